Context: an optimization exercise on an open-source flow, tuned for small area, a short achievable clock period and few clock cycles. The choices shown serve that exercise and are no tape-out recipe.
RTL that was checked went through simulation tests only; none was proved equivalent to the original.
The runs stand in the order in which they began. Some may have run side by side, so a run need not build on the results above it, and the first need not be the original design.
The series may have gaps, and a smaller design here may also do less where the tests do not look.
Function not checked in runs 9, 13, 16, 18, 41, 54 and 55: the RTL went through the layout flow alone.
Power figures rest on the tool's default switching activity, not on a simulated workload.

`flow/run.sh`:
```
#!/bin/bash
# synth_recipe.tcl (not shown) runs the flow's synth.tcl, then flattens the netlist and writes it again
# the make line also repeats each setting of config.mk as NAME=value (left out here)
make -C /OpenROAD-flow-scripts/flow DESIGN_CONFIG=/design/flow/config.mk WORK_HOME=/design/flow/orfs CLKGATE_MAP_FILE= SYNTH_SCRIPT=/design/flow/synth_recipe.tcl finish
```
`flow/config.mk`:
```
export PLATFORM = sky130hd
export DESIGN_NAME = div
export DESIGN_NICKNAME = div
export VERILOG_FILES = /design/flow/design.v
export SDC_FILE = /design/flow/constraint.sdc
export NUM_CORES = 4
export LEC_CHECK = 0
export CAP_MARGIN = 20
export CORE_MARGIN = 2
export CORE_UTILIZATION = 40
export PLACE_DENSITY = 0.65
export SLEW_MARGIN = 20
```
`flow/constraint.sdc`:
```
create_clock -name core_clock -period 8.0 [get_ports {clk}]
set_input_delay 1.6000 -clock core_clock [delete_from_list [all_inputs] [get_ports {clk}]]
set_output_delay 1.6000 -clock core_clock [all_outputs]
set_load 0.01 [all_outputs]
```
`flow/design.v`:
```
module div (
    input wire clk,
    input wire rst_n,
    input wire [32-1:0] dividend_i,     
    input wire [32-1:0] divisor_i,      
    input wire                       start_i,        
    input wire                       ctrl_ready_i,   
    input wire [                3:0] op_i,           
    output reg [32-1:0] result_o,   
    output reg busy_o,   
    output reg valid_o   
);
    typedef enum logic [3:0] {
        STATE_IDLE  = 4'b0001,
        STATE_START = 4'b0010,
        STATE_CALC  = 4'b0100,
        STATE_END   = 4'b1000
    } state_t;
    state_t state;
    reg [32-1:0] dividend_r;
    reg [32-1:0] divisor_r;
    reg [3:0] op_r;
    reg [31:0] count;
    reg [32-1:0] div_result;
    reg [32-1:0] div_remain;
    reg [32-1:0] minuend;
    reg invert_result;
    wire op_div = op_r[0];
    wire op_divu = op_r[1];
    wire op_rem = op_r[2];
    wire op_remu = op_r[3];
    wire [31:0] dividend_invert = (-dividend_r);
    wire [31:0] divisor_invert = (-divisor_r);
    wire minuend_ge_divisor = minuend >= divisor_r;
    wire [31:0] minuend_sub_res = minuend - divisor_r;
    wire [31:0] div_result_tmp = minuend_ge_divisor ? ({div_result[30:0], 1'b1}) : ({div_result[30:0], 1'b0});
    wire [31:0] minuend_tmp = minuend_ge_divisor ? minuend_sub_res[30:0] : minuend[30:0];
    wire [31:0] dividend_abs = dividend_r[31] ? -dividend_r : dividend_r;
    wire [31:0] divisor_abs = divisor_r[31] ? -divisor_r : divisor_r;
    always @(posedge clk) begin
        if (!rst_n) begin
            state         <= STATE_IDLE;
            result_o      <= 32'h0;
            div_result    <= 32'h0;
            div_remain    <= 32'h0;
            op_r          <= 4'h0;
            dividend_r    <= 32'h0;
            divisor_r     <= 32'h0;
            minuend       <= 32'h0;
            invert_result <= 1'b0;
            busy_o        <= 1'b0;
            valid_o       <= 1'b0;
            count         <= 32'h0;
        end else begin
            case (state)
                STATE_IDLE: begin
                    if (ctrl_ready_i) begin
                        valid_o <= 1'b0;
                        if (start_i == 1'b1) begin
                            op_r       <= op_i;
                            dividend_r <= dividend_i;
                            divisor_r  <= divisor_i;
                            state      <= STATE_START;
                            busy_o     <= 1'b1;
                        end else begin
                            op_r       <= 3'h0;
                            dividend_r <= 32'h0;
                            divisor_r  <= 32'h0;
                            result_o   <= 32'h0;
                            busy_o     <= 1'b0;
                        end
                    end
                end
                STATE_START: begin
                    valid_o <= 1'b0;
                    if (divisor_r == 32'h0) begin
                        if (op_div | op_divu) begin
                            result_o <= 32'hffffffff;
                        end else begin
                            result_o <= dividend_r;
                        end
                        state   <= STATE_IDLE;
                        busy_o  <= 1'b0;
                        valid_o <= 1'b1;
                    end else if (
                        (op_div | op_rem) ? (dividend_abs < divisor_abs) : (dividend_r < divisor_r)
                    ) begin
                        if (op_div) begin
                            result_o <= 32'b0;
                        end else if (op_rem) begin
                            result_o <= dividend_r;
                        end else if (op_divu) begin
                            result_o <= 32'b0;
                        end else if (op_remu) begin
                            result_o <= dividend_r;
                        end
                        state   <= STATE_IDLE;
                        busy_o  <= 1'b0;
                        valid_o <= 1'b1;
                    end else begin
                        busy_o     <= 1'b1;
                        count      <= 32'h40000000;
                        state      <= STATE_CALC;
                        div_result <= 32'h0;
                        div_remain <= 32'h0;
                        if (op_div | op_rem) begin
                            if (dividend_r[31] == 1'b1) begin
                                dividend_r <= dividend_invert;
                                minuend    <= dividend_invert[31];
                            end else begin
                                minuend <= dividend_r[31];
                            end
                            if (divisor_r[31] == 1'b1) begin
                                divisor_r <= divisor_invert;
                            end
                        end else begin
                            minuend <= dividend_r[31];
                        end
                        if ((op_div && (dividend_r[31] ^ divisor_r[31] == 1'b1))
                            || (op_rem && (dividend_r[31] == 1'b1))) begin
                            invert_result <= 1'b1;
                        end else begin
                            invert_result <= 1'b0;
                        end
                    end
                end
                STATE_CALC: begin
                    busy_o     <= 1'b1;
                    dividend_r <= {dividend_r[30:0], 1'b0};
                    div_result <= div_result_tmp;
                    count      <= {1'b0, count[31:1]};
                    if (|count) begin
                        minuend <= {minuend_tmp[30:0], dividend_r[30]};
                    end else begin
                        state <= STATE_END;
                        if (minuend_ge_divisor) begin
                            div_remain <= minuend_sub_res;
                        end else begin
                            div_remain <= minuend;
                        end
                    end
                end
                STATE_END: begin
                    state   <= STATE_IDLE;
                    busy_o  <= 1'b0;
                    valid_o <= 1'b1;
                    if (op_div | op_divu) begin
                        if (invert_result) begin
                            result_o <= (-div_result);
                        end else begin
                            result_o <= div_result;
                        end
                    end else begin
                        if (invert_result) begin
                            result_o <= (-div_remain);
                        end else begin
                            result_o <= div_remain;
                        end
                    end
                end
            endcase
        end
    end
endmodule
```
==> results.py, run 1 <==
metrics = {
    "status": {
        "status": "no timing/DRC/antenna violations",
    },
    "floorplan": {
        "core_um2": 41670,
        "dieWidth_um": 208.9,
        "die_h_um": 208.9,
        "die_area_um2": 43660,
        "start_util_pct": 40.32,
        "pin_count": 106,
        "rows": 75,
    },
    "critical_path": {
        "slowest_delay_ns": 0.73,
        "cp_max_fo": 75,
        "path_common_cell": "a211oi_1",
        "crit_chain": "or4_4 -> nor4_4 -> nand4_1 -> or4_1 -> o31a_1 -> xor2_1 -> ha_1 -> a21oi_1 -> o21ai_0 -> a211oi_1 -> a21oi_1 -> a311o_1 -> nand3_4 -> buf_4 -> a211oi_1 -> a211oi_1",
        "startpoint_type": "flip-flop",
        "rrSetupSlack_ns": 2.42,
        "critPathKind": "reg2reg",
        "cp-end-kind": "flip-flop",
        "crit_path_top_delay_cell": "buf_4",
        "worstPathArrival_ns": 6.07,
        "cp.required_ns": 8.48,
    },
    "sta": {
        "layout_min_cycle_time_ns": 5.585,
        "max_freq_ghz": 0.1791,
        "finalSetupViolCount": 0,
        "clock_skew_ns": 0.01514,
        "fin_tns_setup_ns": 0,
        "finalCritPeriodShare_pct": 69.81,
        "hold_slack_ns": 0.4635,
        "slew_headroom_pct": 24.38,
        "tightest_slew_ns": 1.134,
        "drv_slew": 0,
        "final-hold-violation-count": 0,
        "rsz0062_at_grt": "no",
    },
    "synth": {
        "synth_async_sr_flop_share_pct": 0,
        "syn-cell-area_um2": 16800,
        "syn_inst": 2189,
        "yosysWarningCount": 1,
        "synth-compound-area-share_pct": 32.28,
        "yosysTopAreaCellShare_pct": 27.88,
        "yosys-top-cells-area": "dfxtp_1, a21oi_1, ha_1",
        "syn_avg_cell_area_um2": 7.675,
        "synth-simple-area-share_pct": 20.92,
        "yosys_most_used_dff": "dfxtp_1",
        "ys_ff_latch": 234,
        "synthDistinctLibCells": 87,
        "synth-edff-count": 0,
        "seq_area_frac_synth_pct": 27.88,
        "synth_commonest_cells": "a21oi_1, nand2_1, dfxtp_1, clkbuf_1, o21ai_0",
        "synthAdderAreaFrac_pct": 7.418,
        "synth_top_family_by_area": "compound AO/OA/AOI/OAI gates",
        "synthMuxAreaShare_pct": 0.7448,
        "yosysTopAreaCell": "dfxtp_1",
        "syn_nets": 2360,
        "synth.most_common_cell": "a21oi_1",
        "synthXorXnorAreaFrac_pct": 5.422,
    },
    "power_and_ir_drop": {
        "p_comb_share_pct": 39.4,
        "p_leak_uw": 0.007077,
        "pwr-share-clk_pct": 30.0,
        "seqPwrFrac_pct": 30.5,
        "power_density_nw_per_um2": 236.9,
        "switchingPower_uw": 1804,
        "vdd_drop_max_mv": 0.1715,
        "swShare_pct": 39.88,
        "internal-power_uw": 2720,
    },
    "route": {
        "wl_per_cell_um": 23.75,
        "wl_met2_um": 28120,
        "viasPerCell": 6.491,
        "met3_length_um": 5189,
        "drcViolationCount": 0,
        "num_vias": 17747,
        "ant_nets": 0,
        "met1Wirelength_um": 27830,
        "top_layer": "met4",
        "drtIter0Drc": 2175,
        "first_pass_iters": 6,
        "routed_wl_um": 64940,
    },
    "clocking": {
        "cts_tree": "done",
        "cts.sinks": 234,
        "cts_resized": 0,
        "cts_setup_buffers": 0,
        "cts_buffers": 27,
        "cts_hold_buf": 0,
        "cts-htree-levels": 1,
        "cts_root_buf": "clkbuf_16",
        "clockBufferDepth": 3,
        "clock_latency_ns": 0.58,
        "clkSlewWorstSetupHoldPaths_ns": 0.06,
    },
    "hold_path": {
        "min_path_type": "reg2reg",
    },
    "job": {
        "maxCapViolCount": 0,
    },
    "finish": {
        "drive_above_1_share_pct": 5.695,
        "final_nets": 2348,
        "area_growth_pct": 13.64,
        "antennaDiodeCount": 0,
    },
    "global_routing": {
        "gr-total-overflow": 0,
        "grt_antenna_before_repair": 1,
        "grt_pass1_vias": 15849,
        "grt_use_total_pct": 28.73,
        "grt_max_degree": 104,
        "grt_pass1_wl_um": 98300,
    },
    "placed_design": {
        "gp_congestion": 0.9519,
        "portBuffers": 105,
        "dp_hpwl_um": 48000,
    },
}
==> power groups by stage <==
stage | registers, µW | logic, µW | clock network (µW)
final | 1380 | 1780 | 1360
after global routing | 1390 | 1960 | 1420
after CTS | 1380 | 1740 | 1380
after detailed placement | 1400 | 1730 | 0
after global placement | 1400 | 1700 | 0
after floorplan | 1340 | 1280 | 0
==> worst max-delay path: cells and delay by family (launching register included) <==
family / cells / cell delay [ns]
xor+xnor: 1 / 0.16
compound gates: 8 / 1.84
fa+ha+maj: 1 / 0.33
flops: 1 / 0.40
buf+inv: 1 / 0.73
simple gates: 5 / 2.00
==> routing by layer <==
metal	vias to the layer above	track usage (%)
li1	8260	-
met1	8503	40.38
met2	856	43.53
met3	128	2.600
met4	0	15.47
met5	-	0
==> area by class of cell <==
class                   count  area, µm²
fillers                  4194      22570
repair buffers            134       1272
multi-input cells        1729      11310
flip-flops and latches    234       4686
clock inverters            14      219.0
inverters                  51      193.9
well taps                 539      674.4
clock buffers              33      738.2
==> final timing paths <==
check	from	end	cells after the start
min	minuend[11]	minuend[11]	2
min reg2reg	minuend[11]	minuend[11]	2
max reg2reg	dividend_r[10]	divisor_r[10]	16
max	dividend_r[10]	divisor_r[10]	16
==> flip-flops by register name, indices dropped and copies added (netlist names) <==
| signal | cells |
|---|---|
| div_remain | 32 |
| div_result | 32 |
| dividend_r | 32 |
| divisor_r | 32 |
| minuend | 32 |
| result_o | 32 |
| count | 31 |
| op_r | 4 |
| state | 4 |
| busy_o | 1 |
| invert_result | 1 |
| valid_o | 1 |
==> cell usage in the layout, fill, tap and decap left out, types with 24 or more instances in the layout <==
master and instances:
a211oi_1 88, a21oi_1 254, a22o_1 39, and3_1 24
buf_4 28, clkbuf_16 27, clkdlybuf4s50_1 105, dfxtp_1 233
ha_1 98, inv_1 50, nand2_1 253, nand3_1 115
nor2_1 89, nor3_1 48, o211ai_1 31, o21ai_0 139
o31ai_1 33, xnor2_1 78, xor2_1 26
==> metrics by stage <==
stage                     std cells  cell area (µm²)  total power [µW]  setup slack, ns  utilization, %
after detailed placement       2687            18120              3135            2.515           43.49
final                          2734            19090              4523            2.415           45.82
after CTS                      2734            19080              4499            2.490           45.79
after floorplan                2189            16800              2624            3.462               -
after global routing           2734            19090              4771            2.076           45.82
after global placement         2687            18110              3101            2.443           43.46
==> cell families (layout without fill, tap and decap cells) <==
| logic type | count (synthesis) | count (layout) |
|---|---|---|
| adder cells (fa/ha/maj) | 99 | 99 |
| buffers and inverters | 226 | 232 |
| XOR/XNOR | 104 | 104 |
| multiplexers | 10 | 10 |
| AO/OA/AOI/OAI | 817 | 817 |
| flip-flops | 234 | 234 |
| AND/OR/NAND/NOR | 699 | 699 |
Testbench counts, summed over its fixed seeds: cycles 141,936.
==> inputs of run 2 (changes only) <==
==> flow/design.v (replaced) <==
module div (
    input wire clk,
    input wire rst_n,
    input wire [32-1:0] dividend_i,
    input wire [32-1:0] divisor_i,
    input wire                       start_i,
    input wire                       ctrl_ready_i,
    input wire [                3:0] op_i,
    output wire [32-1:0] result_o,
    output reg                        busy_o,
    output reg                        valid_o
);
    localparam [2:0] S_IDLE = 3'd0, S_PREP = 3'd1, S_ITER = 3'd2, S_FIN = 3'd3, S_FIX = 3'd4;
    reg  [2:0] state;
    reg [31:0] r;       
    reg [31:0] x;       
    reg [31:0] q;       
    reg  [4:0] cnt;
    reg        sa, sb;  
    reg        is_rem, is_div;
    wire sgn_i = op_i[0] | op_i[2];
    wire sa_i  = sgn_i & dividend_i[31];
    wire sb_i  = sgn_i & divisor_i[31];
    wire        cin = ~sb | (sa & (state == S_PREP));
    wire [32:0] sum = {1'b0, r} + {1'b0, x} + {32'd0, cin};
    wire        cout = sum[32];
    wire        negq = is_div & (sa ^ sb);
    wire        negr = is_rem & sa;
    reg  [31:0] inc_in;
    reg         inc_c;
    always @(*) begin
        case (state)
            S_PREP:  begin inc_in = r;  inc_c = sa; end
            S_FIX:   begin inc_in = ~r; inc_c = 1'b0; end
            default: begin
                inc_in = is_rem ? (r ^ {32{sa}}) : ~q;
                inc_c  = is_rem ? sa : 1'b1;
            end
        endcase
    end
    wire [31:0] inc_out = inc_in + {31'd0, inc_c};
    function automatic [5:0] blen(input [31:0] v);
        integer i;
        begin
            blen = 6'd0;
            for (i = 0; i < 32; i = i + 1) if (v[i]) blen = i[5:0] + 6'd1;
        end
    endfunction
    wire [5:0] la = blen(r) + {5'd0, sa};           
    wire [5:0] lb = blen(~x | {31'd0, sb});         
    wire [5:0] kk = la - lb;
    wire [4:0] k  = kk[4:0];
    reg  [31:0] x_init;
    always @(*) begin
        x_init = x;
        if (k[0]) x_init = {x_init[30:0], {1{~sb}}};
        if (k[1]) x_init = {x_init[29:0], {2{~sb}}};
        if (k[2]) x_init = {x_init[27:0], {4{~sb}}};
        if (k[3]) x_init = {x_init[23:0], {8{~sb}}};
        if (k[4]) x_init = {x_init[15:0], {16{~sb}}};
    end
    wire bz = ~sb & (&x);                           
    wire lt = ~cout;
    wire eq = sa & ~sb & (&sum[31:0]);             
    assign result_o = q;
    always @(posedge clk) begin
        if (!rst_n) begin
            state   <= S_IDLE;
            busy_o  <= 1'b0;
            valid_o <= 1'b0;
        end else begin
            case (state)
                S_IDLE: begin
                    r      <= dividend_i ^ {32{sa_i}};
                    x      <= divisor_i ^ {32{~sb_i}};
                    sa     <= sa_i;
                    sb     <= sb_i;
                    is_rem <= op_i[2] | op_i[3];
                    is_div <= op_i[0] | op_i[1];
                    if (ctrl_ready_i) begin
                        valid_o <= 1'b0;
                        if (start_i) begin
                            state  <= S_PREP;
                            busy_o <= 1'b1;
                        end
                    end
                end
                S_PREP: begin
                    if (bz | lt) begin
                        if (is_rem & sa & ~eq) begin
                            state <= S_FIX;
                        end else begin
                            q       <= is_rem ? (inc_out & {32{~eq}}) : {32{bz | eq}};
                            state   <= S_IDLE;
                            busy_o  <= 1'b0;
                            valid_o <= 1'b1;
                        end
                    end else begin
                        r     <= inc_out;
                        x     <= x_init;
                        cnt   <= k;
                        q     <= 32'd0;
                        state <= S_ITER;
                    end
                end
                S_ITER: begin
                    if (cout) r <= sum[31:0];
                    q   <= {q[30:0], cout};
                    x   <= {1'b1, x[31:1]};
                    cnt <= cnt - 5'd1;
                    if (cnt == 5'd0) begin
                        if (is_rem | negq) begin
                            state <= S_FIN;
                        end else begin
                            state   <= S_IDLE;
                            busy_o  <= 1'b0;
                            valid_o <= 1'b1;
                        end
                    end
                end
                default: begin   
                    q       <= inc_out;
                    state   <= S_IDLE;
                    busy_o  <= 1'b0;
                    valid_o <= 1'b1;
                end
            endcase
        end
    end
endmodule
==> run 2 against run 1 <==
  * Via count shrank 29%
  * Still clean
  * Worst setup slack worse by 0.35 ns
  * Critical path type unchanged
  * Fmax fell by 5.9%
  * Area after synthesis fell by 25%
  * Synthesized cell count shrank 31%
  * Sequential share of layout area decreased by 1.7 points
  * Hold slack improved by 0.030 ns
  * Final cell count decreased by 29%
  * Sequential cell count down 124
  * Critical endpoint is now x[9]
  * Critical path depth is 5 higher
==> results.py, run 2 <==
metrics = {
    "clocking": {
        "cts_setup_buffers": 0,
        "cts_buffers": 9,
        "cts_root_buf": "clkbuf_16",
        "cts_hold_buf": 0,
        "cts_tree": "done",
        "cts-htree-levels": 3,
        "cts_resized": 0,
        "cts.sinks": 110,
        "clkSlewWorstSetupHoldPaths_ns": 0.08,
        "clock_latency_ns": 0.39,
        "clockBufferDepth": 2,
    },
    "finish": {
        "final_cell_mix": "nand2_1, o21ai_0, nor2_1, edfxtp_1, clkdlybuf4s50_1",
        "multiInputGateArea_um2": 8682,
        "nFillCells": 3077,
        "final_nets": 1654,
        "layout_commonest_cell": "nand2_1",
        "area_growth_pct": 12.53,
        "reg_top3": "q: 32 flops, r: 32 flops, x: 32 flops",
        "drive_above_1_share_pct": 6.883,
        "regArea_um2": 3253,
    },
    "synth": {
        "syn_inst": 1517,
        "yosysTopAreaCellShare_pct": 24.97,
        "synth-edff-count": 105,
        "synth_async_sr_flop_share_pct": 0,
        "synth_commonest_cells": "nand2_1, o21ai_0, nor2_1, edfxtp_1, clkbuf_1",
        "seq_area_frac_synth_pct": 25.76,
        "yosys_most_used_dff": "edfxtp_1",
        "yosysTopAreaCell": "edfxtp_1",
        "syn_nets": 1636,
        "yosys-top-cells-area": "edfxtp_1, xor2_1, o21ai_0",
        "synthDistinctLibCells": 91,
        "yosysWarningCount": 1,
        "syn_avg_cell_area_um2": 8.324,
        "ys_ff_latch": 110,
        "syn-cell-area_um2": 12630,
        "synth.most_common_cell": "nand2_1",
    },
    "floorplan": {
        "core_um2": 31310,
        "die_h_um": 181.7,
        "die_area_um2": 33010,
        "start_util_pct": 40.33,
        "pin_count": 106,
        "rows": 65,
        "dieWidth_um": 181.7,
    },
    "global_routing": {
        "grt_pass1_vias": 11623,
        "grt_use_total_pct": 25.87,
        "grt_pass1_wl_um": 67250,
        "grt_max_degree": 104,
        "gr-total-overflow": 0,
        "grt_antenna_before_repair": 2,
    },
    "critical_path": {
        "critPathKind": "reg2reg",
        "rr_startpoint": "r[1]",
        "cp_top_family": "compound AO/OA/AOI/OAI gates",
        "r2r-end": "x[9]",
        "crit_chain": "inv_1 -> a211oi_1 -> o31ai_1 -> a211oi_1 -> nor3_1 -> nor3_1 -> nor3_1 -> o311ai_0 -> a211oi_1 -> or3_1 -> a21oi_1 -> ha_1 -> ha_1 -> a21o_1 -> a21oi_1 -> xor2_2 -> buf_4 -> a21o_1 -> nor2_1 -> o21ai_0 -> nand2_1",
        "worstPathArrival_ns": 6.06,
        "rrSetupSlack_ns": 2.07,
        "slowest_delay_ns": 0.74,
        "path_buf_inv": 2,
        "crit_path_top_delay_cell": "xor2_2",
        "crit_start": "r[1]",
        "cp_max_fo": 16,
        "cp.required_ns": 8.12,
        "crit_cells": 21,
        "startpoint_type": "flip-flop",
        "cp-end-kind": "flip-flop",
        "cp-endpoint": "x[9]",
        "r2r_cells": 21,
    },
    "sta": {
        "fin_tns_setup_ns": 0,
        "slew_headroom_pct": 32.08,
        "rsz0062_at_grt": "no",
        "clock_skew_ns": 0.01711,
        "tightest_slew_ns": 1.019,
        "finalCritPeriodShare_pct": 74.17,
        "finalSetupViolCount": 0,
        "max_freq_ghz": 0.1685,
        "layout_min_cycle_time_ns": 5.933,
        "drv_slew": 0,
        "final-hold-violation-count": 0,
    },
    "hold_path": {
        "min_path_type": "reg2reg",
    },
    "placed_design": {
        "portBuffers": 105,
        "dp_hpwl_um": 31990,
        "gp_congestion": 0.9741,
    },
    "job": {
        "maxCapViolCount": 0,
    },
    "route": {
        "drtIter0Drc": 1443,
        "drcViolationCount": 0,
        "routed_wl_um": 43350,
        "wl_per_cell_um": 22.31,
        "viasPerCell": 6.462,
        "ant_nets": 0,
        "num_vias": 12555,
        "first_pass_iters": 6,
    },
    "status": {
        "status": "no timing/DRC/antenna violations",
    },
}
-- run 2: cell count changes after synthesis, moves of 43 or more --
cell / previous run / this run
dfxtp_1: 234 / 5
a21oi_1: 254 / 86
nand2_1: 253 / 145
edfxtp_1: 0 / 105
nand3_1: 116 / 39
a211oi_1: 88 / 26
xor2_1: 26 / 82
ha_1: 98 / 44
clkbuf_1: 141 / 88
nor2_1: 93 / 136
-- run 2: cell families (layout without fill, tap and decap cells) --
group / count (synthesis) / count (layout) / synth area share (%)
AOI/OAI and AO/OA: 517 / 517 / 28.61
and+or+nand+nor: 464 / 464 / 17.36
buffers and inverters: 176 / 199 / 6.193
xor gates and xnor gates: 129 / 129 / 9.067
DFF: 110 / 110 / 25.76
muxes: 74 / 74 / 8.175
adders and majority gates: 47 / 47 / 4.836
other: 0 / 1 / 0
-- run 2: worst min path at each step --
stage / from / endpoint / slack, ns / depth (start not counted)
after global routing: valid_o / valid_o / 0.53 / 2
after CTS: valid_o / valid_o / 0.49 / 2
after global placement: valid_o / valid_o / 0.48 / 2
after detailed placement: valid_o / valid_o / 0.47 / 2
after floorplan: valid_o / valid_o / 0.50 / 2
final: valid_o / valid_o / 0.49 / 2
-- run 2: final cells by class --
class	count	share of cell area, %
Clock buffer	10	1.611
Sequential cell	110	22.89
Antenna cell	1	0.01761
Clock inverter	6	0.6604
Tap cell	402	3.540
Multi-Input combinational cell	1231	61.10
Timing Repair Buffer	127	8.699
Inverter	56	1.479
-- run 2: through the flow --
stage	instance area [µm²]	hold slack, ns	util [%]	std cells	worst slack (ns)
3_5_place_dp	13860	0.4663	44.26	1925	2.064
6_report	14210	0.4939	45.38	1943	2.067
4_1_cts	14180	0.4947	45.29	1941	2.038
2_1_floorplan	12630	0.4975	-	1517	0.5277
3_3_place_gp	13860	0.4768	44.26	1925	2.221
5_1_grt	14210	0.5285	45.37	1942	1.685
-- run 2: routing by layer --
metal	routed length [µm]	up-vias	track usage [%]
met5	0	-	0
li1	-	5811	-
met3	3593	82	4.091
met4	1315	0	8.715
met2	20120	627	41.85
met1	18320	6035	35.27
Testbench counts for the RTL of run 2, summed over its fixed seeds: cycles 63,044.
Power of run 2 is left out: the tool's default activity adds up to more than one toggle a clock period on the data nets, which glitch-free logic cannot reach.
==> inputs of run 3 (changes only) <==
--- a/flow/config.mk
+++ b/flow/config.mk
@@ -9,4 +9,5 @@
 export CORE_MARGIN = 2
 export CORE_UTILIZATION = 40
 export PLACE_DENSITY = 0.65
+export SETUP_SLACK_MARGIN = 2
 export SLEW_MARGIN = 20
==> run 3 against run 2 <==
  * Cell area about the same
  * Worst setup slack better by 0.33 ns
  * Die area unchanged
  * Utilization about the same
  * Final cell count about the same
  * Critical path depth down 6
  * Register-to-register slack better by 0.33 ns
  * Non-clock buffer count up 2
  * Fmax up 6.0%
==> results.py, run 3 <==
metrics = {
    "synth": {
        "syn_avg_cell_area_um2": 8.324,
        "synth.most_common_cell": "nand2_1",
        "yosys_most_used_dff": "edfxtp_1",
        "synth_commonest_cells": "nand2_1, o21ai_0, nor2_1, edfxtp_1, clkbuf_1",
        "yosys-top-cells-area": "edfxtp_1, xor2_1, o21ai_0",
        "ys_ff_latch": 110,
        "synth-edff-count": 105,
        "yosysWarningCount": 1,
        "synthDistinctLibCells": 91,
        "syn_nets": 1636,
        "syn-cell-area_um2": 12630,
        "seq_area_frac_synth_pct": 25.76,
        "yosysTopAreaCell": "edfxtp_1",
        "synth_async_sr_flop_share_pct": 0,
        "yosysTopAreaCellShare_pct": 24.97,
        "syn_inst": 1517,
    },
    "clocking": {
        "cts_tree": "done",
        "cts_root_buf": "clkbuf_16",
        "cts_buffers": 9,
        "cts-htree-levels": 3,
        "cts.sinks": 110,
        "clockBufferDepth": 2,
        "clkSlewWorstSetupHoldPaths_ns": 0.09,
        "clock_latency_ns": 0.38,
    },
    "sta": {
        "slew_headroom_pct": 26.22,
        "clock_skew_ns": 0.02198,
        "setup_ws_ns": 2.400,
        "max_freq_ghz": 0.1786,
        "drv_slew": 0,
        "fin_tns_setup_ns": 0,
        "layout_min_cycle_time_ns": 5.600,
        "tightest_slew_ns": 1.107,
        "finalCritPeriodShare_pct": 70.00,
        "finalSetupViolCount": 0,
        "rsz0062_at_grt": "no",
        "final-hold-violation-count": 0,
    },
    "floorplan": {
        "dieWidth_um": 181.7,
        "die_h_um": 181.7,
        "die_area_um2": 33010,
        "start_util_pct": 40.33,
        "pin_count": 106,
        "core_um2": 31310,
        "rows": 65,
    },
    "placed_design": {
        "gp_congestion": 0.9628,
        "portBuffers": 105,
        "dp_hpwl_um": 31700,
        "place_area_um2": 13880,
        "preCtsSetupSlack_ns": 2.284,
    },
    "critical_path": {
        "crit_chain": "inv_1 -> a21oi_1 -> fa_1 -> fa_1 -> nand2b_1 -> a21oi_1 -> nor3_1 -> o41ai_2 -> o31ai_1 -> xor2_2 -> or4_4 -> nor4_4 -> nand4_2 -> a31o_1 -> a221o_1",
        "cp.required_ns": 8.12,
        "cp-end-kind": "flip-flop",
        "cp_max_fo": 27,
        "critPathKind": "reg2reg",
        "startpoint_type": "flip-flop",
        "worstPathArrival_ns": 5.72,
        "path_buf_inv": 1,
        "slowest_delay_ns": 0.68,
        "crit_path_top_delay_cell": "a31o_1",
        "cp_top_family": "compound AO/OA/AOI/OAI gates",
    },
    "route": {
        "wl_per_cell_um": 22.26,
        "viasPerCell": 6.470,
        "drtIter0Drc": 1478,
        "num_vias": 12578,
        "drcViolationCount": 0,
        "first_pass_iters": 8,
        "ant_nets": 0,
        "routed_wl_um": 43280,
    },
    "job": {
        "maxCapViolCount": 0,
    },
    "finish": {
        "post-route-cell-area_um2": 14210,
        "drive_above_1_share_pct": 7.134,
        "reg_top3": "q: 32 flops, r: 32 flops, x: 32 flops",
        "nFillCells": 3059,
        "final_nets": 1656,
        "antennaDiodeCount": 0,
        "layout_commonest_cell": "nand2_1",
        "final_cell_mix": "nand2_1, o21ai_0, nor2_1, edfxtp_1, clkdlybuf4s50_1",
        "area_growth_pct": 12.50,
    },
    "status": {
        "status": "no timing/DRC/antenna violations",
    },
    "hold_path": {
        "min_path_type": "reg2reg",
    },
    "global_routing": {
        "grt_use_total_pct": 25.67,
        "grt_pass1_vias": 11949,
        "grt_pass1_wl_um": 67240,
        "grt_max_degree": 108,
        "gr-total-overflow": 0,
        "grt_antenna_before_repair": 0,
    },
}
## run 3: area by class of cell
class	instances	area [µm²]	area share, %
clock inverter	7	76.32	0.5373
timing repair buffer	129	1235	8.693
clock buffer	9	225.2	1.585
tap	402	503.0	3.541
multi-input combinational	1231	8702	61.26
inverter	56	210.2	1.480
sequential	110	3254	22.91
## run 3: metrics by stage
stage | utilization [%] | hold slack, ns | instances
global placement | 44.34 | 0.4829 | 1926
global route | 45.37 | 0.5328 | 1944
floorplan | - | 0.4975 | 1517
CTS | 45.30 | 0.4986 | 1942
detailed placement | 44.34 | 0.4838 | 1926
finish | 45.37 | 0.5016 | 1944
## run 3: cell families after synthesis
kind of cell             count (synthesis)  share of synthesized area, %
flip-flops                             110                         25.76
AND/OR/NAND/NOR                        464                         17.36
multiplexers                            74                         8.175
adder cells (fa/ha/maj)                 47                         4.836
AO/OA/AOI/OAI                          517                         28.61
buffers and inverters                  176                         6.193
XOR/XNOR                               129                         9.067
## run 3: worst min-delay path, stage by stage, from the launching register on
cell,delay (ns)
dfxtp_1,0.33
nand3_1,0.07
o2bb2ai_1,0.06
## run 3: final timing paths
path            from       to  slack, ns  depth (start not counted)
max               sb    q[30]       2.40                         15
min          valid_o  valid_o       0.50                          2
max reg2reg       sb    q[30]       2.40                         15
min reg2reg  valid_o  valid_o       0.50                          2
## run 3: routing by layer
layer,part of all wire (%),global-route usage [%]
met1,43,35.36
met2,46,41.32
met5,0,0
met3,7.5,3.410
met4,3.5,9.138
## run 3: repair_timing
action | in CTS | in global routing
gates resized for setup | 0 | 1
setup endpoints to repair | 0 | 46
hold buffers | 0 | 0
buffers inserted | 0 | 1
endpoints found under the hold margin | 0 | 0
Power of run 3 is left out for the same reason.
==> inputs of run 4 (changes only) <==
--- a/flow/config.mk
+++ b/flow/config.mk
@@ -9,5 +9,5 @@
 export CORE_MARGIN = 2
 export CORE_UTILIZATION = 40
 export PLACE_DENSITY = 0.65
-export SETUP_SLACK_MARGIN = 2
+export SETUP_SLACK_MARGIN = 4
 export SLEW_MARGIN = 20
==> run 4 against run 3 <==
  * Still clean on timing, DRC and antenna
  * Utilization increased by 7.6 points
  * Area after synthesis unchanged
  * Register-to-register slack improved by 0.33 ns
  * Clock skew decreased by 0.0064 ns
  * Worst setup slack better by 0.33 ns
  * Die area did not move
  * First-iteration DRC count is 27% higher
  * Critical path depth is 6 higher
==> results.py, run 4 <==
metrics = {
    "critical_path": {
        "crit_chain": "a211oi_4 -> o31ai_2 -> a211oi_2 -> nor3_1 -> nor3_1 -> nor3_2 -> o311ai_2 -> a211oi_1 -> or3_1 -> a21oi_2 -> ha_4 -> inv_2 -> fa_4 -> buf_12 -> buf_6 -> mux4_2 -> mux2i_4 -> nor2_1 -> nor3_1 -> nor3_1 -> a221o_1",
        "rrSetupSlack_ns": 2.73,
        "cp_max_fo": 5,
        "worstPathArrival_ns": 5.40,
        "cp.required_ns": 8.13,
        "path_common_cell": "nor3_1",
        "cp-end-kind": "flip-flop",
        "startpoint_type": "flip-flop",
        "path_buf_inv": 3,
        "critPathKind": "reg2reg",
        "slowest_delay_ns": 0.86,
        "cp_top_family": "compound AO/OA/AOI/OAI gates",
        "crit_path_top_delay_cell": "fa_4",
    },
    "synth": {
        "synth-edff-count": 105,
        "yosysTopAreaCell": "edfxtp_1",
        "seq_area_frac_synth_pct": 25.76,
        "synth_commonest_cells": "nand2_1, o21ai_0, nor2_1, edfxtp_1, clkbuf_1",
        "yosysWarningCount": 1,
        "yosys-top-cells-area": "edfxtp_1, xor2_1, o21ai_0",
        "yosys_most_used_dff": "edfxtp_1",
        "synth_async_sr_flop_share_pct": 0,
        "synthDistinctLibCells": 91,
        "syn_avg_cell_area_um2": 8.324,
        "synth.most_common_cell": "nand2_1",
        "syn-cell-area_um2": 12630,
        "syn_inst": 1517,
        "syn_nets": 1636,
        "yosysTopAreaCellShare_pct": 24.97,
        "ys_ff_latch": 110,
    },
    "finish": {
        "final_nets": 1784,
        "drive_above_1_share_pct": 21.14,
        "reg_top3": "q: 32 flops, r: 32 flops, x: 32 flops",
        "antennaDiodeCount": 0,
        "layout_commonest_cell": "nand2_1",
        "post-route-util_pct": 52.98,
        "area_growth_pct": 31.36,
        "instances_no_fill": 2072,
        "final_cell_mix": "nand2_1, nor2_1, o21ai_0, edfxtp_1, clkdlybuf4s50_1",
    },
    "global_routing": {
        "grt_antenna_before_repair": 0,
        "grt_use_total_pct": 29.53,
        "gr-total-overflow": 0,
        "grt_pass1_vias": 12403,
        "grt_pass1_wl_um": 75160,
        "grt_max_degree": 81,
    },
    "clocking": {
        "clock_latency_ns": 0.38,
        "cts_hold_buf": 0,
        "cts.sinks": 110,
        "clkSlewWorstSetupHoldPaths_ns": 0.08,
        "cts_tree": "done",
        "cts_buffers": 9,
        "clockBufferDepth": 2,
        "cts_root_buf": "clkbuf_16",
        "cts-htree-levels": 3,
    },
    "sta": {
        "hold_slack_ns": 0.5075,
        "layout_min_cycle_time_ns": 5.270,
        "slew_headroom_pct": 26.54,
        "rsz0062_at_grt": "yes",
        "finalCritPeriodShare_pct": 65.88,
        "final-hold-violation-count": 0,
        "clock_skew_ns": 0.01557,
        "finalSetupViolCount": 0,
        "max_freq_ghz": 0.1897,
        "drv_slew": 0,
        "fin_tns_setup_ns": 0,
        "tightest_slew_ns": 1.094,
    },
    "floorplan": {
        "rows": 65,
        "dieWidth_um": 181.7,
        "pin_count": 106,
        "die_area_um2": 33010,
        "core_um2": 31310,
        "start_util_pct": 40.33,
        "die_h_um": 181.7,
    },
    "job": {
        "maxCapViolCount": 0,
    },
    "route": {
        "viasPerCell": 6.696,
        "num_vias": 13874,
        "drcViolationCount": 0,
        "drtIter0Drc": 1873,
        "ant_nets": 0,
        "first_pass_iters": 6,
        "wl_per_cell_um": 25.23,
        "routed_wl_um": 52280,
    },
    "hold_path": {
        "min_path_type": "reg2reg",
    },
    "placed_design": {
        "dp_hpwl_um": 33950,
        "portBuffers": 105,
        "post-place-cells": 1926,
        "gp_congestion": 0.9496,
    },
    "status": {
        "status": "no timing/DRC/antenna violations",
    },
}
-- run 4: cell counts after synthesis --
Identical to the previous run, type by type.
-- run 4: area by class of cell --
| cell class | instances | area (µm²) |
|---|---|---|
| clock inverters | 6 | 66.31 |
| inverters | 56 | 215.2 |
| fillers | 2814 | 14720 |
| repair buffers | 251 | 2708 |
| multi-input cells | 1237 | 9604 |
| flip-flops and latches | 110 | 3262 |
| well taps | 402 | 503.0 |
| clock buffers | 10 | 229.0 |
-- run 4: timing repair --
| item | CTS | global route |
|---|---|---|
| buffers inserted | 57 | 55 |
| pin swaps | 38 | 34 |
| resized for setup | 102 | 94 |
| gates cloned | 8 | 10 |
| setup endpoints to repair | 188 | 180 |
-- run 4: worst reg2reg max path: cells and delay by family (launching register included) --
kind	cells	cell delay (ns)
buffers and inverters	3	0.27
AOI/OAI and AO/OA	7	1.48
and+or+nand+nor	7	1.03
muxes	2	0.74
DFF	1	0.48
adders and majority gates	2	1.03
-- run 4: final timing paths --
kind | startpoint | end | depth (start not counted)
setup / recovery | r[4] | x[18] | 21
hold / removal | valid_o | valid_o | 2
setup reg to reg | r[4] | x[18] | 21
hold reg to reg | valid_o | valid_o | 2
-- run 4: routing by layer --
metal | part of all wire (%) | routed length, µm | vias up | GRT usage, %
met2 | 44 | 23020 | 901 | 46.50
met3 | 10 | 5332 | 204 | 5.535
li1 | - | - | 6091 | -
met5 | 0 | 0 | - | 0
met1 | 40 | 20660 | 6678 | 38.94
met4 | 6.2 | 3261 | 0 | 14.70
-- run 4: logic make-up after synthesis --
logic type                 Yosys count  share of synthesized area, %
adders and majority gates           47                         4.836
buffers and inverters              176                         6.193
DFF                                110                         25.76
xor gates and xnor gates           129                         9.067
muxes                               74                         8.175
and+or+nand+nor                    464                         17.36
AOI/OAI and AO/OA                  517                         28.61
-- run 4: metrics by stage --
stage | worst slack (ns) | cell area (µm²)
after global placement | 2.329 | 14080
after CTS | 2.987 | 15460
final | 2.730 | 16590
after global routing | 2.556 | 16590
after detailed placement | 2.268 | 14080
after floorplan | 2.807 | 13010
Power of run 4 is left out for the same reason.
==> inputs of run 5 (changes only) <==
==> flow/design.v (replaced) <==
module div (
    input wire clk,
    input wire rst_n,
    input wire [32-1:0] dividend_i,
    input wire [32-1:0] divisor_i,
    input wire                       start_i,
    input wire                       ctrl_ready_i,
    input wire [                3:0] op_i,
    output wire [32-1:0] result_o,
    output reg                        busy_o,
    output reg                        valid_o
);
    localparam [2:0] S_IDLE = 3'd0, S_PREP = 3'd1, S_ITER = 3'd2, S_FIN = 3'd3, S_FIX = 3'd4;
    reg  [2:0] state;
    reg [31:0] r;       
    reg [31:0] x;       
    reg [31:0] q;       
    reg  [4:0] cnt;
    reg  [4:0] pa, pb;  
    reg        sa, sb;  
    reg        is_rem, is_div;
    reg        eq_r, bz_r;
    function automatic [4:0] msb32(input [31:0] v);
        reg [7:0] nz;
        reg [1:0] p [0:7];
        reg [2:0] g;
        integer i;
        begin
            for (i = 0; i < 8; i = i + 1) begin
                nz[i]   = |v[4*i+:4];
                p[i][1] = v[4*i+3] | v[4*i+2];
                p[i][0] = v[4*i+3] | (~v[4*i+2] & v[4*i+1]);
            end
            g[2] = |nz[7:4];
            g[1] = g[2] ? (nz[7] | nz[6]) : (nz[3] | nz[2]);
            g[0] = g[2] ? (nz[7] | (~nz[6] & nz[5])) : (nz[3] | (~nz[2] & nz[1]));
            msb32 = {g, p[g]};
        end
    endfunction
    wire        sgn_i = op_i[0] | op_i[2];
    wire        sa_i  = sgn_i & dividend_i[31];
    wire        sb_i  = sgn_i & divisor_i[31];
    wire [31:0] a_m   = dividend_i ^ {32{sa_i}};    
    wire [31:0] b_m   = divisor_i ^ {32{sb_i}};     
    wire        cin = ~sb | (sa & (state == S_PREP));
    wire [32:0] sum = {1'b0, r} + {1'b0, x} + {32'd0, cin};
    wire        cout = sum[32];
    wire        prep = (state == S_PREP);
    wire [31:0] inc_in = prep ? r : (is_rem ? (r ^ {32{sa}}) : ~q);
    wire        inc_c  = (prep | is_rem) ? sa : 1'b1;
    wire [31:0] inc_out = inc_in + {31'd0, inc_c};
    wire [5:0] kk = {1'b0, pa} + {5'd0, sa} - {1'b0, pb};
    wire [4:0] k  = kk[4:0];
    reg  [31:0] x_init;
    always @(*) begin
        x_init = x;
        if (k[0]) x_init = {x_init[30:0], {1{~sb}}};
        if (k[1]) x_init = {x_init[29:0], {2{~sb}}};
        if (k[2]) x_init = {x_init[27:0], {4{~sb}}};
        if (k[3]) x_init = {x_init[23:0], {8{~sb}}};
        if (k[4]) x_init = {x_init[15:0], {16{~sb}}};
    end
    wire bz = ~sb & (&x);                           
    wire lt = ~cout;
    wire eq = ~sb & (&sum[31:0]);                   
    assign result_o = q;
    always @(posedge clk) begin
        if (!rst_n) begin
            state   <= S_IDLE;
            busy_o  <= 1'b0;
            valid_o <= 1'b0;
        end else begin
            case (state)
                S_IDLE: begin
                    r      <= a_m;
                    x      <= ~b_m;
                    pa     <= msb32(a_m);
                    pb     <= msb32(b_m | {31'd0, sb_i});
                    sa     <= sa_i;
                    sb     <= sb_i;
                    is_rem <= op_i[2] | op_i[3];
                    is_div <= op_i[0] | op_i[1];
                    if (ctrl_ready_i) begin
                        valid_o <= 1'b0;
                        if (start_i) begin
                            state  <= S_PREP;
                            busy_o <= 1'b1;
                        end
                    end
                end
                S_PREP: begin
                    r    <= inc_out;
                    x    <= x_init;
                    cnt  <= k;
                    q    <= is_rem ? inc_out : {32{bz}};
                    eq_r <= eq;
                    bz_r <= bz;
                    if (bz | lt) begin
                        if (sa & (is_rem | ~sb)) begin
                            state <= S_FIX;
                        end else begin
                            state   <= S_IDLE;
                            busy_o  <= 1'b0;
                            valid_o <= 1'b1;
                        end
                    end else begin
                        state <= S_ITER;
                    end
                end
                S_ITER: begin
                    if (cout) r <= sum[31:0];
                    q   <= {q[30:0], cout};
                    x   <= {1'b1, x[31:1]};
                    cnt <= cnt - 5'd1;
                    if (cnt == 5'd0) begin
                        if (is_rem | (is_div & (sa ^ sb))) begin
                            state <= S_FIN;
                        end else begin
                            state   <= S_IDLE;
                            busy_o  <= 1'b0;
                            valid_o <= 1'b1;
                        end
                    end
                end
                S_FIX: begin
                    if (eq_r) q <= {32{~is_rem}};
                    else      q <= is_rem ? inc_out : {32{bz_r}};
                    state   <= S_IDLE;
                    busy_o  <= 1'b0;
                    valid_o <= 1'b1;
                end
                default: begin   
                    q       <= inc_out;
                    state   <= S_IDLE;
                    busy_o  <= 1'b0;
                    valid_o <= 1'b1;
                end
            endcase
        end
    end
endmodule
--- a/flow/config.mk
+++ b/flow/config.mk
@@ -9,5 +9,4 @@
 export CORE_MARGIN = 2
 export CORE_UTILIZATION = 40
 export PLACE_DENSITY = 0.65
-export SETUP_SLACK_MARGIN = 4
 export SLEW_MARGIN = 20
==> run 5 against run 4 <==
  * Still clean
  * Synthesized cell count is 4.6% higher
  * Critical path depth down 7
  * Area after synthesis increased by 1.7%
  * Global-route usage is 1.6 points lower
  * First-iteration DRC count is 21% lower
  * Cell area is 11% lower
  * Via count shrank 6.3%
  * Routed wire length down 9.9%
  * Hold slack improved by 0.11 ns
  * Sequential share of layout area increased by 4.8 points
  * Highest routed layer unchanged
==> results.py, run 5 <==
metrics = {
    "status": {
        "status": "no timing/DRC/antenna violations",
    },
    "placed_design": {
        "dp_hpwl_um": 35380,
        "preCtsSetupSlack_ns": 2.258,
        "portBuffers": 105,
        "gp_congestion": 0.9467,
    },
    "sta": {
        "drv_slew": 0,
        "setup_ws_ns": 2.646,
        "rsz0062_at_grt": "no",
        "slew_headroom_pct": 32.04,
        "fin_tns_setup_ns": 0,
        "layout_min_cycle_time_ns": 5.354,
        "clock_skew_ns": 0.01617,
        "final-hold-violation-count": 0,
        "max_freq_ghz": 0.1868,
        "finalCritPeriodShare_pct": 66.93,
        "finalSetupViolCount": 0,
        "tightest_slew_ns": 1.009,
    },
    "synth": {
        "synth_async_sr_flop_share_pct": 0,
        "synthAdderAreaFrac_pct": 4.658,
        "syn_nets": 1705,
        "yosysTopAreaCellShare_pct": 27.36,
        "yosysWarningCount": 3,
        "ys_ff_latch": 122,
        "synth-simple-area-share_pct": 20.97,
        "synth-edff-count": 117,
        "synthXorXnorAreaFrac_pct": 8.595,
        "yosys_most_used_dff": "edfxtp_1",
        "synthDistinctLibCells": 82,
        "synth_top_family_by_area": "compound AO/OA/AOI/OAI gates",
        "synth_commonest_cells": "nand2_1, a21oi_1, nor2_1, o21ai_0, edfxtp_1",
        "syn-cell-area_um2": 12840,
        "syn_avg_cell_area_um2": 8.091,
        "synth.most_common_cell": "nand2_1",
        "synthMuxAreaShare_pct": 5.087,
        "seq_area_frac_synth_pct": 28.14,
        "syn_inst": 1587,
        "yosysTopAreaCell": "edfxtp_1",
        "synth-compound-area-share_pct": 27.73,
        "yosys-top-cells-area": "edfxtp_1, xnor2_1, a21oi_1",
    },
    "global_routing": {
        "gr-total-overflow": 0,
        "grt_antenna_before_repair": 0,
        "grt_pass1_wl_um": 72370,
        "grt_use_total_pct": 27.94,
        "grt_max_degree": 69,
        "grt_pass1_vias": 12015,
    },
    "route": {
        "first_pass_iters": 5,
        "drtIter0Drc": 1483,
        "routed_wl_um": 47110,
        "wl_per_cell_um": 23.02,
        "num_vias": 13002,
        "drcViolationCount": 0,
        "viasPerCell": 6.355,
        "ant_nets": 0,
    },
    "clocking": {
        "cts_resized": 0,
        "cts_tree": "done",
        "cts_root_buf": "clkbuf_16",
        "clock_latency_ns": 0.44,
        "clkSlewWorstSetupHoldPaths_ns": 0.06,
        "cts_buffers": 17,
        "cts_setup_buffers": 0,
        "cts_hold_buf": 0,
        "clockBufferDepth": 2,
        "cts.sinks": 122,
        "cts-htree-levels": 4,
    },
    "critical_path": {
        "cp.required_ns": 8.28,
        "rr_startpoint": "sb",
        "critPathKind": "in2reg",
        "path_common_cell": "o21ai_0",
        "path_buf_inv": 4,
        "slowest_delay_ns": 0.68,
        "cp-end-kind": "flip-flop",
        "startpoint_type": "input pin",
        "cp_max_fo": 25,
        "crit_start": "op_i[0]",
        "cp_top_family": "buffers and inverters",
        "crit_chain": "clkdlybuf4s50_1 -> o21ai_1 -> buf_4 -> clkinv_1 -> buf_4 -> or3_1 -> or3_1 -> o21ai_0 -> a21boi_0 -> o21ai_0 -> a21oi_1 -> and2_1 -> o21ai_0 -> a31oi_1",
        "worstPathArrival_ns": 5.64,
        "crit_path_top_delay_cell": "clkinv_1",
    },
    "floorplan": {
        "die_area_um2": 33550,
        "rows": 65,
        "core_um2": 31560,
        "dieWidth_um": 183.2,
        "die_h_um": 183.2,
        "start_util_pct": 40.69,
        "pin_count": 106,
    },
    "hold_path": {
        "hold_path.startpoint": "q[14]",
        "min_path_type": "reg2reg",
    },
    "finish": {
        "layout_commonest_cell": "nand2_1",
        "drive_above_1_share_pct": 6.934,
        "antennaDiodeCount": 0,
        "reg_top3": "q: 32 flops, r: 32 flops, x: 32 flops",
        "final_nets": 1749,
        "final_cell_mix": "nand2_1, a21oi_1, nor2_1, o21ai_0, edfxtp_1",
        "area_growth_pct": 15.23,
    },
    "job": {
        "maxCapViolCount": 0,
    },
}
[run 5: changes by cell type after synthesis, moves of 10 or more]
cell / previous run / this run
a31oi_1: 13 / 23
xnor2_1: 45 / 95
a221o_1: 55 / 27
mux2i_1: 48 / 27
o21ai_0: 140 / 128
nand2b_1: 10 / 34
xor2_1: 82 / 31
nor2b_1: 6 / 29
a21o_1: 23 / 11
edfxtp_1: 105 / 117
a21oi_1: 86 / 149
nand2_1: 145 / 161
clkbuf_1: 88 / 76
[run 5: path summary, 6_finish.rpt]
check	to	slack, ns	cells past startpoint
worst max-delay path	pb[0]	2.65	14
worst min-delay path	q[15]	0.61	2
worst max register to register	eq_r	2.94	14
worst min register to register	q[15]	0.61	2
[run 5: cells by family after synthesis]
group,after synthesis
AND/OR/NAND/NOR,544
multiplexers,47
buffers and inverters,156
AO/OA/AOI/OAI,546
flip-flops,122
XOR/XNOR,126
adder cells (fa/ha/maj),46
[run 5: tightest hold or removal path: cells and delay by family, from the launching register on]
kind / cells / cell delay [ns]
AND/OR/NAND/NOR: 1 / 0.06
AO/OA/AOI/OAI: 1 / 0.07
flip-flops: 1 / 0.38
[run 5: layer usage]
layer | track usage, % | wire, µm
met1 | 39.12 | 20590
met2 | 43.88 | 21200
met3 | 3.892 | 3689
met4 | 10.40 | 1624
met5 | 0 | 0
[run 5: through the flow]
step | hold slack (ns) | cell area, µm² | cells | util, %
4_1_cts | 0.6108 | 14780 | 2046 | 46.85
5_1_grt | 0.6543 | 14800 | 2046 | 46.89
3_5_place_dp | 0.5875 | 14230 | 2014 | 45.10
2_1_floorplan | 0.5833 | 12840 | 1587 | -
6_report | 0.6149 | 14800 | 2046 | 46.89
3_3_place_gp | 0.5621 | 14230 | 2014 | 45.10
[run 5: layout make-up]
class,count,area (µm²)
Fill cell,3086,16760
Tap cell,402,503.0
Clock inverter,15,125.1
Multi-Input combinational cell,1309,8698
Inverter,51,191.4
Timing Repair Buffer,130,1239
Sequential cell,122,3613
Clock buffer,17,425.4
Testbench counts for the RTL of run 5, summed over its fixed seeds: cycles 63,313.
Power of run 5 is not shown: the default activity estimate is doubtful for this run.
==> inputs of run 6 (changes only) <==
--- a/flow/config.mk
+++ b/flow/config.mk
@@ -9,4 +9,5 @@
 export CORE_MARGIN = 2
 export CORE_UTILIZATION = 40
 export PLACE_DENSITY = 0.65
+export SETUP_SLACK_MARGIN = 3
 export SLEW_MARGIN = 20
==> run 6 against run 5 <==
  * Still clean on timing, DRC and antenna
  * Clock-buffer cell count grew 5
  * Final cell count grew 0.29%
  * Routed wire length grew 0.37%
  * Global-route usage grew 0.053 points
  * Register-to-register slack gained 0.26 ns
  * Hold slack lost 0.037 ns
  * Synthesized cell count is the same
  * Die area is the same
==> results.py, run 6 <==
metrics = {
    "status": {
        "status": "no timing/DRC/antenna violations",
    },
    "synth": {
        "synth.most_common_cell": "nand2_1",
        "yosysTopAreaCellShare_pct": 27.36,
        "synthAdderAreaFrac_pct": 4.658,
        "synth_commonest_cells": "nand2_1, a21oi_1, nor2_1, o21ai_0, edfxtp_1",
        "syn_inst": 1587,
        "synth_top_family_by_area": "compound AO/OA/AOI/OAI gates",
        "synth_async_sr_flop_share_pct": 0,
        "ys_ff_latch": 122,
        "synth-edff-count": 117,
        "yosys-top-cells-area": "edfxtp_1, xnor2_1, a21oi_1",
        "yosys_most_used_dff": "edfxtp_1",
        "syn_nets": 1705,
        "synthMuxAreaShare_pct": 5.087,
        "synth-simple-area-share_pct": 20.97,
        "syn_avg_cell_area_um2": 8.091,
        "synthDistinctLibCells": 82,
        "yosysWarningCount": 3,
        "synth-compound-area-share_pct": 27.73,
        "seq_area_frac_synth_pct": 28.14,
        "syn-cell-area_um2": 12840,
        "yosysTopAreaCell": "edfxtp_1",
        "synthXorXnorAreaFrac_pct": 8.595,
    },
    "global_routing": {
        "grt_use_met2_pct": 44.91,
        "grt_max_degree": 69,
        "top_usage_layer": "met2",
        "grt_pass1_wl_um": 72670,
        "gr-usage-met1_pct": 37.51,
        "grt_pass1_vias": 12355,
        "grt_use_total_pct": 28.00,
        "met3_usage_pct": 4.925,
        "grt_antenna_before_repair": 0,
        "gr-total-overflow": 0,
    },
    "sta": {
        "clock_skew_ns": 0.01289,
        "layout_min_cycle_time_ns": 4.795,
        "rsz0062_at_grt": "no",
        "finalSetupViolCount": 0,
        "final-hold-violation-count": 0,
        "drv_slew": 0,
        "tightest_slew_ns": 1.091,
        "slew_headroom_pct": 27.01,
        "fin_tns_setup_ns": 0,
        "max_freq_ghz": 0.2085,
        "finalCritPeriodShare_pct": 59.94,
    },
    "critical_path": {
        "cp_top_family": "simple AND/OR/NAND/NOR gates",
        "startpoint_type": "flip-flop",
        "crit_path_top_delay_cell": "edfxtp_1",
        "path_buf_inv": 1,
        "worstPathArrival_ns": 5.03,
        "cp_max_fo": 11,
        "path_common_cell": "nor4_1",
        "crit_chain": "inv_1 -> a21oi_1 -> fa_1 -> fa_1 -> nand2b_1 -> a21oi_2 -> o211ai_1 -> a221o_1 -> nor4_1 -> nand4b_1 -> nor4_1 -> nand4_1 -> or4_1 -> nor4_1",
        "rrSetupSlack_ns": 3.20,
        "slowest_delay_ns": 0.59,
        "cp-end-kind": "flip-flop",
        "critPathKind": "reg2reg",
        "cp.required_ns": 8.24,
    },
    "route": {
        "routed_wl_um": 47280,
        "drcViolationCount": 0,
        "num_vias": 13230,
        "drtIter0Drc": 1818,
        "ant_nets": 0,
        "wl_per_cell_um": 23.04,
        "first_pass_iters": 6,
        "viasPerCell": 6.447,
    },
    "finish": {
        "reg_top3": "q: 32 flops, r: 32 flops, x: 32 flops",
        "final_nets": 1755,
        "area_growth_pct": 16.09,
        "layout_commonest_cell": "nand2_1",
        "final_cell_mix": "nand2_1, a21oi_1, nor2_1, o21ai_0, edfxtp_1",
        "nFillCells": 3066,
        "antennaDiodeCount": 0,
        "drive_above_1_share_pct": 7.576,
    },
    "clocking": {
        "cts_root_buf": "clkbuf_16",
        "cts.sinks": 122,
        "cts_hold_buf": 0,
        "cts_buffers": 17,
        "cts-htree-levels": 4,
        "clkSlewWorstSetupHoldPaths_ns": 0.06,
        "cts_tree": "done",
        "clock_latency_ns": 0.44,
        "clockBufferDepth": 2,
    },
    "floorplan": {
        "dieWidth_um": 183.2,
        "die_area_um2": 33550,
        "rows": 65,
        "die_h_um": 183.2,
        "start_util_pct": 40.69,
        "pin_count": 106,
        "core_um2": 31560,
    },
    "placed_design": {
        "gp_congestion": 0.9699,
        "dp_hpwl_um": 35340,
        "portBuffers": 105,
    },
    "hold_path": {
        "min_path_type": "reg2reg",
    },
    "job": {
        "maxCapViolCount": 0,
    },
}
run 6: changes by cell type in the layout (fill, tap and decap cells not counted), sizes merged:
cell	before	now
inv	53	51
clkbuf	17	22
clkinv	7	5
bufinv	1	0
buf	25	31
run 6: stage by stage:
stage | cell area [µm²] | utilization [%] | hold WS, ns | setup WS, ns | cells
2_1_floorplan | 12860 | - | 0.5833 | 3.040 | 1587
3_3_place_gp | 14210 | 45.04 | 0.5603 | 2.832 | 2011
3_5_place_dp | 14210 | 45.04 | 0.5685 | 2.788 | 2011
4_1_cts | 14810 | 46.94 | 0.5828 | 3.152 | 2043
5_1_grt | 14910 | 47.24 | 0.6049 | 2.981 | 2052
6_report | 14910 | 47.24 | 0.5781 | 3.205 | 2052
run 6: repair_timing:
action / in CTS / in global routing
buffers inserted: 0 / 9
endpoints found under the hold margin: 0 / 0
resized for setup: 0 / 4
setup endpoints to repair: 0 / 35
run 6: worst reg2reg max path, stage by stage (launching register included):
cell	delay [ns]
edfxtp_1	0.59
inv_1	0.26
a21oi_1	0.09
fa_1	0.45
fa_1	0.42
nand2b_1	0.19
a21oi_2	0.25
o211ai_1	0.11
a221o_1	0.35
nor4_1	0.29
nand4b_1	0.18
nor4_1	0.40
nand4_1	0.15
or4_1	0.56
nor4_1	0.31
run 6: routing by layer:
metal / part of all wire [%] / vias to the layer above
met5: 0 / -
met2: 45 / 708
met3: 8.0 / 112
met4: 3.9 / 0
met1: 43 / 6311
li1: - / 6099
run 6: final timing paths:
check / to / from / depth (start not counted)
worst min-delay path: busy_o / busy_o / 2
worst min register to register: busy_o / busy_o / 2
worst max register to register: eq_r / sb / 14
worst max-delay path: eq_r / sb / 14
run 6: cell type report:
| cell class | count | area, µm² | share of cell area (%) |
|---|---|---|---|
| clock inverter | 10 | 78.83 | 0.5288 |
| timing repair buffer | 136 | 1287 | 8.638 |
| sequential | 122 | 3613 | 24.24 |
| clock buffer | 22 | 518.0 | 3.475 |
| inverter | 51 | 198.9 | 1.335 |
| multi-input combinational | 1309 | 8706 | 58.41 |
| tap | 402 | 503.0 | 3.374 |
Power of run 6 is not shown: the default activity estimate is doubtful for this run.
==> inputs of run 7 (changes only) <==
--- a/flow/config.mk
+++ b/flow/config.mk
@@ -9,5 +9,5 @@
 export CORE_MARGIN = 2
 export CORE_UTILIZATION = 40
 export PLACE_DENSITY = 0.65
-export SETUP_SLACK_MARGIN = 3
+export SETUP_SLACK_MARGIN = 5
 export SLEW_MARGIN = 20
==> run 7 against run 6 <==
  * Still clean
  * Utilization increased by 14 points
  * Routed wire length increased by 25%
  * Clock-buffer cell count decreased by 3
==> results.py, run 7 <==
metrics = {
    "floorplan": {
        "die_area_um2": 33550,
        "core_um2": 31560,
        "die_h_um": 183.2,
        "dieWidth_um": 183.2,
        "pin_count": 106,
        "start_util_pct": 40.69,
        "rows": 65,
    },
    "synth": {
        "synth_commonest_cells": "nand2_1, a21oi_1, nor2_1, o21ai_0, edfxtp_1",
        "syn-cell-area_um2": 12840,
        "synth-edff-count": 117,
        "yosysTopAreaCell": "edfxtp_1",
        "syn_avg_cell_area_um2": 8.091,
        "ys_ff_latch": 122,
        "syn_nets": 1705,
        "synth_async_sr_flop_share_pct": 0,
        "yosys_most_used_dff": "edfxtp_1",
        "yosys-top-cells-area": "edfxtp_1, xnor2_1, a21oi_1",
        "yosysWarningCount": 3,
        "yosysTopAreaCellShare_pct": 27.36,
        "seq_area_frac_synth_pct": 28.14,
        "synthDistinctLibCells": 82,
        "synth.most_common_cell": "nand2_1",
        "syn_inst": 1587,
    },
    "route": {
        "num_vias": 15465,
        "first_pass_iters": 10,
        "drtIter0Drc": 2253,
        "ant_nets": 0,
        "viasPerCell": 6.786,
        "wl_per_cell_um": 25.88,
        "drcViolationCount": 0,
        "routed_wl_um": 58980,
    },
    "global_routing": {
        "gr-total-overflow": 0,
        "grt_pass1_vias": 13921,
        "grt_max_degree": 51,
        "grt_use_total_pct": 32.70,
        "grt_pass1_wl_um": 83460,
        "grt_antenna_before_repair": 3,
    },
    "critical_path": {
        "path_buf_inv": 6,
        "cp_max_fo": 9,
        "crit_path_top_delay_cell": "dfxtp_4",
        "cp.required_ns": 8.16,
        "cp_top_family": "compound AO/OA/AOI/OAI gates",
        "startpoint_type": "flip-flop",
        "path_common_cell": "buf_6",
        "slowest_delay_ns": 0.42,
        "worstPathArrival_ns": 4.28,
        "r2r_cells": 18,
        "crit_cells": 18,
        "critPathKind": "reg2reg",
        "cp-end-kind": "flip-flop",
        "crit_chain": "nor3b_4 -> a21oi_4 -> fa_2 -> fa_2 -> nand2b_4 -> a21oi_4 -> buf_6 -> o21ai_4 -> a21oi_2 -> o311a_1 -> a41oi_4 -> buf_6 -> buf_6 -> o21a_4 -> buf_6 -> a21oi_4 -> buf_6 -> buf_12",
    },
    "sta": {
        "hold_slack_ns": 0.6040,
        "slew_headroom_pct": 34.04,
        "fin_tns_setup_ns": 0,
        "clock_skew_ns": 0.01319,
        "finalCritPeriodShare_pct": 51.55,
        "finalSetupViolCount": 0,
        "layout_min_cycle_time_ns": 4.124,
        "rsz0062_at_grt": "yes",
        "tightest_slew_ns": 0.9894,
        "drv_slew": 0,
        "final-hold-violation-count": 0,
        "max_freq_ghz": 0.2425,
    },
    "finish": {
        "layout_commonest_cell": "buf_4",
        "area_growth_pct": 50.81,
        "final_nets": 1982,
        "drive_above_1_share_pct": 33.53,
        "reg_top3": "q: 32 flops, r: 32 flops, x: 32 flops",
        "post-route-util_pct": 61.36,
        "final_cell_mix": "buf_4, nand2_1, edfxtp_1, a21oi_1, nor2_1",
    },
    "job": {
        "maxCapViolCount": 0,
    },
    "clocking": {
        "cts-htree-levels": 4,
        "clock_latency_ns": 0.45,
        "clockBufferDepth": 2,
        "cts_tree": "done",
        "cts_hold_buf": 0,
        "cts_root_buf": "clkbuf_16",
        "cts.sinks": 122,
        "clkSlewWorstSetupHoldPaths_ns": 0.06,
        "cts_buffers": 17,
    },
    "status": {
        "status": "no timing/DRC/antenna violations",
    },
    "hold_path": {
        "min_path_type": "reg2reg",
        "worstHoldPathCells": 2,
    },
    "placed_design": {
        "portBuffers": 105,
        "dp_hpwl_um": 34960,
        "gp_congestion": 0.9611,
    },
}
-- run 7: cell counts after synthesis --
Identical to the previous run, type by type.
-- run 7: worst paths after layout --
check | start | endpoint | slack, ns
setup / recovery | state[0] | r[9] | 3.88
setup reg to reg | state[0] | r[9] | 3.88
hold reg to reg | q[11] | q[12] | 0.60
hold / removal | q[11] | q[12] | 0.60
-- run 7: cell families (layout without fill, tap and decap cells) --
| group | after synthesis | in the layout | share of synthesized area (%) |
|---|---|---|---|
| other | 0 | 1 | 0 |
| muxes | 47 | 47 | 5.087 |
| and+or+nand+nor | 544 | 546 | 20.97 |
| DFF | 122 | 122 | 28.14 |
| buffers and inverters | 156 | 440 | 4.814 |
| AOI/OAI and AO/OA | 546 | 549 | 27.73 |
| xor gates and xnor gates | 126 | 126 | 8.595 |
| adders and majority gates | 46 | 46 | 4.658 |
-- run 7: layout make-up --
cell class	instances	area [µm²]
Timing Repair inverter	5	37.54
Clock inverter	12	107.6
Tap cell	402	503.0
Inverter	51	237.7
Multi-Input combinational cell	1314	10650
Antenna cell	1	2.502
Sequential cell	122	3618
Timing Repair Buffer	353	3779
Fill cell	2480	12190
Clock buffer	19	432.9
-- run 7: worst register-to-register path, stage by stage, from the launching register on --
cell	delay [ns]
dfxtp_4	0.42
nor3b_4	0.29
a21oi_4	0.09
fa_2	0.39
fa_2	0.41
nand2b_4	0.17
a21oi_4	0.18
buf_6	0.13
o21ai_4	0.06
a21oi_2	0.23
o311a_1	0.25
a41oi_4	0.17
buf_6	0.16
buf_6	0.11
o21a_4	0.21
buf_6	0.12
a21oi_4	0.18
buf_6	0.13
buf_12	0.13
-- run 7: what timing repair did --
| action | CTS | global route |
|---|---|---|
| pin swaps | 116 | 107 |
| resized for setup | 345 | 191 |
| cloned | 20 | 4 |
| setup endpoints to repair | 195 | 181 |
| setup buffers | 167 | 46 |
-- run 7: stage by stage --
step                      instances  setup slack, ns  instance area, µm²
after floorplan                1587            3.632               13390
after global placement         2010            2.408               14520
after detailed placement       2010            2.283               14520
after CTS                      2228            3.862               18090
after global routing           2278            3.734               19360
final                          2279            3.876               19360
-- run 7: metal layers --
layer	routed length (µm)	share of wire (%)	vias up	GRT usage (%)
met3	7162	12	297	6.970
met2	25880	44	1259	50.79
met5	33	0.056	-	0
met4	3678	6.2	4	16.10
met1	22230	38	7344	43.22
li1	-	-	6561	-
Power of run 7 is not shown: the default activity estimate is doubtful for this run.
==> inputs of run 8 (changes only) <==
--- a/flow/config.mk
+++ b/flow/config.mk
@@ -5,6 +5,7 @@
 export SDC_FILE = /design/flow/constraint.sdc
 export NUM_CORES = 4
 export LEC_CHECK = 0
+export ABC_AREA = 1
 export CAP_MARGIN = 20
 export CORE_MARGIN = 2
 export CORE_UTILIZATION = 40
==> run 8 against run 7 <==
  * Still clean on timing, DRC and antenna
  * Synthesized cell count increased by 30%
  * Via count increased by 2.6%
  * Non-clock buffer count decreased by 89
  * Fmax increased by 20%
  * Hold slack got worse by 0.16 ns
  * Register-to-register slack improved by 0.69 ns
==> results.py, run 8 <==
metrics = {
    "sta": {
        "slew_headroom_pct": 35.47,
        "clock_skew_ns": 0.01154,
        "finalCritPeriodShare_pct": 42.96,
        "rsz0062_at_grt": "yes",
        "tightest_slew_ns": 0.9622,
        "finalSetupViolCount": 0,
        "max_freq_ghz": 0.2910,
        "final-hold-violation-count": 0,
        "fin_tns_setup_ns": 0,
        "drv_slew": 0,
        "layout_min_cycle_time_ns": 3.437,
    },
    "critical_path": {
        "cp.required_ns": 8.20,
        "crit_path_top_delay_cell": "fa_2",
        "cp-end-kind": "flip-flop",
        "crit_chain": "buf_12 -> clkinvlp_4 -> ha_4 -> inv_2 -> ha_4 -> fa_2 -> buf_6 -> buf_12 -> buf_16 -> nand2_2 -> o21ai_4 -> nand2_2 -> o21ai_2 -> o21ai_2 -> nand2_1 -> nand3_1 -> nand2_1",
        "cp_max_fo": 11,
        "worstPathArrival_ns": 3.64,
        "slowest_delay_ns": 0.50,
        "r2r_cells": 17,
        "critPathKind": "reg2reg",
        "startpoint_type": "flip-flop",
    },
    "finish": {
        "antennaDiodeCount": 0,
        "buf_share_pct": 14.67,
        "signal_buffers": 264,
        "final_cell_mix": "nand2_1, inv_1, nor2_1, nand3_1, edfxtp_1",
        "seq_cells": 122,
        "sh_seq_area_pct": 18.91,
        "nFillCells": 3102,
        "regArea_um2": 3618,
        "nNonClkInverters": 253,
        "layout_commonest_cell": "nand2_1",
        "final_nets": 2383,
        "multi_input_area_share_pct": 54.49,
        "n_clock_buffer": 19,
        "multiInputGateArea_um2": 10430,
        "clock_cell_area_share_pct": 3.329,
        "drive_above_1_share_pct": 23.57,
        "area_growth_pct": 40.62,
        "multi_input_cells": 1607,
        "largest_class": "multi-input gates",
        "reg_top3": "q: 32 flops, r: 32 flops, x: 32 flops",
    },
    "clocking": {
        "cts_tree": "done",
        "clockBufferDepth": 2,
        "cts_root_buf": "clkbuf_16",
        "cts-htree-levels": 4,
        "cts_buffers": 17,
        "clkSlewWorstSetupHoldPaths_ns": 0.07,
        "clock_latency_ns": 0.46,
        "cts.sinks": 122,
    },
    "synth": {
        "syn_avg_cell_area_um2": 6.614,
        "synth-edff-count": 117,
        "yosysWarningCount": 3,
        "synth_async_sr_flop_share_pct": 0,
        "seq_area_frac_synth_pct": 26.56,
        "synth.most_common_cell": "nand2_1",
        "synthDistinctLibCells": 53,
        "yosysTopAreaCell": "edfxtp_1",
        "synth_commonest_cells": "nand2_1, inv_1, nand3_1, nor2_1, o21ai_0",
        "syn_nets": 2175,
        "ys_ff_latch": 122,
        "yosys-top-cells-area": "edfxtp_1, nand2_1, inv_1",
        "yosys_most_used_dff": "edfxtp_1",
        "syn_inst": 2057,
        "yosysTopAreaCellShare_pct": 25.82,
        "syn-cell-area_um2": 13610,
    },
    "route": {
        "wl_per_cell_um": 22.27,
        "viasPerCell": 5.818,
        "routed_wl_um": 60720,
        "drtIter0Drc": 1836,
        "drcViolationCount": 0,
        "first_pass_iters": 7,
        "ant_nets": 0,
        "num_vias": 15861,
    },
    "floorplan": {
        "die_area_um2": 35510,
        "start_util_pct": 40.57,
        "die_h_um": 188.4,
        "pin_count": 106,
        "rows": 67,
        "core_um2": 33530,
        "dieWidth_um": 188.4,
        "tapCellCount": 448,
    },
    "global_routing": {
        "grt_use_total_pct": 32.98,
        "gr-total-overflow": 0,
        "grt_max_degree": 62,
        "grt_antenna_before_repair": 0,
        "grt_pass1_wl_um": 87890,
        "grt_pass1_vias": 14996,
    },
    "placed_design": {
        "dp_hpwl_um": 40870,
        "portBuffers": 105,
        "gp_congestion": 1.013,
    },
    "hold_path": {
        "worstHoldPathCells": 2,
        "min_path_type": "reg2reg",
    },
    "job": {
        "maxCapViolCount": 0,
    },
    "status": {
        "status": "no timing/DRC/antenna violations",
    },
}
[run 8: changes by cell type after synthesis, sizes merged, moves of 26 or more]
cell / delta
xnor2: -55
nand2b: -35
nor2: +27
a21oi: -87
nand2: +498
xor2: +56
nand3: +120
o21ai: +29
o211ai: +29
a221o: -26
inv: +194
nor2b: -28
[run 8: what timing repair did]
action,in CTS,in global routing
setup endpoints to repair,211,123
gates resized for setup,332,205
hold endpoints to repair,0,0
hold buffers,0,0
setup buffers,81,50
gates cloned,17,2
pin swaps,88,91
[run 8: worst paths after layout]
kind / from / endpoint / slack (ns)
worst max-delay path: sa / x[22] / 4.56
worst min-delay path: busy_o / busy_o / 0.45
worst max register to register: sa / x[22] / 4.56
worst min register to register: busy_o / busy_o / 0.45
[run 8: layer usage]
metal | global-route usage, % | part of all wire, % | vias up
met2 | 55.80 | 47 | 917
li1 | - | - | 7305
met5 | 0 | 0 | -
met4 | 20.67 | 7.2 | 0
met3 | 3.725 | 7.8 | 225
met1 | 40.13 | 38 | 7414
[run 8: kinds of logic (layout without fill, tap and decap cells)]
family	count (synthesis)	in the layout	synth area share, %
adders and majority gates	46	46	4.396
xor gates and xnor gates	127	127	8.700
and+or+nand+nor	1060	1067	33.24
buffers and inverters	335	549	10.35
DFF	122	122	26.56
AOI/OAI and AO/OA	345	345	15.15
muxes	22	22	1.619
[run 8: metrics by stage]
| step | hold WS, ns | setup WS, ns | cell area, µm² | util [%] | instances |
|---|---|---|---|---|---|
| 2_1_floorplan | 0.4650 | 4.704 | 13710 | - | 2057 |
| 3_3_place_gp | 0.4367 | 2.966 | 14990 | 44.69 | 2544 |
| 3_5_place_dp | 0.4378 | 3.028 | 14990 | 44.69 | 2544 |
| 4_1_cts | 0.4474 | 4.736 | 17700 | 52.80 | 2674 |
| 5_1_grt | 0.4725 | 4.515 | 19130 | 57.06 | 2726 |
| 6_report | 0.4457 | 4.563 | 19130 | 57.06 | 2726 |
[run 8: critical path, delay by kind of cell (launching register included)]
kind                       cells  cell delay [ns]
AOI/OAI and AO/OA              3             0.55
and+or+nand+nor                5             0.49
buffers and inverters          6             0.77
adders and majority gates      3             0.96
DFF                            1             0.39
Power of run 8 is not shown: the default activity estimate is doubtful for this run.
==> inputs of run 9 (changes only) <==
==> flow/design.v (replaced) <==
module div (
    input wire clk,
    input wire rst_n,
    input wire [32-1:0] dividend_i,
    input wire [32-1:0] divisor_i,
    input wire                       start_i,
    input wire                       ctrl_ready_i,
    input wire [                3:0] op_i,
    output wire [32-1:0] result_o,
    output reg                        busy_o,
    output reg                        valid_o
);
    reg        s_prep, s_iter, s_fin;   
    reg [31:0] r;       
    reg [31:0] x;       
    reg [31:0] q;       
    reg  [4:0] cnt;
    reg  [4:0] pa, pb;  
    reg        sa, sb;  
    reg        is_rem, is_div;
    reg        cin;               
    reg        inc_q, inc_x, inc_c;  
    reg        f_const, f_val;    
    function automatic [4:0] msb32(input [31:0] v);
        reg [7:0] nz;
        reg [1:0] p [0:7];
        reg [2:0] g;
        integer i;
        begin
            for (i = 0; i < 8; i = i + 1) begin
                nz[i]   = |v[4*i+:4];
                p[i][1] = v[4*i+3] | v[4*i+2];
                p[i][0] = v[4*i+3] | (~v[4*i+2] & v[4*i+1]);
            end
            g[2] = |nz[7:4];
            g[1] = g[2] ? (nz[7] | nz[6]) : (nz[3] | nz[2]);
            g[0] = g[2] ? (nz[7] | (~nz[6] & nz[5])) : (nz[3] | (~nz[2] & nz[1]));
            msb32 = {g, p[g]};
        end
    endfunction
    wire        sgn_i = op_i[0] | op_i[2];
    wire        sa_i  = sgn_i & dividend_i[31];
    wire        sb_i  = sgn_i & divisor_i[31];
    wire [31:0] a_m   = dividend_i ^ {32{sa_i}};    
    wire [31:0] b_m   = divisor_i ^ {32{sb_i}};     
    wire [32:0] sum  = {1'b0, r} + {1'b0, x} + {32'd0, cin};
    wire        cout = sum[32];
    wire [31:0] inc_in  = inc_q ? ~q : (r ^ {32{inc_x}});
    wire [31:0] inc_out = inc_in + {31'd0, inc_c};
    wire [5:0] kk = {1'b0, pa} + {5'd0, sa} - {1'b0, pb};
    wire [4:0] k  = kk[4:0];
    reg  [31:0] x_init;
    always @(*) begin
        x_init = x;
        if (k[0]) x_init = {x_init[30:0], {1{~sb}}};
        if (k[1]) x_init = {x_init[29:0], {2{~sb}}};
        if (k[2]) x_init = {x_init[27:0], {4{~sb}}};
        if (k[3]) x_init = {x_init[23:0], {8{~sb}}};
        if (k[4]) x_init = {x_init[15:0], {16{~sb}}};
    end
    wire bz = ~sb & (&x);                           
    wire lt = ~cout;
    wire eq = ~sb & (&sum[31:0]);                   
    wire early = bz | lt;
    wire fix   = sa & (is_rem | ~sb);               
    wire last  = (cnt == 5'd0);
    wire fin_needed = is_rem | (is_div & (sa ^ sb));
    assign result_o = q;
    always @(posedge clk) begin
        if (!rst_n) begin
            busy_o  <= 1'b0;
            valid_o <= 1'b0;
            s_prep  <= 1'b0;
            s_iter  <= 1'b0;
            s_fin   <= 1'b0;
        end else begin
            if (!busy_o) begin
                if (ctrl_ready_i) begin
                    valid_o <= 1'b0;
                    if (start_i) begin
                        busy_o <= 1'b1;
                        s_prep <= 1'b1;
                    end
                end
            end
            if (s_prep) begin
                s_prep <= 1'b0;
                if (early) begin
                    if (fix) begin
                        s_fin <= 1'b1;
                    end else begin
                        busy_o  <= 1'b0;
                        valid_o <= 1'b1;
                    end
                end else begin
                    s_iter <= 1'b1;
                end
            end
            if (s_iter & last) begin
                s_iter <= 1'b0;
                if (fin_needed) begin
                    s_fin <= 1'b1;
                end else begin
                    busy_o  <= 1'b0;
                    valid_o <= 1'b1;
                end
            end
            if (s_fin) begin
                s_fin   <= 1'b0;
                busy_o  <= 1'b0;
                valid_o <= 1'b1;
            end
        end
    end
    always @(posedge clk) begin
        pa <= msb32(a_m);
        pb <= msb32(b_m | {31'd0, sb_i});
        if (!busy_o) begin
            r      <= a_m;
            x      <= ~b_m;
            sa     <= sa_i;
            sb     <= sb_i;
            is_rem <= op_i[2] | op_i[3];
            is_div <= op_i[0] | op_i[1];
            cin    <= sa_i | ~sb_i;
            inc_q  <= 1'b0;
            inc_x  <= 1'b0;
            inc_c  <= sa_i;
        end
        if (s_prep) begin
            r       <= inc_out;
            x       <= x_init;
            cnt     <= k;
            q       <= is_rem ? inc_out : {32{bz}};
            cin     <= ~sb;
            inc_q   <= is_div;
            inc_x   <= sa;
            inc_c   <= is_rem ? sa : 1'b1;
            f_const <= ~is_rem | eq;
            f_val   <= ~is_rem & (bz | eq);
        end
        if (s_iter) begin
            if (cout) r <= sum[31:0];
            q       <= {q[30:0], cout};
            x       <= {1'b1, x[31:1]};
            cnt     <= cnt - 5'd1;
            f_const <= 1'b0;
        end
        if (s_fin) begin
            q <= f_const ? {32{f_val}} : inc_out;
        end
    end
endmodule
--- a/flow/config.mk
+++ b/flow/config.mk
@@ -10,5 +10,5 @@
 export CORE_MARGIN = 2
 export CORE_UTILIZATION = 40
 export PLACE_DENSITY = 0.65
-export SETUP_SLACK_MARGIN = 5
+export SETUP_SLACK_MARGIN = 4
 export SLEW_MARGIN = 20
==> run 9 against run 8 <==
  * Still clean on timing, DRC and antenna
  * Area after synthesis grew 4.6%
  * Sequential share of layout area is 1.4 points higher
  * Via count shrank 2.1%
  * Non-clock buffer count is 139 lower
  * Clock-buffer cell count unchanged
  * Final cell count is 4.1% higher
  * Global-route usage down 0.84 points
  * Fmax decreased by 9.5%
  * First-iteration DRC count shrank 14%
  * Sequential cell count is 4 higher
  * Hold slack better by 0.12 ns
  * Critical endpoint is now pa[1]
==> results.py, run 9 <==
metrics = {
    "sta": {
        "drv_slew": 0,
        "tightest_slew_ns": 1.081,
        "finalSetupViolCount": 0,
        "clock_skew_ns": 0.01571,
        "hold_slack_ns": 0.5666,
        "slew_headroom_pct": 27.51,
        "setup_ws_ns": 4.202,
        "layout_min_cycle_time_ns": 3.798,
        "final-hold-violation-count": 0,
        "fin_tns_setup_ns": 0,
        "finalCritPeriodShare_pct": 47.47,
        "max_freq_ghz": 0.2633,
        "rsz0062_at_grt": "yes",
    },
    "critical_path": {
        "critPathKind": "in2reg",
        "startpoint_type": "input pin",
        "rr_startpoint": "sa",
        "rrSetupSlack_ns": 4.28,
        "worstPathArrival_ns": 4.12,
        "cp_max_fo": 33,
        "cp.required_ns": 8.33,
        "cp-end-kind": "flip-flop",
        "r2r-end": "x[16]",
        "r2r_cells": 15,
    },
    "clocking": {
        "cts_buffers": 17,
        "cts.sinks": 126,
        "cts_root_buf": "clkbuf_16",
        "clockBufferDepth": 2,
        "cts_tree": "done",
        "clock_latency_ns": 0.47,
        "clkSlewWorstSetupHoldPaths_ns": 0.07,
        "cts-htree-levels": 4,
    },
    "floorplan": {
        "die_h_um": 192.6,
        "start_util_pct": 40.30,
        "pin_count": 106,
        "core_um2": 35310,
        "dieWidth_um": 192.6,
        "die_area_um2": 37100,
        "rows": 69,
    },
    "global_routing": {
        "grt_pass1_wl_um": 88460,
        "grt_max_degree": 61,
        "grt_antenna_before_repair": 1,
        "gr-total-overflow": 0,
        "grt_pass1_vias": 14807,
        "grt_use_total_pct": 32.15,
    },
    "placed_design": {
        "portBuffers": 105,
        "place_area_um2": 15480,
        "gp_congestion": 1.006,
        "dp_hpwl_um": 46660,
        "preCtsSetupSlack_ns": 3.580,
    },
    "route": {
        "wl_per_cell_um": 20.72,
        "viasPerCell": 5.472,
        "drtIter0Drc": 1588,
        "first_pass_iters": 6,
        "ant_nets": 0,
        "num_vias": 15529,
        "drcViolationCount": 0,
        "routed_wl_um": 58790,
    },
    "synth": {
        "syn_inst": 2316,
        "syn-cell-area_um2": 14230,
        "syn_nets": 2434,
        "synth.most_common_cell": "nand2_1",
        "ys_ff_latch": 126,
        "yosys_most_used_dff": "edfxtp_1",
        "synth_async_sr_flop_share_pct": 0,
        "seq_area_frac_synth_pct": 23.14,
        "synthDistinctLibCells": 60,
        "synth-edff-count": 77,
        "yosysTopAreaCellShare_pct": 21.47,
        "yosysWarningCount": 3,
        "yosysTopAreaCell": "nand2_1",
        "syn_avg_cell_area_um2": 6.145,
        "yosys-top-cells-area": "nand2_1, edfxtp_1, inv_1",
        "synth_commonest_cells": "nand2_1, inv_1, nor2_1, o21ai_0, nand3_1",
    },
    "power_and_ir_drop": {
        "vdd_drop_max_mv": 0.1754,
        "p_leak_uw": 0.007634,
        "power_density_nw_per_um2": 287.8,
        "report.power.total_uw": 4655,
    },
    "finish": {
        "final_cell_mix": "nand2_1, inv_1, nor2_1, o21ai_0, nand3_1",
        "drive_above_1_share_pct": 6.944,
        "reg_top3": "q: 32 flops, r: 32 flops, x: 32 flops",
        "layout_commonest_cell": "nand2_1",
        "final_nets": 2482,
        "post-route-cell-area_um2": 16170,
        "nFillCells": 3769,
        "area_growth_pct": 13.65,
        "regArea_um2": 3293,
        "multiInputGateArea_um2": 9414,
    },
    "hold_path": {
        "hold_path.startpoint": "is_div",
        "worstHoldPathCells": 2,
        "min_path_type": "reg2reg",
        "min_to": "inc_q",
    },
    "job": {
        "maxCapViolCount": 0,
    },
    "status": {
        "status": "no timing/DRC/antenna violations",
    },
}
-- run 9: metal layers --
layer	up-vias	share of wire [%]	track usage [%]
met4	0	3.1	10.22
met5	-	0	0
met2	662	45	51.30
met1	7217	44	43.86
met3	85	7.6	5.783
li1	7565	-	-
-- run 9: per-stage QoR --
stage | utilization (%) | instances
5_1_grt | 45.80 | 2837
4_1_cts | 45.49 | 2833
3_5_place_dp | 43.85 | 2801
3_3_place_gp | 43.85 | 2801
6_report | 45.81 | 2838
2_1_floorplan | - | 2316
-- run 9: worst max-delay path, cell delays in order --
cell and delay, ns:
clkdlybuf4s50_1 0.50, inv_2 0.06, nand2_4 0.13, nand2_8 0.21, xor2_2 0.29, nand2_1 0.11
nor2_1 0.36, nand2_1 0.16, nor2_1 0.16, nand2_1 0.09, nand2_1 0.13, inv_1 0.10
nand3_1 0.08, nand4_1 0.09
-- run 9: logic make-up (layout without fill, tap and decap cells) --
logic type / count (synthesis) / in the layout / synth area share, %
muxes: 14 / 14 / 0.9847
and+or+nand+nor: 1276 / 1276 / 37.81
buffers and inverters: 382 / 442 / 11.10
DFF: 126 / 126 / 23.14
adders and majority gates: 46 / 46 / 4.203
AOI/OAI and AO/OA: 353 / 353 / 14.44
other: 0 / 1 / 0
xor gates and xnor gates: 119 / 119 / 8.326
-- run 9: worst max path at each step --
stage,startpoint,end,slack [ns],cells past startpoint
6_report,op_i[2],pa[1],4.20,14
5_1_grt,op_i[2],pa[1],4.00,14
4_1_cts,sa,x[1],4.01,15
3_5_place_dp,op_i[2],pa[1],3.58,11
3_3_place_gp,op_i[2],pa[1],3.61,11
2_1_floorplan,op_i[2],pa[0],4.86,14
-- run 9: what timing repair did --
action | 4_1_cts | 5_1_grt
resized for setup | 1 | 17
endpoints found under the setup margin | 2 | 40
cloned | 1 | 0
setup buffers | 0 | 3
hold buffers | 0 | 0
-- run 9: power by group --
part / internal (µW) / switching, µW
registers: 827 / 162
logic: 886 / 1990
clock network: 436 / 356
-- run 9: final cells by class --
class	instances	area share [%]
multi-input cells	1808	58.20
inverters	285	6.684
flip-flops and latches	126	20.36
repair inverters	1	0.04641
well taps	461	3.566
clock inverters	12	0.6034
repair buffers	125	7.581
diodes	1	0.01547
clock buffers	19	2.940
==> inputs of run 10 (changes only) <==
==> flow/design.v: back to that of run 5 <==
==> run 10 against run 9 <==
  * Still clean
  * Area after synthesis shrank 4.4%
  * Routed wire length shrank 6.0%
  * Sequential cell count shrank 4
  * Global-route usage shrank 1.3 points
  * Die area shrank 4.3%
  * Largest cell class unchanged
  * Critical path depth grew 2
  * Cell area shrank 2.0%
  * Hold slack lost 0.12 ns
  * Worst setup slack lost 0.17 ns
  * Non-clock buffer count grew 14
  * Fmax shrank 4.2%
==> results.py, run 10 <==
metrics = {
    "finish": {
        "area_growth_pct": 16.47,
        "layout_commonest_cell": "nand2_1",
        "final_cell_mix": "nand2_1, inv_1, nand3_1, nor2_1",
        "final_nets": 2250,
        "nFillCells": 3489,
        "instances_no_fill": 2593,
        "reg_top3": "q: 32 flops, r: 32 flops, x: 32 flops",
        "antennaDiodeCount": 0,
        "drive_above_1_share_pct": 6.993,
        "post-route-cell-area_um2": 15850,
    },
    "synth": {
        "yosys-top-cells-area": "edfxtp_1, nand2_1, inv_1",
        "seq_area_frac_synth_pct": 26.56,
        "yosysWarningCount": 3,
        "yosysTopAreaCellShare_pct": 25.82,
        "syn-cell-area_um2": 13610,
        "synth-edff-count": 117,
        "synth_async_sr_flop_share_pct": 0,
        "yosysTopAreaCell": "edfxtp_1",
        "syn_avg_cell_area_um2": 6.614,
        "synth.most_common_cell": "nand2_1",
        "synthDistinctLibCells": 53,
        "synth_commonest_cells": "nand2_1, inv_1, nand3_1, nor2_1, o21ai_0",
        "yosys_most_used_dff": "edfxtp_1",
        "syn_nets": 2175,
        "syn_inst": 2057,
        "ys_ff_latch": 122,
    },
    "floorplan": {
        "rows": 67,
        "core_um2": 33530,
        "start_util_pct": 40.57,
        "die_h_um": 188.4,
        "dieWidth_um": 188.4,
        "die_area_um2": 35510,
        "pin_count": 106,
    },
    "placed_design": {
        "post-place-cells": 2548,
        "dp_hpwl_um": 42930,
        "gp_congestion": 1.003,
        "portBuffers": 105,
        "place_area_um2": 14930,
    },
    "critical_path": {
        "worstPathArrival_ns": 4.15,
        "path_common_cell": "inv_1",
        "cp-end-kind": "flip-flop",
        "crit_path_top_delay_cell": "fa_1",
        "r2r_cells": 16,
        "cp_max_fo": 32,
        "cp.required_ns": 8.19,
        "critPathKind": "reg2reg",
        "startpoint_type": "flip-flop",
        "slowest_delay_ns": 0.44,
        "r2r-end": "x[24]",
        "rr_startpoint": "sa",
        "rrSetupSlack_ns": 4.04,
        "crit_chain": "buf_12 -> clkinvlp_4 -> ha_1 -> inv_1 -> ha_2 -> fa_1 -> xor2_2 -> buf_6 -> inv_1 -> buf_4 -> nor2_1 -> a21oi_1 -> mux2i_1 -> nand2_1 -> nand3_1 -> o221ai_1",
    },
    "job": {
        "maxCapViolCount": 0,
    },
    "route": {
        "wl_per_cell_um": 21.31,
        "first_pass_iters": 6,
        "drtIter0Drc": 1504,
        "num_vias": 14659,
        "routed_wl_um": 55260,
        "ant_nets": 0,
        "drcViolationCount": 0,
        "viasPerCell": 5.653,
    },
    "sta": {
        "fin_tns_setup_ns": 0,
        "tightest_slew_ns": 0.9291,
        "rsz0062_at_grt": "yes",
        "slew_headroom_pct": 37.49,
        "finalSetupViolCount": 0,
        "layout_min_cycle_time_ns": 3.963,
        "finalCritPeriodShare_pct": 49.54,
        "hold_slack_ns": 0.4487,
        "final-hold-violation-count": 0,
        "clock_skew_ns": 0.01138,
        "max_freq_ghz": 0.2523,
        "drv_slew": 0,
    },
    "hold_path": {
        "worstHoldPathCells": 2,
        "min_path_type": "reg2reg",
        "min_to": "busy_o",
        "hold_path.startpoint": "busy_o",
    },
    "clocking": {
        "cts_buffers": 17,
        "clock_latency_ns": 0.46,
        "cts_hold_buf": 0,
        "clockBufferDepth": 2,
        "cts.sinks": 122,
        "cts_root_buf": "clkbuf_16",
        "clkSlewWorstSetupHoldPaths_ns": 0.06,
        "cts_tree": "done",
        "cts-htree-levels": 4,
    },
    "global_routing": {
        "grt_max_degree": 62,
        "grt_use_total_pct": 30.87,
        "grt_pass1_vias": 14052,
        "grt_pass1_wl_um": 82250,
        "gr-total-overflow": 0,
        "grt_antenna_before_repair": 0,
    },
    "status": {
        "status": "no timing/DRC/antenna violations",
    },
}
==> run 10: what timing repair did <==
item                                    CTS  global route
gates resized for setup                  12            33
pin swaps                                 2             3
endpoints found under the hold margin     0             0
endpoints found under the setup margin   72            72
buffers inserted                          0            10
cloned                                    2             1
==> run 10: per-stage QoR <==
step           util (%)  setup slack, ns
6_report          47.26            4.037
5_1_grt           47.26            3.917
4_1_cts           46.42            4.003
3_5_place_dp      44.53            2.903
3_3_place_gp      44.53            2.818
2_1_floorplan         -            4.229
==> run 10: cell type report <==
type	count	area, µm²	share of cell area, %
timing repair buffer	139	1380	8.709
clock inverter	13	107.6	0.6790
sequential	122	3615	22.81
inverter	250	952.2	6.009
multi-input combinational	1602	8756	55.25
clock buffer	19	475.5	3.000
tap	448	560.5	3.537
==> run 10: worst max-delay path by stage <==
stage,endpoint,from,cells past startpoint
after global routing,pa[0],op_i[0],17
final,x[24],sa,16
after CTS,r[17],sa,18
after detailed placement,x[6],sa,14
after global placement,x[6],sa,14
after floorplan,r[0],state[0],18
==> run 10: logic make-up after synthesis <==
kind of cell	Yosys count	synth area share [%]
and+or+nand+nor	1060	33.24
AOI/OAI and AO/OA	345	15.15
buffers and inverters	335	10.35
xor gates and xnor gates	127	8.700
DFF	122	26.56
adders and majority gates	46	4.396
muxes	22	1.619
==> run 10: critical path, delay by kind of cell, from the launching register on <==
family / cells / cell delay, ns
buffers and inverters: 6 / 1.04
adder cells (fa/ha/maj): 3 / 0.95
AND/OR/NAND/NOR: 3 / 0.45
multiplexers: 1 / 0.40
flip-flops: 1 / 0.39
AO/OA/AOI/OAI: 2 / 0.23
XOR/XNOR: 1 / 0.20
==> run 10: metal layers <==
layer | wire length (µm) | GRT usage, % | share of wire [%] | vias up
li1 | - | - | - | 7008
met1 | 22010 | 37.64 | 40 | 6837
met2 | 26480 | 53.60 | 48 | 677
met3 | 3866 | 3.818 | 7.0 | 137
met4 | 2901 | 15.69 | 5.2 | 0
met5 | 0 | 0 | 0 | -
Testbench counts for the RTL of run 10, summed over its fixed seeds: cycles 63,313.
Power of run 10 is not shown: the default activity estimate is doubtful for this run.
==> inputs of run 11 (changes only) <==
--- a/flow/config.mk
+++ b/flow/config.mk
@@ -10,5 +10,5 @@
 export CORE_MARGIN = 2
 export CORE_UTILIZATION = 40
 export PLACE_DENSITY = 0.65
-export SETUP_SLACK_MARGIN = 4
+export SETUP_SLACK_MARGIN = 4.5
 export SLEW_MARGIN = 20
==> run 11 against run 10 <==
  * Hold slack hardly changed
  * Via count is 2.4% higher
  * Die area stayed put
  * Routed wire length is 4.8% higher
  * Utilization is 3.9 points higher
  * Register-to-register slack better by 0.49 ns
  * Largest cell class unchanged
  * Highest routed layer unchanged
==> results.py, run 11 <==
metrics = {
    "placed_design": {
        "gp_congestion": 0.9887,
        "post-place-cells": 2544,
        "portBuffers": 105,
        "dp_hpwl_um": 42290,
    },
    "clocking": {
        "clock_latency_ns": 0.44,
        "cts.sinks": 122,
        "cts-htree-levels": 4,
        "clkSlewWorstSetupHoldPaths_ns": 0.06,
        "cts_root_buf": "clkbuf_16",
        "clockBufferDepth": 2,
        "cts_hold_buf": 0,
        "cts_buffers": 17,
        "cts_tree": "done",
    },
    "hold_path": {
        "min_path_type": "reg2reg",
    },
    "route": {
        "routed_wl_um": 57920,
        "num_vias": 15018,
        "drtIter0Drc": 1521,
        "wl_per_cell_um": 21.89,
        "ant_nets": 0,
        "first_pass_iters": 9,
        "drcViolationCount": 0,
        "viasPerCell": 5.676,
    },
    "synth": {
        "synthDistinctLibCells": 53,
        "syn_avg_cell_area_um2": 6.614,
        "syn_inst": 2057,
        "yosysWarningCount": 3,
        "yosys-top-cells-area": "edfxtp_1, nand2_1, inv_1",
        "yosysTopAreaCellShare_pct": 25.82,
        "yosysTopAreaCell": "edfxtp_1",
        "synth-edff-count": 117,
        "synth_commonest_cells": "nand2_1, inv_1, nand3_1, nor2_1, o21ai_0",
        "synth_async_sr_flop_share_pct": 0,
        "seq_area_frac_synth_pct": 26.56,
        "syn-cell-area_um2": 13610,
        "syn_nets": 2175,
        "yosys_most_used_dff": "edfxtp_1",
        "synth.most_common_cell": "nand2_1",
        "ys_ff_latch": 122,
    },
    "global_routing": {
        "grt_use_total_pct": 31.86,
        "grt_pass1_vias": 14423,
        "grt_pass1_wl_um": 84750,
        "grt_max_degree": 70,
        "grt_antenna_before_repair": 0,
        "gr-total-overflow": 0,
    },
    "finish": {
        "drive_above_1_share_pct": 12.97,
        "layout_commonest_cell": "nand2_1",
        "instances_no_fill": 2646,
        "reg_top3": "q: 32 flops, r: 32 flops, x: 32 flops",
        "area_growth_pct": 25.97,
        "antennaDiodeCount": 0,
        "final_nets": 2303,
        "nFillCells": 3386,
        "final_cell_mix": "nand2_1, inv_1, nand3_1, nor2_1, edfxtp_1",
    },
    "sta": {
        "finalCritPeriodShare_pct": 43.47,
        "clock_skew_ns": 0.01338,
        "slew_headroom_pct": 46.74,
        "rsz0062_at_grt": "yes",
        "tightest_slew_ns": 0.7916,
        "max_freq_ghz": 0.2875,
        "finalSetupViolCount": 0,
        "layout_min_cycle_time_ns": 3.478,
        "fin_tns_setup_ns": 0,
        "drv_slew": 0,
        "final-hold-violation-count": 0,
    },
    "critical_path": {
        "cp-end-kind": "flip-flop",
        "critPathKind": "reg2reg",
        "cp.required_ns": 8.15,
        "startpoint_type": "flip-flop",
        "worstPathArrival_ns": 3.63,
        "cp_max_fo": 24,
    },
    "status": {
        "status": "no timing/DRC/antenna violations",
    },
    "floorplan": {
        "die_area_um2": 35510,
        "start_util_pct": 40.57,
        "pin_count": 106,
        "dieWidth_um": 188.4,
        "rows": 67,
        "core_um2": 33530,
        "die_h_um": 188.4,
    },
    "job": {
        "maxCapViolCount": 0,
    },
}
[run 11: layout make-up]
type / count / area [µm²] / area share (%)
repair inverters: 2 / 15.01 / 0.08760
inverters: 250 / 974.7 / 5.687
well taps: 448 / 560.5 / 3.271
clock buffers: 21 / 514.2 / 3.000
clock inverters: 11 / 82.58 / 0.4818
flip-flops and latches: 122 / 3615 / 21.09
repair buffers: 186 / 1967 / 11.48
multi-input cells: 1606 / 9410 / 54.91
[run 11: cell families after synthesis]
family                   Yosys count  synth area share [%]
AO/OA/AOI/OAI                    345                 15.15
XOR/XNOR                         127                 8.700
adder cells (fa/ha/maj)           46                 4.396
buffers and inverters            335                 10.35
flip-flops                       122                 26.56
multiplexers                      22                 1.619
AND/OR/NAND/NOR                 1060                 33.24
[run 11: metrics by stage]
step	area [µm²]	setup slack, ns	util [%]	hold WS [ns]
3_5_place_dp	14910	2.917	44.46	0.4384
4_1_cts	16660	4.507	49.68	0.4473
6_report	17140	4.522	51.11	0.4484
2_1_floorplan	13610	4.500	-	0.4650
3_3_place_gp	14910	2.929	44.45	0.4349
5_1_grt	17140	4.442	51.11	0.4628
[run 11: path summary, 6_finish.rpt]
check,startpoint,endpoint,slack (ns),cells past startpoint
min,busy_o,busy_o,0.45,2
max,sa,x[31],4.52,15
min reg2reg,busy_o,busy_o,0.45,2
max reg2reg,sa,x[31],4.52,15
[run 11: per-layer routing]
| layer | track usage (%) | share of wire (%) |
|---|---|---|
| met5 | 0 | 0 |
| met4 | 14.36 | 4.4 |
| met3 | 3.408 | 6.0 |
| met2 | 56.80 | 50 |
| met1 | 38.68 | 40 |
[run 11: critical path, cell delays in order, from the launching register on]
cell and delay [ns]:
edfxtp_1 0.39, buf_12 0.13, clkinvlp_4 0.08, buf_4 0.16, ha_1 0.26, inv_1 0.04, ha_2 0.19, fa_2 0.62
buf_12 0.18, inv_12 0.09, mux2i_2 0.25, mux2i_2 0.17, mux2i_2 0.30, nand2_1 0.13, nand3_1 0.09, o211ai_1 0.11
[run 11: what timing repair did]
item                                    in CTS  in global routing
setup buffers                               34                 23
gates resized for setup                    124                 80
pin swaps                                   22                 30
endpoints found under the setup margin     147                 98
gates cloned                                10                  3
Power of run 11 is not shown: the default activity estimate is doubtful for this run.
==> inputs of run 12 (changes only) <==
--- a/flow/config.mk
+++ b/flow/config.mk
@@ -8,7 +8,7 @@
 export ABC_AREA = 1
 export CAP_MARGIN = 20
 export CORE_MARGIN = 2
-export CORE_UTILIZATION = 40
-export PLACE_DENSITY = 0.65
-export SETUP_SLACK_MARGIN = 4.5
+export CORE_UTILIZATION = 55
+export PLACE_DENSITY = 0.7
+export SETUP_SLACK_MARGIN = 4
 export SLEW_MARGIN = 20
==> run 12 against run 11 <==
  * Critical endpoint is now pb[0]
  * Still clean
  * Critical path type is now in2reg
  * Utilization grew 13 points
  * Sequential cell count is the same
  * Fmax shrank 11%
==> results.py, run 12 <==
metrics = {
    "status": {
        "status": "no timing/DRC/antenna violations",
    },
    "placed_design": {
        "dp_hpwl_um": 39650,
        "place_area_um2": 14730,
        "portBuffers": 105,
        "gp_congestion": 0.9992,
        "post-place-cells": 2418,
    },
    "route": {
        "wl_per_cell_um": 21.39,
        "first_pass_iters": 9,
        "routed_wl_um": 52530,
        "ant_nets": 0,
        "num_vias": 15019,
        "viasPerCell": 6.115,
        "drcViolationCount": 0,
        "drtIter0Drc": 2181,
    },
    "global_routing": {
        "gr-total-overflow": 0,
        "grt_pass1_wl_um": 79160,
        "grt_antenna_before_repair": 0,
        "grt_use_total_pct": 39.70,
        "grt_max_degree": 91,
        "grt_pass1_vias": 14119,
    },
    "synth": {
        "synth_async_sr_flop_share_pct": 0,
        "seq_area_frac_synth_pct": 26.56,
        "synth_commonest_cells": "nand2_1, inv_1, nand3_1, nor2_1, o21ai_0",
        "yosysWarningCount": 3,
        "yosys_most_used_dff": "edfxtp_1",
        "synth.most_common_cell": "nand2_1",
        "syn_nets": 2175,
        "yosys-top-cells-area": "edfxtp_1, nand2_1, inv_1",
        "synth-edff-count": 117,
        "syn_inst": 2057,
        "yosysTopAreaCell": "edfxtp_1",
        "syn_avg_cell_area_um2": 6.614,
        "syn-cell-area_um2": 13610,
        "ys_ff_latch": 122,
        "synthDistinctLibCells": 53,
        "yosysTopAreaCellShare_pct": 25.82,
    },
    "clocking": {
        "clockBufferDepth": 2,
        "clock_latency_ns": 0.44,
        "cts_root_buf": "clkbuf_16",
        "cts_buffers": 17,
        "clkSlewWorstSetupHoldPaths_ns": 0.07,
        "cts-htree-levels": 4,
        "cts.sinks": 122,
        "cts_tree": "done",
    },
    "finish": {
        "area_growth_pct": 14.44,
        "reg_top3": "q: 32 flops, r: 32 flops, x: 32 flops",
        "instances_no_fill": 2456,
        "drive_above_1_share_pct": 6.288,
        "layout_commonest_cell": "nand2_1",
        "final_nets": 2236,
        "post-route-cell-area_um2": 15570,
        "final_cell_mix": "nand2_1, inv_1, nand3_1, nor2_1, o21ai_0",
        "nFillCells": 2256,
    },
    "sta": {
        "tightest_slew_ns": 0.9574,
        "max_freq_ghz": 0.2570,
        "clock_skew_ns": 0.02317,
        "finalCritPeriodShare_pct": 48.64,
        "fin_tns_setup_ns": 0,
        "finalSetupViolCount": 0,
        "layout_min_cycle_time_ns": 3.891,
        "slew_headroom_pct": 36.17,
        "drv_slew": 0,
        "hold_slack_ns": 0.4498,
        "final-hold-violation-count": 0,
        "rsz0062_at_grt": "yes",
    },
    "critical_path": {
        "r2r_cells": 15,
        "rrSetupSlack_ns": 4.14,
        "cp.required_ns": 8.19,
        "cp_max_fo": 32,
        "startpoint_type": "input pin",
        "worstPathArrival_ns": 4.08,
        "r2r-end": "x[20]",
        "cp-end-kind": "flip-flop",
        "critPathKind": "in2reg",
        "rr_startpoint": "sa",
    },
    "hold_path": {
        "hold_path.startpoint": "busy_o",
        "worstHoldPathCells": 2,
        "min_path_type": "reg2reg",
        "min_to": "busy_o",
    },
    "floorplan": {
        "die_h_um": 161.3,
        "die_area_um2": 26010,
        "core_um2": 24320,
        "pin_count": 106,
        "dieWidth_um": 161.3,
        "start_util_pct": 55.94,
        "rows": 57,
    },
    "job": {
        "maxCapViolCount": 0,
    },
}
## run 12: routing by layer
metal	up-vias	wire, µm	GRT usage (%)
li1	6990	-	-
met1	6874	19350	48.05
met2	938	24450	67.11
met3	217	4899	5.907
met4	0	3827	23.74
met5	-	0	0
## run 12: how the worst max path moves through the flow
stage | depth (start not counted) | slack [ns] | to | startpoint
floorplan | 18 | 4.23 | r[0] | state[0]
finish | 14 | 4.11 | pb[0] | op_i[0]
global placement | 14 | 3.30 | x[31] | sa
detailed placement | 14 | 3.19 | x[31] | sa
CTS | 14 | 4.02 | x[31] | sa
global route | 16 | 3.96 | pb[0] | op_i[0]
## run 12: cell families (layout without fill, tap and decap cells)
| kind of cell | after synthesis | in the layout | synth area share (%) |
|---|---|---|---|
| AOI/OAI and AO/OA | 345 | 345 | 15.15 |
| xor gates and xnor gates | 127 | 127 | 8.700 |
| adders and majority gates | 46 | 46 | 4.396 |
| buffers and inverters | 335 | 408 | 10.35 |
| DFF | 122 | 122 | 26.56 |
| muxes | 22 | 22 | 1.619 |
| other | 0 | 1 | 0 |
| and+or+nand+nor | 1060 | 1061 | 33.24 |
## run 12: layout make-up
type	instances	area [µm²]	area share (%)
antenna	1	2.502	0.01607
clock buffer	18	439.2	2.821
clock inverter	14	158.9	1.021
inverter	250	949.7	6.099
multi-input combinational	1601	8730	56.07
sequential	122	3613	23.21
tap	324	405.4	2.604
timing repair buffer	125	1266	8.132
timing repair inverter	1	5.005	0.03214
## run 12: worst max-delay path, cell delays in order
cell and delay [ns]:
clkdlybuf4s50_1 0.49, inv_2 0.06, nand2_4 0.16, nand2_8 0.24
xnor2_1 0.60, nor3_2 0.15, nand2_1 0.18, inv_1 0.08
nand3_1 0.10, inv_1 0.05, a21oi_1 0.11, nand3_1 0.08
nor2_1 0.10, nand2_1 0.05
## run 12: metrics by stage
| step | setup slack [ns] | utilization, % |
|---|---|---|
| after floorplan | 4.229 | - |
| after global placement | 3.304 | 60.58 |
| after detailed placement | 3.191 | 60.58 |
| after CTS | 4.016 | 63.23 |
| after global routing | 3.964 | 64.01 |
| final | 4.109 | 64.02 |
## run 12: repair_timing
item                                    in CTS  in global routing
pin swaps                                    0                  1
hold buffers                                 0                  0
gates cloned                                 1                  2
setup buffers                                1                  1
endpoints found under the setup margin      78                 90
gates resized for setup                     12                 25
Power of run 12 is not shown: the default activity estimate is doubtful for this run.
==> inputs of run 13 (changes only) <==
==> flow/design.v (replaced) <==
module div (
    input wire clk,
    input wire rst_n,
    input wire [32-1:0] dividend_i,
    input wire [32-1:0] divisor_i,
    input wire                       start_i,
    input wire                       ctrl_ready_i,
    input wire [                3:0] op_i,
    output wire [32-1:0] result_o,
    output reg                        busy_o,
    output reg                        valid_o
);
    reg        s_prep, s_iter, s_cor, s_fin;   
    reg [32:0] r;       
    reg [31:0] x;       
    reg [31:0] q;       
    reg  [4:0] cnt;
    reg  [4:0] pa, pb;  
    reg        sa, sb;  
    reg        is_rem, is_div;
    reg        cin;               
    reg        inc_q, inc_x, inc_c;  
    reg        f_const, f_val;    
    function automatic [4:0] msb32(input [31:0] v);
        reg [7:0] nz;
        reg [1:0] p [0:7];
        reg [2:0] g;
        integer i;
        begin
            for (i = 0; i < 8; i = i + 1) begin
                nz[i]   = |v[4*i+:4];
                p[i][1] = v[4*i+3] | v[4*i+2];
                p[i][0] = v[4*i+3] | (~v[4*i+2] & v[4*i+1]);
            end
            g[2] = |nz[7:4];
            g[1] = g[2] ? (nz[7] | nz[6]) : (nz[3] | nz[2]);
            g[0] = g[2] ? (nz[7] | (~nz[6] & nz[5])) : (nz[3] | (~nz[2] & nz[1]));
            msb32 = {g, p[g]};
        end
    endfunction
    wire        sgn_i = op_i[0] | op_i[2];
    wire        sa_i  = sgn_i & dividend_i[31];
    wire        sb_i  = sgn_i & divisor_i[31];
    wire [31:0] a_m   = dividend_i ^ {32{sa_i}};    
    wire [31:0] b_m   = divisor_i ^ {32{sb_i}};     
    wire        neg  = r[32];
    wire [32:0] sum  = r + ({1'b1, x} ^ {33{neg}}) + {32'd0, cin ^ neg};
    wire        qbit = ~sum[32];
    wire [31:0] inc_in  = inc_q ? ~q : (r[31:0] ^ {32{inc_x}});
    wire [31:0] inc_out = inc_in + {31'd0, inc_c};
    wire [5:0] kk = {1'b0, pa} + {5'd0, sa} - {1'b0, pb};
    wire [4:0] k  = kk[4:0];
    reg  [31:0] x_init;
    always @(*) begin
        x_init = x;
        if (k[0]) x_init = {x_init[30:0], {1{~sb}}};
        if (k[1]) x_init = {x_init[29:0], {2{~sb}}};
        if (k[2]) x_init = {x_init[27:0], {4{~sb}}};
        if (k[3]) x_init = {x_init[23:0], {8{~sb}}};
        if (k[4]) x_init = {x_init[15:0], {16{~sb}}};
    end
    wire bz = ~sb & (&x);                           
    wire lt = sum[32];
    wire eq = ~sb & (&sum[31:0]);                   
    wire early = bz | lt;
    wire fix   = sa & (is_rem | ~sb);               
    wire last  = (cnt == 5'd0);
    wire fin_needed = is_rem | (is_div & (sa ^ sb));
    assign result_o = q;
    always @(posedge clk) begin
        if (!rst_n) begin
            busy_o  <= 1'b0;
            valid_o <= 1'b0;
            s_prep  <= 1'b0;
            s_iter  <= 1'b0;
            s_cor   <= 1'b0;
            s_fin   <= 1'b0;
        end else begin
            if (!busy_o) begin
                if (ctrl_ready_i) begin
                    valid_o <= 1'b0;
                    if (start_i) begin
                        busy_o <= 1'b1;
                        s_prep <= 1'b1;
                    end
                end
            end
            if (s_prep) begin
                s_prep <= 1'b0;
                if (early) begin
                    if (fix) begin
                        s_fin <= 1'b1;
                    end else begin
                        busy_o  <= 1'b0;
                        valid_o <= 1'b1;
                    end
                end else begin
                    s_iter <= 1'b1;
                end
            end
            if (s_iter & last) begin
                s_iter <= 1'b0;
                if (is_rem & sum[32]) begin
                    s_cor <= 1'b1;
                end else if (fin_needed) begin
                    s_fin <= 1'b1;
                end else begin
                    busy_o  <= 1'b0;
                    valid_o <= 1'b1;
                end
            end
            if (s_cor) begin
                s_cor <= 1'b0;
                s_fin <= 1'b1;
            end
            if (s_fin) begin
                s_fin   <= 1'b0;
                busy_o  <= 1'b0;
                valid_o <= 1'b1;
            end
        end
    end
    always @(posedge clk) begin
        pa <= msb32(a_m);
        pb <= msb32(b_m | {31'd0, sb_i});
        if (!busy_o) begin
            r      <= {1'b0, a_m};
            x      <= ~b_m;
            sa     <= sa_i;
            sb     <= sb_i;
            is_rem <= op_i[2] | op_i[3];
            is_div <= op_i[0] | op_i[1];
            cin    <= sa_i | ~sb_i;
            inc_q  <= 1'b0;
            inc_x  <= 1'b0;
            inc_c  <= sa_i;
        end
        if (s_prep) begin
            r       <= {1'b0, inc_out};
            x       <= x_init;
            cnt     <= k;
            q       <= is_rem ? inc_out : {32{bz}};
            cin     <= ~sb;
            inc_q   <= is_div;
            inc_x   <= sa;
            inc_c   <= is_rem ? sa : 1'b1;
            f_const <= ~is_rem | eq;
            f_val   <= ~is_rem & (bz | eq);
        end
        if (s_iter) begin
            r       <= sum;
            q       <= {q[30:0], qbit};
            if (!last) x <= {1'b1, x[31:1]};
            cnt     <= cnt - 5'd1;
            f_const <= 1'b0;
        end
        if (s_cor) begin
            r <= sum;
        end
        if (s_fin) begin
            q <= f_const ? {32{f_val}} : inc_out;
        end
    end
endmodule
--- a/flow/config.mk
+++ b/flow/config.mk
@@ -8,7 +8,7 @@
 export ABC_AREA = 1
 export CAP_MARGIN = 20
 export CORE_MARGIN = 2
-export CORE_UTILIZATION = 55
-export PLACE_DENSITY = 0.7
+export CORE_UTILIZATION = 40
+export PLACE_DENSITY = 0.65
 export SETUP_SLACK_MARGIN = 4
 export SLEW_MARGIN = 20
==> run 13 against run 12 <==
  * Routed wire length rose by 8.0%
  * Utilization is 18 points lower
  * Area after synthesis rose by 8.8%
  * Hold slack improved by 0.071 ns
  * Critical path type is now reg2reg
  * Critical path depth is 1 lower
  * Largest cell class unchanged
==> results.py, run 13 <==
metrics = {
    "status": {
        "status": "no timing/DRC/antenna violations",
    },
    "floorplan": {
        "start_util_pct": 40.53,
        "die_area_um2": 38570,
        "dieWidth_um": 196.4,
        "pin_count": 106,
        "rows": 70,
        "die_h_um": 196.4,
        "core_um2": 36520,
    },
    "sta": {
        "finalSetupViolCount": 0,
        "rsz0062_at_grt": "yes",
        "finalCritPeriodShare_pct": 47.07,
        "max_freq_ghz": 0.2656,
        "tightest_slew_ns": 0.9830,
        "layout_min_cycle_time_ns": 3.766,
        "setup_ws_ns": 4.234,
        "slew_headroom_pct": 34.39,
        "clock_skew_ns": 0.01007,
        "fin_tns_setup_ns": 0,
        "final-hold-violation-count": 0,
        "drv_slew": 0,
    },
    "critical_path": {
        "rrSetupSlack_ns": 4.23,
        "cp-end-kind": "flip-flop",
        "startpoint_type": "flip-flop",
        "cp_max_fo": 36,
        "critPathKind": "reg2reg",
        "worstPathArrival_ns": 4.10,
        "cp.required_ns": 8.33,
    },
    "synth": {
        "synth_commonest_cells": "nand2_1, inv_1, nor2_1, o21ai_0, xor2_1",
        "syn-cell-area_um2": 14800,
        "yosysWarningCount": 3,
        "synth_async_sr_flop_share_pct": 0,
        "yosysTopAreaCellShare_pct": 19.62,
        "seq_area_frac_synth_pct": 22.65,
        "synthDistinctLibCells": 51,
        "syn_nets": 2545,
        "yosys-top-cells-area": "nand2_1, edfxtp_1, xor2_1",
        "synth-edff-count": 79,
        "syn_avg_cell_area_um2": 6.097,
        "ys_ff_latch": 128,
        "yosysTopAreaCell": "nand2_1",
        "syn_inst": 2428,
        "synth.most_common_cell": "nand2_1",
        "yosys_most_used_dff": "edfxtp_1",
    },
    "finish": {
        "final_nets": 2590,
        "final_cell_mix": "nand2_1, inv_1, o21ai_0, nor2_1, xor2_1",
        "post-route-cell-area_um2": 16780,
        "area_growth_pct": 13.32,
        "reg_top3": "r: 33 flops, q: 32 flops, x: 32 flops",
        "instances_no_fill": 2954,
        "largest_reg_flops": 33,
        "layout_commonest_cell": "nand2_1",
        "drive_above_1_share_pct": 5.511,
        "top_register": "r",
        "antennaDiodeCount": 0,
    },
    "global_routing": {
        "grt_max_degree": 75,
        "grt_use_total_pct": 29.03,
        "gr-total-overflow": 0,
        "grt_antenna_before_repair": 1,
        "grt_pass1_wl_um": 85180,
        "grt_pass1_vias": 14931,
    },
    "route": {
        "first_pass_iters": 6,
        "drcViolationCount": 0,
        "routed_wl_um": 56710,
        "ant_nets": 0,
        "wl_per_cell_um": 19.20,
        "viasPerCell": 5.486,
        "num_vias": 16205,
        "drtIter0Drc": 1633,
    },
    "hold_path": {
        "min_path_type": "reg2reg",
    },
    "placed_design": {
        "dp_hpwl_um": 44660,
        "post-place-cells": 2922,
        "place_area_um2": 16140,
        "portBuffers": 105,
        "preCtsSetupSlack_ns": 3.862,
        "gp_congestion": 1.017,
    },
    "job": {
        "maxCapViolCount": 0,
    },
    "power_and_ir_drop": {
        "p_leak_uw": 0.008127,
        "report.power.total_uw": 5327,
        "vdd_drop_max_mv": 0.2174,
        "power_density_nw_per_um2": 317.5,
    },
    "clocking": {
        "cts-htree-levels": 4,
        "clockBufferDepth": 2,
        "cts_buffers": 17,
        "cts_root_buf": "clkbuf_16",
        "cts_tree": "done",
        "cts_setup_buffers": 0,
        "cts.sinks": 128,
        "clkSlewWorstSetupHoldPaths_ns": 0.06,
        "clock_latency_ns": 0.46,
    },
}
==> run 13: cell count changes after synthesis, moves of 14 or more <==
cell	delta
o21ai_0	+84
inv_1	+48
nand2_1	+124
xor2_1	+59
nand3_1	-26
o211ai_1	-21
o221ai_1	-16
a21oi_1	+59
edfxtp_1	-38
xnor2_1	-28
nor2_1	+63
dfxtp_1	+44
o22ai_1	+14
==> run 13: layer usage <==
layer	GRT usage [%]	vias up	wire (µm)	part of all wire [%]
met5	0	-	11	0.019
met4	7.969	2	1334	2.4
met2	45.25	728	24950	44
met1	39.56	7460	24730	44
li1	-	7932	-	-
met3	7.752	83	5678	10
==> run 13: worst paths after layout <==
path,endpoint,start,cells after the start
max reg2reg,x[26],sa,13
min,s_cor,s_cor,1
max,x[26],sa,13
min reg2reg,s_cor,s_cor,1
==> run 13: through the flow <==
step           utilization (%)  hold WS (ns)
3_5_place_dp             44.20        0.5053
2_1_floorplan                -        0.4230
4_1_cts                  45.91        0.5141
6_report                 45.93        0.5206
5_1_grt                  45.93        0.5355
3_3_place_gp             44.20        0.5069
==> run 13: area by class of cell <==
class	instances	area [µm²]
sequential	128	3354
clock inverter	10	160.2
clock buffer	22	464.2
inverter	297	1119
tap	468	585.6
multi-input combinational	1900	9858
fill	3874	19750
timing repair buffer	129	1235
==> run 13: logic make-up after synthesis <==
group                    synth area share [%]
adder cells (fa/ha/maj)                 3.955
AO/OA/AOI/OAI                           16.33
XOR/XNOR                                9.973
AND/OR/NAND/NOR                         35.37
multiplexers                           0.8114
flip-flops                              22.65
buffers and inverters                   10.91
==> run 13: what timing repair did <==
item                                    in CTS  in global routing
hold buffers                                 0                  0
gates resized for setup                      0                  2
endpoints found under the setup margin       0                  7
==> run 13: critical path, stage by stage (launching register included) <==
cell and delay, ns:
edfxtp_1 0.40, inv_1 0.09, ha_1 0.27, inv_1 0.04, ha_1 0.21, fa_1 0.43, xnor2_2 0.16, buf_4 0.26
inv_1 0.54, o21ai_0 0.24, o21ai_0 0.47, o21ai_0 0.23, a21oi_1 0.20, a21oi_1 0.07
==> run 13: power by group <==
part	internal (µW)	total [µW]	switching, µW
clock	537	867	330
combinational	1060	3420	2360
sequential	853	1040	189
total	2450	5330	2880
==> inputs of run 14 (changes only) <==
==> flow/design.v: back to that of run 5 <==
--- a/flow/config.mk
+++ b/flow/config.mk
@@ -8,7 +8,7 @@
 export ABC_AREA = 1
 export CAP_MARGIN = 20
 export CORE_MARGIN = 2
-export CORE_UTILIZATION = 40
-export PLACE_DENSITY = 0.65
-export SETUP_SLACK_MARGIN = 4
+export CORE_UTILIZATION = 55
+export PLACE_DENSITY = 0.7
+export SETUP_SLACK_MARGIN = 4.5
 export SLEW_MARGIN = 20
==> run 14 against run 13 <==
  * Non-clock buffer count is 51 higher
  * Critical path depth is 1 higher
  * Fmax is 9.8% higher
  * Worst setup slack better by 0.34 ns
  * Via count is 3.5% lower
  * Clock-buffer cell count is 4 lower
  * Hold slack worse by 0.076 ns
  * Routed wire length is 1.0% lower
  * Global-route usage is 13 points higher
  * Area after synthesis is 8.1% lower
  * Critical path type is now in2reg
==> results.py, run 14 <==
metrics = {
    "status": {
        "status": "no timing/DRC/antenna violations",
    },
    "finish": {
        "instances_no_fill": 2515,
        "antennaDiodeCount": 0,
        "final_cell_mix": "nand2_1, inv_1, nand3_1, nor2_1, edfxtp_1",
        "area_growth_pct": 24.20,
        "layout_commonest_cell": "nand2_1",
        "reg_top3": "q: 32 flops, r: 32 flops, x: 32 flops",
        "drive_above_1_share_pct": 12.00,
        "final_nets": 2296,
    },
    "synth": {
        "synthDistinctLibCells": 53,
        "synth-edff-count": 117,
        "synthAdderAreaFrac_pct": 4.396,
        "synth_top_family_by_area": "simple AND/OR/NAND/NOR gates",
        "yosys_most_used_dff": "edfxtp_1",
        "ys_ff_latch": 122,
        "synth-compound-area-share_pct": 15.15,
        "syn_nets": 2175,
        "yosysTopAreaCellShare_pct": 25.82,
        "yosys-top-cells-area": "edfxtp_1, nand2_1, inv_1",
        "syn_avg_cell_area_um2": 6.614,
        "synth.most_common_cell": "nand2_1",
        "synth_async_sr_flop_share_pct": 0,
        "yosysWarningCount": 3,
        "synthMuxAreaShare_pct": 1.619,
        "yosysTopAreaCell": "edfxtp_1",
        "synth-simple-area-share_pct": 33.24,
        "syn_inst": 2057,
        "synth_commonest_cells": "nand2_1, inv_1, nand3_1, nor2_1, o21ai_0",
        "syn-cell-area_um2": 13610,
        "synthXorXnorAreaFrac_pct": 8.700,
        "seq_area_frac_synth_pct": 26.56,
    },
    "clocking": {
        "cts_buffers": 17,
        "clkSlewWorstSetupHoldPaths_ns": 0.07,
        "cts.sinks": 122,
        "cts_hold_buf": 0,
        "cts_tree": "done",
        "cts-htree-levels": 4,
        "clock_latency_ns": 0.44,
        "cts_root_buf": "clkbuf_16",
        "clockBufferDepth": 2,
    },
    "critical_path": {
        "critPathKind": "in2reg",
        "startpoint_type": "input pin",
        "rrSetupSlack_ns": 4.63,
        "cp_top_family": "simple AND/OR/NAND/NOR gates",
        "crit_cells": 14,
        "r2r-end": "x[31]",
        "crit_path_top_delay_cell": "clkbuf_2",
        "rr_startpoint": "sa",
        "crit_start": "dividend_i[31]",
        "r2r_cells": 14,
        "cp.required_ns": 8.17,
        "slowest_delay_ns": 0.35,
        "path_buf_inv": 2,
        "crit_chain": "clkbuf_2 -> nand2_8 -> buf_12 -> xnor2_2 -> nor2_1 -> nand3_1 -> nand2_1 -> nand2_1 -> nand2_2 -> nand2_2 -> nand2_1 -> nor2_1 -> nor2_1 -> nand4_1",
        "cp-end-kind": "flip-flop",
        "cp-endpoint": "pa[0]",
        "worstPathArrival_ns": 3.60,
        "cp_max_fo": 7,
    },
    "floorplan": {
        "start_util_pct": 55.94,
        "core_um2": 24320,
        "dieWidth_um": 161.3,
        "die_h_um": 161.3,
        "pin_count": 106,
        "rows": 57,
        "die_area_um2": 26010,
    },
    "route": {
        "drcViolationCount": 0,
        "top_layer": "met4",
        "num_vias": 15642,
        "first_pass_iters": 8,
        "ant_nets": 0,
        "drtIter0Drc": 2174,
        "viasPerCell": 6.219,
        "routed_wl_um": 56140,
        "wl_per_cell_um": 22.32,
        "met1Wirelength_um": 19920,
        "met3_length_um": 6105,
        "wl_met2_um": 25570,
    },
    "global_routing": {
        "top_usage_layer": "met2",
        "grt_pass1_wl_um": 83860,
        "met3_usage_pct": 7.550,
        "grt_antenna_before_repair": 0,
        "grt_use_total_pct": 42.24,
        "gr-total-overflow": 0,
        "grt_pass1_vias": 14927,
        "grt_use_met2_pct": 68.83,
        "grt_max_degree": 92,
        "gr-usage-met1_pct": 50.86,
    },
    "sta": {
        "final-hold-violation-count": 0,
        "fin_tns_setup_ns": 0,
        "max_freq_ghz": 0.2916,
        "finalSetupViolCount": 0,
        "rsz0062_at_grt": "yes",
        "finalCritPeriodShare_pct": 42.87,
        "slew_headroom_pct": 38.63,
        "clock_skew_ns": 0.01733,
        "tightest_slew_ns": 0.9205,
        "drv_slew": 0,
        "layout_min_cycle_time_ns": 3.430,
    },
    "placed_design": {
        "dp_hpwl_um": 38490,
        "post-place-cells": 2418,
        "portBuffers": 105,
        "gp_congestion": 1.002,
    },
    "hold_path": {
        "min_path_type": "reg2reg",
    },
    "job": {
        "maxCapViolCount": 0,
    },
}
[run 14: cell count changes in the layout (fill, tap and decap cells not counted), sizes merged, moves of 23 or more]
| cell | previous run | this run |
|---|---|---|
| nand2 | 795 | 664 |
| o21ai | 237 | 163 |
| nor2 | 230 | 159 |
| xor2 | 150 | 87 |
| a21oi | 121 | 62 |
| inv | 292 | 245 |
| buf | 24 | 70 |
| dfxtp | 49 | 5 |
| edfxtp | 79 | 117 |
| xnor2 | 10 | 40 |
| nand3 | 126 | 153 |
| o211ai | 24 | 47 |
[run 14: timing repair]
action / CTS / global route
pin swaps: 30 / 23
resized for setup: 120 / 55
cloned: 10 / 2
endpoints found under the setup margin: 128 / 98
buffers inserted: 40 / 13
[run 14: how the worst min path moves through the flow]
| stage | to | startpoint | depth (start not counted) | slack (ns) |
|---|---|---|---|---|
| finish | busy_o | busy_o | 2 | 0.44 |
| global route | busy_o | busy_o | 2 | 0.49 |
| CTS | busy_o | busy_o | 2 | 0.45 |
| detailed placement | busy_o | busy_o | 2 | 0.44 |
| global placement | busy_o | busy_o | 2 | 0.44 |
| floorplan | busy_o | busy_o | 2 | 0.47 |
[run 14: per-stage QoR]
stage / setup WS, ns / hold slack, ns / instance area, µm² / util, %
floorplan: 4.500 / 0.4650 / 13610 / -
global placement: 3.271 / 0.4351 / 14730 / 60.57
detailed placement: 3.271 / 0.4384 / 14740 / 60.62
CTS: 4.490 / 0.4483 / 16520 / 67.94
global route: 4.379 / 0.4872 / 16900 / 69.48
finish: 4.570 / 0.4449 / 16900 / 69.48
[run 14: worst reg2reg max path, delay by kind of cell (launching register included)]
kind / cells / cell delay [ns]
and+or+nand+nor: 2 / 0.18
DFF: 1 / 0.44
muxes: 3 / 0.78
adders and majority gates: 3 / 0.90
AOI/OAI and AO/OA: 1 / 0.09
buffers and inverters: 5 / 0.71
[run 14: layout make-up]
type | count | area, µm²
Clock buffer | 18 | 429.2
Clock inverter | 14 | 163.9
Fill cell | 2021 | 7422
Inverter | 250 | 974.7
Multi-Input combinational cell | 1605 | 9348
Sequential cell | 122 | 3616
Tap cell | 324 | 405.4
Timing Repair Buffer | 180 | 1946
Timing Repair inverter | 2 | 15.01
Testbench counts for the RTL of run 14, summed over its fixed seeds: cycles 63,313.
Power of run 14 is not shown: the default activity estimate is doubtful for this run.
==> inputs of run 15 (changes only) <==
--- a/flow/config.mk
+++ b/flow/config.mk
@@ -8,7 +8,8 @@
 export ABC_AREA = 1
 export CAP_MARGIN = 20
 export CORE_MARGIN = 2
-export CORE_UTILIZATION = 55
-export PLACE_DENSITY = 0.7
+export CORE_UTILIZATION = 50
+export PLACE_DENSITY = 0.65
 export SETUP_SLACK_MARGIN = 4.5
 export SLEW_MARGIN = 20
+export TNS_END_PERCENT = 100
==> run 15 against run 14 <==
  * Clock-buffer cell count increased by 1
  * Non-clock buffer count increased by 5
  * Die area increased by 9.7%
  * Area after synthesis unchanged
  * Register-to-register slack got worse by 0.08 ns
  * Via count decreased by 2.2%
  * Fmax decreased by 0.78%
  * Highest routed layer is now met5
  * Sequential cell count unchanged
==> results.py, run 15 <==
metrics = {
    "critical_path": {
        "critPathKind": "in2reg",
        "cp_max_fo": 8,
        "rr_startpoint": "state[2]",
        "r2r_cells": 16,
        "cp-end-kind": "flip-flop",
        "startpoint_type": "input pin",
        "cp.required_ns": 8.20,
        "rrSetupSlack_ns": 4.55,
        "r2r-end": "eq_r",
        "worstPathArrival_ns": 3.66,
    },
    "route": {
        "routed_wl_um": 56700,
        "viasPerCell": 6.028,
        "drtIter0Drc": 1827,
        "num_vias": 15300,
        "ant_nets": 0,
        "drcViolationCount": 0,
        "wl_per_cell_um": 22.34,
        "first_pass_iters": 6,
    },
    "hold_path": {
        "min_to": "busy_o",
        "hold_path.startpoint": "busy_o",
        "min_path_type": "reg2reg",
        "worstHoldPathCells": 2,
    },
    "sta": {
        "max_freq_ghz": 0.2893,
        "finalCritPeriodShare_pct": 43.21,
        "tightest_slew_ns": 0.9155,
        "finalSetupViolCount": 0,
        "layout_min_cycle_time_ns": 3.457,
        "final-hold-violation-count": 0,
        "slew_headroom_pct": 38.41,
        "rsz0062_at_grt": "yes",
        "clock_skew_ns": 0.01553,
        "drv_slew": 0,
        "fin_tns_setup_ns": 0,
    },
    "synth": {
        "yosysTopAreaCellShare_pct": 25.82,
        "seq_area_frac_synth_pct": 26.56,
        "syn_nets": 2175,
        "synth_async_sr_flop_share_pct": 0,
        "ys_ff_latch": 122,
        "syn_inst": 2057,
        "synth_commonest_cells": "nand2_1, inv_1, nand3_1, nor2_1, o21ai_0",
        "synthDistinctLibCells": 53,
        "yosys_most_used_dff": "edfxtp_1",
        "yosysWarningCount": 3,
        "yosysTopAreaCell": "edfxtp_1",
        "syn_avg_cell_area_um2": 6.614,
        "synth-edff-count": 117,
        "syn-cell-area_um2": 13610,
        "synth.most_common_cell": "nand2_1",
        "yosys-top-cells-area": "edfxtp_1, nand2_1, inv_1",
    },
    "finish": {
        "reg_top3": "q: 32 flops, r: 32 flops, x: 32 flops",
        "regArea_um2": 3620,
        "final_nets": 2302,
        "layout_commonest_cell": "nand2_1",
        "final_cell_mix": "nand2_1, inv_1, nand3_1, nor2_1, edfxtp_1",
        "area_growth_pct": 23.70,
        "instances_no_fill": 2538,
        "nFillCells": 2504,
        "multiInputGateArea_um2": 9304,
        "drive_above_1_share_pct": 11.97,
        "antennaDiodeCount": 0,
    },
    "job": {
        "maxCapViolCount": 0,
    },
    "clocking": {
        "clkSlewWorstSetupHoldPaths_ns": 0.07,
        "clock_latency_ns": 0.45,
        "cts_tree": "done",
        "clockBufferDepth": 2,
        "cts_root_buf": "clkbuf_16",
        "cts_buffers": 17,
        "cts_hold_buf": 0,
        "cts.sinks": 122,
        "cts-htree-levels": 4,
    },
    "global_routing": {
        "grt_max_degree": 88,
        "gr-total-overflow": 0,
        "grt_antenna_before_repair": 1,
        "grt_use_total_pct": 38.82,
        "grt_pass1_vias": 14511,
        "grt_pass1_wl_um": 83090,
    },
    "floorplan": {
        "start_util_pct": 50.77,
        "dieWidth_um": 169.0,
        "rows": 60,
        "die_area_um2": 28550,
        "core_um2": 26800,
        "die_h_um": 169.0,
        "pin_count": 106,
    },
    "status": {
        "status": "no timing/DRC/antenna violations",
    },
    "placed_design": {
        "gp_congestion": 1.006,
        "dp_hpwl_um": 40880,
        "post-place-cells": 2436,
        "portBuffers": 105,
    },
}
[run 15: cell counts after synthesis]
Identical to the previous run, type by type.
[run 15: worst max-delay path, cell delays in order]
cell and delay (ns):
dlygate4sd2_1 0.23, inv_2 0.07, nand2_8 0.14, buf_12 0.15, nand2_8 0.12, buf_4 0.20, xnor2_2 0.15, nor2_4 0.14
nand2_1 0.10, nand2_1 0.10, nand2_2 0.10, nand3_2 0.10, inv_1 0.05, a21oi_1 0.13, nand3_1 0.08, nor2_1 0.12
nand2_1 0.06
[run 15: layout make-up]
class,count,area share [%]
Timing Repair Buffer,185,11.09
Clock inverter,13,1.145
Tap cell,341,2.535
Sequential cell,122,21.51
Inverter,250,5.777
Clock buffer,19,2.572
Timing Repair inverter,2,0.08921
Multi-Input combinational cell,1606,55.28
[run 15: per-layer routing]
layer	up-vias	wire, µm	global-route usage [%]
li1	7139	-	-
met1	7009	21220	46.83
met2	921	26250	64.74
met3	229	5033	5.939
met4	2	4194	25.00
met5	-	13	0
[run 15: metrics by stage]
stage / utilization, % / hold slack (ns) / cell area (µm²) / setup slack, ns
2_1_floorplan: - / 0.4650 / 13610 / 4.500
3_3_place_gp: 55.10 / 0.4317 / 14770 / 3.665
3_5_place_dp: 55.10 / 0.4598 / 14770 / 3.541
4_1_cts: 60.56 / 0.4697 / 16230 / 4.447
5_1_grt: 62.80 / 0.5059 / 16830 / 4.418
6_report: 62.80 / 0.4753 / 16830 / 4.543
[run 15: cell families after synthesis]
logic type,share of synthesized area [%]
AND/OR/NAND/NOR,33.24
AO/OA/AOI/OAI,15.15
adder cells (fa/ha/maj),4.396
multiplexers,1.619
buffers and inverters,10.35
XOR/XNOR,8.700
flip-flops,26.56
[run 15: repair_timing]
action                                 4_1_cts  5_1_grt
cloned                                       8        3
pin swaps                                   23       32
endpoints found under the hold margin        0        0
buffers inserted                            32       27
gates resized for setup                     89       82
setup endpoints to repair                  131       89
[run 15: worst max-delay path by stage]
stage	from	to	slack, ns	cells after the start
2_1_floorplan	state[2]	r[0]	4.50	19
3_3_place_gp	op_i[0]	pb[0]	3.66	16
3_5_place_dp	op_i[0]	pb[0]	3.54	16
4_1_cts	state[2]	r[18]	4.45	18
5_1_grt	op_i[2]	pb[1]	4.42	16
6_report	op_i[2]	pb[0]	4.54	17
Power of run 15 is not shown: the default activity estimate is doubtful for this run.
==> inputs of run 16 (changes only) <==
--- a/flow/design.v
+++ b/flow/design.v
@@ -43,12 +43,14 @@
     wire [31:0] a_m   = dividend_i ^ {32{sa_i}};    
     wire [31:0] b_m   = divisor_i ^ {32{sb_i}};     
     wire        cin = ~sb | (sa & (state == S_PREP));
-    wire [32:0] sum = {1'b0, r} + {1'b0, x} + {32'd0, cin};
+    wire [32:0] sum;
     wire        cout = sum[32];
+    add32 u_add (.a(r), .b(x), .ci(cin), .s(sum));
     wire        prep = (state == S_PREP);
     wire [31:0] inc_in = prep ? r : (is_rem ? (r ^ {32{sa}}) : ~q);
     wire        inc_c  = (prep | is_rem) ? sa : 1'b1;
-    wire [31:0] inc_out = inc_in + {31'd0, inc_c};
+    wire [31:0] inc_out;
+    inc32 u_inc (.a(inc_in), .ci(inc_c), .s(inc_out));
     wire [5:0] kk = {1'b0, pa} + {5'd0, sa} - {1'b0, pb};
     wire [4:0] k  = kk[4:0];
     reg  [31:0] x_init;
@@ -139,3 +141,46 @@
         end
     end
 endmodule
+module add32 (
+    input  wire [31:0] a,
+    input  wire [31:0] b,
+    input  wire        ci,
+    output wire [32:0] s
+);
+    reg [31:0] g [0:5];
+    reg [31:0] p [0:5];
+    integer l, i;
+    always @(*) begin
+        g[0] = a & b;
+        p[0] = a ^ b;
+        g[0][0] = g[0][0] | (p[0][0] & ci);
+        for (l = 0; l < 5; l = l + 1) begin
+            g[l+1] = g[l];
+            p[l+1] = p[l];
+            for (i = 0; i < 32; i = i + 1)
+                if ((i >> l) & 1) begin
+                    g[l+1][i] = g[l][i] | (p[l][i] & g[l][((i >> l) << l) - 1]);
+                    p[l+1][i] = p[l][i] & p[l][((i >> l) << l) - 1];
+                end
+        end
+    end
+    assign s = {g[5][31], (a ^ b) ^ {g[5][30:0], ci}};
+endmodule
+module inc32 (
+    input  wire [31:0] a,
+    input  wire        ci,
+    output wire [31:0] s
+);
+    reg [31:0] t [0:5];
+    integer l, i;
+    always @(*) begin
+        t[0] = a;
+        t[0][0] = a[0] & ci;
+        for (l = 0; l < 5; l = l + 1) begin
+            t[l+1] = t[l];
+            for (i = 0; i < 32; i = i + 1)
+                if ((i >> l) & 1) t[l+1][i] = t[l][i] & t[l][((i >> l) << l) - 1];
+        end
+    end
+    assign s = a ^ {t[5][30:0], ci};
+endmodule
--- a/flow/config.mk
+++ b/flow/config.mk
@@ -8,8 +8,7 @@
 export ABC_AREA = 1
 export CAP_MARGIN = 20
 export CORE_MARGIN = 2
-export CORE_UTILIZATION = 50
+export CORE_UTILIZATION = 40
 export PLACE_DENSITY = 0.65
 export SETUP_SLACK_MARGIN = 4.5
 export SLEW_MARGIN = 20
-export TNS_END_PERCENT = 100
==> run 16 against run 15 <==
  * Highest routed layer is now met4
  * Non-clock buffer count up 36
  * Sequential cell count unchanged
  * Clock skew decreased by 0.00074 ns
  * Utilization is 9.0 points lower
  * Via count decreased by 10%
==> results.py, run 16 <==
metrics = {
    "synth": {
        "ys_ff_latch": 122,
        "synth-compound-area-share_pct": 16.50,
        "synthAdderAreaFrac_pct": 5.833,
        "yosys_most_used_dff": "edfxtp_1",
        "synthXorXnorAreaFrac_pct": 7.128,
        "synth_top_family_by_area": "simple AND/OR/NAND/NOR gates",
        "synthDistinctLibCells": 53,
        "syn_nets": 1895,
        "yosysTopAreaCell": "edfxtp_1",
        "synthMuxAreaShare_pct": 1.713,
        "synth-simple-area-share_pct": 30.01,
        "synth_commonest_cells": "nand2_1, inv_1, nor2_1, o21ai_0, edfxtp_1",
        "syn-cell-area_um2": 12270,
        "syn_inst": 1770,
        "yosys-top-cells-area": "edfxtp_1, nand2_1, inv_1",
        "synth_async_sr_flop_share_pct": 0,
        "synth-edff-count": 117,
        "syn_avg_cell_area_um2": 6.932,
        "synth.most_common_cell": "nand2_1",
        "seq_area_frac_synth_pct": 29.45,
        "yosysTopAreaCellShare_pct": 28.64,
        "yosysWarningCount": 8,
    },
    "sta": {
        "finalCritPeriodShare_pct": 47.78,
        "fin_tns_setup_ns": 0,
        "slew_headroom_pct": 25.79,
        "tightest_slew_ns": 1.112,
        "max_freq_ghz": 0.2616,
        "final-hold-violation-count": 0,
        "finalSetupViolCount": 0,
        "hold_slack_ns": 0.4603,
        "setup_ws_ns": 4.178,
        "drv_slew": 0,
        "layout_min_cycle_time_ns": 3.822,
        "clock_skew_ns": 0.01479,
        "rsz0062_at_grt": "yes",
    },
    "critical_path": {
        "path_common_cell": "nor2_1",
        "crit_path_top_delay_cell": "fa_2",
        "critPathKind": "reg2reg",
        "slowest_delay_ns": 0.48,
        "path_buf_inv": 5,
        "cp_max_fo": 3,
        "worstPathArrival_ns": 4.10,
        "cp_top_family": "simple AND/OR/NAND/NOR gates",
        "cp.required_ns": 8.27,
        "startpoint_type": "flip-flop",
        "cp-end-kind": "flip-flop",
    },
    "floorplan": {
        "dieWidth_um": 179.1,
        "rows": 64,
        "die_h_um": 179.1,
        "die_area_um2": 32090,
        "core_um2": 30430,
        "pin_count": 106,
        "start_util_pct": 40.32,
    },
    "route": {
        "routed_wl_um": 49070,
        "drtIter0Drc": 1611,
        "wl_per_cell_um": 20.87,
        "viasPerCell": 5.838,
        "drcViolationCount": 0,
        "first_pass_iters": 5,
        "num_vias": 13724,
        "ant_nets": 0,
    },
    "clocking": {
        "clockBufferDepth": 2,
        "cts.sinks": 122,
        "clkSlewWorstSetupHoldPaths_ns": 0.06,
        "cts-htree-levels": 4,
        "cts_hold_buf": 0,
        "cts_tree": "done",
        "cts_root_buf": "clkbuf_16",
        "cts_buffers": 17,
        "clock_latency_ns": 0.43,
    },
    "global_routing": {
        "grt_pass1_wl_um": 70940,
        "grt_antenna_before_repair": 0,
        "grt_pass1_vias": 12362,
        "grt_max_degree": 60,
        "grt_use_total_pct": 29.56,
        "gr-total-overflow": 0,
    },
    "placed_design": {
        "gp_congestion": 0.9994,
        "place_area_um2": 13610,
        "preCtsSetupSlack_ns": 3.283,
        "portBuffers": 105,
        "dp_hpwl_um": 32770,
    },
    "finish": {
        "antennaDiodeCount": 0,
        "reg_top3": "q: 32 flops, r: 32 flops, x: 32 flops",
        "drive_above_1_share_pct": 18.41,
        "area_growth_pct": 33.42,
        "final_cell_mix": "nand2_1, inv_1, nor2_1, edfxtp_1, o21ai_0",
        "multiInputGateArea_um2": 8611,
        "layout_commonest_cell": "nand2_1",
        "post-route-util_pct": 53.80,
        "final_nets": 2067,
        "nFillCells": 2835,
        "post-route-cell-area_um2": 16370,
        "regArea_um2": 3621,
    },
    "power_and_ir_drop": {
        "p_leak_uw": 0.006961,
        "power_density_nw_per_um2": 301.8,
        "vdd_drop_max_mv": 0.1851,
    },
    "job": {
        "maxCapViolCount": 0,
    },
    "status": {
        "status": "no timing/DRC/antenna violations",
    },
    "hold_path": {
        "min_path_type": "reg2reg",
    },
}
[run 16: tightest hold or removal path: cells and delay by family, from the launching register on]
| kind | cells | cell delay [ns] |
|---|---|---|
| compound gates | 1 | 0.05 |
| buf+inv | 1 | 0.06 |
| flops | 1 | 0.31 |
[run 16: final cells by class]
cell class              instances  area share [%]
clock inverters                14           1.047
repair buffers                221           13.26
multi-input cells            1373           52.60
clock buffers                  18           2.622
well taps                     396           3.027
flip-flops and latches        122           22.12
repair inverters                7          0.3440
inverters                     200           4.976
[run 16: layer usage]
metal,track usage (%),wire [µm],share of wire [%],vias to the layer above
li1,-,-,-,6314
met1,38.23,19350,39,6428
met2,48.77,22580,46,817
met3,4.411,4480,9.1,165
met4,13.27,2656,5.4,0
met5,0,0,0,-
[run 16: timing repair]
| action | CTS | global route |
|---|---|---|
| gates resized for setup | 116 | 160 |
| endpoints found under the setup margin | 128 | 124 |
| pin swaps | 30 | 49 |
| buffers inserted | 41 | 56 |
| gates cloned | 10 | 7 |
[run 16: power by group]
group	leakage (µW)	total [µW]	switching, µW	internal, µW
clock network	0.000288	822	330	492
registers	0.00114	1050	151	895
logic	0.00553	3070	1890	1180
total	0.00696	4940	2370	2570
[run 16: through the flow]
| stage | power (µW) | cells |
|---|---|---|
| final | 4940 | 2351 |
| after global routing | 5225 | 2351 |
| after CTS | 4525 | 2288 |
| after detailed placement | 3427 | 2205 |
| after global placement | 3398 | 2205 |
| after floorplan | 2734 | 1770 |
[run 16: final timing paths]
kind / depth (start not counted) / startpoint / slack (ns) / endpoint
max: 28 / state[1] / 4.18 / eq_r
max reg2reg: 28 / state[1] / 4.18 / eq_r
min: 2 / busy_o / 0.46 / busy_o
min reg2reg: 2 / busy_o / 0.46 / busy_o
[run 16: logic make-up (layout without fill, tap and decap cells)]
group                    count (synthesis)  after routing
flip-flops                             122            122
AO/OA/AOI/OAI                          328            329
AND/OR/NAND/NOR                        866            871
multiplexers                            21             21
buffers and inverters                  281            460
adder cells (fa/ha/maj)                 53             53
XOR/XNOR                                99             99
==> inputs of run 17 (changes only) <==
--- a/flow/design.v
+++ b/flow/design.v
@@ -43,14 +43,12 @@
     wire [31:0] a_m   = dividend_i ^ {32{sa_i}};    
     wire [31:0] b_m   = divisor_i ^ {32{sb_i}};     
     wire        cin = ~sb | (sa & (state == S_PREP));
-    wire [32:0] sum;
+    wire [32:0] sum = {1'b0, r} + {1'b0, x} + {32'd0, cin};
     wire        cout = sum[32];
-    add32 u_add (.a(r), .b(x), .ci(cin), .s(sum));
     wire        prep = (state == S_PREP);
     wire [31:0] inc_in = prep ? r : (is_rem ? (r ^ {32{sa}}) : ~q);
     wire        inc_c  = (prep | is_rem) ? sa : 1'b1;
-    wire [31:0] inc_out;
-    inc32 u_inc (.a(inc_in), .ci(inc_c), .s(inc_out));
+    wire [31:0] inc_out = inc_in + {31'd0, inc_c};
     wire [5:0] kk = {1'b0, pa} + {5'd0, sa} - {1'b0, pb};
     wire [4:0] k  = kk[4:0];
     reg  [31:0] x_init;
@@ -141,46 +139,3 @@
         end
     end
 endmodule
-module add32 (
-    input  wire [31:0] a,
-    input  wire [31:0] b,
-    input  wire        ci,
-    output wire [32:0] s
-);
-    reg [31:0] g [0:5];
-    reg [31:0] p [0:5];
-    integer l, i;
-    always @(*) begin
-        g[0] = a & b;
-        p[0] = a ^ b;
-        g[0][0] = g[0][0] | (p[0][0] & ci);
-        for (l = 0; l < 5; l = l + 1) begin
-            g[l+1] = g[l];
-            p[l+1] = p[l];
-            for (i = 0; i < 32; i = i + 1)
-                if ((i >> l) & 1) begin
-                    g[l+1][i] = g[l][i] | (p[l][i] & g[l][((i >> l) << l) - 1]);
-                    p[l+1][i] = p[l][i] & p[l][((i >> l) << l) - 1];
-                end
-        end
-    end
-    assign s = {g[5][31], (a ^ b) ^ {g[5][30:0], ci}};
-endmodule
-module inc32 (
-    input  wire [31:0] a,
-    input  wire        ci,
-    output wire [31:0] s
-);
-    reg [31:0] t [0:5];
-    integer l, i;
-    always @(*) begin
-        t[0] = a;
-        t[0][0] = a[0] & ci;
-        for (l = 0; l < 5; l = l + 1) begin
-            t[l+1] = t[l];
-            for (i = 0; i < 32; i = i + 1)
-                if ((i >> l) & 1) t[l+1][i] = t[l][i] & t[l][((i >> l) << l) - 1];
-        end
-    end
-    assign s = a ^ {t[5][30:0], ci};
-endmodule
--- a/flow/config.mk
+++ b/flow/config.mk
@@ -8,7 +8,7 @@
 export ABC_AREA = 1
 export CAP_MARGIN = 20
 export CORE_MARGIN = 2
-export CORE_UTILIZATION = 40
+export CORE_UTILIZATION = 50
 export PLACE_DENSITY = 0.65
 export SETUP_SLACK_MARGIN = 4.5
 export SLEW_MARGIN = 20
==> run 17 against run 16 <==
  * Area after synthesis increased by 11%
  * Highest routed layer is now met5
  * Sequential cell count unchanged
  * Register-to-register slack improved by 0.37 ns
  * Fmax increased by 11%
  * Still clean on timing, DRC and antenna
  * Critical path depth decreased by 11
==> results.py, run 17 <==
metrics = {
    "status": {
        "status": "no timing/DRC/antenna violations",
    },
    "synth": {
        "synth-compound-area-share_pct": 15.15,
        "synthDistinctLibCells": 53,
        "synth.most_common_cell": "nand2_1",
        "yosysWarningCount": 3,
        "syn_nets": 2175,
        "yosys-top-cells-area": "edfxtp_1, nand2_1, inv_1",
        "yosysTopAreaCell": "edfxtp_1",
        "seq_area_frac_synth_pct": 26.56,
        "synthMuxAreaShare_pct": 1.619,
        "yosysTopAreaCellShare_pct": 25.82,
        "synth-edff-count": 117,
        "synthAdderAreaFrac_pct": 4.396,
        "synthXorXnorAreaFrac_pct": 8.700,
        "syn_inst": 2057,
        "synth_async_sr_flop_share_pct": 0,
        "synth-simple-area-share_pct": 33.24,
        "syn_avg_cell_area_um2": 6.614,
        "synth_commonest_cells": "nand2_1, inv_1, nand3_1, nor2_1, o21ai_0",
        "ys_ff_latch": 122,
        "synth_top_family_by_area": "simple AND/OR/NAND/NOR gates",
        "yosys_most_used_dff": "edfxtp_1",
        "syn-cell-area_um2": 13610,
    },
    "route": {
        "drcViolationCount": 0,
        "first_pass_iters": 6,
        "num_vias": 15300,
        "viasPerCell": 6.028,
        "met3_length_um": 5033,
        "ant_nets": 0,
        "top_layer": "met5",
        "wl_per_cell_um": 22.34,
        "wl_met2_um": 26250,
        "drtIter0Drc": 1827,
        "routed_wl_um": 56700,
        "met1Wirelength_um": 21220,
    },
    "hold_path": {
        "min_path_type": "reg2reg",
        "hold_path.startpoint": "busy_o",
    },
    "clocking": {
        "cts.sinks": 122,
        "clockBufferDepth": 2,
        "cts_tree": "done",
        "cts_buffers": 17,
        "cts-htree-levels": 4,
        "cts_hold_buf": 0,
        "cts_root_buf": "clkbuf_16",
        "clkSlewWorstSetupHoldPaths_ns": 0.07,
        "clock_latency_ns": 0.45,
    },
    "sta": {
        "hold_slack_ns": 0.4753,
        "max_freq_ghz": 0.2893,
        "slew_headroom_pct": 38.41,
        "finalCritPeriodShare_pct": 43.21,
        "fin_tns_setup_ns": 0,
        "drv_slew": 0,
        "rsz0062_at_grt": "yes",
        "clock_skew_ns": 0.01553,
        "final-hold-violation-count": 0,
        "finalSetupViolCount": 0,
        "layout_min_cycle_time_ns": 3.457,
        "tightest_slew_ns": 0.9155,
    },
    "job": {
        "maxCapViolCount": 0,
    },
    "finish": {
        "area_growth_pct": 23.70,
        "final_cell_mix": "nand2_1, inv_1, nand3_1, nor2_1, edfxtp_1",
        "final_nets": 2302,
        "drive_above_1_share_pct": 11.97,
        "antennaDiodeCount": 0,
        "post-route-util_pct": 62.80,
        "layout_commonest_cell": "nand2_1",
        "post-route-cell-area_um2": 16830,
        "reg_top3": "q: 32 flops, r: 32 flops, x: 32 flops",
    },
    "global_routing": {
        "grt_use_total_pct": 38.82,
        "grt_pass1_wl_um": 83090,
        "grt_antenna_before_repair": 1,
        "grt_pass1_vias": 14511,
        "grt_max_degree": 88,
        "gr-total-overflow": 0,
    },
    "floorplan": {
        "rows": 60,
        "die_area_um2": 28550,
        "start_util_pct": 50.77,
        "dieWidth_um": 169.0,
        "core_um2": 26800,
        "die_h_um": 169.0,
        "pin_count": 106,
    },
    "critical_path": {
        "rrSetupSlack_ns": 4.55,
        "path_common_cell": "nand2_1",
        "worstPathArrival_ns": 3.66,
        "r2r-end": "eq_r",
        "cp.required_ns": 8.20,
        "cp-end-kind": "flip-flop",
        "critPathKind": "in2reg",
        "crit_path_top_delay_cell": "dlygate4sd2_1",
        "startpoint_type": "input pin",
        "crit_start": "op_i[2]",
        "cp_max_fo": 8,
        "rr_startpoint": "state[2]",
        "crit_chain": "dlygate4sd2_1 -> inv_2 -> nand2_8 -> buf_12 -> nand2_8 -> buf_4 -> xnor2_2 -> nor2_4 -> nand2_1 -> nand2_1 -> nand2_2 -> nand3_2 -> inv_1 -> a21oi_1 -> nand3_1 -> nor2_1 -> nand2_1",
        "r2r_cells": 16,
        "slowest_delay_ns": 0.23,
        "cp-endpoint": "pb[0]",
    },
    "placed_design": {
        "place_area_um2": 14770,
        "dp_hpwl_um": 40880,
        "portBuffers": 105,
        "gp_congestion": 1.006,
    },
}
==> run 17: changes by cell type in the layout (fill, tap and decap cells not counted), sizes merged, moves of 12 or more <==
cell,change
nand3,+41
buf,-37
nand4,+14
xor2,+36
o211a,-12
inv,+51
o211ai,+27
o221ai,-14
o21ai,+20
nand2,+141
==> run 17: worst min path at each step <==
stage                         end  slack (ns)  depth (start not counted)
after global routing      valid_o        0.51                          2
after detailed placement  valid_o        0.46                          2
after global placement     busy_o        0.43                          2
after floorplan            busy_o        0.47                          2
final                      busy_o        0.48                          2
after CTS                 valid_o        0.47                          2
==> run 17: stage by stage <==
step                      instances  setup slack [ns]
after global routing           2538             4.418
after detailed placement       2436             3.541
final                          2538             4.543
after CTS                      2508             4.447
after floorplan                2057             4.500
after global placement         2436             3.665
==> run 17: metal layers <==
layer,vias up,track usage (%)
li1,7139,-
met1,7009,46.83
met2,921,64.74
met3,229,5.939
met4,2,25.00
met5,-,0
==> run 17: area by class of cell <==
type / instances / area, µm²
Clock buffer: 19 / 432.9
Timing Repair Buffer: 185 / 1867
Clock inverter: 13 / 192.7
Sequential cell: 122 / 3620
Tap cell: 341 / 426.7
Fill cell: 2504 / 9971
Multi-Input combinational cell: 1606 / 9304
Timing Repair inverter: 2 / 15.01
Inverter: 250 / 972.2
==> run 17: kinds of logic (layout without fill, tap and decap cells) <==
kind of cell / Yosys count / after routing
multiplexers: 22 / 22
XOR/XNOR: 127 / 128
adder cells (fa/ha/maj): 46 / 46
AO/OA/AOI/OAI: 345 / 345
flip-flops: 122 / 122
buffers and inverters: 335 / 469
AND/OR/NAND/NOR: 1060 / 1065
==> run 17: critical path: cells and delay by family <==
family | cells | cell delay (ns)
simple gates | 10 | 1.06
buf+inv | 5 | 0.70
xor+xnor | 1 | 0.15
compound gates | 1 | 0.13
==> run 17: timing repair <==
action | CTS | global route
resized for setup | 89 | 82
pin swaps | 23 | 32
buffers inserted | 32 | 27
endpoints found under the hold margin | 0 | 0
cloned | 8 | 3
setup endpoints to repair | 131 | 89
Testbench counts for the RTL of run 17, summed over its fixed seeds: cycles 63,313.
Power of run 17 is not shown: the default activity estimate is doubtful for this run.
==> inputs of run 18 (changes only) <==
--- a/flow/design.v
+++ b/flow/design.v
@@ -19,7 +19,6 @@
     reg  [4:0] pa, pb;  
     reg        sa, sb;  
     reg        is_rem, is_div;
-    reg        eq_r, bz_r;
     function automatic [4:0] msb32(input [31:0] v);
         reg [7:0] nz;
         reg [1:0] p [0:7];
@@ -43,13 +42,15 @@
     wire [31:0] a_m   = dividend_i ^ {32{sa_i}};    
     wire [31:0] b_m   = divisor_i ^ {32{sb_i}};     
     wire        cin = ~sb | (sa & (state == S_PREP));
-    wire [32:0] sum = {1'b0, r} + {1'b0, x} + {32'd0, cin};
+    wire [32:0] sum;
     wire        cout = sum[32];
+    add32 u_add (.a(r), .b(x), .ci(cin), .s(sum));
     wire        prep = (state == S_PREP);
     wire [31:0] inc_in = prep ? r : (is_rem ? (r ^ {32{sa}}) : ~q);
     wire        inc_c  = (prep | is_rem) ? sa : 1'b1;
-    wire [31:0] inc_out = inc_in + {31'd0, inc_c};
-    wire [5:0] kk = {1'b0, pa} + {5'd0, sa} - {1'b0, pb};
+    wire [31:0] inc_out;
+    inc32 u_inc (.a(inc_in), .ci(inc_c), .s(inc_out));
+    wire [5:0] kk = {1'b0, pa} - {1'b0, pb};
     wire [4:0] k  = kk[4:0];
     reg  [31:0] x_init;
     always @(*) begin
@@ -62,7 +63,7 @@
     end
     wire bz = ~sb & (&x);                           
     wire lt = ~cout;
-    wire eq = ~sb & (&sum[31:0]);                   
+    wire early = bz | ((sa & ~sb) ? kk[5] : lt);
     assign result_o = q;
     always @(posedge clk) begin
         if (!rst_n) begin
@@ -74,8 +75,8 @@
                 S_IDLE: begin
                     r      <= a_m;
                     x      <= ~b_m;
-                    pa     <= msb32(a_m);
-                    pb     <= msb32(b_m | {31'd0, sb_i});
+                    pa     <= sa_i ? msb32({~dividend_i[30:0], 1'b1}) : msb32(dividend_i);
+                    pb     <= sb_i ? msb32(~divisor_i | 32'd1) : msb32(divisor_i);
                     sa     <= sa_i;
                     sb     <= sb_i;
                     is_rem <= op_i[2] | op_i[3];
@@ -93,10 +94,8 @@
                     x    <= x_init;
                     cnt  <= k;
                     q    <= is_rem ? inc_out : {32{bz}};
-                    eq_r <= eq;
-                    bz_r <= bz;
-                    if (bz | lt) begin
-                        if (sa & (is_rem | ~sb)) begin
+                    if (early) begin
+                        if (sa & is_rem) begin
                             state <= S_FIX;
                         end else begin
                             state   <= S_IDLE;
@@ -123,8 +122,7 @@
                     end
                 end
                 S_FIX: begin
-                    if (eq_r) q <= {32{~is_rem}};
-                    else      q <= is_rem ? inc_out : {32{bz_r}};
+                    q       <= inc_out;
                     state   <= S_IDLE;
                     busy_o  <= 1'b0;
                     valid_o <= 1'b1;
@@ -139,3 +137,46 @@
         end
     end
 endmodule
+module add32 (
+    input  wire [31:0] a,
+    input  wire [31:0] b,
+    input  wire        ci,
+    output wire [32:0] s
+);
+    reg [31:0] g [0:5];
+    reg [31:0] p [0:5];
+    integer l, i;
+    always @(*) begin
+        g[0] = a & b;
+        p[0] = a ^ b;
+        g[0][0] = g[0][0] | (p[0][0] & ci);
+        for (l = 0; l < 5; l = l + 1) begin
+            g[l+1] = g[l];
+            p[l+1] = p[l];
+            for (i = 0; i < 32; i = i + 1)
+                if ((i >> l) & 1) begin
+                    g[l+1][i] = g[l][i] | (p[l][i] & g[l][((i >> l) << l) - 1]);
+                    p[l+1][i] = p[l][i] & p[l][((i >> l) << l) - 1];
+                end
+        end
+    end
+    assign s = {g[5][31], (a ^ b) ^ {g[5][30:0], ci}};
+endmodule
+module inc32 (
+    input  wire [31:0] a,
+    input  wire        ci,
+    output wire [31:0] s
+);
+    reg [31:0] t [0:5];
+    integer l, i;
+    always @(*) begin
+        t[0] = a;
+        t[0][0] = a[0] & ci;
+        for (l = 0; l < 5; l = l + 1) begin
+            t[l+1] = t[l];
+            for (i = 0; i < 32; i = i + 1)
+                if ((i >> l) & 1) t[l+1][i] = t[l][i] & t[l][((i >> l) << l) - 1];
+        end
+    end
+    assign s = a ^ {t[5][30:0], ci};
+endmodule
==> run 18 against run 17 <==
  * Fmax is 1.8% higher
  * Register-to-register slack improved by 0.06 ns
  * Clock skew decreased by 0.0042 ns
  * Global-route usage shrank 5.2 points
  * First-iteration DRC count shrank 14%
  * Synthesized cell count is 2.7% lower
  * Cell area down 10%
  * Non-clock buffer count down 40
  * Sequential cell count shrank 2
  * Worst setup slack better by 0.060 ns
  * Utilization fell by 2.8 points
==> results.py, run 18 <==
metrics = {
    "clocking": {
        "cts_root_buf": "clkbuf_16",
        "clockBufferDepth": 2,
        "cts.sinks": 120,
        "cts-htree-levels": 4,
        "clock_latency_ns": 0.44,
        "cts_buffers": 17,
        "clkSlewWorstSetupHoldPaths_ns": 0.07,
        "cts_tree": "done",
    },
    "route": {
        "ant_nets": 0,
        "routed_wl_um": 45670,
        "wl_per_cell_um": 18.83,
        "met1Wirelength_um": 19430,
        "drtIter0Drc": 1580,
        "first_pass_iters": 5,
        "met3_length_um": 4959,
        "wl_met2_um": 19700,
        "top_layer": "met4",
        "viasPerCell": 5.799,
        "num_vias": 14062,
        "drcViolationCount": 0,
    },
    "critical_path": {
        "worstPathArrival_ns": 3.58,
        "startpoint_type": "input pin",
        "crit_chain": "clkdlybuf4s50_1 -> nand2_1 -> nor3_4 -> nand2_1 -> inv_1 -> nand3_2 -> o21ai_2 -> nor2_1 -> nor3_1",
        "cp-end-kind": "flip-flop",
        "path_common_cell": "nand2_1",
        "rr_startpoint": "state[1]",
        "r2r_cells": 18,
        "slowest_delay_ns": 0.55,
        "path_buf_inv": 2,
        "cp_top_family": "simple AND/OR/NAND/NOR gates",
        "cp.required_ns": 8.19,
        "crit_path_top_delay_cell": "clkdlybuf4s50_1",
        "rrSetupSlack_ns": 4.61,
        "cp_max_fo": 5,
        "critPathKind": "in2reg",
        "r2r-end": "r[9]",
    },
    "power_and_ir_drop": {
        "seqPwrFrac_pct": 25.7,
        "vdd_drop_max_mv": 0.1758,
        "p_leak_uw": 0.006824,
    },
    "finish": {
        "post-route-cell-area_um2": 15070,
        "final_nets": 2205,
        "instances_no_fill": 2425,
        "antennaDiodeCount": 0,
        "area_growth_pct": 18.05,
        "layout_commonest_cell": "nand2_1",
        "final_cell_mix": "nand2_1, inv_1, nand3_1, o21ai_0, nor2_1",
        "drive_above_1_share_pct": 7.876,
        "reg_top3": "q: 32 flops, r: 32 flops, x: 32 flops",
    },
    "floorplan": {
        "core_um2": 25110,
        "die_h_um": 163.8,
        "pin_count": 106,
        "start_util_pct": 50.85,
        "die_area_um2": 26830,
        "rows": 58,
        "dieWidth_um": 163.8,
    },
    "sta": {
        "max_freq_ghz": 0.2944,
        "hold_slack_ns": 0.4822,
        "setup_ws_ns": 4.603,
        "drv_slew": 0,
        "slew_headroom_pct": 49.41,
        "layout_min_cycle_time_ns": 3.397,
        "finalCritPeriodShare_pct": 42.46,
        "fin_tns_setup_ns": 0,
        "finalSetupViolCount": 0,
        "final-hold-violation-count": 0,
        "clock_skew_ns": 0.01132,
        "rsz0062_at_grt": "yes",
        "tightest_slew_ns": 0.7588,
    },
    "synth": {
        "synth_commonest_cells": "nand2_1, inv_1, nand3_1, o21ai_0, nor2_1",
        "synth-edff-count": 115,
        "synth_async_sr_flop_share_pct": 0,
        "yosysTopAreaCellShare_pct": 27.05,
        "yosysTopAreaCell": "edfxtp_1",
        "seq_area_frac_synth_pct": 27.83,
        "syn_inst": 2002,
        "synthDistinctLibCells": 51,
        "yosys-top-cells-area": "edfxtp_1, nand2_1, nand3_1",
        "yosysWarningCount": 10,
        "ys_ff_latch": 120,
        "syn_avg_cell_area_um2": 6.378,
        "yosys_most_used_dff": "edfxtp_1",
        "syn_nets": 2125,
        "synth.most_common_cell": "nand2_1",
        "syn-cell-area_um2": 12770,
    },
    "placed_design": {
        "dp_hpwl_um": 33210,
        "portBuffers": 105,
        "preCtsSetupSlack_ns": 3.283,
        "place_area_um2": 14010,
        "gp_congestion": 1.026,
        "post-place-cells": 2366,
    },
    "global_routing": {
        "grt_max_degree": 63,
        "gr-total-overflow": 0,
        "grt_pass1_wl_um": 68860,
        "grt_antenna_before_repair": 0,
        "grt_use_total_pct": 33.67,
        "grt_pass1_vias": 12617,
    },
    "status": {
        "status": "no timing/DRC/antenna violations",
    },
    "job": {
        "maxCapViolCount": 0,
    },
    "hold_path": {
        "worstHoldPathCells": 2,
        "min_to": "valid_o",
        "min_path_type": "reg2reg",
        "hold_path.startpoint": "valid_o",
    },
}
-- run 18: cell count changes in the layout (fill, tap and decap cells not counted), moves of 12 or more --
cell / change
nand2_1: -65
nand3b_1: +13
o21ai_0: +75
xnor2_1: -21
inv_1: +21
a21oi_1: +49
buf_4: -26
nor2_1: -12
o21ai_1: -31
xor2_4: -12
nand3_1: +54
xor2_1: -55
-- run 18: area by class of cell --
cell class | instances | area (µm²)
sequential | 120 | 3555
timing repair inverter | 3 | 22.52
clock buffer | 18 | 429.2
fill | 2512 | 10040
inverter | 262 | 1006
multi-input combinational | 1533 | 8073
tap | 330 | 412.9
clock inverter | 14 | 163.9
timing repair buffer | 145 | 1411
-- run 18: layer usage --
| metal | vias to the layer above | global-route usage, % |
|---|---|---|
| li1 | 6892 | - |
| met1 | 6388 | 46.80 |
| met2 | 692 | 50.90 |
| met3 | 90 | 7.854 |
| met4 | 0 | 12.56 |
| met5 | - | 0 |
-- run 18: what timing repair did --
| action | 4_1_cts | 5_1_grt |
|---|---|---|
| buffers inserted | 9 | 13 |
| pin swaps | 2 | 9 |
| setup endpoints to repair | 99 | 84 |
| gates resized for setup | 37 | 45 |
| cloned | 4 | 0 |
| hold buffers | 0 | 0 |
-- run 18: worst max-delay path by stage --
stage	from	endpoint	slack (ns)	cells after the start
CTS	dividend_i[31]	r[8]	4.50	7
floorplan	rst_n	r[0]	4.50	6
finish	dividend_i[25]	pa[3]	4.60	9
detailed placement	rst_n	r[11]	3.28	7
global placement	rst_n	r[10]	3.30	7
global route	op_i[2]	r[28]	4.44	8
-- run 18: cells by family after synthesis --
kind of cell | Yosys count | synth area share [%]
adders and majority gates | 51 | 5.409
muxes | 20 | 1.568
and+or+nand+nor | 1036 | 35.23
AOI/OAI and AO/OA | 408 | 17.85
DFF | 120 | 27.83
xor gates and xnor gates | 17 | 1.166
buffers and inverters | 350 | 10.95
-- run 18: worst min-delay path, cell delays in order, from the launching register on --
cell	delay, ns
dfxtp_1	0.31
nand3_1	0.07
nand2_1	0.05
-- run 18: stage by stage --
step | util (%) | total power (µW)
6_report | 60.03 | 4296
3_3_place_gp | 55.79 | 3329
4_1_cts | 58.93 | 4204
2_1_floorplan | - | 2694
3_5_place_dp | 55.79 | 3367
5_1_grt | 60.03 | 4599
==> inputs of run 19 (changes only) <==
--- a/flow/design.v
+++ b/flow/design.v
@@ -50,7 +50,7 @@
     wire        inc_c  = (prep | is_rem) ? sa : 1'b1;
     wire [31:0] inc_out;
     inc32 u_inc (.a(inc_in), .ci(inc_c), .s(inc_out));
-    wire [5:0] kk = {1'b0, pa} - {1'b0, pb};
+    wire [5:0] kk = {1'b0, pa} + {5'd0, sa} - {1'b0, pb};
     wire [4:0] k  = kk[4:0];
     reg  [31:0] x_init;
     always @(*) begin
@@ -75,8 +75,8 @@
                 S_IDLE: begin
                     r      <= a_m;
                     x      <= ~b_m;
-                    pa     <= sa_i ? msb32({~dividend_i[30:0], 1'b1}) : msb32(dividend_i);
-                    pb     <= sb_i ? msb32(~divisor_i | 32'd1) : msb32(divisor_i);
+                    pa     <= msb32(a_m);
+                    pb     <= msb32(b_m | {31'd0, sb_i});
                     sa     <= sa_i;
                     sb     <= sb_i;
                     is_rem <= op_i[2] | op_i[3];
--- a/flow/config.mk
+++ b/flow/config.mk
@@ -10,5 +10,5 @@
 export CORE_MARGIN = 2
 export CORE_UTILIZATION = 50
 export PLACE_DENSITY = 0.65
-export SETUP_SLACK_MARGIN = 4.5
+export SETUP_SLACK_MARGIN = 5
 export SLEW_MARGIN = 20
==> run 19 against run 18 <==
  * Clock power increased by 2%
  * Sequential cell count is the same
  * Still clean
  * Largest power group unchanged
  * Non-clock buffer count is 156 higher
  * Global-route usage increased by 4.6 points
  * Synthesized cell count increased by 0.70%
  * Die area grew 1.3%
  * Highest routed layer is now met5
  * Combinational power rose by 48%
  * Power up 26%
  * Final cell count is 7.4% higher
  * First-iteration DRC count grew 0.32%
  * Fmax rose by 4.3%
  * Sequential power about the same
==> results.py, run 19 <==
metrics = {
    "global_routing": {
        "grt_pass1_wl_um": 78480,
        "grt_max_degree": 71,
        "grt_pass1_vias": 13937,
        "gr-total-overflow": 0,
        "grt_antenna_before_repair": 2,
        "grt_use_total_pct": 38.23,
    },
    "status": {
        "status": "no timing/DRC/antenna violations",
    },
    "power_and_ir_drop": {
        "vdd_drop_max_mv": 0.1843,
        "p_comb_share_pct": 65.5,
        "internal-power_uw": 2798,
        "pwr-share-clk_pct": 14.9,
        "p_leak_uw": 0.008322,
        "seqPwrFrac_pct": 19.7,
        "swShare_pct": 48.36,
        "report.power.total_uw": 5418,
        "switchingPower_uw": 2620,
        "power_density_nw_per_um2": 300.1,
    },
    "synth": {
        "syn_nets": 2144,
        "synth_async_sr_flop_share_pct": 0,
        "syn_inst": 2016,
        "yosysWarningCount": 8,
        "synth-edff-count": 115,
        "syn_avg_cell_area_um2": 6.419,
        "yosys-top-cells-area": "edfxtp_1, nand2_1, nand3_1",
        "syn-cell-area_um2": 12940,
        "yosysTopAreaCell": "edfxtp_1",
        "ys_ff_latch": 120,
        "synthDistinctLibCells": 54,
        "seq_area_frac_synth_pct": 27.46,
        "synth.most_common_cell": "nand2_1",
        "synth_commonest_cells": "nand2_1, inv_1, nand3_1, o21ai_0, edfxtp_1",
        "yosysTopAreaCellShare_pct": 26.69,
        "yosys_most_used_dff": "edfxtp_1",
    },
    "clocking": {
        "cts_tree": "done",
        "clock_latency_ns": 0.43,
        "cts_buffers": 17,
        "cts_hold_buf": 0,
        "cts.sinks": 120,
        "clkSlewWorstSetupHoldPaths_ns": 0.06,
        "cts_root_buf": "clkbuf_16",
        "clockBufferDepth": 2,
        "cts-htree-levels": 4,
    },
    "critical_path": {
        "crit_path_top_delay_cell": "fa_2",
        "crit_chain": "inv_4 -> ha_4 -> inv_2 -> ha_4 -> fa_2 -> buf_12 -> clkinv_8 -> nand2_1 -> nand2_1 -> nand2_1 -> o21ai_2 -> mux2i_1 -> a21oi_1 -> o21ai_1 -> o211ai_1",
        "rr_startpoint": "sa",
        "slowest_delay_ns": 0.61,
        "rrSetupSlack_ns": 4.74,
        "cp.required_ns": 8.10,
        "worstPathArrival_ns": 3.36,
        "cp_top_family": "adder cells",
        "cp-endpoint": "x[30]",
        "path_common_cell": "nand2_1",
        "cp_max_fo": 9,
        "cp-end-kind": "flip-flop",
        "critPathKind": "reg2reg",
        "crit_cells": 15,
        "startpoint_type": "flip-flop",
        "crit_start": "sa",
        "path_buf_inv": 4,
        "r2r_cells": 15,
        "r2r-end": "x[30]",
    },
    "finish": {
        "multiInputGateArea_um2": 9370,
        "final_cell_mix": "nand2_1, inv_1, nand3_1, buf_4, edfxtp_1",
        "regArea_um2": 3556,
        "reg_top3": "q: 32 flops, r: 32 flops, x: 32 flops",
        "drive_above_1_share_pct": 25.45,
        "antennaDiodeCount": 0,
        "layout_commonest_cell": "nand2_1",
        "final_nets": 2390,
        "area_growth_pct": 39.50,
        "nFillCells": 2044,
    },
    "sta": {
        "final-hold-violation-count": 0,
        "slew_headroom_pct": 40.56,
        "clock_skew_ns": 0.01233,
        "finalCritPeriodShare_pct": 40.72,
        "max_freq_ghz": 0.3070,
        "fin_tns_setup_ns": 0,
        "rsz0062_at_grt": "yes",
        "tightest_slew_ns": 0.8916,
        "layout_min_cycle_time_ns": 3.257,
        "drv_slew": 0,
        "finalSetupViolCount": 0,
    },
    "route": {
        "viasPerCell": 5.981,
        "drtIter0Drc": 1585,
        "first_pass_iters": 6,
        "wl_per_cell_um": 20.47,
        "num_vias": 15581,
        "routed_wl_um": 53320,
        "ant_nets": 0,
        "drcViolationCount": 0,
    },
    "placed_design": {
        "dp_hpwl_um": 33100,
        "portBuffers": 105,
        "gp_congestion": 0.9692,
    },
    "hold_path": {
        "min_path_type": "reg2reg",
        "worstHoldPathCells": 2,
        "hold_path.startpoint": "busy_o",
        "min_to": "busy_o",
    },
    "floorplan": {
        "die_h_um": 164.9,
        "start_util_pct": 51.09,
        "dieWidth_um": 164.9,
        "pin_count": 106,
        "core_um2": 25330,
        "rows": 58,
        "die_area_um2": 27180,
    },
    "job": {
        "maxCapViolCount": 0,
    },
}
run 19: cell types whose count changed after synthesis, moves of 8 or more:
cell / previous run / this run
nor2_2: 4 / 13
inv_1: 253 / 224
nand2_1: 575 / 780
nand4_1: 35 / 24
a22oi_1: 1 / 12
o221ai_1: 13 / 31
nor3_1: 22 / 11
nor2_4: 3 / 11
a21oi_1: 111 / 50
o21ai_0: 203 / 130
buf_4: 4 / 15
nand3_1: 204 / 188
nor2_1: 137 / 94
o211ai_1: 48 / 32
run 19: power groups by stage:
stage	clock network (µW)	logic (µW)	registers [µW]
6_report	805	3550	1070
2_1_floorplan	0	1820	1000
3_3_place_gp	0	2410	1070
3_5_place_dp	0	2420	1070
5_1_grt	825	3820	1070
4_1_cts	801	3100	1050
run 19: worst min-delay path: cells and delay by family, from the launching register on:
kind	cells	cell delay, ns
flops	1	0.31
buf+inv	1	0.04
compound gates	1	0.05
run 19: layer usage:
| layer | vias to the layer above | wire length [µm] | GRT usage [%] |
|---|---|---|---|
| li1 | 7220 | - | - |
| met1 | 7158 | 20770 | 49.53 |
| met2 | 983 | 23550 | 60.37 |
| met3 | 216 | 6213 | 9.869 |
| met4 | 4 | 2756 | 16.36 |
| met5 | - | 23 | 0 |
run 19: final cells by class:
class	count	share of cell area, %
clock buffers	23	2.537
clock inverters	9	0.7001
inverters	233	5.233
multi-input cells	1584	51.91
flip-flops and latches	120	19.70
well taps	330	2.287
repair buffers	301	17.28
repair inverters	5	0.3535
run 19: through the flow:
step	util [%]	instances	area [µm²]	hold slack, ns	worst slack, ns
floorplan	-	2016	13190	0.4652	4.522
global placement	55.92	2374	14160	0.4355	3.252
detailed placement	55.92	2374	14160	0.4326	3.279
CTS	67.33	2564	17050	0.4424	4.894
global route	71.27	2605	18050	0.4628	4.706
finish	71.27	2605	18050	0.4389	4.743
run 19: kinds of logic after synthesis:
kind of cell    count (synthesis)  synth area share, %
mux                            15                1.160
simple gates                 1173                38.77
fa+ha+maj                      56                5.821
compound gates                303                14.62
buf+inv                       327                10.68
xor+xnor                       22                1.489
flops                         120                27.46
run 19: repair_timing:
item,CTS,global route
setup buffers,131,40
pin swaps,141,82
endpoints found under the setup margin,161,130
resized for setup,311,169
cloned,27,1
Testbench counts for the RTL of run 19, summed over its fixed seeds: cycles 63,187.
==> inputs of run 20 (changes only) <==
--- a/flow/config.mk
+++ b/flow/config.mk
@@ -10,5 +10,5 @@
 export CORE_MARGIN = 2
 export CORE_UTILIZATION = 50
 export PLACE_DENSITY = 0.65
-export SETUP_SLACK_MARGIN = 5
+export SETUP_SLACK_MARGIN = 4.5
 export SLEW_MARGIN = 20
==> run 20 against run 19 <==
  * Still clean
  * Utilization down 11 points
  * Cell area down 16%
  * Power is 17% lower
  * Combinational power down 27%
  * Hold slack improved by 0.026 ns
  * Sequential power barely moved
  * Area after synthesis unchanged
  * Clock skew about the same
  * First-iteration DRC count is 2.4% lower
  * Die area did not move
  * Critical path type is now in2reg
==> results.py, run 20 <==
metrics = {
    "synth": {
        "syn_avg_cell_area_um2": 6.419,
        "syn_nets": 2144,
        "synth.most_common_cell": "nand2_1",
        "yosys-top-cells-area": "edfxtp_1, nand2_1, nand3_1",
        "yosysTopAreaCellShare_pct": 26.69,
        "synthDistinctLibCells": 54,
        "ys_ff_latch": 120,
        "synth-edff-count": 115,
        "syn-cell-area_um2": 12940,
        "yosys_most_used_dff": "edfxtp_1",
        "yosysTopAreaCell": "edfxtp_1",
        "seq_area_frac_synth_pct": 27.46,
        "yosysWarningCount": 8,
        "syn_inst": 2016,
        "synth_commonest_cells": "nand2_1, inv_1, nand3_1, o21ai_0, edfxtp_1",
        "synth_async_sr_flop_share_pct": 0,
    },
    "route": {
        "viasPerCell": 5.742,
        "drcViolationCount": 0,
        "met1Wirelength_um": 19430,
        "first_pass_iters": 6,
        "met3_length_um": 4150,
        "num_vias": 14045,
        "routed_wl_um": 45970,
        "ant_nets": 0,
        "drtIter0Drc": 1547,
        "top_layer": "met5",
        "wl_met2_um": 20740,
        "wl_per_cell_um": 18.79,
    },
    "floorplan": {
        "dieWidth_um": 164.9,
        "core_um2": 25330,
        "pin_count": 106,
        "rows": 58,
        "die_area_um2": 27180,
        "die_h_um": 164.9,
        "start_util_pct": 51.09,
    },
    "critical_path": {
        "rr_startpoint": "sa",
        "path_common_cell": "nor2_1",
        "worstPathArrival_ns": 3.57,
        "cp_max_fo": 6,
        "crit_chain": "clkdlybuf4s50_1 -> nand3b_1 -> nand2_1 -> nor2_1 -> nand2_1 -> nor2_2 -> nand2_2 -> nor2_4 -> nor2_4 -> nand3_1 -> nor2_1 -> nor2_1 -> nand3_1",
        "slowest_delay_ns": 0.48,
        "cp_top_family": "simple AND/OR/NAND/NOR gates",
        "startpoint_type": "input pin",
        "critPathKind": "in2reg",
        "cp.required_ns": 8.18,
        "r2r_cells": 13,
        "rrSetupSlack_ns": 4.69,
        "path_buf_inv": 1,
        "cp-end-kind": "flip-flop",
        "r2r-end": "x[6]",
        "crit_path_top_delay_cell": "clkdlybuf4s50_1",
    },
    "global_routing": {
        "grt_pass1_vias": 12783,
        "grt_use_total_pct": 34.21,
        "grt_pass1_wl_um": 70710,
        "grt_max_degree": 72,
        "gr-total-overflow": 0,
        "grt_antenna_before_repair": 3,
    },
    "hold_path": {
        "hold_path.startpoint": "valid_o",
        "min_path_type": "reg2reg",
        "worstHoldPathCells": 2,
        "min_to": "valid_o",
    },
    "finish": {
        "antennaDiodeCount": 0,
        "post-route-cell-area_um2": 15200,
        "final_nets": 2231,
        "reg_top3": "q: 32 flops, r: 32 flops, x: 32 flops",
        "nFillCells": 2458,
        "area_growth_pct": 17.45,
        "drive_above_1_share_pct": 9.546,
        "layout_commonest_cell": "nand2_1",
        "post-route-util_pct": 60.01,
        "final_cell_mix": "nand2_1, inv_1, nand3_1, o21ai_0, edfxtp_1",
        "instances_no_fill": 2446,
    },
    "clocking": {
        "clkSlewWorstSetupHoldPaths_ns": 0.06,
        "cts.sinks": 120,
        "clock_latency_ns": 0.44,
        "cts_root_buf": "clkbuf_16",
        "clockBufferDepth": 2,
        "cts_buffers": 17,
        "cts_tree": "done",
        "cts-htree-levels": 4,
    },
    "sta": {
        "setup_ws_ns": 4.608,
        "rsz0062_at_grt": "no",
        "finalSetupViolCount": 0,
        "final-hold-violation-count": 0,
        "slew_headroom_pct": 53.27,
        "max_freq_ghz": 0.2948,
        "finalCritPeriodShare_pct": 42.40,
        "tightest_slew_ns": 0.7009,
        "layout_min_cycle_time_ns": 3.392,
        "fin_tns_setup_ns": 0,
        "drv_slew": 0,
        "clock_skew_ns": 0.01271,
    },
    "power_and_ir_drop": {
        "power_density_nw_per_um2": 295.2,
        "p_leak_uw": 0.007069,
        "vdd_drop_max_mv": 0.1889,
    },
    "placed_design": {
        "preCtsSetupSlack_ns": 2.709,
        "post-place-cells": 2375,
        "dp_hpwl_um": 33880,
        "place_area_um2": 14100,
        "portBuffers": 105,
        "gp_congestion": 0.9748,
    },
    "job": {
        "maxCapViolCount": 0,
    },
    "status": {
        "status": "no timing/DRC/antenna violations",
    },
}
==> run 20: final cells by class <==
class / count / area (µm²) / area share (%)
flip-flops and latches: 120 / 3555 / 23.39
multi-input cells: 1572 / 8194 / 53.91
repair buffers: 157 / 1519 / 9.994
inverters: 233 / 902.1 / 5.936
repair inverters: 2 / 12.51 / 0.08232
well taps: 330 / 412.9 / 2.717
clock buffers: 17 / 425.4 / 2.799
clock inverters: 15 / 177.7 / 1.169
==> run 20: repair_timing <==
action                                  in CTS  in global routing
endpoints found under the setup margin     136                108
hold buffers                                 0                  0
gates resized for setup                     43                 34
pin swaps                                    9                  8
buffers inserted                            20                 13
gates cloned                                 3                  3
==> run 20: worst max path at each step <==
| stage | start | to | depth (start not counted) |
|---|---|---|---|
| after floorplan | state[2] | r[17] | 24 |
| after global placement | sa | x[23] | 12 |
| after detailed placement | sa | x[7] | 12 |
| after CTS | sa | x[20] | 12 |
| after global routing | op_i[2] | pa[1] | 17 |
| final | divisor_i[30] | pb[0] | 13 |
==> run 20: kinds of logic (layout without fill, tap and decap cells) <==
| logic type | after synthesis | after routing | synth area share (%) |
|---|---|---|---|
| simple gates | 1173 | 1176 | 38.77 |
| buf+inv | 327 | 424 | 10.68 |
| compound gates | 303 | 303 | 14.62 |
| flops | 120 | 120 | 27.46 |
| fa+ha+maj | 56 | 56 | 5.821 |
| xor+xnor | 22 | 22 | 1.489 |
| mux | 15 | 15 | 1.160 |
==> run 20: worst reg2reg max path, delay by kind of cell (launching register included) <==
kind,cells,cell delay [ns]
DFF,1,0.41
AOI/OAI and AO/OA,2,0.29
xor gates and xnor gates,1,0.12
adders and majority gates,3,0.90
buffers and inverters,4,1.05
and+or+nand+nor,3,0.38
==> run 20: power by group <==
part	switching [µW]	leakage (µW)	internal [µW]
Clock	330	0.000293	491
Combinational	1710	0.00566	893
Sequential	166	0.00112	900
Total	2200	0.00707	2280
==> run 20: metrics by stage <==
stage,total power [µW],hold WS [ns]
after floorplan,2781,0.4652
after global placement,3440,0.4346
after detailed placement,3467,0.4521
after CTS,4328,0.4644
after global routing,4827,0.4960
final,4487,0.4650
==> run 20: metal layers <==
metal	up-vias	global-route usage, %
li1	6855	-
met1	6444	45.52
met2	634	55.27
met3	106	6.630
met4	6	12.45
met5	-	0
==> inputs of run 21 (changes only) <==
==> flow/flow/run.sh (new file) <==
#!/bin/bash
# The standard layout (standard.sh, standard synthesis included),
# with the port buffers that ORFS inserts before global placement made
# from sky130_fd_sc_hd__buf_1 instead of the library's pick.
set -euo pipefail
export BUFFER_PORTS_ARGS="-buffer_cell sky130_fd_sc_hd__buf_1"
bash standard.sh > standard.log 2>&1
==> flow/standard.sh (new file) <==
#!/bin/bash
# synth_recipe.tcl (not shown) runs the flow's synth.tcl, then flattens the netlist and writes it again
# the make line also repeats each setting of config.mk as NAME=value (left out here)
make -C /OpenROAD-flow-scripts/flow DESIGN_CONFIG=/design/flow/config.mk WORK_HOME=/design/flow/orfs CLKGATE_MAP_FILE= SYNTH_SCRIPT=/design/flow/synth_recipe.tcl "${@:-finish}"
removed: flow/run.sh
==> run 21 against run 20 <==
  * Still clean on timing, DRC and antenna
  * First-iteration DRC count down 14%
  * Utilization down 2.6 points
  * Die area unchanged
  * Combinational power down 2%
  * Clock power up 3.7%
  * Routed wire length down 2.3%
  * Via count down 0.59%
  * Power down 0.46%
  * Critical path depth up 4
  * Clock skew up 0.0027 ns
  * Worst setup slack better by 0.016 ns
  * Hold slack worse by 0.023 ns
==> results.py, run 21 <==
metrics = {
    "sta": {
        "layout_min_cycle_time_ns": 3.376,
        "drv_slew": 0,
        "finalCritPeriodShare_pct": 42.20,
        "max_freq_ghz": 0.2962,
        "slew_headroom_pct": 30.20,
        "final-hold-violation-count": 0,
        "clock_skew_ns": 0.01545,
        "hold_slack_ns": 0.4418,
        "finalSetupViolCount": 0,
        "tightest_slew_ns": 1.045,
        "rsz0062_at_grt": "yes",
        "fin_tns_setup_ns": 0,
    },
    "power_and_ir_drop": {
        "p_leak_uw": 0.006774,
        "power_density_nw_per_um2": 307.2,
        "vdd_drop_max_mv": 0.1793,
    },
    "placed_design": {
        "gp_congestion": 0.9397,
        "dp_hpwl_um": 32880,
        "portBuffers": 105,
    },
    "critical_path": {
        "cp.required_ns": 8.16,
        "crit_chain": "buf_2 -> nor2_4 -> buf_4 -> nor2_4 -> buf_4 -> nand2_1 -> nand2_1 -> nor2_1 -> nand2_1 -> nor2_4 -> nand2_1 -> nor2_1 -> nor2_2 -> nand3b_1 -> nor2_1 -> nor2_1 -> nand3_1",
        "cp-end-kind": "flip-flop",
        "cp_max_fo": 5,
        "crit_path_top_delay_cell": "nor2_4",
        "cp_top_family": "simple AND/OR/NAND/NOR gates",
        "rrSetupSlack_ns": 4.63,
        "path_buf_inv": 3,
        "critPathKind": "in2reg",
        "startpoint_type": "input pin",
        "worstPathArrival_ns": 3.54,
        "slowest_delay_ns": 0.19,
    },
    "synth": {
        "synth_commonest_cells": "nand2_1, inv_1, nand3_1, o21ai_0, edfxtp_1",
        "syn_inst": 2016,
        "synth-edff-count": 115,
        "syn_nets": 2144,
        "yosysTopAreaCellShare_pct": 26.69,
        "ys_ff_latch": 120,
        "synthDistinctLibCells": 54,
        "synth.most_common_cell": "nand2_1",
        "syn-cell-area_um2": 12940,
        "yosys-top-cells-area": "edfxtp_1, nand2_1, nand3_1",
        "synth_async_sr_flop_share_pct": 0,
        "yosysTopAreaCell": "edfxtp_1",
        "seq_area_frac_synth_pct": 27.46,
        "yosys_most_used_dff": "edfxtp_1",
        "yosysWarningCount": 8,
        "syn_avg_cell_area_um2": 6.419,
    },
    "floorplan": {
        "core_um2": 25330,
        "start_util_pct": 51.09,
        "dieWidth_um": 164.9,
        "die_area_um2": 27180,
        "rows": 58,
        "pin_count": 106,
        "die_h_um": 164.9,
    },
    "finish": {
        "final_nets": 2222,
        "drive_above_1_share_pct": 8.923,
        "area_growth_pct": 12.35,
        "layout_commonest_cell": "nand2_1",
        "reg_top3": "q: 32 flops, r: 32 flops, x: 32 flops",
        "final_cell_mix": "nand2_1, inv_1, nand3_1, o21ai_0, edfxtp_1",
    },
    "route": {
        "first_pass_iters": 5,
        "viasPerCell": 5.727,
        "routed_wl_um": 44910,
        "wl_per_cell_um": 18.42,
        "drtIter0Drc": 1332,
        "ant_nets": 0,
        "num_vias": 13962,
        "drcViolationCount": 0,
    },
    "clocking": {
        "clockBufferDepth": 2,
        "clock_latency_ns": 0.43,
        "cts_tree": "done",
        "cts_root_buf": "clkbuf_16",
        "cts_buffers": 17,
        "cts.sinks": 120,
        "clkSlewWorstSetupHoldPaths_ns": 0.06,
        "cts-htree-levels": 4,
        "cts_hold_buf": 0,
    },
    "global_routing": {
        "grt_max_degree": 71,
        "grt_pass1_wl_um": 68640,
        "grt_pass1_vias": 12432,
        "grt_antenna_before_repair": 1,
        "gr-total-overflow": 0,
        "grt_use_total_pct": 33.03,
    },
    "hold_path": {
        "min_path_type": "reg2reg",
    },
    "status": {
        "status": "no timing/DRC/antenna violations",
    },
    "job": {
        "maxCapViolCount": 0,
    },
}
[run 21: cell counts after synthesis]
Identical to the previous run, type by type.
[run 21: cells by family after synthesis]
| logic type | count (synthesis) | synth area share (%) |
|---|---|---|
| buf+inv | 327 | 10.68 |
| simple gates | 1173 | 38.77 |
| compound gates | 303 | 14.62 |
| fa+ha+maj | 56 | 5.821 |
| flops | 120 | 27.46 |
| mux | 15 | 1.160 |
| xor+xnor | 22 | 1.489 |
[run 21: per-stage QoR]
step                utilization [%]  cells  setup WS (ns)  instance area [µm²]  total power, µW
finish                        57.40   2438          4.624                14540             4467
global route                  57.39   2437          4.468                14540             4783
CTS                           56.41   2423          4.513                14290             4334
detailed placement            52.99   2374          3.267                13420             3417
global placement              52.99   2374          3.303                13420             3388
floorplan                         -   2016          4.503                12990             2781
[run 21: cell type report]
cell class,instances,area (µm²)
Clock buffer,24,481.7
Timing Repair inverter,2,15.01
Clock inverter,8,143.9
Antenna cell,1,2.502
Fill cell,2498,10790
Inverter,233,903.4
Multi-Input combinational cell,1571,8160
Tap cell,330,412.9
Sequential cell,120,3553
Timing Repair Buffer,149,864.6
[run 21: routing by layer]
layer	track usage [%]	wire length, µm
met5	0	0
met4	10.32	1285
met3	5.475	4169
met2	52.76	20170
met1	45.70	19280
[run 21: report_power, final]
part	leakage, µW	internal (µW)	switching, µW
Combinational	0.00535	838	1720
Clock	0.000308	546	305
Sequential	0.00112	900	164
[run 21: worst min-delay path, stage by stage, from the launching register on]
cell	delay (ns)
dfxtp_1	0.31
inv_1	0.05
a21oi_1	0.05
[run 21: path summary, 6_finish.rpt]
check | depth (start not counted) | from | end
max | 17 | op_i[2] | pa[1]
min | 2 | busy_o | busy_o
max reg2reg | 13 | sa | x[15]
min reg2reg | 2 | busy_o | busy_o
[run 21: repair_timing]
action                                  CTS  global route
resized for setup                        28            32
endpoints found under the setup margin  135            95
pin swaps                                 5             6
setup buffers                            14            12
cloned                                    3             2
==> inputs of run 22 (changes only) <==
--- a/flow/design.v
+++ b/flow/design.v
@@ -10,15 +10,15 @@
     output reg                        busy_o,
     output reg                        valid_o
 );
-    localparam [2:0] S_IDLE = 3'd0, S_PREP = 3'd1, S_ITER = 3'd2, S_FIN = 3'd3, S_FIX = 3'd4;
-    reg  [2:0] state;
+    localparam [1:0] S_IDLE = 2'd0, S_PREP = 2'd1, S_ITER = 2'd2, S_FIN = 2'd3;
+    reg  [1:0] state;
     reg [31:0] r;       
     reg [31:0] x;       
     reg [31:0] q;       
     reg  [4:0] cnt;
     reg  [4:0] pa, pb;  
     reg        sa, sb;  
-    reg        is_rem, is_div;
+    reg        is_rem;   
     function automatic [4:0] msb32(input [31:0] v);
         reg [7:0] nz;
         reg [1:0] p [0:7];
@@ -50,7 +50,7 @@
     wire        inc_c  = (prep | is_rem) ? sa : 1'b1;
     wire [31:0] inc_out;
     inc32 u_inc (.a(inc_in), .ci(inc_c), .s(inc_out));
-    wire [5:0] kk = {1'b0, pa} + {5'd0, sa} - {1'b0, pb};
+    wire [5:0] kk = {1'b0, pa} - {1'b0, pb};
     wire [4:0] k  = kk[4:0];
     reg  [31:0] x_init;
     always @(*) begin
@@ -73,14 +73,6 @@
         end else begin
             case (state)
                 S_IDLE: begin
-                    r      <= a_m;
-                    x      <= ~b_m;
-                    pa     <= msb32(a_m);
-                    pb     <= msb32(b_m | {31'd0, sb_i});
-                    sa     <= sa_i;
-                    sb     <= sb_i;
-                    is_rem <= op_i[2] | op_i[3];
-                    is_div <= op_i[0] | op_i[1];
                     if (ctrl_ready_i) begin
                         valid_o <= 1'b0;
                         if (start_i) begin
@@ -90,13 +82,9 @@
                     end
                 end
                 S_PREP: begin
-                    r    <= inc_out;
-                    x    <= x_init;
-                    cnt  <= k;
-                    q    <= is_rem ? inc_out : {32{bz}};
                     if (early) begin
                         if (sa & is_rem) begin
-                            state <= S_FIX;
+                            state <= S_FIN;
                         end else begin
                             state   <= S_IDLE;
                             busy_o  <= 1'b0;
@@ -107,12 +95,8 @@
                     end
                 end
                 S_ITER: begin
-                    if (cout) r <= sum[31:0];
-                    q   <= {q[30:0], cout};
-                    x   <= {1'b1, x[31:1]};
-                    cnt <= cnt - 5'd1;
                     if (cnt == 5'd0) begin
-                        if (is_rem | (is_div & (sa ^ sb))) begin
+                        if (is_rem | (sa ^ sb)) begin
                             state <= S_FIN;
                         end else begin
                             state   <= S_IDLE;
@@ -121,20 +105,42 @@
                         end
                     end
                 end
-                S_FIX: begin
-                    q       <= inc_out;
-                    state   <= S_IDLE;
-                    busy_o  <= 1'b0;
-                    valid_o <= 1'b1;
-                end
                 default: begin   
-                    q       <= inc_out;
                     state   <= S_IDLE;
                     busy_o  <= 1'b0;
                     valid_o <= 1'b1;
                 end
             endcase
         end
+    end
+    always @(posedge clk) begin
+        pa <= sa_i ? msb32({~dividend_i[30:0], 1'b1}) : msb32(dividend_i);
+        pb <= sb_i ? msb32(~divisor_i | 32'd1) : msb32(divisor_i);
+        case (state)
+            S_IDLE:  x <= ~b_m;
+            S_PREP:  x <= x_init;
+            default: x <= {1'b1, x[31:1]};
+        endcase
+        cnt <= (state == S_PREP) ? k : cnt - 5'd1;
+        case (state)
+            S_IDLE: begin
+                r      <= a_m;
+                sa     <= sa_i;
+                sb     <= sb_i;
+                is_rem <= op_i[2] | op_i[3];
+            end
+            S_PREP: begin
+                r <= inc_out;
+                q <= is_rem ? inc_out : {32{bz}};
+            end
+            S_ITER: begin
+                if (cout) r <= sum[31:0];
+                q <= {q[30:0], cout};
+            end
+            default: begin   
+                q <= inc_out;
+            end
+        endcase
     end
 endmodule
 module add32 (
==> flow/run.sh (new file) <==
#!/bin/bash
# synth_recipe.tcl (not shown) runs the flow's synth.tcl, then flattens the netlist and writes it again
# the make line also repeats each setting of config.mk as NAME=value (left out here)
make -C /OpenROAD-flow-scripts/flow DESIGN_CONFIG=/design/flow/config.mk WORK_HOME=/design/flow/orfs CLKGATE_MAP_FILE= SYNTH_SCRIPT=/design/flow/synth_recipe.tcl finish
removed: flow/flow/run.sh
removed: flow/standard.sh
==> run 22 against run 21 <==
  * Still clean on timing, DRC and antenna
  * Synthesized cell count is 5.7% higher
  * Non-clock buffer count is 17 lower
  * Critical endpoint is now pa[1]
  * Die area is 2.2% lower
  * Global-route usage is 1.2 points higher
  * Worst setup slack worse by 0.075 ns
  * Clock skew is 0.0048 ns higher
==> results.py, run 22 <==
metrics = {
    "synth": {
        "syn_nets": 2258,
        "syn_avg_cell_area_um2": 5.935,
        "synth.most_common_cell": "nand2_1",
        "synth-edff-count": 69,
        "syn-cell-area_um2": 12650,
        "synth-compound-area-share_pct": 18.22,
        "synthAdderAreaFrac_pct": 5.857,
        "seq_area_frac_synth_pct": 24.14,
        "synthDistinctLibCells": 47,
        "synth_top_family_by_area": "simple AND/OR/NAND/NOR gates",
        "yosys_most_used_dff": "edfxtp_1",
        "yosysTopAreaCell": "nand2_1",
        "synth_commonest_cells": "nand2_1, inv_1, nor2_1, o21ai_0, nand3_1",
        "synth_async_sr_flop_share_pct": 0,
        "syn_inst": 2131,
        "yosysWarningCount": 10,
        "yosysTopAreaCellShare_pct": 19.74,
        "ys_ff_latch": 118,
        "synth-simple-area-share_pct": 38.86,
        "yosys-top-cells-area": "nand2_1, edfxtp_1, dfxtp_1",
        "synthMuxAreaShare_pct": 1.504,
        "synthXorXnorAreaFrac_pct": 0.8310,
    },
    "sta": {
        "final-hold-violation-count": 0,
        "fin_tns_setup_ns": 0,
        "slew_headroom_pct": 43.06,
        "tightest_slew_ns": 0.8541,
        "drv_slew": 0,
        "max_freq_ghz": 0.2898,
        "layout_min_cycle_time_ns": 3.451,
        "clock_skew_ns": 0.02024,
        "hold_slack_ns": 0.4404,
        "rsz0062_at_grt": "yes",
        "finalCritPeriodShare_pct": 43.14,
        "finalSetupViolCount": 0,
    },
    "critical_path": {
        "crit_path_top_delay_cell": "clkdlybuf4s50_1",
        "cp.required_ns": 8.31,
        "slowest_delay_ns": 0.57,
        "cp_max_fo": 5,
        "r2r-end": "r[16]",
        "crit_start": "dividend_i[16]",
        "r2r_cells": 15,
        "rr_startpoint": "is_rem",
        "cp-end-kind": "flip-flop",
        "cp_top_family": "simple AND/OR/NAND/NOR gates",
        "worstPathArrival_ns": 3.77,
        "critPathKind": "in2reg",
        "startpoint_type": "input pin",
        "rrSetupSlack_ns": 4.66,
        "path_buf_inv": 3,
        "crit_chain": "clkdlybuf4s50_1 -> inv_1 -> nor3_2 -> nand2_2 -> o21ai_4 -> inv_1 -> nand3_1 -> nand3_1 -> nand3b_1 -> nor2_1 -> nor2_1",
    },
    "placed_design": {
        "gp_congestion": 0.9918,
        "portBuffers": 104,
        "dp_hpwl_um": 33600,
    },
    "finish": {
        "area_growth_pct": 16.84,
        "reg_top3": "q: 32 flops, r: 32 flops, x: 32 flops",
        "drive_above_1_share_pct": 6.397,
        "final_nets": 2318,
        "layout_commonest_cell": "nand2_1",
        "final_cell_mix": "nand2_1, inv_1, nor2_1, nand3_1, o21ai_0",
        "antennaDiodeCount": 0,
    },
    "job": {
        "maxCapViolCount": 0,
    },
    "floorplan": {
        "dieWidth_um": 163.0,
        "rows": 58,
        "pin_count": 106,
        "core_um2": 25040,
        "die_area_um2": 26580,
        "die_h_um": 163.0,
        "start_util_pct": 50.51,
    },
    "route": {
        "ant_nets": 0,
        "drcViolationCount": 0,
        "routed_wl_um": 46280,
        "viasPerCell": 5.815,
        "drtIter0Drc": 1518,
        "num_vias": 14736,
        "first_pass_iters": 6,
        "wl_per_cell_um": 18.26,
    },
    "hold_path": {
        "worstHoldPathCells": 2,
        "hold_path.startpoint": "busy_o",
        "min_to": "busy_o",
        "min_path_type": "reg2reg",
    },
    "status": {
        "status": "no timing/DRC/antenna violations",
    },
    "clocking": {
        "cts_tree": "done",
        "clkSlewWorstSetupHoldPaths_ns": 0.07,
        "cts_root_buf": "clkbuf_16",
        "clock_latency_ns": 0.44,
        "cts-htree-levels": 4,
        "cts.sinks": 118,
        "clockBufferDepth": 2,
        "cts_hold_buf": 0,
        "cts_buffers": 17,
    },
    "global_routing": {
        "grt_antenna_before_repair": 0,
        "grt_use_total_pct": 34.26,
        "grt_max_degree": 69,
        "grt_pass1_wl_um": 70530,
        "grt_pass1_vias": 13179,
        "gr-total-overflow": 0,
    },
}
==> run 22: logic make-up (layout without fill, tap and decap cells) <==
logic type,after synthesis,after routing
DFF,118,118
adders and majority gates,55,55
muxes,19,19
buffers and inverters,340,411
AOI/OAI and AO/OA,424,424
and+or+nand+nor,1163,1165
xor gates and xnor gates,12,12
==> run 22: worst max-delay path by stage <==
| stage | to | slack (ns) | depth (start not counted) |
|---|---|---|---|
| final | pa[1] | 4.55 | 11 |
| after global routing | pa[1] | 4.47 | 11 |
| after CTS | r[21] | 4.51 | 9 |
| after detailed placement | r[16] | 3.71 | 17 |
| after global placement | r[16] | 3.79 | 17 |
| after floorplan | r[16] | 4.48 | 21 |
==> run 22: per-layer routing <==
metal,track usage [%],part of all wire (%),up-vias,routed length (µm)
met3,6.272,9.8,103,4536
met1,47.29,43,6735,20130
met5,0,0,-,0
li1,-,-,7183,-
met4,15.65,3.9,0,1818
met2,52.00,43,715,19800
==> run 22: worst reg2reg max path, delay by kind of cell (launching register included) <==
family                   cells  cell delay [ns]
adder cells (fa/ha/maj)      3             0.64
AND/OR/NAND/NOR              6             0.93
AO/OA/AOI/OAI                3             0.48
buffers and inverters        3             0.62
flip-flops                   1             0.41
==> run 22: repair_timing <==
item / CTS / global route
setup buffers: 7 / 3
endpoints found under the setup margin: 111 / 63
cloned: 1 / 1
pin swaps: 1 / 3
resized for setup: 21 / 39
==> run 22: through the flow <==
step           instance area (µm²)  cells  util (%)  setup WS, ns
3_5_place_dp                 13890   2490     55.50         3.713
3_3_place_gp                 13890   2490     55.50         3.789
2_1_floorplan                12730   2131         -         4.476
6_report                     14780   2534     59.02         4.549
4_1_cts                      14610   2530     58.36         4.514
5_1_grt                      14780   2534     59.02         4.470
==> run 22: layout make-up <==
cell class                 count  area (µm²)
clock inverter                 8       60.06
clock buffer                  24       514.2
fill                        2513       10260
sequential                   118        3055
timing repair buffer         132        1313
tap                          330       412.9
multi-input combinational   1675        8477
inverter                     247       944.7
Testbench counts for the RTL of run 22, summed over its fixed seeds: cycles 63,181.
Power of run 22 is not shown: the default activity estimate is doubtful for this run.
==> inputs of run 23 (changes only) <==
==> flow/flow/run.sh (new file) <==
#!/bin/bash
# The standard layout (standard.sh, standard synthesis included),
# with the port buffers that ORFS inserts before global placement made
# from sky130_fd_sc_hd__buf_2 instead of the library's pick.
set -euo pipefail
export BUFFER_PORTS_ARGS="-buffer_cell sky130_fd_sc_hd__buf_2"
bash standard.sh > standard.log 2>&1
==> flow/standard.sh (new file) <==
#!/bin/bash
# synth_recipe.tcl (not shown) runs the flow's synth.tcl, then flattens the netlist and writes it again
# the make line also repeats each setting of config.mk as NAME=value (left out here)
make -C /OpenROAD-flow-scripts/flow DESIGN_CONFIG=/design/flow/config.mk WORK_HOME=/design/flow/orfs CLKGATE_MAP_FILE= SYNTH_SCRIPT=/design/flow/synth_recipe.tcl "${@:-finish}"
removed: flow/run.sh
==> run 23 against run 22 <==
  * Non-clock buffer count rose by 1
  * Final cell count barely moved
  * Sequential cell count is the same
  * Largest cell class unchanged
==> results.py, run 23 <==
metrics = {
    "critical_path": {
        "crit_start": "divisor_i[31]",
        "slowest_delay_ns": 0.65,
        "cp_top_family": "compound AO/OA/AOI/OAI gates",
        "cp_max_fo": 64,
        "cp-end-kind": "flip-flop",
        "startpoint_type": "input pin",
        "path_buf_inv": 3,
        "cp.required_ns": 8.27,
        "crit_chain": "buf_2 -> inv_1 -> nor2_1 -> inv_4 -> o21ai_0 -> o211ai_1",
        "rr_startpoint": "is_rem",
        "worstPathArrival_ns": 3.67,
        "crit_path_top_delay_cell": "o21ai_0",
        "critPathKind": "in2reg",
        "rrSetupSlack_ns": 4.63,
    },
    "global_routing": {
        "gr-total-overflow": 0,
        "grt_max_degree": 65,
        "grt_antenna_before_repair": 0,
        "grt_pass1_vias": 12928,
        "grt_pass1_wl_um": 70160,
        "grt_use_total_pct": 34.20,
    },
    "clocking": {
        "clkSlewWorstSetupHoldPaths_ns": 0.06,
        "cts-htree-levels": 4,
        "cts_tree": "done",
        "cts_root_buf": "clkbuf_16",
        "clockBufferDepth": 2,
        "clock_latency_ns": 0.44,
        "cts.sinks": 118,
        "cts_buffers": 17,
    },
    "route": {
        "ant_nets": 0,
        "first_pass_iters": 8,
        "num_vias": 14626,
        "drtIter0Drc": 1584,
        "viasPerCell": 5.770,
        "routed_wl_um": 45660,
        "drcViolationCount": 0,
        "wl_per_cell_um": 18.01,
    },
    "synth": {
        "synth_commonest_cells": "nand2_1, inv_1, nor2_1, o21ai_0, nand3_1",
        "synthDistinctLibCells": 47,
        "syn_avg_cell_area_um2": 5.935,
        "synth_async_sr_flop_share_pct": 0,
        "synth-edff-count": 69,
        "yosys_most_used_dff": "edfxtp_1",
        "synth.most_common_cell": "nand2_1",
        "yosysWarningCount": 10,
        "syn_nets": 2258,
        "seq_area_frac_synth_pct": 24.14,
        "syn-cell-area_um2": 12650,
        "yosys-top-cells-area": "nand2_1, edfxtp_1, dfxtp_1",
        "ys_ff_latch": 118,
        "yosysTopAreaCellShare_pct": 19.74,
        "syn_inst": 2131,
        "yosysTopAreaCell": "nand2_1",
    },
    "floorplan": {
        "rows": 58,
        "pin_count": 106,
        "core_um2": 25040,
        "die_area_um2": 26580,
        "die_h_um": 163.0,
        "start_util_pct": 50.51,
        "dieWidth_um": 163.0,
    },
    "finish": {
        "area_growth_pct": 12.05,
        "nFillCells": 2634,
        "final_nets": 2319,
        "antennaDiodeCount": 0,
        "reg_top3": "q: 32 flops, r: 32 flops, x: 32 flops",
        "post-route-cell-area_um2": 14170,
        "drive_above_1_share_pct": 10.66,
        "final_cell_mix": "nand2_1, inv_1, nor2_1, nand3_1, o21ai_0",
        "instances_no_fill": 2535,
        "layout_commonest_cell": "nand2_1",
    },
    "sta": {
        "final-hold-violation-count": 0,
        "finalCritPeriodShare_pct": 42.38,
        "clock_skew_ns": 0.01713,
        "tightest_slew_ns": 0.8166,
        "fin_tns_setup_ns": 0,
        "layout_min_cycle_time_ns": 3.390,
        "drv_slew": 0,
        "slew_headroom_pct": 45.50,
        "rsz0062_at_grt": "yes",
        "finalSetupViolCount": 0,
        "max_freq_ghz": 0.2950,
    },
    "placed_design": {
        "gp_congestion": 0.9666,
        "dp_hpwl_um": 33390,
        "portBuffers": 104,
        "post-place-cells": 2487,
        "place_area_um2": 13350,
    },
    "hold_path": {
        "hold_path.startpoint": "busy_o",
        "min_path_type": "reg2reg",
    },
    "job": {
        "maxCapViolCount": 0,
    },
    "status": {
        "status": "no timing/DRC/antenna violations",
    },
}
-- run 23: cell count changes in the layout (fill, tap and decap cells not counted), moves of 3 or more --
cell / delta
buf_2: +104
buf_4: +3
clkbuf_1: -3
clkdlybuf4s50_1: -100
dlymetal6s2s_1: -4
nor2_1: +7
nor2_2: -3
nor2_4: -4
nor3_1: +4
nor3_2: -4
o21ai_0: +4
-- run 23: stage by stage --
| stage | utilization, % | hold WS [ns] | worst slack (ns) |
|---|---|---|---|
| after floorplan | - | 0.4348 | 4.476 |
| after global placement | 53.33 | 0.4309 | 3.790 |
| after detailed placement | 53.34 | 0.4356 | 3.692 |
| after CTS | 56.09 | 0.4453 | 4.452 |
| after global routing | 56.60 | 0.4492 | 4.467 |
| final | 56.60 | 0.4428 | 4.610 |
-- run 23: cells by family after synthesis --
logic type	count (synthesis)	share of synthesized area (%)
XOR/XNOR	12	0.8311
AND/OR/NAND/NOR	1163	38.86
AO/OA/AOI/OAI	424	18.22
multiplexers	19	1.504
adder cells (fa/ha/maj)	55	5.857
flip-flops	118	24.14
buffers and inverters	340	10.59
-- run 23: path summary, 6_finish.rpt --
path | to | cells after the start
max | x[18] | 6
max reg2reg | r[16] | 16
min | busy_o | 2
min reg2reg | busy_o | 2
-- run 23: area by class of cell --
cell class	count	area (µm²)	share of cell area (%)
Multi-Input combinational cell	1675	8403	59.30
Timing Repair Buffer	133	765.7	5.403
Tap cell	330	412.9	2.914
Sequential cell	118	3055	21.56
Clock inverter	12	101.3	0.7152
Inverter	247	943.4	6.657
Clock buffer	20	489.2	3.452
-- run 23: what timing repair did --
action	in CTS	in global routing
setup buffers	6	8
cloned	1	1
pin swaps	1	1
endpoints found under the setup margin	88	54
resized for setup	10	17
hold endpoints to repair	0	0
hold buffers	0	0
-- run 23: routing by layer --
layer / vias to the layer above / GRT usage, % / wire length (µm)
li1: 7177 / - / -
met4: 0 / 14.04 / 1611
met3: 93 / 7.745 / 4528
met1: 6670 / 47.53 / 19940
met2: 686 / 51.14 / 19570
met5: - / 0 / 0
-- run 23: tightest hold or removal path: cells and delay by family (launching register included) --
kind / cells / cell delay, ns
AO/OA/AOI/OAI: 1 / 0.05
buffers and inverters: 1 / 0.05
flip-flops: 1 / 0.31
Power of run 23 is not shown: the default activity estimate is doubtful for this run.
==> inputs of run 24 (changes only) <==
==> flow/flow/run.sh (replaced) <==
#!/bin/bash
# The standard layout (standard.sh, standard synthesis included),
# with the port buffers that ORFS inserts before global placement made
# from sky130_fd_sc_hd__buf_1 instead of the library's pick.
set -euo pipefail
export BUFFER_PORTS_ARGS="-buffer_cell sky130_fd_sc_hd__buf_1"
bash standard.sh > standard.log 2>&1
==> run 24 against run 23 <==
  * Largest cell class unchanged
  * Register-to-register slack gained 0.02 ns
  * Worst setup slack gained 0.039 ns
  * Sequential cell count is the same
  * Utilization shrank 0.38 points
  * Final cell count is essentially flat
  * Fmax grew 1.2%
  * Area after synthesis is the same
  * Cell area shrank 0.68%
  * First-iteration DRC count shrank 1.3%
  * Still clean
  * Die area is the same
  * Routed wire length grew 0.80%
==> results.py, run 24 <==
metrics = {
    "route": {
        "routed_wl_um": 46020,
        "drtIter0Drc": 1563,
        "num_vias": 14725,
        "wl_per_cell_um": 18.15,
        "viasPerCell": 5.806,
        "ant_nets": 0,
        "first_pass_iters": 7,
        "drcViolationCount": 0,
    },
    "placed_design": {
        "dp_hpwl_um": 33090,
        "preCtsSetupSlack_ns": 3.722,
        "place_area_um2": 13240,
        "post-place-cells": 2489,
        "gp_congestion": 0.9655,
        "portBuffers": 104,
    },
    "synth": {
        "yosysWarningCount": 10,
        "syn_avg_cell_area_um2": 5.935,
        "syn_inst": 2131,
        "yosys-top-cells-area": "nand2_1, edfxtp_1, dfxtp_1",
        "synth-edff-count": 69,
        "synthDistinctLibCells": 47,
        "seq_area_frac_synth_pct": 24.14,
        "synth_async_sr_flop_share_pct": 0,
        "syn-cell-area_um2": 12650,
        "synth_commonest_cells": "nand2_1, inv_1, nor2_1, o21ai_0, nand3_1",
        "yosysTopAreaCellShare_pct": 19.74,
        "ys_ff_latch": 118,
        "yosysTopAreaCell": "nand2_1",
        "syn_nets": 2258,
        "synth.most_common_cell": "nand2_1",
        "yosys_most_used_dff": "edfxtp_1",
    },
    "critical_path": {
        "crit_chain": "inv_2 -> ha_4 -> buf_16 -> nor2_4 -> or2_2 -> ha_1 -> ha_1 -> nand2_1 -> nor2_4 -> nand2_4 -> nor2_4 -> nand3_1 -> inv_1 -> ha_1 -> a21oi_1 -> a32oi_1",
        "cp-end-kind": "flip-flop",
        "worstPathArrival_ns": 3.50,
        "startpoint_type": "flip-flop",
        "cp.required_ns": 8.15,
        "crit_path_top_delay_cell": "nor2_4",
        "critPathKind": "reg2reg",
        "slowest_delay_ns": 0.39,
        "cp_max_fo": 13,
    },
    "global_routing": {
        "grt_max_degree": 65,
        "grt_pass1_vias": 12941,
        "grt_pass1_wl_um": 69840,
        "grt_antenna_before_repair": 0,
        "grt_use_total_pct": 34.02,
        "gr-total-overflow": 0,
    },
    "floorplan": {
        "start_util_pct": 50.51,
        "die_area_um2": 26580,
        "rows": 58,
        "die_h_um": 163.0,
        "pin_count": 106,
        "core_um2": 25040,
        "dieWidth_um": 163.0,
    },
    "sta": {
        "finalCritPeriodShare_pct": 41.89,
        "setup_ws_ns": 4.649,
        "layout_min_cycle_time_ns": 3.351,
        "finalSetupViolCount": 0,
        "tightest_slew_ns": 1.006,
        "clock_skew_ns": 0.01975,
        "drv_slew": 0,
        "max_freq_ghz": 0.2984,
        "hold_slack_ns": 0.4459,
        "rsz0062_at_grt": "yes",
        "final-hold-violation-count": 0,
        "slew_headroom_pct": 32.70,
        "fin_tns_setup_ns": 0,
    },
    "finish": {
        "final_cell_mix": "nand2_1, inv_1, nor2_1, nand3_1, o21ai_0",
        "antennaDiodeCount": 0,
        "post-route-cell-area_um2": 14070,
        "reg_top3": "q: 32 flops, r: 32 flops, x: 32 flops",
        "drive_above_1_share_pct": 5.848,
        "instances_no_fill": 2536,
        "final_nets": 2320,
        "layout_commonest_cell": "nand2_1",
        "area_growth_pct": 11.29,
        "post-route-util_pct": 56.22,
    },
    "clocking": {
        "cts_hold_buf": 0,
        "cts_buffers": 17,
        "cts.sinks": 118,
        "cts-htree-levels": 4,
        "clkSlewWorstSetupHoldPaths_ns": 0.07,
        "clockBufferDepth": 2,
        "cts_tree": "done",
        "cts_root_buf": "clkbuf_16",
        "clock_latency_ns": 0.44,
    },
    "status": {
        "status": "no timing/DRC/antenna violations",
    },
    "job": {
        "maxCapViolCount": 0,
    },
    "hold_path": {
        "min_path_type": "reg2reg",
    },
}
[run 24: cell count changes in the layout (fill, tap and decap cells not counted), sizes merged]
cell      previous run  this run
clkinvlp             1         3
inv                255       251
clkinv               3         5
buf                133       132
bufinv               0         1
bufbuf               0         1
[run 24: final timing paths]
kind	cells after the start	slack [ns]	endpoint	startpoint
max	16	4.65	r[16]	state[1]
min	2	0.45	busy_o	busy_o
max reg2reg	16	4.65	r[16]	state[1]
min reg2reg	2	0.45	busy_o	busy_o
[run 24: critical path, delay by kind of cell (launching register included)]
| kind | cells | cell delay, ns |
|---|---|---|
| buf+inv | 3 | 0.30 |
| compound gates | 2 | 0.27 |
| simple gates | 7 | 1.31 |
| flops | 1 | 0.36 |
| fa+ha+maj | 4 | 0.80 |
[run 24: layout make-up]
type | instances | area (µm²)
fillers | 2627 | 10960
multi-input cells | 1675 | 8401
flip-flops and latches | 118 | 3055
inverters | 247 | 942.2
repair buffers | 134 | 698.2
clock buffers | 19 | 442.9
well taps | 330 | 412.9
clock inverters | 13 | 122.6
[run 24: repair_timing]
action | 4_1_cts | 5_1_grt
setup endpoints to repair | 90 | 61
resized for setup | 15 | 13
cloned | 2 | 2
pin swaps | 1 | 1
buffers inserted | 5 | 6
[run 24: kinds of logic (layout without fill, tap and decap cells)]
family                   after synthesis  in the layout  synth area share [%]
multiplexers                          19             19                 1.504
AO/OA/AOI/OAI                        424            424                 18.22
flip-flops                           118            118                 24.14
XOR/XNOR                              12             12                0.8311
buffers and inverters                340            413                 10.59
AND/OR/NAND/NOR                     1163           1165                 38.86
adder cells (fa/ha/maj)               55             55                 5.857
[run 24: routing by layer]
| metal | wire length, µm | part of all wire [%] | up-vias | GRT usage, % |
|---|---|---|---|---|
| met5 | 0 | 0 | - | 0 |
| met4 | 1425 | 3.1 | 0 | 11.75 |
| met3 | 4477 | 9.7 | 96 | 6.171 |
| met2 | 20310 | 44 | 705 | 53.35 |
| met1 | 19800 | 43 | 6732 | 47.09 |
| li1 | - | - | 7192 | - |
Power of run 24 is not shown: the default activity estimate is doubtful for this run.
==> inputs of run 25 (changes only) <==
--- a/flow/config.mk
+++ b/flow/config.mk
@@ -9,6 +9,7 @@
 export CAP_MARGIN = 20
 export CORE_MARGIN = 2
 export CORE_UTILIZATION = 50
+export CTS_BUF_LIST = sky130_fd_sc_hd__clkbuf_4 sky130_fd_sc_hd__clkbuf_8
 export PLACE_DENSITY = 0.65
 export SETUP_SLACK_MARGIN = 4.5
 export SLEW_MARGIN = 20
==> run 25 against run 24 <==
  * Area after synthesis unchanged
  * Clock-buffer cell count unchanged
  * Sequential cell count unchanged
  * Die area unchanged
  * Critical path depth decreased by 10
  * Hold slack improved by 0.0034 ns
  * Critical endpoint is now x[30]
  * First-iteration DRC count increased by 4.2%
  * Routed wire length decreased by 0.70%
==> results.py, run 25 <==
metrics = {
    "finish": {
        "multiInputGateArea_um2": 8401,
        "post-route-cell-area_um2": 13910,
        "final_cell_mix": "nand2_1, inv_1, nor2_1, nand3_1, o21ai_0",
        "nFillCells": 2657,
        "layout_commonest_cell": "nand2_1",
        "area_growth_pct": 9.982,
        "antennaDiodeCount": 0,
        "drive_above_1_share_pct": 6.021,
        "regArea_um2": 3055,
        "final_nets": 2323,
        "reg_top3": "q: 32 flops, r: 32 flops, x: 32 flops",
    },
    "global_routing": {
        "grt_max_degree": 65,
        "grt_pass1_vias": 12901,
        "grt_pass1_wl_um": 69740,
        "grt_antenna_before_repair": 0,
        "grt_use_total_pct": 33.92,
        "gr-total-overflow": 0,
    },
    "critical_path": {
        "critPathKind": "in2reg",
        "startpoint_type": "input pin",
        "cp.required_ns": 8.19,
        "rr_startpoint": "state[1]",
        "cp-end-kind": "flip-flop",
        "crit_chain": "buf_1 -> inv_1 -> nor2_1 -> inv_4 -> o21ai_0 -> nand3_1",
        "cp_max_fo": 64,
        "r2r-end": "r[16]",
        "rrSetupSlack_ns": 4.69,
        "r2r_cells": 17,
        "slowest_delay_ns": 0.57,
        "worstPathArrival_ns": 3.57,
        "crit_path_top_delay_cell": "nor2_1",
    },
    "floorplan": {
        "start_util_pct": 50.51,
        "die_area_um2": 26580,
        "core_um2": 25040,
        "pin_count": 106,
        "dieWidth_um": 163.0,
        "rows": 58,
        "die_h_um": 163.0,
    },
    "synth": {
        "synthMuxAreaShare_pct": 1.504,
        "synth-simple-area-share_pct": 38.86,
        "synthDistinctLibCells": 47,
        "yosysTopAreaCellShare_pct": 19.74,
        "yosys-top-cells-area": "nand2_1, edfxtp_1, dfxtp_1",
        "syn_inst": 2131,
        "yosysWarningCount": 10,
        "ys_ff_latch": 118,
        "seq_area_frac_synth_pct": 24.14,
        "synth-compound-area-share_pct": 18.22,
        "synth.most_common_cell": "nand2_1",
        "syn_avg_cell_area_um2": 5.935,
        "synth-edff-count": 69,
        "syn-cell-area_um2": 12650,
        "synth_async_sr_flop_share_pct": 0,
        "yosys_most_used_dff": "edfxtp_1",
        "synth_top_family_by_area": "simple AND/OR/NAND/NOR gates",
        "yosysTopAreaCell": "nand2_1",
        "synthXorXnorAreaFrac_pct": 0.8310,
        "syn_nets": 2258,
        "synthAdderAreaFrac_pct": 5.857,
        "synth_commonest_cells": "nand2_1, inv_1, nor2_1, o21ai_0, nand3_1",
    },
    "route": {
        "met3_length_um": 4251,
        "top_layer": "met4",
        "routed_wl_um": 45700,
        "wl_per_cell_um": 18.00,
        "met1Wirelength_um": 19910,
        "num_vias": 14641,
        "drtIter0Drc": 1628,
        "drcViolationCount": 0,
        "wl_met2_um": 20340,
        "ant_nets": 0,
        "first_pass_iters": 6,
        "viasPerCell": 5.766,
    },
    "hold_path": {
        "min_path_type": "reg2reg",
        "min_to": "busy_o",
        "worstHoldPathCells": 2,
        "hold_path.startpoint": "busy_o",
    },
    "clocking": {
        "cts_tree": "done",
        "cts_buffers": 17,
        "clock_latency_ns": 0.48,
        "cts-htree-levels": 4,
        "clkSlewWorstSetupHoldPaths_ns": 0.09,
        "cts_root_buf": "clkbuf_8",
        "cts.sinks": 118,
        "clockBufferDepth": 2,
    },
    "sta": {
        "tightest_slew_ns": 1.054,
        "layout_min_cycle_time_ns": 3.379,
        "slew_headroom_pct": 29.50,
        "finalCritPeriodShare_pct": 42.24,
        "max_freq_ghz": 0.2959,
        "final-hold-violation-count": 0,
        "setup_ws_ns": 4.621,
        "finalSetupViolCount": 0,
        "clock_skew_ns": 0.02488,
        "rsz0062_at_grt": "yes",
        "hold_slack_ns": 0.4493,
        "fin_tns_setup_ns": 0,
        "drv_slew": 0,
    },
    "placed_design": {
        "place_area_um2": 13240,
        "gp_congestion": 0.9655,
        "dp_hpwl_um": 33090,
        "portBuffers": 104,
        "preCtsSetupSlack_ns": 3.722,
    },
    "status": {
        "status": "no timing/DRC/antenna violations",
    },
    "job": {
        "maxCapViolCount": 0,
    },
}
==> run 25: area by class of cell <==
class,instances,share of cell area (%)
Sequential cell,118,21.97
Tap cell,330,2.968
Timing Repair Buffer,137,5.181
Clock buffer,19,1.835
Clock inverter,13,0.8815
Multi-Input combinational cell,1675,60.39
Inverter,247,6.773
==> run 25: timing repair <==
action / in CTS / in global routing
pin swaps: 1 / 3
cloned: 2 / 2
endpoints found under the setup margin: 90 / 57
hold buffers: 0 / 0
resized for setup: 15 / 13
buffers inserted: 5 / 9
==> run 25: worst max-delay path, delay by kind of cell <==
kind,cells,cell delay [ns]
buf+inv,3,0.67
compound gates,1,0.54
simple gates,2,0.75
==> run 25: logic make-up after synthesis <==
| kind of cell | Yosys count |
|---|---|
| and+or+nand+nor | 1163 |
| AOI/OAI and AO/OA | 424 |
| muxes | 19 |
| adders and majority gates | 55 |
| xor gates and xnor gates | 12 |
| DFF | 118 |
| buffers and inverters | 340 |
==> run 25: worst max path at each step <==
stage / startpoint / to / slack, ns
finish: divisor_i[31] / x[30] / 4.62
global route: state[1] / r[17] / 4.50
CTS: is_rem / r[16] / 4.50
detailed placement: state[1] / r[8] / 3.72
global placement: state[1] / r[7] / 3.76
floorplan: state[1] / r[16] / 4.48
==> run 25: per-stage QoR <==
stage	cells	util, %
CTS	2528	54.97
finish	2539	55.56
floorplan	2131	-
global route	2539	55.56
detailed placement	2489	52.87
global placement	2489	52.87
==> run 25: metal layers <==
layer	global-route usage, %	up-vias
met5	0	-
li1	-	7199
met1	47.33	6689
met4	11.18	0
met2	53.31	677
met3	5.688	76
Power of run 25 is not shown: the default activity estimate is doubtful for this run.
==> inputs of run 26 (changes only) <==
--- a/flow/config.mk
+++ b/flow/config.mk
@@ -9,7 +9,6 @@
 export CAP_MARGIN = 20
 export CORE_MARGIN = 2
 export CORE_UTILIZATION = 50
-export CTS_BUF_LIST = sky130_fd_sc_hd__clkbuf_4 sky130_fd_sc_hd__clkbuf_8
 export PLACE_DENSITY = 0.65
-export SETUP_SLACK_MARGIN = 4.5
+export SETUP_SLACK_MARGIN = 4.75
 export SLEW_MARGIN = 20
==> run 26 against run 25 <==
  * Still clean on timing, DRC and antenna
  * Via count increased by 0.74%
  * Routed wire length increased by 4.4%
  * Die area is the same
  * Cell area rose by 4.6%
  * Global-route usage rose by 1.3 points
  * Sequential share of layout area fell by 0.97 points
  * Synthesized cell count is the same
  * Fmax increased by 4.7%
  * Area after synthesis unchanged
  * Critical path depth grew 1
  * Clock skew down 0.011 ns
==> results.py, run 26 <==
metrics = {
    "sta": {
        "layout_min_cycle_time_ns": 3.227,
        "rsz0062_at_grt": "yes",
        "slew_headroom_pct": 32.30,
        "finalSetupViolCount": 0,
        "finalCritPeriodShare_pct": 40.34,
        "final-hold-violation-count": 0,
        "tightest_slew_ns": 1.012,
        "fin_tns_setup_ns": 0,
        "drv_slew": 0,
        "hold_slack_ns": 0.4404,
        "max_freq_ghz": 0.3099,
        "clock_skew_ns": 0.01368,
    },
    "floorplan": {
        "rows": 58,
        "core_um2": 25040,
        "pin_count": 106,
        "die_h_um": 163.0,
        "die_area_um2": 26580,
        "start_util_pct": 50.51,
        "dieWidth_um": 163.0,
    },
    "synth": {
        "yosysWarningCount": 10,
        "yosysTopAreaCell": "nand2_1",
        "syn_avg_cell_area_um2": 5.935,
        "syn_nets": 2258,
        "yosys_most_used_dff": "edfxtp_1",
        "synthXorXnorAreaFrac_pct": 0.8310,
        "synthMuxAreaShare_pct": 1.504,
        "synthDistinctLibCells": 47,
        "ys_ff_latch": 118,
        "synth_commonest_cells": "nand2_1, inv_1, nor2_1, o21ai_0, nand3_1",
        "synth-edff-count": 69,
        "synth_top_family_by_area": "simple AND/OR/NAND/NOR gates",
        "synth-simple-area-share_pct": 38.86,
        "syn_inst": 2131,
        "seq_area_frac_synth_pct": 24.14,
        "yosys-top-cells-area": "nand2_1, edfxtp_1, dfxtp_1",
        "syn-cell-area_um2": 12650,
        "synth_async_sr_flop_share_pct": 0,
        "synth-compound-area-share_pct": 18.22,
        "yosysTopAreaCellShare_pct": 19.74,
        "synthAdderAreaFrac_pct": 5.857,
        "synth.most_common_cell": "nand2_1",
    },
    "route": {
        "wl_per_cell_um": 18.61,
        "drtIter0Drc": 1647,
        "num_vias": 14750,
        "ant_nets": 0,
        "drcViolationCount": 0,
        "first_pass_iters": 6,
        "viasPerCell": 5.755,
        "routed_wl_um": 47710,
    },
    "finish": {
        "area_growth_pct": 15.04,
        "instances_no_fill": 2563,
        "nFillCells": 2606,
        "multiInputGateArea_um2": 8507,
        "layout_commonest_cell": "nand2_1",
        "drive_above_1_share_pct": 8.240,
        "final_nets": 2347,
        "antennaDiodeCount": 0,
        "regArea_um2": 3055,
        "reg_top3": "q: 32 flops, r: 32 flops, x: 32 flops",
        "final_cell_mix": "nand2_1, inv_1, nor2_1, nand3_1, o21ai_0",
    },
    "clocking": {
        "cts_tree": "done",
        "cts_hold_buf": 0,
        "cts.sinks": 118,
        "clock_latency_ns": 0.44,
        "clkSlewWorstSetupHoldPaths_ns": 0.06,
        "cts-htree-levels": 4,
        "cts_buffers": 17,
        "clockBufferDepth": 2,
        "cts_root_buf": "clkbuf_16",
    },
    "placed_design": {
        "gp_congestion": 0.9885,
        "portBuffers": 104,
        "dp_hpwl_um": 34040,
        "post-place-cells": 2488,
    },
    "hold_path": {
        "min_path_type": "reg2reg",
    },
    "global_routing": {
        "grt_pass1_wl_um": 72160,
        "gr-total-overflow": 0,
        "grt_antenna_before_repair": 1,
        "grt_max_degree": 65,
        "grt_use_total_pct": 35.18,
        "grt_pass1_vias": 13211,
    },
    "critical_path": {
        "cp_max_fo": 41,
        "cp-end-kind": "flip-flop",
        "slowest_delay_ns": 0.60,
        "critPathKind": "in2reg",
        "cp.required_ns": 8.15,
        "crit_path_top_delay_cell": "o21ai_0",
        "startpoint_type": "input pin",
        "path_common_cell": "nor2_1",
        "worstPathArrival_ns": 3.38,
        "crit_chain": "buf_1 -> nor2_1 -> nor2_2 -> clkinvlp_4 -> nor2_1 -> o21ai_0 -> nand2_1",
    },
    "job": {
        "maxCapViolCount": 0,
    },
    "status": {
        "status": "no timing/DRC/antenna violations",
    },
}
==> run 26: cell types whose count changed in the layout (fill, tap and decap cells not counted), moves of 4 or more <==
cell       delta
nor2_1        -9
buf_12        +5
buf_4        +15
buf_1         -6
clkbuf_16    +20
clkbuf_8     -15
buf_6         +4
clkbuf_2      +6
nor2_2        +8
o21ai_0       -4
==> run 26: layer usage <==
| layer | part of all wire [%] | track usage [%] | vias to the layer above |
|---|---|---|---|
| met3 | 10 | 7.415 | 121 |
| met5 | 0.027 | 0 | - |
| met1 | 42 | 48.10 | 6675 |
| li1 | - | - | 7250 |
| met4 | 3.9 | 13.80 | 2 |
| met2 | 44 | 54.33 | 702 |
==> run 26: cell type report <==
class                           instances  area share (%)
Timing Repair inverter                  1         0.06020
Timing Repair Buffer                  160           6.588
Sequential cell                       118           21.00
Multi-Input combinational cell       1675           58.47
Inverter                              247           6.734
Clock buffer                           24           3.750
Clock inverter                          8          0.5590
Tap cell                              330           2.838
==> run 26: final timing paths <==
| kind | startpoint | to | slack, ns | depth (start not counted) |
|---|---|---|---|---|
| worst min-delay path | busy_o | busy_o | 0.44 | 2 |
| worst max-delay path | op_i[0] | r[29] | 4.77 | 7 |
| worst min register to register | busy_o | busy_o | 0.44 | 2 |
| worst max register to register | state[1] | r[6] | 4.84 | 17 |
==> run 26: stage by stage <==
step	cell area [µm²]	worst slack (ns)	util, %
floorplan	12740	4.495	-
global placement	13240	3.768	52.89
detailed placement	13240	3.702	52.89
CTS	14140	4.755	56.49
global route	14550	4.688	58.11
finish	14550	4.773	58.11
==> run 26: repair_timing <==
item                       4_1_cts  5_1_grt
buffers inserted                12       26
pin swaps                        3        9
setup endpoints to repair      122       67
gates resized for setup         26       43
gates cloned                     3        2
==> run 26: critical path, delay by kind of cell <==
kind                   cells  cell delay [ns]
AOI/OAI and AO/OA          1             0.60
and+or+nand+nor            4             0.65
buffers and inverters      2             0.51
==> run 26: logic make-up (layout without fill, tap and decap cells) <==
logic type / after synthesis / in the layout
and+or+nand+nor: 1163 / 1164
AOI/OAI and AO/OA: 424 / 425
buffers and inverters: 340 / 440
DFF: 118 / 118
adders and majority gates: 55 / 55
muxes: 19 / 19
xor gates and xnor gates: 12 / 12
Power of run 26 is not shown: the default activity estimate is doubtful for this run.
==> inputs of run 27 (changes only) <==
--- a/flow/design.v
+++ b/flow/design.v
@@ -50,7 +50,7 @@
     wire        inc_c  = (prep | is_rem) ? sa : 1'b1;
     wire [31:0] inc_out;
     inc32 u_inc (.a(inc_in), .ci(inc_c), .s(inc_out));
-    wire [5:0] kk = {1'b0, pa} - {1'b0, pb};
+    wire [5:0] kk = {1'b0, pa} + {5'd0, sa} - {1'b0, pb};
     wire [4:0] k  = kk[4:0];
     reg  [31:0] x_init;
     always @(*) begin
@@ -114,8 +114,8 @@
         end
     end
     always @(posedge clk) begin
-        pa <= sa_i ? msb32({~dividend_i[30:0], 1'b1}) : msb32(dividend_i);
-        pb <= sb_i ? msb32(~divisor_i | 32'd1) : msb32(divisor_i);
+        pa <= msb32(a_m);
+        pb <= msb32(b_m | {31'd0, sb_i});
         case (state)
             S_IDLE:  x <= ~b_m;
             S_PREP:  x <= x_init;
--- a/flow/config.mk
+++ b/flow/config.mk
@@ -10,5 +10,5 @@
 export CORE_MARGIN = 2
 export CORE_UTILIZATION = 50
 export PLACE_DENSITY = 0.65
-export SETUP_SLACK_MARGIN = 4.75
+export SETUP_SLACK_MARGIN = 4.5
 export SLEW_MARGIN = 20
==> run 27 against run 26 <==
  * Register-to-register slack got worse by 0.22 ns
  * Clock-buffer cell count decreased by 4
  * Final cell count decreased by 3.7%
  * Routed wire length decreased by 9.7%
  * Area after synthesis decreased by 2.7%
  * Critical path type is now reg2reg
  * Still clean
  * Global-route usage decreased by 2.4 points
  * First-iteration DRC count decreased by 1.7%
  * Critical path depth increased by 11
==> results.py, run 27 <==
metrics = {
    "status": {
        "status": "no timing/DRC/antenna violations",
    },
    "critical_path": {
        "crit_chain": "inv_2 -> ha_4 -> buf_12 -> a21oi_1 -> fa_1 -> fa_2 -> inv_1 -> nand2_1 -> nand2_1 -> nand3_1 -> nand2_2 -> nand2_1 -> nand2_4 -> inv_1 -> fa_1 -> o22ai_1 -> nand2_1 -> o21ai_0",
        "crit_path_top_delay_cell": "fa_1",
        "slowest_delay_ns": 0.49,
        "crit_start": "state[1]",
        "cp_max_fo": 10,
        "rr_startpoint": "state[1]",
        "path_common_cell": "nand2_1",
        "startpoint_type": "flip-flop",
        "cp-end-kind": "flip-flop",
        "cp.required_ns": 8.15,
        "worstPathArrival_ns": 3.53,
        "critPathKind": "reg2reg",
        "cp_top_family": "adder cells",
        "rrSetupSlack_ns": 4.62,
        "path_buf_inv": 4,
    },
    "synth": {
        "ys_ff_latch": 118,
        "yosys-top-cells-area": "nand2_1, edfxtp_1, dfxtp_1",
        "synth_async_sr_flop_share_pct": 0,
        "synth.most_common_cell": "nand2_1",
        "yosys_most_used_dff": "edfxtp_1",
        "synth_commonest_cells": "nand2_1, inv_1, nor2_1, o21ai_0, nand3_1",
        "syn-cell-area_um2": 12310,
        "synth-compound-area-share_pct": 16.32,
        "synthDistinctLibCells": 50,
        "synth-edff-count": 69,
        "syn_nets": 2183,
        "yosysTopAreaCellShare_pct": 23.73,
        "syn_avg_cell_area_um2": 6.000,
        "synthAdderAreaFrac_pct": 6.528,
        "yosysTopAreaCell": "nand2_1",
        "seq_area_frac_synth_pct": 24.81,
        "yosysWarningCount": 8,
        "synthMuxAreaShare_pct": 1.220,
        "synthXorXnorAreaFrac_pct": 1.566,
        "synth_top_family_by_area": "simple AND/OR/NAND/NOR gates",
        "synth-simple-area-share_pct": 38.40,
        "syn_inst": 2051,
    },
    "sta": {
        "finalSetupViolCount": 0,
        "rsz0062_at_grt": "yes",
        "fin_tns_setup_ns": 0,
        "drv_slew": 0,
        "clock_skew_ns": 0.01254,
        "max_freq_ghz": 0.2958,
        "tightest_slew_ns": 0.9027,
        "layout_min_cycle_time_ns": 3.380,
        "finalCritPeriodShare_pct": 42.25,
        "final-hold-violation-count": 0,
        "slew_headroom_pct": 39.75,
    },
    "finish": {
        "final_cell_mix": "nand2_1, inv_1, nor2_1, nand3_1, o21ai_0",
        "final_nets": 2262,
        "area_growth_pct": 12.91,
        "nFillCells": 2504,
        "reg_top3": "q: 32 flops, r: 32 flops, x: 32 flops",
        "drive_above_1_share_pct": 7.933,
        "antennaDiodeCount": 0,
        "layout_commonest_cell": "nand2_1",
    },
    "route": {
        "first_pass_iters": 6,
        "routed_wl_um": 43070,
        "drcViolationCount": 0,
        "ant_nets": 0,
        "wl_per_cell_um": 17.46,
        "num_vias": 13953,
        "viasPerCell": 5.656,
        "drtIter0Drc": 1619,
    },
    "hold_path": {
        "min_path_type": "reg2reg",
        "hold_path.startpoint": "busy_o",
    },
    "floorplan": {
        "dieWidth_um": 160.9,
        "rows": 57,
        "pin_count": 106,
        "core_um2": 24250,
        "die_area_um2": 25880,
        "die_h_um": 160.9,
        "start_util_pct": 50.75,
    },
    "placed_design": {
        "portBuffers": 104,
        "dp_hpwl_um": 30330,
        "gp_congestion": 0.9245,
    },
    "global_routing": {
        "gr-total-overflow": 0,
        "grt_use_total_pct": 32.81,
        "grt_pass1_wl_um": 66990,
        "grt_antenna_before_repair": 0,
        "grt_max_degree": 61,
        "grt_pass1_vias": 12372,
    },
    "clocking": {
        "cts_root_buf": "clkbuf_16",
        "clockBufferDepth": 2,
        "cts_hold_buf": 0,
        "cts_buffers": 17,
        "cts_tree": "done",
        "cts.sinks": 118,
        "clkSlewWorstSetupHoldPaths_ns": 0.06,
        "clock_latency_ns": 0.43,
        "cts-htree-levels": 4,
    },
    "job": {
        "maxCapViolCount": 0,
    },
}
## run 27: cell types whose count changed in the layout (fill, tap and decap cells not counted), sizes merged, moves of 8 or more
| cell | previous run | this run |
|---|---|---|
| nand2 | 677 | 795 |
| a21oi | 159 | 99 |
| nand3 | 188 | 135 |
| nor2 | 213 | 161 |
| o21ai | 189 | 155 |
| nand4 | 41 | 26 |
| o221ai | 3 | 18 |
| buf | 152 | 141 |
| clkinvlp | 1 | 9 |
| xor2 | 9 | 17 |
## run 27: logic make-up (layout without fill, tap and decap cells)
| logic type | after synthesis | count (layout) |
|---|---|---|
| buffers and inverters | 343 | 432 |
| AO/OA/AOI/OAI | 345 | 345 |
| XOR/XNOR | 22 | 22 |
| AND/OR/NAND/NOR | 1148 | 1151 |
| multiplexers | 15 | 15 |
| adder cells (fa/ha/maj) | 60 | 60 |
| flip-flops | 118 | 118 |
## run 27: timing repair
item | 4_1_cts | 5_1_grt
setup buffers | 7 | 20
gates resized for setup | 25 | 38
setup endpoints to repair | 137 | 91
pin swaps | 2 | 6
cloned | 5 | 4
## run 27: metrics by stage
stage	instances	cell area (µm²)	worst slack, ns	hold slack (ns)	util (%)
detailed placement	2399	12820	3.377	0.4444	52.86
floorplan	2051	12330	4.504	0.4465	-
global placement	2398	12810	3.433	0.4324	52.81
global route	2467	13890	4.476	0.4802	57.30
CTS	2443	13560	4.462	0.4540	55.92
finish	2467	13890	4.620	0.4469	57.30
## run 27: path summary, 6_finish.rpt
check	to	cells after the start
setup reg to reg	r[16]	18
hold / removal	busy_o	2
setup / recovery	r[16]	18
hold reg to reg	busy_o	2
## run 27: area by class of cell
type                    count  area (µm²)  share of cell area (%)
clock buffers              20       446.7                   3.215
clock inverters            12       77.57                  0.5583
inverters                 249       973.4                   7.006
multi-input cells        1593        8064                   58.04
flip-flops and latches    118        3054                   21.98
well taps                 324       405.4                   2.918
repair buffers            148       853.3                   6.141
repair inverters            3       20.02                  0.1441
## run 27: per-layer routing
metal	vias up	GRT usage [%]	wire length [µm]
li1	6825	-	-
met1	6379	47.42	19180
met2	666	49.75	18720
met3	83	6.353	4065
met4	0	9.416	1105
met5	-	0	0
Testbench counts for the RTL of run 27, summed over its fixed seeds: cycles 63,187.
Power of run 27 is not shown: the default activity estimate is doubtful for this run.
==> inputs of run 28 (changes only) <==
--- a/flow/config.mk
+++ b/flow/config.mk
@@ -10,5 +10,5 @@
 export CORE_MARGIN = 2
 export CORE_UTILIZATION = 50
 export PLACE_DENSITY = 0.65
-export SETUP_SLACK_MARGIN = 4.5
+export SETUP_SLACK_MARGIN = 5
 export SLEW_MARGIN = 20
==> run 28 against run 27 <==
  * Still clean
  * Hold slack improved by 0.0053 ns
  * Utilization rose by 10 points
  * Synthesized cell count did not move
  * Die area did not move
  * Worst setup slack improved by 0.23 ns
  * Non-clock buffer count rose by 137
==> results.py, run 28 <==
metrics = {
    "sta": {
        "setup_ws_ns": 4.848,
        "finalSetupViolCount": 0,
        "finalCritPeriodShare_pct": 39.40,
        "tightest_slew_ns": 0.9487,
        "final-hold-violation-count": 0,
        "hold_slack_ns": 0.4522,
        "slew_headroom_pct": 36.69,
        "rsz0062_at_grt": "yes",
        "max_freq_ghz": 0.3172,
        "drv_slew": 0,
        "fin_tns_setup_ns": 0,
        "layout_min_cycle_time_ns": 3.152,
        "clock_skew_ns": 0.009301,
    },
    "floorplan": {
        "rows": 57,
        "die_area_um2": 25880,
        "core_um2": 24250,
        "dieWidth_um": 160.9,
        "pin_count": 106,
        "start_util_pct": 50.75,
        "die_h_um": 160.9,
    },
    "finish": {
        "final_cell_mix": "nand2_1, inv_1, buf_4, nand3_1, nor2_1",
        "post-route-util_pct": 67.70,
        "layout_commonest_cell": "nand2_1",
        "reg_top3": "q: 32 flops, r: 32 flops, x: 32 flops",
        "nFillCells": 2108,
        "drive_above_1_share_pct": 23.43,
        "area_growth_pct": 33.41,
        "final_nets": 2407,
        "antennaDiodeCount": 0,
    },
    "critical_path": {
        "r2r-end": "r[16]",
        "cp-end-kind": "flip-flop",
        "r2r_cells": 18,
        "startpoint_type": "input pin",
        "worstPathArrival_ns": 3.48,
        "cp.required_ns": 8.32,
        "crit_start": "op_i[2]",
        "rrSetupSlack_ns": 4.88,
        "rr_startpoint": "state[1]",
        "critPathKind": "in2reg",
        "cp_max_fo": 7,
    },
    "hold_path": {
        "min_to": "busy_o",
        "min_path_type": "reg2reg",
        "worstHoldPathCells": 2,
        "hold_path.startpoint": "busy_o",
    },
    "clocking": {
        "cts_buffers": 17,
        "clock_latency_ns": 0.44,
        "clkSlewWorstSetupHoldPaths_ns": 0.06,
        "cts.sinks": 118,
        "cts_hold_buf": 0,
        "cts-htree-levels": 4,
        "cts_tree": "done",
        "clockBufferDepth": 2,
        "cts_root_buf": "clkbuf_16",
    },
    "route": {
        "drcViolationCount": 0,
        "routed_wl_um": 50270,
        "wl_met2_um": 21980,
        "viasPerCell": 5.908,
        "num_vias": 15433,
        "met3_length_um": 5962,
        "wl_per_cell_um": 19.24,
        "ant_nets": 0,
        "drtIter0Drc": 1888,
        "top_layer": "met4",
        "first_pass_iters": 8,
        "met1Wirelength_um": 19810,
    },
    "global_routing": {
        "met3_usage_pct": 7.515,
        "grt_max_degree": 85,
        "grt_antenna_before_repair": 0,
        "grt_pass1_vias": 13182,
        "gr-usage-met1_pct": 47.97,
        "grt_use_total_pct": 35.29,
        "gr-total-overflow": 0,
        "top_usage_layer": "met2",
        "grt_pass1_wl_um": 71400,
        "grt_use_met2_pct": 54.64,
    },
    "synth": {
        "syn-cell-area_um2": 12310,
        "syn_nets": 2183,
        "yosys_most_used_dff": "edfxtp_1",
        "ys_ff_latch": 118,
        "synthDistinctLibCells": 50,
        "synth-edff-count": 69,
        "synth.most_common_cell": "nand2_1",
        "seq_area_frac_synth_pct": 24.81,
        "synth_async_sr_flop_share_pct": 0,
        "yosysTopAreaCell": "nand2_1",
        "syn_avg_cell_area_um2": 6.000,
        "yosysWarningCount": 8,
        "synth_commonest_cells": "nand2_1, inv_1, nor2_1, o21ai_0, nand3_1",
        "yosysTopAreaCellShare_pct": 23.73,
        "yosys-top-cells-area": "nand2_1, edfxtp_1, dfxtp_1",
        "syn_inst": 2051,
    },
    "job": {
        "maxCapViolCount": 0,
    },
    "status": {
        "status": "no timing/DRC/antenna violations",
    },
    "placed_design": {
        "portBuffers": 104,
        "dp_hpwl_um": 30480,
        "gp_congestion": 0.9466,
        "preCtsSetupSlack_ns": 3.250,
    },
}
-- run 28: cell counts after synthesis --
Identical to the previous run, type by type.
-- run 28: timing repair --
item / CTS / global route
cloned: 16 / 5
pin swaps: 51 / 99
gates resized for setup: 153 / 243
hold endpoints to repair: 0 / 0
setup endpoints to repair: 145 / 94
setup buffers: 90 / 74
-- run 28: critical path, cell delays in order --
cell	delay, ns
buf_12	0.11
nor2_4	0.05
buf_6	0.12
nor2_4	0.16
buf_12	0.15
buf_6	0.09
nand2_1	0.05
nand2_2	0.09
nand2_2	0.06
nor2_2	0.13
buf_4	0.13
nand2_1	0.08
nand2_2	0.11
nand2_4	0.09
nand4_1	0.10
nand3_1	0.11
nor2_1	0.15
nand2_1	0.07
-- run 28: how the worst max path moves through the flow --
| stage | end | depth (start not counted) | slack [ns] |
|---|---|---|---|
| floorplan | r[16] | 20 | 4.79 |
| global placement | pb[1] | 15 | 3.35 |
| detailed placement | pb[1] | 15 | 3.25 |
| CTS | r[16] | 18 | 4.93 |
| global route | pb[0] | 20 | 4.76 |
| finish | pb[1] | 18 | 4.85 |
-- run 28: stage by stage --
step                      cells  area (µm²)
after floorplan            2051       12470
after global placement     2395       12860
after detailed placement   2395       12860
after CTS                  2533       14940
after global routing       2612       16420
final                      2612       16420
-- run 28: final cells by class --
class / count / area (µm²) / area share (%)
multi-input cells: 1599 / 9059 / 55.18
clock buffers: 17 / 425.4 / 2.591
repair buffers: 285 / 2297 / 13.99
well taps: 324 / 405.4 / 2.469
flip-flops and latches: 118 / 3055 / 18.61
clock inverters: 15 / 128.9 / 0.7850
repair inverters: 5 / 38.79 / 0.2363
inverters: 249 / 1007 / 6.135
-- run 28: cell families (layout without fill, tap and decap cells) --
| logic type | Yosys count | after routing | share of synthesized area [%] |
|---|---|---|---|
| xor+xnor | 22 | 22 | 1.566 |
| fa+ha+maj | 60 | 60 | 6.528 |
| buf+inv | 343 | 571 | 11.15 |
| simple gates | 1148 | 1153 | 38.40 |
| compound gates | 345 | 349 | 16.32 |
| flops | 118 | 118 | 24.81 |
| mux | 15 | 15 | 1.220 |
Power of run 28 is not shown: the default activity estimate is doubtful for this run.
==> inputs of run 29 (changes only) <==
--- a/flow/config.mk
+++ b/flow/config.mk
@@ -10,5 +10,5 @@
 export CORE_MARGIN = 2
 export CORE_UTILIZATION = 50
 export PLACE_DENSITY = 0.65
-export SETUP_SLACK_MARGIN = 5
+export SETUP_SLACK_MARGIN = 4.75
 export SLEW_MARGIN = 20
==> run 29 against run 28 <==
  * Sequential cell count stayed put
  * Global-route usage is 2.4 points lower
  * Worst setup slack worse by 0.013 ns
  * Routed wire length is 12% lower
  * Synthesized cell count stayed put
  * Clock skew is 0.0048 ns higher
  * Final cell count is 4.4% lower
  * Critical path depth is 3 lower
  * Highest routed layer unchanged
  * Still clean
  * Utilization is 7.9 points lower
  * Register-to-register slack worse by 0.02 ns
  * Non-clock buffer count is 107 lower
==> results.py, run 29 <==
metrics = {
    "critical_path": {
        "rrSetupSlack_ns": 4.86,
        "worstPathArrival_ns": 3.49,
        "critPathKind": "in2reg",
        "cp.required_ns": 8.33,
        "slowest_delay_ns": 0.22,
        "cp_max_fo": 22,
        "r2r_cells": 16,
        "crit_chain": "buf_4 -> o21ai_4 -> clkbuf_16 -> nand2_1 -> nand2_1 -> nor2_1 -> nand2_1 -> nor2_4 -> nand2_2 -> nor2_1 -> nor2_2 -> nand4_1 -> nand3_1 -> nor2_1 -> nand2_1",
        "startpoint_type": "input pin",
        "crit_path_top_delay_cell": "nor2_4",
        "path_common_cell": "nand2_1",
        "rr_startpoint": "sa",
        "cp-end-kind": "flip-flop",
        "r2r-end": "x[30]",
    },
    "route": {
        "drtIter0Drc": 1587,
        "ant_nets": 0,
        "viasPerCell": 5.649,
        "met3_length_um": 4201,
        "routed_wl_um": 44210,
        "wl_per_cell_um": 17.70,
        "top_layer": "met4",
        "num_vias": 14106,
        "met1Wirelength_um": 19340,
        "drcViolationCount": 0,
        "first_pass_iters": 6,
        "wl_met2_um": 19270,
    },
    "synth": {
        "synth-edff-count": 69,
        "synth_commonest_cells": "nand2_1, inv_1, nor2_1, o21ai_0, nand3_1",
        "yosysWarningCount": 8,
        "syn_nets": 2183,
        "seq_area_frac_synth_pct": 24.81,
        "synth_top_family_by_area": "simple AND/OR/NAND/NOR gates",
        "yosys-top-cells-area": "nand2_1, edfxtp_1, dfxtp_1",
        "syn_avg_cell_area_um2": 6.000,
        "synthMuxAreaShare_pct": 1.220,
        "synthAdderAreaFrac_pct": 6.528,
        "syn-cell-area_um2": 12310,
        "yosys_most_used_dff": "edfxtp_1",
        "synth-simple-area-share_pct": 38.40,
        "yosysTopAreaCellShare_pct": 23.73,
        "synth.most_common_cell": "nand2_1",
        "synth_async_sr_flop_share_pct": 0,
        "synth-compound-area-share_pct": 16.32,
        "ys_ff_latch": 118,
        "syn_inst": 2051,
        "synthXorXnorAreaFrac_pct": 1.566,
        "synthDistinctLibCells": 50,
        "yosysTopAreaCell": "nand2_1",
    },
    "finish": {
        "final_cell_mix": "nand2_1, inv_1, nor2_1, nand3_1, o21ai_0",
        "layout_commonest_cell": "nand2_1",
        "antennaDiodeCount": 0,
        "reg_top3": "q: 32 flops, r: 32 flops, x: 32 flops",
        "area_growth_pct": 17.90,
        "final_nets": 2292,
        "drive_above_1_share_pct": 11.04,
        "nFillCells": 2443,
    },
    "sta": {
        "clock_skew_ns": 0.01409,
        "finalSetupViolCount": 0,
        "finalCritPeriodShare_pct": 39.57,
        "fin_tns_setup_ns": 0,
        "tightest_slew_ns": 0.9406,
        "rsz0062_at_grt": "yes",
        "slew_headroom_pct": 37.22,
        "drv_slew": 0,
        "final-hold-violation-count": 0,
        "setup_ws_ns": 4.834,
        "max_freq_ghz": 0.3159,
        "layout_min_cycle_time_ns": 3.166,
    },
    "floorplan": {
        "start_util_pct": 50.75,
        "pin_count": 106,
        "die_area_um2": 25880,
        "dieWidth_um": 160.9,
        "core_um2": 24250,
        "die_h_um": 160.9,
        "rows": 57,
    },
    "placed_design": {
        "dp_hpwl_um": 30450,
        "portBuffers": 104,
        "gp_congestion": 0.9508,
        "preCtsSetupSlack_ns": 3.308,
    },
    "global_routing": {
        "grt_max_degree": 87,
        "grt_pass1_vias": 12534,
        "grt_pass1_wl_um": 67170,
        "grt_antenna_before_repair": 0,
        "grt_use_total_pct": 32.91,
        "gr-total-overflow": 0,
    },
    "hold_path": {
        "min_to": "busy_o",
        "hold_path.startpoint": "busy_o",
        "worstHoldPathCells": 2,
        "min_path_type": "reg2reg",
    },
    "clocking": {
        "clockBufferDepth": 2,
        "clock_latency_ns": 0.44,
        "cts_tree": "done",
        "cts.sinks": 118,
        "cts_buffers": 17,
        "clkSlewWorstSetupHoldPaths_ns": 0.06,
        "cts_hold_buf": 0,
        "cts-htree-levels": 4,
        "cts_root_buf": "clkbuf_16",
    },
    "job": {
        "maxCapViolCount": 0,
    },
    "status": {
        "status": "no timing/DRC/antenna violations",
    },
}
==> run 29: cell counts after synthesis <==
No cell type changed its count.
==> run 29: cells by family (layout without fill, tap and decap cells) <==
logic type	count (synthesis)	in the layout
simple gates	1148	1151
compound gates	345	345
buf+inv	343	462
flops	118	118
fa+ha+maj	60	60
xor+xnor	22	22
mux	15	15
==> run 29: area by class of cell <==
class | count | area [µm²] | area share [%]
Tap cell | 324 | 405.4 | 2.794
Multi-Input combinational cell | 1593 | 8228 | 56.71
Inverter | 249 | 994.7 | 6.856
Timing Repair inverter | 3 | 23.77 | 0.1639
Clock inverter | 6 | 31.28 | 0.2156
Clock buffer | 26 | 564.3 | 3.890
Sequential cell | 118 | 3055 | 21.06
Timing Repair Buffer | 178 | 1205 | 8.305
==> run 29: stage by stage <==
stage / hold WS [ns] / std cells / util, % / area [µm²]
5_1_grt: 0.4726 / 2497 / 59.83 / 14510
3_3_place_gp: 0.4312 / 2398 / 52.89 / 12820
3_5_place_dp: 0.4399 / 2400 / 53.01 / 12850
2_1_floorplan: 0.4457 / 2051 / - / 12370
6_report: 0.4468 / 2497 / 59.83 / 14510
4_1_cts: 0.4487 / 2461 / 57.30 / 13890
==> run 29: critical path, delay by kind of cell <==
family / cells / cell delay, ns
AO/OA/AOI/OAI: 1 / 0.12
buffers and inverters: 2 / 0.39
AND/OR/NAND/NOR: 12 / 1.37
==> run 29: worst max-delay path by stage <==
stage               endpoint  slack, ns           from
floorplan              r[16]       4.77       state[1]
global placement       pb[0]       3.41  divisor_i[31]
detailed placement     pb[0]       3.31  divisor_i[31]
CTS                    r[16]       4.71       state[1]
global route           pb[0]       4.65        op_i[0]
finish                 pb[1]       4.83  divisor_i[31]
==> run 29: routing by layer <==
layer  vias up  global-route usage [%]
met3        92                   5.630
met4         0                   11.65
met1      6446                   46.79
met2       673                   50.33
li1       6895                       -
met5         -                       0
==> run 29: timing repair <==
| item | CTS | global route |
|---|---|---|
| resized for setup | 52 | 77 |
| setup endpoints to repair | 142 | 76 |
| gates cloned | 5 | 4 |
| pin swaps | 7 | 17 |
| buffers inserted | 24 | 32 |
Power of run 29 is not shown: the default activity estimate is doubtful for this run.
==> inputs of run 30 (changes only) <==
--- a/flow/config.mk
+++ b/flow/config.mk
@@ -8,7 +8,7 @@
 export ABC_AREA = 1
 export CAP_MARGIN = 20
 export CORE_MARGIN = 2
-export CORE_UTILIZATION = 50
-export PLACE_DENSITY = 0.65
+export CORE_UTILIZATION = 60
+export PLACE_DENSITY = 0.75
 export SETUP_SLACK_MARGIN = 4.75
 export SLEW_MARGIN = 20
==> run 30 against run 29 <==
  * Global-route usage up 5.2 points
  * Hold slack got worse by 0.0076 ns
  * Largest cell class unchanged
  * Highest routed layer unchanged
  * Synthesized cell count unchanged
  * Register-to-register slack lost 0.05 ns
  * Cell area shrank 0.35%
  * Fmax down 0.86%
  * Final cell count is 2.1% lower
  * Sequential share of layout area grew 0.075 points
  * Non-clock buffer count stayed put
  * Critical path depth up 1
  * Routed wire length is 0.95% lower
  * Clock-buffer cell count fell by 6
==> results.py, run 30 <==
metrics = {
    "finish": {
        "antennaDiodeCount": 0,
        "layout_commonest_cell": "nand2_1",
        "drive_above_1_share_pct": 11.04,
        "final_cell_mix": "nand2_1, inv_1, nor2_1, nand3_1, o21ai_0",
        "reg_top3": "q: 32 flops, r: 32 flops, x: 32 flops",
        "final_nets": 2293,
        "area_growth_pct": 17.48,
    },
    "floorplan": {
        "dieWidth_um": 147.2,
        "start_util_pct": 61.01,
        "core_um2": 20170,
        "rows": 52,
        "pin_count": 106,
        "die_h_um": 147.2,
        "die_area_um2": 21670,
    },
    "placed_design": {
        "portBuffers": 104,
        "dp_hpwl_um": 29490,
        "gp_congestion": 0.9918,
    },
    "critical_path": {
        "critPathKind": "in2reg",
        "startpoint_type": "input pin",
        "rr_startpoint": "sa",
        "worstPathArrival_ns": 3.49,
        "crit_start": "op_i[2]",
        "cp-end-kind": "flip-flop",
        "cp.required_ns": 8.29,
        "cp_max_fo": 16,
    },
    "hold_path": {
        "hold_path.startpoint": "busy_o",
        "min_path_type": "reg2reg",
    },
    "clocking": {
        "clkSlewWorstSetupHoldPaths_ns": 0.06,
        "cts-htree-levels": 4,
        "clock_latency_ns": 0.43,
        "cts_tree": "done",
        "cts_buffers": 17,
        "cts_root_buf": "clkbuf_16",
        "clockBufferDepth": 2,
        "cts.sinks": 118,
        "cts_hold_buf": 0,
    },
    "synth": {
        "yosys-top-cells-area": "nand2_1, edfxtp_1, dfxtp_1",
        "synth_async_sr_flop_share_pct": 0,
        "synthDistinctLibCells": 50,
        "yosysTopAreaCell": "nand2_1",
        "ys_ff_latch": 118,
        "syn_inst": 2051,
        "synth.most_common_cell": "nand2_1",
        "yosysWarningCount": 8,
        "yosys_most_used_dff": "edfxtp_1",
        "synth_commonest_cells": "nand2_1, inv_1, nor2_1, o21ai_0, nand3_1",
        "yosysTopAreaCellShare_pct": 23.73,
        "synth-edff-count": 69,
        "syn_avg_cell_area_um2": 6.000,
        "seq_area_frac_synth_pct": 24.81,
        "syn_nets": 2183,
        "syn-cell-area_um2": 12310,
    },
    "sta": {
        "drv_slew": 0,
        "finalCritPeriodShare_pct": 39.91,
        "hold_slack_ns": 0.4392,
        "fin_tns_setup_ns": 0,
        "slew_headroom_pct": 39.64,
        "final-hold-violation-count": 0,
        "clock_skew_ns": 0.01083,
        "tightest_slew_ns": 0.9044,
        "rsz0062_at_grt": "yes",
        "layout_min_cycle_time_ns": 3.193,
        "max_freq_ghz": 0.3132,
        "finalSetupViolCount": 0,
    },
    "global_routing": {
        "grt_max_degree": 61,
        "grt_pass1_vias": 12529,
        "grt_pass1_wl_um": 65140,
        "gr-total-overflow": 0,
        "grt_antenna_before_repair": 0,
        "grt_use_total_pct": 38.12,
    },
    "route": {
        "drtIter0Drc": 1830,
        "met3_length_um": 5745,
        "drcViolationCount": 0,
        "met1Wirelength_um": 17290,
        "first_pass_iters": 7,
        "top_layer": "met4",
        "ant_nets": 0,
        "num_vias": 14538,
        "wl_per_cell_um": 17.91,
        "routed_wl_um": 43780,
        "wl_met2_um": 19120,
        "viasPerCell": 5.948,
    },
    "job": {
        "maxCapViolCount": 0,
    },
    "status": {
        "status": "no timing/DRC/antenna violations",
    },
}
-- run 30: cell type report --
| cell class | count | area [µm²] |
|---|---|---|
| repair buffers | 178 | 1231 |
| fillers | 1786 | 5713 |
| inverters | 249 | 1002 |
| multi-input cells | 1593 | 8208 |
| clock buffers | 20 | 500.5 |
| repair inverters | 4 | 31.28 |
| well taps | 270 | 337.8 |
| clock inverters | 12 | 90.09 |
| flip-flops and latches | 118 | 3055 |
-- run 30: path summary, 6_finish.rpt --
check                              end  slack (ns)  cells past startpoint
worst max register to register   x[30]        4.81                     16
worst min register to register  busy_o        0.44                      2
worst min-delay path            busy_o        0.44                      2
worst max-delay path             pa[1]        4.81                     16
-- run 30: cells by family (layout without fill, tap and decap cells) --
logic type / after synthesis / after routing / synth area share (%)
compound gates: 345 / 345 / 16.32
xor+xnor: 22 / 22 / 1.566
fa+ha+maj: 60 / 60 / 6.528
buf+inv: 343 / 463 / 11.15
flops: 118 / 118 / 24.81
mux: 15 / 15 / 1.220
simple gates: 1148 / 1151 / 38.40
-- run 30: metrics by stage --
stage | utilization, % | setup slack [ns] | instance area, µm² | cells
after floorplan | - | 4.769 | 12370 | 2051
after global placement | 63.21 | 3.412 | 12750 | 2343
after detailed placement | 63.21 | 3.400 | 12750 | 2343
after CTS | 68.14 | 4.748 | 13740 | 2400
after global routing | 71.67 | 4.634 | 14460 | 2444
final | 71.67 | 4.807 | 14460 | 2444
-- run 30: worst max-delay path, stage by stage --
cell	delay (ns)
buf_2	0.14
nor2_4	0.25
nor2_4	0.11
clkbuf_16	0.19
nand2_1	0.08
nand2_1	0.08
nor2_1	0.17
nand2_1	0.12
nor2_2	0.16
inv_1	0.07
nand3_1	0.06
inv_1	0.04
nand2_1	0.08
nor2_1	0.05
nor2_1	0.15
nand4_1	0.13
-- run 30: metal layers --
layer,up-vias,global-route usage [%]
met5,-,0
met4,0,12.93
met3,134,9.068
met2,931,58.95
met1,6576,52.50
li1,6897,-
-- run 30: repair_timing --
item	4_1_cts	5_1_grt
endpoints found under the hold margin	0	0
pin swaps	6	20
resized for setup	48	90
cloned	7	4
buffers inserted	18	39
endpoints found under the setup margin	137	73
Power of run 30 is not shown: the default activity estimate is doubtful for this run.
==> inputs of run 31 (changes only) <==
==> flow/config.mk (replaced) <==
export PLATFORM = sky130hd
export DESIGN_NAME = div
export DESIGN_NICKNAME = div
export VERILOG_FILES = /design/flow/design.v
export SDC_FILE = /design/flow/constraint.sdc
export NUM_CORES = 4
export LEC_CHECK = 0
export CAP_MARGIN = 20
export CORE_MARGIN = 2
export CORE_UTILIZATION = 50
export PLACE_DENSITY = 0.65
export SETUP_SLACK_MARGIN = 4.75
export SLEW_MARGIN = 20
==> run 31 against run 30 <==
  * Via count decreased by 11%
  * Worst setup slack got worse by 0.21 ns
  * Still clean on timing, DRC and antenna
  * Final cell count decreased by 21%
  * Global-route usage decreased by 3.9 points
  * Hold slack improved by 0.042 ns
  * Non-clock buffer count increased by 36
  * Fmax decreased by 6.2%
==> results.py, run 31 <==
metrics = {
    "global_routing": {
        "gr-total-overflow": 0,
        "met3_usage_pct": 8.866,
        "grt_max_degree": 57,
        "grt_use_met2_pct": 50.82,
        "gr-usage-met1_pct": 48.42,
        "grt_pass1_wl_um": 65220,
        "grt_use_total_pct": 34.25,
        "grt_pass1_vias": 11377,
        "top_usage_layer": "met2",
        "grt_antenna_before_repair": 1,
    },
    "finish": {
        "area_growth_pct": 27.70,
        "layout_commonest_cell": "nand2_1",
        "reg_top3": "q: 32 flops, r: 32 flops, x: 32 flops",
        "post-route-cell-area_um2": 14990,
        "final_cell_mix": "nand2_1, a21oi_1, buf_1, nor2_1, xnor2_1",
        "final_nets": 1740,
        "drive_above_1_share_pct": 19.43,
    },
    "critical_path": {
        "cp_top_family": "compound AO/OA/AOI/OAI gates",
        "cp_max_fo": 4,
        "cp-end-kind": "flip-flop",
        "rrSetupSlack_ns": 4.60,
        "critPathKind": "reg2reg",
        "rr_startpoint": "r[5]",
        "crit_chain": "ha_1 -> a21oi_1 -> nand2_1 -> o211ai_1 -> nand3b_1 -> buf_4 -> a221oi_2 -> xor2_1 -> o22ai_1 -> or3_1",
        "worstPathArrival_ns": 3.59,
        "r2r_cells": 10,
        "slowest_delay_ns": 0.48,
        "crit_path_top_delay_cell": "edfxtp_1",
        "r2r-end": "r[27]",
        "path_buf_inv": 1,
        "cp.required_ns": 8.19,
        "startpoint_type": "flip-flop",
        "crit_cells": 10,
    },
    "hold_path": {
        "min_path_type": "reg2reg",
        "hold_path.startpoint": "cnt[0]",
        "worstHoldPathCells": 1,
        "min_to": "cnt[0]",
    },
    "synth": {
        "seq_area_frac_synth_pct": 26.00,
        "ys_ff_latch": 118,
        "synthDistinctLibCells": 80,
        "synth_async_sr_flop_share_pct": 0,
        "yosysTopAreaCellShare_pct": 17.65,
        "synth-edff-count": 69,
        "yosysTopAreaCell": "edfxtp_1",
        "syn-cell-area_um2": 11740,
        "syn_nets": 1599,
        "yosys-top-cells-area": "edfxtp_1, dfxtp_1, xnor2_1",
        "syn_inst": 1467,
        "synth.most_common_cell": "nand2_1",
        "yosysWarningCount": 8,
        "synth_commonest_cells": "nand2_1, a21oi_1, nor2_1, xnor2_1, o21ai_0",
        "syn_avg_cell_area_um2": 8.004,
        "yosys_most_used_dff": "edfxtp_1",
    },
    "sta": {
        "final-hold-violation-count": 0,
        "setup_ws_ns": 4.595,
        "tightest_slew_ns": 0.8581,
        "slew_headroom_pct": 42.79,
        "max_freq_ghz": 0.2937,
        "finalSetupViolCount": 0,
        "layout_min_cycle_time_ns": 3.405,
        "fin_tns_setup_ns": 0,
        "rsz0062_at_grt": "yes",
        "hold_slack_ns": 0.4816,
        "finalCritPeriodShare_pct": 42.56,
        "clock_skew_ns": 0.01333,
        "drv_slew": 0,
    },
    "clocking": {
        "cts.sinks": 118,
        "cts_buffers": 17,
        "cts-htree-levels": 4,
        "cts_root_buf": "clkbuf_16",
        "cts_tree": "done",
        "clockBufferDepth": 2,
        "clkSlewWorstSetupHoldPaths_ns": 0.06,
        "clock_latency_ns": 0.44,
    },
    "route": {
        "num_vias": 12967,
        "first_pass_iters": 8,
        "drtIter0Drc": 1928,
        "drcViolationCount": 0,
        "viasPerCell": 6.681,
        "wl_per_cell_um": 23.25,
        "ant_nets": 0,
        "routed_wl_um": 45130,
    },
    "status": {
        "status": "no timing/DRC/antenna violations",
    },
    "floorplan": {
        "start_util_pct": 50.47,
        "core_um2": 23260,
        "die_area_um2": 24720,
        "pin_count": 106,
        "die_h_um": 157.2,
        "rows": 56,
        "dieWidth_um": 157.2,
    },
    "placed_design": {
        "preCtsSetupSlack_ns": 3.105,
        "place_area_um2": 12500,
        "gp_congestion": 0.9579,
        "dp_hpwl_um": 28550,
        "portBuffers": 104,
    },
    "job": {
        "maxCapViolCount": 0,
    },
}
[run 31: changes by cell type after synthesis, moves of 35 or more]
cell | previous run | this run
a21oi_1 | 99 | 140
inv_1 | 241 | 60
nand2_1 | 778 | 183
nand3_1 | 134 | 25
nor2_1 | 144 | 90
o21ai_0 | 138 | 86
o22ai_1 | 3 | 38
xnor2_1 | 5 | 87
[run 31: how the worst max path moves through the flow]
stage	slack (ns)	startpoint	end
global route	4.53	state[1]	r[17]
floorplan	4.39	state[1]	r[0]
finish	4.60	r[5]	r[27]
CTS	4.61	state[1]	r[29]
global placement	3.17	op_i[2]	pb[0]
detailed placement	3.10	op_i[2]	pb[0]
[run 31: metrics by stage]
| step | cells | util, % |
|---|---|---|
| final | 1941 | 64.45 |
| after global routing | 1940 | 64.44 |
| after CTS | 1897 | 60.76 |
| after detailed placement | 1814 | 53.75 |
| after global placement | 1814 | 53.75 |
| after floorplan | 1467 | - |
[run 31: cell families after synthesis]
| family | count (synthesis) | share of synthesized area [%] |
|---|---|---|
| AOI/OAI and AO/OA | 497 | 27.91 |
| adders and majority gates | 60 | 6.841 |
| DFF | 118 | 26.00 |
| and+or+nand+nor | 447 | 18.00 |
| xor gates and xnor gates | 115 | 8.578 |
| buffers and inverters | 160 | 5.616 |
| muxes | 70 | 7.055 |
[run 31: layout make-up]
| type | count | area [µm²] |
|---|---|---|
| antenna | 1 | 2.502 |
| clock buffer | 28 | 581.8 |
| timing repair inverter | 2 | 13.76 |
| sequential | 118 | 3058 |
| clock inverter | 4 | 48.80 |
| multi-input combinational | 1191 | 8986 |
| fill | 1999 | 8269 |
| timing repair buffer | 214 | 1608 |
| inverter | 64 | 295.3 |
| tap | 319 | 399.1 |
[run 31: repair_timing]
item | in CTS | in global routing
cloned | 6 | 6
gates resized for setup | 95 | 97
pin swaps | 37 | 36
buffers inserted | 45 | 37
setup endpoints to repair | 142 | 104
hold buffers | 0 | 0
[run 31: per-layer routing]
layer | vias to the layer above | part of all wire [%] | wire [µm]
met2 | 851 | 43 | 19530
met1 | 6167 | 41 | 18540
li1 | 5794 | - | -
met5 | - | 0 | 0
met4 | 0 | 3.9 | 1739
met3 | 155 | 12 | 5317
Power of run 31 is not shown: the default activity estimate is doubtful for this run.
==> inputs of run 32 (changes only) <==
--- a/flow/config.mk
+++ b/flow/config.mk
@@ -5,9 +5,10 @@
 export SDC_FILE = /design/flow/constraint.sdc
 export NUM_CORES = 4
 export LEC_CHECK = 0
+export ABC_AREA = 1
 export CAP_MARGIN = 20
 export CORE_MARGIN = 2
 export CORE_UTILIZATION = 50
 export PLACE_DENSITY = 0.65
-export SETUP_SLACK_MARGIN = 4.75
+export SETUP_SLACK_MARGIN = 4.85
 export SLEW_MARGIN = 20
==> run 32 against run 31 <==
  * Sequential share of layout area down 0.32 points
  * Non-clock buffer count down 19
  * Final cell count increased by 30%
  * Cell area rose by 1.6%
  * Critical path depth increased by 6
  * Fmax up 5.9%
  * Utilization down 1.6 points
  * Clock-buffer cell count down 10
  * Routed wire length up 2.0%
  * Synthesized cell count rose by 40%
  * Via count increased by 11%
  * Critical endpoint is now x[30]
==> results.py, run 32 <==
metrics = {
    "status": {
        "status": "no timing/DRC/antenna violations",
    },
    "sta": {
        "slew_headroom_pct": 39.04,
        "finalCritPeriodShare_pct": 40.17,
        "final-hold-violation-count": 0,
        "finalSetupViolCount": 0,
        "tightest_slew_ns": 0.9134,
        "max_freq_ghz": 0.3112,
        "clock_skew_ns": 0.01192,
        "layout_min_cycle_time_ns": 3.214,
        "fin_tns_setup_ns": 0,
        "drv_slew": 0,
        "rsz0062_at_grt": "yes",
        "hold_slack_ns": 0.4539,
    },
    "route": {
        "first_pass_iters": 6,
        "wl_met2_um": 20140,
        "top_layer": "met5",
        "met3_length_um": 4988,
        "wl_per_cell_um": 18.26,
        "viasPerCell": 5.726,
        "ant_nets": 0,
        "drtIter0Drc": 1648,
        "routed_wl_um": 46040,
        "drcViolationCount": 0,
        "num_vias": 14436,
        "met1Wirelength_um": 19350,
    },
    "synth": {
        "yosys_most_used_dff": "edfxtp_1",
        "syn_inst": 2051,
        "synthDistinctLibCells": 50,
        "yosysWarningCount": 8,
        "syn-cell-area_um2": 12310,
        "ys_ff_latch": 118,
        "synth-edff-count": 69,
        "synth_async_sr_flop_share_pct": 0,
        "seq_area_frac_synth_pct": 24.81,
        "syn_avg_cell_area_um2": 6.000,
        "yosys-top-cells-area": "nand2_1, edfxtp_1, dfxtp_1",
        "synth_commonest_cells": "nand2_1, inv_1, nor2_1, o21ai_0, nand3_1",
        "yosysTopAreaCellShare_pct": 23.73,
        "synth.most_common_cell": "nand2_1",
        "yosysTopAreaCell": "nand2_1",
        "syn_nets": 2183,
    },
    "clocking": {
        "cts-htree-levels": 4,
        "cts_root_buf": "clkbuf_16",
        "cts_buffers": 17,
        "clock_latency_ns": 0.44,
        "cts_hold_buf": 0,
        "cts.sinks": 118,
        "clkSlewWorstSetupHoldPaths_ns": 0.06,
        "cts_tree": "done",
        "cts_resized": 73,
        "cts_setup_buffers": 31,
        "clockBufferDepth": 2,
    },
    "critical_path": {
        "startpoint_type": "flip-flop",
        "r2r_cells": 16,
        "critPathKind": "reg2reg",
        "cp_max_fo": 6,
        "slowest_delay_ns": 0.60,
        "cp-end-kind": "flip-flop",
        "rr_startpoint": "sa",
        "worstPathArrival_ns": 3.39,
        "crit_chain": "inv_2 -> ha_4 -> inv_2 -> ha_4 -> fa_2 -> buf_12 -> clkinvlp_4 -> buf_12 -> buf_4 -> o21ai_2 -> o21ai_1 -> mux2i_1 -> buf_4 -> nand2_1 -> o21ai_0 -> nand3_1",
        "crit_cells": 16,
        "path_buf_inv": 7,
        "cp_top_family": "adder cells",
        "crit_path_top_delay_cell": "fa_2",
        "rrSetupSlack_ns": 4.79,
        "r2r-end": "x[30]",
        "cp.required_ns": 8.18,
    },
    "hold_path": {
        "worstHoldPathCells": 2,
        "min_to": "busy_o",
        "min_path_type": "reg2reg",
        "hold_path.startpoint": "busy_o",
    },
    "floorplan": {
        "rows": 57,
        "dieWidth_um": 160.9,
        "pin_count": 106,
        "die_area_um2": 25880,
        "core_um2": 24250,
        "start_util_pct": 50.75,
        "die_h_um": 160.9,
    },
    "finish": {
        "final_cell_mix": "nand2_1, inv_1, nand3_1, nor2_1, o21ai_0",
        "drive_above_1_share_pct": 15.16,
        "nFillCells": 2266,
        "final_nets": 2316,
        "regArea_um2": 3058,
        "layout_commonest_cell": "nand2_1",
        "area_growth_pct": 23.79,
        "reg_top3": "q: 32 flops, r: 32 flops, x: 32 flops",
        "multiInputGateArea_um2": 8600,
        "antennaDiodeCount": 0,
    },
    "global_routing": {
        "grt_pass1_vias": 12573,
        "gr-total-overflow": 0,
        "grt_pass1_wl_um": 68050,
        "gr-usage-met1_pct": 47.21,
        "grt_max_degree": 61,
        "grt_use_total_pct": 33.46,
        "grt_antenna_before_repair": 1,
        "top_usage_layer": "met2",
        "met3_usage_pct": 7.206,
        "grt_use_met2_pct": 51.93,
    },
    "placed_design": {
        "gp_congestion": 0.9526,
        "dp_hpwl_um": 30470,
        "portBuffers": 104,
    },
    "job": {
        "maxCapViolCount": 0,
    },
}
## run 32: cell count changes in the layout (fill, tap and decap cells not counted), moves of 41 or more
cell     previous run  this run
o21ai_0            69       110
xnor2_1            82         4
nand3_1            19       126
nand2_2             3        57
inv_1              54       225
nor2_1             85       126
nand2_1           178       723
## run 32: cell type report
class	instances	share of cell area (%)
multi-input combinational	1598	56.45
sequential	118	20.07
timing repair buffer	195	9.782
inverter	249	6.604
clock buffer	18	2.817
tap	324	2.661
clock inverter	14	1.363
timing repair inverter	5	0.2464
## run 32: worst max path at each step
stage | startpoint | end | slack, ns
2_1_floorplan | state[1] | r[16] | 4.78
3_3_place_gp | divisor_i[31] | pb[0] | 3.37
3_5_place_dp | divisor_i[31] | pb[0] | 3.38
4_1_cts | state[1] | r[16] | 4.83
5_1_grt | state[1] | r[16] | 4.70
6_report | sa | x[30] | 4.79
## run 32: through the flow
| step | worst slack, ns | instances | cell area, µm² | utilization [%] |
|---|---|---|---|---|
| 2_1_floorplan | 4.778 | 2051 | 12400 | - |
| 3_3_place_gp | 3.369 | 2397 | 12840 | 52.96 |
| 3_5_place_dp | 3.377 | 2397 | 12850 | 52.98 |
| 4_1_cts | 4.830 | 2469 | 14160 | 58.41 |
| 5_1_grt | 4.701 | 2521 | 15230 | 62.82 |
| 6_report | 4.786 | 2521 | 15230 | 62.82 |
## run 32: worst reg2reg max path, cell delays in order, from the launching register on
cell        delay, ns
edfxtp_1         0.40
inv_2            0.08
ha_4             0.26
inv_2            0.04
ha_4             0.16
fa_2             0.61
buf_12           0.13
clkinvlp_4       0.13
buf_12           0.16
buf_4            0.15
o21ai_2          0.19
o21ai_1          0.13
mux2i_1          0.16
buf_4            0.15
nand2_1          0.05
o21ai_0          0.07
nand3_1          0.09
## run 32: cells by family (layout without fill, tap and decap cells)
| kind of cell | after synthesis | after routing | synth area share (%) |
|---|---|---|---|
| AOI/OAI and AO/OA | 345 | 348 | 16.32 |
| xor gates and xnor gates | 22 | 22 | 1.566 |
| adders and majority gates | 60 | 60 | 6.528 |
| buffers and inverters | 343 | 481 | 11.15 |
| DFF | 118 | 118 | 24.81 |
| muxes | 15 | 15 | 1.220 |
| and+or+nand+nor | 1148 | 1153 | 38.40 |
Power of run 32 is not shown: the default activity estimate is doubtful for this run.
==> inputs of run 33 (changes only) <==
--- a/flow/design.v
+++ b/flow/design.v
@@ -19,6 +19,7 @@
     reg  [4:0] pa, pb;  
     reg        sa, sb;  
     reg        is_rem;   
+    reg        cin;      
     function automatic [4:0] msb32(input [31:0] v);
         reg [7:0] nz;
         reg [1:0] p [0:7];
@@ -41,7 +42,6 @@
     wire        sb_i  = sgn_i & divisor_i[31];
     wire [31:0] a_m   = dividend_i ^ {32{sa_i}};    
     wire [31:0] b_m   = divisor_i ^ {32{sb_i}};     
-    wire        cin = ~sb | (sa & (state == S_PREP));
     wire [32:0] sum;
     wire        cout = sum[32];
     add32 u_add (.a(r), .b(x), .ci(cin), .s(sum));
@@ -122,6 +122,7 @@
             default: x <= {1'b1, x[31:1]};
         endcase
         cnt <= (state == S_PREP) ? k : cnt - 5'd1;
+        cin <= (state == S_IDLE) ? (sa_i | ~sb_i) : ~sb;
         case (state)
             S_IDLE: begin
                 r      <= a_m;
--- a/flow/config.mk
+++ b/flow/config.mk
@@ -10,5 +10,5 @@
 export CORE_MARGIN = 2
 export CORE_UTILIZATION = 50
 export PLACE_DENSITY = 0.65
-export SETUP_SLACK_MARGIN = 4.85
+export SETUP_SLACK_MARGIN = 5
 export SLEW_MARGIN = 20
==> run 33 against run 32 <==
  * Global-route usage rose by 0.80 points
  * Area after synthesis increased by 1.3%
  * Worst setup slack improved by 0.16 ns
  * Clock skew rose by 0.00088 ns
  * Utilization rose by 0.26 points
  * Sequential cell count is 1 higher
  * Non-clock buffer count grew 12
  * Hold slack improved by 0.0052 ns
  * Register-to-register slack better by 0.30 ns
  * Die area is 1.3% higher
  * Critical path depth down 1
==> results.py, run 33 <==
metrics = {
    "route": {
        "ant_nets": 0,
        "first_pass_iters": 6,
        "viasPerCell": 5.720,
        "num_vias": 14585,
        "wl_per_cell_um": 18.53,
        "drcViolationCount": 0,
        "drtIter0Drc": 1780,
        "routed_wl_um": 47240,
    },
    "floorplan": {
        "dieWidth_um": 161.9,
        "pin_count": 106,
        "die_h_um": 161.9,
        "die_area_um2": 26210,
        "rows": 57,
        "start_util_pct": 51.11,
        "core_um2": 24390,
    },
    "synth": {
        "syn-cell-area_um2": 12470,
        "ys_ff_latch": 119,
        "synth-edff-count": 69,
        "synth_async_sr_flop_share_pct": 0,
        "yosys-top-cells-area": "nand2_1, edfxtp_1, dfxtp_1",
        "synth_commonest_cells": "nand2_1, inv_1, nand3_1, nor2_1, o21ai_0",
        "yosysTopAreaCell": "nand2_1",
        "syn_nets": 2200,
        "yosysTopAreaCellShare_pct": 24.12,
        "syn_avg_cell_area_um2": 6.028,
        "synthDistinctLibCells": 49,
        "syn_inst": 2068,
        "yosys_most_used_dff": "edfxtp_1",
        "yosysWarningCount": 8,
        "seq_area_frac_synth_pct": 24.65,
        "synth.most_common_cell": "nand2_1",
    },
    "hold_path": {
        "min_path_type": "reg2reg",
        "worstHoldPathCells": 2,
        "hold_path.startpoint": "valid_o",
        "min_to": "valid_o",
    },
    "finish": {
        "final_nets": 2345,
        "post-route-util_pct": 63.09,
        "instances_no_fill": 2550,
        "regArea_um2": 3077,
        "drive_above_1_share_pct": 15.86,
        "multiInputGateArea_um2": 8584,
        "final_cell_mix": "nand2_1, inv_1, nand3_1, o21ai_0, nor2_1",
        "antennaDiodeCount": 0,
        "post-route-cell-area_um2": 15390,
        "area_growth_pct": 23.44,
        "nFillCells": 2360,
        "layout_commonest_cell": "nand2_1",
        "reg_top3": "q: 32 flops, r: 32 flops, x: 32 flops",
    },
    "clocking": {
        "clockBufferDepth": 2,
        "cts-htree-levels": 4,
        "clock_latency_ns": 0.44,
        "cts_tree": "done",
        "cts_hold_buf": 0,
        "cts_root_buf": "clkbuf_16",
        "cts.sinks": 119,
        "clkSlewWorstSetupHoldPaths_ns": 0.06,
        "cts_buffers": 17,
    },
    "placed_design": {
        "gp_congestion": 0.9788,
        "portBuffers": 104,
        "dp_hpwl_um": 30780,
        "place_area_um2": 12990,
        "post-place-cells": 2417,
    },
    "sta": {
        "finalCritPeriodShare_pct": 38.17,
        "slew_headroom_pct": 41.40,
        "finalSetupViolCount": 0,
        "drv_slew": 0,
        "layout_min_cycle_time_ns": 3.054,
        "clock_skew_ns": 0.01281,
        "max_freq_ghz": 0.3275,
        "final-hold-violation-count": 0,
        "fin_tns_setup_ns": 0,
        "tightest_slew_ns": 0.8780,
        "rsz0062_at_grt": "yes",
    },
    "critical_path": {
        "cp-end-kind": "flip-flop",
        "path_buf_inv": 3,
        "worstPathArrival_ns": 3.36,
        "r2r-end": "x[30]",
        "critPathKind": "in2reg",
        "cp.required_ns": 8.30,
        "cp_top_family": "simple AND/OR/NAND/NOR gates",
        "rrSetupSlack_ns": 5.09,
        "rr_startpoint": "sa",
        "crit_path_top_delay_cell": "nor2_4",
        "startpoint_type": "input pin",
        "cp_max_fo": 7,
        "r2r_cells": 15,
        "crit_chain": "buf_12 -> nor2_4 -> buf_6 -> nor2_4 -> buf_12 -> nand2_1 -> nand2_2 -> nor2_2 -> nand2_2 -> nor2_4 -> nor2_1 -> nand4_1 -> nor2_1 -> nor2_1 -> nand4_1",
        "slowest_delay_ns": 0.22,
    },
    "global_routing": {
        "grt_pass1_wl_um": 69830,
        "grt_max_degree": 59,
        "grt_antenna_before_repair": 0,
        "grt_use_total_pct": 34.26,
        "grt_pass1_vias": 12968,
        "gr-total-overflow": 0,
    },
    "status": {
        "status": "no timing/DRC/antenna violations",
    },
    "job": {
        "maxCapViolCount": 0,
    },
}
==> run 33: changes by cell type after synthesis, sizes merged, moves of 8 or more <==
cell   change
a21oi     -11
o21ai     -15
nor2      -10
nand2     +29
or2        +8
inv       +13
==> run 33: timing repair <==
item,in CTS,in global routing
pin swaps,21,58
gates resized for setup,96,138
cloned,14,10
buffers inserted,38,39
endpoints found under the setup margin,131,86
==> run 33: metrics by stage <==
stage / hold slack (ns) / worst slack [ns]
after global routing: 0.5019 / 4.883
after CTS: 0.4614 / 4.966
after detailed placement: 0.4513 / 3.851
after floorplan: 0.4350 / 5.001
final: 0.4591 / 4.946
after global placement: 0.4531 / 3.898
==> run 33: worst max-delay path by stage <==
| stage | start | end | cells after the start |
|---|---|---|---|
| CTS | sa | x[6] | 15 |
| global placement | dividend_i[31] | pa[0] | 14 |
| detailed placement | state[1] | q[31] | 18 |
| finish | op_i[0] | pa[0] | 15 |
| global route | op_i[0] | pa[0] | 15 |
| floorplan | op_i[0] | pa[0] | 14 |
==> run 33: final cells by class <==
cell class                 count  area share [%]
sequential                   119           20.00
multi-input combinational   1601           55.79
clock inverter                11          0.5285
timing repair buffer         207           10.46
clock buffer                  21           3.415
timing repair inverter         5          0.2602
inverter                     262           6.920
tap                          324           2.635
==> run 33: worst reg2reg max path: stages (launching register included) <==
cell and delay [ns]:
edfxtp_1 0.37, inv_2 0.06, ha_1 0.27, inv_1 0.06, ha_4 0.17, fa_2 0.39, xor2_4 0.19, buf_12 0.16
clkinvlp_4 0.22, buf_6 0.21, nor2_1 0.13, a31oi_1 0.08, nand2_1 0.07, nand3_1 0.06, nand3_1 0.13, nand3_1 0.09
==> run 33: cells by family (layout without fill, tap and decap cells) <==
kind of cell               after synthesis  count (layout)  share of synthesized area, %
DFF                                    119             119                         24.65
and+or+nand+nor                       1179            1184                         39.49
muxes                                   13              13                         1.044
adders and majority gates               60              60                         6.444
buffers and inverters                  357             506                         11.64
xor gates and xnor gates                20              20                         1.405
AOI/OAI and AO/OA                      320             324                         15.33
==> run 33: routing by layer <==
metal  vias to the layer above  global-route usage (%)  part of all wire, %
li1                       7008                       -                    -
met1                      6713                   46.34                   42
met2                       745                   54.14                   44
met3                       119                   8.197                   11
met4                         0                   10.82                  3.6
met5                         -                       0                    0
Testbench counts for the RTL of run 33, summed over its fixed seeds: cycles 63,187.
Power of run 33 is not shown: the default activity estimate is doubtful for this run.
==> inputs of run 34 (changes only) <==
--- a/flow/config.mk
+++ b/flow/config.mk
@@ -10,5 +10,5 @@
 export CORE_MARGIN = 2
 export CORE_UTILIZATION = 50
 export PLACE_DENSITY = 0.65
-export SETUP_SLACK_MARGIN = 5
+export SETUP_SLACK_MARGIN = 4.75
 export SLEW_MARGIN = 20
==> run 34 against run 33 <==
  * Still clean on timing, DRC and antenna
  * Critical path depth decreased by 2
  * Largest cell class unchanged
  * First-iteration DRC count down 16%
  * Utilization fell by 4.6 points
  * Die area stayed put
  * Area after synthesis is the same
==> results.py, run 34 <==
metrics = {
    "sta": {
        "rsz0062_at_grt": "yes",
        "tightest_slew_ns": 0.9406,
        "finalCritPeriodShare_pct": 39.83,
        "setup_ws_ns": 4.813,
        "max_freq_ghz": 0.3138,
        "fin_tns_setup_ns": 0,
        "finalSetupViolCount": 0,
        "clock_skew_ns": 0.01735,
        "drv_slew": 0,
        "hold_slack_ns": 0.4755,
        "slew_headroom_pct": 37.22,
        "layout_min_cycle_time_ns": 3.187,
        "final-hold-violation-count": 0,
    },
    "synth": {
        "yosysTopAreaCellShare_pct": 24.12,
        "yosysTopAreaCell": "nand2_1",
        "synth_async_sr_flop_share_pct": 0,
        "syn_inst": 2068,
        "synthDistinctLibCells": 49,
        "synth_commonest_cells": "nand2_1, inv_1, nand3_1, nor2_1, o21ai_0",
        "synth-edff-count": 69,
        "syn_avg_cell_area_um2": 6.028,
        "synth.most_common_cell": "nand2_1",
        "yosys_most_used_dff": "edfxtp_1",
        "seq_area_frac_synth_pct": 24.65,
        "yosys-top-cells-area": "nand2_1, edfxtp_1, dfxtp_1",
        "syn-cell-area_um2": 12470,
        "ys_ff_latch": 119,
        "syn_nets": 2200,
        "yosysWarningCount": 8,
    },
    "critical_path": {
        "worstPathArrival_ns": 3.54,
        "crit_start": "dividend_i[31]",
        "rrSetupSlack_ns": 4.84,
        "cp_max_fo": 17,
        "r2r-end": "x[8]",
        "startpoint_type": "input pin",
        "r2r_cells": 13,
        "cp-endpoint": "pa[0]",
        "cp.required_ns": 8.36,
        "rr_startpoint": "sa",
        "cp-end-kind": "flip-flop",
        "critPathKind": "in2reg",
    },
    "finish": {
        "nFillCells": 2434,
        "layout_commonest_cell": "nand2_1",
        "drive_above_1_share_pct": 9.242,
        "post-route-cell-area_um2": 14270,
        "antennaDiodeCount": 0,
        "area_growth_pct": 14.45,
        "final_nets": 2283,
        "multiInputGateArea_um2": 8158,
        "reg_top3": "q: 32 flops, r: 32 flops, x: 32 flops",
        "post-route-util_pct": 58.49,
        "instances_no_fill": 2488,
        "regArea_um2": 3075,
        "final_cell_mix": "nand2_1, inv_1, nand3_1, nor2_1, o21ai_0",
    },
    "route": {
        "met1Wirelength_um": 18910,
        "top_layer": "met5",
        "ant_nets": 0,
        "drtIter0Drc": 1496,
        "first_pass_iters": 8,
        "wl_met2_um": 19650,
        "routed_wl_um": 44500,
        "num_vias": 13991,
        "viasPerCell": 5.623,
        "wl_per_cell_um": 17.88,
        "drcViolationCount": 0,
        "met3_length_um": 4479,
    },
    "clocking": {
        "cts-htree-levels": 4,
        "clockBufferDepth": 2,
        "cts_buffers": 17,
        "cts.sinks": 119,
        "cts_hold_buf": 0,
        "cts_tree": "done",
        "cts_root_buf": "clkbuf_16",
        "clkSlewWorstSetupHoldPaths_ns": 0.06,
        "clock_latency_ns": 0.43,
    },
    "floorplan": {
        "die_area_um2": 26210,
        "rows": 57,
        "core_um2": 24390,
        "die_h_um": 161.9,
        "pin_count": 106,
        "start_util_pct": 51.11,
        "dieWidth_um": 161.9,
    },
    "placed_design": {
        "preCtsSetupSlack_ns": 3.685,
        "gp_congestion": 0.9501,
        "dp_hpwl_um": 30720,
        "place_area_um2": 12960,
        "post-place-cells": 2418,
        "portBuffers": 104,
    },
    "global_routing": {
        "gr-total-overflow": 0,
        "grt_use_total_pct": 32.86,
        "grt_pass1_vias": 12448,
        "grt_max_degree": 59,
        "grt_antenna_before_repair": 1,
        "grt_pass1_wl_um": 67070,
    },
    "hold_path": {
        "min_path_type": "reg2reg",
    },
    "status": {
        "status": "no timing/DRC/antenna violations",
    },
    "job": {
        "maxCapViolCount": 0,
    },
}
## run 34: cell types whose count changed in the layout (fill, tap and decap cells not counted), moves of 5 or more
cell and change:
buf_4 -36, nand2_1 +48, buf_12 -8, o21ai_0 +8, buf_6 -10, nor2_4 -10
inv_1 +6, nand2_4 -5, o21ai_4 -5, nor2_2 -9, nand2_2 -43, nor2_1 +18
## run 34: worst min-delay path by stage
| stage | start | to | slack [ns] | cells after the start |
|---|---|---|---|---|
| after floorplan | cnt[0] | cnt[0] | 0.44 | 1 |
| after global placement | valid_o | valid_o | 0.45 | 2 |
| after detailed placement | valid_o | valid_o | 0.46 | 2 |
| after CTS | valid_o | valid_o | 0.47 | 2 |
| after global routing | cnt[0] | cnt[0] | 0.51 | 1 |
| final | valid_o | valid_o | 0.48 | 2 |
## run 34: timing repair
item	CTS	global route
pin swaps	6	4
gates cloned	7	4
setup buffers	16	11
endpoints found under the setup margin	100	92
resized for setup	36	48
## run 34: cell type report
type                       count  area share, %
clock inverter                 7         0.4297
sequential                   119          21.56
timing repair inverter         3         0.1666
multi-input combinational   1595          57.18
clock buffer                  25          3.771
inverter                     262          7.165
tap                          324          2.841
timing repair buffer         153          6.893
## run 34: critical path: stages
cell      delay [ns]
clkbuf_2        0.19
inv_2           0.12
nor2_4          0.41
nand2_1         0.10
nand2_1         0.23
nor2_1          0.09
nand2_1         0.10
nor2_1          0.06
nor3_1          0.28
nand2_1         0.10
nand2_1         0.11
nor2_1          0.05
nand4_1         0.11
## run 34: metal layers
layer	vias to the layer above	global-route usage, %
li1	6875	-
met1	6368	44.19
met2	643	51.22
met3	103	8.759
met4	2	11.02
met5	-	0
## run 34: logic make-up (layout without fill, tap and decap cells)
family	after synthesis	in the layout	synth area share, %
buffers and inverters	357	450	11.64
XOR/XNOR	20	20	1.405
multiplexers	13	13	1.044
AND/OR/NAND/NOR	1179	1182	39.49
flip-flops	119	119	24.65
AO/OA/AOI/OAI	320	320	15.33
adder cells (fa/ha/maj)	60	60	6.444
Power of run 34 is not shown: the default activity estimate is doubtful for this run.
==> inputs of run 35 (changes only) <==
--- a/flow/config.mk
+++ b/flow/config.mk
@@ -12,3 +12,4 @@
 export PLACE_DENSITY = 0.65
 export SETUP_SLACK_MARGIN = 4.75
 export SLEW_MARGIN = 20
+export SYNTH_HIERARCHICAL = 1
==> run 35 against run 34 <==
  * First-iteration DRC count grew 13%
  * Largest cell class unchanged
  * Die area rose by 1.1%
  * Still clean
  * Sequential share of layout area down 0.96 points
  * Non-clock buffer count rose by 27
  * Sequential cell count did not move
  * Area after synthesis increased by 1.1%
  * Clock-buffer cell count down 4
  * Final cell count is 0.68% higher
==> results.py, run 35 <==
metrics = {
    "synth": {
        "synth.most_common_cell": "nand2_1",
        "syn_avg_cell_area_um2": 6.149,
        "synth-edff-count": 69,
        "yosys_most_used_dff": "edfxtp_1",
        "yosysTopAreaCell": "nand2_1",
        "synth_async_sr_flop_share_pct": 0,
        "seq_area_frac_synth_pct": 24.38,
        "synth_commonest_cells": "nand2_1, inv_1, o21ai_0, nand3_1, a21oi_1",
        "syn_inst": 2050,
        "syn-cell-area_um2": 12610,
        "ys_ff_latch": 119,
        "yosys-top-cells-area": "nand2_1, edfxtp_1, dfxtp_1",
        "syn_nets": 2179,
        "synthDistinctLibCells": 49,
        "yosysWarningCount": 14,
        "yosysTopAreaCellShare_pct": 20.93,
    },
    "sta": {
        "rsz0062_at_grt": "yes",
        "hold_slack_ns": 0.4537,
        "slew_headroom_pct": 41.13,
        "finalCritPeriodShare_pct": 40.31,
        "max_freq_ghz": 0.3101,
        "finalSetupViolCount": 0,
        "layout_min_cycle_time_ns": 3.225,
        "drv_slew": 0,
        "tightest_slew_ns": 0.8830,
        "clock_skew_ns": 0.01512,
        "setup_ws_ns": 4.775,
        "final-hold-violation-count": 0,
        "fin_tns_setup_ns": 0,
    },
    "route": {
        "viasPerCell": 5.643,
        "wl_per_cell_um": 17.70,
        "drcViolationCount": 0,
        "routed_wl_um": 44350,
        "num_vias": 14135,
        "first_pass_iters": 6,
        "ant_nets": 0,
        "drtIter0Drc": 1688,
    },
    "finish": {
        "final_cell_mix": "nand2_1, inv_1, o21ai_0, nand3_1, a21oi_1",
        "final_nets": 2291,
        "antennaDiodeCount": 0,
        "post-route-cell-area_um2": 14930,
        "layout_commonest_cell": "nand2_1",
        "reg_top3": "q: 32 flops, r: 32 flops, x: 32 flops",
        "nFillCells": 2450,
        "drive_above_1_share_pct": 12.09,
        "post-route-util_pct": 59.81,
        "area_growth_pct": 18.44,
        "instances_no_fill": 2505,
        "regArea_um2": 3075,
        "multiInputGateArea_um2": 8473,
    },
    "placed_design": {
        "place_area_um2": 13120,
        "gp_congestion": 0.9447,
        "portBuffers": 104,
        "post-place-cells": 2403,
        "dp_hpwl_um": 29550,
        "preCtsSetupSlack_ns": 3.661,
    },
    "critical_path": {
        "cp.required_ns": 8.32,
        "slowest_delay_ns": 0.18,
        "critPathKind": "in2reg",
        "cp_max_fo": 8,
        "crit_chain": "clkbuf_4 -> nor2_4 -> buf_4 -> nor2_4 -> clkbuf_16 -> nand2_1 -> nand2_2 -> nand2_1 -> nor2_2 -> nand2_2 -> nor2_4 -> nand2_4 -> nand2_4 -> nor2_2 -> nand2_1 -> nand3_1 -> nor2_1 -> nand2_1",
        "cp_top_family": "simple AND/OR/NAND/NOR gates",
        "crit_path_top_delay_cell": "clkbuf_16",
        "path_buf_inv": 3,
        "cp-end-kind": "flip-flop",
        "startpoint_type": "input pin",
        "path_common_cell": "nand2_1",
        "worstPathArrival_ns": 3.55,
    },
    "floorplan": {
        "die_area_um2": 26500,
        "rows": 58,
        "pin_count": 106,
        "start_util_pct": 50.50,
        "die_h_um": 162.8,
        "core_um2": 24960,
        "dieWidth_um": 162.8,
    },
    "clocking": {
        "clock_latency_ns": 0.44,
        "clkSlewWorstSetupHoldPaths_ns": 0.06,
        "cts_root_buf": "clkbuf_16",
        "cts-htree-levels": 4,
        "clockBufferDepth": 2,
        "cts.sinks": 119,
        "cts_tree": "done",
        "cts_hold_buf": 0,
        "cts_buffers": 17,
    },
    "global_routing": {
        "grt_use_total_pct": 31.64,
        "grt_pass1_vias": 12257,
        "grt_max_degree": 69,
        "gr-total-overflow": 0,
        "grt_pass1_wl_um": 65650,
        "grt_antenna_before_repair": 1,
    },
    "status": {
        "status": "no timing/DRC/antenna violations",
    },
    "hold_path": {
        "min_path_type": "reg2reg",
    },
    "job": {
        "maxCapViolCount": 0,
    },
}
-- run 35: cell count changes in the layout (fill, tap and decap cells not counted), moves of 14 or more --
cell	delta
o21ai_0	+56
nor2_1	-38
a22oi_1	+21
o211ai_2	-14
nand2_1	-113
o31ai_1	+32
a21oi_1	+19
buf_4	+21
o221ai_1	-23
nand2_2	+15
a21oi_2	+16
-- run 35: cells by family after synthesis --
kind of cell	Yosys count	synth area share (%)
muxes	16	1.270
adders and majority gates	57	6.074
AOI/OAI and AO/OA	413	18.55
DFF	119	24.38
xor gates and xnor gates	39	2.769
buffers and inverters	371	11.86
and+or+nand+nor	1035	35.10
-- run 35: final timing paths --
check                             start     end  slack [ns]  depth (start not counted)
worst max-delay path            op_i[2]   pa[1]        4.77                         18
worst min-delay path             busy_o  busy_o        0.45                          2
worst max register to register       sa    x[9]        4.85                         15
worst min register to register   busy_o  busy_o        0.45                          2
-- run 35: modules after synthesis, one instance, submodules excluded --
module / cell area (µm²) / times used
div: 10030 / 1
add32: 1697 / 1
inc32: 875.8 / 1
-- run 35: worst min-delay path: stages, from the launching register on --
cell and delay, ns:
dfxtp_1 0.31, inv_1 0.05, a21oi_1 0.05
-- run 35: cell type report --
| cell class | instances | area share, % |
|---|---|---|
| clock buffers | 21 | 3.402 |
| clock inverters | 11 | 0.7039 |
| inverters | 273 | 7.081 |
| multi-input cells | 1568 | 56.75 |
| flip-flops and latches | 119 | 20.60 |
| well taps | 330 | 2.765 |
| repair buffers | 180 | 8.548 |
| repair inverters | 3 | 0.1508 |
-- run 35: layer usage --
metal / part of all wire [%] / vias to the layer above / GRT usage (%)
li1: - / 6918 / -
met1: 44 / 6390 / 45.10
met2: 43 / 733 / 47.71
met3: 9.8 / 94 / 5.348
met4: 3.2 / 0 / 12.11
met5: 0 / - / 0
-- run 35: repair_timing --
item	4_1_cts	5_1_grt
pin swaps	5	25
endpoints found under the setup margin	124	114
resized for setup	32	105
cloned	6	12
buffers inserted	13	39
endpoints found under the hold margin	0	0
Power of run 35 is not shown: the default activity estimate is doubtful for this run.
==> inputs of run 36 (changes only) <==
--- a/flow/config.mk
+++ b/flow/config.mk
@@ -12,4 +12,4 @@
 export PLACE_DENSITY = 0.65
 export SETUP_SLACK_MARGIN = 4.75
 export SLEW_MARGIN = 20
-export SYNTH_HIERARCHICAL = 1
+export TNS_END_PERCENT = 0
==> run 36 against run 35 <==
  * Die area is 1.1% lower
  * Clock skew is 0.0019 ns higher
  * Area after synthesis is 1.1% lower
  * Via count is 1.0% lower
  * Synthesized cell count is 0.88% higher
  * Register-to-register slack worse by 0.07 ns
  * Fmax is 0.19% higher
  * Routed wire length is 0.14% lower
  * Sequential share of layout area is 1.0 points higher
  * First-iteration DRC count is 2.7% lower
  * Sequential cell count stayed put
==> results.py, run 36 <==
metrics = {
    "clocking": {
        "clockBufferDepth": 2,
        "cts_buffers": 17,
        "cts.sinks": 119,
        "cts_root_buf": "clkbuf_16",
        "cts-htree-levels": 4,
        "clkSlewWorstSetupHoldPaths_ns": 0.06,
        "cts_tree": "done",
        "clock_latency_ns": 0.43,
    },
    "finish": {
        "layout_commonest_cell": "nand2_1",
        "area_growth_pct": 14.07,
        "antennaDiodeCount": 0,
        "final_nets": 2284,
        "reg_top3": "q: 32 flops, r: 32 flops, x: 32 flops",
        "drive_above_1_share_pct": 9.053,
        "final_cell_mix": "nand2_1, inv_1, nand3_1, o21ai_0, nor2_1",
        "nFillCells": 2443,
    },
    "status": {
        "status": "no timing/DRC/antenna violations",
    },
    "critical_path": {
        "crit_start": "sa",
        "worstPathArrival_ns": 3.48,
        "critPathKind": "reg2reg",
        "cp-endpoint": "x[8]",
        "rr_startpoint": "sa",
        "startpoint_type": "flip-flop",
        "rrSetupSlack_ns": 4.78,
        "r2r-end": "x[8]",
        "r2r_cells": 13,
        "cp_max_fo": 31,
        "cp-end-kind": "flip-flop",
        "cp.required_ns": 8.26,
    },
    "global_routing": {
        "grt_pass1_vias": 12338,
        "grt_pass1_wl_um": 66580,
        "gr-total-overflow": 0,
        "grt_antenna_before_repair": 1,
        "grt_max_degree": 59,
        "grt_use_total_pct": 32.59,
    },
    "hold_path": {
        "min_path_type": "reg2reg",
    },
    "route": {
        "drtIter0Drc": 1642,
        "wl_per_cell_um": 17.79,
        "drcViolationCount": 0,
        "first_pass_iters": 5,
        "ant_nets": 0,
        "routed_wl_um": 44280,
        "viasPerCell": 5.620,
        "num_vias": 13989,
    },
    "sta": {
        "max_freq_ghz": 0.3106,
        "hold_slack_ns": 0.4755,
        "clock_skew_ns": 0.01700,
        "rsz0062_at_grt": "yes",
        "drv_slew": 0,
        "finalCritPeriodShare_pct": 40.24,
        "layout_min_cycle_time_ns": 3.219,
        "final-hold-violation-count": 0,
        "fin_tns_setup_ns": 0,
        "finalSetupViolCount": 0,
        "tightest_slew_ns": 0.9409,
        "slew_headroom_pct": 37.20,
    },
    "floorplan": {
        "core_um2": 24390,
        "dieWidth_um": 161.9,
        "rows": 57,
        "die_h_um": 161.9,
        "die_area_um2": 26210,
        "pin_count": 106,
        "start_util_pct": 51.11,
    },
    "synth": {
        "yosys-top-cells-area": "nand2_1, edfxtp_1, dfxtp_1",
        "seq_area_frac_synth_pct": 24.65,
        "syn-cell-area_um2": 12470,
        "synth_commonest_cells": "nand2_1, inv_1, nand3_1, nor2_1, o21ai_0",
        "synth.most_common_cell": "nand2_1",
        "yosysTopAreaCellShare_pct": 24.12,
        "syn_inst": 2068,
        "syn_avg_cell_area_um2": 6.028,
        "yosysWarningCount": 8,
        "synth-edff-count": 69,
        "ys_ff_latch": 119,
        "yosysTopAreaCell": "nand2_1",
        "yosys_most_used_dff": "edfxtp_1",
        "synth_async_sr_flop_share_pct": 0,
        "synthDistinctLibCells": 49,
        "syn_nets": 2200,
    },
    "placed_design": {
        "portBuffers": 104,
        "dp_hpwl_um": 30720,
        "gp_congestion": 0.9501,
    },
    "job": {
        "maxCapViolCount": 0,
    },
}
==> run 36: worst max-delay path, stage by stage, from the launching register on <==
cell	delay, ns
edfxtp_1	0.34
inv_1	0.08
ha_1	0.27
inv_1	0.04
ha_1	0.23
fa_2	0.60
buf_6	0.28
inv_6	0.16
mux2i_1	0.25
o21ai_0	0.17
o21ai_1	0.30
nand2_1	0.14
nand2_1	0.08
o221ai_1	0.10
==> run 36: area by class of cell <==
class                      count  area [µm²]  area share (%)
tap                          324       405.4           2.851
clock inverter                 7       61.31          0.4311
inverter                     262        1030           7.242
sequential                   119        3074           21.62
timing repair inverter         2       15.01          0.1056
timing repair buffer         155       958.4           6.740
multi-input combinational   1595        8138           57.23
clock buffer                  25       538.0           3.784
==> run 36: logic make-up (layout without fill, tap and decap cells) <==
family | after synthesis | after routing | share of synthesized area (%)
xor+xnor | 20 | 20 | 1.405
flops | 119 | 119 | 24.65
simple gates | 1179 | 1182 | 39.49
compound gates | 320 | 320 | 15.33
fa+ha+maj | 60 | 60 | 6.444
buf+inv | 357 | 451 | 11.64
mux | 13 | 13 | 1.044
==> run 36: worst min path at each step <==
stage	from	to	slack, ns	cells after the start
finish	valid_o	valid_o	0.48	2
global route	cnt[0]	cnt[0]	0.51	1
CTS	valid_o	valid_o	0.47	2
detailed placement	valid_o	valid_o	0.46	2
global placement	valid_o	valid_o	0.45	2
floorplan	cnt[0]	cnt[0]	0.44	1
==> run 36: layer usage <==
metal  share of wire (%)  GRT usage [%]  vias to the layer above
li1                    -              -                     6876
met1                  42          44.19                     6342
met2                  44          50.44                      677
met3                  11          8.810                       92
met4                 2.9          10.62                        2
met5               0.020              0                        -
==> run 36: timing repair <==
action / 4_1_cts / 5_1_grt
resized for setup: 27 / 44
setup endpoints to repair: 100 / 110
pin swaps: 5 / 6
setup buffers: 10 / 20
hold buffers: 0 / 0
cloned: 6 / 3
==> run 36: stage by stage <==
stage	setup WS, ns	instances	utilization [%]	area, µm²
2_1_floorplan	4.765	2068	-	12470
3_3_place_gp	3.739	2418	53.12	12960
3_5_place_dp	3.685	2418	53.12	12960
4_1_cts	4.665	2466	56.64	13810
5_1_grt	4.653	2489	58.30	14220
6_report	4.781	2489	58.30	14220
Power of run 36 is not shown: the default activity estimate is doubtful for this run.
==> inputs of run 37 (changes only) <==
--- a/flow/config.mk
+++ b/flow/config.mk
@@ -12,4 +12,4 @@
 export PLACE_DENSITY = 0.65
 export SETUP_SLACK_MARGIN = 4.75
 export SLEW_MARGIN = 20
-export TNS_END_PERCENT = 0
+export TNS_END_PERCENT = 5
==> run 37 against run 36 <==
  * Die area unchanged
  * Sequential share of layout area down 0.11 points
  * Largest cell class unchanged
  * Register-to-register slack worse by 0.02 ns
==> results.py, run 37 <==
metrics = {
    "status": {
        "status": "no timing/DRC/antenna violations",
    },
    "synth": {
        "synth_async_sr_flop_share_pct": 0,
        "synth-edff-count": 69,
        "yosysWarningCount": 8,
        "yosysTopAreaCellShare_pct": 24.12,
        "yosys-top-cells-area": "nand2_1, edfxtp_1, dfxtp_1",
        "syn_inst": 2068,
        "seq_area_frac_synth_pct": 24.65,
        "syn-cell-area_um2": 12470,
        "synthDistinctLibCells": 49,
        "yosysTopAreaCell": "nand2_1",
        "synth_commonest_cells": "nand2_1, inv_1, nand3_1, nor2_1, o21ai_0",
        "yosys_most_used_dff": "edfxtp_1",
        "syn_avg_cell_area_um2": 6.028,
        "syn_nets": 2200,
        "synth.most_common_cell": "nand2_1",
        "ys_ff_latch": 119,
    },
    "floorplan": {
        "rows": 57,
        "die_h_um": 161.9,
        "dieWidth_um": 161.9,
        "die_area_um2": 26210,
        "core_um2": 24390,
        "pin_count": 106,
        "start_util_pct": 51.11,
    },
    "clocking": {
        "clkSlewWorstSetupHoldPaths_ns": 0.06,
        "clockBufferDepth": 2,
        "cts_tree": "done",
        "cts-htree-levels": 4,
        "clock_latency_ns": 0.43,
        "cts_buffers": 17,
        "cts_root_buf": "clkbuf_16",
        "cts.sinks": 119,
    },
    "placed_design": {
        "dp_hpwl_um": 30720,
        "portBuffers": 104,
        "gp_congestion": 0.9501,
        "preCtsSetupSlack_ns": 3.685,
        "post-place-cells": 2418,
    },
    "route": {
        "wl_per_cell_um": 17.73,
        "num_vias": 13945,
        "ant_nets": 0,
        "routed_wl_um": 44180,
        "drtIter0Drc": 1571,
        "drcViolationCount": 0,
        "first_pass_iters": 6,
        "viasPerCell": 5.598,
    },
    "global_routing": {
        "grt_antenna_before_repair": 1,
        "grt_use_total_pct": 32.63,
        "gr-total-overflow": 0,
        "grt_max_degree": 59,
        "grt_pass1_vias": 12356,
        "grt_pass1_wl_um": 66670,
    },
    "sta": {
        "clock_skew_ns": 0.01757,
        "final-hold-violation-count": 0,
        "fin_tns_setup_ns": 0,
        "slew_headroom_pct": 36.43,
        "setup_ws_ns": 4.760,
        "finalSetupViolCount": 0,
        "layout_min_cycle_time_ns": 3.240,
        "tightest_slew_ns": 0.9525,
        "max_freq_ghz": 0.3086,
        "drv_slew": 0,
        "rsz0062_at_grt": "yes",
        "finalCritPeriodShare_pct": 40.50,
    },
    "critical_path": {
        "cp_max_fo": 31,
        "startpoint_type": "flip-flop",
        "critPathKind": "reg2reg",
        "cp-end-kind": "flip-flop",
        "worstPathArrival_ns": 3.49,
        "cp.required_ns": 8.25,
        "rrSetupSlack_ns": 4.76,
    },
    "finish": {
        "multiInputGateArea_um2": 8168,
        "instances_no_fill": 2491,
        "antennaDiodeCount": 0,
        "final_nets": 2286,
        "regArea_um2": 3074,
        "area_growth_pct": 14.63,
        "reg_top3": "q: 32 flops, r: 32 flops, x: 32 flops",
        "drive_above_1_share_pct": 9.414,
        "layout_commonest_cell": "nand2_1",
        "post-route-util_pct": 58.59,
        "nFillCells": 2429,
        "final_cell_mix": "nand2_1, inv_1, nand3_1, o21ai_0, nor2_1",
    },
    "hold_path": {
        "min_path_type": "reg2reg",
    },
    "job": {
        "maxCapViolCount": 0,
    },
}
run 37: changes by cell type in the layout (fill, tap and decap cells not counted), sizes merged:
| cell | change |
|---|---|
| buf | +5 |
| clkbuf | -3 |
run 37: critical path, stage by stage, from the launching register on:
cell and delay [ns]:
edfxtp_1 0.34, inv_1 0.08, ha_1 0.27, inv_1 0.04, ha_1 0.23, fa_2 0.60
buf_6 0.27, inv_6 0.16, mux2i_1 0.21, mux2i_1 0.11, o21ai_0 0.44, nand2_1 0.11
nand2_1 0.09, o221ai_1 0.10
run 37: final cells by class:
cell class	instances	share of cell area [%]
sequential	119	21.51
tap	324	2.837
timing repair inverter	2	0.1051
multi-input combinational	1595	57.16
clock inverter	7	0.4290
timing repair buffer	157	6.987
clock buffer	25	3.765
inverter	262	7.206
run 37: what timing repair did:
| action | CTS | global route |
|---|---|---|
| buffers inserted | 12 | 20 |
| pin swaps | 5 | 10 |
| resized for setup | 27 | 54 |
| endpoints found under the setup margin | 100 | 110 |
| gates cloned | 6 | 3 |
| hold buffers | 0 | 0 |
run 37: worst paths after layout:
check / endpoint / from / depth (start not counted)
setup reg to reg: x[5] / sa / 13
hold reg to reg: valid_o / valid_o / 2
setup / recovery: x[5] / sa / 13
hold / removal: valid_o / valid_o / 2
run 37: stage by stage:
| step | area, µm² | hold slack, ns |
|---|---|---|
| floorplan | 12470 | 0.4350 |
| global route | 14290 | 0.5072 |
| CTS | 13850 | 0.4726 |
| finish | 14290 | 0.4754 |
| detailed placement | 12960 | 0.4645 |
| global placement | 12960 | 0.4522 |
run 37: kinds of logic (layout without fill, tap and decap cells):
family	after synthesis	after routing	synth area share, %
AND/OR/NAND/NOR	1179	1182	39.49
buffers and inverters	357	453	11.64
AO/OA/AOI/OAI	320	320	15.33
flip-flops	119	119	24.65
adder cells (fa/ha/maj)	60	60	6.444
XOR/XNOR	20	20	1.405
multiplexers	13	13	1.044
run 37: routing by layer:
| metal | vias to the layer above | global-route usage (%) | wire, µm |
|---|---|---|---|
| met4 | 2 | 10.70 | 1387 |
| met3 | 96 | 8.529 | 4420 |
| li1 | 6879 | - | - |
| met2 | 658 | 50.50 | 19380 |
| met1 | 6310 | 44.39 | 18980 |
| met5 | - | 0 | 9 |
Power of run 37 is not shown: the default activity estimate is doubtful for this run.
==> inputs of run 38 (changes only) <==
--- a/flow/config.mk
+++ b/flow/config.mk
@@ -9,7 +9,8 @@
 export CAP_MARGIN = 20
 export CORE_MARGIN = 2
 export CORE_UTILIZATION = 50
+export CTS_CLUSTER_DIAMETER = 60
+export CTS_CLUSTER_SIZE = 30
 export PLACE_DENSITY = 0.65
 export SETUP_SLACK_MARGIN = 4.75
 export SLEW_MARGIN = 20
-export TNS_END_PERCENT = 5
==> run 38 against run 37 <==
  * Critical path depth unchanged
  * Final cell count decreased by 0.12%
  * Sequential share of layout area about the same
  * Global-route usage increased by 0.22 points
  * Register-to-register slack improved by 0.08 ns
  * Clock skew about the same
  * Fmax increased by 1.7%
==> results.py, run 38 <==
metrics = {
    "global_routing": {
        "grt_antenna_before_repair": 1,
        "grt_max_degree": 59,
        "grt_pass1_wl_um": 67070,
        "grt_use_total_pct": 32.86,
        "gr-total-overflow": 0,
        "grt_pass1_vias": 12448,
    },
    "route": {
        "routed_wl_um": 44500,
        "drtIter0Drc": 1496,
        "num_vias": 13991,
        "ant_nets": 0,
        "drcViolationCount": 0,
        "first_pass_iters": 8,
        "viasPerCell": 5.623,
        "wl_per_cell_um": 17.88,
    },
    "synth": {
        "synth-simple-area-share_pct": 39.49,
        "synth_commonest_cells": "nand2_1, inv_1, nand3_1, nor2_1, o21ai_0",
        "yosysWarningCount": 8,
        "yosysTopAreaCell": "nand2_1",
        "synthAdderAreaFrac_pct": 6.444,
        "synth.most_common_cell": "nand2_1",
        "synth_top_family_by_area": "simple AND/OR/NAND/NOR gates",
        "synth-edff-count": 69,
        "synthXorXnorAreaFrac_pct": 1.405,
        "yosysTopAreaCellShare_pct": 24.12,
        "yosys_most_used_dff": "edfxtp_1",
        "syn_nets": 2200,
        "synthMuxAreaShare_pct": 1.044,
        "synth_async_sr_flop_share_pct": 0,
        "synth-compound-area-share_pct": 15.33,
        "yosys-top-cells-area": "nand2_1, edfxtp_1, dfxtp_1",
        "seq_area_frac_synth_pct": 24.65,
        "syn_inst": 2068,
        "syn-cell-area_um2": 12470,
        "ys_ff_latch": 119,
        "syn_avg_cell_area_um2": 6.028,
        "synthDistinctLibCells": 49,
    },
    "critical_path": {
        "crit_chain": "clkbuf_2 -> inv_2 -> nor2_4 -> nand2_1 -> nand2_1 -> nor2_1 -> nand2_1 -> nor2_1 -> nor3_1 -> nand2_1 -> nand2_1 -> nor2_1 -> nand4_1",
        "worstPathArrival_ns": 3.54,
        "cp.required_ns": 8.36,
        "critPathKind": "in2reg",
        "rr_startpoint": "sa",
        "slowest_delay_ns": 0.41,
        "rrSetupSlack_ns": 4.84,
        "startpoint_type": "input pin",
        "cp-endpoint": "pa[0]",
        "cp_max_fo": 17,
        "cp-end-kind": "flip-flop",
        "crit_start": "dividend_i[31]",
        "crit_path_top_delay_cell": "nor2_4",
        "r2r-end": "x[8]",
        "path_common_cell": "nand2_1",
        "r2r_cells": 13,
    },
    "finish": {
        "final_nets": 2283,
        "reg_top3": "q: 32 flops, r: 32 flops, x: 32 flops",
        "layout_commonest_cell": "nand2_1",
        "final_cell_mix": "nand2_1, inv_1, nand3_1, nor2_1, o21ai_0",
        "area_growth_pct": 14.45,
        "drive_above_1_share_pct": 9.242,
        "antennaDiodeCount": 0,
    },
    "status": {
        "status": "no timing/DRC/antenna violations",
    },
    "sta": {
        "rsz0062_at_grt": "yes",
        "fin_tns_setup_ns": 0,
        "slew_headroom_pct": 37.22,
        "max_freq_ghz": 0.3138,
        "layout_min_cycle_time_ns": 3.187,
        "final-hold-violation-count": 0,
        "clock_skew_ns": 0.01735,
        "setup_ws_ns": 4.813,
        "tightest_slew_ns": 0.9406,
        "drv_slew": 0,
        "finalCritPeriodShare_pct": 39.83,
        "finalSetupViolCount": 0,
    },
    "clocking": {
        "clock_latency_ns": 0.43,
        "cts.sinks": 119,
        "cts_buffers": 17,
        "cts_hold_buf": 0,
        "clockBufferDepth": 2,
        "cts-htree-levels": 4,
        "clkSlewWorstSetupHoldPaths_ns": 0.06,
        "cts_tree": "done",
        "cts_root_buf": "clkbuf_16",
    },
    "floorplan": {
        "start_util_pct": 51.11,
        "pin_count": 106,
        "dieWidth_um": 161.9,
        "core_um2": 24390,
        "die_area_um2": 26210,
        "rows": 57,
        "die_h_um": 161.9,
    },
    "hold_path": {
        "min_path_type": "reg2reg",
        "hold_path.startpoint": "valid_o",
    },
    "placed_design": {
        "gp_congestion": 0.9501,
        "portBuffers": 104,
        "preCtsSetupSlack_ns": 3.685,
        "dp_hpwl_um": 30720,
    },
    "job": {
        "maxCapViolCount": 0,
    },
}
-- run 38: layout make-up --
class / count / area [µm²]
Clock buffer: 25 / 538.0
Clock inverter: 7 / 61.31
Fill cell: 2434 / 10120
Inverter: 262 / 1022
Multi-Input combinational cell: 1595 / 8158
Sequential cell: 119 / 3075
Tap cell: 324 / 405.4
Timing Repair Buffer: 153 / 983.4
Timing Repair inverter: 3 / 23.77
-- run 38: what timing repair did --
item                                    in CTS  in global routing
cloned                                       7                  4
pin swaps                                    6                  4
endpoints found under the setup margin     100                 92
setup buffers                               16                 11
resized for setup                           36                 48
-- run 38: how the worst min path moves through the flow --
stage                    to  cells past startpoint
global placement    valid_o                      2
detailed placement  valid_o                      2
global route         cnt[0]                      1
floorplan            cnt[0]                      1
CTS                 valid_o                      2
finish              valid_o                      2
-- run 38: logic make-up after synthesis --
logic type	Yosys count
fa+ha+maj	60
buf+inv	357
xor+xnor	20
simple gates	1179
compound gates	320
flops	119
mux	13
-- run 38: critical path, delay by kind of cell --
family / cells / cell delay [ns]
buf+inv: 2 / 0.31
simple gates: 11 / 1.64
-- run 38: stage by stage --
step / hold WS (ns) / instance area [µm²] / util, % / instances
after global placement: 0.4522 / 12960 / 53.12 / 2418
after floorplan: 0.4350 / 12470 / - / 2068
after detailed placement: 0.4645 / 12960 / 53.12 / 2418
final: 0.4755 / 14270 / 58.49 / 2488
after CTS: 0.4726 / 13920 / 57.09 / 2473
after global routing: 0.5072 / 14270 / 58.49 / 2488
-- run 38: routing by layer --
metal	vias to the layer above	GRT usage, %	share of wire [%]
met5	-	0	0.020
met4	2	11.02	3.2
met3	103	8.759	10
met2	643	51.22	44
met1	6368	44.19	43
li1	6875	-	-
Power of run 38 is not shown: the default activity estimate is doubtful for this run.
==> inputs of run 39 (changes only) <==
--- a/flow/config.mk
+++ b/flow/config.mk
@@ -9,8 +9,7 @@
 export CAP_MARGIN = 20
 export CORE_MARGIN = 2
 export CORE_UTILIZATION = 50
-export CTS_CLUSTER_DIAMETER = 60
-export CTS_CLUSTER_SIZE = 30
+export CTS_BUF_LIST = sky130_fd_sc_hd__clkbuf_4 sky130_fd_sc_hd__clkbuf_8
 export PLACE_DENSITY = 0.65
 export SETUP_SLACK_MARGIN = 4.75
 export SLEW_MARGIN = 20
==> run 39 against run 38 <==
  * Sequential cell count is the same
  * Synthesized cell count is the same
  * Critical endpoint is now x[8]
  * Utilization shrank 1.1 points
  * Final cell count shrank 0.32%
  * Via count shrank 1.1%
  * Cell area shrank 1.9%
  * First-iteration DRC count grew 5.1%
  * Routed wire length shrank 1.0%
  * Fmax grew 0.45%
  * Non-clock buffer count shrank 8
  * Worst setup slack gained 0.014 ns
  * Clock-buffer cell count shrank 2
==> results.py, run 39 <==
metrics = {
    "critical_path": {
        "crit_chain": "inv_1 -> ha_1 -> inv_1 -> ha_1 -> fa_2 -> buf_8 -> inv_6 -> mux2i_1 -> o21ai_0 -> o21ai_1 -> nand2_1 -> nand2_1 -> o221ai_1",
        "rr_startpoint": "sa",
        "cp.required_ns": 8.29,
        "path_buf_inv": 4,
        "cp-end-kind": "flip-flop",
        "startpoint_type": "flip-flop",
        "critPathKind": "reg2reg",
        "rrSetupSlack_ns": 4.83,
        "slowest_delay_ns": 0.60,
        "cp_max_fo": 31,
        "worstPathArrival_ns": 3.47,
        "cp_top_family": "adder cells",
        "crit_cells": 13,
        "crit_path_top_delay_cell": "fa_2",
        "r2r-end": "x[8]",
        "r2r_cells": 13,
    },
    "clocking": {
        "cts_hold_buf": 0,
        "cts.sinks": 119,
        "cts_root_buf": "clkbuf_8",
        "cts-htree-levels": 4,
        "clkSlewWorstSetupHoldPaths_ns": 0.08,
        "clock_latency_ns": 0.47,
        "cts_tree": "done",
        "clockBufferDepth": 2,
        "cts_buffers": 17,
    },
    "finish": {
        "layout_commonest_cell": "nand2_1",
        "drive_above_1_share_pct": 8.813,
        "instances_no_fill": 2480,
        "area_growth_pct": 12.34,
        "post-route-util_pct": 57.41,
        "final_nets": 2275,
        "reg_top3": "q: 32 flops, r: 32 flops, x: 32 flops",
        "antennaDiodeCount": 0,
        "final_cell_mix": "nand2_1, inv_1, nand3_1, nor2_1, o21ai_0",
    },
    "synth": {
        "yosysTopAreaCell": "nand2_1",
        "syn-cell-area_um2": 12470,
        "syn_nets": 2200,
        "synth-edff-count": 69,
        "yosys_most_used_dff": "edfxtp_1",
        "synth.most_common_cell": "nand2_1",
        "syn_avg_cell_area_um2": 6.028,
        "yosys-top-cells-area": "nand2_1, edfxtp_1, dfxtp_1",
        "synthDistinctLibCells": 49,
        "ys_ff_latch": 119,
        "yosysWarningCount": 8,
        "seq_area_frac_synth_pct": 24.65,
        "synth_commonest_cells": "nand2_1, inv_1, nand3_1, nor2_1, o21ai_0",
        "syn_inst": 2068,
        "synth_async_sr_flop_share_pct": 0,
        "yosysTopAreaCellShare_pct": 24.12,
    },
    "global_routing": {
        "grt_max_degree": 59,
        "grt_use_total_pct": 32.72,
        "grt_antenna_before_repair": 1,
        "grt_pass1_vias": 12326,
        "grt_pass1_wl_um": 66600,
        "gr-total-overflow": 0,
    },
    "route": {
        "num_vias": 13840,
        "first_pass_iters": 6,
        "routed_wl_um": 44040,
        "ant_nets": 0,
        "wl_per_cell_um": 17.76,
        "viasPerCell": 5.581,
        "drcViolationCount": 0,
        "drtIter0Drc": 1572,
    },
    "floorplan": {
        "die_h_um": 161.9,
        "core_um2": 24390,
        "rows": 57,
        "pin_count": 106,
        "start_util_pct": 51.11,
        "die_area_um2": 26210,
        "dieWidth_um": 161.9,
    },
    "sta": {
        "layout_min_cycle_time_ns": 3.173,
        "clock_skew_ns": 0.02005,
        "finalSetupViolCount": 0,
        "rsz0062_at_grt": "yes",
        "tightest_slew_ns": 0.9119,
        "max_freq_ghz": 0.3152,
        "drv_slew": 0,
        "finalCritPeriodShare_pct": 39.66,
        "final-hold-violation-count": 0,
        "slew_headroom_pct": 39.14,
        "fin_tns_setup_ns": 0,
    },
    "hold_path": {
        "min_path_type": "reg2reg",
        "worstHoldPathCells": 2,
        "hold_path.startpoint": "valid_o",
        "min_to": "valid_o",
    },
    "placed_design": {
        "gp_congestion": 0.9501,
        "post-place-cells": 2418,
        "portBuffers": 104,
        "dp_hpwl_um": 30720,
    },
    "status": {
        "status": "no timing/DRC/antenna violations",
    },
    "job": {
        "maxCapViolCount": 0,
    },
}
-- run 39: cell counts after synthesis --
Identical to the previous run, type by type.
-- run 39: worst min-delay path: cells and delay by family, from the launching register on --
| kind | cells | cell delay (ns) |
|---|---|---|
| AO/OA/AOI/OAI | 1 | 0.05 |
| AND/OR/NAND/NOR | 1 | 0.06 |
| flip-flops | 1 | 0.32 |
-- run 39: how the worst max path moves through the flow --
stage	from	slack (ns)	endpoint
global placement	state[1]	3.74	r[16]
global route	op_i[0]	4.71	pa[0]
detailed placement	state[1]	3.68	r[16]
CTS	op_i[0]	4.76	pb[0]
finish	sa	4.83	x[8]
floorplan	r[0]	4.76	r[0]
-- run 39: layer usage --
metal,vias up,GRT usage [%],routed length (µm)
li1,6849,-,-
met1,6230,44.29,19030
met2,667,49.86,19250
met3,92,9.576,4421
met4,2,11.30,1326
met5,-,0,9
-- run 39: cells by family after synthesis --
logic type | Yosys count | synth area share [%]
multiplexers | 13 | 1.044
AO/OA/AOI/OAI | 320 | 15.33
flip-flops | 119 | 24.65
XOR/XNOR | 20 | 1.405
buffers and inverters | 357 | 11.64
AND/OR/NAND/NOR | 1179 | 39.49
adder cells (fa/ha/maj) | 60 | 6.444
-- run 39: repair_timing --
action | in CTS | in global routing
gates resized for setup | 31 | 48
setup buffers | 14 | 6
setup endpoints to repair | 97 | 93
cloned | 7 | 3
endpoints found under the hold margin | 0 | 0
pin swaps | 6 | 3
-- run 39: area by class of cell --
| cell class | count | area (µm²) |
|---|---|---|
| Tap cell | 324 | 405.4 |
| Inverter | 262 | 1025 |
| Clock inverter | 9 | 121.4 |
| Clock buffer | 23 | 304.0 |
| Fill cell | 2478 | 10390 |
| Timing Repair Buffer | 145 | 912.1 |
| Sequential cell | 119 | 3075 |
| Timing Repair inverter | 3 | 23.77 |
| Multi-Input combinational cell | 1595 | 8137 |
-- run 39: stage by stage --
stage	setup slack (ns)	area [µm²]	hold WS (ns)
3_3_place_gp	3.739	12960	0.4522
3_5_place_dp	3.685	12960	0.4645
6_report	4.827	14000	0.4771
4_1_cts	4.758	13730	0.4763
5_1_grt	4.708	14000	0.5132
2_1_floorplan	4.765	12470	0.4350
Power of run 39 is not shown: the default activity estimate is doubtful for this run.
==> inputs of run 40 (changes only) <==
--- a/flow/config.mk
+++ b/flow/config.mk
@@ -9,7 +9,7 @@
 export CAP_MARGIN = 20
 export CORE_MARGIN = 2
 export CORE_UTILIZATION = 50
-export CTS_BUF_LIST = sky130_fd_sc_hd__clkbuf_4 sky130_fd_sc_hd__clkbuf_8
+export CTS_BUF_LIST = sky130_fd_sc_hd__clkbuf_8
 export PLACE_DENSITY = 0.65
 export SETUP_SLACK_MARGIN = 4.75
 export SLEW_MARGIN = 20
==> run 40 against run 39 <==
  * Final cell count unchanged
  * Register-to-register slack about the same
  * Clock skew is 0.0029 ns higher
  * Critical path depth is the same
  * Via count is essentially flat
==> results.py, run 40 <==
metrics = {
    "status": {
        "status": "no timing/DRC/antenna violations",
    },
    "floorplan": {
        "core_um2": 24390,
        "rows": 57,
        "die_area_um2": 26210,
        "start_util_pct": 51.11,
        "die_h_um": 161.9,
        "dieWidth_um": 161.9,
        "pin_count": 106,
    },
    "route": {
        "drcViolationCount": 0,
        "met1Wirelength_um": 18830,
        "wl_per_cell_um": 17.73,
        "top_layer": "met5",
        "viasPerCell": 5.581,
        "wl_met2_um": 19180,
        "routed_wl_um": 43960,
        "first_pass_iters": 6,
        "num_vias": 13842,
        "drtIter0Drc": 1577,
        "met3_length_um": 4533,
        "ant_nets": 0,
    },
    "synth": {
        "synth_async_sr_flop_share_pct": 0,
        "syn_inst": 2068,
        "yosysTopAreaCellShare_pct": 24.12,
        "synth-edff-count": 69,
        "yosysTopAreaCell": "nand2_1",
        "syn-cell-area_um2": 12470,
        "yosys-top-cells-area": "nand2_1, edfxtp_1, dfxtp_1",
        "yosys_most_used_dff": "edfxtp_1",
        "yosysWarningCount": 8,
        "synth.most_common_cell": "nand2_1",
        "synth_commonest_cells": "nand2_1, inv_1, nand3_1, nor2_1, o21ai_0",
        "seq_area_frac_synth_pct": 24.65,
        "syn_nets": 2200,
        "ys_ff_latch": 119,
        "synthDistinctLibCells": 49,
        "syn_avg_cell_area_um2": 6.028,
    },
    "sta": {
        "slew_headroom_pct": 40.42,
        "fin_tns_setup_ns": 0,
        "max_freq_ghz": 0.3147,
        "finalSetupViolCount": 0,
        "tightest_slew_ns": 0.8927,
        "finalCritPeriodShare_pct": 39.72,
        "drv_slew": 0,
        "clock_skew_ns": 0.02292,
        "layout_min_cycle_time_ns": 3.177,
        "final-hold-violation-count": 0,
        "hold_slack_ns": 0.4774,
        "rsz0062_at_grt": "yes",
    },
    "clocking": {
        "cts-htree-levels": 4,
        "cts_buffers": 17,
        "cts_tree": "done",
        "cts_root_buf": "clkbuf_8",
        "cts.sinks": 119,
        "clockBufferDepth": 2,
        "clkSlewWorstSetupHoldPaths_ns": 0.08,
        "cts_hold_buf": 0,
        "clock_latency_ns": 0.47,
    },
    "placed_design": {
        "dp_hpwl_um": 30720,
        "post-place-cells": 2418,
        "portBuffers": 104,
        "gp_congestion": 0.9501,
    },
    "finish": {
        "antennaDiodeCount": 0,
        "area_growth_pct": 12.31,
        "reg_top3": "q: 32 flops, r: 32 flops, x: 32 flops",
        "layout_commonest_cell": "nand2_1",
        "instances_no_fill": 2480,
        "post-route-util_pct": 57.40,
        "multiInputGateArea_um2": 8137,
        "regArea_um2": 3075,
        "drive_above_1_share_pct": 8.720,
        "final_nets": 2275,
        "nFillCells": 2479,
        "final_cell_mix": "nand2_1, inv_1, nand3_1, nor2_1, o21ai_0",
    },
    "global_routing": {
        "grt_antenna_before_repair": 1,
        "gr-total-overflow": 0,
        "grt_pass1_wl_um": 66610,
        "grt_pass1_vias": 12321,
        "grt_use_total_pct": 32.73,
        "grt_max_degree": 59,
    },
    "critical_path": {
        "cp-end-kind": "flip-flop",
        "cp_max_fo": 31,
        "crit_chain": "inv_1 -> ha_1 -> inv_1 -> ha_1 -> fa_2 -> buf_8 -> inv_6 -> mux2i_1 -> o21ai_0 -> o21ai_1 -> nand2_1 -> nand2_1 -> o221ai_1",
        "worstPathArrival_ns": 3.48,
        "cp_top_family": "adder cells",
        "path_buf_inv": 4,
        "critPathKind": "reg2reg",
        "startpoint_type": "flip-flop",
        "cp.required_ns": 8.30,
        "slowest_delay_ns": 0.59,
        "crit_path_top_delay_cell": "fa_2",
    },
    "hold_path": {
        "min_path_type": "reg2reg",
    },
    "job": {
        "maxCapViolCount": 0,
    },
}
==> run 40: logic make-up (layout without fill, tap and decap cells) <==
logic type / Yosys count / in the layout / share of synthesized area, %
adder cells (fa/ha/maj): 60 / 60 / 6.444
AND/OR/NAND/NOR: 1179 / 1182 / 39.49
multiplexers: 13 / 13 / 1.044
XOR/XNOR: 20 / 20 / 1.405
AO/OA/AOI/OAI: 320 / 320 / 15.33
flip-flops: 119 / 119 / 24.65
buffers and inverters: 357 / 442 / 11.64
==> run 40: per-layer routing <==
metal	track usage (%)	up-vias
li1	-	6850
met1	44.40	6231
met2	49.77	657
met3	9.576	102
met4	11.30	2
met5	0	-
==> run 40: path summary, 6_finish.rpt <==
check                              from      end  slack, ns  cells past startpoint
worst min register to register  valid_o  valid_o       0.48                      2
worst min-delay path            valid_o  valid_o       0.48                      2
worst max register to register       sa     x[8]       4.82                     13
worst max-delay path                 sa     x[8]       4.82                     13
==> run 40: worst reg2reg max path: stages (launching register included) <==
cell and delay (ns):
edfxtp_1 0.35, inv_1 0.08, ha_1 0.27, inv_1 0.04, ha_1 0.22, fa_2 0.59
buf_8 0.24, inv_6 0.16, mux2i_1 0.26, o21ai_0 0.16, o21ai_1 0.32, nand2_1 0.15
nand2_1 0.08, o221ai_1 0.10
==> run 40: cell type report <==
type	count	share of cell area [%]
timing repair buffer	145	6.542
timing repair inverter	3	0.1698
tap	324	2.896
multi-input combinational	1595	58.12
clock inverter	11	0.9205
sequential	119	21.97
inverter	262	7.320
clock buffer	21	2.065
==> run 40: repair_timing <==
action                                  4_1_cts  5_1_grt
endpoints found under the setup margin       97       93
gates resized for setup                      31       49
buffers inserted                             14        6
gates cloned                                  7        3
pin swaps                                     6        3
==> run 40: through the flow <==
step | setup slack, ns | area, µm²
6_report | 4.823 | 14000
5_1_grt | 4.709 | 14000
4_1_cts | 4.758 | 13720
3_5_place_dp | 3.685 | 12960
3_3_place_gp | 3.739 | 12960
2_1_floorplan | 4.765 | 12470
Power of run 40 is not shown: the default activity estimate is doubtful for this run.
==> inputs of run 41 (changes only) <==
--- a/flow/design.v
+++ b/flow/design.v
@@ -50,7 +50,7 @@
     wire        inc_c  = (prep | is_rem) ? sa : 1'b1;
     wire [31:0] inc_out;
     inc32 u_inc (.a(inc_in), .ci(inc_c), .s(inc_out));
-    wire [5:0] kk = {1'b0, pa} + {5'd0, sa} - {1'b0, pb};
+    wire [5:0] kk = {1'b0, pa} - {1'b0, pb};
     wire [4:0] k  = kk[4:0];
     reg  [31:0] x_init;
     always @(*) begin
@@ -114,8 +114,8 @@
         end
     end
     always @(posedge clk) begin
-        pa <= msb32(a_m);
-        pb <= msb32(b_m | {31'd0, sb_i});
+        pa <= sa_i ? msb32({~dividend_i[30:0], 1'b1}) : msb32(dividend_i);
+        pb <= sb_i ? msb32(~divisor_i | 32'd1) : msb32(divisor_i);
         case (state)
             S_IDLE:  x <= ~b_m;
             S_PREP:  x <= x_init;
==> run 41 against run 40 <==
  * Utilization down 1.4 points
  * Area after synthesis increased by 2.7%
  * Final cell count up 2.9%
  * Routed wire length up 6.0%
  * Worst setup slack worse by 0.060 ns
  * Synthesized cell count grew 3.4%
==> results.py, run 41 <==
metrics = {
    "placed_design": {
        "dp_hpwl_um": 34520,
        "place_area_um2": 13350,
        "portBuffers": 104,
        "gp_congestion": 0.9835,
        "post-place-cells": 2499,
    },
    "finish": {
        "regArea_um2": 3075,
        "area_growth_pct": 10.06,
        "antennaDiodeCount": 0,
        "post-route-cell-area_um2": 14100,
        "drive_above_1_share_pct": 6.841,
        "reg_top3": "q: 32 flops, r: 32 flops, x: 32 flops",
        "instances_no_fill": 2552,
        "multiInputGateArea_um2": 8508,
        "layout_commonest_cell": "nand2_1",
        "nFillCells": 2653,
        "final_nets": 2336,
        "final_cell_mix": "nand2_1, inv_1, nor2_1, nand3_1, o21ai_0",
    },
    "sta": {
        "fin_tns_setup_ns": 0,
        "max_freq_ghz": 0.3089,
        "drv_slew": 0,
        "clock_skew_ns": 0.02480,
        "tightest_slew_ns": 0.9144,
        "finalSetupViolCount": 0,
        "slew_headroom_pct": 38.82,
        "rsz0062_at_grt": "yes",
        "final-hold-violation-count": 0,
        "finalCritPeriodShare_pct": 40.47,
        "layout_min_cycle_time_ns": 3.237,
    },
    "clocking": {
        "cts-htree-levels": 4,
        "cts.sinks": 119,
        "clkSlewWorstSetupHoldPaths_ns": 0.09,
        "cts_buffers": 17,
        "cts_root_buf": "clkbuf_8",
        "cts_resized": 28,
        "cts_hold_buf": 0,
        "clock_latency_ns": 0.48,
        "cts_setup_buffers": 7,
        "cts_tree": "done",
        "clockBufferDepth": 2,
    },
    "synth": {
        "synth.most_common_cell": "nand2_1",
        "syn_avg_cell_area_um2": 5.988,
        "yosysWarningCount": 10,
        "synth_async_sr_flop_share_pct": 0,
        "syn_inst": 2139,
        "yosys-top-cells-area": "nand2_1, edfxtp_1, dfxtp_1",
        "yosysTopAreaCell": "nand2_1",
        "synth-edff-count": 69,
        "synth_commonest_cells": "nand2_1, inv_1, nor2_1, o21ai_0, nand3_1",
        "yosysTopAreaCellShare_pct": 19.87,
        "seq_area_frac_synth_pct": 23.99,
        "syn-cell-area_um2": 12810,
        "syn_nets": 2266,
        "yosys_most_used_dff": "edfxtp_1",
        "ys_ff_latch": 119,
        "synthDistinctLibCells": 51,
    },
    "floorplan": {
        "die_area_um2": 26910,
        "dieWidth_um": 164.0,
        "start_util_pct": 50.86,
        "core_um2": 25180,
        "rows": 58,
        "pin_count": 106,
        "die_h_um": 164.0,
    },
    "route": {
        "routed_wl_um": 46590,
        "first_pass_iters": 6,
        "wl_per_cell_um": 18.26,
        "num_vias": 14629,
        "drtIter0Drc": 1661,
        "viasPerCell": 5.732,
        "drcViolationCount": 0,
        "ant_nets": 0,
    },
    "critical_path": {
        "startpoint_type": "flip-flop",
        "cp-end-kind": "flip-flop",
        "cp.required_ns": 8.18,
        "cp_max_fo": 17,
        "worstPathArrival_ns": 3.42,
        "critPathKind": "reg2reg",
        "r2r_cells": 18,
    },
    "global_routing": {
        "grt_use_total_pct": 34.44,
        "grt_antenna_before_repair": 0,
        "grt_max_degree": 66,
        "gr-total-overflow": 0,
        "grt_pass1_wl_um": 71010,
        "grt_pass1_vias": 12872,
    },
    "hold_path": {
        "worstHoldPathCells": 1,
        "min_path_type": "reg2reg",
    },
    "status": {
        "status": "no timing/DRC/antenna violations",
    },
    "job": {
        "maxCapViolCount": 0,
    },
}
## run 41: changes by cell type in the layout (fill, tap and decap cells not counted), moves of 8 or more
cell      change
o221ai_1     -20
a21oi_1      +58
xor2_1        -8
o211ai_1     +19
o21ai_0      +42
o211ai_2     -14
nand4_1      +33
nand3_1      +39
nand2_1     -119
nor2_1       +56
mux2i_1       +8
## run 41: kinds of logic (layout without fill, tap and decap cells)
group / count (synthesis) / after routing / synth area share [%]
flip-flops: 119 / 119 / 23.99
XOR/XNOR: 13 / 13 / 0.8890
adder cells (fa/ha/maj): 55 / 55 / 5.784
AO/OA/AOI/OAI: 406 / 406 / 17.30
AND/OR/NAND/NOR: 1174 / 1176 / 39.39
multiplexers: 21 / 21 / 1.641
buffers and inverters: 351 / 432 / 11.00
## run 41: critical path, stage by stage, from the launching register on
cell and delay, ns:
dfxtp_2 0.34, inv_2 0.10, ha_4 0.19, buf_12 0.14, inv_16 0.06, nand2_8 0.10, nand2_8 0.08, o221ai_1 0.18
ha_2 0.21, ha_1 0.20, nand2_1 0.11, nor2_4 0.15, nand2_4 0.13, nor2_4 0.12, nand3_1 0.11, inv_1 0.08
ha_1 0.28, a221oi_2 0.28, a31oi_1 0.07
## run 41: cell type report
class	count	area share, %
Timing Repair Buffer	141	5.184
Tap cell	330	2.929
Timing Repair inverter	1	0.06213
Multi-Input combinational cell	1671	60.36
Clock inverter	14	0.7545
Sequential cell	119	21.82
Inverter	258	7.136
Clock buffer	18	1.758
## run 41: path summary, 6_finish.rpt
check / start / slack (ns) / to
setup reg to reg: state[1] / 4.76 / r[16]
hold / removal: cnt[0] / 0.48 / cnt[0]
setup / recovery: state[1] / 4.76 / r[16]
hold reg to reg: cnt[0] / 0.48 / cnt[0]
## run 41: metrics by stage
step / setup slack, ns / utilization (%) / hold slack [ns]
finish: 4.763 / 55.98 / 0.4777
global route: 4.605 / 55.98 / 0.4961
CTS: 4.718 / 55.31 / 0.4798
detailed placement: 3.870 / 53.00 / 0.4685
global placement: 4.001 / 53.00 / 0.4604
floorplan: 4.872 / - / 0.4348
## run 41: metal layers
metal  GRT usage, %  routed length [µm]  up-vias
met5              0                   0        -
met3          5.076                4327       89
met1          49.87               20560     6713
met4          12.16                1437        0
met2          52.02               20270      618
li1               -                   -     7209
Power of run 41 is not shown: the default activity estimate is doubtful for this run.
==> inputs of run 42 (changes only) <==
--- a/flow/design.v
+++ b/flow/design.v
@@ -50,7 +50,7 @@
     wire        inc_c  = (prep | is_rem) ? sa : 1'b1;
     wire [31:0] inc_out;
     inc32 u_inc (.a(inc_in), .ci(inc_c), .s(inc_out));
-    wire [5:0] kk = {1'b0, pa} - {1'b0, pb};
+    wire [5:0] kk = {1'b0, pa} + {5'd0, sa} - {1'b0, pb};
     wire [4:0] k  = kk[4:0];
     reg  [31:0] x_init;
     always @(*) begin
@@ -114,8 +114,8 @@
         end
     end
     always @(posedge clk) begin
-        pa <= sa_i ? msb32({~dividend_i[30:0], 1'b1}) : msb32(dividend_i);
-        pb <= sb_i ? msb32(~divisor_i | 32'd1) : msb32(divisor_i);
+        pa <= msb32(a_m);
+        pb <= msb32(b_m | {31'd0, sb_i});
         case (state)
             S_IDLE:  x <= ~b_m;
             S_PREP:  x <= x_init;
--- a/flow/config.mk
+++ b/flow/config.mk
@@ -6,10 +6,10 @@
 export NUM_CORES = 4
 export LEC_CHECK = 0
 export ABC_AREA = 1
-export CAP_MARGIN = 20
+export CAP_MARGIN = 5
 export CORE_MARGIN = 2
 export CORE_UTILIZATION = 50
 export CTS_BUF_LIST = sky130_fd_sc_hd__clkbuf_8
-export PLACE_DENSITY = 0.65
+export PLACE_DENSITY = 0.55
 export SETUP_SLACK_MARGIN = 4.75
-export SLEW_MARGIN = 20
+export SLEW_MARGIN = 5
==> run 42 against run 41 <==
  * Critical path depth shrank 4
  * Largest cell class unchanged
  * Critical endpoint is now x[21]
  * First-iteration DRC count shrank 6.0%
  * Clock-buffer cell count shrank 1
  * Register-to-register slack better by 0.098 ns
==> results.py, run 42 <==
metrics = {
    "status": {
        "status": "no timing/DRC/antenna violations",
    },
    "route": {
        "ant_nets": 0,
        "routed_wl_um": 44750,
        "drcViolationCount": 0,
        "wl_per_cell_um": 17.99,
        "drtIter0Drc": 1561,
        "num_vias": 13933,
        "viasPerCell": 5.602,
        "first_pass_iters": 6,
    },
    "sta": {
        "finalSetupViolCount": 0,
        "finalCritPeriodShare_pct": 39.24,
        "drv_slew": 0,
        "layout_min_cycle_time_ns": 3.139,
        "clock_skew_ns": 0.01931,
        "setup_ws_ns": 4.861,
        "final-hold-violation-count": 0,
        "slew_headroom_pct": 29.89,
        "max_freq_ghz": 0.3186,
        "tightest_slew_ns": 1.048,
        "hold_slack_ns": 0.4728,
        "rsz0062_at_grt": "yes",
        "fin_tns_setup_ns": 0,
    },
    "synth": {
        "yosysWarningCount": 8,
        "synthXorXnorAreaFrac_pct": 1.405,
        "yosysTopAreaCell": "nand2_1",
        "synthAdderAreaFrac_pct": 6.444,
        "synth_top_family_by_area": "simple AND/OR/NAND/NOR gates",
        "synthMuxAreaShare_pct": 1.044,
        "yosysTopAreaCellShare_pct": 24.12,
        "synth_commonest_cells": "nand2_1, inv_1, nand3_1, nor2_1, o21ai_0",
        "synthDistinctLibCells": 49,
        "syn_nets": 2200,
        "synth-edff-count": 69,
        "seq_area_frac_synth_pct": 24.65,
        "ys_ff_latch": 119,
        "yosys-top-cells-area": "nand2_1, edfxtp_1, dfxtp_1",
        "syn_avg_cell_area_um2": 6.028,
        "synth_async_sr_flop_share_pct": 0,
        "syn-cell-area_um2": 12470,
        "synth.most_common_cell": "nand2_1",
        "yosys_most_used_dff": "edfxtp_1",
        "synth-simple-area-share_pct": 39.49,
        "syn_inst": 2068,
        "synth-compound-area-share_pct": 15.33,
    },
    "clocking": {
        "clkSlewWorstSetupHoldPaths_ns": 0.08,
        "cts_tree": "done",
        "clock_latency_ns": 0.47,
        "cts_buffers": 17,
        "cts.sinks": 119,
        "cts_hold_buf": 0,
        "cts-htree-levels": 4,
        "cts_root_buf": "clkbuf_8",
        "clockBufferDepth": 2,
    },
    "placed_design": {
        "portBuffers": 104,
        "post-place-cells": 2419,
        "dp_hpwl_um": 31370,
        "preCtsSetupSlack_ns": 3.716,
        "place_area_um2": 12960,
        "gp_congestion": 0.9198,
    },
    "finish": {
        "post-route-cell-area_um2": 14070,
        "drive_above_1_share_pct": 9.385,
        "final_nets": 2282,
        "final_cell_mix": "nand2_1, inv_1, nand3_1, nor2_1, o21ai_0",
        "layout_commonest_cell": "nand2_1",
        "post-route-util_pct": 57.67,
        "antennaDiodeCount": 0,
        "reg_top3": "q: 32 flops, r: 32 flops, x: 32 flops",
        "area_growth_pct": 12.84,
        "instances_no_fill": 2487,
    },
    "floorplan": {
        "pin_count": 106,
        "die_area_um2": 26210,
        "core_um2": 24390,
        "die_h_um": 161.9,
        "start_util_pct": 51.11,
        "rows": 57,
        "dieWidth_um": 161.9,
    },
    "critical_path": {
        "rrSetupSlack_ns": 4.86,
        "r2r_cells": 14,
        "cp.required_ns": 8.31,
        "startpoint_type": "flip-flop",
        "rr_startpoint": "pb[2]",
        "critPathKind": "reg2reg",
        "cp-end-kind": "flip-flop",
        "r2r-end": "x[21]",
        "worstPathArrival_ns": 3.45,
        "cp_max_fo": 15,
    },
    "hold_path": {
        "min_path_type": "reg2reg",
        "min_to": "valid_o",
        "worstHoldPathCells": 2,
        "hold_path.startpoint": "valid_o",
    },
    "global_routing": {
        "grt_max_degree": 59,
        "grt_pass1_wl_um": 68280,
        "grt_use_total_pct": 33.46,
        "gr-total-overflow": 0,
        "gr-usage-met1_pct": 47.85,
        "grt_use_met2_pct": 52.30,
        "grt_pass1_vias": 12440,
        "met3_usage_pct": 5.950,
        "grt_antenna_before_repair": 1,
        "top_usage_layer": "met2",
    },
    "job": {
        "maxCapViolCount": 0,
    },
}
-- run 42: cell types whose count changed in the layout (fill, tap and decap cells not counted), sizes merged, moves of 7 or more --
cell and change:
nand2 +124, a21oi -58, buf +9, nand3 -44, nor2 -49, nand4 -33
o21ai -47, o221ai +21, or2 +10, xor2 +7, mux2i -8
-- run 42: worst max path at each step --
stage | from | end | slack (ns)
2_1_floorplan | r[0] | r[0] | 4.76
3_3_place_gp | state[1] | r[16] | 3.76
3_5_place_dp | state[1] | r[16] | 3.72
4_1_cts | state[1] | r[8] | 4.75
5_1_grt | op_i[0] | pa[0] | 4.69
6_report | pb[2] | x[21] | 4.86
-- run 42: what timing repair did --
action,in CTS,in global routing
pin swaps,4,11
cloned,6,4
setup endpoints to repair,119,75
resized for setup,39,53
setup buffers,10,16
-- run 42: area by class of cell --
| class | instances | area [µm²] |
|---|---|---|
| Fill cell | 2580 | 10320 |
| Clock buffer | 17 | 234.0 |
| Timing Repair Buffer | 150 | 868.3 |
| Clock inverter | 15 | 224.0 |
| Sequential cell | 119 | 3073 |
| Timing Repair inverter | 4 | 33.78 |
| Tap cell | 324 | 405.4 |
| Inverter | 262 | 1035 |
| Multi-Input combinational cell | 1596 | 8193 |
-- run 42: per-layer routing --
layer | part of all wire (%) | wire, µm | vias up
li1 | - | - | 6867
met2 | 44 | 19850 | 616
met3 | 9.0 | 4009 | 58
met5 | 0.029 | 13 | -
met4 | 2.2 | 1005 | 2
met1 | 44 | 19870 | 6390
-- run 42: logic make-up (layout without fill, tap and decap cells) --
logic type      after synthesis  after routing
simple gates               1179           1183
fa+ha+maj                    60             60
xor+xnor                     20             20
flops                       119            119
compound gates              320            320
mux                          13             13
buf+inv                     357            448
-- run 42: worst max-delay path: stages (launching register included) --
cell,delay [ns]
dfxtp_1,0.31
inv_1,0.04
ha_1,0.27
ha_2,0.34
nand2_1,0.09
nand2_1,0.07
a31o_2,0.22
or2_2,0.39
nand2_8,0.21
clkinvlp_4,0.21
buf_4,0.19
o21ai_1,0.29
nand2_1,0.12
nand3_1,0.10
o221ai_1,0.11
Testbench counts for the RTL of run 42, summed over its fixed seeds: cycles 63,187.
Power of run 42 is not shown: the default activity estimate is doubtful for this run.
==> inputs of run 43 (changes only) <==
--- a/flow/config.mk
+++ b/flow/config.mk
@@ -6,10 +6,10 @@
 export NUM_CORES = 4
 export LEC_CHECK = 0
 export ABC_AREA = 1
-export CAP_MARGIN = 5
+export CAP_MARGIN = 20
 export CORE_MARGIN = 2
 export CORE_UTILIZATION = 50
 export CTS_BUF_LIST = sky130_fd_sc_hd__clkbuf_8
 export PLACE_DENSITY = 0.55
-export SETUP_SLACK_MARGIN = 4.75
-export SLEW_MARGIN = 5
+export SETUP_SLACK_MARGIN = 4.6
+export SLEW_MARGIN = 20
==> run 43 against run 42 <==
  * Area after synthesis unchanged
  * Global-route usage is 0.20 points lower
  * Cell area fell by 1.8%
  * Synthesized cell count is the same
  * Utilization decreased by 1.0 points
  * Register-to-register slack got worse by 0.13 ns
  * Highest routed layer is now met4
==> results.py, run 43 <==
metrics = {
    "synth": {
        "syn_nets": 2200,
        "synthDistinctLibCells": 49,
        "yosysWarningCount": 8,
        "yosys-top-cells-area": "nand2_1, edfxtp_1, dfxtp_1",
        "syn_inst": 2068,
        "synth-edff-count": 69,
        "syn-cell-area_um2": 12470,
        "yosys_most_used_dff": "edfxtp_1",
        "synth_commonest_cells": "nand2_1, inv_1, nand3_1, nor2_1, o21ai_0",
        "ys_ff_latch": 119,
        "syn_avg_cell_area_um2": 6.028,
        "seq_area_frac_synth_pct": 24.65,
        "yosysTopAreaCell": "nand2_1",
        "synth.most_common_cell": "nand2_1",
        "yosysTopAreaCellShare_pct": 24.12,
        "synth_async_sr_flop_share_pct": 0,
    },
    "critical_path": {
        "r2r_cells": 15,
        "cp.required_ns": 8.37,
        "startpoint_type": "flip-flop",
        "rrSetupSlack_ns": 4.73,
        "r2r-end": "x[6]",
        "worstPathArrival_ns": 3.64,
        "critPathKind": "reg2reg",
        "cp-end-kind": "flip-flop",
        "rr_startpoint": "pb[2]",
        "cp_max_fo": 29,
    },
    "finish": {
        "multiInputGateArea_um2": 8093,
        "regArea_um2": 3073,
        "instances_no_fill": 2474,
        "drive_above_1_share_pct": 8.047,
        "nFillCells": 2602,
        "post-route-util_pct": 56.65,
        "antennaDiodeCount": 0,
        "area_growth_pct": 10.85,
        "layout_commonest_cell": "nand2_1",
        "final_nets": 2269,
        "reg_top3": "q: 32 flops, r: 32 flops, x: 32 flops",
        "final_cell_mix": "nand2_1, inv_1, nand3_1, nor2_1, o21ai_0",
    },
    "job": {
        "maxCapViolCount": 0,
    },
    "placed_design": {
        "preCtsSetupSlack_ns": 3.716,
        "gp_congestion": 0.9198,
        "dp_hpwl_um": 31370,
        "portBuffers": 104,
        "post-place-cells": 2419,
    },
    "global_routing": {
        "grt_use_total_pct": 33.27,
        "grt_max_degree": 59,
        "grt_pass1_wl_um": 67860,
        "gr-total-overflow": 0,
        "grt_pass1_vias": 12420,
        "grt_antenna_before_repair": 0,
    },
    "clocking": {
        "cts-htree-levels": 4,
        "cts_buffers": 17,
        "cts_tree": "done",
        "cts_root_buf": "clkbuf_8",
        "clockBufferDepth": 2,
        "cts.sinks": 119,
        "clock_latency_ns": 0.46,
        "clkSlewWorstSetupHoldPaths_ns": 0.08,
        "cts_hold_buf": 0,
    },
    "route": {
        "drcViolationCount": 0,
        "drtIter0Drc": 1539,
        "first_pass_iters": 6,
        "wl_per_cell_um": 17.75,
        "num_vias": 13920,
        "routed_wl_um": 43920,
        "ant_nets": 0,
        "viasPerCell": 5.627,
    },
    "sta": {
        "setup_ws_ns": 4.727,
        "finalCritPeriodShare_pct": 40.91,
        "layout_min_cycle_time_ns": 3.273,
        "fin_tns_setup_ns": 0,
        "final-hold-violation-count": 0,
        "max_freq_ghz": 0.3056,
        "clock_skew_ns": 0.02260,
        "drv_slew": 0,
        "rsz0062_at_grt": "yes",
        "tightest_slew_ns": 1.079,
        "finalSetupViolCount": 0,
        "slew_headroom_pct": 27.83,
    },
    "floorplan": {
        "pin_count": 106,
        "core_um2": 24390,
        "start_util_pct": 51.11,
        "dieWidth_um": 161.9,
        "rows": 57,
        "die_h_um": 161.9,
        "die_area_um2": 26210,
    },
    "hold_path": {
        "min_path_type": "reg2reg",
        "hold_path.startpoint": "valid_o",
        "worstHoldPathCells": 2,
        "min_to": "valid_o",
    },
    "status": {
        "status": "no timing/DRC/antenna violations",
    },
}
## run 43: cell counts after synthesis
Identical to the previous run, type by type.
## run 43: area by class of cell
| cell class | instances | area share [%] |
|---|---|---|
| Multi-Input combinational cell | 1594 | 58.57 |
| Sequential cell | 119 | 22.24 |
| Inverter | 262 | 7.434 |
| Timing Repair Buffer | 140 | 5.351 |
| Tap cell | 324 | 2.934 |
| Clock buffer | 17 | 1.693 |
| Clock inverter | 15 | 1.621 |
| Timing Repair inverter | 3 | 0.1630 |
## run 43: cell families after synthesis
logic type,synth area share (%)
fa+ha+maj,6.444
xor+xnor,1.405
mux,1.044
compound gates,15.33
flops,24.65
buf+inv,11.64
simple gates,39.49
## run 43: how the worst max path moves through the flow
| stage | startpoint | endpoint | slack, ns | cells after the start |
|---|---|---|---|---|
| finish | pb[2] | x[6] | 4.73 | 15 |
| floorplan | r[0] | r[0] | 4.76 | 13 |
| global placement | state[1] | r[16] | 3.76 | 17 |
| CTS | pb[2] | x[21] | 4.61 | 14 |
| detailed placement | state[1] | r[16] | 3.72 | 17 |
| global route | state[1] | r[21] | 4.53 | 18 |
## run 43: what timing repair did
action	4_1_cts	5_1_grt
pin swaps	2	4
setup endpoints to repair	117	76
gates resized for setup	21	34
buffers inserted	6	11
gates cloned	5	1
## run 43: per-stage QoR
step                cell area, µm²  hold slack, ns
floorplan                    12470          0.4350
global placement             12960          0.4527
detailed placement           12960          0.4599
CTS                          13580          0.4730
global route                 13820          0.5054
finish                       13820          0.4674
## run 43: routing by layer
layer	vias to the layer above	track usage (%)	part of all wire, %
li1	6827	-	-
met1	6412	48.05	45
met4	0	8.769	2.3
met2	607	51.57	44
met3	74	5.465	9.1
met5	-	0	0
## run 43: critical path, cell delays in order, from the launching register on
cell and delay [ns]:
dfxtp_1 0.31, inv_1 0.04, ha_1 0.28, ha_1 0.42, nand2_1 0.11, nand2_1 0.08
a31o_2 0.22, or2_2 0.32, nand2_8 0.22, clkinvlp_4 0.12, buf_4 0.20, nand2_1 0.27
o21ai_0 0.27, nand2_1 0.11, nand2_1 0.09, o221ai_1 0.10
Power of run 43 is not shown: the default activity estimate is doubtful for this run.
==> inputs of run 44 (changes only) <==
--- a/flow/config.mk
+++ b/flow/config.mk
@@ -11,5 +11,5 @@
 export CORE_UTILIZATION = 50
 export CTS_BUF_LIST = sky130_fd_sc_hd__clkbuf_8
 export PLACE_DENSITY = 0.55
-export SETUP_SLACK_MARGIN = 4.6
+export SETUP_SLACK_MARGIN = 4.75
 export SLEW_MARGIN = 20
==> run 44 against run 43 <==
  * Area after synthesis did not move
  * Sequential cell count unchanged
  * Register-to-register slack improved by 0.13 ns
  * Via count about the same
  * Still clean on timing, DRC and antenna
  * Cell area increased by 1.8%
  * Fmax is 4.3% higher
  * Clock skew shrank 0.0033 ns
  * Sequential share of layout area shrank 0.39 points
  * Worst setup slack improved by 0.13 ns
==> results.py, run 44 <==
metrics = {
    "sta": {
        "max_freq_ghz": 0.3186,
        "drv_slew": 0,
        "tightest_slew_ns": 1.048,
        "rsz0062_at_grt": "yes",
        "layout_min_cycle_time_ns": 3.139,
        "final-hold-violation-count": 0,
        "slew_headroom_pct": 29.89,
        "clock_skew_ns": 0.01931,
        "fin_tns_setup_ns": 0,
        "finalSetupViolCount": 0,
        "finalCritPeriodShare_pct": 39.24,
    },
    "synth": {
        "seq_area_frac_synth_pct": 24.65,
        "ys_ff_latch": 119,
        "syn-cell-area_um2": 12470,
        "synth_async_sr_flop_share_pct": 0,
        "yosysWarningCount": 8,
        "yosysTopAreaCell": "nand2_1",
        "synth.most_common_cell": "nand2_1",
        "yosysTopAreaCellShare_pct": 24.12,
        "synth_commonest_cells": "nand2_1, inv_1, nand3_1, nor2_1, o21ai_0",
        "yosys_most_used_dff": "edfxtp_1",
        "syn_avg_cell_area_um2": 6.028,
        "syn_inst": 2068,
        "yosys-top-cells-area": "nand2_1, edfxtp_1, dfxtp_1",
        "synthDistinctLibCells": 49,
        "syn_nets": 2200,
        "synth-edff-count": 69,
    },
    "finish": {
        "area_growth_pct": 12.84,
        "final_cell_mix": "nand2_1, inv_1, nand3_1, nor2_1, o21ai_0",
        "antennaDiodeCount": 0,
        "drive_above_1_share_pct": 9.385,
        "reg_top3": "q: 32 flops, r: 32 flops, x: 32 flops",
        "regArea_um2": 3073,
        "post-route-util_pct": 57.67,
        "nFillCells": 2580,
        "multiInputGateArea_um2": 8193,
        "layout_commonest_cell": "nand2_1",
        "final_nets": 2282,
    },
    "hold_path": {
        "worstHoldPathCells": 2,
        "min_to": "valid_o",
        "min_path_type": "reg2reg",
        "hold_path.startpoint": "valid_o",
    },
    "global_routing": {
        "grt_pass1_vias": 12440,
        "gr-total-overflow": 0,
        "grt_use_total_pct": 33.46,
        "grt_max_degree": 59,
        "grt_pass1_wl_um": 68280,
        "grt_antenna_before_repair": 1,
    },
    "clocking": {
        "cts-htree-levels": 4,
        "cts_hold_buf": 0,
        "cts_buffers": 17,
        "cts_root_buf": "clkbuf_8",
        "cts.sinks": 119,
        "clockBufferDepth": 2,
        "clock_latency_ns": 0.47,
        "cts_tree": "done",
        "clkSlewWorstSetupHoldPaths_ns": 0.08,
    },
    "route": {
        "viasPerCell": 5.602,
        "drtIter0Drc": 1561,
        "wl_per_cell_um": 17.99,
        "routed_wl_um": 44750,
        "first_pass_iters": 6,
        "drcViolationCount": 0,
        "num_vias": 13933,
        "ant_nets": 0,
    },
    "floorplan": {
        "dieWidth_um": 161.9,
        "start_util_pct": 51.11,
        "die_h_um": 161.9,
        "die_area_um2": 26210,
        "core_um2": 24390,
        "rows": 57,
        "pin_count": 106,
    },
    "critical_path": {
        "cp-end-kind": "flip-flop",
        "slowest_delay_ns": 0.39,
        "worstPathArrival_ns": 3.45,
        "crit_path_top_delay_cell": "or2_2",
        "cp_max_fo": 15,
        "rr_startpoint": "pb[2]",
        "r2r-end": "x[21]",
        "startpoint_type": "flip-flop",
        "crit_chain": "inv_1 -> ha_1 -> ha_2 -> nand2_1 -> nand2_1 -> a31o_2 -> or2_2 -> nand2_8 -> clkinvlp_4 -> buf_4 -> o21ai_1 -> nand2_1 -> nand3_1 -> o221ai_1",
        "r2r_cells": 14,
        "rrSetupSlack_ns": 4.86,
        "cp.required_ns": 8.31,
        "critPathKind": "reg2reg",
        "path_common_cell": "nand2_1",
    },
    "job": {
        "maxCapViolCount": 0,
    },
    "placed_design": {
        "dp_hpwl_um": 31370,
        "portBuffers": 104,
        "gp_congestion": 0.9198,
    },
    "status": {
        "status": "no timing/DRC/antenna violations",
    },
}
==> run 44: changes by cell type in the layout (fill, tap and decap cells not counted), sizes merged <==
cell and delta:
buf +13, clkbuf -3, nand2 +2, inv +1
==> run 44: critical path: cells and delay by family (launching register included) <==
family,cells,cell delay [ns]
buffers and inverters,3,0.44
and+or+nand+nor,6,0.98
adders and majority gates,2,0.61
DFF,1,0.31
AOI/OAI and AO/OA,3,0.62
==> run 44: layout make-up <==
type                            count  area share, %
Multi-Input combinational cell   1596          58.25
Sequential cell                   119          21.85
Inverter                          262          7.356
Timing Repair Buffer              150          6.173
Tap cell                          324          2.882
Clock buffer                       17          1.663
Clock inverter                     15          1.592
Timing Repair inverter              4         0.2402
==> run 44: repair_timing <==
action | 4_1_cts | 5_1_grt
gates cloned | 6 | 4
setup buffers | 10 | 16
gates resized for setup | 39 | 53
setup endpoints to repair | 119 | 75
pin swaps | 4 | 11
==> run 44: through the flow <==
step | hold slack (ns) | std cells | instance area (µm²) | setup WS, ns
final | 0.4728 | 2487 | 14070 | 4.861
after global routing | 0.5054 | 2487 | 14070 | 4.692
after CTS | 0.4730 | 2467 | 13700 | 4.750
after detailed placement | 0.4599 | 2419 | 12960 | 3.716
after global placement | 0.4527 | 2419 | 12960 | 3.757
after floorplan | 0.4350 | 2068 | 12470 | 4.765
==> run 44: routing by layer <==
metal | vias up | share of wire [%] | global-route usage (%)
met1 | 6390 | 44 | 47.85
met5 | - | 0.029 | 0
li1 | 6867 | - | -
met2 | 616 | 44 | 52.30
met3 | 58 | 9.0 | 5.950
met4 | 2 | 2.2 | 8.447
==> run 44: cells by family (layout without fill, tap and decap cells) <==
kind of cell / after synthesis / after routing / synth area share, %
muxes: 13 / 13 / 1.044
xor gates and xnor gates: 20 / 20 / 1.405
and+or+nand+nor: 1179 / 1183 / 39.49
DFF: 119 / 119 / 24.65
AOI/OAI and AO/OA: 320 / 320 / 15.33
buffers and inverters: 357 / 448 / 11.64
adders and majority gates: 60 / 60 / 6.444
==> run 44: worst max-delay path by stage <==
stage	startpoint	endpoint	slack, ns	cells after the start
6_report	pb[2]	x[21]	4.86	14
5_1_grt	op_i[0]	pa[0]	4.69	14
4_1_cts	state[1]	r[8]	4.75	17
3_5_place_dp	state[1]	r[16]	3.72	17
3_3_place_gp	state[1]	r[16]	3.76	17
2_1_floorplan	r[0]	r[0]	4.76	13
Power of run 44 is not shown: the default activity estimate is doubtful for this run.
==> inputs of run 45 (changes only) <==
--- a/flow/config.mk
+++ b/flow/config.mk
@@ -11,5 +11,5 @@
 export CORE_UTILIZATION = 50
 export CTS_BUF_LIST = sky130_fd_sc_hd__clkbuf_8
 export PLACE_DENSITY = 0.55
-export SETUP_SLACK_MARGIN = 4.75
+export SETUP_SLACK_MARGIN = 4.9
 export SLEW_MARGIN = 20
==> run 45 against run 44 <==
  * Still clean on timing, DRC and antenna
  * Sequential share of layout area decreased by 0.93 points
  * Cell area rose by 4.5%
  * Sequential cell count unchanged
  * Global-route usage increased by 0.46 points
  * Fmax is 2.2% higher
  * Hold slack got worse by 0.0044 ns
  * Register-to-register slack gained 0.07 ns
  * First-iteration DRC count decreased by 3.9%
  * Critical path type unchanged
  * Highest routed layer unchanged
==> results.py, run 45 <==
metrics = {
    "status": {
        "status": "no timing/DRC/antenna violations",
    },
    "clocking": {
        "cts_buffers": 17,
        "cts.sinks": 119,
        "clockBufferDepth": 2,
        "cts-htree-levels": 4,
        "clock_latency_ns": 0.46,
        "cts_tree": "done",
        "clkSlewWorstSetupHoldPaths_ns": 0.08,
        "cts_root_buf": "clkbuf_8",
        "cts_hold_buf": 0,
    },
    "route": {
        "ant_nets": 0,
        "first_pass_iters": 6,
        "viasPerCell": 5.627,
        "wl_per_cell_um": 18.54,
        "drcViolationCount": 0,
        "drtIter0Drc": 1500,
        "num_vias": 14236,
        "routed_wl_um": 46900,
    },
    "synth": {
        "yosysWarningCount": 8,
        "syn_inst": 2068,
        "seq_area_frac_synth_pct": 24.65,
        "syn_avg_cell_area_um2": 6.028,
        "syn-cell-area_um2": 12470,
        "yosys_most_used_dff": "edfxtp_1",
        "ys_ff_latch": 119,
        "synth_async_sr_flop_share_pct": 0,
        "synth.most_common_cell": "nand2_1",
        "syn_nets": 2200,
        "synth-edff-count": 69,
        "synthDistinctLibCells": 49,
        "synth_commonest_cells": "nand2_1, inv_1, nand3_1, nor2_1, o21ai_0",
        "yosysTopAreaCell": "nand2_1",
        "yosys-top-cells-area": "nand2_1, edfxtp_1, dfxtp_1",
        "yosysTopAreaCellShare_pct": 24.12,
    },
    "sta": {
        "fin_tns_setup_ns": 0,
        "tightest_slew_ns": 1.141,
        "slew_headroom_pct": 23.62,
        "layout_min_cycle_time_ns": 3.072,
        "drv_slew": 0,
        "setup_ws_ns": 4.928,
        "max_freq_ghz": 0.3255,
        "clock_skew_ns": 0.01813,
        "final-hold-violation-count": 0,
        "rsz0062_at_grt": "yes",
        "finalCritPeriodShare_pct": 38.40,
        "finalSetupViolCount": 0,
    },
    "global_routing": {
        "grt_use_total_pct": 33.92,
        "gr-total-overflow": 0,
        "grt_pass1_wl_um": 68790,
        "grt_pass1_vias": 12714,
        "grt_max_degree": 59,
        "grt_antenna_before_repair": 1,
    },
    "floorplan": {
        "start_util_pct": 51.11,
        "dieWidth_um": 161.9,
        "rows": 57,
        "pin_count": 106,
        "core_um2": 24390,
        "die_area_um2": 26210,
        "die_h_um": 161.9,
    },
    "critical_path": {
        "worstPathArrival_ns": 3.37,
        "crit_start": "sa",
        "critPathKind": "reg2reg",
        "cp.required_ns": 8.30,
        "r2r-end": "x[11]",
        "rrSetupSlack_ns": 4.93,
        "cp-endpoint": "x[11]",
        "rr_startpoint": "sa",
        "r2r_cells": 13,
        "cp_max_fo": 12,
        "startpoint_type": "flip-flop",
        "cp-end-kind": "flip-flop",
    },
    "finish": {
        "layout_commonest_cell": "nand2_1",
        "reg_top3": "q: 32 flops, r: 32 flops, x: 32 flops",
        "antennaDiodeCount": 0,
        "post-route-util_pct": 60.25,
        "final_cell_mix": "nand2_1, inv_1, nand3_1, nor2_1, o21ai_0",
        "drive_above_1_share_pct": 12.51,
        "area_growth_pct": 17.90,
        "final_nets": 2325,
    },
    "hold_path": {
        "worstHoldPathCells": 2,
        "hold_path.startpoint": "valid_o",
        "min_path_type": "reg2reg",
    },
    "placed_design": {
        "gp_congestion": 0.9048,
        "dp_hpwl_um": 31570,
        "portBuffers": 104,
        "preCtsSetupSlack_ns": 3.664,
    },
    "job": {
        "maxCapViolCount": 0,
    },
}
-- run 45: logic make-up (layout without fill, tap and decap cells) --
kind of cell	count (synthesis)	after routing	share of synthesized area, %
xor gates and xnor gates	20	20	1.405
AOI/OAI and AO/OA	320	320	15.33
and+or+nand+nor	1179	1183	39.49
DFF	119	119	24.65
adders and majority gates	60	60	6.444
muxes	13	13	1.044
buffers and inverters	357	491	11.64
-- run 45: worst min path at each step --
stage / endpoint / slack, ns
after floorplan: cnt[0] / 0.44
after global placement: valid_o / 0.45
after detailed placement: valid_o / 0.46
after CTS: valid_o / 0.47
after global routing: valid_o / 0.51
final: valid_o / 0.47
-- run 45: area by class of cell --
type	count	area, µm²
fill	2481	9694
clock buffer	18	247.7
timing repair inverter	3	25.02
clock inverter	14	146.4
inverter	262	1041
timing repair buffer	194	1416
tap	324	405.4
multi-input combinational	1596	8341
sequential	119	3074
-- run 45: metrics by stage --
step	cell area, µm²	std cells	hold WS (ns)
after floorplan	12480	2068	0.4350
after global placement	12970	2420	0.4495
after detailed placement	12970	2420	0.4609
after CTS	13860	2477	0.4731
after global routing	14700	2530	0.5067
final	14700	2530	0.4684
-- run 45: metal layers --
layer  track usage [%]  up-vias  part of all wire [%]
met5                 0        -                 0.028
met4             12.03        2                   3.2
met3             8.555       92                    10
met2             52.51      659                    44
met1             45.95     6531                    42
li1                  -     6952                     -
-- run 45: worst max-delay path, stage by stage, from the launching register on --
cell and delay, ns:
edfxtp_1 0.40, inv_1 0.14, ha_1 0.17, inv_1 0.07, ha_1 0.31, a31o_2 0.26
or2_2 0.39, nand2_8 0.18, clkinvlp_4 0.18, buf_4 0.20, o21ai_1 0.31, nand2_1 0.09
nand2_1 0.09, o221ai_1 0.11
-- run 45: repair_timing --
action / 4_1_cts / 5_1_grt
endpoints found under the setup margin: 125 / 88
resized for setup: 62 / 97
gates cloned: 8 / 10
pin swaps: 7 / 31
setup buffers: 17 / 43
Power of run 45 is not shown: the default activity estimate is doubtful for this run.
==> inputs of run 46 (changes only) <==
--- a/flow/design.v
+++ b/flow/design.v
@@ -61,7 +61,7 @@
         if (k[3]) x_init = {x_init[23:0], {8{~sb}}};
         if (k[4]) x_init = {x_init[15:0], {16{~sb}}};
     end
-    wire bz = ~sb & (&x);                           
+    wire bz = ~sb & (pb == 5'd0) & x[0];
     wire lt = ~cout;
     wire early = bz | ((sa & ~sb) ? kk[5] : lt);
     assign result_o = q;
--- a/flow/config.mk
+++ b/flow/config.mk
@@ -11,5 +11,5 @@
 export CORE_UTILIZATION = 50
 export CTS_BUF_LIST = sky130_fd_sc_hd__clkbuf_8
 export PLACE_DENSITY = 0.55
-export SETUP_SLACK_MARGIN = 4.9
+export SETUP_SLACK_MARGIN = 4.75
 export SLEW_MARGIN = 20
==> run 46 against run 45 <==
  * Area after synthesis down 2.4%
  * Worst setup slack worse by 0.12 ns
  * Clock skew down 0.0032 ns
  * First-iteration DRC count down 4.3%
  * Final cell count down 3.6%
  * Still clean
  * Utilization down 2.9 points
  * Register-to-register slack worse by 0.12 ns
==> results.py, run 46 <==
metrics = {
    "critical_path": {
        "r2r_cells": 16,
        "critPathKind": "reg2reg",
        "crit_start": "sa",
        "r2r-end": "x[30]",
        "cp.required_ns": 8.20,
        "rr_startpoint": "sa",
        "rrSetupSlack_ns": 4.80,
        "cp-endpoint": "x[30]",
        "cp-end-kind": "flip-flop",
        "startpoint_type": "flip-flop",
        "worstPathArrival_ns": 3.40,
        "cp_max_fo": 12,
    },
    "synth": {
        "synth-compound-area-share_pct": 16.35,
        "yosys-top-cells-area": "nand2_1, edfxtp_1, dfxtp_1",
        "ys_ff_latch": 119,
        "syn_inst": 2019,
        "yosysTopAreaCellShare_pct": 24.07,
        "synth.most_common_cell": "nand2_1",
        "yosysWarningCount": 8,
        "yosys_most_used_dff": "edfxtp_1",
        "synth_async_sr_flop_share_pct": 0,
        "syn_nets": 2151,
        "syn_avg_cell_area_um2": 6.025,
        "synth-simple-area-share_pct": 37.51,
        "synthAdderAreaFrac_pct": 6.603,
        "synth_commonest_cells": "nand2_1, inv_1, nor2_1, o21ai_0, nand3_1",
        "syn-cell-area_um2": 12170,
        "synthXorXnorAreaFrac_pct": 1.368,
        "synthMuxAreaShare_pct": 1.316,
        "synthDistinctLibCells": 50,
        "yosysTopAreaCell": "nand2_1",
        "synth-edff-count": 69,
        "seq_area_frac_synth_pct": 25.26,
        "synth_top_family_by_area": "simple AND/OR/NAND/NOR gates",
    },
    "route": {
        "drcViolationCount": 0,
        "first_pass_iters": 8,
        "routed_wl_um": 42720,
        "ant_nets": 0,
        "drtIter0Drc": 1435,
        "wl_per_cell_um": 17.51,
        "viasPerCell": 5.581,
        "num_vias": 13612,
    },
    "finish": {
        "layout_commonest_cell": "nand2_1",
        "final_cell_mix": "nand2_1, inv_1, nand3_1, nor2_1, o21ai_0",
        "antennaDiodeCount": 0,
        "reg_top3": "q: 32 flops, r: 32 flops, x: 32 flops",
        "area_growth_pct": 13.63,
        "drive_above_1_share_pct": 8.747,
        "final_nets": 2234,
    },
    "sta": {
        "finalSetupViolCount": 0,
        "drv_slew": 0,
        "finalCritPeriodShare_pct": 39.94,
        "slew_headroom_pct": 42.69,
        "layout_min_cycle_time_ns": 3.195,
        "final-hold-violation-count": 0,
        "fin_tns_setup_ns": 0,
        "clock_skew_ns": 0.01489,
        "max_freq_ghz": 0.3129,
        "rsz0062_at_grt": "yes",
        "tightest_slew_ns": 0.8587,
    },
    "clocking": {
        "cts_buffers": 17,
        "clock_latency_ns": 0.46,
        "cts_hold_buf": 0,
        "cts-htree-levels": 4,
        "cts_tree": "done",
        "cts.sinks": 119,
        "cts_root_buf": "clkbuf_8",
        "clockBufferDepth": 2,
        "clkSlewWorstSetupHoldPaths_ns": 0.08,
    },
    "floorplan": {
        "die_area_um2": 25600,
        "dieWidth_um": 160.0,
        "core_um2": 24110,
        "start_util_pct": 50.47,
        "rows": 57,
        "pin_count": 106,
        "die_h_um": 160.0,
    },
    "global_routing": {
        "grt_use_total_pct": 32.56,
        "grt_max_degree": 67,
        "grt_antenna_before_repair": 0,
        "grt_pass1_wl_um": 65320,
        "gr-total-overflow": 0,
        "grt_pass1_vias": 11949,
    },
    "placed_design": {
        "portBuffers": 104,
        "dp_hpwl_um": 30260,
        "gp_congestion": 0.9100,
    },
    "hold_path": {
        "min_path_type": "reg2reg",
        "hold_path.startpoint": "cnt[0]",
        "worstHoldPathCells": 1,
    },
    "status": {
        "status": "no timing/DRC/antenna violations",
    },
    "job": {
        "maxCapViolCount": 0,
    },
}
[run 46: critical path, stage by stage, from the launching register on]
cell and delay, ns:
edfxtp_1 0.35, inv_1 0.08, ha_1 0.27, inv_1 0.03
ha_1 0.22, fa_2 0.59, buf_12 0.16, clkinvlp_4 0.20
buf_6 0.19, nand2_1 0.05, o21ai_0 0.13, nand2_1 0.09
o21ai_0 0.13, a21oi_1 0.17, o21ai_1 0.11, nand3_1 0.10
nand3_1 0.06
[run 46: metal layers]
metal	vias up	global-route usage [%]	wire length, µm
met5	-	0	0
met2	643	50.00	18540
met1	6207	46.86	19510
met4	0	10.03	990
met3	51	5.429	3675
li1	6711	-	-
[run 46: cells by family (layout without fill, tap and decap cells)]
logic type,Yosys count,count (layout)
AOI/OAI and AO/OA,332,332
muxes,16,16
xor gates and xnor gates,19,19
DFF,119,119
buffers and inverters,349,442
adders and majority gates,60,60
and+or+nand+nor,1124,1127
[run 46: metrics by stage]
| step | utilization (%) | area (µm²) | hold WS [ns] | cells | setup slack, ns |
|---|---|---|---|---|---|
| final | 57.34 | 13820 | 0.4478 | 2439 | 4.805 |
| after floorplan | - | 12180 | 0.4115 | 2019 | 4.757 |
| after global routing | 57.34 | 13820 | 0.4545 | 2439 | 4.682 |
| after detailed placement | 52.54 | 12660 | 0.4357 | 2369 | 3.275 |
| after global placement | 52.53 | 12660 | 0.4277 | 2369 | 3.399 |
| after CTS | 55.93 | 13480 | 0.4478 | 2420 | 4.723 |
[run 46: how the worst min path moves through the flow]
stage	to
5_1_grt	cnt[0]
3_5_place_dp	cnt[0]
2_1_floorplan	cnt[0]
4_1_cts	cnt[0]
3_3_place_gp	cnt[0]
6_report	cnt[0]
[run 46: final cells by class]
type                    count  area, µm²
fillers                  2555      10280
multi-input cells        1554       7935
flip-flops and latches    119       3074
inverters                 255       1001
repair buffers            151      933.4
well taps                 324      405.4
clock buffers              20      275.3
clock inverters            12      172.7
repair inverters            4      26.28
[run 46: timing repair]
item	in CTS	in global routing
gates resized for setup	45	56
buffers inserted	11	16
pin swaps	2	8
setup endpoints to repair	138	98
gates cloned	8	3
Testbench counts for the RTL of run 46, summed over its fixed seeds: cycles 63,187.
Power of run 46 is not shown: the default activity estimate is doubtful for this run.
==> inputs of run 47 (changes only) <==
--- a/flow/config.mk
+++ b/flow/config.mk
@@ -10,6 +10,7 @@
 export CORE_MARGIN = 2
 export CORE_UTILIZATION = 50
 export CTS_BUF_LIST = sky130_fd_sc_hd__clkbuf_8
+export GPL_ROUTABILITY_DRIVEN = 0
 export PLACE_DENSITY = 0.55
 export SETUP_SLACK_MARGIN = 4.75
 export SLEW_MARGIN = 20
==> run 47 against run 46 <==
  * Still clean on timing, DRC and antenna
  * Die area unchanged
  * Clock-buffer cell count unchanged
  * Sequential cell count unchanged
  * Sequential share of layout area unchanged
  * Cell area unchanged
  * Global-route usage did not move
  * Clock skew unchanged
  * Largest cell class unchanged
==> results.py, run 47 <==
metrics = {
    "route": {
        "viasPerCell": 5.581,
        "ant_nets": 0,
        "routed_wl_um": 42720,
        "drtIter0Drc": 1435,
        "first_pass_iters": 8,
        "num_vias": 13612,
        "drcViolationCount": 0,
        "wl_per_cell_um": 17.51,
    },
    "critical_path": {
        "critPathKind": "reg2reg",
        "cp-end-kind": "flip-flop",
        "cp_max_fo": 12,
        "crit_start": "sa",
        "worstPathArrival_ns": 3.40,
        "startpoint_type": "flip-flop",
        "rr_startpoint": "sa",
        "cp.required_ns": 8.20,
    },
    "synth": {
        "yosysTopAreaCell": "nand2_1",
        "syn_inst": 2019,
        "yosysWarningCount": 8,
        "syn_nets": 2151,
        "synthDistinctLibCells": 50,
        "synth_async_sr_flop_share_pct": 0,
        "yosysTopAreaCellShare_pct": 24.07,
        "ys_ff_latch": 119,
        "synth_commonest_cells": "nand2_1, inv_1, nor2_1, o21ai_0, nand3_1",
        "yosys-top-cells-area": "nand2_1, edfxtp_1, dfxtp_1",
        "seq_area_frac_synth_pct": 25.26,
        "syn-cell-area_um2": 12170,
        "yosys_most_used_dff": "edfxtp_1",
        "synth-edff-count": 69,
        "syn_avg_cell_area_um2": 6.025,
        "synth.most_common_cell": "nand2_1",
    },
    "clocking": {
        "cts_buffers": 17,
        "cts.sinks": 119,
        "clock_latency_ns": 0.46,
        "clockBufferDepth": 2,
        "cts_tree": "done",
        "clkSlewWorstSetupHoldPaths_ns": 0.08,
        "cts-htree-levels": 4,
        "cts_root_buf": "clkbuf_8",
    },
    "finish": {
        "antennaDiodeCount": 0,
        "post-route-util_pct": 57.34,
        "layout_commonest_cell": "nand2_1",
        "reg_top3": "q: 32 flops, r: 32 flops, x: 32 flops",
        "final_cell_mix": "nand2_1, inv_1, nand3_1, nor2_1, o21ai_0",
        "final_nets": 2234,
        "area_growth_pct": 13.63,
        "nFillCells": 2555,
        "drive_above_1_share_pct": 8.747,
        "instances_no_fill": 2439,
    },
    "placed_design": {
        "dp_hpwl_um": 30260,
        "post-place-cells": 2369,
        "portBuffers": 104,
    },
    "floorplan": {
        "pin_count": 106,
        "core_um2": 24110,
        "dieWidth_um": 160.0,
        "start_util_pct": 50.47,
        "die_area_um2": 25600,
        "die_h_um": 160.0,
        "rows": 57,
    },
    "global_routing": {
        "grt_use_total_pct": 32.56,
        "gr-total-overflow": 0,
        "grt_pass1_wl_um": 65320,
        "grt_max_degree": 67,
        "grt_antenna_before_repair": 0,
        "grt_pass1_vias": 11949,
    },
    "sta": {
        "slew_headroom_pct": 42.69,
        "final-hold-violation-count": 0,
        "fin_tns_setup_ns": 0,
        "drv_slew": 0,
        "clock_skew_ns": 0.01489,
        "layout_min_cycle_time_ns": 3.195,
        "hold_slack_ns": 0.4478,
        "rsz0062_at_grt": "yes",
        "finalSetupViolCount": 0,
        "max_freq_ghz": 0.3129,
        "finalCritPeriodShare_pct": 39.94,
        "tightest_slew_ns": 0.8587,
    },
    "status": {
        "status": "no timing/DRC/antenna violations",
    },
    "hold_path": {
        "min_path_type": "reg2reg",
        "hold_path.startpoint": "cnt[0]",
    },
    "job": {
        "maxCapViolCount": 0,
    },
}
[run 47: cell counts after synthesis]
No cell type changed its count.
[run 47: logic make-up after synthesis]
kind of cell / Yosys count / synth area share [%]
multiplexers: 16 / 1.316
flip-flops: 119 / 25.26
buffers and inverters: 349 / 11.59
AO/OA/AOI/OAI: 332 / 16.35
adder cells (fa/ha/maj): 60 / 6.603
XOR/XNOR: 19 / 1.368
AND/OR/NAND/NOR: 1124 / 37.51
[run 47: path summary, 6_finish.rpt]
check | to | slack, ns | cells past startpoint
setup / recovery | x[30] | 4.80 | 16
hold / removal | cnt[0] | 0.45 | 1
setup reg to reg | x[30] | 4.80 | 16
hold reg to reg | cnt[0] | 0.45 | 1
[run 47: worst max-delay path, cell delays in order (launching register included)]
cell,delay [ns]
edfxtp_1,0.35
inv_1,0.08
ha_1,0.27
inv_1,0.03
ha_1,0.22
fa_2,0.59
buf_12,0.16
clkinvlp_4,0.20
buf_6,0.19
nand2_1,0.05
o21ai_0,0.13
nand2_1,0.09
o21ai_0,0.13
a21oi_1,0.17
o21ai_1,0.11
nand3_1,0.10
nand3_1,0.06
[run 47: cell type report]
| cell class | instances | area [µm²] | area share, % |
|---|---|---|---|
| multi-input combinational | 1554 | 7935 | 57.40 |
| sequential | 119 | 3074 | 22.24 |
| inverter | 255 | 1001 | 7.241 |
| timing repair buffer | 151 | 933.4 | 6.752 |
| tap | 324 | 405.4 | 2.933 |
| clock buffer | 20 | 275.3 | 1.991 |
| clock inverter | 12 | 172.7 | 1.249 |
| timing repair inverter | 4 | 26.28 | 0.1901 |
[run 47: routing by layer]
metal / global-route usage (%) / share of wire [%]
met2: 50.00 / 43
met1: 46.86 / 46
met5: 0 / 0
met3: 5.429 / 8.6
met4: 10.03 / 2.3
[run 47: repair_timing]
| item | CTS | global route |
|---|---|---|
| gates cloned | 8 | 3 |
| buffers inserted | 11 | 16 |
| hold buffers | 0 | 0 |
| pin swaps | 2 | 8 |
| setup endpoints to repair | 138 | 98 |
| resized for setup | 45 | 56 |
[run 47: through the flow]
| step | cell area, µm² | worst slack [ns] |
|---|---|---|
| after global placement | 12660 | 3.399 |
| final | 13820 | 4.805 |
| after global routing | 13820 | 4.682 |
| after CTS | 13480 | 4.723 |
| after detailed placement | 12660 | 3.275 |
| after floorplan | 12180 | 4.757 |
Power of run 47 is not shown: the default activity estimate is doubtful for this run.
==> inputs of run 48 (changes only) <==
--- a/flow/config.mk
+++ b/flow/config.mk
@@ -10,7 +10,6 @@
 export CORE_MARGIN = 2
 export CORE_UTILIZATION = 50
 export CTS_BUF_LIST = sky130_fd_sc_hd__clkbuf_8
-export GPL_ROUTABILITY_DRIVEN = 0
 export PLACE_DENSITY = 0.55
-export SETUP_SLACK_MARGIN = 4.75
+export SETUP_SLACK_MARGIN = 4.65
 export SLEW_MARGIN = 20
==> run 48 against run 47 <==
  * Clock-buffer cell count decreased by 2
  * Highest routed layer unchanged
  * Sequential share of layout area increased by 0.45 points
  * Fmax decreased by 2.9%
  * First-iteration DRC count increased by 5.2%
  * Critical path depth unchanged
  * Synthesized cell count unchanged
  * Utilization decreased by 1.1 points
==> results.py, run 48 <==
metrics = {
    "synth": {
        "synth-edff-count": 69,
        "seq_area_frac_synth_pct": 25.26,
        "yosysTopAreaCellShare_pct": 24.07,
        "syn-cell-area_um2": 12170,
        "synth.most_common_cell": "nand2_1",
        "synth_commonest_cells": "nand2_1, inv_1, nor2_1, o21ai_0, nand3_1",
        "syn_nets": 2151,
        "syn_avg_cell_area_um2": 6.025,
        "yosysTopAreaCell": "nand2_1",
        "yosys_most_used_dff": "edfxtp_1",
        "yosysWarningCount": 8,
        "synth_async_sr_flop_share_pct": 0,
        "yosys-top-cells-area": "nand2_1, edfxtp_1, dfxtp_1",
        "syn_inst": 2019,
        "synthDistinctLibCells": 50,
        "ys_ff_latch": 119,
    },
    "global_routing": {
        "grt_antenna_before_repair": 0,
        "grt_max_degree": 65,
        "grt_pass1_vias": 11785,
        "gr-total-overflow": 0,
        "grt_use_total_pct": 32.47,
        "grt_pass1_wl_um": 64880,
    },
    "critical_path": {
        "crit_path_top_delay_cell": "fa_2",
        "cp_top_family": "adder cells",
        "worstPathArrival_ns": 3.61,
        "crit_chain": "inv_1 -> ha_1 -> inv_1 -> ha_2 -> fa_2 -> buf_12 -> clkinvlp_4 -> buf_6 -> mux2i_2 -> inv_1 -> nand2_1 -> o21ai_0 -> o21ai_0 -> nand2_1 -> nand3_1 -> o211ai_1",
        "path_buf_inv": 6,
        "cp.required_ns": 8.32,
        "cp_max_fo": 14,
        "path_common_cell": "inv_1",
        "slowest_delay_ns": 0.49,
        "startpoint_type": "flip-flop",
        "critPathKind": "reg2reg",
        "cp-end-kind": "flip-flop",
    },
    "clocking": {
        "clockBufferDepth": 2,
        "cts_buffers": 17,
        "cts.sinks": 119,
        "cts_root_buf": "clkbuf_8",
        "clkSlewWorstSetupHoldPaths_ns": 0.10,
        "cts-htree-levels": 4,
        "cts_tree": "done",
        "clock_latency_ns": 0.48,
    },
    "floorplan": {
        "rows": 57,
        "core_um2": 24110,
        "start_util_pct": 50.47,
        "dieWidth_um": 160.0,
        "pin_count": 106,
        "die_h_um": 160.0,
        "die_area_um2": 25600,
    },
    "placed_design": {
        "portBuffers": 104,
        "dp_hpwl_um": 30350,
        "gp_congestion": 0.9404,
    },
    "sta": {
        "slew_headroom_pct": 39.06,
        "layout_min_cycle_time_ns": 3.289,
        "tightest_slew_ns": 0.9131,
        "finalSetupViolCount": 0,
        "fin_tns_setup_ns": 0,
        "clock_skew_ns": 0.02893,
        "finalCritPeriodShare_pct": 41.12,
        "rsz0062_at_grt": "yes",
        "final-hold-violation-count": 0,
        "drv_slew": 0,
        "max_freq_ghz": 0.3040,
    },
    "route": {
        "wl_per_cell_um": 17.69,
        "num_vias": 13453,
        "drcViolationCount": 0,
        "viasPerCell": 5.552,
        "first_pass_iters": 6,
        "routed_wl_um": 42860,
        "ant_nets": 0,
        "drtIter0Drc": 1509,
    },
    "status": {
        "status": "no timing/DRC/antenna violations",
    },
    "finish": {
        "reg_top3": "q: 32 flops, r: 32 flops, x: 32 flops",
        "antennaDiodeCount": 0,
        "final_cell_mix": "nand2_1, inv_1, nand3_1, nor2_1, o21ai_0",
        "drive_above_1_share_pct": 7.480,
        "final_nets": 2218,
        "layout_commonest_cell": "nand2_1",
        "area_growth_pct": 11.40,
    },
    "job": {
        "maxCapViolCount": 0,
    },
    "hold_path": {
        "min_path_type": "reg2reg",
    },
}
## run 48: cell counts after synthesis
No cell type changed its count.
## run 48: path summary, 6_finish.rpt
| path | depth (start not counted) | from | slack, ns | end |
|---|---|---|---|---|
| setup reg to reg | 16 | sa | 4.71 | x[26] |
| hold reg to reg | 2 | busy_o | 0.44 | busy_o |
| setup / recovery | 16 | sa | 4.71 | x[26] |
| hold / removal | 2 | busy_o | 0.44 | busy_o |
## run 48: area by class of cell
cell class,count,area [µm²]
multi-input combinational,1554,7884
clock buffer,18,247.7
sequential,119,3075
timing repair buffer,137,793.3
fill,2543,10550
timing repair inverter,2,16.27
inverter,255,997.2
tap,324,405.4
clock inverter,14,132.6
## run 48: timing repair
action | in CTS | in global routing
pin swaps | 3 | 4
hold buffers | 0 | 0
setup endpoints to repair | 104 | 88
gates resized for setup | 33 | 42
cloned | 6 | 3
buffers inserted | 10 | 3
## run 48: stage by stage
stage	hold slack (ns)	setup slack, ns	utilization [%]	std cells	area [µm²]
final	0.4450	4.711	56.22	2423	13550
after floorplan	0.4115	4.709	-	2019	12170
after global placement	0.4268	3.325	52.52	2369	12660
after global routing	0.4630	4.583	56.22	2423	13550
after CTS	0.4469	4.620	55.27	2417	13320
after detailed placement	0.4334	3.277	52.52	2369	12660
## run 48: logic make-up (layout without fill, tap and decap cells)
| group | Yosys count | count (layout) | share of synthesized area [%] |
|---|---|---|---|
| fa+ha+maj | 60 | 60 | 6.603 |
| flops | 119 | 119 | 25.26 |
| simple gates | 1124 | 1127 | 37.51 |
| compound gates | 332 | 332 | 16.35 |
| mux | 16 | 16 | 1.316 |
| xor+xnor | 19 | 19 | 1.368 |
| buf+inv | 349 | 426 | 11.59 |
## run 48: tightest hold or removal path, stage by stage, from the launching register on
cell and delay [ns]:
dfxtp_1 0.32, inv_1 0.05, a21oi_1 0.05
## run 48: metal layers
layer  global-route usage, %  share of wire (%)
met5                       0                  0
met4                   9.214                2.5
met3                   5.584                8.4
met2                   50.10                 43
met1                   46.76                 46
Power of run 48 is not shown: the default activity estimate is doubtful for this run.
==> inputs of run 49 (changes only) <==
--- a/flow/design.v
+++ b/flow/design.v
@@ -61,7 +61,7 @@
         if (k[3]) x_init = {x_init[23:0], {8{~sb}}};
         if (k[4]) x_init = {x_init[15:0], {16{~sb}}};
     end
-    wire bz = ~sb & (pb == 5'd0) & x[0];
+    wire bz = ~sb & (&x);                           
     wire lt = ~cout;
     wire early = bz | ((sa & ~sb) ? kk[5] : lt);
     assign result_o = q;
==> flow/flow/run.sh (replaced) <==
#!/bin/bash
set -euo pipefail
export BUFFER_PORTS_ARGS="-buffer_cell sky130_fd_sc_hd__buf_1"
export RECOVER_POWER=50
bash standard.sh > standard.log 2>&1
--- a/flow/config.mk
+++ b/flow/config.mk
@@ -11,5 +11,5 @@
 export CORE_UTILIZATION = 50
 export CTS_BUF_LIST = sky130_fd_sc_hd__clkbuf_8
 export PLACE_DENSITY = 0.55
-export SETUP_SLACK_MARGIN = 4.65
+export SETUP_SLACK_MARGIN = 4.75
 export SLEW_MARGIN = 20
==> run 49 against run 48 <==
  * The layout now fails its checks (capacitance limit, slew limit)
  * Critical path depth shrank 8
  * Sequential share of layout area is 0.63 points lower
  * Die area grew 2.4%
  * Final cell count grew 2.6%
  * Utilization increased by 0.87 points
  * Area after synthesis increased by 2.5%
  * Sequential cell count is the same
  * First-iteration DRC count is 7.4% lower
  * Worst setup slack worse by 2.1 ns
  * Routed wire length up 4.6%
  * Largest cell class unchanged
==> results.py, run 49 <==
metrics = {
    "status": {
        "status": "complete, but fails checks",
        "so_faults": "capacitance limit, slew limit",
    },
    "sta": {
        "final-hold-violation-count": 0,
        "finalCritPeriodShare_pct": 67.52,
        "tightest_slew_ns": 3.566,
        "drv_slew": 108,
        "clock_skew_ns": 0.02284,
        "slew_headroom_pct": -137.7,
        "rsz0062_at_grt": "yes",
        "fin_tns_setup_ns": 0,
        "max_freq_ghz": 0.1851,
        "finalSetupViolCount": 0,
        "layout_min_cycle_time_ns": 5.402,
        "setup_ws_ns": 2.598,
    },
    "finish": {
        "reg_top3": "q: 32 flops, r: 32 flops, x: 32 flops",
        "area_growth_pct": 11.70,
        "multiInputGateArea_um2": 8097,
        "final_cell_mix": "nand2_1, inv_1, nand3_1, nor2_1, o21ai_0",
        "final_nets": 2282,
        "layout_commonest_cell": "nand2_1",
        "nFillCells": 2601,
        "post-route-util_pct": 57.09,
        "drive_above_1_share_pct": 8.368,
        "antennaDiodeCount": 0,
        "regArea_um2": 3073,
    },
    "critical_path": {
        "crit_start": "state[1]",
        "rr_startpoint": "state[1]",
        "cp-end-kind": "flip-flop",
        "path_common_cell": "clkbuf_1",
        "cp_max_fo": 50,
        "cp.required_ns": 8.14,
        "crit_path_top_delay_cell": "clkbuf_1",
        "slowest_delay_ns": 1.83,
        "worstPathArrival_ns": 5.54,
        "startpoint_type": "flip-flop",
        "rrSetupSlack_ns": 2.60,
        "r2r-end": "r[1]",
        "crit_chain": "inv_1 -> ha_1 -> clkbuf_1 -> clkbuf_1 -> nor2_1 -> buf_4 -> o21ai_0 -> buf_8",
        "critPathKind": "reg2reg",
        "r2r_cells": 8,
    },
    "synth": {
        "yosys_most_used_dff": "edfxtp_1",
        "synth.most_common_cell": "nand2_1",
        "ys_ff_latch": 119,
        "syn-cell-area_um2": 12470,
        "syn_inst": 2068,
        "yosysTopAreaCell": "nand2_1",
        "yosys-top-cells-area": "nand2_1, edfxtp_1, dfxtp_1",
        "seq_area_frac_synth_pct": 24.65,
        "synth_commonest_cells": "nand2_1, inv_1, nand3_1, nor2_1, o21ai_0",
        "yosysWarningCount": 8,
        "synth-edff-count": 69,
        "synthDistinctLibCells": 49,
        "syn_nets": 2200,
        "synth_async_sr_flop_share_pct": 0,
        "yosysTopAreaCellShare_pct": 24.12,
        "syn_avg_cell_area_um2": 6.028,
    },
    "global_routing": {
        "grt_max_degree": 59,
        "grt_use_total_pct": 33.46,
        "grt_pass1_wl_um": 68280,
        "grt_pass1_vias": 12440,
        "gr-total-overflow": 0,
        "grt_antenna_before_repair": 1,
    },
    "route": {
        "viasPerCell": 5.623,
        "drcViolationCount": 0,
        "num_vias": 13985,
        "met1Wirelength_um": 19810,
        "top_layer": "met5",
        "wl_per_cell_um": 18.02,
        "wl_met2_um": 19770,
        "routed_wl_um": 44830,
        "first_pass_iters": 6,
        "ant_nets": 0,
        "met3_length_um": 4190,
        "drtIter0Drc": 1398,
    },
    "floorplan": {
        "start_util_pct": 51.11,
        "pin_count": 106,
        "dieWidth_um": 161.9,
        "die_area_um2": 26210,
        "core_um2": 24390,
        "die_h_um": 161.9,
        "rows": 57,
    },
    "hold_path": {
        "hold_path.startpoint": "valid_o",
        "min_path_type": "reg2reg",
        "worstHoldPathCells": 2,
        "min_to": "valid_o",
    },
    "placed_design": {
        "preCtsSetupSlack_ns": 3.716,
        "dp_hpwl_um": 31370,
        "portBuffers": 104,
        "gp_congestion": 0.9198,
    },
    "clocking": {
        "cts-htree-levels": 4,
        "clockBufferDepth": 2,
        "cts_tree": "done",
        "cts_buffers": 17,
        "cts_root_buf": "clkbuf_8",
        "clkSlewWorstSetupHoldPaths_ns": 0.08,
        "clock_latency_ns": 0.46,
        "cts_hold_buf": 0,
        "cts.sinks": 119,
    },
    "job": {
        "maxCapViolCount": 2,
    },
}
run 49: worst max-delay path: cells and delay by family (launching register included):
family	cells	cell delay [ns]
AO/OA/AOI/OAI	1	1.09
adder cells (fa/ha/maj)	1	0.29
buffers and inverters	5	3.21
flip-flops	1	0.35
AND/OR/NAND/NOR	1	0.05
run 49: through the flow:
stage	instance area, µm²	std cells	hold slack, ns
global route	13920	2487	0.5054
finish	13920	2487	0.4732
floorplan	12470	2068	0.4350
global placement	12960	2419	0.4527
CTS	13700	2467	0.4730
detailed placement	12960	2419	0.4599
run 49: worst max-delay path by stage:
stage | to | slack, ns | depth (start not counted)
after floorplan | r[0] | 4.76 | 13
after global placement | r[16] | 3.76 | 17
after detailed placement | r[16] | 3.72 | 17
after CTS | r[8] | 4.75 | 17
after global routing | r[1] | 2.35 | 8
final | r[1] | 2.60 | 8
run 49: area by class of cell:
class / count / area share (%)
clock buffer: 17 / 1.680
clock inverter: 15 / 1.608
inverter: 262 / 7.251
multi-input combinational: 1596 / 58.15
sequential: 119 / 22.07
tap: 324 / 2.911
timing repair buffer: 150 / 6.092
timing repair inverter: 4 / 0.2426
run 49: logic make-up (layout without fill, tap and decap cells):
group | after synthesis | in the layout | share of synthesized area, %
xor gates and xnor gates | 20 | 20 | 1.405
AOI/OAI and AO/OA | 320 | 320 | 15.33
muxes | 13 | 13 | 1.044
adders and majority gates | 60 | 60 | 6.444
buffers and inverters | 357 | 448 | 11.64
and+or+nand+nor | 1179 | 1183 | 39.49
DFF | 119 | 119 | 24.65
run 49: per-layer routing:
| layer | global-route usage [%] | vias to the layer above |
|---|---|---|
| met5 | 0 | - |
| met4 | 8.447 | 2 |
| met3 | 5.950 | 69 |
| met2 | 52.30 | 648 |
| met1 | 47.85 | 6402 |
| li1 | - | 6864 |
run 49: what timing repair did:
action / in CTS / in global routing
gates cloned: 6 / 4
setup endpoints to repair: 119 / 75
resized for setup: 39 / 53
setup buffers: 10 / 16
pin swaps: 4 / 11
Testbench counts for the RTL of run 49, summed over its fixed seeds: cycles 63,187.
Power of run 49 is not shown: the default activity estimate is doubtful for this run.
==> inputs of run 50 (changes only) <==
--- a/flow/design.v
+++ b/flow/design.v
@@ -61,7 +61,7 @@
         if (k[3]) x_init = {x_init[23:0], {8{~sb}}};
         if (k[4]) x_init = {x_init[15:0], {16{~sb}}};
     end
-    wire bz = ~sb & (&x);                           
+    wire bz = ~sb & (pb == 5'd0) & x[0];
     wire lt = ~cout;
     wire early = bz | ((sa & ~sb) ? kk[5] : lt);
     assign result_o = q;
==> flow/flow/run.sh (replaced) <==
#!/bin/bash
# The standard layout (standard.sh, standard synthesis included),
# with the port buffers that ORFS inserts before global placement made
# from sky130_fd_sc_hd__buf_1 instead of the library's pick.
set -euo pipefail
export BUFFER_PORTS_ARGS="-buffer_cell sky130_fd_sc_hd__buf_1"
bash standard.sh > standard.log 2>&1
--- a/flow/config.mk
+++ b/flow/config.mk
@@ -8,7 +8,7 @@
 export ABC_AREA = 1
 export CAP_MARGIN = 20
 export CORE_MARGIN = 2
-export CORE_UTILIZATION = 50
+export CORE_UTILIZATION = 45
 export CTS_BUF_LIST = sky130_fd_sc_hd__clkbuf_8
 export PLACE_DENSITY = 0.55
 export SETUP_SLACK_MARGIN = 4.75
==> run 50 against run 49 <==
  * Now clean on timing, DRC and antenna
  * Via count is 3.8% lower
  * Clock-buffer cell count up 2
  * Worst setup slack improved by 2.2 ns
  * Final cell count fell by 1.2%
  * Register-to-register slack improved by 2.2 ns
  * Die area is 8.2% higher
  * First-iteration DRC count decreased by 9.8%
  * Non-clock buffer count is 3 higher
  * Cell area decreased by 0.15%
  * Area after synthesis fell by 2.4%
  * Utilization decreased by 5.1 points
  * Critical path depth is 9 higher
  * Highest routed layer is now met4
==> results.py, run 50 <==
metrics = {
    "synth": {
        "yosysTopAreaCell": "nand2_1",
        "syn_nets": 2151,
        "synth-edff-count": 69,
        "synth.most_common_cell": "nand2_1",
        "syn_avg_cell_area_um2": 6.025,
        "synthDistinctLibCells": 50,
        "syn_inst": 2019,
        "yosys-top-cells-area": "nand2_1, edfxtp_1, dfxtp_1",
        "synth_async_sr_flop_share_pct": 0,
        "yosysWarningCount": 8,
        "seq_area_frac_synth_pct": 25.26,
        "synth_commonest_cells": "nand2_1, inv_1, nor2_1, o21ai_0, nand3_1",
        "yosysTopAreaCellShare_pct": 24.07,
        "ys_ff_latch": 119,
        "yosys_most_used_dff": "edfxtp_1",
        "syn-cell-area_um2": 12170,
    },
    "critical_path": {
        "startpoint_type": "flip-flop",
        "slowest_delay_ns": 0.39,
        "crit_path_top_delay_cell": "edfxtp_1",
        "worstPathArrival_ns": 3.49,
        "cp.required_ns": 8.32,
        "cp_top_family": "adder cells",
        "cp_max_fo": 28,
        "critPathKind": "reg2reg",
        "cp-end-kind": "flip-flop",
        "crit_chain": "inv_2 -> ha_1 -> inv_1 -> ha_2 -> fa_2 -> xor2_2 -> buf_12 -> clkinv_1 -> buf_4 -> nor2_2 -> inv_1 -> o21ai_0 -> nand2_1 -> o21ai_1 -> nand2_1 -> a22oi_1 -> o21ai_0",
        "path_buf_inv": 6,
    },
    "sta": {
        "layout_min_cycle_time_ns": 3.173,
        "clock_skew_ns": 0.02096,
        "finalCritPeriodShare_pct": 39.66,
        "slew_headroom_pct": 38.68,
        "final-hold-violation-count": 0,
        "setup_ws_ns": 4.827,
        "hold_slack_ns": 0.4456,
        "fin_tns_setup_ns": 0,
        "rsz0062_at_grt": "yes",
        "finalSetupViolCount": 0,
        "tightest_slew_ns": 0.9113,
        "max_freq_ghz": 0.3152,
        "drv_slew": 0,
    },
    "global_routing": {
        "grt_antenna_before_repair": 0,
        "grt_max_degree": 69,
        "gr-total-overflow": 0,
        "grt_use_total_pct": 31.19,
        "grt_pass1_vias": 12195,
        "grt_pass1_wl_um": 67920,
    },
    "finish": {
        "antennaDiodeCount": 0,
        "area_growth_pct": 14.29,
        "nFillCells": 2814,
        "final_cell_mix": "nand2_1, inv_1, nand3_1, o21ai_0, nor2_1",
        "regArea_um2": 3074,
        "reg_top3": "q: 32 flops, r: 32 flops, x: 32 flops",
        "post-route-util_pct": 52.02,
        "drive_above_1_share_pct": 9.495,
        "multiInputGateArea_um2": 8004,
        "final_nets": 2236,
        "layout_commonest_cell": "nand2_1",
    },
    "route": {
        "drcViolationCount": 0,
        "num_vias": 13447,
        "drtIter0Drc": 1261,
        "viasPerCell": 5.471,
        "first_pass_iters": 8,
        "ant_nets": 0,
        "routed_wl_um": 44890,
        "wl_per_cell_um": 18.26,
    },
    "job": {
        "maxCapViolCount": 0,
    },
    "clocking": {
        "clock_latency_ns": 0.47,
        "cts_tree": "done",
        "clockBufferDepth": 2,
        "cts_root_buf": "clkbuf_8",
        "cts.sinks": 119,
        "cts_buffers": 17,
        "cts-htree-levels": 4,
        "clkSlewWorstSetupHoldPaths_ns": 0.09,
    },
    "hold_path": {
        "min_path_type": "reg2reg",
    },
    "status": {
        "status": "no timing/DRC/antenna violations",
    },
    "placed_design": {
        "portBuffers": 104,
        "dp_hpwl_um": 31160,
        "gp_congestion": 0.8942,
        "preCtsSetupSlack_ns": 3.347,
    },
    "floorplan": {
        "die_area_um2": 28370,
        "start_util_pct": 45.52,
        "rows": 60,
        "pin_count": 106,
        "die_h_um": 168.4,
        "dieWidth_um": 168.4,
        "core_um2": 26730,
    },
}
-- run 50: changes by cell type in the layout (fill, tap and decap cells not counted), sizes merged, moves of 6 or more --
cell,delta
or2,-7
nand3,-6
a21oi,-10
o221ai,-7
a22oi,+6
o21ai,+11
nand2,-34
-- run 50: cells by family after synthesis --
group                    after synthesis  share of synthesized area, %
XOR/XNOR                              19                         1.368
AND/OR/NAND/NOR                     1124                         37.51
AO/OA/AOI/OAI                        332                         16.35
multiplexers                          16                         1.316
adder cells (fa/ha/maj)               60                         6.603
buffers and inverters                349                         11.59
flip-flops                           119                         25.26
-- run 50: what timing repair did --
item                                    CTS  global route
resized for setup                        46            78
buffers inserted                         14            13
endpoints found under the setup margin  102            80
pin swaps                                 6            15
hold buffers                              0             0
gates cloned                              9             2
-- run 50: worst register-to-register path, delay by kind of cell, from the launching register on --
family,cells,cell delay [ns]
and+or+nand+nor,3,0.36
buffers and inverters,6,0.67
AOI/OAI and AO/OA,4,0.52
adders and majority gates,3,0.85
DFF,1,0.39
xor gates and xnor gates,1,0.22
-- run 50: final cells by class --
cell class / instances / area share [%]
timing repair inverter: 3 / 0.1530
tap: 341 / 3.069
sequential: 119 / 22.11
inverter: 255 / 7.100
clock inverter: 13 / 1.008
multi-input combinational: 1555 / 57.57
clock buffer: 19 / 1.881
timing repair buffer: 153 / 7.109
-- run 50: final timing paths --
path         slack [ns]  startpoint  cells after the start      to
min                0.45      busy_o                      2  busy_o
max                4.83          sa                     17    x[8]
min reg2reg        0.45      busy_o                      2  busy_o
max reg2reg        4.83          sa                     17    x[8]
-- run 50: metal layers --
layer | track usage, % | routed length (µm) | vias to the layer above
li1 | - | - | 6719
met1 | 43.20 | 20030 | 6096
met2 | 47.75 | 19290 | 561
met3 | 6.770 | 4084 | 71
met4 | 11.36 | 1487 | 0
met5 | 0 | 0 | -
-- run 50: per-stage QoR --
stage	area, µm²	std cells
CTS	13530	2443
floorplan	12180	2019
finish	13900	2458
global route	13900	2458
detailed placement	12700	2388
global placement	12700	2388
Testbench counts for the RTL of run 50, summed over its fixed seeds: cycles 63,187.
Power of run 50 is not shown: the default activity estimate is doubtful for this run.
==> inputs of run 51 (changes only) <==
--- a/flow/config.mk
+++ b/flow/config.mk
@@ -8,8 +8,8 @@
 export ABC_AREA = 1
 export CAP_MARGIN = 20
 export CORE_MARGIN = 2
-export CORE_UTILIZATION = 45
+export CORE_UTILIZATION = 50
 export CTS_BUF_LIST = sky130_fd_sc_hd__clkbuf_8
-export PLACE_DENSITY = 0.55
+export PLACE_DENSITY = 0.65
 export SETUP_SLACK_MARGIN = 4.75
 export SLEW_MARGIN = 20
==> run 51 against run 50 <==
  * Sequential cell count did not move
  * Global-route usage is 0.44 points higher
  * Area after synthesis stayed put
  * Fmax rose by 0.33%
  * Sequential share of layout area about the same
  * Critical path type is now in2reg
  * Critical endpoint is now pa[0]
==> results.py, run 51 <==
metrics = {
    "synth": {
        "syn_nets": 2151,
        "yosysWarningCount": 8,
        "syn_avg_cell_area_um2": 6.025,
        "syn_inst": 2019,
        "seq_area_frac_synth_pct": 25.26,
        "synth_commonest_cells": "nand2_1, inv_1, nor2_1, o21ai_0, nand3_1",
        "yosysTopAreaCell": "nand2_1",
        "yosysTopAreaCellShare_pct": 24.07,
        "yosys_most_used_dff": "edfxtp_1",
        "synthDistinctLibCells": 50,
        "synth.most_common_cell": "nand2_1",
        "synth_async_sr_flop_share_pct": 0,
        "yosys-top-cells-area": "nand2_1, edfxtp_1, dfxtp_1",
        "synth-edff-count": 69,
        "ys_ff_latch": 119,
        "syn-cell-area_um2": 12170,
    },
    "route": {
        "ant_nets": 0,
        "viasPerCell": 5.586,
        "first_pass_iters": 8,
        "routed_wl_um": 42070,
        "wl_per_cell_um": 17.20,
        "drtIter0Drc": 1344,
        "num_vias": 13664,
        "drcViolationCount": 0,
    },
    "finish": {
        "drive_above_1_share_pct": 9.001,
        "post-route-util_pct": 57.59,
        "final_nets": 2241,
        "final_cell_mix": "nand2_1, inv_1, nand3_1, nor2_1, o21ai_0",
        "area_growth_pct": 14.12,
        "reg_top3": "q: 32 flops, r: 32 flops, x: 32 flops",
        "layout_commonest_cell": "nand2_1",
        "antennaDiodeCount": 0,
    },
    "floorplan": {
        "rows": 57,
        "core_um2": 24110,
        "die_area_um2": 25600,
        "start_util_pct": 50.47,
        "dieWidth_um": 160.0,
        "die_h_um": 160.0,
        "pin_count": 106,
    },
    "global_routing": {
        "grt_pass1_wl_um": 64010,
        "grt_pass1_vias": 11807,
        "gr-total-overflow": 0,
        "grt_max_degree": 70,
        "grt_use_total_pct": 31.63,
        "grt_antenna_before_repair": 1,
    },
    "clocking": {
        "clock_latency_ns": 0.47,
        "cts_root_buf": "clkbuf_8",
        "clkSlewWorstSetupHoldPaths_ns": 0.08,
        "clockBufferDepth": 2,
        "cts.sinks": 119,
        "cts_hold_buf": 0,
        "cts_tree": "done",
        "cts_buffers": 17,
        "cts-htree-levels": 4,
    },
    "critical_path": {
        "slowest_delay_ns": 0.25,
        "cp.required_ns": 8.34,
        "worstPathArrival_ns": 3.50,
        "cp_max_fo": 6,
        "crit_path_top_delay_cell": "nor2_4",
        "path_common_cell": "nor2_4",
        "crit_chain": "clkbuf_2 -> nor2_4 -> nor2_4 -> buf_2 -> nand2_1 -> nand2_1 -> nor2_1 -> nand2_1 -> nor2_2 -> nand2_2 -> nor2_4 -> nor2_4 -> nand3b_1 -> nor2_1 -> nor2_1 -> nand3_1",
        "critPathKind": "in2reg",
        "cp-end-kind": "flip-flop",
        "startpoint_type": "input pin",
    },
    "sta": {
        "slew_headroom_pct": 46.43,
        "clock_skew_ns": 0.01988,
        "layout_min_cycle_time_ns": 3.162,
        "drv_slew": 0,
        "finalSetupViolCount": 0,
        "tightest_slew_ns": 0.8026,
        "final-hold-violation-count": 0,
        "fin_tns_setup_ns": 0,
        "finalCritPeriodShare_pct": 39.53,
        "max_freq_ghz": 0.3162,
        "setup_ws_ns": 4.838,
        "rsz0062_at_grt": "yes",
    },
    "placed_design": {
        "gp_congestion": 0.9810,
        "preCtsSetupSlack_ns": 3.324,
        "portBuffers": 104,
        "dp_hpwl_um": 29820,
    },
    "hold_path": {
        "min_path_type": "reg2reg",
    },
    "job": {
        "maxCapViolCount": 0,
    },
    "status": {
        "status": "no timing/DRC/antenna violations",
    },
}
==> run 51: cell count changes in the layout (fill, tap and decap cells not counted), sizes merged <==
cell,previous run,this run
buf,148,151
bufbuf,3,0
bufinv,2,4
clkbuf,21,28
clkinv,6,7
inv,258,253
==> run 51: final cells by class <==
type	instances	area, µm²
repair buffers	158	957.2
clock inverters	11	153.9
multi-input cells	1555	7969
flip-flops and latches	119	3075
fillers	2497	10220
well taps	324	405.4
repair inverters	3	21.27
clock buffers	21	289.0
inverters	255	1012
==> run 51: cells by family (layout without fill, tap and decap cells) <==
| group | Yosys count | after routing | synth area share [%] |
|---|---|---|---|
| buffers and inverters | 349 | 448 | 11.59 |
| adder cells (fa/ha/maj) | 60 | 60 | 6.603 |
| AND/OR/NAND/NOR | 1124 | 1128 | 37.51 |
| multiplexers | 16 | 16 | 1.316 |
| AO/OA/AOI/OAI | 332 | 332 | 16.35 |
| XOR/XNOR | 19 | 19 | 1.368 |
| flip-flops | 119 | 119 | 25.26 |
==> run 51: path summary, 6_finish.rpt <==
kind                              start      to  slack [ns]  cells after the start
worst max-delay path            op_i[2]   pa[0]        4.84                     16
worst min-delay path             busy_o  busy_o        0.45                      2
worst max register to register       sa   x[30]        4.85                     16
worst min register to register   busy_o  busy_o        0.45                      2
==> run 51: what timing repair did <==
item                       CTS  global route
resized for setup           43            63
setup endpoints to repair  106            98
setup buffers               10            26
gates cloned                 7             3
pin swaps                    3            12
==> run 51: worst max-delay path: cells and delay by family <==
kind | cells | cell delay (ns)
simple gates | 14 | 1.59
buf+inv | 2 | 0.30
==> run 51: routing by layer <==
metal,global-route usage [%],vias to the layer above,wire length [µm]
met4,8.108,2,1300
met1,44.29,6185,18550
met5,0,-,13
met3,5.377,85,3818
met2,50.77,674,18390
li1,-,6718,-
==> run 51: per-stage QoR <==
step	hold WS, ns	instance area (µm²)	cells
6_report	0.4459	13880	2446
5_1_grt	0.4677	13880	2446
4_1_cts	0.4483	13400	2417
3_5_place_dp	0.4387	12660	2368
3_3_place_gp	0.4272	12650	2367
2_1_floorplan	0.4115	12180	2019
Power of run 51 is not shown: the default activity estimate is doubtful for this run.
==> inputs of run 52 (changes only) <==
--- a/flow/config.mk
+++ b/flow/config.mk
@@ -11,5 +11,5 @@
 export CORE_UTILIZATION = 50
 export CTS_BUF_LIST = sky130_fd_sc_hd__clkbuf_8
 export PLACE_DENSITY = 0.65
-export SETUP_SLACK_MARGIN = 4.75
+export SETUP_SLACK_MARGIN = 4.8
 export SLEW_MARGIN = 20
==> run 52 against run 51 <==
  * Sequential cell count did not move
  * Clock skew down 0.0057 ns
  * Final cell count grew 0.45%
  * Global-route usage is 0.40 points higher
  * Sequential share of layout area fell by 0.33 points
  * Hold slack got worse by 0.010 ns
  * Worst setup slack better by 0.060 ns
  * First-iteration DRC count rose by 25%
  * Register-to-register slack better by 0.05 ns
  * Area after synthesis did not move
  * Largest cell class unchanged
==> results.py, run 52 <==
metrics = {
    "synth": {
        "yosysTopAreaCell": "nand2_1",
        "syn_avg_cell_area_um2": 6.025,
        "synthDistinctLibCells": 50,
        "yosys_most_used_dff": "edfxtp_1",
        "synth.most_common_cell": "nand2_1",
        "synth_commonest_cells": "nand2_1, inv_1, nor2_1, o21ai_0, nand3_1",
        "syn_inst": 2019,
        "yosysTopAreaCellShare_pct": 24.07,
        "syn_nets": 2151,
        "ys_ff_latch": 119,
        "yosys-top-cells-area": "nand2_1, edfxtp_1, dfxtp_1",
        "yosysWarningCount": 8,
        "seq_area_frac_synth_pct": 25.26,
        "syn-cell-area_um2": 12170,
        "synth-edff-count": 69,
        "synth_async_sr_flop_share_pct": 0,
    },
    "floorplan": {
        "rows": 57,
        "die_h_um": 160.0,
        "core_um2": 24110,
        "die_area_um2": 25600,
        "pin_count": 106,
        "dieWidth_um": 160.0,
        "start_util_pct": 50.47,
    },
    "global_routing": {
        "grt_antenna_before_repair": 0,
        "grt_pass1_wl_um": 64850,
        "grt_pass1_vias": 12164,
        "gr-total-overflow": 0,
        "grt_max_degree": 65,
        "grt_use_total_pct": 32.03,
    },
    "critical_path": {
        "cp.required_ns": 8.34,
        "crit_chain": "inv_2 -> ha_4 -> inv_2 -> ha_4 -> fa_2 -> buf_12 -> clkinvlp_4 -> buf_8 -> buf_4 -> nand2_1 -> nand2_1 -> nand2_1 -> o21ai_0 -> mux2i_1 -> nand2_1 -> nand3_1 -> nand3_1",
        "path_common_cell": "nand2_1",
        "slowest_delay_ns": 0.60,
        "worstPathArrival_ns": 3.45,
        "cp_max_fo": 5,
        "startpoint_type": "flip-flop",
        "crit_path_top_delay_cell": "fa_2",
        "critPathKind": "reg2reg",
        "cp-end-kind": "flip-flop",
    },
    "clocking": {
        "cts_root_buf": "clkbuf_8",
        "clockBufferDepth": 2,
        "cts_tree": "done",
        "cts_buffers": 17,
        "cts-htree-levels": 4,
        "cts_hold_buf": 0,
        "clock_latency_ns": 0.46,
        "clkSlewWorstSetupHoldPaths_ns": 0.07,
        "cts.sinks": 119,
    },
    "job": {
        "maxCapViolCount": 0,
    },
    "sta": {
        "finalCritPeriodShare_pct": 38.79,
        "clock_skew_ns": 0.01420,
        "rsz0062_at_grt": "yes",
        "final-hold-violation-count": 0,
        "setup_ws_ns": 4.897,
        "finalSetupViolCount": 0,
        "max_freq_ghz": 0.3223,
        "drv_slew": 0,
        "slew_headroom_pct": 44.08,
        "layout_min_cycle_time_ns": 3.103,
        "tightest_slew_ns": 0.8379,
        "fin_tns_setup_ns": 0,
    },
    "route": {
        "ant_nets": 0,
        "drtIter0Drc": 1683,
        "wl_per_cell_um": 17.14,
        "first_pass_iters": 7,
        "num_vias": 13687,
        "routed_wl_um": 42100,
        "drcViolationCount": 0,
        "viasPerCell": 5.571,
    },
    "finish": {
        "area_growth_pct": 15.82,
        "reg_top3": "q: 32 flops, r: 32 flops, x: 32 flops",
        "instances_no_fill": 2457,
        "final_cell_mix": "nand2_1, inv_1, nand3_1, nor2_1, o21ai_0",
        "post-route-cell-area_um2": 14090,
        "drive_above_1_share_pct": 10.13,
        "antennaDiodeCount": 0,
        "final_nets": 2252,
        "layout_commonest_cell": "nand2_1",
    },
    "placed_design": {
        "dp_hpwl_um": 29760,
        "place_area_um2": 12660,
        "portBuffers": 104,
        "post-place-cells": 2368,
        "gp_congestion": 0.9732,
        "preCtsSetupSlack_ns": 3.628,
    },
    "hold_path": {
        "min_path_type": "reg2reg",
    },
    "status": {
        "status": "no timing/DRC/antenna violations",
    },
}
[run 52: cell types whose count changed in the layout (fill, tap and decap cells not counted), moves of 3 or more]
| cell | before | now |
|---|---|---|
| o21ai_1 | 19 | 28 |
| inv_2 | 2 | 8 |
| buf_4 | 39 | 46 |
| nor2_1 | 131 | 125 |
| clkbuf_8 | 22 | 18 |
| buf_12 | 6 | 10 |
| o21ai_2 | 4 | 7 |
| ha_4 | 1 | 4 |
| o21ai_0 | 127 | 115 |
| nor2_2 | 13 | 16 |
[run 52: path summary, 6_finish.rpt]
check | startpoint | end | slack (ns) | cells past startpoint
hold / removal | cnt[0] | cnt[0] | 0.44 | 1
setup / recovery | sa | x[29] | 4.90 | 17
hold reg to reg | cnt[0] | cnt[0] | 0.44 | 1
setup reg to reg | sa | x[29] | 4.90 | 17
[run 52: cells by family after synthesis]
kind of cell               share of synthesized area, %
DFF                                               25.26
muxes                                             1.316
adders and majority gates                         6.603
xor gates and xnor gates                          1.368
and+or+nand+nor                                   37.51
AOI/OAI and AO/OA                                 16.35
buffers and inverters                             11.59
[run 52: cell type report]
class,instances,area (µm²)
Inverter,255,1008
Sequential cell,119,3074
Multi-Input combinational cell,1554,8038
Fill cell,2471,10020
Clock inverter,14,142.6
Clock buffer,18,247.7
Timing Repair Buffer,170,1150
Tap cell,324,405.4
Timing Repair inverter,3,23.77
[run 52: critical path: cells and delay by family (launching register included)]
family                   cells  cell delay (ns)
flip-flops                   1             0.40
AND/OR/NAND/NOR              6             0.48
buffers and inverters        6             0.71
multiplexers                 1             0.29
adder cells (fa/ha/maj)      3             1.02
AO/OA/AOI/OAI                1             0.11
[run 52: what timing repair did]
action | in CTS | in global routing
gates cloned | 6 | 6
pin swaps | 4 | 17
endpoints found under the setup margin | 131 | 98
gates resized for setup | 49 | 90
buffers inserted | 21 | 24
[run 52: per-stage QoR]
step	hold WS (ns)	utilization [%]
2_1_floorplan	0.4115	-
3_3_place_gp	0.4262	52.54
3_5_place_dp	0.4314	52.54
4_1_cts	0.4404	55.96
5_1_grt	0.4440	58.45
6_report	0.4356	58.45
[run 52: metal layers]
layer | share of wire [%] | wire (µm) | track usage (%)
met5 | 0 | 0 | 0
met3 | 9.0 | 3800 | 4.597
met4 | 3.4 | 1441 | 10.85
met1 | 44 | 18650 | 46.02
met2 | 43 | 18210 | 49.43
Power of run 52 is not shown: the default activity estimate is doubtful for this run.
==> inputs of run 53 (changes only) <==
--- a/flow/config.mk
+++ b/flow/config.mk
@@ -11,5 +11,5 @@
 export CORE_UTILIZATION = 50
 export CTS_BUF_LIST = sky130_fd_sc_hd__clkbuf_8
 export PLACE_DENSITY = 0.65
-export SETUP_SLACK_MARGIN = 4.8
+export SETUP_SLACK_MARGIN = 4.85
 export SLEW_MARGIN = 20
==> run 53 against run 52 <==
  * Die area did not move
  * Utilization grew 0.79 points
  * Clock-buffer cell count fell by 1
  * Area after synthesis unchanged
  * Non-clock buffer count grew 6
  * Via count grew 0.83%
  * Critical path depth shrank 1
  * Critical endpoint is now x[30]
  * Hold slack better by 0.0075 ns
  * Final cell count rose by 0.33%
==> results.py, run 53 <==
metrics = {
    "status": {
        "status": "no timing/DRC/antenna violations",
    },
    "finish": {
        "instances_no_fill": 2465,
        "drive_above_1_share_pct": 11.63,
        "multiInputGateArea_um2": 8143,
        "final_nets": 2260,
        "reg_top3": "q: 32 flops, r: 32 flops, x: 32 flops",
        "antennaDiodeCount": 0,
        "layout_commonest_cell": "nand2_1",
        "final_cell_mix": "nand2_1, inv_1, nand3_1, nor2_1, o21ai_0",
        "regArea_um2": 3078,
        "post-route-util_pct": 59.24,
        "nFillCells": 2471,
        "area_growth_pct": 17.39,
    },
    "route": {
        "viasPerCell": 5.599,
        "routed_wl_um": 43450,
        "ant_nets": 0,
        "num_vias": 13801,
        "first_pass_iters": 6,
        "wl_per_cell_um": 17.63,
        "drcViolationCount": 0,
        "drtIter0Drc": 1381,
    },
    "floorplan": {
        "rows": 57,
        "core_um2": 24110,
        "pin_count": 106,
        "start_util_pct": 50.47,
        "dieWidth_um": 160.0,
        "die_area_um2": 25600,
        "die_h_um": 160.0,
    },
    "synth": {
        "yosysWarningCount": 8,
        "yosysTopAreaCell": "nand2_1",
        "ys_ff_latch": 119,
        "syn_inst": 2019,
        "synthDistinctLibCells": 50,
        "yosys_most_used_dff": "edfxtp_1",
        "syn_avg_cell_area_um2": 6.025,
        "syn_nets": 2151,
        "yosysTopAreaCellShare_pct": 24.07,
        "synth-edff-count": 69,
        "synth_async_sr_flop_share_pct": 0,
        "yosys-top-cells-area": "nand2_1, edfxtp_1, dfxtp_1",
        "syn-cell-area_um2": 12170,
        "synth_commonest_cells": "nand2_1, inv_1, nor2_1, o21ai_0, nand3_1",
        "synth.most_common_cell": "nand2_1",
        "seq_area_frac_synth_pct": 25.26,
    },
    "sta": {
        "max_freq_ghz": 0.3179,
        "clock_skew_ns": 0.01305,
        "finalSetupViolCount": 0,
        "drv_slew": 0,
        "final-hold-violation-count": 0,
        "slew_headroom_pct": 46.23,
        "tightest_slew_ns": 0.8056,
        "rsz0062_at_grt": "yes",
        "finalCritPeriodShare_pct": 39.32,
        "layout_min_cycle_time_ns": 3.146,
        "fin_tns_setup_ns": 0,
        "hold_slack_ns": 0.4431,
    },
    "clocking": {
        "cts.sinks": 119,
        "cts_tree": "done",
        "cts_root_buf": "clkbuf_8",
        "clock_latency_ns": 0.47,
        "clkSlewWorstSetupHoldPaths_ns": 0.07,
        "cts-htree-levels": 4,
        "clockBufferDepth": 2,
        "cts_hold_buf": 0,
        "cts_buffers": 17,
    },
    "critical_path": {
        "worstPathArrival_ns": 3.36,
        "r2r-end": "x[30]",
        "cp_max_fo": 8,
        "startpoint_type": "flip-flop",
        "rr_startpoint": "sa",
        "rrSetupSlack_ns": 4.85,
        "critPathKind": "reg2reg",
        "cp-end-kind": "flip-flop",
        "crit_start": "sa",
        "r2r_cells": 16,
        "cp-endpoint": "x[30]",
        "cp.required_ns": 8.21,
    },
    "global_routing": {
        "grt_use_total_pct": 32.74,
        "grt_antenna_before_repair": 0,
        "gr-total-overflow": 0,
        "grt_pass1_vias": 12176,
        "grt_pass1_wl_um": 65430,
        "grt_max_degree": 70,
    },
    "placed_design": {
        "post-place-cells": 2370,
        "portBuffers": 104,
        "gp_congestion": 0.9552,
        "dp_hpwl_um": 30230,
    },
    "job": {
        "maxCapViolCount": 0,
    },
    "hold_path": {
        "min_path_type": "reg2reg",
    },
}
-- run 53: repair_timing --
item                       CTS  global route
setup endpoints to repair  119            85
setup buffers               12            38
resized for setup           63           112
pin swaps                    7            28
cloned                      11             2
-- run 53: cells by family (layout without fill, tap and decap cells) --
group	after synthesis	in the layout	synth area share, %
adder cells (fa/ha/maj)	60	60	6.603
flip-flops	119	119	25.26
multiplexers	16	16	1.316
AND/OR/NAND/NOR	1124	1128	37.51
buffers and inverters	349	467	11.59
AO/OA/AOI/OAI	332	332	16.35
XOR/XNOR	19	19	1.368
-- run 53: through the flow --
step,cell area (µm²),setup WS [ns]
after global placement,12680,3.588
after CTS,13560,4.808
final,14280,4.854
after global routing,14280,4.758
after detailed placement,12680,3.587
after floorplan,12210,4.851
-- run 53: routing by layer --
layer / track usage (%) / vias up / part of all wire (%)
li1: - / 6761 / -
met5: 0 / - / 0
met3: 6.364 / 116 / 9.8
met2: 51.81 / 692 / 43
met4: 11.83 / 0 / 4.1
met1: 44.61 / 6232 / 43
-- run 53: worst min path at each step --
stage	slack (ns)	start	endpoint	cells after the start
floorplan	0.41	cnt[0]	cnt[0]	1
global placement	0.43	cnt[0]	cnt[0]	1
detailed placement	0.44	cnt[0]	cnt[0]	1
CTS	0.45	cnt[0]	cnt[0]	1
global route	0.47	cnt[0]	cnt[0]	1
finish	0.44	cnt[0]	cnt[0]	1
-- run 53: worst max-delay path: stages (launching register included) --
cell,delay (ns)
edfxtp_1,0.37
inv_2,0.07
ha_4,0.26
inv_2,0.04
ha_4,0.16
fa_2,0.60
buf_12,0.14
clkinvlp_4,0.16
buf_12,0.19
mux2i_1,0.14
inv_1,0.08
nand2_1,0.05
o21ai_0,0.10
mux2i_1,0.25
nand2_1,0.12
nand3_1,0.08
nand3_1,0.07
-- run 53: area by class of cell --
type,count,share of cell area (%)
clock inverter,15,0.9550
inverter,255,7.114
tap,324,2.839
multi-input combinational,1555,57.02
sequential,119,21.55
timing repair buffer,176,8.665
clock buffer,17,1.638
timing repair inverter,4,0.2190
Power of run 53 is not shown: the default activity estimate is doubtful for this run.
==> inputs of run 54 (changes only) <==
--- a/flow/design.v
+++ b/flow/design.v
@@ -50,7 +50,7 @@
     wire        inc_c  = (prep | is_rem) ? sa : 1'b1;
     wire [31:0] inc_out;
     inc32 u_inc (.a(inc_in), .ci(inc_c), .s(inc_out));
-    wire [5:0] kk = {1'b0, pa} + {5'd0, sa} - {1'b0, pb};
+    wire [5:0] kk = {1'b0, pa} - {1'b0, pb};
     wire [4:0] k  = kk[4:0];
     reg  [31:0] x_init;
     always @(*) begin
@@ -114,7 +114,7 @@
         end
     end
     always @(posedge clk) begin
-        pa <= msb32(a_m);
+        pa <= msb32(sa_i ? {~dividend_i[30:0], 1'b1} : dividend_i);
         pb <= msb32(b_m | {31'd0, sb_i});
         case (state)
             S_IDLE:  x <= ~b_m;
--- a/flow/config.mk
+++ b/flow/config.mk
@@ -11,5 +11,5 @@
 export CORE_UTILIZATION = 50
 export CTS_BUF_LIST = sky130_fd_sc_hd__clkbuf_8
 export PLACE_DENSITY = 0.65
-export SETUP_SLACK_MARGIN = 4.85
+export SETUP_SLACK_MARGIN = 4.75
 export SLEW_MARGIN = 20
==> run 54 against run 53 <==
  * Still clean
  * Critical path depth is the same
  * Routed wire length shrank 2.2%
  * Area after synthesis shrank 0.72%
  * Cell area shrank 3.7%
  * Synthesized cell count shrank 3.2%
==> results.py, run 54 <==
metrics = {
    "clocking": {
        "clkSlewWorstSetupHoldPaths_ns": 0.08,
        "cts_tree": "done",
        "cts-htree-levels": 4,
        "cts_buffers": 17,
        "clock_latency_ns": 0.48,
        "clockBufferDepth": 2,
        "cts.sinks": 119,
        "cts_root_buf": "clkbuf_8",
    },
    "hold_path": {
        "worstHoldPathCells": 2,
        "min_path_type": "reg2reg",
    },
    "route": {
        "routed_wl_um": 42500,
        "wl_per_cell_um": 17.89,
        "ant_nets": 0,
        "first_pass_iters": 7,
        "drcViolationCount": 0,
        "num_vias": 13555,
        "viasPerCell": 5.705,
        "drtIter0Drc": 1518,
    },
    "floorplan": {
        "rows": 56,
        "start_util_pct": 51.15,
        "core_um2": 23610,
        "die_area_um2": 25410,
        "die_h_um": 159.4,
        "pin_count": 106,
        "dieWidth_um": 159.4,
    },
    "finish": {
        "final_cell_mix": "nand2_1, inv_1, nand3_1, o21ai_0, buf_1",
        "final_nets": 2171,
        "reg_top3": "q: 32 flops, r: 32 flops, x: 32 flops",
        "drive_above_1_share_pct": 10.21,
        "post-route-cell-area_um2": 13750,
        "nFillCells": 2382,
        "area_growth_pct": 13.88,
        "layout_commonest_cell": "nand2_1",
        "antennaDiodeCount": 0,
        "multiInputGateArea_um2": 7990,
        "regArea_um2": 3075,
    },
    "synth": {
        "synth.most_common_cell": "nand2_1",
        "yosys_most_used_dff": "edfxtp_1",
        "syn-cell-area_um2": 12080,
        "syn_inst": 1954,
        "yosys-top-cells-area": "nand2_1, edfxtp_1, dfxtp_1",
        "syn_nets": 2081,
        "synthDistinctLibCells": 50,
        "seq_area_frac_synth_pct": 25.44,
        "yosysWarningCount": 8,
        "ys_ff_latch": 119,
        "synth-edff-count": 69,
        "synth_commonest_cells": "nand2_1, inv_1, nand3_1, o21ai_0, nor2_1",
        "syn_avg_cell_area_um2": 6.181,
        "synth_async_sr_flop_share_pct": 0,
        "yosysTopAreaCellShare_pct": 21.35,
        "yosysTopAreaCell": "nand2_1",
    },
    "sta": {
        "final-hold-violation-count": 0,
        "slew_headroom_pct": 44.15,
        "rsz0062_at_grt": "yes",
        "fin_tns_setup_ns": 0,
        "tightest_slew_ns": 0.8378,
        "max_freq_ghz": 0.3168,
        "layout_min_cycle_time_ns": 3.156,
        "finalCritPeriodShare_pct": 39.45,
        "drv_slew": 0,
        "finalSetupViolCount": 0,
        "clock_skew_ns": 0.01683,
    },
    "critical_path": {
        "cp_top_family": "simple AND/OR/NAND/NOR gates",
        "path_common_cell": "nor2_4",
        "r2r_cells": 14,
        "critPathKind": "in2reg",
        "startpoint_type": "input pin",
        "slowest_delay_ns": 0.25,
        "cp_max_fo": 6,
        "cp.required_ns": 8.35,
        "crit_cells": 16,
        "path_buf_inv": 2,
        "crit_chain": "clkbuf_2 -> nor2_4 -> buf_6 -> nor2_4 -> nand2_2 -> nand2_1 -> nor2_1 -> nand2_2 -> nor2_4 -> nand2_2 -> nor2_4 -> nor2_4 -> nand3b_1 -> nor2_1 -> nor2_2 -> nand3_1",
        "crit_path_top_delay_cell": "nor2_4",
        "cp-end-kind": "flip-flop",
        "worstPathArrival_ns": 3.50,
    },
    "global_routing": {
        "grt_pass1_vias": 11902,
        "grt_use_total_pct": 32.17,
        "grt_pass1_wl_um": 64780,
        "grt_max_degree": 62,
        "gr-total-overflow": 0,
        "grt_antenna_before_repair": 0,
    },
    "status": {
        "status": "no timing/DRC/antenna violations",
    },
    "placed_design": {
        "gp_congestion": 0.9645,
        "dp_hpwl_um": 29920,
        "place_area_um2": 12600,
        "portBuffers": 104,
    },
    "job": {
        "maxCapViolCount": 0,
    },
}
[run 54: changes by cell type after synthesis, sizes merged, moves of 11 or more]
cell | before | now
nand2 | 790 | 702
nor2 | 151 | 133
nand3 | 135 | 149
a21oi | 78 | 91
mux2i | 16 | 29
o211ai | 27 | 16
[run 54: timing repair]
action / CTS / global route
pin swaps: 11 / 20
hold buffers: 0 / 0
endpoints found under the hold margin: 0 / 0
endpoints found under the setup margin: 105 / 87
setup buffers: 14 / 16
gates cloned: 6 / 2
resized for setup: 38 / 67
[run 54: metrics by stage]
stage / worst slack (ns) / utilization [%] / hold WS, ns / instances
2_1_floorplan: 4.787 / - / 0.4499 / 1954
3_3_place_gp: 3.599 / 53.34 / 0.4325 / 2306
3_5_place_dp: 3.550 / 53.34 / 0.4324 / 2306
4_1_cts: 4.721 / 56.68 / 0.4451 / 2358
5_1_grt: 4.660 / 58.25 / 0.4670 / 2376
6_report: 4.844 / 58.25 / 0.4403 / 2376
[run 54: cell type report]
type                       instances  area share, %
tap                              319          2.902
inverter                         260          7.268
clock inverter                    13          1.465
multi-input combinational       1495          58.09
sequential                       119          22.36
clock buffer                      19          1.901
timing repair buffer             151          6.013
[run 54: routing by layer]
metal	wire length [µm]	vias to the layer above	global-route usage [%]
met3	3810	84	3.907
met4	1397	0	12.31
met1	18500	6215	45.47
met5	0	-	0
li1	-	6591	-
met2	18790	665	50.22
[run 54: final timing paths]
check / slack [ns] / start / end
worst max register to register: 4.92 / state[1] / r[8]
worst max-delay path: 4.84 / op_i[0] / pa[1]
worst min register to register: 0.44 / busy_o / busy_o
worst min-delay path: 0.44 / busy_o / busy_o
[run 54: cell families after synthesis]
logic type	count (synthesis)	share of synthesized area (%)
muxes	29	2.403
xor gates and xnor gates	27	1.958
AOI/OAI and AO/OA	350	17.35
buffers and inverters	347	11.56
DFF	119	25.44
and+or+nand+nor	1027	35.15
adders and majority gates	55	6.133
[run 54: worst min-delay path: cells and delay by family (launching register included)]
family	cells	cell delay, ns
flip-flops	1	0.31
AO/OA/AOI/OAI	1	0.05
buffers and inverters	1	0.05
Power of run 54 is not shown: the default activity estimate is doubtful for this run.
==> inputs of run 55 (changes only) <==
--- a/flow/config.mk
+++ b/flow/config.mk
@@ -11,5 +11,5 @@
 export CORE_UTILIZATION = 50
 export CTS_BUF_LIST = sky130_fd_sc_hd__clkbuf_8
 export PLACE_DENSITY = 0.65
-export SETUP_SLACK_MARGIN = 4.75
+export SETUP_SLACK_MARGIN = 4.8
 export SLEW_MARGIN = 20
==> run 55 against run 54 <==
  * Still clean on timing, DRC and antenna
  * Synthesized cell count is the same
  * Clock-buffer cell count up 2
  * Register-to-register slack worse by 0.03 ns
  * Routed wire length up 3.9%
  * First-iteration DRC count grew 2.1%
  * Critical endpoint is now pb[1]
  * Largest cell class unchanged
==> results.py, run 55 <==
metrics = {
    "critical_path": {
        "startpoint_type": "input pin",
        "cp_max_fo": 7,
        "slowest_delay_ns": 0.20,
        "r2r_cells": 18,
        "rr_startpoint": "state[1]",
        "rrSetupSlack_ns": 4.89,
        "cp.required_ns": 8.41,
        "r2r-end": "r[21]",
        "crit_chain": "buf_4 -> nor2_4 -> buf_6 -> nor2_4 -> buf_6 -> nand2_1 -> nand2_4 -> nor2_4 -> nand3_2 -> nor2_4 -> buf_4 -> buf_4 -> nand4_1 -> nor2_1 -> nor2_1 -> nand2_1 -> nor2_1 -> nand2_1",
        "cp-end-kind": "flip-flop",
        "crit_path_top_delay_cell": "nor2_4",
        "path_buf_inv": 5,
        "critPathKind": "in2reg",
        "worstPathArrival_ns": 3.59,
        "cp_top_family": "simple AND/OR/NAND/NOR gates",
        "path_common_cell": "nor2_4",
    },
    "finish": {
        "layout_commonest_cell": "nand2_1",
        "area_growth_pct": 17.01,
        "final_cell_mix": "nand2_1, inv_1, nand3_1, o21ai_0, buf_1",
        "antennaDiodeCount": 0,
        "final_nets": 2192,
        "reg_top3": "q: 32 flops, r: 32 flops, x: 32 flops",
        "drive_above_1_share_pct": 12.51,
    },
    "route": {
        "first_pass_iters": 5,
        "wl_met2_um": 19500,
        "drtIter0Drc": 1550,
        "wl_per_cell_um": 18.41,
        "top_layer": "met4",
        "ant_nets": 0,
        "drcViolationCount": 0,
        "viasPerCell": 5.761,
        "met3_length_um": 4303,
        "num_vias": 13808,
        "routed_wl_um": 44140,
        "met1Wirelength_um": 18700,
    },
    "floorplan": {
        "core_um2": 23610,
        "rows": 56,
        "die_h_um": 159.4,
        "start_util_pct": 51.15,
        "pin_count": 106,
        "die_area_um2": 25410,
        "dieWidth_um": 159.4,
    },
    "clocking": {
        "clkSlewWorstSetupHoldPaths_ns": 0.08,
        "cts_tree": "done",
        "clock_latency_ns": 0.46,
        "clockBufferDepth": 2,
        "cts_hold_buf": 0,
        "cts.sinks": 119,
        "cts_root_buf": "clkbuf_8",
        "cts_buffers": 17,
        "cts-htree-levels": 4,
    },
    "synth": {
        "synthMuxAreaShare_pct": 2.403,
        "synthDistinctLibCells": 50,
        "synth_commonest_cells": "nand2_1, inv_1, nand3_1, o21ai_0, nor2_1",
        "syn_inst": 1954,
        "synth-edff-count": 69,
        "yosysTopAreaCellShare_pct": 21.35,
        "synth-simple-area-share_pct": 35.15,
        "yosys_most_used_dff": "edfxtp_1",
        "yosysWarningCount": 8,
        "syn_nets": 2081,
        "synthAdderAreaFrac_pct": 6.133,
        "synth_top_family_by_area": "simple AND/OR/NAND/NOR gates",
        "synth-compound-area-share_pct": 17.35,
        "ys_ff_latch": 119,
        "syn-cell-area_um2": 12080,
        "seq_area_frac_synth_pct": 25.44,
        "synthXorXnorAreaFrac_pct": 1.958,
        "synth_async_sr_flop_share_pct": 0,
        "synth.most_common_cell": "nand2_1",
        "yosysTopAreaCell": "nand2_1",
        "syn_avg_cell_area_um2": 6.181,
        "yosys-top-cells-area": "nand2_1, edfxtp_1, dfxtp_1",
    },
    "sta": {
        "layout_min_cycle_time_ns": 3.178,
        "drv_slew": 0,
        "slew_headroom_pct": 53.93,
        "finalCritPeriodShare_pct": 39.72,
        "tightest_slew_ns": 0.6910,
        "fin_tns_setup_ns": 0,
        "max_freq_ghz": 0.3147,
        "clock_skew_ns": 0.01467,
        "final-hold-violation-count": 0,
        "rsz0062_at_grt": "yes",
        "finalSetupViolCount": 0,
    },
    "placed_design": {
        "dp_hpwl_um": 30470,
        "portBuffers": 104,
        "gp_congestion": 0.9657,
    },
    "hold_path": {
        "worstHoldPathCells": 2,
        "min_path_type": "reg2reg",
        "min_to": "busy_o",
        "hold_path.startpoint": "busy_o",
    },
    "global_routing": {
        "grt_pass1_wl_um": 67380,
        "grt_antenna_before_repair": 0,
        "grt_pass1_vias": 12236,
        "grt_max_degree": 62,
        "grt_use_total_pct": 33.53,
        "gr-total-overflow": 0,
    },
    "job": {
        "maxCapViolCount": 0,
    },
    "status": {
        "status": "no timing/DRC/antenna violations",
    },
}
## run 55: worst register-to-register path: cells and delay by family (launching register included)
family | cells | cell delay [ns]
compound gates | 1 | 0.17
fa+ha+maj | 3 | 0.58
buf+inv | 4 | 0.51
flops | 1 | 0.33
simple gates | 10 | 1.28
## run 55: worst max-delay path by stage
stage	from	to	slack (ns)	cells after the start
5_1_grt	op_i[0]	pb[1]	4.71	18
2_1_floorplan	r[0]	r[0]	4.81	14
6_report	op_i[0]	pb[1]	4.82	18
3_3_place_gp	state[1]	r[17]	3.52	17
4_1_cts	op_i[2]	pb[1]	4.75	17
3_5_place_dp	state[1]	r[17]	3.44	17
## run 55: layout make-up
type / instances / area (µm²)
tap: 319 / 399.1
clock buffer: 21 / 289.0
sequential: 119 / 3075
timing repair inverter: 3 / 21.27
timing repair buffer: 169 / 1017
multi-input combinational: 1495 / 8139
fill: 2341 / 9480
inverter: 260 / 1013
clock inverter: 11 / 177.7
## run 55: logic make-up (layout without fill, tap and decap cells)
logic type	after synthesis	after routing
and+or+nand+nor	1027	1034
adders and majority gates	55	55
xor gates and xnor gates	27	27
DFF	119	119
buffers and inverters	347	464
muxes	29	29
AOI/OAI and AO/OA	350	350
## run 55: routing by layer
metal  vias up  GRT usage (%)
li1       6635              -
met1      6293          46.88
met2       759          52.35
met3       121          5.653
met4         0          11.53
met5         -              0
## run 55: through the flow
| stage | cells | utilization (%) | cell area [µm²] | setup slack [ns] | hold slack, ns |
|---|---|---|---|---|---|
| 3_5_place_dp | 2305 | 53.37 | 12600 | 3.437 | 0.4379 |
| 4_1_cts | 2373 | 57.50 | 13580 | 4.751 | 0.4502 |
| 6_report | 2397 | 59.85 | 14130 | 4.822 | 0.4477 |
| 3_3_place_gp | 2305 | 53.37 | 12600 | 3.517 | 0.4334 |
| 5_1_grt | 2397 | 59.85 | 14130 | 4.712 | 0.4924 |
| 2_1_floorplan | 1954 | - | 12080 | 4.806 | 0.4499 |
## run 55: repair_timing
action,in CTS,in global routing
pin swaps,13,39
gates cloned,9,2
setup buffers,27,22
setup endpoints to repair,119,107
resized for setup,53,115
Power of run 55 is not shown: the default activity estimate is doubtful for this run.

static timing again, ports no longer ideal:
The flow's constraints put no driver on any port. The routed layouts listed below were extracted and timed again, unchanged, in two steps. Step 1, drivers: a clkbuf_16 drives clk and a buf_2 each remaining input, both assumed. Step 2, shift: input delay + t, output delay - t, t = (earliest + latest rising clock arrival at the registers) / 2. This alone moves slack from input paths to output paths. Slacks: ideal / step 1 / step 2; pairs: ideal / step 1.
run | t (ns) | setup slack, ns | worst setup path at the end | worst data-port slew with drivers (ns) | cell pins on the clock port's net
run 1 | 0.629 | 2.415 / 2.415 / 2.415 | register to register | 0.05 | 1
run 2 | 0.432 | 2.067 / 2.067 / 2.067 | register to register | 0.04 | 1
run 3 | 0.419 | 2.400 / 2.400 / 2.400 | register to register | 0.04 | 1
run 4 | 0.426 | 2.730 / 2.730 / 2.730 | register to register | 0.07 | 1
run 5 | 0.485 | 2.646 / 2.670 / 2.185 | input to register | 0.05 | 1
run 6 | 0.484 | 3.205 / 3.205 / 2.773 | input to register | 0.05 | 1
run 7 | 0.498 | 3.876 / 3.876 / 3.876 | register to register | 0.06 | 1
run 8 | 0.510 | 4.563 / 4.563 / 4.171 | input to register | 0.06 | 1
run 9 | 0.510 | 4.202 / 4.231 / 3.721 | input to register | 0.05 | 1
run 10 | 0.506 | 4.037 / 4.037 / 3.642 | input to register | 0.04 | 1
run 11 | 0.484 | 4.522 / 4.522 / 4.190 | input to register | 0.04 | 1
run 12 | 0.481 | 4.109 / 4.131 / 3.649 | input to register | 0.06 | 1
run 13 | 0.502 | 4.234 / 4.234 / 3.868 | input to register | 0.04 | 1
run 14 | 0.480 | 4.570 / 4.596 / 4.116 | input to register | 0.06 | 1
run 15 | 0.493 | 4.543 / 4.548 / 4.080 | input to register | 0.04 | 1
run 16 | 0.475 | 4.178 / 4.178 / 4.111 | input to register | 0.05 | 1
run 17 | 0.493 | 4.543 / 4.548 / 4.080 | input to register | 0.04 | 1
run 18 | 0.490 | 4.603 / 4.608 / 4.150 | input to register | 0.04 | 1
run 19 | 0.471 | 4.743 / 4.743 / 4.311 | input to register | 0.08 | 1
run 20 | 0.482 | 4.608 / 4.632 / 4.150 | input to register | 0.04 | 1
run 21 | 0.476 | 4.624 / 4.629 / 4.178 | input to register | 0.04 | 1
run 22 | 0.480 | 4.549 / 4.580 / 4.100 | input to register | 0.04 | 1
run 23 | 0.485 | 4.610 / 4.631 / 4.155 | input to register | 0.03 | 1
run 24 | 0.486 | 4.649 / 4.649 / 4.253 | input to register | 0.04 | 1
run 25 | 0.514 | 4.621 / 4.650 / 4.136 | input to register | 0.04 | 1
run 26 | 0.482 | 4.773 / 4.804 / 4.322 | input to register | 0.03 | 1
run 27 | 0.475 | 4.620 / 4.620 / 4.233 | input to register | 0.04 | 1
run 28 | 0.480 | 4.848 / 4.832 / 4.351 | input to register | 0.08 | 1
run 29 | 0.480 | 4.834 / 4.856 / 4.380 | input to register | 0.04 | 1
run 30 | 0.478 | 4.807 / 4.810 / 4.363 | input to register | 0.05 | 1
run 31 | 0.481 | 4.595 / 4.595 / 4.325 | input to register | 0.04 | 1
run 32 | 0.479 | 4.786 / 4.786 / 4.415 | input to register | 0.06 | 1
run 33 | 0.483 | 4.946 / 4.951 / 4.468 | input to register | 0.12 | 1
run 34 | 0.479 | 4.813 / 4.835 / 4.365 | input to register | 0.04 | 1
run 35 | 0.479 | 4.775 / 4.793 / 4.313 | input to register | 0.04 | 1
run 36 | 0.478 | 4.781 / 4.781 / 4.350 | input to register | 0.04 | 1
run 37 | 0.477 | 4.760 / 4.760 / 4.425 | input to register | 0.04 | 1
run 38 | 0.479 | 4.813 / 4.835 / 4.365 | input to register | 0.04 | 1
run 39 | 0.510 | 4.827 / 4.827 / 4.412 | input to register | 0.04 | 1
run 40 | 0.510 | 4.823 / 4.823 / 4.427 | input to register | 0.04 | 1
run 41 | 0.510 | 4.763 / 4.763 / 4.372 | input to register | 0.04 | 1
run 42 | 0.507 | 4.861 / 4.861 / 4.438 | input to register | 0.03 | 1
run 43 | 0.502 | 4.727 / 4.727 / 4.288 | input to register | 0.03 | 1
run 44 | 0.507 | 4.861 / 4.861 / 4.438 | input to register | 0.03 | 1
run 45 | 0.500 | 4.928 / 4.928 / 4.445 | input to register | 0.04 | 1
run 46 | 0.502 | 4.805 / 4.805 / 4.437 | input to register | 0.04 | 1
run 47 | 0.502 | 4.805 / 4.805 / 4.437 | input to register | 0.04 | 1
run 48 | 0.514 | 4.711 / 4.711 / 4.296 | input to register | 0.04 | 1
run 49 | 0.502 | 2.598 / 2.598 / 2.598 | register to register | 0.03 | 1
run 50 | 0.510 | 4.827 / 4.827 / 4.422 | input to register | 0.04 | 1
run 51 | 0.506 | 4.838 / 4.851 / 4.360 | input to register | 0.04 | 1
run 52 | 0.502 | 4.897 / 4.897 / 4.453 | input to register | 0.04 | 1
run 53 | 0.518 | 4.854 / 4.854 / 4.410 | input to register | 0.04 | 1
run 54 | 0.518 | 4.844 / 4.874 / 4.356 | input to register | 0.04 | 1
run 55 | 0.504 | 4.822 / 4.849 / 4.346 | input to register | 0.05 | 1
For run 28, which loses most, drivers alone change the setup slack by -0.016 ns; drivers and shift together by -0.497 ns.
